What follows belongs to an exercise in optimizing a design on an open flow for small area and a short achievable clock period; a production flow would make more cautious choices. At most, simulation tests tie the RTL to the original design; equivalence was not proved. Runs are listed by start time; runs that overlapped did not see each other's results, and the first one shown may already differ from the original design. Some runs may be left out. An edit can pass the tests and still lose a function that they never use. Function not checked in runs 2 to 18, 20, 28 to 30, 33, 37 to 39, 44 and 45: the RTL went through the layout flow alone.

===== run.sh =====
#!/bin/bash
# synth_recipe.tcl (not shown) runs the flow's synth.tcl, then flattens the netlist and writes it again
# the make line also repeats each setting of config.mk as NAME=value (left out here)
make -C /OpenROAD-flow-scripts/flow DESIGN_CONFIG=/design/flow/config.mk WORK_HOME=/design/flow/orfs CLKGATE_MAP_FILE= SYNTH_SCRIPT=/design/flow/synth_recipe.tcl finish

===== config.mk =====
export PLATFORM = sky130hd
export DESIGN_NAME = MAC
export DESIGN_NICKNAME = MAC
export VERILOG_FILES = /design/flow/design.v
export SDC_FILE = /design/flow/constraint.sdc
export NUM_CORES = 4
export LEC_CHECK = 0
export CAP_MARGIN = 20
export CORE_MARGIN = 2
export CORE_UTILIZATION = 40
export SLEW_MARGIN = 20

===== constraint.sdc =====
create_clock -name core_clock -period 18.0 [get_ports {clk}]
set_input_delay 3.6000 -clock core_clock [delete_from_list [all_inputs] [get_ports {clk}]]
set_output_delay 3.6000 -clock core_clock [all_outputs]
set_load 0.01 [all_outputs]

===== design.v =====
module HalfAdder(A,B,sum,C);                                                                            
	input A,B;
	output sum,C;
	assign sum = A ^ B;
	assign C = (A & B);
endmodule
module FullAdder1(A,B,Cin,sum,C);                                                                            
	input A,B,Cin;
	output sum,C;
	assign sum = A ^ B ^ Cin;
	assign C = ((A ^ B)&Cin) | (A&B);
endmodule
module Wallace (a,b,out);
input [7:0]a,b;
output [15:0]out;
reg c[7:0][7:0];
wire [55:1]sum;
wire [55:1]ca;
wire [10:0]d;
integer i,j;
always @* begin
for( i=0;i<8;i++)
begin
	for(j=0;j<8;j++)
	begin
		if(b[i]==0)
		c[i][j]=1'b0;
		else 
		c[i][j]=a[j];
	end
end	
end
assign out[0]=c[0][0];
HalfAdder h1(c[0][1],c[1][0],sum[1],ca[1]);
FullAdder1 f1(c[0][2],c[1][1],c[2][0],sum[2],ca[2]);
FullAdder1 f2(c[0][3],c[1][2],c[2][1],sum[3],ca[3]);
FullAdder1 f3(c[0][4],c[1][3],c[2][2],sum[4],ca[4]);
FullAdder1 f4(c[0][5],c[1][4],c[2][3],sum[5],ca[5]);	
FullAdder1 f5(c[0][6],c[1][5],c[2][4],sum[6],ca[6]);
FullAdder1 f6(c[0][7],c[1][6],c[2][5],sum[7],ca[7]);
HalfAdder h2(c[1][7],c[2][6],sum[8],ca[8]);
FullAdder1 f7(c[2][7],c[3][6],c[4][5],sum[9],ca[9]);
HalfAdder h3(c[3][1],c[4][0],sum[10],ca[10]);
FullAdder1 f11(c[3][2],c[4][1],c[5][0],sum[11],ca[11]);
FullAdder1 f8(c[3][3],c[4][2],c[5][1],sum[12],ca[12]);
FullAdder1 f9(c[3][4],c[4][3],c[5][2],sum[13],ca[13]);
FullAdder1 f10(c[3][5],c[4][4],c[5][3],sum[14],ca[14]);	
FullAdder1 f12(c[3][7],c[4][6],c[5][5],sum[15],ca[15]);
HalfAdder h4(c[4][7],c[5][6],sum[16],ca[16]);
HalfAdder h5(sum[2],ca[1],sum[17],ca[17]);
FullAdder1 f13(sum[3],ca[2],c[3][0],sum[18],ca[18]);
FullAdder1 f14(sum[4],ca[3],sum[10],sum[19],ca[19]);
FullAdder1 f15(sum[5],ca[4],sum[11],sum[20],ca[20]);
FullAdder1 f16(sum[6],ca[5],sum[12],sum[21],ca[21]);
FullAdder1 f17(sum[7],ca[6],sum[13],sum[22],ca[22]);
FullAdder1 f18(sum[8],ca[7],sum[14],sum[23],ca[23]);
FullAdder1 f19(ca[14],sum[9],ca[8],sum[24],ca[24]);
HalfAdder h6(ca[11],c[6][0],sum[25],ca[25]);
FullAdder1 f20(ca[12],c[6][1],c[7][0],sum[26],ca[26]);
FullAdder1 f21(ca[13],c[6][2],c[7][1],sum[27],ca[27]);
FullAdder1 f22(c[5][4],c[6][3],c[7][2],sum[28],ca[28]);
FullAdder1 f23(ca[9],c[6][4],c[7][3],sum[29],ca[29]);
FullAdder1 f24(ca[15],c[6][5],c[7][4],sum[30],ca[30]);
FullAdder1 f25(c[5][7],c[6][6],c[7][5],sum[31],ca[31]);
HalfAdder h7(c[6][7],c[7][6],sum[32],ca[32]);
HalfAdder h8(sum[18],ca[17],sum[33],ca[33]);
HalfAdder h9(sum[19],ca[18],sum[34],ca[34]);
FullAdder1 f26(sum[20],ca[19],ca[10],sum[35],ca[35]);
FullAdder1 f27(sum[21],ca[20],sum[25],sum[36],ca[36]);
FullAdder1 f28(sum[22],ca[21],sum[26],sum[37],ca[37]);
FullAdder1 f29(sum[23],ca[22],sum[27],sum[38],ca[38]);
FullAdder1 f30(sum[24],ca[23],sum[28],sum[39],ca[39]);
FullAdder1 f31(sum[15],ca[24],sum[29],sum[40],ca[40]);
HalfAdder h10(sum[16],sum[30],sum[41],ca[41]);
HalfAdder h11(ca[16],sum[31],sum[42],ca[42]);
HalfAdder h12(ca[33],sum[34],sum[43],ca[43]);
HalfAdder h13(ca[34],sum[35],sum[44],ca[44]);
HalfAdder h14(ca[35],sum[36],sum[45],ca[45]);
FullAdder1 f32(sum[37],ca[36],ca[25],sum[46],ca[46]);
FullAdder1 f33(sum[38],ca[37],ca[26],sum[47],ca[47]);
FullAdder1 f34(sum[39],ca[38],ca[27],sum[48],ca[48]);
FullAdder1 f35(sum[40],ca[39],ca[28],sum[49],ca[49]);
FullAdder1 f36(sum[41],ca[40],ca[29],sum[50],ca[50]);
FullAdder1 f37(sum[42],ca[41],ca[30],sum[51],ca[51]);
FullAdder1 f38(ca[42],sum[32],ca[31],sum[52],ca[52]);
HalfAdder h15(c[7][7],ca[32],sum[53],ca[53]);
assign out[1]=sum[1];
assign out[2]=sum[17];
assign out[3]=sum[33];
assign out[4]=sum[43];
HalfAdder h16(sum[44],ca[43],out[5],d[0]);
FullAdder1 f39(sum[45],ca[44],d[0],out[6],d[1]);
FullAdder1 f40(sum[46],ca[45],d[1],out[7],d[2]);
FullAdder1 f41(sum[47],ca[46],d[2],out[8],d[3]);
FullAdder1 f42(sum[48],ca[47],d[3],out[9],d[4]);
FullAdder1 f43(sum[49],ca[48],d[4],out[10],d[5]);
FullAdder1 f44(sum[50],ca[49],d[5],out[11],d[6]);
FullAdder1 f45(sum[51],ca[50],d[6],out[12],d[7]);
FullAdder1 f46(sum[52],ca[51],d[7],out[13],d[8]);
FullAdder1 f47(sum[53],ca[52],d[8],out[14],d[9]);
HalfAdder h17(d[9],ca[53],out[15],d[10]);
endmodule
module FullAdder3(A,B,Cin,sum,C);                                                                            
	input A,B,Cin;
	output sum,C;
	assign sum = A ^ B ^ Cin;
	assign C = ((A ^ B)&Cin) | (A&B);
endmodule
module FA4_2(A,B,Cin,Sum,Carry);
	input [3:0] A,B;
	input Cin;
	output [3:0] Sum;
	output Carry;
	wire w0,w1,w2;
	FullAdder3 fa0 (A[0],B[0],Cin,Sum[0],w0);
	FullAdder3 fa1 (A[1],B[1],w0,Sum[1],w1);
	FullAdder3 fa2 (A[2],B[2],w1,Sum[2],w2);
	FullAdder3 fa3 (A[3],B[3],w2,Sum[3],Carry);
endmodule
module FA8(A,B,Cin,Sum,Carry);
	input [7:0] A,B;
	input Cin;
	output [7:0] Sum;
	output Carry;
	wire w0;
	FA4_2 fa4_0 (A[3:0],B[3:0],Cin,Sum[3:0],w0);
	FA4_2 fa4_1 (A[7:4],B[7:4],w0,Sum[7:4],Carry);
endmodule
module Wallace16bit(A,B,out);
	input [15:0] A,B;
	output [35:0] out;
	wire [15:0] pp1,pp2,pp3,pp4;
	Wallace w1(A[7:0],B[7:0],pp1); 
	Wallace w2(A[15:8],B[7:0],pp2);
	Wallace w3(A[7:0],B[15:8],pp3);
	Wallace w4(A[15:8],B[15:8],pp4);
	assign out[7:0] = pp1[7:0];
	wire c1,c2,c3,c4,c5;
	wire [7:0] temp1,temp2;
	FA8 F1 (pp1[15:8],pp2[7:0],1'b0,temp1,c1);
	FA8 F2 (temp1,pp3[7:0],1'b0,out[15:8],c2);
	FA8 F3 (pp2[15:8],pp3[15:8],c1,temp2,c3);
	FA8 F4 (temp2,pp4[7:0],c2,out[23:16],c4);
	wire [7:0] ca1;
	assign ca1[0] = c3;
	assign ca1[7:1] = 7'd0;
	FA8 F5 (pp4[15:8],ca1,c4,out[31:24],c5);
	assign out[35:32] = 4'd0;
endmodule
module FullAdder2(A,B,Cin,sum,C);                                                                            
	input A,B,Cin;
	output sum,C;
	assign sum = A ^ B ^ Cin;
	assign C = ((A ^ B)&Cin) | (A&B);
endmodule
module FA4_1(A,B,Cin,Sum,Carry);
	input [3:0] A,B;
	input Cin;
	output [3:0] Sum;
	output Carry;
	wire w0,w1,w2;
	FullAdder2 fa0 (A[0],B[0],Cin,Sum[0],w0);
	FullAdder2 fa1 (A[1],B[1],w0,Sum[1],w1);
	FullAdder2 fa2 (A[2],B[2],w1,Sum[2],w2);
	FullAdder2 fa3 (A[3],B[3],w2,Sum[3],Carry);
endmodule
module FA16(A,B,Cin,Sum,Carry);
	input [15:0] A,B;
	input Cin;
	output [15:0] Sum;
	output Carry;
	wire w0,w1,w2;
	FA4_1 fa4_0 (A[3:0],B[3:0],Cin,Sum[3:0],w0);
	FA4_1 fa4_1 (A[7:4],B[7:4],w0,Sum[7:4],w1);
	FA4_1 fa4_2 (A[11:8],B[11:8],w1,Sum[11:8],w2);
	FA4_1 fa4_3 (A[15:12],B[15:12],w2,Sum[15:12],Carry);
endmodule
module FullAdder(A,B,Cin,sum,C);                                                                            
input A,B,Cin;
output sum,C;
assign sum = A ^ B ^ Cin;
assign C = ((A ^ B)&Cin) | (A&B);
endmodule
module FA4(A,B,Cin,Sum,Carry);
	input [3:0] A,B;
	input Cin;
	output [3:0] Sum;
	output Carry;
	wire w0,w1,w2;
	FullAdder fa0 (A[0],B[0],Cin,Sum[0],w0);
	FullAdder fa1 (A[1],B[1],w0,Sum[1],w1);
	FullAdder fa2 (A[2],B[2],w1,Sum[2],w2);
	FullAdder fa3 (A[3],B[3],w2,Sum[3],Carry);
endmodule
module FA36(A,B,Sum,Carry);
	input [35:0] A,B;
	output [35:0] Sum;
	output Carry;
	wire w0,w1;
	FA16 fa36_0 (A[15:0],B[15:0],1'b0,Sum[15:0],w0);
	FA16 fa36_1 (A[31:16],B[31:16],w0,Sum[31:16],w1);
	FA4 fa36_2 (A[35:32],B[35:32],w1,Sum[35:32],Carry);
endmodule
module DFlipFlop(d,clk,reset,q);
	input [35:0] d;
	input clk, reset;
	output reg [35:0] q;
	always @(posedge clk or posedge reset)
	begin
		if(reset)
 			q <= 36'd0;
		else
			q <= d;
	end
endmodule
module MAC(A,B,out,clk,reset);
	input [15:0] A,B;
	input clk,reset;
	output [35:0] out;
	wire [35:0] out1,temp;
	Wallace16bit w(A,B,out1);
	DFlipFlop d1 (out1,clk,reset,temp);
	wire [35:0] sumt,outff;
	wire c;
	FA36 fa (temp,outff,out,c);
	DFlipFlop d2 (out,clk,reset,outff);
endmodule

==> flow_metrics.py, run 1 <==
metrics = {
    "setup_path": {
        "worstSetupPathType": "flip-flop to primary output",
        "crit_required_ps": 14400,
        "cp_num_buf_inv": 1,
        "crit_fanout": 2,
        "max_stage_delay_ps": 410,
        "arrival_ps": 13980,
        "cp_top_family": "adder cells",
        "critPathSlowestCell": "fa_2",
        "start_kind": "flip-flop",
        "critical_path.most_common_cell": "fa_2",
        "critPathCaptureType": "primary output",
    },
    "global_route": {
        "grt.met1_usage_pct": 21.6,
        "grt_pass1_vias": 6558,
        "grt_pass1_wl_um": 33500,
        "grt_usage_pct": 15.2,
        "met3_usage_pct": 2.21,
        "top_usage_layer": "met2",
        "use_met2_pct": 24.9,
        "grt.overflow.total": 0,
        "antenna_found_initial": 0,
        "grt_max_degree": 69,
    },
    "logic_synthesis": {
        "yosys_warnings": 4,
        "synth_area_per_cell_sq_um": 11.2,
        "synth-seq-cells": 68,
        "postSynthCellCount": 945,
        "synth_cell_types": 10,
        "synth.yosys.seq_area_share_pct": 16.0,
        "synth.net_count": 1305,
        "syn_area_sq_um": 10600,
    },
    "drt": {
        "viasPerCell": 4.55,
        "drt-initial-drc-count": 186,
        "drc_errors": 0,
        "detail-route-antenna-nets": 0,
        "firstDrtPassIters": 4,
        "finalWirelength_um": 19200,
        "vias": 5912,
        "drt-wirelength-per-cell_um": 14.8,
    },
    "sta": {
        "finalClockSkew_ps": 11.3,
        "min_period_ps": 17580,
        "max-slew-margin-rel_pct": 44.3,
        "clock.fmax_mhz": 56.9,
        "min_period_over_period_pct": 97.7,
        "setup_viol": 0,
        "hold_viol": 0,
        "rsz0062_at_grt": "no",
        "slew_viol_final": 0,
        "tightest_slew_ps": 836,
        "finalWorstSetupSlack_ps": 417,
    },
    "die": {
        "rows": 59,
        "die_area_sq_um": 27900,
        "ios": 70,
        "die-height_um": 167,
        "coreArea_sq_um": 26100,
        "initial_core_util_pct": 40.7,
        "die-width_um": 167,
    },
    "place": {
        "gp_congestion": 0.759,
        "numPortBuffers": 69,
        "place_ws_ps": -910,
        "numPlacedInstances": 1283,
        "place_hpwl_um": 15000,
    },
    "clock_tree": {
        "postCtsSetupBuffers": 0,
        "cts_root_buffer": "clkbuf_16",
        "cts_tree": "done",
        "cts_sinks": 68,
        "htreeDepth": 3,
        "clockBufferDepth": 2,
        "clk_latency_ps": 340,
        "cts_buffers": 9,
        "clk_pin_slew_ps": 60,
    },
    "cells_and_area": {
        "syn2layout_area_growth_pct": 9.10,
        "fin_cells": 1298,
        "final_core_util_pct": 44.5,
        "layout-drive-gt1-share_pct": 5.19,
        "fin_nets": 1319,
        "antennaDiodeCount": 0,
        "fillers": 2443,
    },
    "status": {
        "status": "timing/DRC/antenna clean",
    },
    "worst_hold_path": {
        "hold_path.class": "flip-flop to flip-flop",
    },
    "job": {
        "drv_cap": 0,
    },
}
## worst paths after layout
path / slack [ps] / endpoint / cells past startpoint / start
hold / removal: 460 / d2.q[35]$_DFF_PP0_ / 1 / d2.q[35]$_DFF_PP0_
setup / recovery: 420 / out[34] / 36 / d1.q[0]$_DFF_PP0_
min in group asynchronous: 3840 / d1.q[24]$_DFF_PP0_ / 3 / reset
hold reg to reg: 460 / d2.q[35]$_DFF_PP0_ / 1 / d2.q[35]$_DFF_PP0_
max in group asynchronous: 13620 / d2.q[4]$_DFF_PP0_ / 3 / reset
setup reg to reg: 4470 / d2.q[35]$_DFF_PP0_ / 36 / d1.q[0]$_DFF_PP0_
## worst register-to-register path: cells and delay by family (launching register included)
kind                       cells  cell delay, ps
xor gates and xnor gates       1             160
adders and majority gates     35           12890
DFF                            1             360
## state kept, by name, summed over array words and instances, names as in the netlist
name  flops
d2.q     36
d1.q     32
## stage by stage
step / TNS [ps] / hold WS (ps) / area (sq um)
2_1_floorplan: 0 / 432 / 10700
3_3_place_gp: -2280 / 453 / 11200
3_5_place_dp: -2860 / 448 / 11200
4_1_cts: 0 / 461 / 11600
5_1_grt: 0 / 493 / 11600
6_report: 0 / 456 / 11600
## cells by family after synthesis
logic type / synth area share, %
and+or+nand+nor: 14.2
buffers and inverters: 13.2
DFF: 16.0
xor gates and xnor gates: 0.542
adders and majority gates: 56.1
## cell type report
type,instances,area (sq um),share of cell area (%)
Clock inverter,6,113,0.972
Clock buffer,9,225,1.94
Inverter,222,833,7.19
Multi-Input combinational cell,587,7590,65.6
Tap cell,335,419,3.62
Sequential cell,68,1700,14.7
Timing Repair Buffer,71,698,6.03
## metal layers
metal,routed length [um],share of wire [%]
met5,0,0
met4,209,1.1
met3,490,2.6
met2,9430,49
met1,9070,47
## timing repair
action / 4_1_cts / 5_1_grt
pin swaps: 6 / 8
hold buffers: 0 / 0
endpoints found under the setup margin: 6 / 4
resized for setup: 16 / 1
## cells in the mapped netlist
cell | n | area share [%]
fa_1 | 250 | 47
inv_1 | 222 | 7.8
dfrtp_1 | 68 | 16
buf_4 | 53 | 3.7
nand2_1 | 39 | 1.4
ha_1 | 76 | 9.0
xor2_1 | 4 | 0.33
buf_6 | 15 | 1.6
xnor3_1 | 1 | 0.21
and2_1 | 217 | 13
## cells in the final DEF, fill, tap and decap left out
master / n
inv_1: 221
clkdlybuf4s50_1: 66
clkbuf_16: 9
buf_4: 2
xnor3_1: 1
fa_1: 219
clkinv_2: 1
and2_1: 217
fa_2: 31
inv_6: 1
inv_2: 1
xor2_1: 4
ha_1: 76
bufinv_16: 3
buf_2: 1
clkinv_4: 1
dfrtp_1: 68
dlygate4sd2_1: 2
nand2_1: 39
Power of run 1 is not shown: the default activity estimate is doubtful for this run.
## Run 2: large edit since run 1, in outline
design.v: 227 -> 1065 lines; modules unchanged: 0
  MAC: edited, 12 -> 1065 lines, not shown
  removed: HalfAdder, FullAdder1, Wallace, FullAdder3, FA4_2, FA8, Wallace16bit, FullAdder2, FA4_1, FA16, FullAdder, FA4, FA36, DFlipFlop
==> run 2 against run 1 <==
Against the previous run: clock skew grew 1.2 ps; die area is essentially flat; flip-flop and latch count is the same; fmax grew 130%; via count grew 23%; core utilization grew 1.2 points; routed wire length grew 40%; first-iteration DRC count grew 95%; still clean on timing, DRC and antenna; final area grew 2.8%.
==> flow_metrics.py, run 2 <==
metrics = {
    "logic_synthesis": {
        "synth_top_family_by_area": "adder cells",
        "synth_area_per_cell_sq_um": 9.80,
        "synthXorXnorAreaFrac_pct": 2.55,
        "yosys_warnings": 1,
        "synth_commonest_cells": "243 x inv_1, 225 x fa_1, 164 x and2_1",
        "synthFlopType": "dfrtp_1",
        "yosys.area_share.simple_pct": 16.5,
        "synth_top_area_share_pct": 42.4,
        "synth.yosys.seq_area_share_pct": 16.0,
        "postSynthCellCount": 1085,
        "synth_most_common_cell": "inv_1",
        "synth_compound_area_share_pct": 6.50,
        "yosys.area.top_type": "fa_1",
        "synth-seq-cells": 68,
        "synth-edff-count": 0,
        "synthTopCellsByArea": "fa_1 42%, dfrtp_1 16%, and2_1 9.7%, inv_1 8.6%, ha_1 5.7%",
        "synthAdderAreaFrac_pct": 48.0,
        "synth.net_count": 1392,
        "syn_area_sq_um": 10600,
        "synth_cell_types": 54,
        "async_flop_share_pct": 100,
        "synthMuxAreaShare_pct": 0.283,
    },
    "cells_and_area": {
        "syn2layout_area_growth_pct": 12.1,
        "fin_nets": 1435,
        "final_core_util_pct": 45.7,
        "regMostFlops": "cs0",
        "reg_top3": "cs0 (36), cs1 (32)",
        "largest_reg_flops": 36,
        "final_cell_mix": "242 x inv_1, 225 x fa_1, 164 x and2_1, 106 x nand2_1, 69 x clkdlybuf4s50_1",
        "antennaDiodeCount": 0,
        "layout-drive-gt1-share_pct": 3.18,
        "final_common_cell": "inv_1",
    },
    "drt": {
        "firstDrtPassIters": 5,
        "drt-wirelength-per-cell_um": 18.3,
        "viasPerCell": 4.94,
        "finalWirelength_um": 26800,
        "drt-initial-drc-count": 362,
        "vias": 7243,
        "detail-route-antenna-nets": 0,
        "drc_errors": 0,
    },
    "die": {
        "ios": 70,
        "rows": 59,
        "die-height_um": 167,
        "die_area_sq_um": 27900,
        "coreArea_sq_um": 26100,
        "initial_core_util_pct": 40.8,
        "die-width_um": 167,
    },
    "worst_hold_path": {
        "hold_path.class": "flip-flop to flip-flop",
        "min_to": "cs0[35]$_DFF_PP0_",
        "hold_path_depth": 1,
        "min_from": "cs0[35]$_DFF_PP0_",
    },
    "setup_path": {
        "worstSetupPathType": "input port to flip-flop",
        "crit_fanout": 16,
        "crit_required_ps": 18230,
        "start_kind": "input port",
        "rr_startpoint": "cs0[7]$_DFF_PP0_",
        "rrSetupSlack_ps": 12300,
        "r2r_cells": 17,
        "r2r-end": "cs1[17]$_DFF_PP0_",
        "critPathCaptureType": "flip-flop",
        "arrival_ps": 7930,
    },
    "sta": {
        "min_period_ps": 7700,
        "fin_tns_setup_ps": 0,
        "rsz0062_at_grt": "no",
        "min_period_over_period_pct": 42.8,
        "tightest_slew_ps": 885,
        "max-slew-margin-rel_pct": 41.0,
        "slew_viol_final": 0,
        "setup_viol": 0,
        "finalWorstSetupSlack_ps": 10300,
        "clock.fmax_mhz": 130,
        "finalClockSkew_ps": 12.5,
        "hold_viol": 0,
    },
    "clock_tree": {
        "cts_hold_buf": 0,
        "post_cts_resized": 0,
        "clockBufferDepth": 2,
        "cts_root_buffer": "clkbuf_16",
        "cts_buffers": 9,
        "cts_tree": "done",
        "clk_pin_slew_ps": 60,
        "cts_sinks": 68,
        "postCtsSetupBuffers": 0,
        "clk_latency_ps": 360,
        "htreeDepth": 3,
    },
    "global_route": {
        "grt.met1_usage_pct": 26.9,
        "grt.overflow.total": 0,
        "grt_pass1_vias": 8065,
        "grt_pass1_wl_um": 43600,
        "antenna_found_initial": 0,
        "top_usage_layer": "met2",
        "met3_usage_pct": 3.59,
        "grt_max_degree": 69,
        "use_met2_pct": 34.6,
        "grt_usage_pct": 20.4,
    },
    "job": {
        "drv_cap": 0,
    },
    "place": {
        "gp_congestion": 0.876,
        "place_hpwl_um": 21800,
        "place_ws_ps": 9960,
        "numPortBuffers": 69,
    },
    "status": {
        "status": "timing/DRC/antenna clean",
    },
}
[run 2: changes by cell type after synthesis, moves of 11 or more]
cell	before	now
a21o_1	0	13
inv_1	222	243
ha_1	76	48
buf_6	15	1
nand2_1	39	106
nor2_1	0	21
clkbuf_1	0	34
o21ai_0	0	11
fa_1	250	225
a21oi_1	0	29
buf_4	53	0
and2_1	217	164
xnor2_1	0	18
[run 2: layout make-up]
| class | instances | area [sq um] |
|---|---|---|
| fill | 2510 | 14100 |
| multi-input combinational | 734 | 7850 |
| sequential | 68 | 1700 |
| inverter | 243 | 912 |
| timing repair buffer | 72 | 713 |
| tap | 335 | 419 |
| clock buffer | 9 | 225 |
| clock inverter | 6 | 88.8 |
[run 2: routing by layer]
layer	part of all wire (%)	wire length, um	vias up
met5	0	0	-
met1	43	11600	3722
met3	5.3	1430	34
li1	-	-	3300
met2	49	13100	187
met4	2.7	715	0
[run 2: how the worst max path moves through the flow]
stage	slack (ps)	end	startpoint	depth (start not counted)
final	10300	cs1[16]$_DFF_PP0_	A[8]	13
after global routing	10130	cs1[16]$_DFF_PP0_	A[8]	13
after CTS	10310	cs1[16]$_DFF_PP0_	A[8]	13
after detailed placement	9960	cs1[16]$_DFF_PP0_	A[8]	13
after global placement	10000	cs1[16]$_DFF_PP0_	A[8]	13
after floorplan	10880	cs1[16]$_DFF_PP0_	A[13]	13
[run 2: critical path: stages]
cell and delay [ps]:
clkdlybuf4s50_1 810, and2_1 390, fa_1 500, inv_1 60
fa_1 450, fa_1 440, fa_1 430, inv_1 80
fa_1 410, inv_1 80, fa_1 400, inv_1 60
ha_1 220
[run 2: cell families (layout without fill, tap and decap cells)]
kind of cell / Yosys count / count (layout)
DFF: 68 / 68
and+or+nand+nor: 329 / 329
xor gates and xnor gates: 31 / 31
buffers and inverters: 283 / 330
AOI/OAI and AO/OA: 98 / 98
adders and majority gates: 273 / 273
muxes: 3 / 3
[run 2: stage by stage]
| stage | instance area, sq um | hold slack, ps | std cells |
|---|---|---|---|
| finish | 11900 | 463 | 1467 |
| floorplan | 10600 | 487 | 1085 |
| global placement | 11600 | 451 | 1452 |
| detailed placement | 11600 | 452 | 1452 |
| CTS | 11900 | 466 | 1467 |
| global route | 11900 | 494 | 1467 |
Power of run 2 is left out: the tool's default activity adds up to more than one toggle a clock period on the data nets, which glitch-free logic cannot reach.
--- run 3: outline of the changes from run 2 ---
design.v: 1065 -> 837 lines; modules unchanged: 0
  MAC: edited, 1065 -> 825 lines, not shown
  FA: new, 6 lines
  HA: new, 6 lines
==> module FA as of run 3 <==
module FA(a, b, c, s, co);
  input a, b, c;
  output s, co;
  assign s = a ^ b ^ c;
  assign co = (a & b) | (a & c) | (b & c);
endmodule
==> module HA as of run 3 <==
module HA(a, b, s, co);
  input a, b;
  output s, co;
  assign s = a ^ b;
  assign co = a & b;
endmodule
removed: run.sh
==> flow/run.sh (new file) <==
#!/bin/bash
# Standard ORFS layout (standard.sh, standard synthesis unchanged) with two layout
# choices: port buffers of a given strength, and repair_timing aiming for extra setup slack
# so that the layout is optimised beyond the 18 ns constraint (the SDC is not changed).
set -euo pipefail
HERE=$(cd "$(dirname "$0")" && pwd)
source "$HERE/knobs.sh"
bash standard.sh BUFFER_PORTS_ARGS="-buffer_cell $PORT_BUF" SETUP_SLACK_MARGIN=$MARGIN finish > make_flow.log 2>&1
==> flow/knobs.sh (new file) <==
PORT_BUF=sky130_fd_sc_hd__buf_4
MARGIN=0
==> standard.sh (new file) <==
#!/bin/bash
# synth_recipe.tcl (not shown) runs the flow's synth.tcl, then flattens the netlist and writes it again
# the make line also repeats each setting of config.mk as NAME=value (left out here)
make -C /OpenROAD-flow-scripts/flow DESIGN_CONFIG=/design/flow/config.mk WORK_HOME=/design/flow/orfs CLKGATE_MAP_FILE= SYNTH_SCRIPT=/design/flow/synth_recipe.tcl "${@:-finish}"
--- a/config.mk
+++ b/config.mk
@@ -10,2 +10,3 @@
 export CORE_UTILIZATION = 40
 export SLEW_MARGIN = 20
+export SYNTH_HIERARCHICAL = 1
==> run 3 against run 2 <==
Against the previous run: synthesized cell count down 19%; largest cell class unchanged; fmax is 4.1% higher; worst hold slack better by 35 ps; still clean on timing, DRC and antenna; synthesized area shrank 5.6%; final cell count is 15% lower; final area down 6.7%; non-clock buffer count down 2.
==> flow_metrics.py, run 3 <==
metrics = {
    "status": {
        "status": "timing/DRC/antenna clean",
    },
    "drt": {
        "firstDrtPassIters": 4,
        "drt-wirelength-per-cell_um": 21.1,
        "drc_errors": 0,
        "viasPerCell": 5.30,
        "detail-route-antenna-nets": 0,
        "vias": 6632,
        "finalWirelength_um": 26400,
        "drt-initial-drc-count": 357,
    },
    "clock_tree": {
        "clk_pin_slew_ps": 60,
        "htreeDepth": 3,
        "cts_hold_buf": 0,
        "clockBufferDepth": 2,
        "postCtsSetupBuffers": 0,
        "cts_buffers": 9,
        "cts_root_buffer": "clkbuf_16",
        "cts_sinks": 68,
        "cts_tree": "done",
        "clk_latency_ps": 340,
        "post_cts_resized": 0,
    },
    "logic_synthesis": {
        "synthFlopType": "dfrtp_1",
        "postSynthCellCount": 879,
        "yosys_warnings": 7,
        "synth_top_area_share_pct": 44.9,
        "syn_area_sq_um": 10000,
        "async_flop_share_pct": 100,
        "synth.yosys.seq_area_share_pct": 17.0,
        "synth-edff-count": 0,
        "yosys.area.top_type": "fa_1",
        "synth_commonest_cells": "259 x and2_1, 225 x fa_1, 68 x dfrtp_1",
        "synth.net_count": 1186,
        "synth_area_per_cell_sq_um": 11.4,
        "synthTopCellsByArea": "fa_1 45%, dfrtp_1 17%, and2_1 16%, ha_1 6.0%, a21oi_1 1.9%",
        "synth_most_common_cell": "and2_1",
        "synth_cell_types": 51,
        "synth-seq-cells": 68,
    },
    "global_route": {
        "grt.overflow.total": 0,
        "grt_max_degree": 69,
        "grt_usage_pct": 21.3,
        "grt_pass1_wl_um": 41900,
        "grt_pass1_vias": 7517,
        "antenna_found_initial": 0,
    },
    "cells_and_area": {
        "fin_cells": 1252,
        "regMostFlops": "cs0",
        "largest_reg_flops": 36,
        "final_cell_mix": "259 x and2_1, 225 x fa_1, 70 x buf_4, 68 x dfrtp_1, 48 x ha_1",
        "final_core_util_pct": 45.4,
        "fin_nets": 1230,
        "final_common_cell": "and2_1",
        "fin_area_sq_um": 11100,
        "layout-drive-gt1-share_pct": 10.1,
        "reg_top3": "cs0 (36), cs1 (32)",
        "syn2layout_area_growth_pct": 10.7,
        "antennaDiodeCount": 0,
    },
    "place": {
        "gp_congestion": 0.848,
        "place_hpwl_um": 21100,
        "dpl_cell_area_sq_um": 10800,
        "numPlacedInstances": 1236,
        "numPortBuffers": 69,
    },
    "die": {
        "die-width_um": 162,
        "ios": 70,
        "coreArea_sq_um": 24500,
        "rows": 57,
        "die_area_sq_um": 26400,
        "initial_core_util_pct": 41.0,
        "die-height_um": 162,
    },
    "sta": {
        "slew_viol_final": 0,
        "min_period_over_period_pct": 41.1,
        "max-slew-margin-rel_pct": 34.1,
        "tightest_slew_ps": 982,
        "hold_viol": 0,
        "finalClockSkew_ps": 7.71,
        "fin_tns_setup_ps": 0,
        "min_period_ps": 7400,
        "clock.fmax_mhz": 135,
        "setup_viol": 0,
        "rsz0062_at_grt": "no",
    },
    "setup_path": {
        "critPathCaptureType": "primary output",
        "arrival_ps": 3800,
        "worstSetupPathType": "flip-flop to primary output",
        "start_kind": "flip-flop",
        "crit_required_ps": 14400,
        "crit_fanout": 4,
        "cp_num_buf_inv": 1,
        "cp_top_family": "compound AO/OA/AOI/OAI gates",
        "crit_chain": "ha_1, fa_1, a21oi_1, o22ai_1, nor4bb_1, o21ai_1, a211oi_1, o31ai_1, xnor2_1, buf_4",
        "max_stage_delay_ps": 550,
        "critPathSlowestCell": "a211oi_1",
        "rr_startpoint": "cs0[0]$_DFF_PP0_",
        "startpoint": "cs0[0]$_DFF_PP0_",
    },
    "worst_hold_path": {
        "hold_path.class": "flip-flop to flip-flop",
        "min_from": "cs1[0]$_DFF_PP0_",
    },
    "job": {
        "drv_cap": 0,
    },
}
## run 3: per-stage QoR
step	hold WS, ps	setup slack (ps)
6_report	498	10600
5_1_grt	532	10350
3_5_place_dp	489	10780
3_3_place_gp	485	10820
4_1_cts	502	10590
2_1_floorplan	524	11000
## run 3: metal layers
metal	share of wire (%)	GRT usage (%)	vias to the layer above
met5	0	0	-
met4	2.1	5.79	0
met3	3.9	2.57	35
met2	52	37.1	166
met1	42	28.3	3488
li1	-	-	2943
## run 3: cells by family after synthesis
logic type,synth area share [%]
AOI/OAI and AO/OA,7.59
and+or+nand+nor,20.2
xor gates and xnor gates,2.53
buffers and inverters,1.82
DFF,17.0
adders and majority gates,50.9
## run 3: worst reg2reg max path, delay by kind of cell, from the launching register on
kind | cells | cell delay, ps
flip-flops | 1 | 360
AO/OA/AOI/OAI | 3 | 700
XOR/XNOR | 1 | 360
AND/OR/NAND/NOR | 2 | 740
adder cells (fa/ha/maj) | 8 | 3690
## run 3: final timing paths
kind                                endpoint  cells past startpoint  slack [ps]
max in group asynchronous  cs1[28]$_DFF_PP0_                      3       13900
setup reg to reg           cs1[17]$_DFF_PP0_                     14       12030
hold / removal              cs0[0]$_DFF_PP0_                      1         500
hold reg to reg             cs0[0]$_DFF_PP0_                      1         500
setup / recovery                     out[28]                     10       10600
min in group asynchronous  cs0[35]$_DFF_PP0_                      3        3520
## run 3: area by class of cell
type / count / area, sq um
timing repair buffer: 70 / 526
clock buffer: 11 / 233
sequential: 68 / 1700
tap: 324 / 405
fill: 2299 / 13400
inverter: 11 / 41.3
clock inverter: 5 / 52.6
multi-input combinational: 763 / 8150
## run 3: per-module statistics from Yosys (local to each module, per instance)
module  copies in the design  flip-flops and latches  cell area [sq um]  cells inside
MAC                        1                      68               5350           639
FA                       224                       0               20.0             1
HA                        16                       0               12.5             1
Power of run 3 is left out for the same reason.
==> inputs of run 4 (changes only) <==
==> run.sh (new file) <==
#!/bin/bash
# synth_recipe.tcl (not shown) runs the flow's synth.tcl, then flattens the netlist and writes it again
# the make line also repeats each setting of config.mk as NAME=value (left out here)
make -C /OpenROAD-flow-scripts/flow DESIGN_CONFIG=/design/flow/config.mk WORK_HOME=/design/flow/orfs CLKGATE_MAP_FILE= SYNTH_SCRIPT=/design/flow/synth_recipe.tcl finish
removed: flow/run.sh
removed: flow/knobs.sh
removed: standard.sh
==> run 4 against run 3 <==
Against the previous run: still clean; routed wire length is essentially flat; setup slack got worse by 500 ps; die area unchanged; critical path type unchanged; highest routed layer unchanged.
==> flow_metrics.py, run 4 <==
metrics = {
    "status": {
        "status": "timing/DRC/antenna clean",
    },
    "job": {
        "drv_cap": 0,
    },
    "die": {
        "initial_core_util_pct": 41.0,
        "ios": 70,
        "die-height_um": 162,
        "die-width_um": 162,
        "die_area_sq_um": 26400,
        "coreArea_sq_um": 24500,
        "rows": 57,
    },
    "logic_synthesis": {
        "synth_compound_area_share_pct": 7.59,
        "synthAdderAreaFrac_pct": 50.9,
        "synth_most_common_cell": "and2_1",
        "synthXorXnorAreaFrac_pct": 2.53,
        "syn_area_sq_um": 10000,
        "synth-edff-count": 0,
        "synthFlopType": "dfrtp_1",
        "yosys_warnings": 7,
        "synthMuxAreaShare_pct": 0,
        "synth_top_family_by_area": "adder cells",
        "synth_commonest_cells": "259 x and2_1, 225 x fa_1, 68 x dfrtp_1",
        "synthTopCellsByArea": "fa_1 45%, dfrtp_1 17%, and2_1 16%, ha_1 6.0%, a21oi_1 1.9%",
        "synth_cell_types": 51,
        "async_flop_share_pct": 100,
        "synth.yosys.seq_area_share_pct": 17.0,
        "synth_top_area_share_pct": 44.9,
        "postSynthCellCount": 879,
        "synth_area_per_cell_sq_um": 11.4,
        "yosys.area.top_type": "fa_1",
        "synth.net_count": 1186,
        "yosys.area_share.simple_pct": 20.2,
        "synth-seq-cells": 68,
    },
    "cells_and_area": {
        "fin_nets": 1232,
        "fin_area_sq_um": 11300,
        "final_cell_mix": "259 x and2_1, 225 x fa_1, 69 x clkdlybuf4s50_1, 68 x dfrtp_1, 48 x ha_1",
        "regMostFlops": "cs0",
        "layout-drive-gt1-share_pct": 3.12,
        "final_core_util_pct": 46.2,
        "syn2layout_area_growth_pct": 12.5,
        "reg_top3": "cs0 (36), cs1 (32)",
        "largest_reg_flops": 36,
        "antennaDiodeCount": 0,
        "final_common_cell": "and2_1",
        "fillers": 2279,
    },
    "sta": {
        "fin_tns_setup_ps": 0,
        "slew_viol_final": 0,
        "whs_ps": 499,
        "min_period_ps": 7910,
        "finalClockSkew_ps": 15.5,
        "setup_viol": 0,
        "clock.fmax_mhz": 126,
        "min_period_over_period_pct": 43.9,
        "rsz0062_at_grt": "no",
        "hold_viol": 0,
        "max-slew-margin-rel_pct": 25.1,
        "tightest_slew_ps": 1120,
    },
    "clock_tree": {
        "clk_latency_ps": 350,
        "postCtsSetupBuffers": 0,
        "htreeDepth": 3,
        "cts_hold_buf": 0,
        "cts_root_buffer": "clkbuf_16",
        "clockBufferDepth": 2,
        "cts_tree": "done",
        "clk_pin_slew_ps": 50,
        "post_cts_resized": 0,
        "cts_sinks": 68,
        "cts_buffers": 9,
    },
    "worst_hold_path": {
        "hold_path.class": "flip-flop to flip-flop",
        "min_from": "cs1[0]$_DFF_PP0_",
        "hold_path_depth": 1,
        "min_to": "cs0[0]$_DFF_PP0_",
    },
    "global_route": {
        "grt_max_degree": 69,
        "antenna_found_initial": 1,
        "grt.overflow.total": 0,
        "grt_pass1_vias": 7544,
        "grt_usage_pct": 21.6,
        "grt_pass1_wl_um": 42400,
    },
    "place": {
        "gp_congestion": 0.820,
        "place_hpwl_um": 20600,
        "dpl_cell_area_sq_um": 11000,
        "numPortBuffers": 69,
    },
    "setup_path": {
        "critPathCaptureType": "primary output",
        "start_kind": "flip-flop",
        "r2r_cells": 13,
        "arrival_ps": 4310,
        "rrSetupSlack_ps": 12040,
        "worstSetupPathType": "flip-flop to primary output",
        "crit_required_ps": 14400,
        "crit_fanout": 4,
        "r2r-end": "cs1[17]$_DFF_PP0_",
        "rr_startpoint": "cs0[4]$_DFF_PP0_",
    },
    "drt": {
        "vias": 6709,
        "firstDrtPassIters": 4,
        "drc_errors": 0,
        "finalWirelength_um": 26500,
        "drt-wirelength-per-cell_um": 21.1,
        "drt-initial-drc-count": 388,
        "viasPerCell": 5.35,
        "detail-route-antenna-nets": 0,
    },
}
-- run 4: cell counts after synthesis --
Identical to the previous run, type by type.
-- run 4: worst max path at each step --
stage,from,end,slack [ps],cells after the start
final,cs0[0]$_DFF_PP0_,out[28],10090,10
after global routing,cs0[0]$_DFF_PP0_,out[28],9940,10
after CTS,cs0[0]$_DFF_PP0_,out[26],10190,10
after detailed placement,B[12],cs1[17]$_DFF_PP0_,10010,9
after global placement,B[12],cs1[17]$_DFF_PP0_,10000,9
after floorplan,A[4],cs1[17]$_DFF_PP0_,11000,9
-- run 4: logic make-up (layout without fill, tap and decap cells) --
group | count (synthesis) | count (layout)
xor gates and xnor gates | 29 | 29
buffers and inverters | 48 | 99
and+or+nand+nor | 345 | 345
DFF | 68 | 68
adders and majority gates | 273 | 273
AOI/OAI and AO/OA | 116 | 116
-- run 4: per-module statistics from Yosys (local to each module, per instance) --
module	copies in the design	area (sq um)	flops+latches	cells
MAC	1	5350	68	639
FA	224	20.0	0	1
HA	16	12.5	0	1
-- run 4: final cells by class --
class,count,area [sq um],share of cell area [%]
clock buffers,10,239,2.12
multi-input cells,763,8150,72.2
flip-flops and latches,68,1700,15.1
repair buffers,72,713,6.32
well taps,324,405,3.59
clock inverters,6,40.0,0.355
inverters,11,41.3,0.366
-- run 4: layer usage --
metal / vias up / part of all wire, % / global-route usage (%) / wire (um)
li1: 2946 / - / - / -
met4: 0 / 2.1 / 6.23 / 549
met5: - / 0 / 0 / 0
met2: 174 / 51 / 37.0 / 13600
met1: 3560 / 43 / 29.1 / 11300
met3: 29 / 3.9 / 2.83 / 1020
-- run 4: critical path, cell delays in order (launching register included) --
cell	delay, ps
dfrtp_1	360
ha_1	230
fa_1	420
a21oi_1	230
o22ai_1	240
nor4bb_1	500
o21ai_1	280
a211oi_1	560
o31ai_1	160
xnor2_1	360
clkdlybuf4s50_1	620
-- run 4: through the flow --
stage	instances	worst slack (ps)
2_1_floorplan	879	11000
3_3_place_gp	1238	10000
3_5_place_dp	1238	10010
4_1_cts	1254	10190
5_1_grt	1254	9940
6_report	1254	10090
Power of run 4 is left out for the same reason.
==> inputs of run 5 (changes only) <==
==> flow/run.sh (new file) <==
#!/bin/bash
# Standard ORFS layout (standard.sh, standard synthesis unchanged) with two layout
# choices: port buffers of a given strength, and repair_timing aiming for extra setup slack
# so that the layout is optimised beyond the 18 ns constraint (the SDC is not changed).
set -euo pipefail
HERE=$(cd "$(dirname "$0")" && pwd)
source "$HERE/knobs.sh"
bash standard.sh BUFFER_PORTS_ARGS="-buffer_cell $PORT_BUF" SETUP_SLACK_MARGIN=$MARGIN finish > make_flow.log 2>&1
==> flow/knobs.sh (new file) <==
PORT_BUF=sky130_fd_sc_hd__buf_4
MARGIN=11.5
==> standard.sh (new file) <==
#!/bin/bash
# synth_recipe.tcl (not shown) runs the flow's synth.tcl, then flattens the netlist and writes it again
# the make line also repeats each setting of config.mk as NAME=value (left out here)
make -C /OpenROAD-flow-scripts/flow DESIGN_CONFIG=/design/flow/config.mk WORK_HOME=/design/flow/orfs CLKGATE_MAP_FILE= SYNTH_SCRIPT=/design/flow/synth_recipe.tcl "${@:-finish}"
removed: run.sh
==> run 5 against run 4 <==
Against the previous run: clock skew shrank 4.8 ps; synthesized cell count is the same; count of clock-buffer cells in the layout is the same; sequential share of layout area shrank 1.7 points; non-clock buffer count grew 45; synthesized area is the same; setup slack gained 1300 ps; final area grew 13%; flip-flop and latch count is the same; critical path depth shrank 2; global-route usage grew 1.2 points; largest cell class unchanged.
==> flow_metrics.py, run 5 <==
metrics = {
    "logic_synthesis": {
        "synth_commonest_cells": "259 x and2_1, 225 x fa_1, 68 x dfrtp_1",
        "synth-edff-count": 0,
        "yosys.area.top_type": "fa_1",
        "synth_top_area_share_pct": 44.9,
        "postSynthCellCount": 879,
        "synthFlopType": "dfrtp_1",
        "synthTopCellsByArea": "fa_1 45%, dfrtp_1 17%, and2_1 16%, ha_1 6.0%, a21oi_1 1.9%",
        "synth_most_common_cell": "and2_1",
        "synth_area_per_cell_sq_um": 11.4,
        "yosys_warnings": 7,
        "synth_cell_types": 51,
        "synth.yosys.seq_area_share_pct": 17.0,
        "syn_area_sq_um": 10000,
        "synth-seq-cells": 68,
        "async_flop_share_pct": 100,
        "synth.net_count": 1186,
    },
    "clock_tree": {
        "clk_latency_ps": 350,
        "cts_root_buffer": "clkbuf_16",
        "cts_tree": "done",
        "cts_sinks": 68,
        "clockBufferDepth": 2,
        "cts_buffers": 9,
        "clk_pin_slew_ps": 60,
        "htreeDepth": 3,
    },
    "sta": {
        "min_period_ps": 6610,
        "slew_viol_final": 0,
        "finalClockSkew_ps": 10.7,
        "clock.fmax_mhz": 151,
        "max-slew-margin-rel_pct": 38.6,
        "min_period_over_period_pct": 36.7,
        "hold_viol": 0,
        "finalWorstSetupSlack_ps": 11390,
        "tightest_slew_ps": 921,
        "fin_tns_setup_ps": 0,
        "rsz0062_at_grt": "yes",
        "setup_viol": 0,
    },
    "global_route": {
        "grt_usage_pct": 22.8,
        "grt_max_degree": 69,
        "grt_pass1_wl_um": 44600,
        "grt.overflow.total": 0,
        "antenna_found_initial": 0,
        "grt_pass1_vias": 7873,
    },
    "cells_and_area": {
        "final_core_util_pct": 52.0,
        "final_common_cell": "and2_1",
        "antennaDiodeCount": 0,
        "reg_top3": "cs0 (36), cs1 (32)",
        "layout-drive-gt1-share_pct": 31.4,
        "fin_area_sq_um": 12700,
        "fin_nets": 1277,
        "largest_reg_flops": 36,
        "regMostFlops": "cs0",
        "final_cell_mix": "237 x and2_1, 163 x fa_1, 80 x buf_4, 68 x dfrtp_1, 62 x fa_2",
        "syn2layout_area_growth_pct": 26.8,
    },
    "die": {
        "die-width_um": 162,
        "ios": 70,
        "die_area_sq_um": 26400,
        "die-height_um": 162,
        "rows": 57,
        "initial_core_util_pct": 41.0,
        "coreArea_sq_um": 24500,
    },
    "drt": {
        "firstDrtPassIters": 5,
        "vias": 7095,
        "detail-route-antenna-nets": 0,
        "drt-initial-drc-count": 395,
        "finalWirelength_um": 28900,
        "drt-wirelength-per-cell_um": 22.2,
        "drc_errors": 0,
        "viasPerCell": 5.46,
    },
    "setup_path": {
        "arrival_ps": 6890,
        "start_kind": "input port",
        "cp_top_family": "adder cells",
        "critPathSlowestCell": "fa_2",
        "crit_required_ps": 18280,
        "worstSetupPathType": "input port to flip-flop",
        "critical_path.most_common_cell": "fa_2",
        "max_stage_delay_ps": 560,
        "cp_num_buf_inv": 1,
        "crit_chain": "buf_8, and2_4, fa_1, fa_2, fa_1, fa_2, fa_2, fa_2",
        "critPathCaptureType": "flip-flop",
        "crit_fanout": 16,
    },
    "worst_hold_path": {
        "hold_path.class": "flip-flop to flip-flop",
    },
    "status": {
        "status": "timing/DRC/antenna clean",
    },
    "place": {
        "place_ws_ps": 10960,
        "dpl_cell_area_sq_um": 11000,
        "gp_congestion": 0.827,
        "place_hpwl_um": 21000,
        "numPortBuffers": 69,
    },
    "job": {
        "drv_cap": 0,
    },
}
run 5: cell counts after synthesis:
Identical to the previous run, type by type.
run 5: stage by stage:
| step | std cells | hold slack [ps] |
|---|---|---|
| floorplan | 879 | 524 |
| global placement | 1236 | 503 |
| detailed placement | 1236 | 489 |
| CTS | 1281 | 513 |
| global route | 1299 | 542 |
| finish | 1299 | 512 |
run 5: layer usage:
layer,global-route usage [%],vias to the layer above,share of wire (%)
li1,-,3030,-
met1,29.4,3826,41
met2,39.3,201,52
met3,3.28,38,4.3
met4,8.49,0,2.6
met5,0,-,0
run 5: area by class of cell:
class	count	area [sq um]
Tap cell	324	405
Multi-Input combinational cell	763	9070
Clock buffer	10	239
Timing Repair Buffer	117	1180
Inverter	11	41.3
Clock inverter	6	95.1
Sequential cell	68	1700
Fill cell	2156	11700
run 5: what timing repair did:
action / in CTS / in global routing
endpoints found under the setup margin: 29 / 28
setup buffers: 28 / 18
resized for setup: 150 / 54
hold buffers: 0 / 0
gates cloned: 1 / 0
pin swaps: 40 / 37
hold endpoints to repair: 0 / 0
run 5: cells by family after synthesis:
| group | Yosys count | share of synthesized area, % |
|---|---|---|
| compound gates | 116 | 7.59 |
| fa+ha+maj | 273 | 50.9 |
| simple gates | 345 | 20.2 |
| xor+xnor | 29 | 2.53 |
| flops | 68 | 17.0 |
| buf+inv | 48 | 1.82 |
run 5: worst paths after layout:
check / from / depth (start not counted) / slack (ps) / end
min in group asynchronous: reset / 3 / 3520 / cs1[12]$_DFF_PP0_
worst min register to register: cs0[34]$_DFF_PP0_ / 1 / 510 / cs0[34]$_DFF_PP0_
worst min-delay path: cs0[34]$_DFF_PP0_ / 1 / 510 / cs0[34]$_DFF_PP0_
max in group asynchronous: reset / 3 / 13870 / cs0[20]$_DFF_PP0_
worst max register to register: cs1[0]$_DFF_PP0_ / 16 / 12500 / cs1[17]$_DFF_PP0_
worst max-delay path: A[11] / 8 / 11390 / cs1[17]$_DFF_PP0_
run 5: per-module statistics from Yosys, one instance, submodules excluded:
module	cells inside	times used	flip-flops and latches	area, sq um
MAC	639	1	68	5350
HA	1	16	0	12.5
FA	1	224	0	20.0
run 5: worst register-to-register path, cell delays in order, from the launching register on:
cell,delay [ps]
dfrtp_1,370
ha_2,200
fa_2,370
a21oi_4,180
o22ai_4,130
nor4bb_4,370
or2_4,220
o31a_1,240
buf_6,140
xnor2_4,80
buf_4,160
fa_2,400
fa_2,580
fa_1,440
fa_2,560
fa_2,450
fa_2,540
Power of run 5 is left out for the same reason.
==> inputs of run 6 (changes only) <==
==> flow/knobs.sh (replaced) <==
PORT_BUF=sky130_fd_sc_hd__buf_4
MARGIN=10
==> run 6 against run 5 <==
Against the previous run: register-to-register slack got worse by 470 ps; largest cell class unchanged; synthesized cell count is the same; routed wire length decreased by 8.4%; critical endpoint is now out[28]; final area decreased by 13%.
==> flow_metrics.py, run 6 <==
metrics = {
    "status": {
        "status": "timing/DRC/antenna clean",
    },
    "clock_tree": {
        "cts_buffers": 9,
        "cts_root_buffer": "clkbuf_16",
        "clk_pin_slew_ps": 60,
        "clockBufferDepth": 2,
        "post_cts_resized": 0,
        "cts_tree": "done",
        "htreeDepth": 3,
        "postCtsSetupBuffers": 0,
        "clk_latency_ps": 340,
        "cts_sinks": 68,
        "cts_hold_buf": 0,
    },
    "cells_and_area": {
        "final_common_cell": "and2_1",
        "fillers": 2299,
        "reg_top3": "cs0 (36), cs1 (32)",
        "largest_reg_flops": 36,
        "final_cell_mix": "259 x and2_1, 225 x fa_1, 70 x buf_4, 68 x dfrtp_1, 48 x ha_1",
        "antennaDiodeCount": 0,
        "regMostFlops": "cs0",
        "fin_nets": 1230,
        "layout-drive-gt1-share_pct": 10.1,
        "syn2layout_area_growth_pct": 10.7,
        "ff_latch_area_sq_um": 1700,
        "multi_input_area_sq_um": 8150,
    },
    "sta": {
        "hold_viol": 0,
        "tightest_slew_ps": 982,
        "min_period_over_period_pct": 41.1,
        "max-slew-margin-rel_pct": 34.1,
        "min_period_ps": 7400,
        "clock.fmax_mhz": 135,
        "slew_viol_final": 0,
        "rsz0062_at_grt": "no",
        "finalClockSkew_ps": 7.71,
        "setup_viol": 0,
        "fin_tns_setup_ps": 0,
    },
    "setup_path": {
        "arrival_ps": 3800,
        "start_kind": "flip-flop",
        "crit_required_ps": 14400,
        "crit_fanout": 4,
        "critPathCaptureType": "primary output",
        "worstSetupPathType": "flip-flop to primary output",
    },
    "logic_synthesis": {
        "synth.yosys.seq_area_share_pct": 17.0,
        "synth.net_count": 1186,
        "async_flop_share_pct": 100,
        "yosys.area.top_type": "fa_1",
        "postSynthCellCount": 879,
        "synth_cell_types": 51,
        "synth_top_area_share_pct": 44.9,
        "synth_most_common_cell": "and2_1",
        "synth_area_per_cell_sq_um": 11.4,
        "synth_commonest_cells": "259 x and2_1, 225 x fa_1, 68 x dfrtp_1",
        "synth-edff-count": 0,
        "synth-seq-cells": 68,
        "yosys_warnings": 7,
        "synthTopCellsByArea": "fa_1 45%, dfrtp_1 17%, and2_1 16%, ha_1 6.0%, a21oi_1 1.9%",
        "syn_area_sq_um": 10000,
        "synthFlopType": "dfrtp_1",
    },
    "drt": {
        "viasPerCell": 5.30,
        "finalWirelength_um": 26400,
        "vias": 6632,
        "drt-wirelength-per-cell_um": 21.1,
        "detail-route-antenna-nets": 0,
        "drt-initial-drc-count": 357,
        "firstDrtPassIters": 4,
        "drc_errors": 0,
    },
    "place": {
        "numPortBuffers": 69,
        "place_hpwl_um": 21100,
        "gp_congestion": 0.848,
    },
    "global_route": {
        "grt_pass1_wl_um": 41900,
        "antenna_found_initial": 0,
        "grt_usage_pct": 21.3,
        "grt_pass1_vias": 7517,
        "grt_max_degree": 69,
        "grt.overflow.total": 0,
    },
    "die": {
        "rows": 57,
        "die_area_sq_um": 26400,
        "die-width_um": 162,
        "initial_core_util_pct": 41.0,
        "ios": 70,
        "die-height_um": 162,
        "coreArea_sq_um": 24500,
    },
    "job": {
        "drv_cap": 0,
    },
    "worst_hold_path": {
        "hold_path.class": "flip-flop to flip-flop",
    },
}
==> run 6: cell counts after synthesis <==
Identical to the previous run, type by type.
==> run 6: layout make-up <==
class	instances	share of cell area [%]
clock buffer	11	2.10
clock inverter	5	0.473
inverter	11	0.372
multi-input combinational	763	73.4
sequential	68	15.3
tap	324	3.65
timing repair buffer	70	4.73
==> run 6: critical path: stages (launching register included) <==
cell and delay [ps]:
dfrtp_1 360, ha_1 220, fa_1 430, a21oi_1 240, o22ai_1 210, nor4bb_1 480
o21ai_1 280, a211oi_1 550, o31ai_1 160, xnor2_1 330, buf_4 190
==> run 6: worst paths after layout <==
path | startpoint | to | slack, ps | depth (start not counted)
max in group asynchronous | reset | cs1[28]$_DFF_PP0_ | 13900 | 3
min | cs1[0]$_DFF_PP0_ | cs0[0]$_DFF_PP0_ | 500 | 1
max | cs0[0]$_DFF_PP0_ | out[28] | 10600 | 10
min in group asynchronous | reset | cs0[35]$_DFF_PP0_ | 3520 | 3
min reg2reg | cs1[0]$_DFF_PP0_ | cs0[0]$_DFF_PP0_ | 500 | 1
max reg2reg | cs0[0]$_DFF_PP0_ | cs1[17]$_DFF_PP0_ | 12030 | 14
==> run 6: metrics by stage <==
stage | util [%] | setup slack [ps] | instance area, sq um | instances | hold slack, ps
after floorplan | - | 11000 | 10000 | 879 | 524
after global placement | 44.2 | 10820 | 10800 | 1236 | 485
after detailed placement | 44.2 | 10780 | 10800 | 1236 | 489
after CTS | 45.4 | 10590 | 11100 | 1252 | 502
after global routing | 45.4 | 10350 | 11100 | 1252 | 532
final | 45.4 | 10600 | 11100 | 1252 | 498
==> run 6: modules after synthesis (local to each module, per instance) <==
module	copies in the design	cells inside	flops+latches
FA	224	1	0
MAC	1	639	68
HA	16	1	0
==> run 6: kinds of logic after synthesis <==
group,after synthesis,synth area share [%]
buffers and inverters,48,1.82
AO/OA/AOI/OAI,116,7.59
adder cells (fa/ha/maj),273,50.9
XOR/XNOR,29,2.53
AND/OR/NAND/NOR,345,20.2
flip-flops,68,17.0
==> run 6: per-layer routing <==
metal	part of all wire (%)	up-vias	GRT usage (%)
met5	0	-	0
met3	3.9	35	2.57
li1	-	2943	-
met2	52	166	37.1
met1	42	3488	28.3
met4	2.1	0	5.79
Power of run 6 is left out for the same reason.
--- run 7: outline of the changes from run 6 ---
design.v: 837 -> 838 lines; modules unchanged: 2
  MAC: edited, 825 -> 826 lines, not shown
==> flow/knobs.sh (replaced) <==
PORT_BUF=sky130_fd_sc_hd__buf_4
MARGIN=0
==> run 7 against run 6 <==
Against the previous run: still clean; flip-flop and latch count did not move; setup slack better by 300 ps; die area did not move; synthesized area stayed put; global-route usage is 0.23 points lower; first-iteration DRC count is 8.4% higher; register-to-register slack improved by 510 ps; core utilization hardly changed; via count grew 0.32%; non-clock buffer count did not move; worst hold slack worse by 6.6 ps; critical endpoint is now out[26].
==> flow_metrics.py, run 7 <==
metrics = {
    "status": {
        "status": "timing/DRC/antenna clean",
    },
    "logic_synthesis": {
        "synth_most_common_cell": "and2_1",
        "synth.net_count": 1186,
        "synth_top_family_by_area": "adder cells",
        "synth_commonest_cells": "259 x and2_1, 225 x fa_1, 68 x dfrtp_1",
        "async_flop_share_pct": 100,
        "synthTopCellsByArea": "fa_1 45%, dfrtp_1 17%, and2_1 16%, ha_1 6.0%, a21oi_1 1.9%",
        "synth_top_area_share_pct": 44.9,
        "synth_cell_types": 51,
        "synthFlopType": "dfrtp_1",
        "synthXorXnorAreaFrac_pct": 2.53,
        "synth_area_per_cell_sq_um": 11.4,
        "yosys_warnings": 7,
        "syn_area_sq_um": 10000,
        "synth-seq-cells": 68,
        "synth-edff-count": 0,
        "yosys.area_share.simple_pct": 20.2,
        "synth_compound_area_share_pct": 7.59,
        "yosys.area.top_type": "fa_1",
        "synthMuxAreaShare_pct": 0,
        "synthAdderAreaFrac_pct": 50.9,
        "synth.yosys.seq_area_share_pct": 17.0,
        "postSynthCellCount": 879,
    },
    "cells_and_area": {
        "fillers": 2299,
        "largest_reg_flops": 36,
        "ff_latch_area_sq_um": 1700,
        "fin_nets": 1230,
        "syn2layout_area_growth_pct": 10.7,
        "regMostFlops": "x",
        "layout-drive-gt1-share_pct": 10.3,
        "final_cell_mix": "259 x and2_1, 225 x fa_1, 70 x buf_4, 68 x dfrtp_1, 48 x ha_1",
        "reg_top3": "x (36), y (32)",
        "multi_input_area_sq_um": 8150,
        "fin_area_sq_um": 11100,
        "fin_cells": 1252,
        "final_common_cell": "and2_1",
        "antennaDiodeCount": 0,
    },
    "clock_tree": {
        "cts_sinks": 68,
        "cts_hold_buf": 0,
        "cts_root_buffer": "clkbuf_16",
        "clk_latency_ps": 330,
        "postCtsSetupBuffers": 0,
        "htreeDepth": 3,
        "post_cts_resized": 0,
        "clk_pin_slew_ps": 50,
        "cts_tree": "done",
        "clockBufferDepth": 2,
        "cts_buffers": 9,
    },
    "setup_path": {
        "worstSetupPathType": "flip-flop to primary output",
        "start_kind": "flip-flop",
        "critPathCaptureType": "primary output",
        "arrival_ps": 3500,
        "crit_fanout": 4,
        "r2r-end": "y[17]$_DFF_PP0_",
        "r2r_cells": 14,
        "rrSetupSlack_ps": 12540,
        "rr_startpoint": "y[0]$_DFF_PP0_",
        "crit_required_ps": 14400,
    },
    "sta": {
        "min_period_over_period_pct": 39.5,
        "min_period_ps": 7100,
        "tightest_slew_ps": 912,
        "finalWorstSetupSlack_ps": 10900,
        "setup_viol": 0,
        "slew_viol_final": 0,
        "clock.fmax_mhz": 141,
        "finalClockSkew_ps": 6.28,
        "max-slew-margin-rel_pct": 38.9,
        "rsz0062_at_grt": "no",
        "fin_tns_setup_ps": 0,
        "hold_viol": 0,
    },
    "place": {
        "dpl_cell_area_sq_um": 10800,
        "numPortBuffers": 69,
        "numPlacedInstances": 1236,
        "gp_congestion": 0.899,
        "place_hpwl_um": 20600,
        "place_ws_ps": 11110,
    },
    "worst_hold_path": {
        "min_from": "x[0]$_DFF_PP0_",
        "min_to": "x[0]$_DFF_PP0_",
        "hold_path.class": "flip-flop to flip-flop",
        "hold_path_depth": 1,
    },
    "drt": {
        "viasPerCell": 5.31,
        "drt-initial-drc-count": 387,
        "finalWirelength_um": 25900,
        "firstDrtPassIters": 5,
        "drt-wirelength-per-cell_um": 20.7,
        "drc_errors": 0,
        "vias": 6653,
        "detail-route-antenna-nets": 0,
    },
    "global_route": {
        "grt_max_degree": 69,
        "antenna_found_initial": 0,
        "grt_pass1_wl_um": 41700,
        "grt_pass1_vias": 7273,
        "grt_usage_pct": 21.0,
        "grt.overflow.total": 0,
    },
    "die": {
        "die-width_um": 162,
        "rows": 57,
        "coreArea_sq_um": 24500,
        "ios": 70,
        "die-height_um": 162,
        "initial_core_util_pct": 41.0,
        "die_area_sq_um": 26400,
    },
    "job": {
        "drv_cap": 0,
    },
}
==> run 7: logic make-up after synthesis <==
| group | Yosys count |
|---|---|
| AND/OR/NAND/NOR | 345 |
| adder cells (fa/ha/maj) | 273 |
| AO/OA/AOI/OAI | 116 |
| flip-flops | 68 |
| buffers and inverters | 48 |
| XOR/XNOR | 29 |
==> run 7: worst max path at each step <==
stage	start	endpoint	depth (start not counted)
5_1_grt	y[0]$_DFF_PP0_	out[26]	10
3_5_place_dp	B[4]	y[17]$_DFF_PP0_	8
4_1_cts	y[0]$_DFF_PP0_	out[28]	10
3_3_place_gp	B[14]	y[15]$_DFF_PP0_	8
6_report	y[0]$_DFF_PP0_	out[26]	10
2_1_floorplan	A[14]	y[17]$_DFF_PP0_	8
==> run 7: per-module statistics from Yosys, one instance, submodules excluded <==
module	times used	cell area, sq um	flip-flops and latches
FA	224	20.0	0
MAC	1	5350	68
HA	16	12.5	0
==> run 7: layout make-up <==
class | instances | area share [%]
flip-flops and latches | 68 | 15.3
well taps | 324 | 3.65
clock buffers | 11 | 2.27
inverters | 11 | 0.372
clock inverters | 5 | 0.327
repair buffers | 70 | 4.73
multi-input cells | 763 | 73.3
==> run 7: critical path, stage by stage, from the launching register on <==
cell and delay, ps:
dfrtp_1 360, ha_1 220, fa_1 400, a21oi_1 220
o22ai_1 190, nor4bb_1 360, o21ai_1 220, a211oi_1 520
nor2_1 160, xor2_1 330, buf_4 190
==> run 7: layer usage <==
metal	GRT usage, %	vias to the layer above	share of wire [%]
li1	-	2942	-
met1	30.3	3553	48
met2	33.8	129	48
met3	2.93	29	3.1
met4	5.39	0	1.7
met5	0	-	0
==> run 7: metrics by stage <==
step	hold WS, ps	utilization, %
floorplan	524	-
global placement	476	44.2
detailed placement	492	44.2
CTS	500	45.4
global route	501	45.4
finish	491	45.4
Power of run 7 is left out for the same reason.
==> inputs of run 8 (changes only) <==
--- a/design.v
+++ b/design.v
@@ -823,5 +823,212 @@
       y <= ny;
     end
-  assign out = x + y;
+  wire [35:0] g = x & y;
+  wire [35:0] p = x ^ y;
+  wire G0_1 = g[1] | (p[1] & g[0]);
+  wire P0_1 = p[1] & p[0];
+  wire G0_3 = g[3] | (p[3] & g[2]);
+  wire P0_3 = p[3] & p[2];
+  wire G0_5 = g[5] | (p[5] & g[4]);
+  wire P0_5 = p[5] & p[4];
+  wire G0_7 = g[7] | (p[7] & g[6]);
+  wire P0_7 = p[7] & p[6];
+  wire G0_9 = g[9] | (p[9] & g[8]);
+  wire P0_9 = p[9] & p[8];
+  wire G0_11 = g[11] | (p[11] & g[10]);
+  wire P0_11 = p[11] & p[10];
+  wire G0_13 = g[13] | (p[13] & g[12]);
+  wire P0_13 = p[13] & p[12];
+  wire G0_15 = g[15] | (p[15] & g[14]);
+  wire P0_15 = p[15] & p[14];
+  wire G0_17 = g[17] | (p[17] & g[16]);
+  wire P0_17 = p[17] & p[16];
+  wire G0_19 = g[19] | (p[19] & g[18]);
+  wire P0_19 = p[19] & p[18];
+  wire G0_21 = g[21] | (p[21] & g[20]);
+  wire P0_21 = p[21] & p[20];
+  wire G0_23 = g[23] | (p[23] & g[22]);
+  wire P0_23 = p[23] & p[22];
+  wire G0_25 = g[25] | (p[25] & g[24]);
+  wire P0_25 = p[25] & p[24];
+  wire G0_27 = g[27] | (p[27] & g[26]);
+  wire P0_27 = p[27] & p[26];
+  wire G0_29 = g[29] | (p[29] & g[28]);
+  wire P0_29 = p[29] & p[28];
+  wire G0_31 = g[31] | (p[31] & g[30]);
+  wire P0_31 = p[31] & p[30];
+  wire G0_33 = g[33] | (p[33] & g[32]);
+  wire P0_33 = p[33] & p[32];
+  wire G1_2 = g[2] | (p[2] & G0_1);
+  wire P1_2 = p[2] & P0_1;
+  wire G1_3 = G0_3 | (P0_3 & G0_1);
+  wire P1_3 = P0_3 & P0_1;
+  wire G1_6 = g[6] | (p[6] & G0_5);
+  wire P1_6 = p[6] & P0_5;
+  wire G1_7 = G0_7 | (P0_7 & G0_5);
+  wire P1_7 = P0_7 & P0_5;
+  wire G1_10 = g[10] | (p[10] & G0_9);
+  wire P1_10 = p[10] & P0_9;
+  wire G1_11 = G0_11 | (P0_11 & G0_9);
+  wire P1_11 = P0_11 & P0_9;
+  wire G1_14 = g[14] | (p[14] & G0_13);
+  wire P1_14 = p[14] & P0_13;
+  wire G1_15 = G0_15 | (P0_15 & G0_13);
+  wire P1_15 = P0_15 & P0_13;
+  wire G1_18 = g[18] | (p[18] & G0_17);
+  wire P1_18 = p[18] & P0_17;
+  wire G1_19 = G0_19 | (P0_19 & G0_17);
+  wire P1_19 = P0_19 & P0_17;
+  wire G1_22 = g[22] | (p[22] & G0_21);
+  wire P1_22 = p[22] & P0_21;
+  wire G1_23 = G0_23 | (P0_23 & G0_21);
+  wire P1_23 = P0_23 & P0_21;
+  wire G1_26 = g[26] | (p[26] & G0_25);
+  wire P1_26 = p[26] & P0_25;
+  wire G1_27 = G0_27 | (P0_27 & G0_25);
+  wire P1_27 = P0_27 & P0_25;
+  wire G1_30 = g[30] | (p[30] & G0_29);
+  wire P1_30 = p[30] & P0_29;
+  wire G1_31 = G0_31 | (P0_31 & G0_29);
+  wire P1_31 = P0_31 & P0_29;
+  wire G1_34 = g[34] | (p[34] & G0_33);
+  wire P1_34 = p[34] & P0_33;
+  wire G2_4 = g[4] | (p[4] & G1_3);
+  wire P2_4 = p[4] & P1_3;
+  wire G2_5 = G0_5 | (P0_5 & G1_3);
+  wire P2_5 = P0_5 & P1_3;
+  wire G2_6 = G1_6 | (P1_6 & G1_3);
+  wire P2_6 = P1_6 & P1_3;
+  wire G2_7 = G1_7 | (P1_7 & G1_3);
+  wire P2_7 = P1_7 & P1_3;
+  wire G2_12 = g[12] | (p[12] & G1_11);
+  wire P2_12 = p[12] & P1_11;
+  wire G2_13 = G0_13 | (P0_13 & G1_11);
+  wire P2_13 = P0_13 & P1_11;
+  wire G2_14 = G1_14 | (P1_14 & G1_11);
+  wire P2_14 = P1_14 & P1_11;
+  wire G2_15 = G1_15 | (P1_15 & G1_11);
+  wire P2_15 = P1_15 & P1_11;
+  wire G2_20 = g[20] | (p[20] & G1_19);
+  wire P2_20 = p[20] & P1_19;
+  wire G2_21 = G0_21 | (P0_21 & G1_19);
+  wire P2_21 = P0_21 & P1_19;
+  wire G2_22 = G1_22 | (P1_22 & G1_19);
+  wire P2_22 = P1_22 & P1_19;
+  wire G2_23 = G1_23 | (P1_23 & G1_19);
+  wire P2_23 = P1_23 & P1_19;
+  wire G2_28 = g[28] | (p[28] & G1_27);
+  wire P2_28 = p[28] & P1_27;
+  wire G2_29 = G0_29 | (P0_29 & G1_27);
+  wire P2_29 = P0_29 & P1_27;
+  wire G2_30 = G1_30 | (P1_30 & G1_27);
+  wire P2_30 = P1_30 & P1_27;
+  wire G2_31 = G1_31 | (P1_31 & G1_27);
+  wire P2_31 = P1_31 & P1_27;
+  wire G3_8 = g[8] | (p[8] & G2_7);
+  wire P3_8 = p[8] & P2_7;
+  wire G3_9 = G0_9 | (P0_9 & G2_7);
+  wire P3_9 = P0_9 & P2_7;
+  wire G3_10 = G1_10 | (P1_10 & G2_7);
+  wire P3_10 = P1_10 & P2_7;
+  wire G3_11 = G1_11 | (P1_11 & G2_7);
+  wire P3_11 = P1_11 & P2_7;
+  wire G3_12 = G2_12 | (P2_12 & G2_7);
+  wire P3_12 = P2_12 & P2_7;
+  wire G3_13 = G2_13 | (P2_13 & G2_7);
+  wire P3_13 = P2_13 & P2_7;
+  wire G3_14 = G2_14 | (P2_14 & G2_7);
+  wire P3_14 = P2_14 & P2_7;
+  wire G3_15 = G2_15 | (P2_15 & G2_7);
+  wire P3_15 = P2_15 & P2_7;
+  wire G3_24 = g[24] | (p[24] & G2_23);
+  wire P3_24 = p[24] & P2_23;
+  wire G3_25 = G0_25 | (P0_25 & G2_23);
+  wire P3_25 = P0_25 & P2_23;
+  wire G3_26 = G1_26 | (P1_26 & G2_23);
+  wire P3_26 = P1_26 & P2_23;
+  wire G3_27 = G1_27 | (P1_27 & G2_23);
+  wire P3_27 = P1_27 & P2_23;
+  wire G3_28 = G2_28 | (P2_28 & G2_23);
+  wire P3_28 = P2_28 & P2_23;
+  wire G3_29 = G2_29 | (P2_29 & G2_23);
+  wire P3_29 = P2_29 & P2_23;
+  wire G3_30 = G2_30 | (P2_30 & G2_23);
+  wire P3_30 = P2_30 & P2_23;
+  wire G3_31 = G2_31 | (P2_31 & G2_23);
+  wire P3_31 = P2_31 & P2_23;
+  wire G4_16 = g[16] | (p[16] & G3_15);
+  wire P4_16 = p[16] & P3_15;
+  wire G4_17 = G0_17 | (P0_17 & G3_15);
+  wire P4_17 = P0_17 & P3_15;
+  wire G4_18 = G1_18 | (P1_18 & G3_15);
+  wire P4_18 = P1_18 & P3_15;
+  wire G4_19 = G1_19 | (P1_19 & G3_15);
+  wire P4_19 = P1_19 & P3_15;
+  wire G4_20 = G2_20 | (P2_20 & G3_15);
+  wire P4_20 = P2_20 & P3_15;
+  wire G4_21 = G2_21 | (P2_21 & G3_15);
+  wire P4_21 = P2_21 & P3_15;
+  wire G4_22 = G2_22 | (P2_22 & G3_15);
+  wire P4_22 = P2_22 & P3_15;
+  wire G4_23 = G2_23 | (P2_23 & G3_15);
+  wire P4_23 = P2_23 & P3_15;
+  wire G4_24 = G3_24 | (P3_24 & G3_15);
+  wire P4_24 = P3_24 & P3_15;
+  wire G4_25 = G3_25 | (P3_25 & G3_15);
+  wire P4_25 = P3_25 & P3_15;
+  wire G4_26 = G3_26 | (P3_26 & G3_15);
+  wire P4_26 = P3_26 & P3_15;
+  wire G4_27 = G3_27 | (P3_27 & G3_15);
+  wire P4_27 = P3_27 & P3_15;
+  wire G4_28 = G3_28 | (P3_28 & G3_15);
+  wire P4_28 = P3_28 & P3_15;
+  wire G4_29 = G3_29 | (P3_29 & G3_15);
+  wire P4_29 = P3_29 & P3_15;
+  wire G4_30 = G3_30 | (P3_30 & G3_15);
+  wire P4_30 = P3_30 & P3_15;
+  wire G4_31 = G3_31 | (P3_31 & G3_15);
+  wire P4_31 = P3_31 & P3_15;
+  wire G5_32 = g[32] | (p[32] & G4_31);
+  wire P5_32 = p[32] & P4_31;
+  wire G5_33 = G0_33 | (P0_33 & G4_31);
+  wire P5_33 = P0_33 & P4_31;
+  wire G5_34 = G1_34 | (P1_34 & G4_31);
+  wire P5_34 = P1_34 & P4_31;
+  assign out[0] = p[0];
+  assign out[1] = p[1] ^ g[0];
+  assign out[2] = p[2] ^ G0_1;
+  assign out[3] = p[3] ^ G1_2;
+  assign out[4] = p[4] ^ G1_3;
+  assign out[5] = p[5] ^ G2_4;
+  assign out[6] = p[6] ^ G2_5;
+  assign out[7] = p[7] ^ G2_6;
+  assign out[8] = p[8] ^ G2_7;
+  assign out[9] = p[9] ^ G3_8;
+  assign out[10] = p[10] ^ G3_9;
+  assign out[11] = p[11] ^ G3_10;
+  assign out[12] = p[12] ^ G3_11;
+  assign out[13] = p[13] ^ G3_12;
+  assign out[14] = p[14] ^ G3_13;
+  assign out[15] = p[15] ^ G3_14;
+  assign out[16] = p[16] ^ G3_15;
+  assign out[17] = p[17] ^ G4_16;
+  assign out[18] = p[18] ^ G4_17;
+  assign out[19] = p[19] ^ G4_18;
+  assign out[20] = p[20] ^ G4_19;
+  assign out[21] = p[21] ^ G4_20;
+  assign out[22] = p[22] ^ G4_21;
+  assign out[23] = p[23] ^ G4_22;
+  assign out[24] = p[24] ^ G4_23;
+  assign out[25] = p[25] ^ G4_24;
+  assign out[26] = p[26] ^ G4_25;
+  assign out[27] = p[27] ^ G4_26;
+  assign out[28] = p[28] ^ G4_27;
+  assign out[29] = p[29] ^ G4_28;
+  assign out[30] = p[30] ^ G4_29;
+  assign out[31] = p[31] ^ G4_30;
+  assign out[32] = p[32] ^ G4_31;
+  assign out[33] = p[33] ^ G5_32;
+  assign out[34] = p[34] ^ G5_33;
+  assign out[35] = p[35] ^ G5_34;
 endmodule
 module FA(a, b, c, s, co);
==> run 8 against run 7 <==
Against the previous run: non-clock buffer count unchanged; largest cell class unchanged; count of clock-buffer cells in the layout decreased by 2; fmax decreased by 0.53%; critical endpoint is now out[13]; still clean; global-route usage decreased by 0.69 points; first-iteration DRC count decreased by 25%.
==> flow_metrics.py, run 8 <==
metrics = {
    "status": {
        "status": "timing/DRC/antenna clean",
    },
    "clock_tree": {
        "clockBufferDepth": 2,
        "cts_buffers": 9,
        "cts_tree": "done",
        "htreeDepth": 3,
        "cts_hold_buf": 0,
        "cts_root_buffer": "clkbuf_16",
        "cts_sinks": 68,
        "clk_pin_slew_ps": 60,
        "post_cts_resized": 0,
        "postCtsSetupBuffers": 0,
        "clk_latency_ps": 350,
    },
    "logic_synthesis": {
        "synthTopCellsByArea": "fa_1 48%, dfrtp_1 18%, and2_1 17%, ha_1 6.3%, clkbuf_1 1.3%",
        "synthFlopType": "dfrtp_1",
        "async_flop_share_pct": 100,
        "synth.net_count": 1106,
        "synth_cell_types": 43,
        "synth_commonest_cells": "256 x and2_1, 229 x fa_1, 68 x dfrtp_1",
        "synth_area_per_cell_sq_um": 12.1,
        "yosys.area.top_type": "fa_1",
        "synth_most_common_cell": "and2_1",
        "synth-seq-cells": 68,
        "yosys_warnings": 7,
        "synth_top_area_share_pct": 47.8,
        "synth-edff-count": 0,
        "postSynthCellCount": 795,
        "syn_area_sq_um": 9600,
        "synth.yosys.seq_area_share_pct": 17.7,
    },
    "die": {
        "rows": 56,
        "initial_core_util_pct": 40.8,
        "die_area_sq_um": 25200,
        "die-width_um": 159,
        "ios": 70,
        "die-height_um": 159,
        "coreArea_sq_um": 23500,
    },
    "sta": {
        "finalClockSkew_ps": 11.9,
        "hold_viol": 0,
        "min_period_ps": 7140,
        "fin_tns_setup_ps": 0,
        "slew_viol_final": 0,
        "clock.fmax_mhz": 140,
        "max-slew-margin-rel_pct": 36.3,
        "whs_ps": 466,
        "rsz0062_at_grt": "no",
        "min_period_over_period_pct": 39.7,
        "tightest_slew_ps": 944,
        "setup_viol": 0,
    },
    "drt": {
        "detail-route-antenna-nets": 0,
        "drt-initial-drc-count": 292,
        "drc_errors": 0,
        "finalWirelength_um": 23800,
        "drt-wirelength-per-cell_um": 20.4,
        "firstDrtPassIters": 5,
        "vias": 6021,
        "viasPerCell": 5.16,
    },
    "setup_path": {
        "cp_num_buf_inv": 2,
        "max_stage_delay_ps": 800,
        "crit_required_ps": 14400,
        "critPathCaptureType": "primary output",
        "cp_top_family": "compound AO/OA/AOI/OAI gates",
        "worstSetupPathType": "flip-flop to primary output",
        "arrival_ps": 3540,
        "crit_fanout": 5,
        "start_kind": "flip-flop",
        "critPathSlowestCell": "o311ai_0",
        "crit_chain": "ha_1, inv_1, fa_1, nand2b_1, a21o_1, a21oi_1, o21ai_1, a21oi_1, nor2_1, o311ai_0, buf_4",
        "critical_path.most_common_cell": "a21oi_1",
    },
    "cells_and_area": {
        "ff_latch_area_sq_um": 1700,
        "layout-drive-gt1-share_pct": 10.6,
        "fillers": 2217,
        "multi_input_area_sq_um": 7670,
        "final_common_cell": "and2_1",
        "final_cell_mix": "256 x and2_1, 229 x fa_1, 70 x buf_4, 68 x dfrtp_1, 48 x ha_1",
        "reg_top3": "x (36), y (32)",
        "fin_nets": 1153,
        "largest_reg_flops": 36,
        "syn2layout_area_growth_pct": 11.1,
        "regMostFlops": "x",
        "antennaDiodeCount": 0,
    },
    "job": {
        "drv_cap": 0,
    },
    "global_route": {
        "grt_pass1_vias": 6839,
        "grt_max_degree": 69,
        "grt.overflow.total": 0,
        "grt.met1_usage_pct": 27.5,
        "antenna_found_initial": 0,
        "grt_pass1_wl_um": 39100,
        "top_usage_layer": "met2",
        "use_met2_pct": 34.2,
        "grt_usage_pct": 20.4,
        "met3_usage_pct": 4.05,
    },
    "place": {
        "place_hpwl_um": 18400,
        "gp_congestion": 0.809,
        "numPortBuffers": 69,
    },
    "worst_hold_path": {
        "hold_path.class": "flip-flop to flip-flop",
    },
}
## run 8: per-stage QoR
stage | std cells | area, sq um | util (%) | worst slack, ps
3_3_place_gp | 1150 | 10400 | 44.1 | 11120
2_1_floorplan | 795 | 9600 | - | 11260
5_1_grt | 1166 | 10700 | 45.3 | 10610
6_report | 1166 | 10700 | 45.3 | 10860
4_1_cts | 1166 | 10700 | 45.3 | 10790
3_5_place_dp | 1150 | 10400 | 44.1 | 11100
## run 8: cells by family (layout without fill, tap and decap cells)
group / count (synthesis) / count (layout) / share of synthesized area (%)
XOR/XNOR: 22 / 22 / 2.01
buffers and inverters: 59 / 111 / 2.35
multiplexers: 2 / 2 / 0.209
AND/OR/NAND/NOR: 309 / 309 / 19.5
flip-flops: 68 / 68 / 17.7
AO/OA/AOI/OAI: 58 / 58 / 4.15
adder cells (fa/ha/maj): 277 / 277 / 54.0
## run 8: final timing paths
check,start,endpoint,slack [ps],cells after the start
max,y[0]$_DFF_PP0_,out[13],10860,11
max reg2reg,y[0]$_DFF_PP0_,y[18]$_DFF_PP0_,12290,16
max in group asynchronous,reset,x[11]$_DFF_PP0_,13910,3
min in group asynchronous,reset,y[0]$_DFF_PP0_,3520,3
min,x[35]$_DFF_PP0_,x[35]$_DFF_PP0_,470,1
min reg2reg,x[35]$_DFF_PP0_,x[35]$_DFF_PP0_,470,1
## run 8: routing by layer
layer | part of all wire, % | up-vias
li1 | - | 2597
met1 | 42 | 3244
met2 | 51 | 156
met3 | 5.3 | 24
met4 | 1.9 | 0
met5 | 0 | -
## run 8: final cells by class
| class | count | area share (%) |
|---|---|---|
| Multi-Input combinational cell | 668 | 71.9 |
| Sequential cell | 68 | 16.0 |
| Timing Repair Buffer | 70 | 4.93 |
| Tap cell | 319 | 3.74 |
| Clock buffer | 9 | 2.11 |
| Inverter | 25 | 0.880 |
| Clock inverter | 7 | 0.481 |
## run 8: modules after synthesis (local to each module, per instance)
module  times used  flip-flops and latches  cell area [sq um]
FA             224                       0               20.0
MAC              1                      68               4910
HA              16                       0               12.5
Power of run 8 is left out for the same reason.
--- run 9: outline of the changes from run 8 ---
design.v: 1045 -> 1098 lines; modules unchanged: 2
  MAC: edited, 1033 -> 1081 lines, not shown
  INV: new, 5 lines
==> module INV as of run 9 <==
module INV(a, y);
  input a;
  output y;
  assign y = ~a;
endmodule
==> run 9 against run 8 <==
Against the previous run: die area is 2.0% lower; final area is 2.5% lower; flip-flop and latch count unchanged; critical path depth decreased by 4; core utilization decreased by 0.60 points; non-clock buffer count up 3; count of clock-buffer cells in the layout did not move; synthesized cell count rose by 11%; via count is 9.6% higher; routed wire length grew 5.3%; critical endpoint is now out[29].
==> flow_metrics.py, run 9 <==
metrics = {
    "die": {
        "initial_core_util_pct": 40.4,
        "rows": 56,
        "die-width_um": 157,
        "ios": 70,
        "coreArea_sq_um": 23300,
        "die-height_um": 157,
        "die_area_sq_um": 24700,
    },
    "drt": {
        "top_layer": "met4",
        "dr_wl_met3_um": 1720,
        "viasPerCell": 5.38,
        "finalWirelength_um": 25100,
        "wl_met2_um": 12400,
        "drc_errors": 0,
        "firstDrtPassIters": 5,
        "drt-wirelength-per-cell_um": 20.4,
        "detail-route-antenna-nets": 0,
        "drt-initial-drc-count": 395,
        "drt-met1-wl_um": 10200,
        "vias": 6601,
    },
    "setup_path": {
        "worstSetupPathType": "flip-flop to primary output",
        "crit_fanout": 7,
        "startpoint": "y[18]$_DFF_PP0_",
        "r2r_cells": 15,
        "r2r-end": "y[16]$_DFF_PP0_",
        "arrival_ps": 3510,
        "start_kind": "flip-flop",
        "critPathCaptureType": "primary output",
        "crit_required_ps": 14400,
        "rr_startpoint": "y[0]$_DFF_PP0_",
        "rrSetupSlack_ps": 12140,
    },
    "clock_tree": {
        "cts_sinks": 68,
        "cts_hold_buf": 0,
        "cts_buffers": 9,
        "htreeDepth": 3,
        "cts_root_buffer": "clkbuf_16",
        "clockBufferDepth": 2,
        "postCtsSetupBuffers": 0,
        "post_cts_resized": 0,
        "clk_latency_ps": 350,
        "cts_tree": "done",
        "clk_pin_slew_ps": 60,
    },
    "logic_synthesis": {
        "synth_top_area_share_pct": 48.8,
        "yosys_warnings": 7,
        "async_flop_share_pct": 100,
        "syn_area_sq_um": 9400,
        "synth-edff-count": 0,
        "synth_area_per_cell_sq_um": 10.6,
        "synth_most_common_cell": "nor2_1",
        "synthTopCellsByArea": "fa_1 49%, dfrtp_1 18%, nor2_1 11%, ha_1 6.4%, clkbuf_1 2.6%",
        "synth.yosys.seq_area_share_pct": 18.1,
        "synth_commonest_cells": "280 x nor2_1, 229 x fa_1, 68 x dfrtp_1",
        "synthFlopType": "dfrtp_1",
        "synth-seq-cells": 68,
        "synth.net_count": 1195,
        "postSynthCellCount": 884,
        "yosys.area.top_type": "fa_1",
        "synth_cell_types": 52,
    },
    "cells_and_area": {
        "antennaDiodeCount": 0,
        "fillers": 2245,
        "final_cell_mix": "280 x nor2_1, 229 x fa_1, 73 x buf_4, 68 x dfrtp_1, 57 x inv_1",
        "regMostFlops": "x",
        "syn2layout_area_growth_pct": 10.6,
        "layout-drive-gt1-share_pct": 11.9,
        "reg_top3": "x (36), y (32)",
        "fin_nets": 1214,
        "final_common_cell": "nor2_1",
        "largest_reg_flops": 36,
    },
    "sta": {
        "max-slew-margin-rel_pct": 39.9,
        "hold_viol": 0,
        "min_period_over_period_pct": 39.5,
        "rsz0062_at_grt": "no",
        "clock.fmax_mhz": 141,
        "finalClockSkew_ps": 6.06,
        "tightest_slew_ps": 901,
        "setup_viol": 0,
        "fin_tns_setup_ps": 0,
        "min_period_ps": 7110,
        "slew_viol_final": 0,
    },
    "worst_hold_path": {
        "hold_path_depth": 1,
        "min_to": "x[35]$_DFF_PP0_",
        "min_from": "x[35]$_DFF_PP0_",
        "hold_path.class": "flip-flop to flip-flop",
    },
    "global_route": {
        "grt_usage_pct": 22.4,
        "grt_pass1_vias": 7254,
        "grt.overflow.total": 0,
        "grt_max_degree": 69,
        "grt_pass1_wl_um": 40900,
        "antenna_found_initial": 0,
    },
    "status": {
        "status": "timing/DRC/antenna clean",
    },
    "job": {
        "drv_cap": 0,
    },
    "place": {
        "numPortBuffers": 69,
        "place_hpwl_um": 19500,
        "gp_congestion": 0.866,
    },
}
-- run 9: changes by cell type in the layout (fill, tap and decap cells not counted), moves of 3 or more --
cell / previous run / this run
nor3_1: 5 / 10
o22ai_1: 0 / 3
nor2_1: 11 / 280
o21bai_1: 4 / 1
buf_4: 70 / 73
xnor2_1: 13 / 17
a21oi_2: 0 / 6
inv_1: 24 / 57
or4_1: 3 / 0
o21ai_0: 11 / 4
and2_1: 256 / 2
xor2_1: 9 / 6
o41ai_2: 0 / 3
-- run 9: cell families after synthesis --
group,share of synthesized area (%)
AOI/OAI and AO/OA,5.67
xor gates and xnor gates,2.14
adders and majority gates,55.2
buffers and inverters,4.95
DFF,18.1
muxes,0.120
and+or+nand+nor,13.9
-- run 9: area by class of cell --
type	instances	area [sq um]	share of cell area, %
multi-input combinational	693	7230	69.5
timing repair buffer	73	548	5.27
clock inverter	7	76.3	0.734
clock buffer	9	225	2.17
tap	319	399	3.84
sequential	68	1700	16.4
inverter	58	218	2.09
-- run 9: per-layer routing --
layer / track usage (%) / up-vias
met5: 0 / -
met4: 7.97 / 0
met3: 4.02 / 45
met2: 36.8 / 289
met1: 30.2 / 3489
li1: - / 2778
-- run 9: worst max-delay path, cell delays in order (launching register included) --
cell and delay, ps:
dfrtp_1 390, ha_1 370, nand4_1 250, nor3_1 740, a21boi_4 450, a21oi_2 110, o311ai_1 600, buf_4 230
-- run 9: per-stage QoR --
| step | setup WS [ps] | instances | hold slack (ps) | instance area (sq um) | util (%) |
|---|---|---|---|---|---|
| detailed placement | 10650 | 1211 | 470 | 10100 | 43.4 |
| finish | 10890 | 1227 | 468 | 10400 | 44.7 |
| global route | 10630 | 1227 | 487 | 10400 | 44.7 |
| CTS | 10860 | 1227 | 480 | 10400 | 44.7 |
| floorplan | 10950 | 884 | 465 | 9400 | - |
| global placement | 10680 | 1211 | 455 | 10100 | 43.4 |
-- run 9: how the worst max path moves through the flow --
| stage | end | slack (ps) |
|---|---|---|
| after floorplan | y[17]$_DFF_PP0_ | 10950 |
| after global placement | y[18]$_DFF_PP0_ | 10680 |
| after detailed placement | y[18]$_DFF_PP0_ | 10650 |
| after CTS | out[15] | 10860 |
| after global routing | out[15] | 10630 |
| final | out[29] | 10890 |
-- run 9: modules after synthesis, one instance, submodules excluded --
module,cells,copies in the design,flip-flops and latches
HA,1,16,0
FA,1,224,0
MAC,612,1,68
INV,1,32,0
Power of run 9 is left out for the same reason.
==> inputs of run 10 (changes only) <==
--- a/design.v
+++ b/design.v
@@ -791,70 +791,136 @@
   wire s479, c480;
   FA us479 (acc[30], pp_15_15, c420, s479, c480);
-  assign nx[0] = acc[0];
-  assign ny[0] = pp_0_0;
-  assign nx[1] = pp_1_0;
-  assign ny[1] = s421;
-  assign nx[2] = c422;
-  assign ny[2] = s423;
-  assign nx[3] = c424;
-  assign ny[3] = s425;
-  assign nx[4] = c426;
-  assign ny[4] = s427;
-  assign nx[5] = c428;
-  assign ny[5] = s429;
-  assign nx[6] = c430;
-  assign ny[6] = s431;
-  assign nx[7] = c432;
-  assign ny[7] = s433;
-  assign nx[8] = c434;
-  assign ny[8] = s435;
-  assign nx[9] = c436;
-  assign ny[9] = s437;
-  assign nx[10] = c438;
-  assign ny[10] = s439;
-  assign nx[11] = c440;
-  assign ny[11] = s441;
-  assign nx[12] = c442;
-  assign ny[12] = s443;
-  assign nx[13] = c444;
-  assign ny[13] = s445;
-  assign nx[14] = c446;
-  assign ny[14] = s447;
-  assign nx[15] = c448;
-  assign ny[15] = s449;
-  assign nx[16] = c450;
-  assign ny[16] = s451;
-  assign nx[17] = c452;
-  assign ny[17] = s453;
-  assign nx[18] = c454;
-  assign ny[18] = s455;
-  assign nx[19] = c456;
-  assign ny[19] = s457;
-  assign nx[20] = c458;
-  assign ny[20] = s459;
-  assign nx[21] = c460;
-  assign ny[21] = s461;
-  assign nx[22] = c462;
-  assign ny[22] = s463;
-  assign nx[23] = s465;
-  assign ny[23] = c464;
-  assign nx[24] = c466;
-  assign ny[24] = s467;
-  assign nx[25] = c468;
-  assign ny[25] = s469;
-  assign nx[26] = c470;
-  assign ny[26] = s471;
-  assign nx[27] = s473;
-  assign ny[27] = c472;
-  assign nx[28] = c474;
-  assign ny[28] = s475;
-  assign nx[29] = s477;
-  assign ny[29] = c476;
-  assign nx[30] = s479;
-  assign ny[30] = c478;
-  assign nx[31] = acc[31];
-  assign ny[31] = c480;
+  wire s481, c482;
+  HA us481 (acc[0], pp_0_0, s481, c482);
+  wire s483, c484;
+  FA us483 (pp_1_0, c482, s421, s483, c484);
+  wire s485, c486;
+  FA us485 (c422, c484, s423, s485, c486);
+  wire s487, c488;
+  FA us487 (c424, s425, c486, s487, c488);
+  wire s489, c490;
+  FA us489 (c426, s427, c488, s489, c490);
+  wire s491, c492;
+  FA us491 (c428, s429, c490, s491, c492);
+  wire s493, c494;
+  HA us493 (c430, s431, s493, c494);
+  wire s495, c496;
+  FA us495 (c432, s433, c494, s495, c496);
+  wire s497, c498;
+  HA us497 (c434, s435, s497, c498);
+  wire s499, c500;
+  HA us499 (s497, c496, s499, c500);
+  wire s501, c502;
+  FA us501 (c436, c498, s437, s501, c502);
+  wire s503, c504;
+  HA us503 (c438, s439, s503, c504);
+  wire s505, c506;
+  HA us505 (c440, s441, s505, c506);
+  wire s507, c508;
+  HA us507 (c442, s443, s507, c508);
+  wire s509, c510;
+  HA us509 (c444, s445, s509, c510);
+  wire s511, c512;
+  HA us511 (c446, c510, s511, c512);
+  wire s513, c514;
+  HA us513 (c448, s449, s513, c514);
+  wire s515, c516;
+  HA us515 (c450, s451, s515, c516);
+  wire s517, c518;
+  HA us517 (c452, s453, s517, c518);
+  wire s519, c520;
+  HA us519 (c454, s455, s519, c520);
+  wire s521, c522;
+  HA us521 (c456, s457, s521, c522);
+  wire s523, c524;
+  HA us523 (c458, s459, s523, c524);
+  wire s525, c526;
+  HA us525 (c460, s461, s525, c526);
+  wire s527, c528;
+  HA us527 (c462, s463, s527, c528);
+  wire s529, c530;
+  HA us529 (s465, c464, s529, c530);
+  wire s531, c532;
+  HA us531 (c466, s467, s531, c532);
+  wire s533, c534;
+  HA us533 (c468, s469, s533, c534);
+  wire s535, c536;
+  HA us535 (c470, s471, s535, c536);
+  wire s537, c538;
+  HA us537 (s473, c472, s537, c538);
+  wire s539, c540;
+  HA us539 (c474, s475, s539, c540);
+  wire s541, c542;
+  HA us541 (s477, c476, s541, c542);
+  wire s543, c544;
+  HA us543 (s479, c478, s543, c544);
+  wire s545, c546;
+  HA us545 (acc[31], c480, s545, c546);
+  assign nx[0] = s481;
+  assign ny[0] = 1'b0;
+  assign nx[1] = s483;
+  assign ny[1] = 1'b0;
+  assign nx[2] = s485;
+  assign ny[2] = 1'b0;
+  assign nx[3] = s487;
+  assign ny[3] = 1'b0;
+  assign nx[4] = s489;
+  assign ny[4] = 1'b0;
+  assign nx[5] = s491;
+  assign ny[5] = 1'b0;
+  assign nx[6] = s493;
+  assign ny[6] = c492;
+  assign nx[7] = s495;
+  assign ny[7] = 1'b0;
+  assign nx[8] = s499;
+  assign ny[8] = 1'b0;
+  assign nx[9] = s501;
+  assign ny[9] = c500;
+  assign nx[10] = c502;
+  assign ny[10] = s503;
+  assign nx[11] = c504;
+  assign ny[11] = s505;
+  assign nx[12] = c506;
+  assign ny[12] = s507;
+  assign nx[13] = c508;
+  assign ny[13] = s509;
+  assign nx[14] = s447;
+  assign ny[14] = s511;
+  assign nx[15] = c512;
+  assign ny[15] = s513;
+  assign nx[16] = c514;
+  assign ny[16] = s515;
+  assign nx[17] = c516;
+  assign ny[17] = s517;
+  assign nx[18] = c518;
+  assign ny[18] = s519;
+  assign nx[19] = c520;
+  assign ny[19] = s521;
+  assign nx[20] = c522;
+  assign ny[20] = s523;
+  assign nx[21] = c524;
+  assign ny[21] = s525;
+  assign nx[22] = c526;
+  assign ny[22] = s527;
+  assign nx[23] = c528;
+  assign ny[23] = s529;
+  assign nx[24] = s531;
+  assign ny[24] = c530;
+  assign nx[25] = c532;
+  assign ny[25] = s533;
+  assign nx[26] = c534;
+  assign ny[26] = s535;
+  assign nx[27] = c536;
+  assign ny[27] = s537;
+  assign nx[28] = s539;
+  assign ny[28] = c538;
+  assign nx[29] = c540;
+  assign ny[29] = s541;
+  assign nx[30] = s543;
+  assign ny[30] = c542;
+  assign nx[31] = s545;
+  assign ny[31] = c544;
   assign nx[32] = acc[32];
-  assign ny[32] = 1'b0;
+  assign ny[32] = c546;
   assign nx[33] = acc[33];
   assign ny[33] = 1'b0;
@@ -873,10 +939,4 @@
   wire [35:0] g = x & y;
   wire [35:0] p = x ^ y;
-  wire G0_1 = g[1] | (p[1] & g[0]);
-  wire P0_1 = p[1] & p[0];
-  wire G0_3 = g[3] | (p[3] & g[2]);
-  wire P0_3 = p[3] & p[2];
-  wire G0_5 = g[5] | (p[5] & g[4]);
-  wire P0_5 = p[5] & p[4];
   wire G0_7 = g[7] | (p[7] & g[6]);
   wire P0_7 = p[7] & p[6];
@@ -907,163 +967,133 @@
   wire G0_33 = g[33] | (p[33] & g[32]);
   wire P0_33 = p[33] & p[32];
-  wire G1_2 = g[2] | (p[2] & G0_1);
-  wire P1_2 = p[2] & P0_1;
-  wire G1_3 = G0_3 | (P0_3 & G0_1);
-  wire P1_3 = P0_3 & P0_1;
-  wire G1_6 = g[6] | (p[6] & G0_5);
-  wire P1_6 = p[6] & P0_5;
-  wire G1_7 = G0_7 | (P0_7 & G0_5);
-  wire P1_7 = P0_7 & P0_5;
-  wire G1_10 = g[10] | (p[10] & G0_9);
-  wire P1_10 = p[10] & P0_9;
-  wire G1_11 = G0_11 | (P0_11 & G0_9);
-  wire P1_11 = P0_11 & P0_9;
-  wire G1_14 = g[14] | (p[14] & G0_13);
-  wire P1_14 = p[14] & P0_13;
-  wire G1_15 = G0_15 | (P0_15 & G0_13);
-  wire P1_15 = P0_15 & P0_13;
-  wire G1_18 = g[18] | (p[18] & G0_17);
-  wire P1_18 = p[18] & P0_17;
-  wire G1_19 = G0_19 | (P0_19 & G0_17);
-  wire P1_19 = P0_19 & P0_17;
-  wire G1_22 = g[22] | (p[22] & G0_21);
-  wire P1_22 = p[22] & P0_21;
-  wire G1_23 = G0_23 | (P0_23 & G0_21);
-  wire P1_23 = P0_23 & P0_21;
-  wire G1_26 = g[26] | (p[26] & G0_25);
-  wire P1_26 = p[26] & P0_25;
-  wire G1_27 = G0_27 | (P0_27 & G0_25);
-  wire P1_27 = P0_27 & P0_25;
-  wire G1_30 = g[30] | (p[30] & G0_29);
-  wire P1_30 = p[30] & P0_29;
-  wire G1_31 = G0_31 | (P0_31 & G0_29);
-  wire P1_31 = P0_31 & P0_29;
-  wire G1_34 = g[34] | (p[34] & G0_33);
-  wire P1_34 = p[34] & P0_33;
-  wire G2_4 = g[4] | (p[4] & G1_3);
-  wire P2_4 = p[4] & P1_3;
-  wire G2_5 = G0_5 | (P0_5 & G1_3);
-  wire P2_5 = P0_5 & P1_3;
-  wire G2_6 = G1_6 | (P1_6 & G1_3);
-  wire P2_6 = P1_6 & P1_3;
-  wire G2_7 = G1_7 | (P1_7 & G1_3);
-  wire P2_7 = P1_7 & P1_3;
-  wire G2_12 = g[12] | (p[12] & G1_11);
-  wire P2_12 = p[12] & P1_11;
-  wire G2_13 = G0_13 | (P0_13 & G1_11);
-  wire P2_13 = P0_13 & P1_11;
-  wire G2_14 = G1_14 | (P1_14 & G1_11);
-  wire P2_14 = P1_14 & P1_11;
-  wire G2_15 = G1_15 | (P1_15 & G1_11);
-  wire P2_15 = P1_15 & P1_11;
-  wire G2_20 = g[20] | (p[20] & G1_19);
-  wire P2_20 = p[20] & P1_19;
-  wire G2_21 = G0_21 | (P0_21 & G1_19);
-  wire P2_21 = P0_21 & P1_19;
-  wire G2_22 = G1_22 | (P1_22 & G1_19);
-  wire P2_22 = P1_22 & P1_19;
-  wire G2_23 = G1_23 | (P1_23 & G1_19);
-  wire P2_23 = P1_23 & P1_19;
-  wire G2_28 = g[28] | (p[28] & G1_27);
-  wire P2_28 = p[28] & P1_27;
-  wire G2_29 = G0_29 | (P0_29 & G1_27);
-  wire P2_29 = P0_29 & P1_27;
-  wire G2_30 = G1_30 | (P1_30 & G1_27);
-  wire P2_30 = P1_30 & P1_27;
-  wire G2_31 = G1_31 | (P1_31 & G1_27);
-  wire P2_31 = P1_31 & P1_27;
-  wire G3_8 = g[8] | (p[8] & G2_7);
-  wire P3_8 = p[8] & P2_7;
-  wire G3_9 = G0_9 | (P0_9 & G2_7);
-  wire P3_9 = P0_9 & P2_7;
-  wire G3_10 = G1_10 | (P1_10 & G2_7);
-  wire P3_10 = P1_10 & P2_7;
-  wire G3_11 = G1_11 | (P1_11 & G2_7);
-  wire P3_11 = P1_11 & P2_7;
-  wire G3_12 = G2_12 | (P2_12 & G2_7);
-  wire P3_12 = P2_12 & P2_7;
-  wire G3_13 = G2_13 | (P2_13 & G2_7);
-  wire P3_13 = P2_13 & P2_7;
-  wire G3_14 = G2_14 | (P2_14 & G2_7);
-  wire P3_14 = P2_14 & P2_7;
-  wire G3_15 = G2_15 | (P2_15 & G2_7);
-  wire P3_15 = P2_15 & P2_7;
-  wire G3_24 = g[24] | (p[24] & G2_23);
-  wire P3_24 = p[24] & P2_23;
-  wire G3_25 = G0_25 | (P0_25 & G2_23);
-  wire P3_25 = P0_25 & P2_23;
-  wire G3_26 = G1_26 | (P1_26 & G2_23);
-  wire P3_26 = P1_26 & P2_23;
-  wire G3_27 = G1_27 | (P1_27 & G2_23);
-  wire P3_27 = P1_27 & P2_23;
-  wire G3_28 = G2_28 | (P2_28 & G2_23);
-  wire P3_28 = P2_28 & P2_23;
-  wire G3_29 = G2_29 | (P2_29 & G2_23);
-  wire P3_29 = P2_29 & P2_23;
-  wire G3_30 = G2_30 | (P2_30 & G2_23);
-  wire P3_30 = P2_30 & P2_23;
-  wire G3_31 = G2_31 | (P2_31 & G2_23);
-  wire P3_31 = P2_31 & P2_23;
-  wire G4_16 = g[16] | (p[16] & G3_15);
-  wire P4_16 = p[16] & P3_15;
-  wire G4_17 = G0_17 | (P0_17 & G3_15);
-  wire P4_17 = P0_17 & P3_15;
-  wire G4_18 = G1_18 | (P1_18 & G3_15);
-  wire P4_18 = P1_18 & P3_15;
-  wire G4_19 = G1_19 | (P1_19 & G3_15);
-  wire P4_19 = P1_19 & P3_15;
-  wire G4_20 = G2_20 | (P2_20 & G3_15);
-  wire P4_20 = P2_20 & P3_15;
-  wire G4_21 = G2_21 | (P2_21 & G3_15);
-  wire P4_21 = P2_21 & P3_15;
-  wire G4_22 = G2_22 | (P2_22 & G3_15);
-  wire P4_22 = P2_22 & P3_15;
-  wire G4_23 = G2_23 | (P2_23 & G3_15);
-  wire P4_23 = P2_23 & P3_15;
-  wire G4_24 = G3_24 | (P3_24 & G3_15);
-  wire P4_24 = P3_24 & P3_15;
-  wire G4_25 = G3_25 | (P3_25 & G3_15);
-  wire P4_25 = P3_25 & P3_15;
-  wire G4_26 = G3_26 | (P3_26 & G3_15);
-  wire P4_26 = P3_26 & P3_15;
-  wire G4_27 = G3_27 | (P3_27 & G3_15);
-  wire P4_27 = P3_27 & P3_15;
-  wire G4_28 = G3_28 | (P3_28 & G3_15);
-  wire P4_28 = P3_28 & P3_15;
-  wire G4_29 = G3_29 | (P3_29 & G3_15);
-  wire P4_29 = P3_29 & P3_15;
-  wire G4_30 = G3_30 | (P3_30 & G3_15);
-  wire P4_30 = P3_30 & P3_15;
-  wire G4_31 = G3_31 | (P3_31 & G3_15);
-  wire P4_31 = P3_31 & P3_15;
-  wire G5_32 = g[32] | (p[32] & G4_31);
-  wire P5_32 = p[32] & P4_31;
-  wire G5_33 = G0_33 | (P0_33 & G4_31);
-  wire P5_33 = P0_33 & P4_31;
-  wire G5_34 = G1_34 | (P1_34 & G4_31);
-  wire P5_34 = P1_34 & P4_31;
+  wire G1_8 = g[8] | (p[8] & G0_7);
+  wire P1_8 = p[8] & P0_7;
+  wire G1_9 = G0_9 | (P0_9 & G0_7);
+  wire P1_9 = P0_9 & P0_7;
+  wire G1_12 = g[12] | (p[12] & G0_11);
+  wire P1_12 = p[12] & P0_11;
+  wire G1_13 = G0_13 | (P0_13 & G0_11);
+  wire P1_13 = P0_13 & P0_11;
+  wire G1_16 = g[16] | (p[16] & G0_15);
+  wire P1_16 = p[16] & P0_15;
+  wire G1_17 = G0_17 | (P0_17 & G0_15);
+  wire P1_17 = P0_17 & P0_15;
+  wire G1_20 = g[20] | (p[20] & G0_19);
+  wire P1_20 = p[20] & P0_19;
+  wire G1_21 = G0_21 | (P0_21 & G0_19);
+  wire P1_21 = P0_21 & P0_19;
+  wire G1_24 = g[24] | (p[24] & G0_23);
+  wire P1_24 = p[24] & P0_23;
+  wire G1_25 = G0_25 | (P0_25 & G0_23);
+  wire P1_25 = P0_25 & P0_23;
+  wire G1_28 = g[28] | (p[28] & G0_27);
+  wire P1_28 = p[28] & P0_27;
+  wire G1_29 = G0_29 | (P0_29 & G0_27);
+  wire P1_29 = P0_29 & P0_27;
+  wire G1_32 = g[32] | (p[32] & G0_31);
+  wire P1_32 = p[32] & P0_31;
+  wire G1_33 = G0_33 | (P0_33 & G0_31);
+  wire P1_33 = P0_33 & P0_31;
+  wire G2_10 = g[10] | (p[10] & G1_9);
+  wire P2_10 = p[10] & P1_9;
+  wire G2_11 = G0_11 | (P0_11 & G1_9);
+  wire P2_11 = P0_11 & P1_9;
+  wire G2_12 = G1_12 | (P1_12 & G1_9);
+  wire P2_12 = P1_12 & P1_9;
+  wire G2_13 = G1_13 | (P1_13 & G1_9);
+  wire P2_13 = P1_13 & P1_9;
+  wire G2_18 = g[18] | (p[18] & G1_17);
+  wire P2_18 = p[18] & P1_17;
+  wire G2_19 = G0_19 | (P0_19 & G1_17);
+  wire P2_19 = P0_19 & P1_17;
+  wire G2_20 = G1_20 | (P1_20 & G1_17);
+  wire P2_20 = P1_20 & P1_17;
+  wire G2_21 = G1_21 | (P1_21 & G1_17);
+  wire P2_21 = P1_21 & P1_17;
+  wire G2_26 = g[26] | (p[26] & G1_25);
+  wire P2_26 = p[26] & P1_25;
+  wire G2_27 = G0_27 | (P0_27 & G1_25);
+  wire P2_27 = P0_27 & P1_25;
+  wire G2_28 = G1_28 | (P1_28 & G1_25);
+  wire P2_28 = P1_28 & P1_25;
+  wire G2_29 = G1_29 | (P1_29 & G1_25);
+  wire P2_29 = P1_29 & P1_25;
+  wire G2_34 = g[34] | (p[34] & G1_33);
+  wire P2_34 = p[34] & P1_33;
+  wire G3_14 = g[14] | (p[14] & G2_13);
+  wire P3_14 = p[14] & P2_13;
+  wire G3_15 = G0_15 | (P0_15 & G2_13);
+  wire P3_15 = P0_15 & P2_13;
+  wire G3_16 = G1_16 | (P1_16 & G2_13);
+  wire P3_16 = P1_16 & P2_13;
+  wire G3_17 = G1_17 | (P1_17 & G2_13);
+  wire P3_17 = P1_17 & P2_13;
+  wire G3_18 = G2_18 | (P2_18 & G2_13);
+  wire P3_18 = P2_18 & P2_13;
+  wire G3_19 = G2_19 | (P2_19 & G2_13);
+  wire P3_19 = P2_19 & P2_13;
+  wire G3_20 = G2_20 | (P2_20 & G2_13);
+  wire P3_20 = P2_20 & P2_13;
+  wire G3_21 = G2_21 | (P2_21 & G2_13);
+  wire P3_21 = P2_21 & P2_13;
+  wire G3_30 = g[30] | (p[30] & G2_29);
+  wire P3_30 = p[30] & P2_29;
+  wire G3_31 = G0_31 | (P0_31 & G2_29);
+  wire P3_31 = P0_31 & P2_29;
+  wire G3_32 = G1_32 | (P1_32 & G2_29);
+  wire P3_32 = P1_32 & P2_29;
+  wire G3_33 = G1_33 | (P1_33 & G2_29);
+  wire P3_33 = P1_33 & P2_29;
+  wire G3_34 = G2_34 | (P2_34 & G2_29);
+  wire P3_34 = P2_34 & P2_29;
+  wire G4_22 = g[22] | (p[22] & G3_21);
+  wire P4_22 = p[22] & P3_21;
+  wire G4_23 = G0_23 | (P0_23 & G3_21);
+  wire P4_23 = P0_23 & P3_21;
+  wire G4_24 = G1_24 | (P1_24 & G3_21);
+  wire P4_24 = P1_24 & P3_21;
+  wire G4_25 = G1_25 | (P1_25 & G3_21);
+  wire P4_25 = P1_25 & P3_21;
+  wire G4_26 = G2_26 | (P2_26 & G3_21);
+  wire P4_26 = P2_26 & P3_21;
+  wire G4_27 = G2_27 | (P2_27 & G3_21);
+  wire P4_27 = P2_27 & P3_21;
+  wire G4_28 = G2_28 | (P2_28 & G3_21);
+  wire P4_28 = P2_28 & P3_21;
+  wire G4_29 = G2_29 | (P2_29 & G3_21);
+  wire P4_29 = P2_29 & P3_21;
+  wire G4_30 = G3_30 | (P3_30 & G3_21);
+  wire P4_30 = P3_30 & P3_21;
+  wire G4_31 = G3_31 | (P3_31 & G3_21);
+  wire P4_31 = P3_31 & P3_21;
+  wire G4_32 = G3_32 | (P3_32 & G3_21);
+  wire P4_32 = P3_32 & P3_21;
+  wire G4_33 = G3_33 | (P3_33 & G3_21);
+  wire P4_33 = P3_33 & P3_21;
+  wire G4_34 = G3_34 | (P3_34 & G3_21);
+  wire P4_34 = P3_34 & P3_21;
   assign out[0] = p[0];
-  assign out[1] = p[1] ^ g[0];
-  assign out[2] = p[2] ^ G0_1;
-  assign out[3] = p[3] ^ G1_2;
-  assign out[4] = p[4] ^ G1_3;
-  assign out[5] = p[5] ^ G2_4;
-  assign out[6] = p[6] ^ G2_5;
-  assign out[7] = p[7] ^ G2_6;
-  assign out[8] = p[8] ^ G2_7;
-  assign out[9] = p[9] ^ G3_8;
-  assign out[10] = p[10] ^ G3_9;
-  assign out[11] = p[11] ^ G3_10;
-  assign out[12] = p[12] ^ G3_11;
-  assign out[13] = p[13] ^ G3_12;
-  assign out[14] = p[14] ^ G3_13;
+  assign out[1] = p[1];
+  assign out[2] = p[2];
+  assign out[3] = p[3];
+  assign out[4] = p[4];
+  assign out[5] = p[5];
+  assign out[6] = p[6];
+  assign out[7] = p[7] ^ g[6];
+  assign out[8] = p[8] ^ G0_7;
+  assign out[9] = p[9] ^ G1_8;
+  assign out[10] = p[10] ^ G1_9;
+  assign out[11] = p[11] ^ G2_10;
+  assign out[12] = p[12] ^ G2_11;
+  assign out[13] = p[13] ^ G2_12;
+  assign out[14] = p[14] ^ G2_13;
   assign out[15] = p[15] ^ G3_14;
   assign out[16] = p[16] ^ G3_15;
-  assign out[17] = p[17] ^ G4_16;
-  assign out[18] = p[18] ^ G4_17;
-  assign out[19] = p[19] ^ G4_18;
-  assign out[20] = p[20] ^ G4_19;
-  assign out[21] = p[21] ^ G4_20;
-  assign out[22] = p[22] ^ G4_21;
+  assign out[17] = p[17] ^ G3_16;
+  assign out[18] = p[18] ^ G3_17;
+  assign out[19] = p[19] ^ G3_18;
+  assign out[20] = p[20] ^ G3_19;
+  assign out[21] = p[21] ^ G3_20;
+  assign out[22] = p[22] ^ G3_21;
   assign out[23] = p[23] ^ G4_22;
   assign out[24] = p[24] ^ G4_23;
@@ -1076,7 +1106,7 @@
   assign out[31] = p[31] ^ G4_30;
   assign out[32] = p[32] ^ G4_31;
-  assign out[33] = p[33] ^ G5_32;
-  assign out[34] = p[34] ^ G5_33;
-  assign out[35] = p[35] ^ G5_34;
+  assign out[33] = p[33] ^ G4_32;
+  assign out[34] = p[34] ^ G4_33;
+  assign out[35] = p[35] ^ G4_34;
 endmodule
 module FA(a, b, c, s, co);
==> run 10 against run 9 <==
Against the previous run: core utilization is 0.16 points lower; non-clock buffer count is 3 lower; clock skew is 5.3 ps higher; synthesized area is 2.4% lower; global-route usage is 1.6 points lower; first-iteration DRC count is 8.1% lower; final area is 3.3% lower; fmax is 2.5% lower; synthesized cell count is 4.6% lower; final cell count is 6.8% lower; setup slack worse by 180 ps; register-to-register slack better by 140 ps; critical path type is now input port to flip-flop; largest cell class unchanged; highest routed layer unchanged.
==> flow_metrics.py, run 10 <==
metrics = {
    "global_route": {
        "grt_pass1_wl_um": 37800,
        "grt_max_degree": 62,
        "antenna_found_initial": 0,
        "grt.overflow.total": 0,
        "grt_pass1_vias": 6960,
        "grt_usage_pct": 20.9,
    },
    "logic_synthesis": {
        "synth_commonest_cells": "268 x nor2_1, 234 x fa_1, 69 x ha_1",
        "synthFlopType": "dfrtp_1",
        "synth-edff-count": 0,
        "synth.yosys.seq_area_share_pct": 16.6,
        "syn_area_sq_um": 9170,
        "postSynthCellCount": 843,
        "async_flop_share_pct": 100,
        "yosys_warnings": 7,
        "synth_area_per_cell_sq_um": 10.9,
        "synth_most_common_cell": "nor2_1",
        "synth-seq-cells": 61,
        "synthTopCellsByArea": "fa_1 51%, dfrtp_1 17%, nor2_1 11%, ha_1 9.4%, clkbuf_1 2.3%",
        "synth_cell_types": 32,
        "synth_top_area_share_pct": 51.1,
        "yosys.area.top_type": "fa_1",
        "synth.net_count": 1180,
    },
    "cells_and_area": {
        "reg_top3": "x (36), y (25)",
        "fin_cells": 1143,
        "syn2layout_area_growth_pct": 9.63,
        "fin_nets": 1190,
        "regMostFlops": "x",
        "fin_area_sq_um": 10100,
        "largest_reg_flops": 36,
        "layout-drive-gt1-share_pct": 10.5,
        "final_cell_mix": "268 x nor2_1, 234 x fa_1, 70 x buf_4, 69 x ha_1, 61 x dfrtp_1",
        "antennaDiodeCount": 0,
        "final_common_cell": "nor2_1",
        "fillers": 2132,
    },
    "sta": {
        "fin_tns_setup_ps": 0,
        "hold_viol": 0,
        "rsz0062_at_grt": "no",
        "tightest_slew_ps": 850,
        "setup_viol": 0,
        "slew_viol_final": 0,
        "finalWorstSetupSlack_ps": 10710,
        "max-slew-margin-rel_pct": 43.3,
        "finalClockSkew_ps": 11.3,
        "min_period_ps": 7290,
        "min_period_over_period_pct": 40.5,
        "clock.fmax_mhz": 137,
    },
    "drt": {
        "detail-route-antenna-nets": 0,
        "drt-initial-drc-count": 363,
        "viasPerCell": 5.30,
        "vias": 6056,
        "drt-wirelength-per-cell_um": 20.2,
        "drc_errors": 0,
        "firstDrtPassIters": 5,
        "finalWirelength_um": 23100,
    },
    "worst_hold_path": {
        "hold_path.class": "flip-flop to flip-flop",
        "hold_path_depth": 1,
        "min_to": "x[35]$_DFF_PP0_",
        "min_from": "x[35]$_DFF_PP0_",
    },
    "die": {
        "coreArea_sq_um": 22600,
        "die-width_um": 155,
        "ios": 70,
        "initial_core_util_pct": 40.6,
        "die-height_um": 155,
        "rows": 55,
        "die_area_sq_um": 24200,
    },
    "clock_tree": {
        "clockBufferDepth": 2,
        "clk_pin_slew_ps": 60,
        "htreeDepth": 3,
        "postCtsSetupBuffers": 0,
        "cts_root_buffer": "clkbuf_16",
        "post_cts_resized": 0,
        "clk_latency_ps": 350,
        "cts_hold_buf": 0,
        "cts_sinks": 61,
        "cts_tree": "done",
        "cts_buffers": 9,
    },
    "place": {
        "numPlacedInstances": 1127,
        "place_ws_ps": 10370,
        "dpl_cell_area_sq_um": 9760,
        "numPortBuffers": 69,
        "gp_congestion": 0.894,
        "place_hpwl_um": 17700,
    },
    "job": {
        "drv_cap": 0,
    },
    "setup_path": {
        "arrival_ps": 7510,
        "crit_required_ps": 18220,
        "start_kind": "input port",
        "crit_fanout": 16,
        "r2r-end": "y[18]$_DFF_PP0_",
        "worstSetupPathType": "input port to flip-flop",
        "rr_startpoint": "y[9]$_DFF_PP0_",
        "rrSetupSlack_ps": 12280,
        "critPathCaptureType": "flip-flop",
        "r2r_cells": 15,
    },
    "status": {
        "status": "timing/DRC/antenna clean",
    },
}
run 10: cell families after synthesis:
logic type | synth area share, %
DFF | 16.6
xor gates and xnor gates | 2.10
buffers and inverters | 5.24
adders and majority gates | 60.5
AOI/OAI and AO/OA | 3.03
and+or+nand+nor | 12.5
run 10: metrics by stage:
step	hold slack [ps]	util [%]
final	470	44.6
after global routing	525	44.6
after CTS	477	44.6
after detailed placement	463	43.2
after global placement	468	43.2
after floorplan	480	-
run 10: area by class of cell:
class	instances	area [sq um]	area share (%)
Tap cell	285	357	3.55
Clock buffer	12	246	2.45
Sequential cell	61	1530	15.2
Timing Repair Buffer	70	526	5.23
Clock inverter	4	47.5	0.473
Multi-Input combinational cell	661	7170	71.3
Inverter	50	188	1.87
run 10: per-module statistics from Yosys (local to each module, per instance):
module / cell area (sq um) / cells inside / copies in the design / flops+latches
MAC: 3900 / 538 / 1 / 61
FA: 20.0 / 1 / 231 / 0
HA: 12.5 / 1 / 42 / 0
INV: 3.75 / 1 / 32 / 0
run 10: worst max-delay path, stage by stage:
cell	delay, ps
buf_4	100
inv_1	530
nor2_1	150
fa_1	520
fa_1	550
fa_1	430
fa_1	400
fa_1	520
fa_1	420
ha_1	280
run 10: worst max-delay path by stage:
stage / start / endpoint / slack [ps] / cells past startpoint
2_1_floorplan: B[6] / y[17]$_DFF_PP0_ / 10680 / 11
3_3_place_gp: B[5] / y[18]$_DFF_PP0_ / 10380 / 10
3_5_place_dp: B[5] / y[18]$_DFF_PP0_ / 10370 / 10
4_1_cts: B[5] / y[16]$_DFF_PP0_ / 10740 / 10
5_1_grt: A[11] / y[16]$_DFF_PP0_ / 10590 / 10
6_report: B[15] / y[16]$_DFF_PP0_ / 10710 / 10
run 10: metal layers:
metal | GRT usage (%) | wire length, um | vias to the layer above
li1 | - | - | 2583
met1 | 27.4 | 9550 | 3181
met3 | 3.76 | 1340 | 62
met2 | 33.6 | 11200 | 230
met5 | 0 | 0 | -
met4 | 10.2 | 1060 | 0
Power of run 10 is not shown: the default activity estimate is doubtful for this run.
==> inputs of run 11 (changes only) <==
==> design.v: back to that of run 9 <==
==> flow/run.sh (replaced) <==
#!/bin/bash
# The standard layout (standard.sh: standard synthesis and ORFS flow, SDC unchanged),
# with a hook after repair_design that sizes the port buffers and the operand inverters
# (hooks.tcl); knobs.sh holds the cell choices. make's output goes to make_flow.log, each
# ORFS step's log to orfs/logs/.
set -euo pipefail
HERE=$(cd "$(dirname "$0")" && pwd)
source "$HERE/knobs.sh"
export PORT_BUF_IN PORT_BUF_OUT OPND_INV
bash standard.sh POST_RESIZE_TCL="$HERE/hooks.tcl" SETUP_SLACK_MARGIN=$MARGIN finish > make_flow.log 2>&1
==> flow/hooks.tcl (new file) <==
# Sourced by ORFS after repair_design in the resize step (POST_RESIZE_TCL).
# Port buffers: inputs get $::env(PORT_BUF_IN), outputs $::env(PORT_BUF_OUT).
# Inverters fed by an input buffer (the operand inverters of the NOR partial
# products, each driving 16 gates) get $::env(OPND_INV).
set block [ord::get_db_block]
set n_in 0; set n_out 0; set n_inv 0
foreach bterm [$block getBTerms] {
  set net [$bterm getNet]
  if {$net eq "NULL"} continue
  set name [$bterm getName]
  if {$name eq "clk"} continue
  if {[$bterm getIoType] eq "INPUT"} {
    foreach it [$net getITerms] {
      set inst [$it getInst]
      set m [[$inst getMaster] getName]
      if {![string match "sky130_fd_sc_hd__buf_*" $m]} continue
      if {$m ne $::env(PORT_BUF_IN)} { replace_cell [get_cells [$inst getName]] [get_lib_cells $::env(PORT_BUF_IN)] }
      incr n_in
      foreach ot [$inst getITerms] {
        if {![$ot isOutputSignal]} continue
        set onet [$ot getNet]
        if {$onet eq "NULL"} continue
        foreach lt [$onet getITerms] {
          set li [$lt getInst]
          set lm [[$li getMaster] getName]
          if {[string match "sky130_fd_sc_hd__inv_*" $lm] && [$lt isInputSignal] && $::env(OPND_INV) ne ""} {
            replace_cell [get_cells [$li getName]] [get_lib_cells $::env(OPND_INV)]
            incr n_inv
          }
        }
      }
    }
  } else {
    foreach it [$net getITerms] {
      if {![$it isOutputSignal]} continue
      set inst [$it getInst]
      set m [[$inst getMaster] getName]
      if {![string match "sky130_fd_sc_hd__buf_*" $m]} continue
      if {$m ne $::env(PORT_BUF_OUT)} { replace_cell [get_cells [$inst getName]] [get_lib_cells $::env(PORT_BUF_OUT)] }
      incr n_out
    }
  }
}
puts "hooks: $n_in input buffers, $n_out output buffers, $n_inv operand inverters resized"
==> flow/knobs.sh (replaced) <==
PORT_BUF_IN=sky130_fd_sc_hd__buf_1
PORT_BUF_OUT=sky130_fd_sc_hd__buf_2
OPND_INV=sky130_fd_sc_hd__inv_4
MARGIN=0
==> run 11 against run 10 <==
Against the previous run: critical path depth unchanged; via count rose by 7.3%; register-to-register slack got worse by 150 ps; critical endpoint is now out[15]; first-iteration DRC count increased by 17%; still clean; synthesized area rose by 2.5%; worst hold slack worse by 4.6 ps.
==> flow_metrics.py, run 11 <==
metrics = {
    "clock_tree": {
        "clk_latency_ps": 350,
        "postCtsSetupBuffers": 0,
        "clockBufferDepth": 2,
        "cts_root_buffer": "clkbuf_16",
        "cts_tree": "done",
        "clk_pin_slew_ps": 60,
        "cts_buffers": 9,
        "htreeDepth": 3,
        "post_cts_resized": 0,
        "cts_hold_buf": 0,
        "cts_sinks": 68,
    },
    "setup_path": {
        "start_kind": "flip-flop",
        "max_stage_delay_ps": 720,
        "critPathSlowestCell": "o311ai_1",
        "worstSetupPathType": "flip-flop to primary output",
        "r2r_cells": 15,
        "critPathCaptureType": "primary output",
        "arrival_ps": 3910,
        "crit_required_ps": 14400,
        "crit_chain": "ha_1, inv_1, fa_1, nand2b_1, a211oi_2, nor2_1, a41oi_1, a21oi_1, o311ai_1, clkdlybuf4s50_1",
        "crit_fanout": 3,
    },
    "cells_and_area": {
        "antennaDiodeCount": 0,
        "fin_nets": 1214,
        "final_common_cell": "nor2_1",
        "layout-drive-gt1-share_pct": 4.30,
        "reg_top3": "x (36), y (32)",
        "largest_reg_flops": 36,
        "syn2layout_area_growth_pct": 12.5,
        "regMostFlops": "x",
        "final_cell_mix": "280 x nor2_1, 229 x fa_1, 69 x clkdlybuf4s50_1, 68 x dfrtp_1, 57 x inv_1",
    },
    "global_route": {
        "grt_usage_pct": 22.2,
        "grt.overflow.total": 0,
        "antenna_found_initial": 0,
        "grt_pass1_wl_um": 40100,
        "grt_pass1_vias": 7125,
        "grt_max_degree": 69,
    },
    "die": {
        "die-height_um": 157,
        "rows": 56,
        "ios": 70,
        "coreArea_sq_um": 23300,
        "initial_core_util_pct": 40.4,
        "die-width_um": 157,
        "die_area_sq_um": 24700,
    },
    "logic_synthesis": {
        "synthXorXnorAreaFrac_pct": 2.14,
        "async_flop_share_pct": 100,
        "yosys.area.top_type": "fa_1",
        "postSynthCellCount": 884,
        "syn_area_sq_um": 9400,
        "synthFlopType": "dfrtp_1",
        "synthTopCellsByArea": "fa_1 49%, dfrtp_1 18%, nor2_1 11%, ha_1 6.4%, clkbuf_1 2.6%",
        "synth_area_per_cell_sq_um": 10.6,
        "synth-seq-cells": 68,
        "synth.yosys.seq_area_share_pct": 18.1,
        "synthAdderAreaFrac_pct": 55.2,
        "synth-edff-count": 0,
        "synth_most_common_cell": "nor2_1",
        "synthMuxAreaShare_pct": 0.120,
        "synth_top_area_share_pct": 48.8,
        "synth_top_family_by_area": "adder cells",
        "yosys_warnings": 7,
        "synth.net_count": 1195,
        "synth_compound_area_share_pct": 5.67,
        "synth_cell_types": 52,
        "yosys.area_share.simple_pct": 13.9,
        "synth_commonest_cells": "280 x nor2_1, 229 x fa_1, 68 x dfrtp_1",
    },
    "sta": {
        "fin_tns_setup_ps": 0,
        "max-slew-margin-rel_pct": 40.3,
        "slew_viol_final": 0,
        "clock.fmax_mhz": 133,
        "hold_viol": 0,
        "min_period_ps": 7510,
        "rsz0062_at_grt": "no",
        "min_period_over_period_pct": 41.7,
        "finalClockSkew_ps": 7.20,
        "tightest_slew_ps": 896,
        "setup_viol": 0,
    },
    "drt": {
        "drc_errors": 0,
        "detail-route-antenna-nets": 0,
        "vias": 6497,
        "finalWirelength_um": 25200,
        "firstDrtPassIters": 6,
        "viasPerCell": 5.30,
        "drt-initial-drc-count": 423,
        "drt-wirelength-per-cell_um": 20.5,
    },
    "status": {
        "status": "timing/DRC/antenna clean",
    },
    "worst_hold_path": {
        "hold_path.class": "flip-flop to flip-flop",
        "hold_path_depth": 1,
    },
    "job": {
        "drv_cap": 0,
    },
    "place": {
        "place_hpwl_um": 19600,
        "gp_congestion": 0.856,
        "numPortBuffers": 69,
    },
}
[run 11: changes by cell type after synthesis, moves of 6 or more]
cell and delta:
buf_1 -8, buf_4 -6, clkbuf_1 +8, dfrtp_1 +7, ha_1 -21, inv_1 +8
nor2_1 +12
[run 11: layout make-up]
class / instances / area [sq um]
repair buffers: 73 / 721
multi-input cells: 693 / 7230
well taps: 319 / 399
inverters: 58 / 218
clock inverters: 7 / 76.3
flip-flops and latches: 68 / 1700
fillers: 2235 / 12700
clock buffers: 9 / 225
[run 11: per-module statistics from Yosys, one instance, submodules excluded]
module	cells inside	cell area [sq um]	times used
MAC	612	4600	1
HA	1	12.5	16
INV	1	3.75	32
FA	1	20.0	224
[run 11: kinds of logic after synthesis]
logic type	after synthesis
simple gates	325
xor+xnor	23
flops	68
compound gates	67
buf+inv	123
mux	1
fa+ha+maj	277
[run 11: stage by stage]
step	util [%]	setup WS [ps]	hold slack [ps]	area, sq um	instances
finish	45.5	10490	466	10600	1227
detailed placement	44.2	10310	459	10300	1211
CTS	45.5	10390	468	10600	1227
global route	45.5	10240	491	10600	1227
floorplan	-	10950	465	9400	884
global placement	44.2	10380	451	10300	1211
[run 11: critical path: cells and delay by family (launching register included)]
kind                       cells  cell delay (ps)
DFF                            1              330
AOI/OAI and AO/OA              4             1620
adders and majority gates      2              520
and+or+nand+nor                2              370
buffers and inverters          2              720
[run 11: routing by layer]
metal / GRT usage (%) / up-vias / part of all wire, %
met4: 9.31 / 0 / 4.3
li1: - / 2773 / -
met5: 0 / - / 0
met2: 35.1 / 282 / 48
met3: 4.96 / 51 / 7.2
met1: 29.6 / 3391 / 41
[run 11: path summary, 6_finish.rpt]
kind | from | to | slack (ps)
max in group asynchronous | reset | x[18]$_DFF_PP0_ | 13570
worst min-delay path | x[35]$_DFF_PP0_ | x[35]$_DFF_PP0_ | 470
min in group asynchronous | reset | x[34]$_DFF_PP0_ | 3840
worst max-delay path | x[0]$_DFF_PP0_ | out[15] | 10490
worst max register to register | x[0]$_DFF_PP0_ | y[17]$_DFF_PP0_ | 12130
worst min register to register | x[35]$_DFF_PP0_ | x[35]$_DFF_PP0_ | 470
Power of run 11 is not shown: default switching activity piles up to over one toggle a cycle in this logic, so the estimate is an artifact.
==> inputs of run 12 (changes only) <==
--- a/flow/run.sh
+++ b/flow/run.sh
@@ -8,3 +8,3 @@
 source "$HERE/knobs.sh"
 export PORT_BUF_IN PORT_BUF_OUT OPND_INV
-bash standard.sh POST_RESIZE_TCL="$HERE/hooks.tcl" SETUP_SLACK_MARGIN=$MARGIN finish > make_flow.log 2>&1
+bash standard.sh BUFFER_PORTS_ARGS="-buffer_cell $PORT_BUF_IN" POST_RESIZE_TCL="$HERE/hooks.tcl" SETUP_SLACK_MARGIN=$MARGIN finish > make_flow.log 2>&1
--- a/flow/hooks.tcl
+++ b/flow/hooks.tcl
@@ -14,5 +14,5 @@
       set inst [$it getInst]
       set m [[$inst getMaster] getName]
-      if {![string match "sky130_fd_sc_hd__buf_*" $m]} continue
+      if {![string match "sky130_fd_sc_hd__*buf*" $m]} continue
       if {$m ne $::env(PORT_BUF_IN)} { replace_cell [get_cells [$inst getName]] [get_lib_cells $::env(PORT_BUF_IN)] }
       incr n_in
@@ -36,5 +36,5 @@
       set inst [$it getInst]
       set m [[$inst getMaster] getName]
-      if {![string match "sky130_fd_sc_hd__buf_*" $m]} continue
+      if {![string match "sky130_fd_sc_hd__*buf*" $m]} continue
       if {$m ne $::env(PORT_BUF_OUT)} { replace_cell [get_cells [$inst getName]] [get_lib_cells $::env(PORT_BUF_OUT)] }
       incr n_out
--- a/config.mk
+++ b/config.mk
@@ -9,4 +9,5 @@
 export CORE_MARGIN = 2
 export CORE_UTILIZATION = 40
+export CTS_BUF_LIST = sky130_fd_sc_hd__clkbuf_8
 export SLEW_MARGIN = 20
 export SYNTH_HIERARCHICAL = 1
==> run 12 against run 11 <==
Against the previous run: via count is 0.15% higher; critical endpoint unchanged; flip-flop and latch count stayed put; core utilization is 1.9 points lower; non-clock buffer count stayed put; first-iteration DRC count is 6.4% lower; final area is 4.1% lower; count of clock-buffer cells in the layout stayed put; global-route usage is 0.12 points higher; largest cell class unchanged.
==> flow_metrics.py, run 12 <==
metrics = {
    "sta": {
        "setup_viol": 0,
        "fin_tns_setup_ps": 0,
        "hold_viol": 0,
        "slew_viol_final": 0,
        "finalClockSkew_ps": 15.1,
        "clock.fmax_mhz": 139,
        "min_period_over_period_pct": 39.9,
        "whs_ps": 461,
        "min_period_ps": 7180,
        "max-slew-margin-rel_pct": 38.3,
        "rsz0062_at_grt": "no",
        "tightest_slew_ps": 925,
    },
    "logic_synthesis": {
        "synth_most_common_cell": "nor2_1",
        "synthFlopType": "dfrtp_1",
        "async_flop_share_pct": 100,
        "synthTopCellsByArea": "fa_1 49%, dfrtp_1 18%, nor2_1 11%, ha_1 6.4%, clkbuf_1 2.6%",
        "synth_cell_types": 52,
        "synth-edff-count": 0,
        "synth_commonest_cells": "280 x nor2_1, 229 x fa_1, 68 x dfrtp_1",
        "synth-seq-cells": 68,
        "syn_area_sq_um": 9400,
        "synth_area_per_cell_sq_um": 10.6,
        "postSynthCellCount": 884,
        "yosys.area.top_type": "fa_1",
        "synth_top_area_share_pct": 48.8,
        "synth.yosys.seq_area_share_pct": 18.1,
        "yosys_warnings": 7,
        "synth.net_count": 1195,
    },
    "drt": {
        "drt-wirelength-per-cell_um": 20.4,
        "drc_errors": 0,
        "vias": 6507,
        "viasPerCell": 5.30,
        "drt-initial-drc-count": 396,
        "finalWirelength_um": 25100,
        "detail-route-antenna-nets": 0,
        "firstDrtPassIters": 5,
    },
    "global_route": {
        "grt_pass1_wl_um": 40700,
        "grt_max_degree": 69,
        "grt_usage_pct": 22.3,
        "antenna_found_initial": 0,
        "grt.overflow.total": 0,
        "grt_pass1_vias": 7177,
    },
    "cells_and_area": {
        "antennaDiodeCount": 0,
        "regMostFlops": "x",
        "syn2layout_area_growth_pct": 7.89,
        "largest_reg_flops": 36,
        "fillers": 2258,
        "final_common_cell": "nor2_1",
        "reg_top3": "x (36), y (32)",
        "fin_nets": 1214,
        "final_core_util_pct": 43.6,
        "final_cell_mix": "280 x nor2_1, 229 x fa_1, 68 x dfrtp_1, 48 x ha_1, 36 x buf_2",
        "multi_input_area_sq_um": 7230,
        "layout-drive-gt1-share_pct": 11.8,
        "fin_area_sq_um": 10100,
        "ff_latch_area_sq_um": 1700,
    },
    "setup_path": {
        "r2r-end": "y[16]$_DFF_PP0_",
        "critPathCaptureType": "primary output",
        "crit_required_ps": 14400,
        "cp_top_family": "compound AO/OA/AOI/OAI gates",
        "arrival_ps": 3580,
        "worstSetupPathType": "flip-flop to primary output",
        "critPathSlowestCell": "o311ai_1",
        "crit_fanout": 3,
        "cp_num_buf_inv": 2,
        "r2r_cells": 15,
        "rr_startpoint": "y[0]$_DFF_PP0_",
        "start_kind": "flip-flop",
        "crit_chain": "ha_1, inv_1, fa_1, nand2b_1, a211oi_2, nor2_1, a41oi_1, a21oi_1, o311ai_1, buf_2",
        "rrSetupSlack_ps": 12070,
        "max_stage_delay_ps": 740,
    },
    "job": {
        "drv_cap": 0,
    },
    "die": {
        "die-height_um": 157,
        "die_area_sq_um": 24700,
        "rows": 56,
        "ios": 70,
        "die-width_um": 157,
        "initial_core_util_pct": 40.4,
        "coreArea_sq_um": 23300,
    },
    "place": {
        "dpl_cell_area_sq_um": 9970,
        "place_hpwl_um": 19200,
        "gp_congestion": 0.900,
        "numPortBuffers": 69,
    },
    "worst_hold_path": {
        "hold_path_depth": 1,
        "min_to": "x[35]$_DFF_PP0_",
        "hold_path.class": "flip-flop to flip-flop",
        "min_from": "x[35]$_DFF_PP0_",
    },
    "clock_tree": {
        "clk_latency_ps": 380,
        "cts_buffers": 9,
        "htreeDepth": 3,
        "cts_sinks": 68,
        "clockBufferDepth": 2,
        "postCtsSetupBuffers": 0,
        "clk_pin_slew_ps": 90,
        "post_cts_resized": 0,
        "cts_root_buffer": "clkbuf_8",
        "cts_hold_buf": 0,
        "cts_tree": "done",
    },
    "status": {
        "status": "timing/DRC/antenna clean",
    },
}
## run 12: cell count changes in the layout (fill, tap and decap cells not counted), sizes merged
cell / change
buf: +69
clkdlybuf4s50: -69
clkinv: +2
clkinvlp: -2
bufinv: -1
inv: +1
## run 12: cell families (layout without fill, tap and decap cells)
family,count (synthesis),count (layout),share of synthesized area (%)
flops,68,68,18.1
buf+inv,123,147,4.95
simple gates,325,325,13.9
xor+xnor,23,23,2.14
mux,1,1,0.120
fa+ha+maj,277,277,55.2
compound gates,67,67,5.67
## run 12: layer usage
metal / global-route usage (%) / share of wire (%)
met1: 30.2 / 41
met3: 4.10 / 8.0
met5: 0 / 0
met2: 37.2 / 49
met4: 5.84 / 2.0
## run 12: area by class of cell
cell class / count / area share [%]
Multi-Input combinational cell: 693 / 71.3
Sequential cell: 68 / 16.8
Tap cell: 319 / 3.94
Timing Repair Buffer: 73 / 3.29
Inverter: 58 / 2.96
Clock buffer: 9 / 1.22
Clock inverter: 7 / 0.493
## run 12: worst max-delay path by stage
stage	from	to	slack, ps	cells past startpoint
after floorplan	B[6]	y[17]$_DFF_PP0_	10950	10
after global placement	B[5]	y[18]$_DFF_PP0_	10720	9
final	y[0]$_DFF_PP0_	out[15]	10820	10
after CTS	y[0]$_DFF_PP0_	out[15]	10790	10
after global routing	y[0]$_DFF_PP0_	out[15]	10540	10
after detailed placement	B[5]	y[19]$_DFF_PP0_	11010	9
## run 12: Yosys stat by module, one instance, submodules excluded
module	area (sq um)	cells inside	copies in the design	flops+latches
FA	20.0	1	224	0
INV	3.75	1	32	0
MAC	4600	612	1	68
HA	12.5	1	16	0
## run 12: worst reg2reg max path, cell delays in order, from the launching register on
cell      delay [ps]
dfrtp_1          340
ha_1             130
inv_1             40
fa_1             410
nand2b_1         240
a211oi_2         340
nor2_1           140
a41oi_1          380
a21oi_1          160
o311ai_1         740
fa_1             560
fa_1             530
fa_1             450
fa_1             400
fa_1             510
fa_1             420
## run 12: per-stage QoR
step | instances | setup slack (ps)
after global routing | 1227 | 10540
after floorplan | 884 | 10950
after detailed placement | 1211 | 11010
after global placement | 1211 | 10720
after CTS | 1227 | 10790
final | 1227 | 10820
Power of run 12 is left out for the same reason.
==> inputs of run 13 (changes only) <==
--- a/config.mk
+++ b/config.mk
@@ -9,5 +9,4 @@
 export CORE_MARGIN = 2
 export CORE_UTILIZATION = 40
-export CTS_BUF_LIST = sky130_fd_sc_hd__clkbuf_8
 export SLEW_MARGIN = 20
 export SYNTH_HIERARCHICAL = 1
==> run 13 against run 12 <==
Against the previous run: still clean; synthesized cell count stayed put; clock skew down 3.5 ps; via count grew 0.45%; die area is the same; final cell count did not move; critical endpoint unchanged.
==> flow_metrics.py, run 13 <==
metrics = {
    "status": {
        "status": "timing/DRC/antenna clean",
    },
    "worst_hold_path": {
        "min_to": "x[35]$_DFF_PP0_",
        "hold_path_depth": 1,
        "hold_path.class": "flip-flop to flip-flop",
        "min_from": "x[35]$_DFF_PP0_",
    },
    "clock_tree": {
        "cts_sinks": 68,
        "clk_pin_slew_ps": 60,
        "cts_hold_buf": 0,
        "clockBufferDepth": 2,
        "cts_root_buffer": "clkbuf_16",
        "postCtsSetupBuffers": 0,
        "cts_buffers": 9,
        "cts_tree": "done",
        "clk_latency_ps": 350,
        "post_cts_resized": 0,
        "htreeDepth": 3,
    },
    "logic_synthesis": {
        "yosys_warnings": 7,
        "synth_commonest_cells": "280 x nor2_1, 229 x fa_1, 68 x dfrtp_1",
        "synth_area_per_cell_sq_um": 10.6,
        "synth_top_area_share_pct": 48.8,
        "synth.yosys.seq_area_share_pct": 18.1,
        "syn_area_sq_um": 9400,
        "async_flop_share_pct": 100,
        "postSynthCellCount": 884,
        "synth_most_common_cell": "nor2_1",
        "synth-edff-count": 0,
        "yosys.area.top_type": "fa_1",
        "synth-seq-cells": 68,
        "synth_cell_types": 52,
        "synthTopCellsByArea": "fa_1 49%, dfrtp_1 18%, nor2_1 11%, ha_1 6.4%, clkbuf_1 2.6%",
        "synthFlopType": "dfrtp_1",
        "synth.net_count": 1195,
    },
    "cells_and_area": {
        "largest_reg_flops": 36,
        "layout-drive-gt1-share_pct": 11.8,
        "antennaDiodeCount": 0,
        "regMostFlops": "x",
        "final_common_cell": "nor2_1",
        "fin_nets": 1214,
        "reg_top3": "x (36), y (32)",
        "final_cell_mix": "280 x nor2_1, 229 x fa_1, 68 x dfrtp_1, 48 x ha_1, 36 x buf_2",
        "syn2layout_area_growth_pct": 8.97,
        "fin_area_sq_um": 10200,
    },
    "setup_path": {
        "cp_num_buf_inv": 2,
        "rrSetupSlack_ps": 12120,
        "cp_top_family": "compound AO/OA/AOI/OAI gates",
        "max_stage_delay_ps": 700,
        "critPathSlowestCell": "o311ai_1",
        "crit_chain": "ha_1, inv_1, fa_1, nand2b_1, a211oi_2, nor2_1, a41oi_1, a21oi_1, o311ai_1, buf_2",
        "start_kind": "flip-flop",
        "crit_required_ps": 14400,
        "r2r_cells": 15,
        "r2r-end": "y[16]$_DFF_PP0_",
        "critPathCaptureType": "primary output",
        "crit_fanout": 3,
        "worstSetupPathType": "flip-flop to primary output",
        "rr_startpoint": "y[0]$_DFF_PP0_",
        "arrival_ps": 3490,
    },
    "die": {
        "coreArea_sq_um": 23300,
        "die-width_um": 157,
        "die_area_sq_um": 24700,
        "ios": 70,
        "die-height_um": 157,
        "initial_core_util_pct": 40.4,
        "rows": 56,
    },
    "drt": {
        "drc_errors": 0,
        "drt-wirelength-per-cell_um": 20.4,
        "finalWirelength_um": 25100,
        "firstDrtPassIters": 5,
        "viasPerCell": 5.33,
        "drt-initial-drc-count": 467,
        "vias": 6536,
        "detail-route-antenna-nets": 0,
    },
    "place": {
        "numPortBuffers": 69,
        "dpl_cell_area_sq_um": 9970,
        "place_hpwl_um": 19200,
        "gp_congestion": 0.900,
    },
    "sta": {
        "min_period_over_period_pct": 39.4,
        "fin_tns_setup_ps": 0,
        "setup_viol": 0,
        "hold_viol": 0,
        "slew_viol_final": 0,
        "rsz0062_at_grt": "no",
        "finalClockSkew_ps": 11.6,
        "clock.fmax_mhz": 141,
        "max-slew-margin-rel_pct": 39.1,
        "tightest_slew_ps": 913,
        "min_period_ps": 7100,
    },
    "global_route": {
        "antenna_found_initial": 0,
        "grt.overflow.total": 0,
        "grt_pass1_wl_um": 40600,
        "grt_usage_pct": 22.3,
        "grt_pass1_vias": 7167,
        "grt_max_degree": 69,
    },
    "job": {
        "drv_cap": 0,
    },
}
run 13: cell counts after synthesis:
No cell type changed its count.
run 13: layer usage:
layer	share of wire (%)	global-route usage (%)	up-vias	wire, um
li1	-	-	2779	-
met1	41	30.6	3411	10400
met2	49	36.9	313	12200
met3	7.7	3.77	33	1930
met4	2.1	6.02	0	520
met5	0	0	-	0
run 13: worst max-delay path by stage:
| stage | from | endpoint | slack (ps) | cells after the start |
|---|---|---|---|---|
| floorplan | B[6] | y[17]$_DFF_PP0_ | 10950 | 10 |
| global placement | B[5] | y[18]$_DFF_PP0_ | 10720 | 9 |
| detailed placement | B[5] | y[19]$_DFF_PP0_ | 11010 | 9 |
| CTS | y[0]$_DFF_PP0_ | out[15] | 10840 | 10 |
| global route | y[0]$_DFF_PP0_ | out[15] | 10590 | 10 |
| finish | y[0]$_DFF_PP0_ | out[15] | 10910 | 10 |
run 13: final cells by class:
cell class              count  area, sq um
clock buffers               9          225
well taps                 319          399
repair buffers             73          334
inverters                  58          300
fillers                  2240        13000
clock inverters             7         50.0
multi-input cells         693         7230
flip-flops and latches     68         1700
run 13: cell families after synthesis:
kind of cell | synth area share, %
AO/OA/AOI/OAI | 5.67
XOR/XNOR | 2.14
adder cells (fa/ha/maj) | 55.2
buffers and inverters | 4.95
flip-flops | 18.1
multiplexers | 0.120
AND/OR/NAND/NOR | 13.9
run 13: Yosys stat by module, one instance, submodules excluded:
module / flops+latches / cells
MAC: 68 / 612
FA: 0 / 1
HA: 0 / 1
INV: 0 / 1
run 13: stage by stage:
step	instances	util, %	hold WS, ps	setup WS (ps)
after floorplan	884	-	465	10950
after global placement	1211	42.3	451	10720
after detailed placement	1211	42.9	446	11010
after CTS	1227	44.0	462	10840
after global routing	1227	44.0	505	10590
final	1227	44.0	455	10910
Power of run 13 is left out for the same reason.
==> run 14: too many edits to list; what changed since run 13 <==
design.v: 1098 -> 1456 lines; modules unchanged: 3
  MAC: edited, 1081 -> 1409 lines, not shown
  AOI21: new, 5 lines
  OAI21: new, 5 lines
  NAND2: new, 5 lines
  NOR2: new, 5 lines
  XOR2: new, 5 lines
  XNOR2: new, 5 lines
==> module AOI21 as of run 14 <==
module AOI21(a1, a2, b1, y);
  input a1, a2, b1;
  output y;
  assign y = ~((a1 & a2) | b1);
endmodule
==> module OAI21 as of run 14 <==
module OAI21(a1, a2, b1, y);
  input a1, a2, b1;
  output y;
  assign y = ~((a1 | a2) & b1);
endmodule
==> module NAND2 as of run 14 <==
module NAND2(a, b, y);
  input a, b;
  output y;
  assign y = ~(a & b);
endmodule
==> module NOR2 as of run 14 <==
module NOR2(a, b, y);
  input a, b;
  output y;
  assign y = ~(a | b);
endmodule
==> module XOR2 as of run 14 <==
module XOR2(a, b, y);
  input a, b;
  output y;
  assign y = a ^ b;
endmodule
==> module XNOR2 as of run 14 <==
module XNOR2(a, b, y);
  input a, b;
  output y;
  assign y = ~(a ^ b);
endmodule
==> run 14 against run 13 <==
Against the previous run: first-iteration DRC count down 23%; non-clock buffer count shrank 2; core utilization fell by 2.8 points; global-route usage shrank 2.9 points; die area is 7.7% higher; largest cell class unchanged; routed wire length down 5.6%; setup slack better by 190 ps.
==> flow_metrics.py, run 14 <==
metrics = {
    "status": {
        "status": "timing/DRC/antenna clean",
    },
    "setup_path": {
        "cp_num_buf_inv": 2,
        "worstSetupPathType": "flip-flop to primary output",
        "critical_path.most_common_cell": "a21oi_2",
        "crit_fanout": 17,
        "arrival_ps": 3310,
        "max_stage_delay_ps": 470,
        "cp_top_family": "compound AO/OA/AOI/OAI gates",
        "crit_chain": "ha_1, a21oi_2, o21ai_1, a21oi_2, o21ai_2, buf_4, a21oi_2, xnor2_1, buf_2",
        "critPathSlowestCell": "o21ai_1",
        "start_kind": "flip-flop",
        "crit_required_ps": 14400,
        "critPathCaptureType": "primary output",
    },
    "clock_tree": {
        "cts_sinks": 68,
        "post_cts_resized": 0,
        "cts_tree": "done",
        "clk_latency_ps": 350,
        "cts_root_buffer": "clkbuf_16",
        "clockBufferDepth": 2,
        "postCtsSetupBuffers": 0,
        "clk_pin_slew_ps": 70,
        "cts_buffers": 9,
        "cts_hold_buf": 0,
        "htreeDepth": 3,
    },
    "logic_synthesis": {
        "synth_most_common_cell": "nor2_1",
        "synthTopCellsByArea": "fa_1 44%, dfrtp_1 17%, nor2_1 9.7%, buf_6 6.3%, ha_1 5.9%",
        "yosys_warnings": 7,
        "synth-edff-count": 0,
        "synthFlopType": "dfrtp_1",
        "yosys.area.top_type": "fa_1",
        "synth_commonest_cells": "263 x nor2_1, 224 x fa_1, 82 x inv_1",
        "synth.yosys.seq_area_share_pct": 16.8,
        "synth_cell_types": 14,
        "postSynthCellCount": 947,
        "synth_area_per_cell_sq_um": 10.7,
        "synth-seq-cells": 68,
        "synth_top_area_share_pct": 44.2,
        "syn_area_sq_um": 10100,
        "synth.net_count": 1253,
        "async_flop_share_pct": 100,
    },
    "place": {
        "place_ws_ps": 11040,
        "numPortBuffers": 69,
        "numPlacedInstances": 1248,
        "place_hpwl_um": 18100,
        "dpl_cell_area_sq_um": 10000,
        "gp_congestion": 0.844,
    },
    "drt": {
        "detail-route-antenna-nets": 0,
        "drt-initial-drc-count": 358,
        "drt-wirelength-per-cell_um": 18.7,
        "vias": 6300,
        "viasPerCell": 4.98,
        "finalWirelength_um": 23700,
        "firstDrtPassIters": 4,
        "drc_errors": 0,
    },
    "cells_and_area": {
        "layout-drive-gt1-share_pct": 16.6,
        "fin_area_sq_um": 10300,
        "fillers": 2438,
        "regMostFlops": "x",
        "antennaDiodeCount": 0,
        "final_cell_mix": "263 x nor2_1, 224 x fa_1, 68 x dfrtp_1, 49 x inv_1",
        "fin_cells": 1264,
        "reg_top3": "x (36), y (32)",
        "syn2layout_area_growth_pct": 1.74,
        "final_common_cell": "nor2_1",
        "largest_reg_flops": 36,
        "fin_nets": 1235,
    },
    "sta": {
        "min_period_ps": 6910,
        "setup_viol": 0,
        "clock.fmax_mhz": 145,
        "hold_viol": 0,
        "slew_viol_final": 0,
        "finalClockSkew_ps": 10.7,
        "max-slew-margin-rel_pct": 40.4,
        "fin_tns_setup_ps": 0,
        "rsz0062_at_grt": "no",
        "min_period_over_period_pct": 38.4,
        "tightest_slew_ps": 893,
        "finalWorstSetupSlack_ps": 11090,
    },
    "die": {
        "die_area_sq_um": 26600,
        "initial_core_util_pct": 40.5,
        "die-width_um": 163,
        "rows": 58,
        "die-height_um": 163,
        "coreArea_sq_um": 25000,
        "ios": 70,
    },
    "global_route": {
        "grt.overflow.total": 0,
        "antenna_found_initial": 0,
        "grt_pass1_wl_um": 39000,
        "grt_max_degree": 69,
        "grt_pass1_vias": 7015,
        "grt_usage_pct": 19.4,
    },
    "worst_hold_path": {
        "hold_path.class": "flip-flop to flip-flop",
    },
    "job": {
        "drv_cap": 0,
    },
}
-- run 14: metal layers --
layer  track usage [%]  share of wire, %  vias to the layer above
li1                  -                 -                     2759
met5                 0                 0                        -
met1              25.8                43                     3348
met4              6.19               2.4                        0
met3              2.23               3.9                       31
met2              33.4                51                      162
-- run 14: per-module statistics from Yosys (local to each module, per instance) --
module / cell area (sq um) / times used / cells inside
MAC: 3660 / 1 / 425
FA: 20.0 / 224 / 1
HA: 12.5 / 48 / 1
AOI21: 8.76 / 48 / 1
XNOR2: 8.76 / 21 / 1
XOR2: 8.76 / 14 / 1
OAI21: 5.00 / 32 / 1
INV: 3.75 / 81 / 1
NAND2: 3.75 / 28 / 1
NOR2: 3.75 / 26 / 1
-- run 14: final timing paths --
path	from	endpoint	slack, ps	cells after the start
min in group asynchronous	reset	x[4]$_DFF_PP0_	3520	3
worst max-delay path	x[1]$_DFF_PP0_	out[17]	11090	9
worst min register to register	x[35]$_DFF_PP0_	x[35]$_DFF_PP0_	450	1
worst min-delay path	x[35]$_DFF_PP0_	x[35]$_DFF_PP0_	450	1
max in group asynchronous	reset	y[29]$_DFF_PP0_	13880	3
worst max register to register	x[1]$_DFF_PP0_	y[18]$_DFF_PP0_	12370	14
-- run 14: logic make-up after synthesis --
group           Yosys count  share of synthesized area [%]
fa+ha+maj               272                           50.1
xor+xnor                 35                           3.02
flops                    68                           16.8
compound gates           80                           5.73
simple gates            310                           11.9
buf+inv                 182                           12.4
-- run 14: cell type report --
cell class / count / area [sq um] / area share (%)
Inverter: 82 / 390 / 3.78
Timing Repair Buffer: 71 / 319 / 3.09
Tap cell: 330 / 413 / 4.00
Clock inverter: 7 / 80.1 / 0.776
Clock buffer: 9 / 225 / 2.18
Sequential cell: 68 / 1700 / 16.5
Multi-Input combinational cell: 697 / 7190 / 69.7
-- run 14: per-stage QoR --
| step | hold WS, ps | utilization [%] |
|---|---|---|
| after CTS | 457 | 41.2 |
| after detailed placement | 442 | 40.0 |
| final | 451 | 41.2 |
| after global placement | 442 | 39.5 |
| after global routing | 479 | 41.2 |
| after floorplan | 432 | - |
Power of run 14 is left out for the same reason.
## Run 15: large edit since run 14, in outline
design.v: 1456 -> 1622 lines; modules unchanged: 9
  MAC: edited, 1409 -> 1575 lines, not shown
==> run 15 against run 14 <==
Against the previous run: final cell count grew 6.8%; core utilization grew 0.43 points; first-iteration DRC count grew 22%; synthesized area grew 5.1%; routed wire length grew 20%; worst hold slack gained 7.3 ps; global-route usage grew 1.9 points; setup slack gained 270 ps; synthesized cell count grew 8.8%; non-clock buffer count shrank 1; critical path depth shrank 2; register-to-register slack gained 230 ps; critical path type unchanged; critical endpoint is now out[16]; highest routed layer unchanged.
==> flow_metrics.py, run 15 <==
metrics = {
    "global_route": {
        "grt.overflow.total": 0,
        "grt_max_degree": 69,
        "grt_pass1_wl_um": 45600,
        "antenna_found_initial": 0,
        "grt_pass1_vias": 8090,
        "grt_usage_pct": 21.3,
    },
    "clock_tree": {
        "postCtsSetupBuffers": 0,
        "htreeDepth": 3,
        "cts_root_buffer": "clkbuf_16",
        "clk_pin_slew_ps": 60,
        "cts_buffers": 9,
        "cts_hold_buf": 0,
        "cts_tree": "done",
        "post_cts_resized": 0,
        "clk_latency_ps": 350,
        "cts_sinks": 68,
        "clockBufferDepth": 2,
    },
    "sta": {
        "fin_tns_setup_ps": 0,
        "tightest_slew_ps": 885,
        "clock.fmax_mhz": 151,
        "finalClockSkew_ps": 10.4,
        "max-slew-margin-rel_pct": 41.0,
        "hold_viol": 0,
        "slew_viol_final": 0,
        "rsz0062_at_grt": "no",
        "min_period_ps": 6640,
        "setup_viol": 0,
        "min_period_over_period_pct": 36.9,
    },
    "worst_hold_path": {
        "hold_path.class": "flip-flop to flip-flop",
    },
    "drt": {
        "drt-wirelength-per-cell_um": 21.1,
        "viasPerCell": 5.42,
        "detail-route-antenna-nets": 0,
        "finalWirelength_um": 28500,
        "vias": 7313,
        "drt-initial-drc-count": 435,
        "firstDrtPassIters": 22,
        "drc_errors": 0,
    },
    "die": {
        "initial_core_util_pct": 40.8,
        "ios": 70,
        "coreArea_sq_um": 26100,
        "die-width_um": 167,
        "die_area_sq_um": 28000,
        "die-height_um": 167,
        "rows": 59,
    },
    "place": {
        "numPortBuffers": 69,
        "gp_congestion": 0.897,
        "place_hpwl_um": 22800,
        "dpl_cell_area_sq_um": 10500,
    },
    "setup_path": {
        "crit_fanout": 5,
        "crit_chain": "ha_1, a21oi_2, o21ai_1, a21oi_2, o21ai_1, xor2_1, buf_2",
        "cp_num_buf_inv": 1,
        "max_stage_delay_ps": 560,
        "arrival_ps": 3040,
        "start_kind": "flip-flop",
        "cp_top_family": "compound AO/OA/AOI/OAI gates",
        "crit_required_ps": 14400,
        "worstSetupPathType": "flip-flop to primary output",
        "critPathSlowestCell": "xor2_1",
        "critPathCaptureType": "primary output",
    },
    "logic_synthesis": {
        "synthTopCellsByArea": "fa_1 42%, dfrtp_1 16%, nor2_1 10%, a21oi_2 6.7%, buf_6 6.0%",
        "async_flop_share_pct": 100,
        "synth_top_area_share_pct": 42.1,
        "yosys_warnings": 7,
        "synth.yosys.seq_area_share_pct": 16.0,
        "synth-edff-count": 0,
        "synth_commonest_cells": "289 x nor2_1, 224 x fa_1, 81 x a21oi_2",
        "postSynthCellCount": 1030,
        "syn_area_sq_um": 10700,
        "synth_most_common_cell": "nor2_1",
        "synth_area_per_cell_sq_um": 10.3,
        "yosys.area.top_type": "fa_1",
        "synthFlopType": "dfrtp_1",
        "synth_cell_types": 14,
        "synth.net_count": 1336,
        "synth-seq-cells": 68,
    },
    "job": {
        "drv_cap": 0,
    },
    "cells_and_area": {
        "fin_area_sq_um": 10900,
        "fillers": 2593,
        "layout-drive-gt1-share_pct": 18.2,
        "syn2layout_area_growth_pct": 2.14,
        "largest_reg_flops": 36,
        "reg_top3": "x (36), y (32)",
        "fin_nets": 1317,
        "final_common_cell": "nor2_1",
        "regMostFlops": "x",
        "antennaDiodeCount": 0,
        "final_cell_mix": "289 x nor2_1, 224 x fa_1, 81 x a21oi_2, 68 x dfrtp_1, 64 x nand2_1",
    },
    "status": {
        "status": "timing/DRC/antenna clean",
    },
}
==> run 15: changes by cell type in the layout (fill, tap and decap cells not counted), moves of 2 or more <==
cell | previous run | this run
a21oi_2 | 48 | 81
bufinv_16 | 1 | 4
inv_1 | 49 | 8
inv_6 | 3 | 1
nand2_1 | 28 | 64
nor2_1 | 263 | 289
o21ai_1 | 31 | 61
==> run 15: per-module statistics from Yosys, one instance, submodules excluded <==
| module | cell area (sq um) | flip-flops and latches |
|---|---|---|
| NOR2 | 3.75 | 0 |
| MAC | 3660 | 68 |
| FA | 20.0 | 0 |
| AOI21 | 8.76 | 0 |
| INV | 3.75 | 0 |
| XNOR2 | 8.76 | 0 |
| XOR2 | 8.76 | 0 |
| OAI21 | 5.00 | 0 |
| NAND2 | 3.75 | 0 |
| HA | 12.5 | 0 |
==> run 15: worst paths after layout <==
check	from	endpoint	slack, ps	depth (start not counted)
min in group asynchronous	reset	x[35]$_DFF_PP0_	3520	3
worst min register to register	x[35]$_DFF_PP0_	x[35]$_DFF_PP0_	460	1
worst min-delay path	x[35]$_DFF_PP0_	x[35]$_DFF_PP0_	460	1
worst max-delay path	y[1]$_DFF_PP0_	out[16]	11360	7
max in group asynchronous	reset	y[13]$_DFF_PP0_	13890	3
worst max register to register	y[1]$_DFF_PP0_	y[17]$_DFF_PP0_	12600	12
==> run 15: area by class of cell <==
type                            count  area, sq um  share of cell area [%]
Clock inverter                      6          136                    1.25
Sequential cell                    68         1700                    15.6
Inverter                           41          236                    2.17
Timing Repair Buffer               70          312                    2.86
Tap cell                          335          419                    3.85
Multi-Input combinational cell    821         7850                    72.1
Clock buffer                        9          225                    2.07
==> run 15: worst reg2reg max path, delay by kind of cell (launching register included) <==
family                   cells  cell delay [ps]
AO/OA/AOI/OAI                4             1190
XOR/XNOR                     1              560
adder cells (fa/ha/maj)      7             3180
flip-flops                   1              370
==> run 15: kinds of logic (layout without fill, tap and decap cells) <==
kind of cell | after synthesis | in the layout | synth area share, %
simple gates | 372 | 372 | 13.6
fa+ha+maj | 272 | 272 | 47.7
compound gates | 142 | 142 | 9.53
buf+inv | 141 | 126 | 10.3
flops | 68 | 68 | 16.0
xor+xnor | 35 | 35 | 2.88
==> run 15: through the flow <==
step / std cells / setup slack [ps] / utilization [%] / hold WS (ps)
finish: 1350 / 11360 / 41.6 / 459
global route: 1350 / 11290 / 41.6 / 490
CTS: 1350 / 11410 / 41.6 / 461
detailed placement: 1335 / 11040 / 40.3 / 443
global placement: 1335 / 10750 / 39.8 / 448
floorplan: 1030 / 11190 / - / 432
==> run 15: metal layers <==
metal | vias to the layer above | track usage (%) | share of wire (%)
met4 | 0 | 4.42 | 1.5
met3 | 35 | 3.45 | 7.3
met5 | - | 0 | 0
met1 | 3822 | 29.6 | 43
li1 | 3121 | - | -
met2 | 335 | 35.6 | 49
Power of run 15 is left out for the same reason.
==> inputs of run 16 (changes only) <==
==> design.v: back to that of run 14 <==
--- a/flow/run.sh
+++ b/flow/run.sh
@@ -7,4 +7,4 @@
 HERE=$(cd "$(dirname "$0")" && pwd)
 source "$HERE/knobs.sh"
-export PORT_BUF_IN PORT_BUF_OUT OPND_INV
+export PORT_BUF_IN PORT_BUF_OUT OPND_INV DOWNSIZE HOOK_MARGIN
 bash standard.sh BUFFER_PORTS_ARGS="-buffer_cell $PORT_BUF_IN" POST_RESIZE_TCL="$HERE/hooks.tcl" SETUP_SLACK_MARGIN=$MARGIN finish > make_flow.log 2>&1
--- a/flow/hooks.tcl
+++ b/flow/hooks.tcl
@@ -43,2 +43,29 @@
 }
 puts "hooks: $n_in input buffers, $n_out output buffers, $n_inv operand inverters resized"
+
+# Optional: every other cell to its drive-1 size (synthesis picks larger ones for speed),
+# then repair_timing aiming at $::env(HOOK_MARGIN) ns of setup slack, so that only the
+# cells on the paths that set the achieved period are sized up.
+if {[info exists ::env(DOWNSIZE)] && $::env(DOWNSIZE)} {
+  set n_down 0
+  foreach inst [$block getInsts] {
+    set m [[$inst getMaster] getName]
+    if {[string match "*dfrtp*" $m] || [string match "*dfstp*" $m]} continue
+    if {![regexp {^(sky130_fd_sc_hd__[a-z0-9]+)_([0-9]+)$} $m -> base sz]} continue
+    if {$sz <= 1} continue
+    set iname [$inst getName]
+    if {[string match "input*" $iname] || [string match "output*" $iname]} continue
+    if {[string match "sky130_fd_sc_hd__inv*" $m] && $::env(OPND_INV) eq $m} continue
+    set lc [get_lib_cells -quiet ${base}_1]
+    if {$lc eq ""} continue
+    replace_cell [get_cells $iname] $lc
+    incr n_down
+  }
+  puts "hooks: $n_down cells downsized"
+}
+if {[info exists ::env(HOOK_MARGIN)] && $::env(HOOK_MARGIN) > 0} {
+  estimate_parasitics -placement
+  puts "hooks: worst slack before [sta::worst_slack_cmd max]"
+  repair_timing -setup -setup_margin $::env(HOOK_MARGIN) -match_cell_footprint -verbose
+  puts "hooks: worst slack after [sta::worst_slack_cmd max]"
+}
--- a/flow/knobs.sh
+++ b/flow/knobs.sh
@@ -3,2 +3,4 @@
 OPND_INV=sky130_fd_sc_hd__inv_4
 MARGIN=0
+DOWNSIZE=1
+HOOK_MARGIN=0
==> run 16 against run 15 <==
Against the previous run: global-route usage shrank 2.2 points; critical path depth up 3; clock skew hardly changed; first-iteration DRC count fell by 13%; register-to-register slack worse by 680 ps; count of clock-buffer cells in the layout stayed put; final area down 7.1%; final cell count shrank 6.3%; core utilization decreased by 1.2 points; via count fell by 13%; routed wire length fell by 18%.
==> flow_metrics.py, run 16 <==
metrics = {
    "global_route": {
        "grt_usage_pct": 19.1,
        "antenna_found_initial": 0,
        "grt_pass1_wl_um": 38200,
        "grt_max_degree": 69,
        "grt_pass1_vias": 6924,
        "grt.overflow.total": 0,
    },
    "sta": {
        "min_period_ps": 7570,
        "max-slew-margin-rel_pct": 36.0,
        "finalWorstSetupSlack_ps": 10430,
        "slew_viol_final": 0,
        "hold_viol": 0,
        "setup_viol": 0,
        "finalClockSkew_ps": 9.95,
        "tightest_slew_ps": 961,
        "fin_tns_setup_ps": 0,
        "clock.fmax_mhz": 132,
        "rsz0062_at_grt": "no",
        "min_period_over_period_pct": 42.1,
    },
    "clock_tree": {
        "cts_root_buffer": "clkbuf_16",
        "clockBufferDepth": 2,
        "cts_buffers": 9,
        "clk_latency_ps": 350,
        "cts_hold_buf": 0,
        "cts_tree": "done",
        "htreeDepth": 3,
        "clk_pin_slew_ps": 70,
        "post_cts_resized": 0,
        "postCtsSetupBuffers": 0,
        "cts_sinks": 68,
    },
    "logic_synthesis": {
        "syn_area_sq_um": 10100,
        "synthFlopType": "dfrtp_1",
        "postSynthCellCount": 947,
        "yosys.area.top_type": "fa_1",
        "synth-edff-count": 0,
        "synth.net_count": 1253,
        "synth.yosys.seq_area_share_pct": 16.8,
        "synth_area_per_cell_sq_um": 10.7,
        "yosys_warnings": 7,
        "synth_cell_types": 14,
        "synth_most_common_cell": "nor2_1",
        "synth_commonest_cells": "263 x nor2_1, 224 x fa_1, 82 x inv_1",
        "synthTopCellsByArea": "fa_1 44%, dfrtp_1 17%, nor2_1 9.7%, buf_6 6.3%, ha_1 5.9%",
        "synth_top_area_share_pct": 44.2,
        "synth-seq-cells": 68,
        "async_flop_share_pct": 100,
    },
    "setup_path": {
        "crit_fanout": 17,
        "arrival_ps": 3970,
        "worstSetupPathType": "flip-flop to primary output",
        "critPathCaptureType": "primary output",
        "endpoint": "out[33]",
        "start_kind": "flip-flop",
        "rrSetupSlack_ps": 11920,
        "max_stage_delay_ps": 710,
        "r2r_cells": 14,
        "cp_num_buf_inv": 2,
        "startpoint": "x[1]$_DFF_PP0_",
        "r2r-end": "y[18]$_DFF_PP0_",
        "crit_required_ps": 14400,
        "path_depth": 10,
        "cp_top_family": "compound AO/OA/AOI/OAI gates",
        "critical_path.most_common_cell": "a21oi_1",
        "crit_chain": "ha_1, a21oi_1, o21ai_1, a21oi_1, o21ai_1, clkbuf_2, a21oi_1, nor2_1, xor2_1, buf_2",
        "critPathSlowestCell": "a21oi_1",
        "rr_startpoint": "x[1]$_DFF_PP0_",
    },
    "worst_hold_path": {
        "hold_path_depth": 1,
        "hold_path.class": "flip-flop to flip-flop",
    },
    "drt": {
        "drt-initial-drc-count": 380,
        "detail-route-antenna-nets": 0,
        "vias": 6344,
        "drt-wirelength-per-cell_um": 18.5,
        "finalWirelength_um": 23400,
        "drc_errors": 0,
        "viasPerCell": 5.02,
        "firstDrtPassIters": 5,
    },
    "die": {
        "die-height_um": 163,
        "die_area_sq_um": 26600,
        "rows": 58,
        "coreArea_sq_um": 25000,
        "ios": 70,
        "die-width_um": 163,
        "initial_core_util_pct": 40.5,
    },
    "cells_and_area": {
        "layout-drive-gt1-share_pct": 9.41,
        "final_cell_mix": "282 x nor2_1, 224 x fa_1, 68 x dfrtp_1, 49 x inv_1",
        "fin_nets": 1236,
        "syn2layout_area_growth_pct": -0.271,
        "reg_top3": "x (36), y (32)",
        "largest_reg_flops": 36,
        "ff_latch_area_sq_um": 1700,
        "antennaDiodeCount": 0,
        "fillers": 2467,
        "multi_input_area_sq_um": 6960,
        "regMostFlops": "x",
        "final_core_util_pct": 40.4,
        "final_common_cell": "nor2_1",
    },
    "place": {
        "gp_congestion": 0.844,
        "numPortBuffers": 69,
        "place_ws_ps": 10430,
        "place_hpwl_um": 18000,
    },
    "status": {
        "status": "timing/DRC/antenna clean",
    },
    "job": {
        "drv_cap": 0,
    },
}
run 16: cell count changes in the layout (fill, tap and decap cells not counted), sizes merged:
| cell | previous run | this run |
|---|---|---|
| bufinv | 4 | 1 |
| a21oi | 81 | 48 |
| clkbuf | 9 | 11 |
| nor2 | 308 | 282 |
| inv | 42 | 85 |
| o21ai | 61 | 32 |
| clkinv | 0 | 1 |
| clkinvlp | 1 | 2 |
| nand2 | 64 | 28 |
run 16: worst reg2reg max path, stage by stage (launching register included):
cell	delay, ps
dfrtp_1	370
ha_1	320
a21oi_1	330
o21ai_1	250
a21oi_1	710
o21ai_1	200
clkbuf_2	420
a21oi_1	280
xnor2_1	280
fa_1	510
fa_1	550
fa_1	440
fa_1	390
fa_1	510
fa_1	400
run 16: final cells by class:
type / count / area share, %
Tap cell: 330 / 4.08
Multi-Input combinational cell: 697 / 68.8
Inverter: 82 / 3.86
Sequential cell: 68 / 16.8
Clock buffer: 9 / 2.23
Clock inverter: 7 / 0.817
Timing Repair Buffer: 72 / 3.40
run 16: cells by family after synthesis:
kind of cell    after synthesis  share of synthesized area, %
compound gates               80                          5.73
fa+ha+maj                   272                          50.1
flops                        68                          16.8
buf+inv                     182                          12.4
xor+xnor                     35                          3.02
simple gates                310                          11.9
run 16: Yosys stat by module, one instance, submodules excluded:
module  cells inside  times used  cell area (sq um)
AOI21              1          48               8.76
HA                 1          48               12.5
XOR2               1          14               8.76
OAI21              1          32               5.00
NOR2               1          26               3.75
FA                 1         224               20.0
INV                1          81               3.75
XNOR2              1          21               8.76
NAND2              1          28               3.75
MAC              425           1               3660
run 16: routing by layer:
metal  part of all wire, %  routed length [um]  vias to the layer above  track usage [%]
met1                    42                9920                     3328             25.4
li1                      -                   -                     2773                -
met3                   5.7                1330                       35             3.45
met4                   2.5                 596                        0             5.91
met2                    49               11600                      208             32.0
met5                     0                   0                        -                0
run 16: worst min path at each step:
stage,from,endpoint,slack [ps]
2_1_floorplan,x[35]$_DFF_PP0_,x[35]$_DFF_PP0_,430
3_3_place_gp,x[35]$_DFF_PP0_,x[35]$_DFF_PP0_,440
3_5_place_dp,x[35]$_DFF_PP0_,x[35]$_DFF_PP0_,440
4_1_cts,x[35]$_DFF_PP0_,x[35]$_DFF_PP0_,460
5_1_grt,x[35]$_DFF_PP0_,x[35]$_DFF_PP0_,480
6_report,x[35]$_DFF_PP0_,x[35]$_DFF_PP0_,450
run 16: metrics by stage:
stage	std cells	hold WS [ps]	instance area, sq um
final	1265	452	10100
after global routing	1265	479	10100
after CTS	1264	457	10100
after detailed placement	1248	442	9770
after global placement	1248	442	9880
after floorplan	947	432	10100
Power of run 16 is left out for the same reason.
## Run 17: large edit since run 16, in outline
design.v: 1456 -> 1403 lines; modules unchanged: 9
  MAC: edited, 1409 -> 1356 lines, shown in part
==> module MAC, changes in run 17, first 51 of 985 lines <==
@@ -7,4 +7,6 @@
   wire [35:0] acc = out;
   wire [35:0] nx, ny;
+  reg cr;    
+  wire ncr;
   wire na0, nb0;
   INV uia0 (A[0], na0);
@@ -791,16 +793,29 @@
   wire s479, c480;
   FA us479 (acc[30], pp_15_15, c420, s479, c480);
-  assign nx[0] = acc[0];
-  assign ny[0] = pp_0_0;
-  assign nx[1] = pp_1_0;
-  assign ny[1] = s421;
-  assign nx[2] = c422;
-  assign ny[2] = s423;
-  assign nx[3] = c424;
-  assign ny[3] = s425;
-  assign nx[4] = c426;
-  assign ny[4] = s427;
-  assign nx[5] = c428;
-  assign ny[5] = s429;
+  wire s481, c482;
+  HA us481 (acc[0], pp_0_0, s481, c482);
+  wire s483, c484;
+  FA us483 (pp_1_0, c482, s421, s483, c484);
+  wire s485, c486;
+  FA us485 (c422, c484, s423, s485, c486);
+  wire s487, c488;
+  FA us487 (c424, s425, c486, s487, c488);
+  wire s489, c490;
+  FA us489 (c426, s427, c488, s489, c490);
+  wire s491, c492;
+  FA us491 (c428, s429, c490, s491, c492);
+  assign ncr = c492;
+  assign nx[0] = s481;
+  assign ny[0] = 1'b0;
+  assign nx[1] = s483;
+  assign ny[1] = 1'b0;
+  assign nx[2] = s485;
+  assign ny[2] = 1'b0;
+  assign nx[3] = s487;
+  assign ny[3] = 1'b0;
+  assign nx[4] = s489;
+  assign ny[4] = 1'b0;
+  assign nx[5] = s491;
+  assign ny[5] = 1'b0;
   assign nx[6] = c430;
   assign ny[6] = s431;
@@ -867,543 +882,475 @@
       x <= 36'd0;
==> flow/knobs.sh (replaced) <==
PORT_BUF_IN=sky130_fd_sc_hd__buf_1
PORT_BUF_OUT=sky130_fd_sc_hd__buf_2
OPND_INV=sky130_fd_sc_hd__inv_4
MARGIN=0
DOWNSIZE=0
HOOK_MARGIN=0
==> run 17 against run 16 <==
Against the previous run: highest routed layer unchanged; die area is 1.7% lower; final cell count is 3.2% lower; worst hold slack better by 18 ps; flip-flop and latch count is 5 lower; register-to-register slack better by 350 ps; still clean; core utilization is 0.97 points higher; critical endpoint is now out[18]; setup slack better by 510 ps.
==> flow_metrics.py, run 17 <==
metrics = {
    "logic_synthesis": {
        "synth_cell_types": 14,
        "synthMuxAreaShare_pct": 0,
        "synth_most_common_cell": "nor2_1",
        "synth_compound_area_share_pct": 5.34,
        "postSynthCellCount": 913,
        "yosys_warnings": 7,
        "synth-seq-cells": 63,
        "async_flop_share_pct": 100,
        "syn_area_sq_um": 9960,
        "synthFlopType": "dfrtp_1",
        "yosys.area.top_type": "fa_1",
        "yosys.area_share.simple_pct": 12.1,
        "synth_top_area_share_pct": 46.0,
        "synth-edff-count": 0,
        "synth_commonest_cells": "259 x nor2_1, 229 x fa_1, 71 x inv_1",
        "synth_area_per_cell_sq_um": 10.9,
        "synthAdderAreaFrac_pct": 51.4,
        "synth_top_family_by_area": "adder cells",
        "synth.net_count": 1219,
        "synth.yosys.seq_area_share_pct": 15.8,
        "synthTopCellsByArea": "fa_1 46%, dfrtp_1 16%, nor2_1 9.8%, ha_1 5.4%, buf_6 5.3%",
        "synthXorXnorAreaFrac_pct": 2.64,
    },
    "die": {
        "die_area_sq_um": 26200,
        "rows": 57,
        "ios": 70,
        "die-width_um": 162,
        "coreArea_sq_um": 24400,
        "die-height_um": 162,
        "initial_core_util_pct": 40.8,
    },
    "cells_and_area": {
        "reg_top3": "x (36), y (26), cr (1)",
        "largest_reg_flops": 36,
        "final_cell_mix": "259 x nor2_1, 229 x fa_1, 63 x dfrtp_1, 47 x a21oi_2, 43 x ha_1",
        "final_common_cell": "nor2_1",
        "layout-drive-gt1-share_pct": 17.4,
        "regMostFlops": "x",
        "syn2layout_area_growth_pct": 1.24,
        "fin_nets": 1202,
        "antennaDiodeCount": 0,
        "fillers": 2387,
    },
    "drt": {
        "drt-initial-drc-count": 360,
        "drc_errors": 0,
        "detail-route-antenna-nets": 0,
        "firstDrtPassIters": 5,
        "drt-wirelength-per-cell_um": 19.0,
        "vias": 6149,
        "finalWirelength_um": 23200,
        "viasPerCell": 5.02,
    },
    "sta": {
        "max-slew-margin-rel_pct": 42.7,
        "hold_viol": 0,
        "tightest_slew_ps": 860,
        "clock.fmax_mhz": 142,
        "setup_viol": 0,
        "slew_viol_final": 0,
        "rsz0062_at_grt": "no",
        "min_period_over_period_pct": 39.2,
        "fin_tns_setup_ps": 0,
        "min_period_ps": 7060,
        "finalClockSkew_ps": 12.2,
    },
    "setup_path": {
        "max_stage_delay_ps": 540,
        "start_kind": "flip-flop",
        "critPathSlowestCell": "o21ai_1",
        "arrival_ps": 3460,
        "crit_fanout": 14,
        "crit_chain": "ha_1, nand2_1, o21ai_1, inv_1, o21ai_2, buf_4, inv_1, o21ai_1, xor2_1, buf_2",
        "cp_num_buf_inv": 4,
        "crit_required_ps": 14400,
        "worstSetupPathType": "flip-flop to primary output",
        "critPathCaptureType": "primary output",
        "cp_top_family": "buffers and inverters",
    },
    "status": {
        "status": "timing/DRC/antenna clean",
    },
    "clock_tree": {
        "clockBufferDepth": 2,
        "cts_tree": "done",
        "post_cts_resized": 0,
        "clk_latency_ps": 350,
        "htreeDepth": 3,
        "cts_buffers": 9,
        "cts_sinks": 63,
        "cts_hold_buf": 0,
        "postCtsSetupBuffers": 0,
        "clk_pin_slew_ps": 60,
        "cts_root_buffer": "clkbuf_16",
    },
    "global_route": {
        "grt_pass1_wl_um": 37800,
        "grt_max_degree": 64,
        "antenna_found_initial": 0,
        "grt_usage_pct": 19.0,
        "grt.overflow.total": 0,
        "grt_pass1_vias": 6796,
    },
    "place": {
        "numPortBuffers": 69,
        "gp_congestion": 0.840,
        "place_hpwl_um": 17500,
    },
    "job": {
        "drv_cap": 0,
    },
    "worst_hold_path": {
        "hold_path.class": "flip-flop to flip-flop",
    },
}
[run 17: metal layers]
| metal | wire [um] | GRT usage (%) |
|---|---|---|
| met5 | 0 | 0 |
| met1 | 10200 | 26.5 |
| met4 | 489 | 4.79 |
| met2 | 11400 | 31.0 |
| met3 | 1140 | 3.27 |
[run 17: cell families (layout without fill, tap and decap cells)]
group                    after synthesis  count (layout)
AO/OA/AOI/OAI                         71              71
XOR/XNOR                              30              30
adder cells (fa/ha/maj)              272             272
buffers and inverters                171             159
flip-flops                            63              63
AND/OR/NAND/NOR                      306             306
[run 17: area by class of cell]
| cell class | count | area [sq um] | share of cell area (%) |
|---|---|---|---|
| Tap cell | 324 | 405 | 4.02 |
| Sequential cell | 63 | 1580 | 15.6 |
| Multi-Input combinational cell | 679 | 7120 | 70.6 |
| Clock buffer | 10 | 239 | 2.37 |
| Clock inverter | 6 | 68.8 | 0.682 |
| Inverter | 71 | 349 | 3.46 |
| Timing Repair Buffer | 72 | 327 | 3.24 |
[run 17: path summary, 6_finish.rpt]
path                            startpoint              end  slack (ps)  cells past startpoint
max                         x[6]$_DFF_PP0_          out[18]       10940                     10
min                        x[35]$_DFF_PP0_  x[35]$_DFF_PP0_         470                      1
max reg2reg                 x[6]$_DFF_PP0_  y[19]$_DFF_PP0_       12270                     15
min reg2reg                x[35]$_DFF_PP0_  x[35]$_DFF_PP0_         470                      1
max in group asynchronous            reset   x[2]$_DFF_PP0_       13910                      3
min in group asynchronous            reset  x[34]$_DFF_PP0_        3500                      3
[run 17: metrics by stage]
step | utilization [%] | area, sq um | instances | setup WS, ps | hold WS [ps]
5_1_grt | 41.4 | 10100 | 1225 | 10810 | 491
3_3_place_gp | 39.6 | 9650 | 1209 | 10690 | 442
2_1_floorplan | - | 9960 | 913 | 11190 | 432
3_5_place_dp | 40.1 | 9780 | 1209 | 10990 | 469
4_1_cts | 41.4 | 10100 | 1225 | 10890 | 480
6_report | 41.4 | 10100 | 1225 | 10940 | 470
[run 17: Yosys stat by module (local to each module, per instance)]
module  cells  flops+latches
AOI21       1              0
FA          1              0
HA          1              0
INV         1              0
MAC       420             63
NAND2       1              0
NOR2        1              0
OAI21       1              0
XNOR2       1              0
XOR2        1              0
Power of run 17 is left out for the same reason.
==> run 18: too many edits to list; what changed since run 17 <==
design.v: 1403 -> 1515 lines; modules unchanged: 9
  MAC: edited, 1356 -> 1468 lines, not shown
==> run 18 against run 17 <==
Against the previous run: still clean on timing, DRC and antenna; final cell count is 4.9% higher; synthesized cell count grew 6.1%; critical path depth unchanged; core utilization is 0.051 points lower; global-route usage is 2.0 points higher; critical path type is now input port to flip-flop; largest cell class unchanged.
==> flow_metrics.py, run 18 <==
metrics = {
    "status": {
        "status": "timing/DRC/antenna clean",
    },
    "logic_synthesis": {
        "postSynthCellCount": 969,
        "synth-seq-cells": 63,
        "synthXorXnorAreaFrac_pct": 2.55,
        "synthAdderAreaFrac_pct": 49.7,
        "synth.yosys.seq_area_share_pct": 15.3,
        "synth.net_count": 1275,
        "yosys.area_share.simple_pct": 13.2,
        "synth_top_family_by_area": "adder cells",
        "synthMuxAreaShare_pct": 0,
        "synth_top_area_share_pct": 44.5,
        "synth_cell_types": 14,
        "yosys.area.top_type": "fa_1",
        "syn_area_sq_um": 10300,
        "synthFlopType": "dfrtp_1",
        "synth_compound_area_share_pct": 7.95,
        "synth_area_per_cell_sq_um": 10.6,
        "synth_commonest_cells": "277 x nor2_1, 229 x fa_1, 66 x a21oi_2",
        "async_flop_share_pct": 100,
        "yosys_warnings": 7,
        "synthTopCellsByArea": "fa_1 45%, dfrtp_1 15%, nor2_1 10%, a21oi_2 5.6%, ha_1 5.2%",
        "synth_most_common_cell": "nor2_1",
        "synth-edff-count": 0,
    },
    "clock_tree": {
        "cts_sinks": 63,
        "cts_hold_buf": 0,
        "cts_tree": "done",
        "htreeDepth": 3,
        "clockBufferDepth": 2,
        "cts_buffers": 9,
        "postCtsSetupBuffers": 0,
        "clk_latency_ps": 340,
        "post_cts_resized": 0,
        "cts_root_buffer": "clkbuf_16",
        "clk_pin_slew_ps": 60,
    },
    "cells_and_area": {
        "antennaDiodeCount": 0,
        "regMostFlops": "x",
        "reg_top3": "x (36), y (26), cr (1)",
        "final_cell_mix": "277 x nor2_1, 229 x fa_1, 66 x a21oi_2, 63 x dfrtp_1, 51 x nand2_1",
        "fin_nets": 1257,
        "layout-drive-gt1-share_pct": 18.1,
        "fin_cells": 1285,
        "final_common_cell": "nor2_1",
        "largest_reg_flops": 36,
        "final_core_util_pct": 41.3,
        "syn2layout_area_growth_pct": 1.29,
    },
    "sta": {
        "hold_viol": 0,
        "min_period_ps": 6620,
        "tightest_slew_ps": 778,
        "min_period_over_period_pct": 36.8,
        "finalClockSkew_ps": 13.5,
        "setup_viol": 0,
        "fin_tns_setup_ps": 0,
        "slew_viol_final": 0,
        "clock.fmax_mhz": 151,
        "rsz0062_at_grt": "no",
        "whs_ps": 458,
        "max-slew-margin-rel_pct": 48.1,
    },
    "drt": {
        "drc_errors": 0,
        "detail-route-antenna-nets": 0,
        "viasPerCell": 5.21,
        "drt-wirelength-per-cell_um": 20.5,
        "drt-initial-drc-count": 368,
        "firstDrtPassIters": 4,
        "finalWirelength_um": 26300,
        "vias": 6691,
    },
    "setup_path": {
        "r2r_cells": 12,
        "max_stage_delay_ps": 570,
        "critical_path.most_common_cell": "fa_1",
        "arrival_ps": 6820,
        "critPathSlowestCell": "fa_1",
        "crit_fanout": 16,
        "rrSetupSlack_ps": 12930,
        "crit_chain": "buf_1, inv_4, buf_4, nor2_1, fa_1, fa_1, fa_1, fa_1, fa_1, fa_1",
        "worstSetupPathType": "input port to flip-flop",
        "start_kind": "input port",
        "critPathCaptureType": "flip-flop",
        "crit_required_ps": 18210,
    },
    "die": {
        "ios": 70,
        "die_area_sq_um": 27000,
        "initial_core_util_pct": 40.8,
        "coreArea_sq_um": 25300,
        "die-width_um": 164,
        "rows": 58,
        "die-height_um": 164,
    },
    "place": {
        "gp_congestion": 0.937,
        "numPortBuffers": 69,
        "numPlacedInstances": 1270,
        "place_hpwl_um": 20800,
    },
    "global_route": {
        "grt.overflow.total": 0,
        "grt_usage_pct": 21.0,
        "grt_max_degree": 64,
        "grt_pass1_wl_um": 42400,
        "grt_pass1_vias": 7572,
        "antenna_found_initial": 0,
    },
    "worst_hold_path": {
        "hold_path_depth": 1,
        "hold_path.class": "flip-flop to flip-flop",
    },
    "job": {
        "drv_cap": 0,
    },
}
run 18: per-stage QoR:
step / setup slack (ps) / area (sq um)
after global routing: 11300 / 10400
after floorplan: 11190 / 10300
final: 11380 / 10400
after CTS: 11400 / 10400
after detailed placement: 11040 / 10100
after global placement: 10710 / 9980
run 18: path summary, 6_finish.rpt:
| kind | end | start |
|---|---|---|
| max | y[17]$_DFF_PP0_ | B[0] |
| min | x[35]$_DFF_PP0_ | x[35]$_DFF_PP0_ |
| max reg2reg | y[18]$_DFF_PP0_ | x[8]$_DFF_PP0_ |
| min reg2reg | x[35]$_DFF_PP0_ | x[35]$_DFF_PP0_ |
| max in group asynchronous | x[4]$_DFF_PP0_ | reset |
| min in group asynchronous | x[34]$_DFF_PP0_ | reset |
run 18: area by class of cell:
cell class / instances / area, sq um
clock buffers: 10 / 239
flip-flops and latches: 63 / 1580
multi-input cells: 765 / 7570
well taps: 330 / 413
fillers: 2511 / 14800
clock inverters: 5 / 81.3
inverters: 41 / 236
repair buffers: 71 / 319
run 18: logic make-up after synthesis:
group           count (synthesis)
simple gates                  349
fa+ha+maj                     272
buf+inv                       141
compound gates                114
flops                          63
xor+xnor                       30
run 18: layer usage:
layer | part of all wire, % | vias to the layer above | wire [um] | global-route usage, %
li1 | - | 2908 | - | -
met1 | 45 | 3505 | 11800 | 29.6
met2 | 45 | 239 | 12000 | 32.3
met3 | 7.4 | 39 | 1950 | 4.72
met4 | 2.4 | 0 | 622 | 7.08
met5 | 0 | - | 0 | 0
run 18: modules after synthesis (local to each module, per instance):
module	flops+latches	cells inside
OAI21	0	1
AOI21	0	1
XOR2	0	1
NAND2	0	1
MAC	63	420
INV	0	1
NOR2	0	1
HA	0	1
FA	0	1
XNOR2	0	1
run 18: critical path: cells and delay by family:
family                     cells  cell delay [ps]
adders and majority gates      6             2740
buffers and inverters          3              370
and+or+nand+nor                1              100
Power of run 18 is left out for the same reason.
## Run 19: large edit since run 18, in outline
design.v: 1515 -> 1343 lines; modules unchanged: 9
  MAC: edited, 1468 -> 1296 lines, not shown
==> run 19 against run 18 <==
Against the previous run: critical path type unchanged; routed wire length is 7.6% lower; largest cell class unchanged; critical path depth stayed put; final cell count is 6.8% lower; global-route usage is 0.77 points lower.
==> flow_metrics.py, run 19 <==
metrics = {
    "sta": {
        "clock.fmax_mhz": 148,
        "rsz0062_at_grt": "no",
        "hold_viol": 0,
        "slew_viol_final": 0,
        "min_period_over_period_pct": 37.5,
        "tightest_slew_ps": 841,
        "min_period_ps": 6740,
        "finalClockSkew_ps": 13.0,
        "setup_viol": 0,
        "max-slew-margin-rel_pct": 43.9,
        "fin_tns_setup_ps": 0,
    },
    "drt": {
        "firstDrtPassIters": 5,
        "viasPerCell": 5.17,
        "drt-wirelength-per-cell_um": 20.3,
        "drt-initial-drc-count": 456,
        "vias": 6198,
        "detail-route-antenna-nets": 0,
        "drc_errors": 0,
        "finalWirelength_um": 24300,
    },
    "clock_tree": {
        "cts_buffers": 9,
        "clk_latency_ps": 350,
        "cts_hold_buf": 0,
        "htreeDepth": 3,
        "clk_pin_slew_ps": 60,
        "clockBufferDepth": 2,
        "cts_root_buffer": "clkbuf_16",
        "post_cts_resized": 0,
        "postCtsSetupBuffers": 0,
        "cts_sinks": 63,
        "cts_tree": "done",
    },
    "global_route": {
        "grt_max_degree": 64,
        "grt.overflow.total": 0,
        "antenna_found_initial": 0,
        "grt.met1_usage_pct": 27.0,
        "grt_usage_pct": 20.2,
        "grt_pass1_vias": 7005,
        "top_usage_layer": "met2",
        "grt_pass1_wl_um": 39500,
        "use_met2_pct": 33.1,
        "met3_usage_pct": 3.54,
    },
    "cells_and_area": {
        "regMostFlops": "x",
        "reg_top3": "x (36), y (26), cr (1)",
        "layout-drive-gt1-share_pct": 18.1,
        "final_cell_mix": "256 x nor2_1, 229 x fa_1, 63 x dfrtp_1, 46 x a21oi_2, 43 x ha_1",
        "syn2layout_area_growth_pct": 1.91,
        "final_common_cell": "nor2_1",
        "largest_reg_flops": 36,
        "antennaDiodeCount": 0,
        "fin_nets": 1175,
    },
    "die": {
        "initial_core_util_pct": 40.6,
        "die-width_um": 161,
        "die-height_um": 161,
        "die_area_sq_um": 25900,
        "ios": 70,
        "rows": 57,
        "coreArea_sq_um": 24200,
    },
    "setup_path": {
        "crit_fanout": 16,
        "worstSetupPathType": "input port to flip-flop",
        "critPathSlowestCell": "fa_1",
        "critPathCaptureType": "flip-flop",
        "arrival_ps": 6960,
        "critical_path.most_common_cell": "fa_1",
        "crit_chain": "buf_1, inv_4, buf_4, nor2_1, fa_1, fa_1, fa_1, fa_1, fa_1, fa_1",
        "rrSetupSlack_ps": 12540,
        "max_stage_delay_ps": 570,
        "cp_top_family": "adder cells",
        "crit_required_ps": 18220,
        "cp_num_buf_inv": 3,
        "start_kind": "input port",
    },
    "logic_synthesis": {
        "synth_top_area_share_pct": 46.6,
        "yosys.area.top_type": "fa_1",
        "yosys_warnings": 7,
        "synth.net_count": 1189,
        "async_flop_share_pct": 100,
        "synth_area_per_cell_sq_um": 11.2,
        "syn_area_sq_um": 9850,
        "synthTopCellsByArea": "fa_1 47%, dfrtp_1 16%, nor2_1 9.8%, ha_1 5.5%, buf_6 5.4%",
        "synthFlopType": "dfrtp_1",
        "synth_commonest_cells": "256 x nor2_1, 229 x fa_1, 63 x dfrtp_1",
        "synth_most_common_cell": "nor2_1",
        "synth-edff-count": 0,
        "synth_cell_types": 14,
        "synth-seq-cells": 63,
        "postSynthCellCount": 883,
        "synth.yosys.seq_area_share_pct": 16.0,
    },
    "worst_hold_path": {
        "hold_path.class": "flip-flop to flip-flop",
    },
    "place": {
        "place_hpwl_um": 19000,
        "gp_congestion": 0.841,
        "numPortBuffers": 69,
    },
    "job": {
        "drv_cap": 0,
    },
    "status": {
        "status": "timing/DRC/antenna clean",
    },
}
==> run 19: cell types whose count changed in the layout (fill, tap and decap cells not counted), moves of 3 or more <==
cell     change
inv_1        +3
nor2_1      -21
a21oi_2     -20
nand2_1     -24
xnor2_1      +5
xor2_1       -5
o21ai_1     -24
buf_4        +4
==> run 19: kinds of logic (layout without fill, tap and decap cells) <==
logic type      after synthesis  count (layout)  share of synthesized area [%]
compound gates               70              70                           5.31
fa+ha+maj                   272             272                           52.0
simple gates                304             304                           12.1
xor+xnor                     30              30                           2.67
buf+inv                     144             135                           11.9
flops                        63              63                           16.0
==> run 19: through the flow <==
stage,area [sq um],hold WS [ps],util [%],cells,worst slack (ps)
2_1_floorplan,9850,435,-,883,11190
3_3_place_gp,9550,451,39.4,1182,10690
4_1_cts,10000,460,41.4,1198,11280
5_1_grt,10000,504,41.4,1198,11140
3_5_place_dp,9680,451,39.9,1182,10940
6_report,10000,458,41.4,1198,11260
==> run 19: final cells by class <==
cell class / count / area (sq um)
fillers: 2366 / 14200
multi-input cells: 676 / 7100
flip-flops and latches: 63 / 1580
clock buffers: 9 / 225
well taps: 324 / 405
clock inverters: 7 / 128
inverters: 44 / 248
repair buffers: 75 / 349
==> run 19: layer usage <==
| metal | routed length [um] | part of all wire, % |
|---|---|---|
| met2 | 11900 | 49 |
| met3 | 1440 | 5.9 |
| met4 | 827 | 3.4 |
| met1 | 10200 | 42 |
| met5 | 0 | 0 |
==> run 19: worst paths after layout <==
path / from / to / cells past startpoint
worst max-delay path: B[15] / y[16]$_DFF_PP0_ / 10
worst min register to register: x[35]$_DFF_PP0_ / x[35]$_DFF_PP0_ / 1
worst min-delay path: x[35]$_DFF_PP0_ / x[35]$_DFF_PP0_ / 1
min in group asynchronous: reset / x[34]$_DFF_PP0_ / 3
max in group asynchronous: reset / x[1]$_DFF_PP0_ / 3
worst max register to register: x[6]$_DFF_PP0_ / y[19]$_DFF_PP0_ / 13
==> run 19: Yosys stat by module (local to each module, per instance), a selection <==
module | copies in the design | cell area, sq um | flip-flops and latches | cells inside
INV | 43 | 3.75 | 0 | 1
XOR2 | 6 | 8.76 | 0 | 1
XNOR2 | 24 | 8.76 | 0 | 1
MAC | 1 | 3600 | 63 | 420
OAI21 | 24 | 5.00 | 0 | 1
NAND2 | 27 | 3.75 | 0 | 1
AOI21 | 46 | 8.76 | 0 | 1
HA | 43 | 12.5 | 0 | 1
Power of run 19 is left out for the same reason.
==> run 20: too many edits to list; what changed since run 19 <==
design.v: 1343 -> 1389 lines; modules unchanged: 9
  MAC: edited, 1296 -> 1337 lines, shown in part
  OR2: new, 5 lines
==> module MAC, changes in run 20, first 38 of 1535 lines <==
@@ -5,326 +5,317 @@
   reg [35:0] x;
   reg [35:0] y;
-  wire [35:0] acc = out;
+  wire [35:0] nacc;    
+  assign nacc[0] = x[0];
+  assign nacc[1] = x[1];
+  assign nacc[2] = x[2];
+  assign nacc[3] = x[3];
+  assign nacc[4] = x[4];
+  assign nacc[5] = x[5];
+  INV uacc6 (out[6], nacc[6]);
+  INV uacc7 (out[7], nacc[7]);
+  INV uacc8 (out[8], nacc[8]);
+  INV uacc9 (out[9], nacc[9]);
+  INV uacc10 (out[10], nacc[10]);
+  INV uacc11 (out[11], nacc[11]);
+  INV uacc12 (out[12], nacc[12]);
+  INV uacc13 (out[13], nacc[13]);
+  INV uacc14 (out[14], nacc[14]);
+  INV uacc15 (out[15], nacc[15]);
+  INV uacc16 (out[16], nacc[16]);
+  INV uacc17 (out[17], nacc[17]);
+  INV uacc18 (out[18], nacc[18]);
+  INV uacc19 (out[19], nacc[19]);
+  INV uacc20 (out[20], nacc[20]);
+  INV uacc21 (out[21], nacc[21]);
+  INV uacc22 (out[22], nacc[22]);
+  INV uacc23 (out[23], nacc[23]);
+  INV uacc24 (out[24], nacc[24]);
+  INV uacc25 (out[25], nacc[25]);
+  INV uacc26 (out[26], nacc[26]);
+  INV uacc27 (out[27], nacc[27]);
+  INV uacc28 (out[28], nacc[28]);
+  INV uacc29 (out[29], nacc[29]);
+  INV uacc30 (out[30], nacc[30]);
+  INV uacc31 (out[31], nacc[31]);
+  INV uacc32 (out[32], nacc[32]);
==> module OR2 as of run 20 <==
module OR2(a, b, y);
  input a, b;
  output y;
  assign y = a | b;
endmodule
==> flow/knobs.sh (replaced) <==
PORT_BUF_IN=sky130_fd_sc_hd__buf_4
PORT_BUF_OUT=sky130_fd_sc_hd__buf_2
OPND_INV=sky130_fd_sc_hd__inv_4
MARGIN=0
DOWNSIZE=0
HOOK_MARGIN=0
==> run 20 against run 19 <==
Against the previous run: setup slack improved by 36 ps; die area increased by 1.1%; synthesized area increased by 1.1%; register-to-register slack about the same; fmax increased by 0.53%; core utilization about the same; global-route usage decreased by 0.12 points; non-clock buffer count shrank 5; critical path depth fell by 2; clock skew increased by 0.75 ps; final area grew 0.64%.
==> flow_metrics.py, run 20 <==
metrics = {
    "drt": {
        "viasPerCell": 5.03,
        "drt-wirelength-per-cell_um": 19.9,
        "vias": 6230,
        "drt-initial-drc-count": 492,
        "detail-route-antenna-nets": 0,
        "finalWirelength_um": 24700,
        "drc_errors": 0,
        "firstDrtPassIters": 5,
    },
    "sta": {
        "slew_viol_final": 0,
        "min_period_ps": 6710,
        "min_period_over_period_pct": 37.3,
        "finalWorstSetupSlack_ps": 11290,
        "fin_tns_setup_ps": 0,
        "setup_viol": 0,
        "max-slew-margin-rel_pct": 45.6,
        "rsz0062_at_grt": "no",
        "finalClockSkew_ps": 13.7,
        "hold_viol": 0,
        "clock.fmax_mhz": 149,
        "tightest_slew_ps": 816,
    },
    "setup_path": {
        "critPathCaptureType": "primary output",
        "worstSetupPathType": "flip-flop to primary output",
        "arrival_ps": 3110,
        "start_kind": "flip-flop",
        "crit_fanout": 5,
        "crit_required_ps": 14400,
    },
    "die": {
        "die-width_um": 162,
        "rows": 57,
        "ios": 70,
        "coreArea_sq_um": 24400,
        "die_area_sq_um": 26200,
        "die-height_um": 162,
        "initial_core_util_pct": 40.8,
    },
    "clock_tree": {
        "post_cts_resized": 0,
        "clk_pin_slew_ps": 70,
        "cts_sinks": 63,
        "cts_buffers": 9,
        "htreeDepth": 3,
        "clockBufferDepth": 2,
        "postCtsSetupBuffers": 0,
        "cts_tree": "done",
        "cts_root_buffer": "clkbuf_16",
        "clk_latency_ps": 360,
        "cts_hold_buf": 0,
    },
    "logic_synthesis": {
        "postSynthCellCount": 929,
        "synth_area_per_cell_sq_um": 10.7,
        "async_flop_share_pct": 100,
        "synth.net_count": 1192,
        "synth_most_common_cell": "nand2_1",
        "synth-edff-count": 0,
        "yosys.area.top_type": "fa_1",
        "synthTopCellsByArea": "fa_1 46%, dfstp_2 17%, nand2_1 10%, buf_6 7.0%, a21oi_2 4.0%",
        "synth_cell_types": 15,
        "synthFlopType": "dfstp_2",
        "synth_commonest_cells": "270 x nand2_1, 229 x fa_1, 63 x dfstp_2",
        "yosys_warnings": 7,
        "synth.yosys.seq_area_share_pct": 16.6,
        "synth-seq-cells": 63,
        "synth_top_area_share_pct": 46.1,
        "syn_area_sq_um": 9950,
    },
    "global_route": {
        "grt_usage_pct": 20.1,
        "antenna_found_initial": 0,
        "grt.overflow.total": 0,
        "grt_max_degree": 64,
        "grt_pass1_vias": 6834,
        "grt_pass1_wl_um": 39400,
    },
    "cells_and_area": {
        "antennaDiodeCount": 0,
        "layout-drive-gt1-share_pct": 22.5,
        "multi_input_area_sq_um": 7120,
        "fin_nets": 1173,
        "syn2layout_area_growth_pct": 1.46,
        "final_cell_mix": "270 x nand2_1, 229 x fa_1, 63 x dfstp_2, 50 x nor2_1",
        "final_common_cell": "nand2_1",
        "largest_reg_flops": 36,
        "regMostFlops": "x",
        "final_core_util_pct": 41.4,
        "fillers": 2381,
        "ff_latch_area_sq_um": 1660,
        "reg_top3": "x (36), y (26), cr (1)",
    },
    "job": {
        "drv_cap": 0,
    },
    "place": {
        "gp_congestion": 0.861,
        "numPortBuffers": 69,
        "place_hpwl_um": 19400,
        "place_ws_ps": 11140,
    },
    "worst_hold_path": {
        "hold_path.class": "flip-flop to flip-flop",
    },
    "status": {
        "status": "timing/DRC/antenna clean",
    },
}
==> run 20: cell types whose count changed in the layout (fill, tap and decap cells not counted), sizes merged, moves of 17 or more <==
cell,change
xor2,+27
ha,-43
nand2,+253
dfstp,+63
nor2,-227
or2,+17
dfrtp,-63
==> run 20: final timing paths <==
kind | startpoint | to | slack, ps | cells past startpoint
min in group asynchronous | reset | x[30]$_DFF_PP1_ | 3880 | 3
min reg2reg | x[0]$_DFF_PP1_ | x[0]$_DFF_PP1_ | 500 | 1
min | x[0]$_DFF_PP1_ | x[0]$_DFF_PP1_ | 500 | 1
max in group asynchronous | reset | y[7]$_DFF_PP1_ | 14020 | 3
max | x[6]$_DFF_PP1_ | out[21] | 11290 | 8
max reg2reg | x[6]$_DFF_PP1_ | y[18]$_DFF_PP1_ | 12540 | 14
==> run 20: metal layers <==
layer / vias to the layer above / share of wire, % / track usage, %
met5: - / 0 / 0
met4: 0 / 2.1 / 5.47
met3: 33 / 6.8 / 4.37
met2: 219 / 46 / 31.4
met1: 3283 / 45 / 28.7
li1: 2695 / - / -
==> run 20: cell families after synthesis <==
logic type                 count (synthesis)  synth area share (%)
AOI/OAI and AO/OA                         70                  5.26
and+or+nand+nor                          347                  13.8
DFF                                       63                  16.6
buffers and inverters                    147                  11.9
xor gates and xnor gates                  73                  6.42
adders and majority gates                229                  46.1
==> run 20: through the flow <==
stage / hold slack, ps / cells / cell area [sq um]
after floorplan: 473 / 929 / 9950
after global placement: 488 / 1223 / 9880
after detailed placement: 492 / 1223 / 9790
after CTS: 504 / 1239 / 10100
after global routing: 525 / 1239 / 10100
final: 501 / 1239 / 10100
==> run 20: layout make-up <==
type,count,area share [%]
Clock buffer,9,2.23
Clock inverter,7,0.793
Timing Repair Buffer,70,4.31
Tap cell,324,4.01
Sequential cell,63,16.4
Multi-Input combinational cell,719,70.5
Inverter,47,1.77
==> run 20: critical path, cell delays in order, from the launching register on <==
cell	delay, ps
dfstp_2	540
xor2_1	300
nand2_1	150
o21ai_1	570
a21oi_2	170
o21ai_1	390
a21oi_2	100
xnor2_1	310
buf_2	200
==> run 20: Yosys stat by module (local to each module, per instance) <==
module	copies in the design	flops+latches
OR2	17	0
OAI21	24	0
XNOR2	40	0
XOR2	33	0
NOR2	50	0
NAND2	24	0
INV	46	0
MAC	1	63
FA	229	0
AOI21	46	0
Power of run 20 is left out for the same reason.
==> inputs of run 21 (changes only) <==
==> design.v: back to that of run 19 <==
--- a/flow/run.sh
+++ b/flow/run.sh
@@ -8,3 +8,5 @@
 source "$HERE/knobs.sh"
 export PORT_BUF_IN PORT_BUF_OUT OPND_INV DOWNSIZE HOOK_MARGIN
-bash standard.sh BUFFER_PORTS_ARGS="-buffer_cell $PORT_BUF_IN" POST_RESIZE_TCL="$HERE/hooks.tcl" SETUP_SLACK_MARGIN=$MARGIN finish > make_flow.log 2>&1
+EXTRA=()
+if [[ -n "${CTS_ARGS_K:-}" ]]; then EXTRA+=("CTS_ARGS=$CTS_ARGS_K"); fi
+bash standard.sh BUFFER_PORTS_ARGS="-buffer_cell $PORT_BUF_IN" POST_RESIZE_TCL="$HERE/hooks.tcl" SETUP_SLACK_MARGIN=$MARGIN ${EXTRA[@]+"${EXTRA[@]}"} finish > make_flow.log 2>&1
==> flow/knobs.sh (replaced) <==
PORT_BUF_IN=sky130_fd_sc_hd__buf_1
PORT_BUF_OUT=sky130_fd_sc_hd__buf_2
OPND_INV=sky130_fd_sc_hd__inv_4
MARGIN=0
DOWNSIZE=0
HOOK_MARGIN=0
CTS_ARGS_K="-sink_clustering_enable -repair_clock_nets -dont_use_dummy_load"
==> run 21 against run 20 <==
Against the previous run: still clean; via count down 0.51%; non-clock buffer count rose by 5; sequential share of layout area down 0.48 points; clock skew is 8.2 ps higher; count of clock-buffer cells in the layout unchanged; setup slack got worse by 43 ps; final area shrank 1.9%; global-route usage rose by 0.064 points; routed wire length down 1.4%; final cell count is 3.9% lower; critical path type is now input port to flip-flop; highest routed layer unchanged.
==> flow_metrics.py, run 21 <==
metrics = {
    "drt": {
        "drt-initial-drc-count": 514,
        "drt-wirelength-per-cell_um": 20.4,
        "detail-route-antenna-nets": 0,
        "viasPerCell": 5.20,
        "finalWirelength_um": 24400,
        "firstDrtPassIters": 5,
        "vias": 6198,
        "drc_errors": 0,
    },
    "logic_synthesis": {
        "synth_most_common_cell": "nor2_1",
        "synth_top_area_share_pct": 46.6,
        "synth-edff-count": 0,
        "synth.net_count": 1189,
        "yosys_warnings": 7,
        "syn_area_sq_um": 9850,
        "synth_area_per_cell_sq_um": 11.2,
        "synth_cell_types": 14,
        "postSynthCellCount": 883,
        "synthFlopType": "dfrtp_1",
        "async_flop_share_pct": 100,
        "yosys.area.top_type": "fa_1",
        "synth_commonest_cells": "256 x nor2_1, 229 x fa_1, 63 x dfrtp_1",
        "synth-seq-cells": 63,
        "synthTopCellsByArea": "fa_1 47%, dfrtp_1 16%, nor2_1 9.8%, ha_1 5.5%, buf_6 5.4%",
        "synth.yosys.seq_area_share_pct": 16.0,
    },
    "die": {
        "initial_core_util_pct": 40.6,
        "die-height_um": 161,
        "coreArea_sq_um": 24200,
        "die_area_sq_um": 25900,
        "rows": 57,
        "die-width_um": 161,
        "ios": 70,
    },
    "sta": {
        "hold_viol": 0,
        "min_period_over_period_pct": 37.5,
        "fin_tns_setup_ps": 0,
        "min_period_ps": 6750,
        "clock.fmax_mhz": 148,
        "setup_viol": 0,
        "tightest_slew_ps": 843,
        "max-slew-margin-rel_pct": 43.8,
        "whs_ps": 456,
        "finalClockSkew_ps": 21.9,
        "slew_viol_final": 0,
        "rsz0062_at_grt": "no",
    },
    "cells_and_area": {
        "fin_area_sq_um": 9910,
        "final_common_cell": "nor2_1",
        "layout-drive-gt1-share_pct": 17.4,
        "fin_nets": 1175,
        "antennaDiodeCount": 0,
        "reg_top3": "x (36), y (26), cr (1)",
        "largest_reg_flops": 36,
        "regMostFlops": "x",
        "syn2layout_area_growth_pct": 0.610,
        "final_cell_mix": "256 x nor2_1, 229 x fa_1, 63 x dfrtp_1, 46 x a21oi_2, 43 x ha_1",
    },
    "job": {
        "drv_cap": 0,
    },
    "place": {
        "numPortBuffers": 69,
        "place_hpwl_um": 19000,
        "gp_congestion": 0.841,
        "dpl_cell_area_sq_um": 9680,
    },
    "clock_tree": {
        "cts_buffers": 9,
        "postCtsSetupBuffers": 0,
        "cts_hold_buf": 0,
        "clk_pin_slew_ps": 60,
        "cts_tree": "done",
        "clk_latency_ps": 350,
        "htreeDepth": 3,
        "post_cts_resized": 0,
        "clockBufferDepth": 2,
        "cts_root_buffer": "clkbuf_16",
        "cts_sinks": 63,
    },
    "setup_path": {
        "crit_fanout": 16,
        "worstSetupPathType": "input port to flip-flop",
        "rrSetupSlack_ps": 12550,
        "crit_required_ps": 18210,
        "arrival_ps": 6960,
        "start_kind": "input port",
        "critPathCaptureType": "flip-flop",
    },
    "status": {
        "status": "timing/DRC/antenna clean",
    },
    "worst_hold_path": {
        "hold_path.class": "flip-flop to flip-flop",
    },
    "global_route": {
        "grt_pass1_wl_um": 39400,
        "grt_usage_pct": 20.2,
        "antenna_found_initial": 0,
        "grt.overflow.total": 0,
        "grt_pass1_vias": 6973,
        "grt_max_degree": 64,
    },
}
-- run 21: cell count changes in the layout (fill, tap and decap cells not counted), sizes merged, moves of 5 or more --
cell,delta
nand2,-253
xnor2,-16
dfstp,-63
buf,+5
or2,-17
dfrtp,+63
ha,+43
inv,-5
xor2,-27
nor2,+227
-- run 21: worst max-delay path, stage by stage --
cell	delay, ps
buf_1	120
inv_4	30
buf_4	200
nor2_1	170
fa_1	470
fa_1	570
fa_1	460
fa_1	400
fa_1	500
fa_1	410
-- run 21: path summary, 6_finish.rpt --
kind                                  from               to  depth (start not counted)
setup / recovery                     B[15]  y[16]$_DFF_PP0_                         10
hold / removal             x[35]$_DFF_PP0_  x[35]$_DFF_PP0_                          1
setup reg to reg            x[6]$_DFF_PP0_  y[19]$_DFF_PP0_                         13
hold reg to reg            x[35]$_DFF_PP0_  x[35]$_DFF_PP0_                          1
max in group asynchronous            reset   x[7]$_DFF_PP0_                          3
min in group asynchronous            reset  x[34]$_DFF_PP0_                          3
-- run 21: logic make-up (layout without fill, tap and decap cells) --
family | count (synthesis) | in the layout | share of synthesized area [%]
adder cells (fa/ha/maj) | 272 | 272 | 52.0
buffers and inverters | 144 | 128 | 11.9
AO/OA/AOI/OAI | 70 | 70 | 5.31
AND/OR/NAND/NOR | 304 | 304 | 12.1
flip-flops | 63 | 63 | 16.0
XOR/XNOR | 30 | 30 | 2.67
-- run 21: metal layers --
layer / vias up / global-route usage (%) / wire length (um) / share of wire, %
li1: 2611 / - / - / -
met1: 3293 / 27.0 / 10300 / 42
met5: - / 0 / 0 / 0
met4: 0 / 7.59 / 785 / 3.2
met3: 53 / 3.62 / 1390 / 5.7
met2: 241 / 33.1 / 11900 / 49
-- run 21: per-stage QoR --
stage	cells	util, %	worst slack, ps
finish	1191	40.9	11250
global route	1191	40.9	11150
CTS	1191	40.9	11270
detailed placement	1182	39.9	10940
global placement	1182	39.4	10690
floorplan	883	-	11190
-- run 21: Yosys stat by module, one instance, submodules excluded --
module	flops+latches	cell area (sq um)	copies in the design	cells inside
MAC	63	3600	1	420
FA	0	20.0	229	1
HA	0	12.5	43	1
AOI21	0	8.76	46	1
XNOR2	0	8.76	24	1
XOR2	0	8.76	6	1
OAI21	0	5.00	24	1
INV	0	3.75	43	1
NAND2	0	3.75	27	1
NOR2	0	3.75	21	1
-- run 21: cell type report --
class	instances	area, sq um
Sequential cell	63	1580
Clock buffer	9	225
Multi-Input combinational cell	676	7100
Timing Repair Buffer	75	349
Tap cell	324	405
Fill cell	2381	14300
Inverter	44	248
Power of run 21 is left out for the same reason.
==> inputs of run 22 (changes only) <==
==> flow/knobs.sh (replaced) <==
PORT_BUF_IN=sky130_fd_sc_hd__buf_1
PORT_BUF_OUT=sky130_fd_sc_hd__buf_2
OPND_INV=sky130_fd_sc_hd__inv_4
MARGIN=0
DOWNSIZE=0
HOOK_MARGIN=11.6
CTS_ARGS_K=""
==> run 22 against run 21 <==
Against the previous run: still clean on timing, DRC and antenna; fmax decreased by 0.30%; global-route usage increased by 1.3 points; routed wire length increased by 7.2%; final cell count increased by 4.2%; count of clock-buffer cells in the layout unchanged; die area unchanged; first-iteration DRC count decreased by 17%; via count increased by 2.9%; core utilization increased by 3.7 points; register-to-register slack got worse by 40 ps; sequential share of layout area decreased by 1.3 points; highest routed layer unchanged.
==> flow_metrics.py, run 22 <==
metrics = {
    "global_route": {
        "grt.overflow.total": 0,
        "grt.met1_usage_pct": 27.2,
        "antenna_found_initial": 0,
        "grt_usage_pct": 21.5,
        "grt_pass1_wl_um": 41200,
        "use_met2_pct": 36.1,
        "grt_max_degree": 64,
        "top_usage_layer": "met2",
        "grt_pass1_vias": 7002,
        "met3_usage_pct": 3.67,
    },
    "clock_tree": {
        "cts_hold_buf": 0,
        "clockBufferDepth": 2,
        "cts_root_buffer": "clkbuf_16",
        "cts_buffers": 9,
        "clk_latency_ps": 360,
        "htreeDepth": 3,
        "postCtsSetupBuffers": 0,
        "cts_sinks": 63,
        "clk_pin_slew_ps": 70,
        "cts_tree": "done",
        "post_cts_resized": 0,
    },
    "worst_hold_path": {
        "hold_path.class": "flip-flop to flip-flop",
        "hold_path_depth": 1,
    },
    "die": {
        "die-height_um": 161,
        "ios": 70,
        "rows": 57,
        "coreArea_sq_um": 24200,
        "initial_core_util_pct": 40.6,
        "die-width_um": 161,
        "die_area_sq_um": 25900,
    },
    "setup_path": {
        "crit_required_ps": 14400,
        "r2r_cells": 13,
        "critPathCaptureType": "primary output",
        "worstSetupPathType": "flip-flop to primary output",
        "arrival_ps": 3170,
        "start_kind": "flip-flop",
        "crit_fanout": 5,
    },
    "logic_synthesis": {
        "synth_cell_types": 14,
        "synth-edff-count": 0,
        "synth_top_area_share_pct": 46.6,
        "synthTopCellsByArea": "fa_1 47%, dfrtp_1 16%, nor2_1 9.8%, ha_1 5.5%, buf_6 5.4%",
        "synth_commonest_cells": "256 x nor2_1, 229 x fa_1, 63 x dfrtp_1",
        "synth_most_common_cell": "nor2_1",
        "syn_area_sq_um": 9850,
        "yosys_warnings": 7,
        "synth_area_per_cell_sq_um": 11.2,
        "synthFlopType": "dfrtp_1",
        "async_flop_share_pct": 100,
        "synth-seq-cells": 63,
        "synth.net_count": 1189,
        "synth.yosys.seq_area_share_pct": 16.0,
        "yosys.area.top_type": "fa_1",
        "postSynthCellCount": 883,
    },
    "drt": {
        "finalWirelength_um": 26100,
        "drt-initial-drc-count": 426,
        "firstDrtPassIters": 4,
        "drc_errors": 0,
        "detail-route-antenna-nets": 0,
        "drt-wirelength-per-cell_um": 21.0,
        "vias": 6379,
        "viasPerCell": 5.14,
    },
    "cells_and_area": {
        "reg_top3": "x (36), y (26), cr (1)",
        "syn2layout_area_growth_pct": 9.68,
        "fillers": 2314,
        "fin_nets": 1218,
        "antennaDiodeCount": 0,
        "multi_input_area_sq_um": 7300,
        "layout-drive-gt1-share_pct": 29.2,
        "ff_latch_area_sq_um": 1580,
        "largest_reg_flops": 36,
        "final_common_cell": "nor2_1",
        "final_cell_mix": "235 x nor2_1, 190 x fa_1, 63 x dfrtp_1, 46 x a21oi_2, 43 x ha_1",
        "regMostFlops": "x",
    },
    "sta": {
        "hold_viol": 0,
        "fin_tns_setup_ps": 0,
        "setup_viol": 0,
        "min_period_ps": 6770,
        "max-slew-margin-rel_pct": 42.7,
        "slew_viol_final": 0,
        "rsz0062_at_grt": "no",
        "tightest_slew_ps": 859,
        "clock.fmax_mhz": 148,
        "finalClockSkew_ps": 11.3,
        "min_period_over_period_pct": 37.6,
    },
    "job": {
        "drv_cap": 0,
    },
    "place": {
        "numPortBuffers": 69,
        "gp_congestion": 0.841,
        "place_hpwl_um": 21900,
    },
    "status": {
        "status": "timing/DRC/antenna clean",
    },
}
[run 22: changes by cell type in the layout (fill, tap and decap cells not counted), moves of 13 or more]
| cell | change |
|---|---|
| nor2_1 | -21 |
| inv_4 | -14 |
| fa_1 | -39 |
| bufinv_8 | +13 |
| buf_4 | +25 |
| fa_2 | +39 |
[run 22: through the flow]
| step | hold WS [ps] | worst slack [ps] | std cells | util [%] | cell area (sq um) |
|---|---|---|---|---|---|
| 6_report | 462 | 11230 | 1241 | 44.5 | 10800 |
| 5_1_grt | 503 | 11090 | 1241 | 44.5 | 10800 |
| 4_1_cts | 467 | 11260 | 1241 | 44.5 | 10800 |
| 3_5_place_dp | 457 | 11050 | 1225 | 43.4 | 10500 |
| 3_3_place_gp | 451 | 10690 | 1182 | 39.4 | 9550 |
| 2_1_floorplan | 435 | 11190 | 883 | - | 9850 |
[run 22: logic make-up after synthesis]
group	share of synthesized area (%)
AND/OR/NAND/NOR	12.1
flip-flops	16.0
AO/OA/AOI/OAI	5.31
buffers and inverters	11.9
XOR/XNOR	2.67
adder cells (fa/ha/maj)	52.0
[run 22: routing by layer]
metal	up-vias	wire length, um
met2	260	13100
met3	58	1470
met1	3364	10300
li1	2697	-
met5	-	0
met4	0	1290
[run 22: worst paths after layout]
check                           startpoint              end  slack [ps]
setup reg to reg            x[6]$_DFF_PP0_  y[19]$_DFF_PP0_       12510
min in group asynchronous            reset  x[34]$_DFF_PP0_        3480
hold reg to reg            x[35]$_DFF_PP0_  x[35]$_DFF_PP0_         460
setup / recovery            x[6]$_DFF_PP0_          out[17]       11230
max in group asynchronous            reset  x[17]$_DFF_PP0_       13940
hold / removal             x[35]$_DFF_PP0_  x[35]$_DFF_PP0_         460
[run 22: critical path, cell delays in order, from the launching register on]
cell	delay (ps)
dfrtp_1	360
ha_1	350
nand2_1	140
o21ai_1	610
inv_1	90
o21ai_1	340
a21oi_2	100
xnor2_1	580
buf_2	250
[run 22: cell type report]
cell class	count	share of cell area, %
multi-input combinational	676	67.6
sequential	63	14.6
timing repair buffer	117	7.61
tap	324	3.75
inverter	44	3.74
clock buffer	9	2.09
clock inverter	7	0.533
timing repair inverter	1	0.0579
[run 22: Yosys stat by module (local to each module, per instance)]
module  flip-flops and latches  copies in the design  cells  area (sq um)
NAND2                        0                    27      1          3.75
AOI21                        0                    46      1          8.76
FA                           0                   229      1          20.0
NOR2                         0                    21      1          3.75
OAI21                        0                    24      1          5.00
HA                           0                    43      1          12.5
MAC                         63                     1    420          3600
XNOR2                        0                    24      1          8.76
INV                          0                    43      1          3.75
XOR2                         0                     6      1          8.76
Power of run 22 is left out for the same reason.
==> inputs of run 23 (changes only) <==
--- a/flow/knobs.sh
+++ b/flow/knobs.sh
@@ -4,4 +4,4 @@
 MARGIN=0
 DOWNSIZE=0
-HOOK_MARGIN=11.6
-CTS_ARGS_K=""
+HOOK_MARGIN=0
+CTS_ARGS_K="-sink_clustering_enable -repair_clock_nets -dont_use_dummy_load -buf_list sky130_fd_sc_hd__clkbuf_8"
==> run 23 against run 22 <==
Against the previous run: die area unchanged; register-to-register slack improved by 50 ps; clock skew rose by 25 ps; global-route usage decreased by 1.3 points; sequential share of layout area rose by 1.5 points; via count fell by 3.5%; highest routed layer unchanged; synthesized cell count is the same; fmax grew 0.63%.
==> flow_metrics.py, run 23 <==
metrics = {
    "place": {
        "place_hpwl_um": 19000,
        "gp_congestion": 0.841,
        "numPortBuffers": 69,
        "dpl_cell_area_sq_um": 9680,
    },
    "setup_path": {
        "crit_fanout": 5,
        "start_kind": "flip-flop",
        "startpoint": "x[6]$_DFF_PP0_",
        "worstSetupPathType": "flip-flop to primary output",
        "rr_startpoint": "x[6]$_DFF_PP0_",
        "arrival_ps": 3130,
        "crit_required_ps": 14400,
        "critPathCaptureType": "primary output",
    },
    "cells_and_area": {
        "final_core_util_pct": 40.4,
        "antennaDiodeCount": 0,
        "reg_top3": "x (36), y (26), cr (1)",
        "final_common_cell": "nor2_1",
        "fillers": 2396,
        "largest_reg_flops": 36,
        "final_cell_mix": "256 x nor2_1, 229 x fa_1, 63 x dfrtp_1, 46 x a21oi_2, 43 x ha_1",
        "regMostFlops": "x",
        "fin_area_sq_um": 9800,
        "fin_nets": 1175,
        "syn2layout_area_growth_pct": -0.419,
        "layout-drive-gt1-share_pct": 17.4,
    },
    "drt": {
        "wl_met2_um": 11800,
        "vias": 6157,
        "drc_errors": 0,
        "drt-initial-drc-count": 449,
        "top_layer": "met4",
        "dr_wl_met3_um": 1350,
        "finalWirelength_um": 24300,
        "drt-met1-wl_um": 10400,
        "firstDrtPassIters": 4,
        "viasPerCell": 5.17,
        "drt-wirelength-per-cell_um": 20.4,
        "detail-route-antenna-nets": 0,
    },
    "global_route": {
        "grt_usage_pct": 20.2,
        "grt_pass1_wl_um": 39200,
        "grt_pass1_vias": 6948,
        "grt.overflow.total": 0,
        "antenna_found_initial": 0,
        "grt_max_degree": 64,
    },
    "die": {
        "initial_core_util_pct": 40.6,
        "coreArea_sq_um": 24200,
        "ios": 70,
        "die-height_um": 161,
        "die-width_um": 161,
        "die_area_sq_um": 25900,
        "rows": 57,
    },
    "status": {
        "status": "timing/DRC/antenna clean",
    },
    "sta": {
        "setup_viol": 0,
        "min_period_ps": 6730,
        "fin_tns_setup_ps": 0,
        "finalClockSkew_ps": 36.6,
        "rsz0062_at_grt": "no",
        "tightest_slew_ps": 849,
        "hold_viol": 0,
        "slew_viol_final": 0,
        "max-slew-margin-rel_pct": 43.4,
        "clock.fmax_mhz": 149,
        "min_period_over_period_pct": 37.4,
    },
    "logic_synthesis": {
        "synth-edff-count": 0,
        "yosys_warnings": 7,
        "synth-seq-cells": 63,
        "synthMuxAreaShare_pct": 0,
        "postSynthCellCount": 883,
        "synth_commonest_cells": "256 x nor2_1, 229 x fa_1, 63 x dfrtp_1",
        "synth.net_count": 1189,
        "synth_most_common_cell": "nor2_1",
        "synth_top_area_share_pct": 46.6,
        "synth.yosys.seq_area_share_pct": 16.0,
        "synthFlopType": "dfrtp_1",
        "synthXorXnorAreaFrac_pct": 2.67,
        "synth_top_family_by_area": "adder cells",
        "synthTopCellsByArea": "fa_1 47%, dfrtp_1 16%, nor2_1 9.8%, ha_1 5.5%, buf_6 5.4%",
        "yosys.area.top_type": "fa_1",
        "synth_cell_types": 14,
        "synthAdderAreaFrac_pct": 52.0,
        "synth_compound_area_share_pct": 5.31,
        "yosys.area_share.simple_pct": 12.1,
        "synth_area_per_cell_sq_um": 11.2,
        "syn_area_sq_um": 9850,
        "async_flop_share_pct": 100,
    },
    "clock_tree": {
        "cts_tree": "done",
        "clk_pin_slew_ps": 70,
        "post_cts_resized": 0,
        "cts_hold_buf": 0,
        "htreeDepth": 3,
        "cts_root_buffer": "clkbuf_8",
        "clockBufferDepth": 2,
        "clk_latency_ps": 380,
        "postCtsSetupBuffers": 0,
        "cts_buffers": 9,
        "cts_sinks": 63,
    },
    "worst_hold_path": {
        "hold_path.class": "flip-flop to flip-flop",
        "min_from": "x[35]$_DFF_PP0_",
    },
    "job": {
        "drv_cap": 0,
    },
}
## run 23: final timing paths
check,endpoint,slack (ps),cells past startpoint
max,out[17],11270,8
min in group asynchronous,x[34]$_DFF_PP0_,3450,3
min reg2reg,x[35]$_DFF_PP0_,460,1
max in group asynchronous,x[7]$_DFF_PP0_,13940,3
min,x[35]$_DFF_PP0_,460,1
max reg2reg,y[19]$_DFF_PP0_,12560,13
## run 23: metrics by stage
stage | cells | hold slack [ps] | worst slack [ps]
5_1_grt | 1191 | 506 | 11110
2_1_floorplan | 883 | 435 | 11190
3_3_place_gp | 1182 | 451 | 10690
6_report | 1191 | 459 | 11270
4_1_cts | 1191 | 462 | 11270
3_5_place_dp | 1182 | 451 | 10940
## run 23: cell families (layout without fill, tap and decap cells)
logic type	count (synthesis)	after routing
compound gates	70	70
xor+xnor	30	30
fa+ha+maj	272	272
buf+inv	144	128
flops	63	63
simple gates	304	304
## run 23: layout make-up
type | count | area [sq um] | share of cell area, %
inverters | 44 | 248 | 2.53
flip-flops and latches | 63 | 1580 | 16.1
clock buffers | 9 | 124 | 1.26
well taps | 324 | 405 | 4.13
repair buffers | 75 | 349 | 3.56
multi-input cells | 676 | 7100 | 72.4
## run 23: modules after synthesis (local to each module, per instance)
module | cells inside | copies in the design
INV | 1 | 43
OAI21 | 1 | 24
HA | 1 | 43
XNOR2 | 1 | 24
MAC | 420 | 1
FA | 1 | 229
AOI21 | 1 | 46
NAND2 | 1 | 27
XOR2 | 1 | 6
NOR2 | 1 | 21
## run 23: critical path, cell delays in order, from the launching register on
cell,delay (ps)
dfrtp_1,370
ha_1,340
nand2_1,140
o21ai_1,570
inv_1,90
o21ai_1,350
a21oi_2,100
xnor2_1,540
buf_2,250
## run 23: layer usage
| metal | up-vias | GRT usage, % |
|---|---|---|
| met1 | 3281 | 27.1 |
| met5 | - | 0 |
| met4 | 0 | 7.95 |
| li1 | 2606 | - |
| met3 | 46 | 3.74 |
| met2 | 224 | 32.7 |
Power of run 23 is left out for the same reason.
==> inputs of run 24 (changes only) <==
==> flow/knobs.sh (replaced) <==
PORT_BUF_IN=sky130_fd_sc_hd__buf_1
PORT_BUF_OUT=sky130_fd_sc_hd__buf_2
OPND_INV=sky130_fd_sc_hd__inv_4
MARGIN=0
DOWNSIZE=0
HOOK_MARGIN=0
CTS_ARGS_K="-sink_clustering_enable -repair_clock_nets -dont_use_dummy_load -buf_list {sky130_fd_sc_hd__clkbuf_4 sky130_fd_sc_hd__clkbuf_8} -sink_clustering_size 10"
==> run 24 against run 23 <==
Against the previous run: worst hold slack unchanged; sequential share of layout area did not move; register-to-register slack about the same; critical endpoint unchanged; highest routed layer unchanged.
==> flow_metrics.py, run 24 <==
metrics = {
    "cells_and_area": {
        "antennaDiodeCount": 0,
        "reg_top3": "x (36), y (26), cr (1)",
        "multi_input_area_sq_um": 7100,
        "syn2layout_area_growth_pct": -0.419,
        "layout-drive-gt1-share_pct": 17.4,
        "ff_latch_area_sq_um": 1580,
        "final_common_cell": "nor2_1",
        "fin_cells": 1191,
        "fin_nets": 1175,
        "regMostFlops": "x",
        "final_cell_mix": "256 x nor2_1, 229 x fa_1, 63 x dfrtp_1, 46 x a21oi_2, 43 x ha_1",
        "largest_reg_flops": 36,
        "fillers": 2396,
    },
    "sta": {
        "slew_viol_final": 0,
        "finalClockSkew_ps": 36.6,
        "setup_viol": 0,
        "rsz0062_at_grt": "no",
        "min_period_ps": 6730,
        "min_period_over_period_pct": 37.4,
        "hold_viol": 0,
        "max-slew-margin-rel_pct": 43.4,
        "fin_tns_setup_ps": 0,
        "tightest_slew_ps": 849,
        "clock.fmax_mhz": 149,
    },
    "global_route": {
        "grt_pass1_wl_um": 39200,
        "grt_usage_pct": 20.2,
        "grt.met1_usage_pct": 27.1,
        "antenna_found_initial": 0,
        "top_usage_layer": "met2",
        "use_met2_pct": 32.7,
        "grt.overflow.total": 0,
        "grt_max_degree": 64,
        "met3_usage_pct": 3.74,
        "grt_pass1_vias": 6948,
    },
    "die": {
        "initial_core_util_pct": 40.6,
        "die-width_um": 161,
        "die-height_um": 161,
        "rows": 57,
        "ios": 70,
        "die_area_sq_um": 25900,
        "coreArea_sq_um": 24200,
    },
    "drt": {
        "detail-route-antenna-nets": 0,
        "firstDrtPassIters": 4,
        "drt-wirelength-per-cell_um": 20.4,
        "finalWirelength_um": 24300,
        "vias": 6157,
        "drc_errors": 0,
        "viasPerCell": 5.17,
        "drt-initial-drc-count": 449,
    },
    "setup_path": {
        "r2r-end": "y[19]$_DFF_PP0_",
        "crit_chain": "ha_1, nand2_1, o21ai_1, inv_1, o21ai_1, a21oi_2, xnor2_1, buf_2",
        "r2r_cells": 13,
        "crit_fanout": 5,
        "max_stage_delay_ps": 570,
        "rrSetupSlack_ps": 12560,
        "worstSetupPathType": "flip-flop to primary output",
        "cp_num_buf_inv": 2,
        "rr_startpoint": "x[6]$_DFF_PP0_",
        "arrival_ps": 3130,
        "crit_required_ps": 14400,
        "start_kind": "flip-flop",
        "cp_top_family": "compound AO/OA/AOI/OAI gates",
        "critPathCaptureType": "primary output",
        "critPathSlowestCell": "o21ai_1",
        "critical_path.most_common_cell": "o21ai_1",
    },
    "logic_synthesis": {
        "syn_area_sq_um": 9850,
        "synth_cell_types": 14,
        "synth_top_area_share_pct": 46.6,
        "async_flop_share_pct": 100,
        "synth_most_common_cell": "nor2_1",
        "postSynthCellCount": 883,
        "synth.yosys.seq_area_share_pct": 16.0,
        "yosys_warnings": 7,
        "synth_area_per_cell_sq_um": 11.2,
        "synth-edff-count": 0,
        "yosys.area.top_type": "fa_1",
        "synthTopCellsByArea": "fa_1 47%, dfrtp_1 16%, nor2_1 9.8%, ha_1 5.5%, buf_6 5.4%",
        "synth-seq-cells": 63,
        "synth_commonest_cells": "256 x nor2_1, 229 x fa_1, 63 x dfrtp_1",
        "synthFlopType": "dfrtp_1",
        "synth.net_count": 1189,
    },
    "clock_tree": {
        "clk_latency_ps": 380,
        "clockBufferDepth": 2,
        "cts_hold_buf": 0,
        "cts_buffers": 9,
        "htreeDepth": 3,
        "cts_root_buffer": "clkbuf_8",
        "postCtsSetupBuffers": 0,
        "cts_sinks": 63,
        "post_cts_resized": 0,
        "clk_pin_slew_ps": 70,
        "cts_tree": "done",
    },
    "worst_hold_path": {
        "min_from": "x[35]$_DFF_PP0_",
        "min_to": "x[35]$_DFF_PP0_",
        "hold_path.class": "flip-flop to flip-flop",
        "hold_path_depth": 1,
    },
    "job": {
        "drv_cap": 0,
    },
    "place": {
        "place_hpwl_um": 19000,
        "numPlacedInstances": 1182,
        "numPortBuffers": 69,
        "gp_congestion": 0.841,
    },
    "status": {
        "status": "timing/DRC/antenna clean",
    },
}
-- run 24: kinds of logic after synthesis --
kind of cell    Yosys count  synth area share, %
simple gates            304                 12.1
fa+ha+maj               272                 52.0
buf+inv                 144                 11.9
compound gates           70                 5.31
flops                    63                 16.0
xor+xnor                 30                 2.67
-- run 24: how the worst max path moves through the flow --
stage,startpoint,to,slack (ps),cells after the start
2_1_floorplan,A[10],y[17]$_DFF_PP0_,11190,10
3_3_place_gp,A[12],y[17]$_DFF_PP0_,10690,9
3_5_place_dp,B[15],y[16]$_DFF_PP0_,10940,10
4_1_cts,x[6]$_DFF_PP0_,out[17],11270,8
5_1_grt,y[7]$_DFF_PP0_,out[17],11110,8
6_report,x[6]$_DFF_PP0_,out[17],11270,8
-- run 24: layer usage --
metal	wire [um]	part of all wire (%)	vias to the layer above
met2	11800	49	224
met4	776	3.2	0
met5	0	0	-
met3	1350	5.5	46
met1	10400	43	3281
li1	-	-	2606
-- run 24: per-stage QoR --
stage          hold slack [ps]  utilization (%)  area, sq um  setup slack [ps]
2_1_floorplan              435                -         9850             11190
3_3_place_gp               451             39.4         9550             10690
3_5_place_dp               451             39.9         9680             10940
4_1_cts                    462             40.4         9800             11270
5_1_grt                    506             40.4         9800             11110
6_report                   459             40.4         9800             11270
-- run 24: worst register-to-register path, stage by stage (launching register included) --
cell and delay (ps):
dfrtp_1 370, ha_1 340, nand2_1 140, o21ai_1 570, inv_1 90, o21ai_1 350, a21oi_2 100, xnor2_1 540
fa_1 530, fa_1 430, fa_1 500, fa_1 400, fa_1 520, fa_1 420
-- run 24: modules after synthesis, one instance, submodules excluded --
module | times used | cells inside | flops+latches | area [sq um]
OAI21 | 24 | 1 | 0 | 5.00
INV | 43 | 1 | 0 | 3.75
FA | 229 | 1 | 0 | 20.0
NOR2 | 21 | 1 | 0 | 3.75
XNOR2 | 24 | 1 | 0 | 8.76
AOI21 | 46 | 1 | 0 | 8.76
NAND2 | 27 | 1 | 0 | 3.75
HA | 43 | 1 | 0 | 12.5
XOR2 | 6 | 1 | 0 | 8.76
MAC | 1 | 420 | 63 | 3600
-- run 24: final cells by class --
type                       instances  area share, %
clock buffer                       9           1.26
inverter                          44           2.53
multi-input combinational        676           72.4
tap                              324           4.13
timing repair buffer              75           3.56
sequential                        63           16.1
Power of run 24 is left out for the same reason.
==> inputs of run 25 (changes only) <==
--- a/flow/run.sh
+++ b/flow/run.sh
@@ -7,5 +7,5 @@
 HERE=$(cd "$(dirname "$0")" && pwd)
 source "$HERE/knobs.sh"
-export PORT_BUF_IN PORT_BUF_OUT OPND_INV DOWNSIZE HOOK_MARGIN
+export PORT_BUF_IN PORT_BUF_OUT OPND_INV DOWNSIZE HOOK_MARGIN SWAP_CELLS
 EXTRA=()
 if [[ -n "${CTS_ARGS_K:-}" ]]; then EXTRA+=("CTS_ARGS=$CTS_ARGS_K"); fi
--- a/flow/hooks.tcl
+++ b/flow/hooks.tcl
@@ -70,2 +70,18 @@
   puts "hooks: worst slack after [sta::worst_slack_cmd max]"
 }
+
+# Optional: given cell masters swapped wholesale (e.g. every fa_1 to fa_2), from SWAP_CELLS
+# as "from1 to1 from2 to2 ...".
+if {[info exists ::env(SWAP_CELLS)] && $::env(SWAP_CELLS) ne ""} {
+  set n_sw 0
+  foreach {from to} $::env(SWAP_CELLS) {
+    set lc [get_lib_cells $to]
+    foreach inst [$block getInsts] {
+      if {[[$inst getMaster] getName] eq $from} {
+        replace_cell [get_cells [$inst getName]] $lc
+        incr n_sw
+      }
+    }
+  }
+  puts "hooks: $n_sw cells swapped"
+}
==> flow/knobs.sh (replaced) <==
PORT_BUF_IN=sky130_fd_sc_hd__buf_1
PORT_BUF_OUT=sky130_fd_sc_hd__buf_2
OPND_INV=sky130_fd_sc_hd__inv_4
MARGIN=0
DOWNSIZE=0
HOOK_MARGIN=0
CTS_ARGS_K="-sink_clustering_enable -repair_clock_nets -dont_use_dummy_load -buf_list sky130_fd_sc_hd__clkbuf_8"
SWAP_CELLS="sky130_fd_sc_hd__fa_1 sky130_fd_sc_hd__fa_2"
--- a/config.mk
+++ b/config.mk
@@ -8,5 +8,6 @@
 export CAP_MARGIN = 20
 export CORE_MARGIN = 2
-export CORE_UTILIZATION = 40
+export CORE_UTILIZATION = 60
+export PLACE_DENSITY = 0.8
 export SLEW_MARGIN = 20
 export SYNTH_HIERARCHICAL = 1
==> run 25 against run 24 <==
Against the previous run: synthesized cell count stayed put; critical path depth stayed put; die area is 33% lower; core utilization is 24 points higher; worst hold slack hardly changed; clock skew is 6.6 ps lower; flip-flop and latch count stayed put; register-to-register slack worse by 190 ps; setup slack worse by 66 ps; global-route usage is 8.6 points higher; first-iteration DRC count is 3.6% lower; final area is 4.1% higher.
==> flow_metrics.py, run 25 <==
metrics = {
    "status": {
        "status": "timing/DRC/antenna clean",
    },
    "setup_path": {
        "crit_required_ps": 14400,
        "critical_path.most_common_cell": "o21ai_1",
        "crit_fanout": 5,
        "max_stage_delay_ps": 630,
        "crit_chain": "ha_1, nand2_1, o21ai_1, inv_1, o21ai_1, a21oi_2, xnor2_1, buf_2",
        "start_kind": "flip-flop",
        "critPathCaptureType": "primary output",
        "arrival_ps": 3190,
        "worstSetupPathType": "flip-flop to primary output",
        "critPathSlowestCell": "xnor2_1",
    },
    "drt": {
        "drt-met1-wl_um": 8790,
        "firstDrtPassIters": 6,
        "wl_met2_um": 11800,
        "drt-initial-drc-count": 433,
        "detail-route-antenna-nets": 0,
        "drc_errors": 0,
        "finalWirelength_um": 23900,
        "top_layer": "met4",
        "dr_wl_met3_um": 2310,
        "drt-wirelength-per-cell_um": 22.2,
        "vias": 6407,
        "viasPerCell": 5.94,
    },
    "cells_and_area": {
        "reg_top3": "x (36), y (26), cr (1)",
        "final_core_util_pct": 64.0,
        "final_common_cell": "nor2_1",
        "largest_reg_flops": 36,
        "layout-drive-gt1-share_pct": 43.5,
        "fin_cells": 1078,
        "fillers": 1153,
        "regMostFlops": "x",
        "final_cell_mix": "256 x nor2_1, 229 x fa_2, 63 x dfrtp_1, 46 x a21oi_2, 43 x ha_1",
        "antennaDiodeCount": 0,
        "syn2layout_area_growth_pct": 3.65,
        "fin_nets": 1170,
        "fin_area_sq_um": 10200,
    },
    "global_route": {
        "grt_max_degree": 64,
        "grt_usage_pct": 28.8,
        "antenna_found_initial": 0,
        "grt.overflow.total": 0,
        "grt_pass1_vias": 7211,
        "grt_pass1_wl_um": 37900,
    },
    "logic_synthesis": {
        "synth_commonest_cells": "256 x nor2_1, 229 x fa_1, 63 x dfrtp_1",
        "async_flop_share_pct": 100,
        "synth-seq-cells": 63,
        "synth_cell_types": 14,
        "synth.net_count": 1189,
        "syn_area_sq_um": 9850,
        "synth_area_per_cell_sq_um": 11.2,
        "synth-edff-count": 0,
        "synthFlopType": "dfrtp_1",
        "synthTopCellsByArea": "fa_1 47%, dfrtp_1 16%, nor2_1 9.8%, ha_1 5.5%, buf_6 5.4%",
        "synth_top_area_share_pct": 46.6,
        "postSynthCellCount": 883,
        "yosys_warnings": 7,
        "synth.yosys.seq_area_share_pct": 16.0,
        "synth_most_common_cell": "nor2_1",
        "yosys.area.top_type": "fa_1",
    },
    "clock_tree": {
        "postCtsSetupBuffers": 0,
        "cts_sinks": 63,
        "clk_latency_ps": 360,
        "cts_buffers": 9,
        "clk_pin_slew_ps": 90,
        "post_cts_resized": 0,
        "htreeDepth": 3,
        "cts_tree": "done",
        "cts_root_buffer": "clkbuf_8",
        "cts_hold_buf": 0,
        "clockBufferDepth": 2,
    },
    "sta": {
        "fin_tns_setup_ps": 0,
        "max-slew-margin-rel_pct": 45.5,
        "finalClockSkew_ps": 30.0,
        "min_period_ps": 6790,
        "min_period_over_period_pct": 37.7,
        "clock.fmax_mhz": 147,
        "hold_viol": 0,
        "rsz0062_at_grt": "no",
        "slew_viol_final": 0,
        "tightest_slew_ps": 817,
        "setup_viol": 0,
    },
    "job": {
        "drv_cap": 0,
    },
    "die": {
        "rows": 46,
        "initial_core_util_pct": 61.8,
        "coreArea_sq_um": 15900,
        "die_area_sq_um": 17500,
        "die-width_um": 132,
        "ios": 70,
        "die-height_um": 132,
    },
    "place": {
        "dpl_cell_area_sq_um": 10100,
        "place_hpwl_um": 18700,
        "numPortBuffers": 69,
        "numPlacedInstances": 1069,
        "gp_congestion": 0.876,
    },
    "worst_hold_path": {
        "hold_path.class": "flip-flop to flip-flop",
    },
}
-- run 25: changes by cell type in the layout (fill, tap and decap cells not counted), sizes merged --
| cell | before | now |
|---|---|---|
| buf | 75 | 70 |
-- run 25: Yosys stat by module, one instance, submodules excluded --
module / times used / area (sq um) / flops+latches / cells
AOI21: 46 / 8.76 / 0 / 1
XNOR2: 24 / 8.76 / 0 / 1
NAND2: 27 / 3.75 / 0 / 1
FA: 229 / 20.0 / 0 / 1
OAI21: 24 / 5.00 / 0 / 1
HA: 43 / 12.5 / 0 / 1
INV: 43 / 3.75 / 0 / 1
XOR2: 6 / 8.76 / 0 / 1
MAC: 1 / 3600 / 63 / 420
NOR2: 21 / 3.75 / 0 / 1
-- run 25: path summary, 6_finish.rpt --
| kind | start | endpoint | slack [ps] | depth (start not counted) |
|---|---|---|---|---|
| worst max-delay path | x[7]$_DFF_PP0_ | out[17] | 11210 | 8 |
| worst min-delay path | x[35]$_DFF_PP0_ | x[35]$_DFF_PP0_ | 460 | 1 |
| worst max register to register | x[7]$_DFF_PP0_ | y[18]$_DFF_PP0_ | 12370 | 13 |
| worst min register to register | x[35]$_DFF_PP0_ | x[35]$_DFF_PP0_ | 460 | 1 |
| max in group asynchronous | reset | x[4]$_DFF_PP0_ | 13950 | 3 |
| min in group asynchronous | reset | x[32]$_DFF_PP0_ | 3450 | 3 |
-- run 25: final cells by class --
cell class,instances,area (sq um),share of cell area [%]
multi-input combinational,676,7670,75.2
sequential,63,1580,15.4
timing repair buffer,70,312,3.05
tap,216,270,2.65
inverter,44,248,2.43
clock buffer,9,124,1.21
-- run 25: critical path, delay by kind of cell (launching register included) --
kind                       cells  cell delay, ps
AOI/OAI and AO/OA              3            1040
xor gates and xnor gates       1             630
DFF                            1             360
buffers and inverters          2             350
adders and majority gates      1             340
and+or+nand+nor                1             140
-- run 25: metrics by stage --
step	setup WS (ps)	hold slack (ps)
after floorplan	11190	435
after global placement	10710	470
after detailed placement	11010	455
after CTS	11230	468
after global routing	11140	482
final	11210	459
-- run 25: cell families after synthesis --
group | Yosys count | synth area share, %
adder cells (fa/ha/maj) | 272 | 52.0
XOR/XNOR | 30 | 2.67
AO/OA/AOI/OAI | 70 | 5.31
buffers and inverters | 144 | 11.9
AND/OR/NAND/NOR | 304 | 12.1
flip-flops | 63 | 16.0
-- run 25: metal layers --
metal | vias to the layer above | track usage [%]
met5 | - | 0
met4 | 0 | 12.4
met3 | 84 | 6.61
met2 | 398 | 47.4
met1 | 3338 | 37.1
li1 | 2587 | -
Power of run 25 is left out for the same reason.
==> inputs of run 26 (changes only) <==
--- a/flow/run.sh
+++ b/flow/run.sh
@@ -7,5 +7,5 @@
 HERE=$(cd "$(dirname "$0")" && pwd)
 source "$HERE/knobs.sh"
-export PORT_BUF_IN PORT_BUF_OUT OPND_INV DOWNSIZE HOOK_MARGIN SWAP_CELLS
+export PORT_BUF_IN PORT_BUF_OUT OPND_INV DOWNSIZE HOOK_MARGIN SWAP_CELLS HOOK_SEQ
 EXTRA=()
 if [[ -n "${CTS_ARGS_K:-}" ]]; then EXTRA+=("CTS_ARGS=$CTS_ARGS_K"); fi
--- a/flow/hooks.tcl
+++ b/flow/hooks.tcl
@@ -67,5 +67,7 @@
   estimate_parasitics -placement
   puts "hooks: worst slack before [sta::worst_slack_cmd max]"
-  repair_timing -setup -setup_margin $::env(HOOK_MARGIN) -match_cell_footprint -verbose
+  set seq {}
+  if {[info exists ::env(HOOK_SEQ)] && $::env(HOOK_SEQ) ne ""} { set seq [list -sequence $::env(HOOK_SEQ)] }
+  repair_timing -setup -setup_margin $::env(HOOK_MARGIN) -match_cell_footprint {*}$seq -verbose
   puts "hooks: worst slack after [sta::worst_slack_cmd max]"
 }
==> flow/knobs.sh (replaced) <==
PORT_BUF_IN=sky130_fd_sc_hd__buf_1
PORT_BUF_OUT=sky130_fd_sc_hd__buf_2
OPND_INV=sky130_fd_sc_hd__inv_4
MARGIN=0
DOWNSIZE=0
HOOK_MARGIN=11.2
CTS_ARGS_K="-sink_clustering_enable -repair_clock_nets -dont_use_dummy_load -buf_list sky130_fd_sc_hd__clkbuf_8"
SWAP_CELLS=""
HOOK_SEQ="sizeup"
==> run 26 against run 25 <==
Against the previous run: final cell count unchanged; register-to-register slack better by 180 ps; still clean; routed wire length down 3.1%; final area down 4.3%; synthesized area unchanged.
==> flow_metrics.py, run 26 <==
metrics = {
    "worst_hold_path": {
        "min_from": "x[35]$_DFF_PP0_",
        "min_to": "x[35]$_DFF_PP0_",
        "hold_path_depth": 1,
        "hold_path.class": "flip-flop to flip-flop",
    },
    "logic_synthesis": {
        "synthTopCellsByArea": "fa_1 47%, dfrtp_1 16%, nor2_1 9.8%, ha_1 5.5%, buf_6 5.4%",
        "synth_top_area_share_pct": 46.6,
        "async_flop_share_pct": 100,
        "synth_area_per_cell_sq_um": 11.2,
        "postSynthCellCount": 883,
        "synth_most_common_cell": "nor2_1",
        "synth-seq-cells": 63,
        "yosys.area.top_type": "fa_1",
        "synth_commonest_cells": "256 x nor2_1, 229 x fa_1, 63 x dfrtp_1",
        "synth_cell_types": 14,
        "syn_area_sq_um": 9850,
        "synth.yosys.seq_area_share_pct": 16.0,
        "yosys_warnings": 7,
        "synth.net_count": 1189,
        "synth-edff-count": 0,
        "synthFlopType": "dfrtp_1",
    },
    "setup_path": {
        "r2r_cells": 13,
        "crit_required_ps": 14400,
        "rrSetupSlack_ps": 12550,
        "crit_fanout": 5,
        "worstSetupPathType": "flip-flop to primary output",
        "critPathCaptureType": "primary output",
        "arrival_ps": 3100,
        "start_kind": "flip-flop",
        "r2r-end": "y[18]$_DFF_PP0_",
        "rr_startpoint": "x[7]$_DFF_PP0_",
    },
    "global_route": {
        "top_usage_layer": "met2",
        "grt.met1_usage_pct": 37.2,
        "antenna_found_initial": 0,
        "use_met2_pct": 46.4,
        "grt_usage_pct": 28.5,
        "met3_usage_pct": 6.34,
        "grt_pass1_vias": 7176,
        "grt_max_degree": 64,
        "grt.overflow.total": 0,
        "grt_pass1_wl_um": 37800,
    },
    "drt": {
        "finalWirelength_um": 23200,
        "detail-route-antenna-nets": 0,
        "drt-initial-drc-count": 480,
        "viasPerCell": 5.86,
        "drt-wirelength-per-cell_um": 21.5,
        "drc_errors": 0,
        "firstDrtPassIters": 5,
        "vias": 6312,
    },
    "clock_tree": {
        "clockBufferDepth": 2,
        "cts_tree": "done",
        "post_cts_resized": 0,
        "cts_buffers": 9,
        "clk_pin_slew_ps": 90,
        "cts_hold_buf": 0,
        "htreeDepth": 3,
        "cts_root_buffer": "clkbuf_8",
        "clk_latency_ps": 360,
        "postCtsSetupBuffers": 0,
        "cts_sinks": 63,
    },
    "sta": {
        "min_period_ps": 6700,
        "slew_viol_final": 0,
        "clock.fmax_mhz": 149,
        "tightest_slew_ps": 809,
        "rsz0062_at_grt": "no",
        "min_period_over_period_pct": 37.2,
        "hold_viol": 0,
        "max-slew-margin-rel_pct": 46.1,
        "finalClockSkew_ps": 26.0,
        "fin_tns_setup_ps": 0,
        "setup_viol": 0,
    },
    "status": {
        "status": "timing/DRC/antenna clean",
    },
    "cells_and_area": {
        "fin_nets": 1170,
        "antennaDiodeCount": 0,
        "regMostFlops": "x",
        "reg_top3": "x (36), y (26), cr (1)",
        "ff_latch_area_sq_um": 1580,
        "fillers": 1234,
        "syn2layout_area_growth_pct": -0.762,
        "final_cell_mix": "250 x nor2_1, 217 x fa_1, 63 x dfrtp_1, 46 x a21oi_2, 43 x ha_1",
        "layout-drive-gt1-share_pct": 19.0,
        "multi_input_area_sq_um": 7160,
        "largest_reg_flops": 36,
        "final_common_cell": "nor2_1",
    },
    "die": {
        "die-width_um": 132,
        "rows": 46,
        "die_area_sq_um": 17500,
        "coreArea_sq_um": 15900,
        "initial_core_util_pct": 61.8,
        "die-height_um": 132,
        "ios": 70,
    },
    "place": {
        "gp_congestion": 0.876,
        "place_hpwl_um": 17900,
        "numPortBuffers": 69,
    },
    "job": {
        "drv_cap": 0,
    },
}
run 26: critical path: stages, from the launching register on:
cell	delay (ps)
dfrtp_1	360
ha_1	340
nand2_1	130
o21ai_1	520
inv_1	90
o21ai_1	410
a21oi_2	110
xnor2_1	540
buf_2	250
run 26: through the flow:
stage / std cells / setup slack [ps] / util [%] / cell area [sq um] / hold WS [ps]
floorplan: 883 / 11190 / - / 9850 / 435
global placement: 1069 / 10710 / 58.8 / 9380 / 470
detailed placement: 1069 / 11090 / 60.5 / 9650 / 455
CTS: 1078 / 11320 / 61.3 / 9770 / 466
global route: 1078 / 11190 / 61.3 / 9770 / 480
finish: 1078 / 11300 / 61.3 / 9770 / 458
run 26: cell families after synthesis:
| logic type | after synthesis | synth area share (%) |
|---|---|---|
| simple gates | 304 | 12.1 |
| flops | 63 | 16.0 |
| compound gates | 70 | 5.31 |
| fa+ha+maj | 272 | 52.0 |
| xor+xnor | 30 | 2.67 |
| buf+inv | 144 | 11.9 |
run 26: layer usage:
metal	up-vias	part of all wire [%]	wire, um
met5	-	0	0
met4	0	3.7	850
met2	343	50	11500
met3	72	8.8	2030
li1	2594	-	-
met1	3303	38	8740
run 26: Yosys stat by module (local to each module, per instance):
module	cell area [sq um]	cells	flops+latches
AOI21	8.76	1	0
FA	20.0	1	0
HA	12.5	1	0
INV	3.75	1	0
MAC	3600	420	63
NAND2	3.75	1	0
NOR2	3.75	1	0
OAI21	5.00	1	0
XNOR2	8.76	1	0
XOR2	8.76	1	0
run 26: worst max path at each step:
stage	startpoint	endpoint	slack, ps	depth (start not counted)
finish	x[7]$_DFF_PP0_	out[17]	11300	8
global route	y[6]$_DFF_PP0_	out[17]	11190	8
CTS	x[6]$_DFF_PP0_	out[17]	11320	8
detailed placement	B[7]	y[19]$_DFF_PP0_	11090	9
global placement	B[14]	y[16]$_DFF_PP0_	10710	9
floorplan	A[10]	y[17]$_DFF_PP0_	11190	10
run 26: final cells by class:
class	instances	area share, %
Timing Repair Buffer	70	3.19
Multi-Input combinational cell	676	73.3
Clock buffer	9	1.27
Inverter	44	3.34
Tap cell	216	2.77
Sequential cell	63	16.1
Power of run 26 is left out for the same reason.
==> inputs of run 27 (changes only) <==
--- a/flow/run.sh
+++ b/flow/run.sh
@@ -7,5 +7,5 @@
 HERE=$(cd "$(dirname "$0")" && pwd)
 source "$HERE/knobs.sh"
-export PORT_BUF_IN PORT_BUF_OUT OPND_INV DOWNSIZE HOOK_MARGIN SWAP_CELLS HOOK_SEQ
+export PORT_BUF_IN PORT_BUF_OUT OPND_INV DOWNSIZE HOOK_MARGIN
 EXTRA=()
 if [[ -n "${CTS_ARGS_K:-}" ]]; then EXTRA+=("CTS_ARGS=$CTS_ARGS_K"); fi
--- a/flow/hooks.tcl
+++ b/flow/hooks.tcl
@@ -67,23 +67,5 @@
   estimate_parasitics -placement
   puts "hooks: worst slack before [sta::worst_slack_cmd max]"
-  set seq {}
-  if {[info exists ::env(HOOK_SEQ)] && $::env(HOOK_SEQ) ne ""} { set seq [list -sequence $::env(HOOK_SEQ)] }
-  repair_timing -setup -setup_margin $::env(HOOK_MARGIN) -match_cell_footprint {*}$seq -verbose
+  repair_timing -setup -setup_margin $::env(HOOK_MARGIN) -match_cell_footprint -verbose
   puts "hooks: worst slack after [sta::worst_slack_cmd max]"
 }
-
-# Optional: given cell masters swapped wholesale (e.g. every fa_1 to fa_2), from SWAP_CELLS
-# as "from1 to1 from2 to2 ...".
-if {[info exists ::env(SWAP_CELLS)] && $::env(SWAP_CELLS) ne ""} {
-  set n_sw 0
-  foreach {from to} $::env(SWAP_CELLS) {
-    set lc [get_lib_cells $to]
-    foreach inst [$block getInsts] {
-      if {[[$inst getMaster] getName] eq $from} {
-        replace_cell [get_cells [$inst getName]] $lc
-        incr n_sw
-      }
-    }
-  }
-  puts "hooks: $n_sw cells swapped"
-}
==> flow/knobs.sh (replaced) <==
PORT_BUF_IN=sky130_fd_sc_hd__buf_1
PORT_BUF_OUT=sky130_fd_sc_hd__buf_2
OPND_INV=sky130_fd_sc_hd__inv_4
MARGIN=0
DOWNSIZE=0
HOOK_MARGIN=0
CTS_ARGS_K="-sink_clustering_enable -repair_clock_nets -dont_use_dummy_load -buf_list sky130_fd_sc_hd__clkbuf_8"
==> run 27 against run 26 <==
Against the previous run: critical path type unchanged; final cell count unchanged; count of clock-buffer cells in the layout unchanged; global-route usage down 0.91 points; setup slack got worse by 39 ps; worst hold slack barely moved; first-iteration DRC count is 19% higher; synthesized area stayed put; die area unchanged; clock skew increased by 0.57 ps; sequential share of layout area is 0.23 points higher; synthesized cell count unchanged; via count barely moved.
==> flow_metrics.py, run 27 <==
metrics = {
    "clock_tree": {
        "cts_buffers": 9,
        "clk_latency_ps": 370,
        "clockBufferDepth": 2,
        "postCtsSetupBuffers": 0,
        "cts_sinks": 63,
        "cts_tree": "done",
        "htreeDepth": 3,
        "clk_pin_slew_ps": 90,
        "cts_hold_buf": 0,
        "cts_root_buffer": "clkbuf_8",
        "post_cts_resized": 0,
    },
    "drt": {
        "finalWirelength_um": 22800,
        "vias": 6310,
        "firstDrtPassIters": 5,
        "viasPerCell": 5.85,
        "detail-route-antenna-nets": 0,
        "drc_errors": 0,
        "drt-initial-drc-count": 570,
        "drt-wirelength-per-cell_um": 21.2,
    },
    "logic_synthesis": {
        "syn_area_sq_um": 9850,
        "synth_commonest_cells": "256 x nor2_1, 229 x fa_1, 63 x dfrtp_1",
        "postSynthCellCount": 883,
        "synth_most_common_cell": "nor2_1",
        "synth_cell_types": 14,
        "synth-edff-count": 0,
        "synthFlopType": "dfrtp_1",
        "synthTopCellsByArea": "fa_1 47%, dfrtp_1 16%, nor2_1 9.8%, ha_1 5.5%, buf_6 5.4%",
        "async_flop_share_pct": 100,
        "synth-seq-cells": 63,
        "synth_top_area_share_pct": 46.6,
        "synth.net_count": 1189,
        "yosys.area.top_type": "fa_1",
        "synth_area_per_cell_sq_um": 11.2,
        "synth.yosys.seq_area_share_pct": 16.0,
        "yosys_warnings": 7,
    },
    "setup_path": {
        "critPathCaptureType": "primary output",
        "arrival_ps": 3140,
        "start_kind": "flip-flop",
        "r2r-end": "y[18]$_DFF_PP0_",
        "r2r_cells": 13,
        "startpoint": "x[6]$_DFF_PP0_",
        "crit_required_ps": 14400,
        "worstSetupPathType": "flip-flop to primary output",
        "rrSetupSlack_ps": 12500,
        "rr_startpoint": "x[6]$_DFF_PP0_",
        "crit_fanout": 5,
        "endpoint": "out[17]",
    },
    "die": {
        "rows": 46,
        "initial_core_util_pct": 61.8,
        "die_area_sq_um": 17500,
        "coreArea_sq_um": 15900,
        "die-height_um": 132,
        "die-width_um": 132,
        "ios": 70,
    },
    "cells_and_area": {
        "largest_reg_flops": 36,
        "antennaDiodeCount": 0,
        "reg_top3": "x (36), y (26), cr (1)",
        "layout-drive-gt1-share_pct": 16.9,
        "fin_nets": 1170,
        "final_cell_mix": "256 x nor2_1, 229 x fa_1, 63 x dfrtp_1, 46 x a21oi_2, 43 x ha_1",
        "final_common_cell": "nor2_1",
        "syn2layout_area_growth_pct": -2.17,
        "regMostFlops": "x",
    },
    "place": {
        "numPortBuffers": 69,
        "place_hpwl_um": 17700,
        "gp_congestion": 0.876,
    },
    "global_route": {
        "grt_pass1_vias": 6935,
        "grt_usage_pct": 27.6,
        "met3_usage_pct": 5.42,
        "grt_pass1_wl_um": 36500,
        "grt_max_degree": 64,
        "grt.met1_usage_pct": 37.0,
        "antenna_found_initial": 0,
        "use_met2_pct": 44.7,
        "top_usage_layer": "met2",
        "grt.overflow.total": 0,
    },
    "sta": {
        "rsz0062_at_grt": "no",
        "setup_viol": 0,
        "hold_viol": 0,
        "max-slew-margin-rel_pct": 45.8,
        "fin_tns_setup_ps": 0,
        "slew_viol_final": 0,
        "finalClockSkew_ps": 26.5,
        "tightest_slew_ps": 814,
        "clock.fmax_mhz": 148,
        "min_period_over_period_pct": 37.5,
        "min_period_ps": 6740,
    },
    "worst_hold_path": {
        "hold_path.class": "flip-flop to flip-flop",
        "hold_path_depth": 1,
    },
    "job": {
        "drv_cap": 0,
    },
    "status": {
        "status": "timing/DRC/antenna clean",
    },
}
[run 27: worst max-delay path: stages, from the launching register on]
cell and delay, ps:
dfrtp_1 370, ha_1 340, nand2_1 130, o21ai_1 530
inv_1 90, o21ai_1 400, a21oi_2 110, xnor2_1 570
buf_2 250
[run 27: worst min-delay path by stage]
stage / startpoint / to
detailed placement: x[35]$_DFF_PP0_ / x[35]$_DFF_PP0_
global placement: x[35]$_DFF_PP0_ / x[35]$_DFF_PP0_
finish: x[35]$_DFF_PP0_ / x[35]$_DFF_PP0_
global route: x[35]$_DFF_PP0_ / x[35]$_DFF_PP0_
CTS: x[35]$_DFF_PP0_ / x[35]$_DFF_PP0_
floorplan: x[35]$_DFF_PP0_ / x[35]$_DFF_PP0_
[run 27: logic make-up after synthesis]
family | after synthesis | synth area share [%]
AOI/OAI and AO/OA | 70 | 5.31
adders and majority gates | 272 | 52.0
DFF | 63 | 16.0
xor gates and xnor gates | 30 | 2.67
buffers and inverters | 144 | 11.9
and+or+nand+nor | 304 | 12.1
[run 27: routing by layer]
layer  up-vias  wire length, um
met1      3220             8580
met5         -                0
met2       407            11100
met3        89             2250
met4         0              911
li1       2594                -
[run 27: cell type report]
type / instances / area [sq um]
Sequential cell: 63 / 1580
Inverter: 44 / 248
Clock buffer: 9 / 124
Tap cell: 216 / 270
Multi-Input combinational cell: 676 / 7100
Fill cell: 1263 / 6310
Timing Repair Buffer: 70 / 312
[run 27: through the flow]
step	hold slack [ps]	instance area, sq um	worst slack [ps]	cells	utilization (%)
floorplan	435	9850	11190	883	-
CTS	468	9630	11240	1078	60.4
global route	481	9630	11110	1078	60.4
detailed placement	455	9510	11040	1069	59.6
finish	458	9630	11260	1078	60.4
global placement	470	9380	10710	1069	58.8
[run 27: Yosys stat by module (local to each module, per instance)]
module / flops+latches / cell area (sq um) / times used
AOI21: 0 / 8.76 / 46
FA: 0 / 20.0 / 229
HA: 0 / 12.5 / 43
INV: 0 / 3.75 / 43
MAC: 63 / 3600 / 1
NAND2: 0 / 3.75 / 27
NOR2: 0 / 3.75 / 21
OAI21: 0 / 5.00 / 24
XNOR2: 0 / 8.76 / 24
XOR2: 0 / 8.76 / 6
Power of run 27 is left out for the same reason.
## Run 28: large edit since run 27, in outline
design.v: 1343 -> 1515 lines; modules unchanged: 9
  MAC: edited, 1296 -> 1468 lines, not shown
==> run 28 against run 27 <==
Against the previous run: critical endpoint is now y[19]$_DFF_PP0_; flip-flop and latch count stayed put; core utilization about the same; still clean on timing, DRC and antenna; fmax is 1.4% higher; setup slack improved by 96 ps; register-to-register slack better by 290 ps.
==> flow_metrics.py, run 28 <==
metrics = {
    "setup_path": {
        "start_kind": "input port",
        "critPathSlowestCell": "fa_1",
        "critical_path.most_common_cell": "fa_1",
        "critPathCaptureType": "flip-flop",
        "arrival_ps": 6870,
        "crit_required_ps": 18220,
        "crit_chain": "buf_1, inv_4, nor2_1, fa_1, fa_1, fa_1, fa_1, fa_1, fa_1",
        "worstSetupPathType": "input port to flip-flop",
        "crit_fanout": 16,
        "max_stage_delay_ps": 590,
    },
    "status": {
        "status": "timing/DRC/antenna clean",
    },
    "global_route": {
        "grt_pass1_wl_um": 40900,
        "grt_pass1_vias": 7437,
        "grt.overflow.total": 0,
        "grt_max_degree": 64,
        "grt_usage_pct": 30.1,
        "antenna_found_initial": 0,
    },
    "logic_synthesis": {
        "yosys_warnings": 7,
        "postSynthCellCount": 969,
        "synthFlopType": "dfrtp_1",
        "yosys.area.top_type": "fa_1",
        "synth_commonest_cells": "277 x nor2_1, 229 x fa_1, 66 x a21oi_2",
        "synth-edff-count": 0,
        "synth.net_count": 1275,
        "synth_area_per_cell_sq_um": 10.6,
        "synth_top_area_share_pct": 44.5,
        "synth-seq-cells": 63,
        "synth_cell_types": 14,
        "syn_area_sq_um": 10300,
        "synth_most_common_cell": "nor2_1",
        "synthTopCellsByArea": "fa_1 45%, dfrtp_1 15%, nor2_1 10%, a21oi_2 5.6%, ha_1 5.2%",
        "async_flop_share_pct": 100,
        "synth.yosys.seq_area_share_pct": 15.3,
    },
    "drt": {
        "drc_errors": 0,
        "viasPerCell": 5.98,
        "drt-initial-drc-count": 711,
        "finalWirelength_um": 25400,
        "drt-wirelength-per-cell_um": 21.7,
        "vias": 6988,
        "detail-route-antenna-nets": 0,
        "firstDrtPassIters": 5,
    },
    "sta": {
        "fin_tns_setup_ps": 0,
        "min_period_over_period_pct": 36.9,
        "hold_viol": 0,
        "rsz0062_at_grt": "no",
        "min_period_ps": 6650,
        "tightest_slew_ps": 788,
        "finalClockSkew_ps": 29.8,
        "max-slew-margin-rel_pct": 47.4,
        "clock.fmax_mhz": 150,
        "slew_viol_final": 0,
        "setup_viol": 0,
    },
    "clock_tree": {
        "clockBufferDepth": 2,
        "clk_latency_ps": 370,
        "cts_sinks": 63,
        "cts_tree": "done",
        "postCtsSetupBuffers": 0,
        "cts_buffers": 9,
        "clk_pin_slew_ps": 80,
        "htreeDepth": 3,
        "cts_root_buffer": "clkbuf_8",
        "cts_hold_buf": 0,
        "post_cts_resized": 0,
    },
    "die": {
        "die-width_um": 135,
        "die_area_sq_um": 18200,
        "ios": 70,
        "die-height_um": 135,
        "coreArea_sq_um": 16700,
        "initial_core_util_pct": 61.7,
        "rows": 47,
    },
    "cells_and_area": {
        "syn2layout_area_growth_pct": -2.03,
        "final_common_cell": "nor2_1",
        "layout-drive-gt1-share_pct": 17.5,
        "antennaDiodeCount": 0,
        "reg_top3": "x (36), y (26), cr (1)",
        "largest_reg_flops": 36,
        "fin_nets": 1256,
        "final_core_util_pct": 60.4,
        "regMostFlops": "x",
        "final_cell_mix": "277 x nor2_1, 229 x fa_1, 66 x a21oi_2, 63 x dfrtp_1, 51 x nand2_1",
    },
    "job": {
        "drv_cap": 0,
    },
    "worst_hold_path": {
        "hold_path.class": "flip-flop to flip-flop",
    },
    "place": {
        "place_hpwl_um": 20100,
        "numPortBuffers": 69,
        "gp_congestion": 0.950,
    },
}
==> run 28: cell types whose count changed after synthesis <==
| cell | change |
|---|---|
| nand2_1 | +24 |
| o21ai_1 | +24 |
| nor2_1 | +21 |
| a21oi_2 | +20 |
| xnor2_1 | -5 |
| xor2_1 | +5 |
| inv_1 | -3 |
==> run 28: worst max-delay path: cells and delay by family <==
kind	cells	cell delay, ps
adder cells (fa/ha/maj)	6	2840
buffers and inverters	2	300
AND/OR/NAND/NOR	1	120
==> run 28: through the flow <==
stage / std cells / area, sq um / hold slack [ps] / setup slack [ps]
2_1_floorplan: 969 / 10300 / 435 / 11190
3_3_place_gp: 1159 / 9840 / 448 / 10790
3_5_place_dp: 1159 / 9970 / 455 / 11020
4_1_cts: 1168 / 10100 / 466 / 11390
5_1_grt: 1168 / 10100 / 503 / 11280
6_report: 1168 / 10100 / 455 / 11350
==> run 28: per-module statistics from Yosys (local to each module, per instance) <==
module,cell area [sq um],times used,cells inside
HA,12.5,43,1
INV,3.75,40,1
NAND2,3.75,51,1
NOR2,3.75,42,1
XNOR2,8.76,19,1
AOI21,8.76,66,1
MAC,3600,1,420
FA,20.0,229,1
OAI21,5.00,48,1
XOR2,8.76,11,1
==> run 28: cells by family (layout without fill, tap and decap cells) <==
family,count (synthesis),after routing,synth area share [%]
buffers and inverters,141,120,11.2
AND/OR/NAND/NOR,349,349,13.2
AO/OA/AOI/OAI,114,114,7.95
flip-flops,63,63,15.3
XOR/XNOR,30,30,2.55
adder cells (fa/ha/maj),272,272,49.7
==> run 28: final timing paths <==
check,start,cells after the start,endpoint,slack [ps]
min in group asynchronous,reset,3,x[35]$_DFF_PP0_,3450
setup reg to reg,y[8]$_DFF_PP0_,12,y[19]$_DFF_PP0_,12790
hold reg to reg,x[35]$_DFF_PP0_,1,x[35]$_DFF_PP0_,460
hold / removal,x[35]$_DFF_PP0_,1,x[35]$_DFF_PP0_,460
max in group asynchronous,reset,3,y[10]$_DFF_PP0_,13980
setup / recovery,B[5],9,y[19]$_DFF_PP0_,11350
==> run 28: layer usage <==
layer	vias to the layer above	GRT usage, %	routed length (um)
met4	0	8.85	670
li1	2903	-	-
met1	3547	42.7	10100
met3	63	10.4	3260
met5	-	0	0
met2	475	44.6	11300
==> run 28: area by class of cell <==
cell class	instances	area, sq um
multi-input cells	765	7570
fillers	1406	6610
flip-flops and latches	63	1580
repair buffers	70	312
well taps	220	275
inverters	41	236
clock buffers	9	124
Power of run 28 is left out for the same reason.
==> run 29: too many edits to list; what changed since run 28 <==
design.v: 1515 -> 1317 lines; modules unchanged: 9
  MAC: edited, 1468 -> 1270 lines, shown in part
==> module MAC, changes in run 29, first 54 of 900 lines <==
@@ -805,5 +805,9 @@
   wire s491, c492;
   FA us491 (c428, s429, c490, s491, c492);
-  assign ncr = c492;
+  wire s493, c494;
+  FA us493 (c430, s431, c492, s493, c494);
+  wire s495, c496;
+  FA us495 (c432, s433, c494, s495, c496);
+  assign ncr = c496;
   assign nx[0] = s481;
   assign ny[0] = 1'b0;
@@ -818,8 +822,8 @@
   assign nx[5] = s491;
   assign ny[5] = 1'b0;
-  assign nx[6] = c430;
-  assign ny[6] = s431;
-  assign nx[7] = c432;
-  assign ny[7] = s433;
+  assign nx[6] = s493;
+  assign ny[6] = 1'b0;
+  assign nx[7] = s495;
+  assign ny[7] = 1'b0;
   assign nx[8] = c434;
   assign ny[8] = s435;
@@ -889,485 +893,287 @@
     end
   wire ag1, ap2;
-  HA uap2 (x[6], y[6], ap2, ag1);
+  HA uap2 (x[8], y[8], ap2, ag1);
   wire ag3, ap4;
-  HA uap4 (x[7], y[7], ap4, ag3);
+  HA uap4 (x[9], y[9], ap4, ag3);
   wire ag5, ap6;
-  HA uap6 (x[8], y[8], ap6, ag5);
+  HA uap6 (x[10], y[10], ap6, ag5);
   wire ag7, ap8;
-  HA uap8 (x[9], y[9], ap8, ag7);
+  HA uap8 (x[11], y[11], ap8, ag7);
   wire ag9, ap10;
-  HA uap10 (x[10], y[10], ap10, ag9);
+  HA uap10 (x[12], y[12], ap10, ag9);
   wire ag11, ap12;
-  HA uap12 (x[11], y[11], ap12, ag11);
+  HA uap12 (x[13], y[13], ap12, ag11);
   wire ag13, ap14;
-  HA uap14 (x[12], y[12], ap14, ag13);
+  HA uap14 (x[14], y[14], ap14, ag13);
   wire ag15, ap16;
-  HA uap16 (x[13], y[13], ap16, ag15);
+  HA uap16 (x[15], y[15], ap16, ag15);
   wire ag17, ap18;
-  HA uap18 (x[14], y[14], ap18, ag17);
+  HA uap18 (x[16], y[16], ap18, ag17);
   wire ag19, ap20;
==> run 29 against run 28 <==
Against the previous run: sequential share of layout area up 0.40 points; still clean on timing, DRC and antenna; clock skew down 5.3 ps; worst hold slack better by 1.7 ps; setup slack worse by 290 ps; core utilization down 0.47 points; synthesized area down 5.5%; synthesized cell count down 10%; first-iteration DRC count down 34%; fmax down 4.2%; via count down 10%; final area down 5.6%; largest cell class unchanged.
==> flow_metrics.py, run 29 <==
metrics = {
    "status": {
        "status": "timing/DRC/antenna clean",
    },
    "clock_tree": {
        "cts_sinks": 61,
        "cts_hold_buf": 0,
        "htreeDepth": 3,
        "cts_root_buffer": "clkbuf_8",
        "clockBufferDepth": 2,
        "clk_pin_slew_ps": 80,
        "postCtsSetupBuffers": 0,
        "clk_latency_ps": 360,
        "cts_buffers": 9,
        "post_cts_resized": 0,
        "cts_tree": "done",
    },
    "logic_synthesis": {
        "synth-seq-cells": 61,
        "synth.net_count": 1174,
        "synth_most_common_cell": "nor2_1",
        "synth_area_per_cell_sq_um": 11.2,
        "synth_cell_types": 14,
        "yosys_warnings": 7,
        "synthFlopType": "dfrtp_1",
        "synth.yosys.seq_area_share_pct": 15.7,
        "synth-edff-count": 0,
        "yosys.area.top_type": "fa_1",
        "synthTopCellsByArea": "fa_1 48%, dfrtp_1 16%, nor2_1 9.8%, buf_6 5.4%, ha_1 5.3%",
        "postSynthCellCount": 868,
        "async_flop_share_pct": 100,
        "synth_top_area_share_pct": 47.5,
        "synth_commonest_cells": "254 x nor2_1, 231 x fa_1, 61 x dfrtp_1",
        "syn_area_sq_um": 9730,
    },
    "setup_path": {
        "critPathSlowestCell": "fa_1",
        "start_kind": "input port",
        "cp_top_family": "adder cells",
        "startpoint": "A[0]",
        "crit_required_ps": 18210,
        "worstSetupPathType": "input port to flip-flop",
        "rr_startpoint": "x[8]$_DFF_PP0_",
        "rrSetupSlack_ps": 12810,
        "r2r-end": "y[19]$_DFF_PP0_",
        "crit_chain": "buf_1, inv_4, nor2_1, ha_1, fa_1, fa_1, fa_1, fa_1, fa_1, fa_1, fa_1",
        "critPathCaptureType": "flip-flop",
        "cp_num_buf_inv": 2,
        "arrival_ps": 7150,
        "r2r_cells": 12,
        "max_stage_delay_ps": 450,
        "crit_fanout": 16,
        "critical_path.most_common_cell": "fa_1",
    },
    "cells_and_area": {
        "antennaDiodeCount": 0,
        "largest_reg_flops": 36,
        "reg_top3": "x (36), y (24), cr (1)",
        "regMostFlops": "x",
        "fin_cells": 1064,
        "fin_nets": 1156,
        "layout-drive-gt1-share_pct": 16.9,
        "final_cell_mix": "254 x nor2_1, 231 x fa_1, 61 x dfrtp_1, 42 x a21oi_2, 41 x ha_1",
        "final_common_cell": "nor2_1",
        "syn2layout_area_growth_pct": -2.12,
    },
    "sta": {
        "tightest_slew_ps": 769,
        "setup_viol": 0,
        "hold_viol": 0,
        "fin_tns_setup_ps": 0,
        "clock.fmax_mhz": 144,
        "max-slew-margin-rel_pct": 48.7,
        "finalClockSkew_ps": 24.4,
        "min_period_ps": 6940,
        "min_period_over_period_pct": 38.6,
        "whs_ps": 457,
        "rsz0062_at_grt": "no",
        "slew_viol_final": 0,
    },
    "die": {
        "die_area_sq_um": 17300,
        "coreArea_sq_um": 15900,
        "die-width_um": 131,
        "rows": 46,
        "die-height_um": 131,
        "ios": 70,
        "initial_core_util_pct": 61.2,
    },
    "drt": {
        "vias": 6255,
        "drt-wirelength-per-cell_um": 21.2,
        "finalWirelength_um": 22500,
        "drt-initial-drc-count": 472,
        "drc_errors": 0,
        "firstDrtPassIters": 5,
        "detail-route-antenna-nets": 0,
        "viasPerCell": 5.88,
    },
    "global_route": {
        "use_met2_pct": 44.3,
        "met3_usage_pct": 6.79,
        "grt_max_degree": 62,
        "grt_usage_pct": 27.4,
        "grt_pass1_vias": 6850,
        "top_usage_layer": "met2",
        "grt.met1_usage_pct": 36.7,
        "antenna_found_initial": 0,
        "grt_pass1_wl_um": 35900,
        "grt.overflow.total": 0,
    },
    "worst_hold_path": {
        "min_to": "x[35]$_DFF_PP0_",
        "min_from": "x[35]$_DFF_PP0_",
        "hold_path.class": "flip-flop to flip-flop",
        "hold_path_depth": 1,
    },
    "place": {
        "numPlacedInstances": 1055,
        "place_hpwl_um": 17300,
        "gp_congestion": 0.922,
        "numPortBuffers": 69,
    },
    "job": {
        "drv_cap": 0,
    },
}
==> run 29: cell types whose count changed after synthesis, moves of 3 or more <==
cell	before	now
a21oi_2	66	42
o21ai_1	48	22
xor2_1	11	6
nor2_1	277	254
nand2_1	51	25
xnor2_1	19	22
==> run 29: metrics by stage <==
step | worst slack, ps | cell area, sq um | utilization [%]
after CTS | 11090 | 9520 | 59.9
after global placement | 10530 | 9270 | 58.4
after global routing | 10990 | 9520 | 59.9
after detailed placement | 10740 | 9400 | 59.2
final | 11060 | 9520 | 59.9
after floorplan | 10920 | 9730 | -
==> run 29: logic make-up after synthesis <==
family	synth area share (%)
compound gates	4.91
simple gates	12.1
flops	15.7
buf+inv	12.0
xor+xnor	2.52
fa+ha+maj	52.8
==> run 29: final cells by class <==
type | instances | area, sq um
Tap cell | 216 | 270
Clock buffer | 9 | 124
Timing Repair Buffer | 71 | 319
Fill cell | 1325 | 6360
Multi-Input combinational cell | 664 | 7040
Sequential cell | 61 | 1530
Inverter | 43 | 244
==> run 29: layer usage <==
layer / vias to the layer above / wire, um
met5: - / 0
met4: 0 / 692
met3: 75 / 2370
met2: 433 / 11000
met1: 3204 / 8480
li1: 2543 / -
==> run 29: Yosys stat by module (local to each module, per instance) <==
module | cell area, sq um | copies in the design | cells
MAC | 3550 | 1 | 418
FA | 20.0 | 231 | 1
HA | 12.5 | 41 | 1
AOI21 | 8.76 | 42 | 1
XNOR2 | 8.76 | 22 | 1
XOR2 | 8.76 | 6 | 1
OAI21 | 5.00 | 22 | 1
INV | 3.75 | 42 | 1
NAND2 | 3.75 | 25 | 1
NOR2 | 3.75 | 19 | 1
==> run 29: how the worst max path moves through the flow <==
stage / to / slack (ps) / cells past startpoint
final: x[7]$_DFF_PP0_ / 11060 / 11
after global routing: x[7]$_DFF_PP0_ / 10990 / 11
after CTS: x[7]$_DFF_PP0_ / 11090 / 11
after detailed placement: x[7]$_DFF_PP0_ / 10740 / 11
after global placement: x[7]$_DFF_PP0_ / 10530 / 11
after floorplan: x[7]$_DFF_PP0_ / 10920 / 12
==> run 29: worst register-to-register path, cell delays in order (launching register included) <==
cell and delay [ps]:
dfrtp_1 360, ha_1 340, nand2_1 130, o21ai_1 490, inv_1 90, o21ai_1 420, xor2_1 460, fa_1 510
fa_1 520, fa_1 450, fa_1 390, fa_1 500, fa_1 400
Power of run 29 is left out for the same reason.
## Run 30: large edit since run 29, in outline
design.v: 1317 -> 1403 lines; modules unchanged: 9
  MAC: edited, 1270 -> 1356 lines, shown in part
==> module MAC, changes in run 30, first 54 of 791 lines <==
@@ -805,9 +805,5 @@
   wire s491, c492;
   FA us491 (c428, s429, c490, s491, c492);
-  wire s493, c494;
-  FA us493 (c430, s431, c492, s493, c494);
-  wire s495, c496;
-  FA us495 (c432, s433, c494, s495, c496);
-  assign ncr = c496;
+  assign ncr = c492;
   assign nx[0] = s481;
   assign ny[0] = 1'b0;
@@ -822,8 +818,8 @@
   assign nx[5] = s491;
   assign ny[5] = 1'b0;
-  assign nx[6] = s493;
-  assign ny[6] = 1'b0;
-  assign nx[7] = s495;
-  assign ny[7] = 1'b0;
+  assign nx[6] = c430;
+  assign ny[6] = s431;
+  assign nx[7] = c432;
+  assign ny[7] = s433;
   assign nx[8] = c434;
   assign ny[8] = s435;
@@ -893,287 +889,373 @@
     end
   wire ag1, ap2;
-  HA uap2 (x[8], y[8], ap2, ag1);
+  HA uap2 (x[6], y[6], ap2, ag1);
   wire ag3, ap4;
-  HA uap4 (x[9], y[9], ap4, ag3);
+  HA uap4 (x[7], y[7], ap4, ag3);
   wire ag5, ap6;
-  HA uap6 (x[10], y[10], ap6, ag5);
+  HA uap6 (x[8], y[8], ap6, ag5);
   wire ag7, ap8;
-  HA uap8 (x[11], y[11], ap8, ag7);
+  HA uap8 (x[9], y[9], ap8, ag7);
   wire ag9, ap10;
-  HA uap10 (x[12], y[12], ap10, ag9);
+  HA uap10 (x[10], y[10], ap10, ag9);
   wire ag11, ap12;
-  HA uap12 (x[13], y[13], ap12, ag11);
+  HA uap12 (x[11], y[11], ap12, ag11);
   wire ag13, ap14;
-  HA uap14 (x[14], y[14], ap14, ag13);
+  HA uap14 (x[12], y[12], ap14, ag13);
   wire ag15, ap16;
-  HA uap16 (x[15], y[15], ap16, ag15);
+  HA uap16 (x[13], y[13], ap16, ag15);
   wire ag17, ap18;
-  HA uap18 (x[16], y[16], ap18, ag17);
+  HA uap18 (x[14], y[14], ap18, ag17);
   wire ag19, ap20;
==> run 30 against run 29 <==
Against the previous run: still clean; first-iteration DRC count shrank 8.7%; synthesized area up 2.4%; count of clock-buffer cells in the layout unchanged; worst hold slack worse by 2.7 ps; flip-flop and latch count is 2 higher.
==> flow_metrics.py, run 30 <==
metrics = {
    "status": {
        "status": "timing/DRC/antenna clean",
    },
    "place": {
        "dpl_cell_area_sq_um": 9640,
        "place_hpwl_um": 17400,
        "gp_congestion": 0.904,
        "numPlacedInstances": 1104,
        "numPortBuffers": 69,
    },
    "global_route": {
        "antenna_found_initial": 0,
        "grt.overflow.total": 0,
        "grt_pass1_vias": 7199,
        "grt_max_degree": 64,
        "grt_pass1_wl_um": 37400,
        "top_usage_layer": "met2",
        "met3_usage_pct": 5.75,
        "grt.met1_usage_pct": 36.4,
        "grt_usage_pct": 28.1,
        "use_met2_pct": 46.2,
    },
    "worst_hold_path": {
        "hold_path.class": "flip-flop to flip-flop",
    },
    "cells_and_area": {
        "final_cell_mix": "259 x nor2_1, 229 x fa_1, 63 x dfrtp_1, 47 x a21oi_2, 43 x ha_1",
        "regMostFlops": "x",
        "reg_top3": "x (36), y (26), cr (1)",
        "syn2layout_area_growth_pct": -1.98,
        "antennaDiodeCount": 0,
        "fin_area_sq_um": 9770,
        "fin_cells": 1113,
        "largest_reg_flops": 36,
        "final_common_cell": "nor2_1",
        "final_core_util_pct": 59.5,
        "fin_nets": 1201,
        "layout-drive-gt1-share_pct": 16.7,
    },
    "logic_synthesis": {
        "synthFlopType": "dfrtp_1",
        "yosys_warnings": 7,
        "synth.yosys.seq_area_share_pct": 15.8,
        "synthTopCellsByArea": "fa_1 46%, dfrtp_1 16%, nor2_1 9.8%, ha_1 5.4%, buf_6 5.3%",
        "async_flop_share_pct": 100,
        "synth_top_area_share_pct": 46.0,
        "synth_compound_area_share_pct": 5.34,
        "yosys.area.top_type": "fa_1",
        "syn_area_sq_um": 9960,
        "synth-edff-count": 0,
        "synth_cell_types": 14,
        "synth_top_family_by_area": "adder cells",
        "synth_most_common_cell": "nor2_1",
        "synth_area_per_cell_sq_um": 10.9,
        "synth.net_count": 1219,
        "synth_commonest_cells": "259 x nor2_1, 229 x fa_1, 71 x inv_1",
        "synthAdderAreaFrac_pct": 51.4,
        "synthMuxAreaShare_pct": 0,
        "postSynthCellCount": 913,
        "synthXorXnorAreaFrac_pct": 2.64,
        "yosys.area_share.simple_pct": 12.1,
        "synth-seq-cells": 63,
    },
    "drt": {
        "drt-wirelength-per-cell_um": 20.3,
        "finalWirelength_um": 22600,
        "detail-route-antenna-nets": 0,
        "drc_errors": 0,
        "firstDrtPassIters": 6,
        "vias": 6422,
        "viasPerCell": 5.77,
        "drt-initial-drc-count": 431,
    },
    "setup_path": {
        "worstSetupPathType": "flip-flop to primary output",
        "rrSetupSlack_ps": 12240,
        "cp_num_buf_inv": 4,
        "cp_top_family": "buffers and inverters",
        "critPathCaptureType": "primary output",
        "crit_required_ps": 14400,
        "crit_chain": "ha_1, nand2_1, o21ai_1, inv_1, o21ai_2, buf_4, inv_1, o21ai_1, xor2_1, buf_2",
        "crit_fanout": 14,
        "arrival_ps": 3450,
        "max_stage_delay_ps": 520,
        "start_kind": "flip-flop",
        "critPathSlowestCell": "o21ai_1",
    },
    "sta": {
        "finalClockSkew_ps": 19.6,
        "min_period_over_period_pct": 39.2,
        "fin_tns_setup_ps": 0,
        "rsz0062_at_grt": "no",
        "tightest_slew_ps": 830,
        "clock.fmax_mhz": 142,
        "setup_viol": 0,
        "hold_viol": 0,
        "slew_viol_final": 0,
        "max-slew-margin-rel_pct": 44.7,
        "min_period_ps": 7050,
    },
    "die": {
        "die-height_um": 133,
        "coreArea_sq_um": 16400,
        "initial_core_util_pct": 60.7,
        "rows": 47,
        "die_area_sq_um": 17700,
        "die-width_um": 133,
        "ios": 70,
    },
    "clock_tree": {
        "cts_tree": "done",
        "post_cts_resized": 0,
        "clockBufferDepth": 2,
        "htreeDepth": 3,
        "clk_latency_ps": 370,
        "clk_pin_slew_ps": 70,
        "cts_sinks": 63,
        "cts_buffers": 9,
        "cts_root_buffer": "clkbuf_8",
        "cts_hold_buf": 0,
        "postCtsSetupBuffers": 0,
    },
    "job": {
        "drv_cap": 0,
    },
}
-- run 30: cell types whose count changed after synthesis, sizes merged --
cell / before / now
xor2: 6 / 13
ha: 41 / 43
inv: 43 / 71
a21oi: 42 / 47
o21ai: 22 / 24
dfrtp: 61 / 63
xnor2: 22 / 17
fa: 231 / 229
nor2: 275 / 280
nand2: 25 / 26
-- run 30: worst reg2reg max path, delay by kind of cell (launching register included) --
kind / cells / cell delay, ps
fa+ha+maj: 7 / 3110
flops: 1 / 380
simple gates: 1 / 60
buf+inv: 3 / 740
xor+xnor: 1 / 420
compound gates: 3 / 920
-- run 30: per-stage QoR --
step | setup slack [ps] | hold slack [ps]
2_1_floorplan | 11190 | 432
3_3_place_gp | 10760 | 443
3_5_place_dp | 11050 | 450
4_1_cts | 10950 | 460
5_1_grt | 10780 | 472
6_report | 10950 | 454
-- run 30: path summary, 6_finish.rpt --
| check | to | from | cells past startpoint |
|---|---|---|---|
| max in group asynchronous | x[21]$_DFF_PP0_ | reset | 3 |
| worst min register to register | x[35]$_DFF_PP0_ | x[35]$_DFF_PP0_ | 1 |
| worst min-delay path | x[35]$_DFF_PP0_ | x[35]$_DFF_PP0_ | 1 |
| worst max register to register | y[19]$_DFF_PP0_ | x[6]$_DFF_PP0_ | 15 |
| min in group asynchronous | x[15]$_DFF_PP0_ | reset | 3 |
| worst max-delay path | out[18] | x[6]$_DFF_PP0_ | 10 |
-- run 30: Yosys stat by module (local to each module, per instance) --
module | flip-flops and latches | area [sq um] | copies in the design | cells
AOI21 | 0 | 8.76 | 47 | 1
FA | 0 | 20.0 | 229 | 1
HA | 0 | 12.5 | 43 | 1
INV | 0 | 3.75 | 70 | 1
MAC | 63 | 3600 | 1 | 420
NAND2 | 0 | 3.75 | 26 | 1
NOR2 | 0 | 3.75 | 24 | 1
OAI21 | 0 | 5.00 | 24 | 1
XNOR2 | 0 | 8.76 | 17 | 1
XOR2 | 0 | 8.76 | 13 | 1
-- run 30: per-layer routing --
layer / vias up / share of wire (%)
li1: 2654 / -
met1: 3323 / 37
met2: 358 / 50
met3: 87 / 8.5
met4: 0 / 4.8
met5: - / 0
-- run 30: layout make-up --
type | count | area [sq um]
multi-input cells | 679 | 7120
clock buffers | 9 | 124
fillers | 1309 | 6640
well taps | 220 | 275
flip-flops and latches | 63 | 1580
repair buffers | 71 | 319
inverters | 71 | 349
-- run 30: logic make-up after synthesis --
logic type	Yosys count
xor gates and xnor gates	30
and+or+nand+nor	306
adders and majority gates	272
DFF	63
buffers and inverters	171
AOI/OAI and AO/OA	71
Power of run 30 is left out for the same reason.
==> inputs of run 31 (changes only) <==
==> design.v: back to that of run 19 <==
--- a/config.mk
+++ b/config.mk
@@ -8,6 +8,6 @@
 export CAP_MARGIN = 20
 export CORE_MARGIN = 2
-export CORE_UTILIZATION = 60
-export PLACE_DENSITY = 0.8
+export CORE_UTILIZATION = 75
+export PLACE_DENSITY = 0.9
 export SLEW_MARGIN = 20
 export SYNTH_HIERARCHICAL = 1
==> run 31 against run 30 <==
Against the previous run: synthesized area shrank 1.2%; via count grew 2.9%; sequential share of layout area grew 0.32 points; worst hold slack gained 17 ps; count of clock-buffer cells in the layout is the same; largest cell class unchanged; setup slack gained 220 ps; critical path type unchanged; critical path depth shrank 2.
==> flow_metrics.py, run 31 <==
metrics = {
    "drt": {
        "drt-wirelength-per-cell_um": 23.1,
        "finalWirelength_um": 23900,
        "firstDrtPassIters": 6,
        "viasPerCell": 6.39,
        "drt-initial-drc-count": 770,
        "drc_errors": 0,
        "vias": 6611,
        "detail-route-antenna-nets": 0,
    },
    "clock_tree": {
        "postCtsSetupBuffers": 0,
        "clockBufferDepth": 2,
        "clk_pin_slew_ps": 60,
        "cts_root_buffer": "clkbuf_8",
        "post_cts_resized": 0,
        "cts_hold_buf": 0,
        "htreeDepth": 3,
        "cts_tree": "done",
        "cts_buffers": 9,
        "cts_sinks": 63,
        "clk_latency_ps": 370,
    },
    "logic_synthesis": {
        "synth_most_common_cell": "nor2_1",
        "synthTopCellsByArea": "fa_1 47%, dfrtp_1 16%, nor2_1 9.8%, ha_1 5.5%, buf_6 5.4%",
        "synthFlopType": "dfrtp_1",
        "synth_top_area_share_pct": 46.6,
        "synth_cell_types": 14,
        "postSynthCellCount": 883,
        "synth_area_per_cell_sq_um": 11.2,
        "synth-seq-cells": 63,
        "synth.yosys.seq_area_share_pct": 16.0,
        "yosys.area.top_type": "fa_1",
        "synth-edff-count": 0,
        "async_flop_share_pct": 100,
        "synth_commonest_cells": "256 x nor2_1, 229 x fa_1, 63 x dfrtp_1",
        "yosys_warnings": 7,
        "synth.net_count": 1189,
        "syn_area_sq_um": 9850,
    },
    "setup_path": {
        "rrSetupSlack_ps": 12390,
        "cp_top_family": "compound AO/OA/AOI/OAI gates",
        "rr_startpoint": "x[6]$_DFF_PP0_",
        "cp_num_buf_inv": 2,
        "r2r_cells": 13,
        "arrival_ps": 3230,
        "r2r-end": "y[18]$_DFF_PP0_",
        "start_kind": "flip-flop",
        "crit_fanout": 5,
        "max_stage_delay_ps": 560,
        "critPathSlowestCell": "xnor2_1",
        "critPathCaptureType": "primary output",
        "critical_path.most_common_cell": "o21ai_1",
        "crit_required_ps": 14400,
        "worstSetupPathType": "flip-flop to primary output",
        "crit_chain": "ha_1, nand2_1, o21ai_1, inv_1, o21ai_1, a21oi_2, xnor2_1, buf_2",
    },
    "worst_hold_path": {
        "min_from": "x[35]$_DFF_PP0_",
        "min_to": "x[35]$_DFF_PP0_",
        "hold_path.class": "flip-flop to flip-flop",
        "hold_path_depth": 1,
    },
    "sta": {
        "min_period_over_period_pct": 37.9,
        "min_period_ps": 6830,
        "finalClockSkew_ps": 18.5,
        "rsz0062_at_grt": "no",
        "clock.fmax_mhz": 146,
        "slew_viol_final": 0,
        "setup_viol": 0,
        "hold_viol": 0,
        "max-slew-margin-rel_pct": 45.6,
        "tightest_slew_ps": 816,
        "fin_tns_setup_ps": 0,
    },
    "cells_and_area": {
        "final_cell_mix": "256 x nor2_1, 229 x fa_1, 63 x dfrtp_1, 46 x a21oi_2, 43 x ha_1",
        "regMostFlops": "x",
        "layout-drive-gt1-share_pct": 16.9,
        "fillers": 830,
        "antennaDiodeCount": 0,
        "reg_top3": "x (36), y (26), cr (1)",
        "syn2layout_area_growth_pct": -2.73,
        "fin_nets": 1170,
        "largest_reg_flops": 36,
        "final_common_cell": "nor2_1",
    },
    "global_route": {
        "grt_usage_pct": 36.0,
        "grt_max_degree": 64,
        "grt.overflow.total": 0,
        "grt_pass1_wl_um": 37700,
        "antenna_found_initial": 0,
        "grt_pass1_vias": 7240,
    },
    "place": {
        "numPortBuffers": 69,
        "gp_congestion": 0.909,
        "place_hpwl_um": 17900,
    },
    "job": {
        "drv_cap": 0,
    },
    "die": {
        "die_area_sq_um": 14100,
        "coreArea_sq_um": 12700,
        "die-width_um": 119,
        "initial_core_util_pct": 77.4,
        "die-height_um": 119,
        "rows": 41,
        "ios": 70,
    },
    "status": {
        "status": "timing/DRC/antenna clean",
    },
}
run 31: cell count changes in the layout (fill, tap and decap cells not counted), sizes merged:
cell   change
a21oi      -1
xnor2      +7
buf        -1
inv       -27
nand2      +1
nor2       -3
xor2       -7
run 31: cell families after synthesis:
kind of cell	synth area share [%]
compound gates	5.31
xor+xnor	2.67
fa+ha+maj	52.0
buf+inv	11.9
simple gates	12.1
flops	16.0
run 31: per-stage QoR:
stage | worst slack (ps) | instances | area [sq um] | util [%] | hold slack, ps
5_1_grt | 11080 | 1034 | 9580 | 75.3 | 499
6_report | 11170 | 1034 | 9580 | 75.3 | 471
2_1_floorplan | 11190 | 883 | 9850 | - | 435
3_5_place_dp | 11030 | 1025 | 9450 | 74.3 | 476
4_1_cts | 11290 | 1034 | 9580 | 75.3 | 484
3_3_place_gp | 10740 | 1025 | 9330 | 73.3 | 447
run 31: layout make-up:
| class | count | area, sq um | share of cell area (%) |
|---|---|---|---|
| Multi-Input combinational cell | 676 | 7100 | 74.2 |
| Sequential cell | 63 | 1580 | 16.5 |
| Timing Repair Buffer | 70 | 312 | 3.25 |
| Inverter | 44 | 248 | 2.59 |
| Tap cell | 172 | 215 | 2.25 |
| Clock buffer | 9 | 124 | 1.29 |
run 31: Yosys stat by module, one instance, submodules excluded, excerpt:
| module | area [sq um] | times used |
|---|---|---|
| HA | 12.5 | 43 |
| NAND2 | 3.75 | 27 |
| XOR2 | 8.76 | 6 |
| INV | 3.75 | 43 |
| OAI21 | 5.00 | 24 |
| NOR2 | 3.75 | 21 |
| MAC | 3600 | 1 |
| FA | 20.0 | 229 |
| AOI21 | 8.76 | 46 |
run 31: routing by layer:
metal	part of all wire, %	wire length [um]	global-route usage, %	vias to the layer above
li1	-	-	-	2593
met1	35	8310	47.8	3290
met2	47	11200	56.0	603
met3	14	3240	10.6	125
met4	4.7	1120	15.6	0
met5	0	0	0	-
run 31: how the worst max path moves through the flow:
stage               slack [ps]              end  cells after the start            from
global placement         10740  y[18]$_DFF_PP0_                      9            B[7]
global route             11080          out[17]                      8  x[7]$_DFF_PP0_
CTS                      11290          out[17]                      8  x[6]$_DFF_PP0_
detailed placement       11030  y[21]$_DFF_PP0_                      9            B[5]
floorplan                11190  y[17]$_DFF_PP0_                     10           A[10]
finish                   11170          out[17]                      8  x[6]$_DFF_PP0_
Power of run 31 is left out for the same reason.
==> inputs of run 32 (changes only) <==
==> flow/knobs.sh (replaced) <==
PORT_BUF_IN=sky130_fd_sc_hd__buf_1
PORT_BUF_OUT=sky130_fd_sc_hd__buf_1
OPND_INV=sky130_fd_sc_hd__inv_2
MARGIN=0
DOWNSIZE=0
HOOK_MARGIN=0
CTS_ARGS_K="-sink_clustering_enable -repair_clock_nets -dont_use_dummy_load -buf_list sky130_fd_sc_hd__clkbuf_8"
--- a/config.mk
+++ b/config.mk
@@ -8,6 +8,6 @@
 export CAP_MARGIN = 20
 export CORE_MARGIN = 2
-export CORE_UTILIZATION = 75
-export PLACE_DENSITY = 0.9
+export CORE_UTILIZATION = 60
+export PLACE_DENSITY = 0.8
 export SLEW_MARGIN = 20
 export SYNTH_HIERARCHICAL = 1
==> run 32 against run 31 <==
Against the previous run: still clean; core utilization down 16 points; synthesized cell count unchanged; critical path depth up 1; via count down 5.5%; non-clock buffer count unchanged; register-to-register slack better by 80 ps; setup slack better by 74 ps; synthesized area unchanged; largest cell class unchanged.
==> flow_metrics.py, run 32 <==
metrics = {
    "cells_and_area": {
        "fin_cells": 1078,
        "antennaDiodeCount": 0,
        "multi_input_area_sq_um": 7100,
        "reg_top3": "x (36), y (26), cr (1)",
        "final_common_cell": "nor2_1",
        "regMostFlops": "x",
        "fillers": 1300,
        "syn2layout_area_growth_pct": -3.47,
        "final_cell_mix": "256 x nor2_1, 229 x fa_1, 69 x buf_1, 63 x dfrtp_1, 46 x a21oi_2",
        "ff_latch_area_sq_um": 1580,
        "layout-drive-gt1-share_pct": 12.8,
        "largest_reg_flops": 36,
        "fin_nets": 1170,
    },
    "logic_synthesis": {
        "synthFlopType": "dfrtp_1",
        "synth-edff-count": 0,
        "synth.yosys.seq_area_share_pct": 16.0,
        "synth.net_count": 1189,
        "async_flop_share_pct": 100,
        "synthTopCellsByArea": "fa_1 47%, dfrtp_1 16%, nor2_1 9.8%, ha_1 5.5%, buf_6 5.4%",
        "synth_commonest_cells": "256 x nor2_1, 229 x fa_1, 63 x dfrtp_1",
        "yosys.area.top_type": "fa_1",
        "synth_cell_types": 14,
        "yosys_warnings": 7,
        "synth_most_common_cell": "nor2_1",
        "synth_top_area_share_pct": 46.6,
        "syn_area_sq_um": 9850,
        "postSynthCellCount": 883,
        "synth_area_per_cell_sq_um": 11.2,
        "synth-seq-cells": 63,
    },
    "clock_tree": {
        "cts_root_buffer": "clkbuf_8",
        "clk_pin_slew_ps": 80,
        "htreeDepth": 3,
        "clk_latency_ps": 350,
        "clockBufferDepth": 2,
        "cts_tree": "done",
        "cts_hold_buf": 0,
        "post_cts_resized": 0,
        "cts_sinks": 63,
        "cts_buffers": 9,
        "postCtsSetupBuffers": 0,
    },
    "job": {
        "drv_cap": 0,
    },
    "die": {
        "ios": 70,
        "coreArea_sq_um": 15900,
        "rows": 46,
        "die-width_um": 132,
        "initial_core_util_pct": 61.8,
        "die_area_sq_um": 17500,
        "die-height_um": 132,
    },
    "setup_path": {
        "cp_top_family": "adder cells",
        "path_depth": 9,
        "start_kind": "input port",
        "arrival_ps": 6970,
        "max_stage_delay_ps": 550,
        "critPathSlowestCell": "fa_1",
        "crit_fanout": 16,
        "critPathCaptureType": "flip-flop",
        "endpoint": "y[16]$_DFF_PP0_",
        "crit_chain": "buf_1, inv_2, nor2_1, fa_1, fa_1, fa_1, fa_1, fa_1, fa_1",
        "r2r_cells": 13,
        "r2r-end": "y[18]$_DFF_PP0_",
        "crit_required_ps": 18210,
        "rr_startpoint": "x[6]$_DFF_PP0_",
        "critical_path.most_common_cell": "fa_1",
        "cp_num_buf_inv": 2,
        "startpoint": "B[15]",
        "rrSetupSlack_ps": 12470,
        "worstSetupPathType": "input port to flip-flop",
    },
    "place": {
        "numPortBuffers": 69,
        "gp_congestion": 0.876,
        "place_hpwl_um": 17600,
        "numPlacedInstances": 1069,
    },
    "drt": {
        "drc_errors": 0,
        "drt-initial-drc-count": 523,
        "drt-wirelength-per-cell_um": 21.1,
        "finalWirelength_um": 22800,
        "viasPerCell": 5.79,
        "detail-route-antenna-nets": 0,
        "vias": 6246,
        "firstDrtPassIters": 7,
    },
    "sta": {
        "max-slew-margin-rel_pct": 46.1,
        "slew_viol_final": 0,
        "min_period_over_period_pct": 37.5,
        "min_period_ps": 6750,
        "fin_tns_setup_ps": 0,
        "setup_viol": 0,
        "clock.fmax_mhz": 148,
        "finalClockSkew_ps": 24.4,
        "rsz0062_at_grt": "no",
        "hold_viol": 0,
        "tightest_slew_ps": 809,
    },
    "global_route": {
        "antenna_found_initial": 0,
        "grt_max_degree": 64,
        "grt_pass1_vias": 6849,
        "grt_pass1_wl_um": 36600,
        "grt_usage_pct": 27.7,
        "grt.overflow.total": 0,
    },
    "worst_hold_path": {
        "hold_path.class": "flip-flop to flip-flop",
    },
    "status": {
        "status": "timing/DRC/antenna clean",
    },
}
[run 32: cell counts after synthesis]
Identical to the previous run, type by type.
[run 32: worst min-delay path by stage]
stage	cells past startpoint	end	from
after floorplan	1	x[35]$_DFF_PP0_	x[35]$_DFF_PP0_
after global placement	1	x[35]$_DFF_PP0_	x[35]$_DFF_PP0_
after detailed placement	1	x[35]$_DFF_PP0_	x[35]$_DFF_PP0_
after CTS	1	x[35]$_DFF_PP0_	x[35]$_DFF_PP0_
after global routing	1	x[35]$_DFF_PP0_	x[35]$_DFF_PP0_
final	1	x[35]$_DFF_PP0_	x[35]$_DFF_PP0_
[run 32: per-module statistics from Yosys, one instance, submodules excluded, excerpt]
module,copies in the design,flip-flops and latches
AOI21,46,0
FA,229,0
HA,43,0
MAC,1,63
NOR2,21,0
OAI21,24,0
XNOR2,24,0
XOR2,6,0
[run 32: worst reg2reg max path, delay by kind of cell (launching register included)]
| kind | cells | cell delay, ps |
|---|---|---|
| xor gates and xnor gates | 1 | 640 |
| DFF | 1 | 360 |
| AOI/OAI and AO/OA | 3 | 1020 |
| buffers and inverters | 1 | 90 |
| and+or+nand+nor | 1 | 120 |
| adders and majority gates | 7 | 3180 |
[run 32: kinds of logic after synthesis]
group,Yosys count,share of synthesized area [%]
AO/OA/AOI/OAI,70,5.31
XOR/XNOR,30,2.67
AND/OR/NAND/NOR,304,12.1
adder cells (fa/ha/maj),272,52.0
buffers and inverters,144,11.9
flip-flops,63,16.0
[run 32: layout make-up]
type | instances | share of cell area, %
well taps | 216 | 2.84
inverters | 44 | 1.74
multi-input cells | 676 | 74.7
repair buffers | 70 | 2.80
clock buffers | 9 | 1.30
flip-flops and latches | 63 | 16.6
[run 32: per-stage QoR]
stage / setup slack [ps] / instance area [sq um] / util, % / hold WS, ps
detailed placement: 10920 / 9380 / 58.8 / 458
global route: 11190 / 9500 / 59.6 / 483
floorplan: 11190 / 9850 / - / 435
CTS: 11270 / 9500 / 59.6 / 469
global placement: 10710 / 9380 / 58.8 / 470
finish: 11250 / 9500 / 59.6 / 460
[run 32: per-layer routing]
layer / vias to the layer above / track usage, % / share of wire (%)
li1: 2590 / - / -
met1: 3190 / 38.1 / 38
met2: 388 / 45.1 / 48
met3: 78 / 4.34 / 9.3
met4: 0 / 10.7 / 3.9
met5: - / 0 / 0
Power of run 32 is left out for the same reason.
==> inputs of run 33 (changes only) <==
==> design.v: back to that of run 28 <==
==> flow/knobs.sh (replaced) <==
PORT_BUF_IN=sky130_fd_sc_hd__buf_1
PORT_BUF_OUT=sky130_fd_sc_hd__buf_2
OPND_INV=sky130_fd_sc_hd__inv_4
MARGIN=0
DOWNSIZE=1
HOOK_MARGIN=0
CTS_ARGS_K="-sink_clustering_enable -repair_clock_nets -dont_use_dummy_load -buf_list sky130_fd_sc_hd__clkbuf_8"
==> run 33 against run 32 <==
Against the previous run: critical endpoint is now y[19]$_DFF_PP0_; still clean on timing, DRC and antenna; fmax increased by 1.5%; highest routed layer unchanged; global-route usage is 1.8 points higher; setup slack gained 100 ps; flip-flop and latch count unchanged.
==> flow_metrics.py, run 33 <==
metrics = {
    "status": {
        "status": "timing/DRC/antenna clean",
    },
    "cells_and_area": {
        "final_cell_mix": "298 x nor2_1, 229 x fa_1, 66 x a21oi_1, 63 x dfrtp_1, 51 x nand2_1",
        "final_core_util_pct": 58.8,
        "fillers": 1443,
        "final_common_cell": "nor2_1",
        "layout-drive-gt1-share_pct": 8.43,
        "syn2layout_area_growth_pct": -4.68,
        "reg_top3": "x (36), y (26), cr (1)",
        "largest_reg_flops": 36,
        "regMostFlops": "x",
        "fin_nets": 1257,
        "antennaDiodeCount": 0,
    },
    "setup_path": {
        "crit_fanout": 16,
        "start_kind": "input port",
        "critPathCaptureType": "flip-flop",
        "arrival_ps": 6870,
        "worstSetupPathType": "input port to flip-flop",
        "crit_required_ps": 18220,
    },
    "die": {
        "coreArea_sq_um": 16700,
        "initial_core_util_pct": 61.7,
        "die-height_um": 135,
        "ios": 70,
        "die_area_sq_um": 18200,
        "die-width_um": 135,
        "rows": 47,
    },
    "drt": {
        "wl_met2_um": 11100,
        "top_layer": "met4",
        "drt-initial-drc-count": 605,
        "finalWirelength_um": 25000,
        "firstDrtPassIters": 5,
        "drt-wirelength-per-cell_um": 21.4,
        "viasPerCell": 5.93,
        "dr_wl_met3_um": 3160,
        "detail-route-antenna-nets": 0,
        "vias": 6929,
        "drc_errors": 0,
        "drt-met1-wl_um": 10200,
    },
    "clock_tree": {
        "cts_sinks": 63,
        "htreeDepth": 3,
        "clk_latency_ps": 360,
        "clockBufferDepth": 2,
        "cts_hold_buf": 0,
        "post_cts_resized": 0,
        "cts_root_buffer": "clkbuf_8",
        "cts_buffers": 9,
        "clk_pin_slew_ps": 80,
        "postCtsSetupBuffers": 0,
        "cts_tree": "done",
    },
    "sta": {
        "setup_viol": 0,
        "min_period_ps": 6650,
        "min_period_over_period_pct": 37.0,
        "clock.fmax_mhz": 150,
        "hold_viol": 0,
        "max-slew-margin-rel_pct": 58.0,
        "rsz0062_at_grt": "no",
        "finalWorstSetupSlack_ps": 11350,
        "fin_tns_setup_ps": 0,
        "finalClockSkew_ps": 20.6,
        "tightest_slew_ps": 629,
        "slew_viol_final": 0,
    },
    "logic_synthesis": {
        "synth-edff-count": 0,
        "synth_cell_types": 14,
        "synth_most_common_cell": "nor2_1",
        "synthTopCellsByArea": "fa_1 45%, dfrtp_1 15%, nor2_1 10%, a21oi_2 5.6%, ha_1 5.2%",
        "synth_area_per_cell_sq_um": 10.6,
        "syn_area_sq_um": 10300,
        "synth_commonest_cells": "277 x nor2_1, 229 x fa_1, 66 x a21oi_2",
        "yosys_warnings": 7,
        "synth-seq-cells": 63,
        "async_flop_share_pct": 100,
        "synthFlopType": "dfrtp_1",
        "yosys.area.top_type": "fa_1",
        "synth.yosys.seq_area_share_pct": 15.3,
        "synth_top_area_share_pct": 44.5,
        "postSynthCellCount": 969,
        "synth.net_count": 1275,
    },
    "global_route": {
        "grt.overflow.total": 0,
        "grt_max_degree": 64,
        "grt_pass1_wl_um": 40300,
        "grt_usage_pct": 29.5,
        "grt_pass1_vias": 7383,
        "antenna_found_initial": 0,
    },
    "place": {
        "place_hpwl_um": 19700,
        "gp_congestion": 0.950,
        "numPortBuffers": 69,
        "place_ws_ps": 11010,
    },
    "worst_hold_path": {
        "hold_path.class": "flip-flop to flip-flop",
    },
    "job": {
        "drv_cap": 0,
    },
}
run 33: modules after synthesis (local to each module, per instance), excerpt:
module / times used / area, sq um / cells
NOR2: 42 / 3.75 / 1
INV: 40 / 3.75 / 1
XOR2: 11 / 8.76 / 1
NAND2: 51 / 3.75 / 1
OAI21: 48 / 5.00 / 1
AOI21: 66 / 8.76 / 1
MAC: 1 / 3600 / 420
FA: 229 / 20.0 / 1
XNOR2: 19 / 8.76 / 1
run 33: path summary, 6_finish.rpt:
| check | from | to | slack, ps | cells past startpoint |
|---|---|---|---|---|
| max | B[5] | y[19]$_DFF_PP0_ | 11350 | 9 |
| min | x[35]$_DFF_PP0_ | x[35]$_DFF_PP0_ | 460 | 1 |
| max reg2reg | x[6]$_DFF_PP0_ | y[19]$_DFF_PP0_ | 12830 | 12 |
| min reg2reg | x[35]$_DFF_PP0_ | x[35]$_DFF_PP0_ | 460 | 1 |
| max in group asynchronous | reset | y[6]$_DFF_PP0_ | 14220 | 4 |
| min in group asynchronous | reset | x[34]$_DFF_PP0_ | 3240 | 3 |
run 33: cell type report:
cell class	instances	area (sq um)	area share, %
clock buffers	9	124	1.26
inverters	41	236	2.41
multi-input cells	765	7270	74.0
flip-flops and latches	63	1580	16.1
well taps	220	275	2.80
repair buffers	71	339	3.45
run 33: per-layer routing:
layer | GRT usage (%) | vias to the layer above
met3 | 11.3 | 62
li1 | - | 2907
met2 | 43.7 | 485
met5 | 0 | -
met1 | 41.7 | 3475
met4 | 7.87 | 0
run 33: metrics by stage:
stage	area, sq um	hold WS [ps]	std cells
6_report	9820	462	1169
5_1_grt	9820	500	1169
4_1_cts	9790	467	1168
3_5_place_dp	9660	457	1159
3_3_place_gp	9840	448	1159
2_1_floorplan	10300	435	969
run 33: logic make-up (layout without fill, tap and decap cells):
family,after synthesis,in the layout,share of synthesized area (%)
AND/OR/NAND/NOR,349,349,13.2
XOR/XNOR,30,30,2.55
AO/OA/AOI/OAI,114,114,7.95
flip-flops,63,63,15.3
adder cells (fa/ha/maj),272,272,49.7
buffers and inverters,141,121,11.2
run 33: worst max-delay path, cell delays in order:
cell and delay (ps):
buf_1 100, inv_4 190, nor2_1 110, fa_1 470, fa_1 580, fa_1 450
fa_1 400, fa_1 510, fa_1 430
Power of run 33 is left out for the same reason.
==> inputs of run 34 (changes only) <==
==> design.v: back to that of run 19 <==
==> flow/knobs.sh (replaced) <==
PORT_BUF_IN=sky130_fd_sc_hd__buf_1
PORT_BUF_OUT=sky130_fd_sc_hd__buf_1
OPND_INV=sky130_fd_sc_hd__inv_2
MARGIN=0
DOWNSIZE=1
HOOK_MARGIN=0
CTS_ARGS_K="-sink_clustering_enable -repair_clock_nets -dont_use_dummy_load -buf_list sky130_fd_sc_hd__clkbuf_8"
==> run 34 against run 33 <==
Against the previous run: still clean on timing, DRC and antenna; non-clock buffer count did not move; worst hold slack got worse by 1.9 ps; sequential share of layout area rose by 0.88 points; first-iteration DRC count fell by 22%; register-to-register slack got worse by 180 ps; synthesized cell count fell by 8.9%; fmax fell by 1.4%; final cell count fell by 7.7%; count of clock-buffer cells in the layout did not move; routed wire length fell by 8.8%; flip-flop and latch count did not move.
==> flow_metrics.py, run 34 <==
metrics = {
    "worst_hold_path": {
        "hold_path.class": "flip-flop to flip-flop",
    },
    "logic_synthesis": {
        "yosys.area_share.simple_pct": 12.1,
        "synth.yosys.seq_area_share_pct": 16.0,
        "syn_area_sq_um": 9850,
        "postSynthCellCount": 883,
        "synth-seq-cells": 63,
        "yosys.area.top_type": "fa_1",
        "synth_cell_types": 14,
        "synth_commonest_cells": "256 x nor2_1, 229 x fa_1, 63 x dfrtp_1",
        "synthAdderAreaFrac_pct": 52.0,
        "synth_top_family_by_area": "adder cells",
        "synthFlopType": "dfrtp_1",
        "synth_compound_area_share_pct": 5.31,
        "synth_area_per_cell_sq_um": 11.2,
        "synth_top_area_share_pct": 46.6,
        "yosys_warnings": 7,
        "async_flop_share_pct": 100,
        "synthXorXnorAreaFrac_pct": 2.67,
        "synth-edff-count": 0,
        "synthTopCellsByArea": "fa_1 47%, dfrtp_1 16%, nor2_1 9.8%, ha_1 5.5%, buf_6 5.4%",
        "synth_most_common_cell": "nor2_1",
        "synth.net_count": 1189,
        "synthMuxAreaShare_pct": 0,
    },
    "drt": {
        "dr_wl_met3_um": 2060,
        "top_layer": "met4",
        "vias": 6273,
        "detail-route-antenna-nets": 0,
        "drc_errors": 0,
        "drt-met1-wl_um": 8820,
        "finalWirelength_um": 22800,
        "viasPerCell": 5.81,
        "wl_met2_um": 11000,
        "drt-initial-drc-count": 474,
        "drt-wirelength-per-cell_um": 21.2,
        "firstDrtPassIters": 5,
    },
    "cells_and_area": {
        "final_cell_mix": "277 x nor2_1, 229 x fa_1, 69 x buf_1, 63 x dfrtp_1, 46 x a21oi_1",
        "antennaDiodeCount": 0,
        "regMostFlops": "x",
        "syn2layout_area_growth_pct": -5.48,
        "largest_reg_flops": 36,
        "fin_nets": 1171,
        "layout-drive-gt1-share_pct": 5.10,
        "final_common_cell": "nor2_1",
        "reg_top3": "x (36), y (26), cr (1)",
    },
    "global_route": {
        "grt_usage_pct": 27.7,
        "grt_pass1_vias": 6974,
        "antenna_found_initial": 0,
        "grt_pass1_wl_um": 36500,
        "grt.overflow.total": 0,
        "grt_max_degree": 64,
    },
    "sta": {
        "slew_viol_final": 0,
        "rsz0062_at_grt": "no",
        "fin_tns_setup_ps": 0,
        "hold_viol": 0,
        "clock.fmax_mhz": 148,
        "min_period_ps": 6750,
        "min_period_over_period_pct": 37.5,
        "tightest_slew_ps": 660,
        "max-slew-margin-rel_pct": 55.7,
        "setup_viol": 0,
        "finalClockSkew_ps": 24.4,
    },
    "job": {
        "drv_cap": 0,
    },
    "clock_tree": {
        "cts_hold_buf": 0,
        "postCtsSetupBuffers": 0,
        "htreeDepth": 3,
        "clk_latency_ps": 360,
        "clk_pin_slew_ps": 80,
        "cts_sinks": 63,
        "clockBufferDepth": 2,
        "post_cts_resized": 0,
        "cts_tree": "done",
        "cts_root_buffer": "clkbuf_8",
        "cts_buffers": 9,
    },
    "status": {
        "status": "timing/DRC/antenna clean",
    },
    "die": {
        "rows": 46,
        "die_area_sq_um": 17500,
        "coreArea_sq_um": 15900,
        "ios": 70,
        "die-width_um": 132,
        "die-height_um": 132,
        "initial_core_util_pct": 61.8,
    },
    "setup_path": {
        "start_kind": "input port",
        "arrival_ps": 6970,
        "worstSetupPathType": "input port to flip-flop",
        "crit_fanout": 16,
        "crit_required_ps": 18230,
        "critPathCaptureType": "flip-flop",
    },
    "place": {
        "place_hpwl_um": 17600,
        "numPortBuffers": 69,
        "gp_congestion": 0.876,
    },
}
[run 34: final timing paths]
check / endpoint / slack, ps / cells past startpoint / startpoint
max in group asynchronous: x[4]$_DFF_PP0_ / 14250 / 4 / reset
min in group asynchronous: x[32]$_DFF_PP0_ / 3210 / 3 / reset
max reg2reg: y[18]$_DFF_PP0_ / 12650 / 13 / x[6]$_DFF_PP0_
min: x[35]$_DFF_PP0_ / 460 / 1 / x[35]$_DFF_PP0_
min reg2reg: x[35]$_DFF_PP0_ / 460 / 1 / x[35]$_DFF_PP0_
max: y[15]$_DFF_PP0_ / 11250 / 9 / B[14]
[run 34: cell families after synthesis]
family / count (synthesis)
simple gates: 304
fa+ha+maj: 272
buf+inv: 144
compound gates: 70
flops: 63
xor+xnor: 30
[run 34: through the flow]
| stage | cell area (sq um) | worst slack [ps] | instances | hold slack, ps | utilization, % |
|---|---|---|---|---|---|
| final | 9310 | 11250 | 1079 | 460 | 58.4 |
| after global routing | 9310 | 11200 | 1079 | 482 | 58.4 |
| after CTS | 9280 | 11270 | 1078 | 469 | 58.2 |
| after detailed placement | 9150 | 10880 | 1069 | 458 | 57.4 |
| after global placement | 9380 | 10710 | 1069 | 470 | 58.8 |
| after floorplan | 9850 | 11190 | 883 | 435 | - |
[run 34: area by class of cell]
cell class	instances	area [sq um]
Multi-Input combinational cell	676	6880
Fill cell	1355	6640
Sequential cell	63	1580
Timing Repair Buffer	71	294
Tap cell	216	270
Inverter	44	165
Clock buffer	9	124
[run 34: layer usage]
layer | up-vias | GRT usage, %
met5 | - | 0
met4 | 0 | 12.2
met3 | 78 | 5.84
met2 | 386 | 44.3
met1 | 3215 | 36.9
li1 | 2594 | -
[run 34: modules after synthesis (local to each module, per instance)]
module  flip-flops and latches  copies in the design  area [sq um]
AOI21                        0                    46          8.76
XOR2                         0                     6          8.76
HA                           0                    43          12.5
MAC                         63                     1          3600
NOR2                         0                    21          3.75
INV                          0                    43          3.75
OAI21                        0                    24          5.00
XNOR2                        0                    24          8.76
FA                           0                   229          20.0
NAND2                        0                    27          3.75
[run 34: worst max-delay path, stage by stage]
cell	delay, ps
buf_1	80
inv_2	320
nor2_1	130
fa_1	550
fa_1	440
fa_1	490
fa_1	410
fa_1	540
fa_1	410
Power of run 34 is left out for the same reason.
==> inputs of run 35 (changes only) <==
--- a/flow/knobs.sh
+++ b/flow/knobs.sh
@@ -1,5 +1,5 @@
 PORT_BUF_IN=sky130_fd_sc_hd__buf_1
 PORT_BUF_OUT=sky130_fd_sc_hd__buf_1
-OPND_INV=sky130_fd_sc_hd__inv_2
+OPND_INV=sky130_fd_sc_hd__inv_4
 MARGIN=0
 DOWNSIZE=1
==> run 35 against run 34 <==
Against the previous run: still clean on timing, DRC and antenna; register-to-register slack got worse by 100 ps; critical path depth increased by 1; worst hold slack about the same; final cell count unchanged; synthesized cell count unchanged; die area unchanged; sequential share of layout area decreased by 0.15 points; critical path type is now flip-flop to primary output; critical endpoint is now out[23]; largest cell class unchanged.
==> flow_metrics.py, run 35 <==
metrics = {
    "status": {
        "status": "timing/DRC/antenna clean",
    },
    "clock_tree": {
        "cts_tree": "done",
        "postCtsSetupBuffers": 0,
        "clockBufferDepth": 2,
        "cts_buffers": 9,
        "htreeDepth": 3,
        "clk_pin_slew_ps": 80,
        "cts_hold_buf": 0,
        "clk_latency_ps": 360,
        "cts_sinks": 63,
        "cts_root_buffer": "clkbuf_8",
        "post_cts_resized": 0,
    },
    "cells_and_area": {
        "syn2layout_area_growth_pct": -4.64,
        "largest_reg_flops": 36,
        "regMostFlops": "x",
        "final_common_cell": "nor2_1",
        "final_core_util_pct": 58.9,
        "final_cell_mix": "277 x nor2_1, 229 x fa_1, 69 x buf_1, 63 x dfrtp_1, 46 x a21oi_1",
        "fin_cells": 1079,
        "reg_top3": "x (36), y (26), cr (1)",
        "fin_nets": 1171,
        "layout-drive-gt1-share_pct": 5.10,
        "antennaDiodeCount": 0,
    },
    "drt": {
        "detail-route-antenna-nets": 0,
        "vias": 6333,
        "drc_errors": 0,
        "drt-wirelength-per-cell_um": 21.4,
        "drt-initial-drc-count": 477,
        "viasPerCell": 5.87,
        "firstDrtPassIters": 6,
        "finalWirelength_um": 23100,
    },
    "logic_synthesis": {
        "synth.yosys.seq_area_share_pct": 16.0,
        "synthTopCellsByArea": "fa_1 47%, dfrtp_1 16%, nor2_1 9.8%, ha_1 5.5%, buf_6 5.4%",
        "synth-seq-cells": 63,
        "synth_area_per_cell_sq_um": 11.2,
        "synth_cell_types": 14,
        "async_flop_share_pct": 100,
        "syn_area_sq_um": 9850,
        "synth_commonest_cells": "256 x nor2_1, 229 x fa_1, 63 x dfrtp_1",
        "synth-edff-count": 0,
        "synth.net_count": 1189,
        "synthFlopType": "dfrtp_1",
        "synth_most_common_cell": "nor2_1",
        "postSynthCellCount": 883,
        "yosys_warnings": 7,
        "synth_top_area_share_pct": 46.6,
        "yosys.area.top_type": "fa_1",
    },
    "sta": {
        "tightest_slew_ps": 720,
        "min_period_over_period_pct": 37.0,
        "fin_tns_setup_ps": 0,
        "min_period_ps": 6670,
        "max-slew-margin-rel_pct": 51.7,
        "setup_viol": 0,
        "slew_viol_final": 0,
        "hold_viol": 0,
        "finalClockSkew_ps": 23.7,
        "finalWorstSetupSlack_ps": 11330,
        "rsz0062_at_grt": "no",
        "clock.fmax_mhz": 150,
    },
    "setup_path": {
        "crit_required_ps": 14400,
        "cp_top_family": "compound AO/OA/AOI/OAI gates",
        "cp_num_buf_inv": 2,
        "critPathCaptureType": "primary output",
        "crit_fanout": 3,
        "arrival_ps": 3070,
        "critPathSlowestCell": "a21oi_1",
        "critical_path.most_common_cell": "a21oi_1",
        "max_stage_delay_ps": 420,
        "worstSetupPathType": "flip-flop to primary output",
        "crit_chain": "ha_1, a21oi_1, o21ai_1, a21oi_1, o21ai_1, a21oi_1, inv_1, a21oi_1, xnor2_1, buf_1",
        "start_kind": "flip-flop",
    },
    "die": {
        "die_area_sq_um": 17500,
        "coreArea_sq_um": 15900,
        "ios": 70,
        "die-width_um": 132,
        "die-height_um": 132,
        "initial_core_util_pct": 61.8,
        "rows": 46,
    },
    "global_route": {
        "grt_pass1_vias": 6972,
        "grt_usage_pct": 27.6,
        "antenna_found_initial": 0,
        "grt_max_degree": 64,
        "grt.overflow.total": 0,
        "grt_pass1_wl_um": 36400,
    },
    "job": {
        "drv_cap": 0,
    },
    "place": {
        "numPlacedInstances": 1069,
        "numPortBuffers": 69,
        "gp_congestion": 0.876,
        "place_hpwl_um": 17700,
        "place_ws_ps": 10920,
    },
    "worst_hold_path": {
        "hold_path.class": "flip-flop to flip-flop",
    },
}
run 35: through the flow:
stage          hold WS [ps]  instance area [sq um]
3_3_place_gp            470                   9380
4_1_cts                 468                   9360
2_1_floorplan           435                   9850
3_5_place_dp            457                   9230
5_1_grt                 482                   9390
6_report                460                   9390
run 35: final timing paths:
kind | startpoint | end | slack [ps] | depth (start not counted)
worst min register to register | x[35]$_DFF_PP0_ | x[35]$_DFF_PP0_ | 460 | 1
worst max register to register | x[6]$_DFF_PP0_ | y[18]$_DFF_PP0_ | 12550 | 13
worst min-delay path | x[35]$_DFF_PP0_ | x[35]$_DFF_PP0_ | 460 | 1
max in group asynchronous | reset | y[11]$_DFF_PP0_ | 14210 | 4
min in group asynchronous | reset | x[32]$_DFF_PP0_ | 3250 | 3
worst max-delay path | x[21]$_DFF_PP0_ | out[23] | 11330 | 10
run 35: cell type report:
class                   instances  area (sq um)
well taps                     216           270
clock buffers                   9           124
repair buffers                 71           294
multi-input cells             676          6880
fillers                      1326          6550
flip-flops and latches         63          1580
inverters                      44           248
run 35: modules after synthesis, one instance, submodules excluded, a selection:
| module | times used | cells |
|---|---|---|
| INV | 43 | 1 |
| XOR2 | 6 | 1 |
| NAND2 | 27 | 1 |
| FA | 229 | 1 |
| AOI21 | 46 | 1 |
| NOR2 | 21 | 1 |
| MAC | 1 | 420 |
run 35: logic make-up (layout without fill, tap and decap cells):
group                      after synthesis  after routing  share of synthesized area, %
and+or+nand+nor                        304            304                          12.1
adders and majority gates              272            272                          52.0
buffers and inverters                  144            124                          11.9
AOI/OAI and AO/OA                       70             70                          5.31
DFF                                     63             63                          16.0
xor gates and xnor gates                30             30                          2.67
run 35: per-layer routing:
layer  vias to the layer above  global-route usage [%]  part of all wire (%)
li1                       2596                       -                     -
met1                      3263                    37.2                    39
met2                       396                    44.0                    48
met3                        78                    5.54                   8.9
met4                         0                    12.1                   4.1
met5                         -                       0                     0
Power of run 35 is left out for the same reason.
==> inputs of run 36 (changes only) <==
--- a/flow/knobs.sh
+++ b/flow/knobs.sh
@@ -1,4 +1,4 @@
 PORT_BUF_IN=sky130_fd_sc_hd__buf_1
-PORT_BUF_OUT=sky130_fd_sc_hd__buf_1
+PORT_BUF_OUT=sky130_fd_sc_hd__buf_2
 OPND_INV=sky130_fd_sc_hd__inv_4
 MARGIN=0
==> run 36 against run 35 <==
Against the previous run: final cell count stayed put; non-clock buffer count stayed put; setup slack better by 37 ps; largest cell class unchanged; count of clock-buffer cells in the layout stayed put; clock skew is 8.5 ps higher; core utilization is 0.28 points higher; die area stayed put; via count is 0.16% higher.
==> flow_metrics.py, run 36 <==
metrics = {
    "setup_path": {
        "r2r_cells": 13,
        "rr_startpoint": "x[6]$_DFF_PP0_",
        "r2r-end": "y[18]$_DFF_PP0_",
        "crit_chain": "buf_1, inv_4, nor2_1, fa_1, fa_1, fa_1, fa_1, fa_1, fa_1",
        "arrival_ps": 6840,
        "critical_path.most_common_cell": "fa_1",
        "rrSetupSlack_ps": 12610,
        "crit_required_ps": 18220,
        "crit_fanout": 16,
        "worstSetupPathType": "input port to flip-flop",
        "max_stage_delay_ps": 570,
        "critPathCaptureType": "flip-flop",
        "critPathSlowestCell": "fa_1",
        "start_kind": "input port",
    },
    "cells_and_area": {
        "antennaDiodeCount": 0,
        "syn2layout_area_growth_pct": -4.18,
        "fin_nets": 1171,
        "largest_reg_flops": 36,
        "regMostFlops": "x",
        "final_cell_mix": "277 x nor2_1, 229 x fa_1, 63 x dfrtp_1, 46 x a21oi_1, 43 x ha_1",
        "final_common_cell": "nor2_1",
        "layout-drive-gt1-share_pct": 9.27,
        "final_core_util_pct": 59.2,
        "fillers": 1325,
        "reg_top3": "x (36), y (26), cr (1)",
    },
    "global_route": {
        "grt_usage_pct": 27.6,
        "grt_pass1_vias": 7028,
        "grt.overflow.total": 0,
        "antenna_found_initial": 0,
        "grt_max_degree": 64,
        "grt_pass1_wl_um": 36600,
    },
    "logic_synthesis": {
        "synth_top_area_share_pct": 46.6,
        "synthMuxAreaShare_pct": 0,
        "synthTopCellsByArea": "fa_1 47%, dfrtp_1 16%, nor2_1 9.8%, ha_1 5.5%, buf_6 5.4%",
        "synth_most_common_cell": "nor2_1",
        "synth.net_count": 1189,
        "synth_top_family_by_area": "adder cells",
        "yosys.area_share.simple_pct": 12.1,
        "async_flop_share_pct": 100,
        "yosys_warnings": 7,
        "synth_commonest_cells": "256 x nor2_1, 229 x fa_1, 63 x dfrtp_1",
        "synth-seq-cells": 63,
        "synth_compound_area_share_pct": 5.31,
        "syn_area_sq_um": 9850,
        "synth.yosys.seq_area_share_pct": 16.0,
        "synth_cell_types": 14,
        "synth_area_per_cell_sq_um": 11.2,
        "yosys.area.top_type": "fa_1",
        "synth-edff-count": 0,
        "synthXorXnorAreaFrac_pct": 2.67,
        "postSynthCellCount": 883,
        "synthAdderAreaFrac_pct": 52.0,
        "synthFlopType": "dfrtp_1",
    },
    "sta": {
        "min_period_ps": 6630,
        "slew_viol_final": 0,
        "clock.fmax_mhz": 151,
        "max-slew-margin-rel_pct": 52.2,
        "finalClockSkew_ps": 32.2,
        "fin_tns_setup_ps": 0,
        "setup_viol": 0,
        "rsz0062_at_grt": "no",
        "hold_viol": 0,
        "tightest_slew_ps": 712,
        "finalWorstSetupSlack_ps": 11370,
        "whs_ps": 458,
        "min_period_over_period_pct": 36.8,
    },
    "status": {
        "status": "timing/DRC/antenna clean",
    },
    "clock_tree": {
        "postCtsSetupBuffers": 0,
        "clk_latency_ps": 360,
        "cts_hold_buf": 0,
        "cts_sinks": 63,
        "cts_root_buffer": "clkbuf_8",
        "clockBufferDepth": 2,
        "post_cts_resized": 0,
        "htreeDepth": 3,
        "cts_tree": "done",
        "clk_pin_slew_ps": 90,
        "cts_buffers": 9,
    },
    "drt": {
        "detail-route-antenna-nets": 0,
        "finalWirelength_um": 22800,
        "drt-wirelength-per-cell_um": 21.1,
        "vias": 6343,
        "viasPerCell": 5.88,
        "drc_errors": 0,
        "firstDrtPassIters": 6,
        "drt-initial-drc-count": 476,
    },
    "die": {
        "die_area_sq_um": 17500,
        "coreArea_sq_um": 15900,
        "die-height_um": 132,
        "ios": 70,
        "rows": 46,
        "initial_core_util_pct": 61.8,
        "die-width_um": 132,
    },
    "worst_hold_path": {
        "hold_path_depth": 1,
        "min_to": "x[35]$_DFF_PP0_",
        "min_from": "x[35]$_DFF_PP0_",
        "hold_path.class": "flip-flop to flip-flop",
    },
    "place": {
        "place_ws_ps": 10910,
        "numPortBuffers": 69,
        "gp_congestion": 0.876,
        "place_hpwl_um": 17700,
    },
    "job": {
        "drv_cap": 0,
    },
}
-- run 36: kinds of logic after synthesis --
group | after synthesis
AO/OA/AOI/OAI | 70
XOR/XNOR | 30
adder cells (fa/ha/maj) | 272
buffers and inverters | 144
flip-flops | 63
AND/OR/NAND/NOR | 304
-- run 36: metal layers --
layer	GRT usage (%)	routed length (um)	share of wire, %	up-vias
met3	5.69	2490	11	72
met4	11.2	949	4.2	0
met2	44.1	10900	48	456
met1	37.6	8460	37	3218
li1	-	-	-	2597
met5	0	0	0	-
-- run 36: cell type report --
class / instances / area, sq um / area share (%)
Clock buffer: 9 / 124 / 1.31
Inverter: 44 / 248 / 2.63
Multi-Input combinational cell: 676 / 6880 / 72.9
Sequential cell: 63 / 1580 / 16.7
Tap cell: 216 / 270 / 2.86
Timing Repair Buffer: 71 / 339 / 3.59
-- run 36: per-module statistics from Yosys, one instance, submodules excluded, excerpt --
module  cells inside  flip-flops and latches  cell area, sq um  copies in the design
AOI21              1                       0              8.76                    46
FA                 1                       0              20.0                   229
HA                 1                       0              12.5                    43
MAC              420                      63              3600                     1
NAND2              1                       0              3.75                    27
OAI21              1                       0              5.00                    24
XOR2               1                       0              8.76                     6
-- run 36: critical path, delay by kind of cell --
kind          cells  cell delay (ps)
fa+ha+maj         6             2830
buf+inv           2              310
simple gates      1              100
-- run 36: worst max-delay path by stage --
stage,start,depth (start not counted),slack (ps),end
2_1_floorplan,A[10],10,11190,y[17]$_DFF_PP0_
3_3_place_gp,B[14],9,10710,y[16]$_DFF_PP0_
3_5_place_dp,reset,3,10910,x[0]$_DFF_PP0_
4_1_cts,reset,3,11230,y[10]$_DFF_PP0_
5_1_grt,x[7]$_DFF_PP0_,8,11240,out[17]
6_report,A[12],9,11370,y[17]$_DFF_PP0_
-- run 36: per-stage QoR --
step | instances | cell area (sq um)
2_1_floorplan | 883 | 9850
3_3_place_gp | 1069 | 9380
3_5_place_dp | 1069 | 9280
4_1_cts | 1078 | 9400
5_1_grt | 1079 | 9430
6_report | 1079 | 9430
Power of run 36 is left out for the same reason.
==> run 37: too many edits to list; what changed since run 36 <==
design.v: 1343 -> 1381 lines; modules unchanged: 9
  MAC: edited, 1296 -> 1334 lines, not shown
==> run 37 against run 36 <==
Against the previous run: worst hold slack barely moved; still clean; routed wire length grew 6.5%; largest cell class unchanged; flip-flop and latch count stayed put; count of clock-buffer cells in the layout unchanged; synthesized cell count is 3.6% higher; critical path depth is 1 lower; fmax decreased by 0.44%; sequential share of layout area barely moved; core utilization increased by 0.14 points.
==> flow_metrics.py, run 37 <==
metrics = {
    "status": {
        "status": "timing/DRC/antenna clean",
    },
    "global_route": {
        "grt_max_degree": 64,
        "grt_pass1_wl_um": 38400,
        "antenna_found_initial": 0,
        "grt.overflow.total": 0,
        "use_met2_pct": 46.8,
        "grt.met1_usage_pct": 38.7,
        "met3_usage_pct": 9.23,
        "grt_usage_pct": 29.6,
        "grt_pass1_vias": 7191,
        "top_usage_layer": "met2",
    },
    "sta": {
        "finalClockSkew_ps": 17.4,
        "hold_viol": 0,
        "clock.fmax_mhz": 150,
        "rsz0062_at_grt": "no",
        "setup_viol": 0,
        "slew_viol_final": 0,
        "max-slew-margin-rel_pct": 52.2,
        "min_period_ps": 6660,
        "fin_tns_setup_ps": 0,
        "tightest_slew_ps": 711,
        "min_period_over_period_pct": 37.0,
    },
    "setup_path": {
        "arrival_ps": 3060,
        "start_kind": "flip-flop",
        "max_stage_delay_ps": 610,
        "crit_required_ps": 14400,
        "critPathCaptureType": "primary output",
        "worstSetupPathType": "flip-flop to primary output",
        "startpoint": "y[6]$_DFF_PP0_",
        "cp_top_family": "compound AO/OA/AOI/OAI gates",
        "crit_chain": "xnor2_1, nor2_1, a21oi_1, inv_1, a21oi_1, o21ai_1, xnor2_1, buf_2",
        "cp_num_buf_inv": 2,
        "critPathSlowestCell": "xnor2_1",
        "rr_startpoint": "y[6]$_DFF_PP0_",
        "crit_fanout": 5,
    },
    "clock_tree": {
        "clk_latency_ps": 380,
        "cts_hold_buf": 0,
        "cts_root_buffer": "clkbuf_8",
        "cts_sinks": 63,
        "post_cts_resized": 0,
        "postCtsSetupBuffers": 0,
        "clockBufferDepth": 2,
        "cts_tree": "done",
        "htreeDepth": 3,
        "clk_pin_slew_ps": 80,
        "cts_buffers": 9,
    },
    "die": {
        "die_area_sq_um": 17400,
        "die-height_um": 132,
        "rows": 46,
        "die-width_um": 132,
        "initial_core_util_pct": 61.4,
        "ios": 70,
        "coreArea_sq_um": 15900,
    },
    "logic_synthesis": {
        "async_flop_share_pct": 100,
        "synth_cell_types": 14,
        "synth-seq-cells": 63,
        "synth_commonest_cells": "261 x nor2_1, 229 x fa_1, 63 x dfrtp_1",
        "synth.yosys.seq_area_share_pct": 16.1,
        "synth_most_common_cell": "nor2_1",
        "synth-edff-count": 0,
        "synth.net_count": 1195,
        "yosys_warnings": 7,
        "postSynthCellCount": 915,
        "synth_top_area_share_pct": 46.8,
        "yosys.area.top_type": "fa_1",
        "synth_area_per_cell_sq_um": 10.7,
        "synthTopCellsByArea": "fa_1 47%, dfrtp_1 16%, nor2_1 10%, buf_6 5.4%, xnor2_1 4.5%",
        "synthFlopType": "dfrtp_1",
        "syn_area_sq_um": 9790,
    },
    "job": {
        "drv_cap": 0,
    },
    "worst_hold_path": {
        "hold_path.class": "flip-flop to flip-flop",
        "min_from": "x[35]$_DFF_PP0_",
    },
    "place": {
        "gp_congestion": 0.860,
        "place_hpwl_um": 18200,
        "numPortBuffers": 69,
    },
    "drt": {
        "drt-wirelength-per-cell_um": 21.9,
        "detail-route-antenna-nets": 0,
        "finalWirelength_um": 24300,
        "vias": 6554,
        "firstDrtPassIters": 6,
        "drt-initial-drc-count": 594,
        "viasPerCell": 5.90,
        "drc_errors": 0,
    },
    "cells_and_area": {
        "antennaDiodeCount": 0,
        "reg_top3": "x (36), y (26), cr (1)",
        "final_cell_mix": "282 x nor2_1, 229 x fa_1, 63 x dfrtp_1, 50 x xnor2_1, 48 x nand2_1",
        "fin_nets": 1177,
        "largest_reg_flops": 36,
        "fillers": 1323,
        "regMostFlops": "x",
        "final_common_cell": "nor2_1",
        "syn2layout_area_growth_pct": -3.40,
        "layout-drive-gt1-share_pct": 8.94,
    },
}
[run 37: cell count changes after synthesis, sizes merged]
cell   change
nor2       +5
nand2     +21
ha        -26
xnor2     +26
a21oi     -21
o21ai     +21
inv        +6
[run 37: worst reg2reg max path: cells and delay by family (launching register included)]
| family | cells | cell delay (ps) |
|---|---|---|
| flip-flops | 1 | 390 |
| buffers and inverters | 1 | 90 |
| adder cells (fa/ha/maj) | 6 | 2810 |
| XOR/XNOR | 2 | 890 |
| AND/OR/NAND/NOR | 1 | 130 |
| AO/OA/AOI/OAI | 3 | 940 |
[run 37: through the flow]
stage	instances	setup slack [ps]	cell area [sq um]	hold WS (ps)	util [%]
detailed placement	1101	10790	9300	449	58.3
global placement	1101	10760	9320	447	58.5
global route	1111	11140	9460	464	59.3
finish	1111	11340	9460	458	59.3
CTS	1110	11180	9430	461	59.1
floorplan	915	11190	9790	435	-
[run 37: Yosys stat by module (local to each module, per instance)]
module,times used,flops+latches,cells
AOI21,25,0,1
FA,229,0,1
HA,17,0,1
INV,49,0,1
MAC,1,63,420
NAND2,48,0,1
NOR2,26,0,1
OAI21,45,0,1
XNOR2,50,0,1
XOR2,6,0,1
[run 37: final cells by class]
class	instances	area, sq um	share of cell area, %
Timing Repair Buffer	71	339	3.59
Clock buffer	9	124	1.31
Sequential cell	63	1580	16.7
Tap cell	216	270	2.86
Multi-Input combinational cell	702	6880	72.7
Inverter	50	270	2.86
[run 37: path summary, 6_finish.rpt]
kind	end	slack, ps	cells after the start
min in group asynchronous	x[31]$_DFF_PP0_	3240	3
max in group asynchronous	x[3]$_DFF_PP0_	14220	4
worst max register to register	y[18]$_DFF_PP0_	12630	13
worst min-delay path	x[35]$_DFF_PP0_	460	1
worst min register to register	x[35]$_DFF_PP0_	460	1
worst max-delay path	out[17]	11340	8
[run 37: cells by family (layout without fill, tap and decap cells)]
| logic type | count (synthesis) | count (layout) | share of synthesized area (%) |
|---|---|---|---|
| fa+ha+maj | 246 | 246 | 49.0 |
| simple gates | 330 | 330 | 13.2 |
| compound gates | 70 | 70 | 4.54 |
| flops | 63 | 63 | 16.1 |
| buf+inv | 150 | 130 | 12.2 |
| xor+xnor | 56 | 56 | 5.01 |
[run 37: per-layer routing]
layer / share of wire, % / up-vias
met5: 0 / -
met4: 3.6 / 0
met3: 12 / 79
met2: 48 / 482
met1: 36 / 3325
li1: - / 2668
Power of run 37 is left out for the same reason.
## Run 38: large edit since run 37, in outline
design.v: 1381 -> 1347 lines; modules unchanged: 9
  MAC: edited, 1334 -> 1300 lines, not shown
==> run 38 against run 37 <==
Against the previous run: fmax is 0.71% lower; via count is 5.3% lower; worst hold slack worse by 6.0 ps; first-iteration DRC count is 13% lower; global-route usage is 2.4 points lower; setup slack worse by 48 ps; die area is 0.91% higher; synthesized cell count is 3.2% lower; register-to-register slack better by 20 ps; non-clock buffer count stayed put; critical endpoint is now out[29].
==> flow_metrics.py, run 38 <==
metrics = {
    "status": {
        "status": "timing/DRC/antenna clean",
    },
    "clock_tree": {
        "cts_root_buffer": "clkbuf_8",
        "cts_tree": "done",
        "htreeDepth": 3,
        "cts_sinks": 64,
        "clk_pin_slew_ps": 70,
        "clk_latency_ps": 350,
        "post_cts_resized": 0,
        "postCtsSetupBuffers": 0,
        "cts_hold_buf": 0,
        "clockBufferDepth": 2,
        "cts_buffers": 9,
    },
    "cells_and_area": {
        "final_cell_mix": "277 x nor2_1, 228 x fa_1, 64 x dfrtp_1, 47 x a21oi_1, 44 x ha_1",
        "multi_input_area_sq_um": 6880,
        "ff_latch_area_sq_um": 1600,
        "fillers": 1352,
        "reg_top3": "x (36), y (27), cr (1)",
        "largest_reg_flops": 36,
        "fin_nets": 1174,
        "layout-drive-gt1-share_pct": 9.24,
        "regMostFlops": "x",
        "syn2layout_area_growth_pct": -4.20,
        "final_common_cell": "nor2_1",
        "antennaDiodeCount": 0,
    },
    "logic_synthesis": {
        "synth_top_area_share_pct": 46.2,
        "synthXorXnorAreaFrac_pct": 2.75,
        "syn_area_sq_um": 9880,
        "synth-seq-cells": 64,
        "async_flop_share_pct": 100,
        "synthFlopType": "dfrtp_1",
        "synth_cell_types": 14,
        "yosys.area.top_type": "fa_1",
        "synthMuxAreaShare_pct": 0,
        "synth-edff-count": 0,
        "synth_area_per_cell_sq_um": 11.2,
        "synthTopCellsByArea": "fa_1 46%, dfrtp_1 16%, nor2_1 9.7%, ha_1 5.6%, buf_6 5.4%",
        "yosys.area_share.simple_pct": 12.1,
        "synth.yosys.seq_area_share_pct": 16.2,
        "synth_most_common_cell": "nor2_1",
        "synth_commonest_cells": "256 x nor2_1, 228 x fa_1, 64 x dfrtp_1",
        "synth_compound_area_share_pct": 5.38,
        "yosys_warnings": 7,
        "synthAdderAreaFrac_pct": 51.8,
        "synth.net_count": 1192,
        "postSynthCellCount": 886,
        "synth_top_family_by_area": "adder cells",
    },
    "setup_path": {
        "rr_startpoint": "x[5]$_DFF_PP0_",
        "arrival_ps": 3110,
        "startpoint": "x[5]$_DFF_PP0_",
        "crit_fanout": 5,
        "start_kind": "flip-flop",
        "crit_required_ps": 14400,
        "r2r_cells": 13,
        "worstSetupPathType": "flip-flop to primary output",
        "critPathCaptureType": "primary output",
        "endpoint": "out[29]",
        "rrSetupSlack_ps": 12650,
        "r2r-end": "y[18]$_DFF_PP0_",
    },
    "die": {
        "die_area_sq_um": 17500,
        "die-width_um": 132,
        "die-height_um": 132,
        "rows": 46,
        "ios": 70,
        "coreArea_sq_um": 16000,
        "initial_core_util_pct": 61.8,
    },
    "global_route": {
        "grt.overflow.total": 0,
        "grt_usage_pct": 27.2,
        "grt_pass1_wl_um": 36100,
        "grt_max_degree": 65,
        "grt_pass1_vias": 6732,
        "antenna_found_initial": 0,
    },
    "drt": {
        "vias": 6206,
        "drt-wirelength-per-cell_um": 20.5,
        "firstDrtPassIters": 6,
        "drt-initial-drc-count": 519,
        "drc_errors": 0,
        "detail-route-antenna-nets": 0,
        "viasPerCell": 5.74,
        "finalWirelength_um": 22200,
    },
    "sta": {
        "rsz0062_at_grt": "no",
        "hold_viol": 0,
        "slew_viol_final": 0,
        "max-slew-margin-rel_pct": 54.7,
        "setup_viol": 0,
        "fin_tns_setup_ps": 0,
        "min_period_ps": 6710,
        "whs_ps": 452,
        "clock.fmax_mhz": 149,
        "finalClockSkew_ps": 27.2,
        "min_period_over_period_pct": 37.3,
        "tightest_slew_ps": 675,
    },
    "place": {
        "gp_congestion": 0.919,
        "numPortBuffers": 69,
        "place_hpwl_um": 17400,
    },
    "worst_hold_path": {
        "hold_path.class": "flip-flop to flip-flop",
    },
    "job": {
        "drv_cap": 0,
    },
}
==> run 38: how the worst min path moves through the flow <==
stage                            to  slack (ps)  depth (start not counted)             from
floorplan           x[35]$_DFF_PP0_         440                          1  x[35]$_DFF_PP0_
global placement    x[35]$_DFF_PP0_         450                          1  x[35]$_DFF_PP0_
detailed placement  x[35]$_DFF_PP0_         450                          1  x[35]$_DFF_PP0_
CTS                 x[35]$_DFF_PP0_         460                          1  x[35]$_DFF_PP0_
global route        x[35]$_DFF_PP0_         490                          1  x[35]$_DFF_PP0_
finish              x[35]$_DFF_PP0_         450                          1  x[35]$_DFF_PP0_
==> run 38: layer usage <==
metal / up-vias / share of wire (%) / global-route usage [%]
li1: 2608 / - / -
met1: 3164 / 39 / 38.1
met2: 368 / 47 / 42.5
met3: 66 / 10 / 5.88
met4: 0 / 3.7 / 10.2
met5: - / 0 / 0
==> run 38: modules after synthesis, one instance, submodules excluded <==
module,flops+latches,area (sq um),cells
MAC,64,3620,421
FA,0,20.0,1
NOR2,0,3.75,1
XOR2,0,8.76,1
NAND2,0,3.75,1
HA,0,12.5,1
INV,0,3.75,1
AOI21,0,8.76,1
OAI21,0,5.00,1
XNOR2,0,8.76,1
==> run 38: final cells by class <==
type / instances / share of cell area [%]
multi-input cells: 678 / 72.7
inverters: 44 / 2.62
repair buffers: 71 / 3.58
well taps: 216 / 2.86
clock buffers: 9 / 1.31
flip-flops and latches: 64 / 16.9
==> run 38: through the flow <==
stage          util, %  instances  setup slack, ps  area (sq um)
3_3_place_gp      58.8       1072            10780          9420
5_1_grt           59.2       1082            10940          9470
3_5_place_dp      58.2       1072            10760          9310
2_1_floorplan        -        886            11190          9880
4_1_cts           59.0       1081            11130          9430
6_report          59.2       1082            11290          9470
==> run 38: kinds of logic (layout without fill, tap and decap cells) <==
logic type               count (synthesis)  in the layout
AND/OR/NAND/NOR                        304            304
adder cells (fa/ha/maj)                272            272
buffers and inverters                  144            124
AO/OA/AOI/OAI                           71             71
flip-flops                              64             64
XOR/XNOR                                31             31
==> run 38: critical path, stage by stage, from the launching register on <==
cell	delay, ps
dfrtp_1	360
ha_1	310
a21oi_1	440
o21ai_1	300
a21oi_1	350
inv_1	130
a21oi_1	250
inv_1	70
a21oi_1	150
xnor2_1	210
buf_2	200
Power of run 38 is left out for the same reason.
==> run 39: too many edits to list; what changed since run 38 <==
design.v: 1347 -> 1321 lines; modules unchanged: 9
  MAC: edited, 1300 -> 1274 lines, shown in part
==> module MAC, changes in run 39, first 54 of 703 lines <==
@@ -803,5 +803,9 @@
   wire s489, c490;
   FA us489 (c426, s427, c488, s489, c490);
-  assign ncr = c490;
+  wire s491, c492;
+  FA us491 (c428, s429, c490, s491, c492);
+  wire s493, c494;
+  FA us493 (c430, s431, c492, s493, c494);
+  assign ncr = c494;
   assign nx[0] = s481;
   assign ny[0] = 1'b0;
@@ -814,8 +818,8 @@
   assign nx[4] = s489;
   assign ny[4] = 1'b0;
-  assign nx[5] = c428;
-  assign ny[5] = s429;
-  assign nx[6] = c430;
-  assign ny[6] = s431;
+  assign nx[5] = s491;
+  assign ny[5] = 1'b0;
+  assign nx[6] = s493;
+  assign ny[6] = 1'b0;
   assign nx[7] = c432;
   assign ny[7] = s433;
@@ -887,317 +891,291 @@
     end
   wire ag1, ap2;
-  HA uap2 (x[5], y[5], ap2, ag1);
+  HA uap2 (x[7], y[7], ap2, ag1);
   wire ag3, ap4;
-  HA uap4 (x[6], y[6], ap4, ag3);
+  HA uap4 (x[8], y[8], ap4, ag3);
   wire ag5, ap6;
-  HA uap6 (x[7], y[7], ap6, ag5);
+  HA uap6 (x[9], y[9], ap6, ag5);
   wire ag7, ap8;
-  HA uap8 (x[8], y[8], ap8, ag7);
+  HA uap8 (x[10], y[10], ap8, ag7);
   wire ag9, ap10;
-  HA uap10 (x[9], y[9], ap10, ag9);
+  HA uap10 (x[11], y[11], ap10, ag9);
   wire ag11, ap12;
-  HA uap12 (x[10], y[10], ap12, ag11);
+  HA uap12 (x[12], y[12], ap12, ag11);
   wire ag13, ap14;
-  HA uap14 (x[11], y[11], ap14, ag13);
+  HA uap14 (x[13], y[13], ap14, ag13);
   wire ag15, ap16;
-  HA uap16 (x[12], y[12], ap16, ag15);
+  HA uap16 (x[14], y[14], ap16, ag15);
   wire ag17, ap18;
-  HA uap18 (x[13], y[13], ap18, ag17);
+  HA uap18 (x[15], y[15], ap18, ag17);
   wire ag19, ap20;
==> run 39 against run 38 <==
Against the previous run: flip-flop and latch count shrank 2; final area decreased by 1.1%; first-iteration DRC count up 8.5%; worst hold slack improved by 4.9 ps; synthesized cell count is 1.7% lower; register-to-register slack improved by 60 ps; core utilization down 0.23 points; clock skew decreased by 5.5 ps; critical path type is now input port to flip-flop; highest routed layer unchanged.
==> flow_metrics.py, run 39 <==
metrics = {
    "cells_and_area": {
        "layout-drive-gt1-share_pct": 9.39,
        "largest_reg_flops": 36,
        "antennaDiodeCount": 0,
        "regMostFlops": "x",
        "fillers": 1340,
        "syn2layout_area_growth_pct": -4.14,
        "reg_top3": "x (36), y (25), cr (1)",
        "final_common_cell": "nor2_1",
        "final_cell_mix": "275 x nor2_1, 230 x fa_1, 62 x dfrtp_1, 43 x a21oi_1, 42 x ha_1",
        "fin_nets": 1160,
    },
    "global_route": {
        "grt_max_degree": 63,
        "grt.overflow.total": 0,
        "grt_pass1_wl_um": 35700,
        "antenna_found_initial": 0,
        "grt_pass1_vias": 6740,
        "grt_usage_pct": 27.0,
    },
    "logic_synthesis": {
        "synthFlopType": "dfrtp_1",
        "synthTopCellsByArea": "fa_1 47%, dfrtp_1 16%, nor2_1 9.8%, buf_6 5.4%, ha_1 5.4%",
        "synth-seq-cells": 62,
        "synth_top_area_share_pct": 47.2,
        "synth-edff-count": 0,
        "synth_area_per_cell_sq_um": 11.2,
        "synth.net_count": 1177,
        "synth_commonest_cells": "254 x nor2_1, 230 x fa_1, 62 x dfrtp_1",
        "synth_cell_types": 14,
        "yosys.area.top_type": "fa_1",
        "async_flop_share_pct": 100,
        "synth.yosys.seq_area_share_pct": 15.9,
        "synth_most_common_cell": "nor2_1",
        "postSynthCellCount": 871,
        "syn_area_sq_um": 9760,
        "yosys_warnings": 7,
    },
    "setup_path": {
        "crit_chain": "buf_1, inv_4, buf_1, nor2_1, fa_1, fa_1, fa_1, fa_1, fa_1, fa_1",
        "rr_startpoint": "x[7]$_DFF_PP0_",
        "start_kind": "input port",
        "crit_fanout": 16,
        "worstSetupPathType": "input port to flip-flop",
        "startpoint": "B[14]",
        "crit_required_ps": 18210,
        "r2r_cells": 13,
        "critPathSlowestCell": "buf_1",
        "arrival_ps": 7480,
        "rrSetupSlack_ps": 12710,
        "r2r-end": "y[17]$_DFF_PP0_",
        "critPathCaptureType": "flip-flop",
        "path_depth": 10,
        "cp_num_buf_inv": 3,
        "critical_path.most_common_cell": "fa_1",
        "cp_top_family": "adder cells",
        "max_stage_delay_ps": 750,
    },
    "sta": {
        "min_period_over_period_pct": 40.4,
        "finalClockSkew_ps": 21.7,
        "fin_tns_setup_ps": 0,
        "tightest_slew_ps": 1030,
        "slew_viol_final": 0,
        "setup_viol": 0,
        "hold_viol": 0,
        "min_period_ps": 7260,
        "rsz0062_at_grt": "no",
        "max-slew-margin-rel_pct": 31.4,
        "clock.fmax_mhz": 138,
    },
    "die": {
        "die_area_sq_um": 17300,
        "ios": 70,
        "rows": 46,
        "die-width_um": 132,
        "coreArea_sq_um": 15900,
        "die-height_um": 132,
        "initial_core_util_pct": 61.5,
    },
    "drt": {
        "drt-wirelength-per-cell_um": 20.6,
        "finalWirelength_um": 22000,
        "drt-initial-drc-count": 563,
        "wl_met2_um": 10500,
        "top_layer": "met4",
        "drc_errors": 0,
        "viasPerCell": 5.84,
        "dr_wl_met3_um": 2350,
        "vias": 6241,
        "drt-met1-wl_um": 8260,
        "detail-route-antenna-nets": 0,
        "firstDrtPassIters": 5,
    },
    "place": {
        "numPortBuffers": 69,
        "gp_congestion": 0.888,
        "place_hpwl_um": 16900,
    },
    "worst_hold_path": {
        "min_to": "x[35]$_DFF_PP0_",
        "hold_path.class": "flip-flop to flip-flop",
        "hold_path_depth": 1,
        "min_from": "x[35]$_DFF_PP0_",
    },
    "status": {
        "status": "timing/DRC/antenna clean",
    },
    "clock_tree": {
        "clk_latency_ps": 350,
        "cts_sinks": 62,
        "postCtsSetupBuffers": 0,
        "clk_pin_slew_ps": 70,
        "cts_hold_buf": 0,
        "cts_root_buffer": "clkbuf_8",
        "clockBufferDepth": 2,
        "htreeDepth": 3,
        "cts_tree": "done",
        "cts_buffers": 9,
        "post_cts_resized": 0,
    },
    "job": {
        "drv_cap": 0,
    },
}
==> run 39: kinds of logic after synthesis <==
group	Yosys count	share of synthesized area, %
simple gates	300	12.1
fa+ha+maj	272	52.5
buf+inv	143	11.9
compound gates	65	4.98
flops	62	15.9
xor+xnor	29	2.60
==> run 39: worst max-delay path by stage <==
stage                           end
finish              y[15]$_DFF_PP0_
global route        y[17]$_DFF_PP0_
CTS                 y[17]$_DFF_PP0_
detailed placement  y[17]$_DFF_PP0_
global placement    y[20]$_DFF_PP0_
floorplan           y[17]$_DFF_PP0_
==> run 39: worst reg2reg max path: stages, from the launching register on <==
cell,delay [ps]
dfrtp_1,360
ha_1,310
a21oi_1,480
o21ai_1,320
a21oi_1,350
inv_1,110
a21oi_1,170
xnor2_1,280
fa_1,510
fa_1,460
fa_1,520
fa_1,390
fa_1,500
fa_1,410
==> run 39: area by class of cell <==
class / instances / area [sq um] / share of cell area [%]
inverter: 43 / 244 / 2.61
clock buffer: 9 / 124 / 1.32
multi-input combinational: 666 / 6840 / 73.0
sequential: 62 / 1550 / 16.6
tap: 216 / 270 / 2.89
timing repair buffer: 72 / 335 / 3.58
==> run 39: layer usage <==
layer  vias to the layer above  global-route usage [%]
met4                         0                    10.5
met1                      3190                    36.4
met2                       410                    42.6
li1                       2560                       -
met5                         -                       0
met3                        81                    6.64
==> run 39: metrics by stage <==
step	hold slack [ps]	area [sq um]	instances	worst slack, ps	utilization, %
after global placement	448	9310	1058	10770	58.6
after floorplan	435	9760	871	11190	-
after CTS	463	9340	1067	10760	58.8
after global routing	485	9360	1068	10690	58.9
after detailed placement	454	9210	1058	10380	58.0
final	457	9360	1068	10740	58.9
==> run 39: per-module statistics from Yosys, one instance, submodules excluded, a selection <==
module,flops+latches,copies in the design,cells,area [sq um]
HA,0,42,1,12.5
AOI21,0,43,1,8.76
INV,0,42,1,3.75
NOR2,0,19,1,3.75
NAND2,0,25,1,3.75
FA,0,230,1,20.0
XNOR2,0,23,1,8.76
MAC,62,1,419,3570
Power of run 39 is left out for the same reason.
==> inputs of run 40 (changes only) <==
==> design.v: back to that of run 19 <==
--- a/config.mk
+++ b/config.mk
@@ -6,8 +6,8 @@
 export NUM_CORES = 4
 export LEC_CHECK = 0
-export CAP_MARGIN = 20
+export CAP_MARGIN = 5
 export CORE_MARGIN = 2
 export CORE_UTILIZATION = 60
 export PLACE_DENSITY = 0.8
-export SLEW_MARGIN = 20
+export SLEW_MARGIN = 5
 export SYNTH_HIERARCHICAL = 1
==> run 40 against run 39 <==
Against the previous run: still clean; setup slack gained 620 ps; non-clock buffer count shrank 1; die area grew 0.81%; final area grew 0.79%; final cell count grew 1.0%; critical endpoint is now y[17]$_DFF_PP0_; highest routed layer unchanged.
==> flow_metrics.py, run 40 <==
metrics = {
    "sta": {
        "rsz0062_at_grt": "no",
        "whs_ps": 458,
        "finalClockSkew_ps": 32.2,
        "hold_viol": 0,
        "clock.fmax_mhz": 151,
        "min_period_ps": 6640,
        "min_period_over_period_pct": 36.9,
        "max-slew-margin-rel_pct": 50.6,
        "fin_tns_setup_ps": 0,
        "finalWorstSetupSlack_ps": 11360,
        "slew_viol_final": 0,
        "setup_viol": 0,
        "tightest_slew_ps": 736,
    },
    "die": {
        "die-width_um": 132,
        "initial_core_util_pct": 61.8,
        "coreArea_sq_um": 15900,
        "die_area_sq_um": 17500,
        "rows": 46,
        "die-height_um": 132,
        "ios": 70,
    },
    "logic_synthesis": {
        "postSynthCellCount": 883,
        "syn_area_sq_um": 9850,
        "yosys.area.top_type": "fa_1",
        "synth_most_common_cell": "nor2_1",
        "synthFlopType": "dfrtp_1",
        "synth-seq-cells": 63,
        "synth-edff-count": 0,
        "yosys_warnings": 7,
        "synth_cell_types": 14,
        "synth_top_area_share_pct": 46.6,
        "synth.yosys.seq_area_share_pct": 16.0,
        "synthTopCellsByArea": "fa_1 47%, dfrtp_1 16%, nor2_1 9.8%, ha_1 5.5%, buf_6 5.4%",
        "synth_area_per_cell_sq_um": 11.2,
        "synth_commonest_cells": "256 x nor2_1, 229 x fa_1, 63 x dfrtp_1",
        "async_flop_share_pct": 100,
        "synth.net_count": 1189,
    },
    "clock_tree": {
        "post_cts_resized": 0,
        "cts_root_buffer": "clkbuf_8",
        "cts_hold_buf": 0,
        "clockBufferDepth": 2,
        "cts_buffers": 9,
        "htreeDepth": 3,
        "clk_latency_ps": 360,
        "postCtsSetupBuffers": 0,
        "cts_sinks": 63,
        "clk_pin_slew_ps": 90,
        "cts_tree": "done",
    },
    "drt": {
        "vias": 6302,
        "firstDrtPassIters": 5,
        "detail-route-antenna-nets": 0,
        "drt-wirelength-per-cell_um": 21.1,
        "viasPerCell": 5.84,
        "finalWirelength_um": 22700,
        "drc_errors": 0,
        "drt-initial-drc-count": 450,
    },
    "setup_path": {
        "worstSetupPathType": "input port to flip-flop",
        "rr_startpoint": "x[6]$_DFF_PP0_",
        "critPathCaptureType": "flip-flop",
        "startpoint": "A[12]",
        "arrival_ps": 6850,
        "crit_fanout": 16,
        "crit_required_ps": 18210,
        "start_kind": "input port",
    },
    "job": {
        "drv_cap": 0,
    },
    "cells_and_area": {
        "fin_nets": 1171,
        "final_common_cell": "nor2_1",
        "antennaDiodeCount": 0,
        "reg_top3": "x (36), y (26), cr (1)",
        "syn2layout_area_growth_pct": -4.18,
        "layout-drive-gt1-share_pct": 9.27,
        "final_cell_mix": "277 x nor2_1, 229 x fa_1, 63 x dfrtp_1, 46 x a21oi_1, 43 x ha_1",
        "final_core_util_pct": 59.2,
        "fillers": 1326,
        "regMostFlops": "x",
        "largest_reg_flops": 36,
    },
    "global_route": {
        "antenna_found_initial": 0,
        "grt_max_degree": 64,
        "grt.overflow.total": 0,
        "grt_pass1_vias": 7028,
        "grt_usage_pct": 27.6,
        "grt_pass1_wl_um": 36600,
    },
    "worst_hold_path": {
        "min_from": "x[35]$_DFF_PP0_",
        "hold_path.class": "flip-flop to flip-flop",
    },
    "place": {
        "place_hpwl_um": 17700,
        "place_ws_ps": 10910,
        "numPortBuffers": 69,
        "gp_congestion": 0.876,
    },
    "status": {
        "status": "timing/DRC/antenna clean",
    },
}
[run 40: cell types whose count changed in the layout (fill, tap and decap cells not counted), moves of 2 or more]
| cell | previous run | this run |
|---|---|---|
| o21ai_1 | 22 | 24 |
| nor2_1 | 275 | 277 |
| a21oi_1 | 43 | 46 |
| nand2_1 | 25 | 27 |
[run 40: final cells by class]
cell class | count | area (sq um) | share of cell area (%)
clock buffers | 9 | 124 | 1.31
inverters | 44 | 248 | 2.63
multi-input cells | 676 | 6880 | 72.9
flip-flops and latches | 63 | 1580 | 16.7
well taps | 216 | 270 | 2.86
repair buffers | 71 | 339 | 3.59
[run 40: metrics by stage]
step | instances | cell area, sq um
after detailed placement | 1069 | 9280
after global routing | 1079 | 9430
after floorplan | 883 | 9850
after CTS | 1078 | 9400
final | 1079 | 9430
after global placement | 1069 | 9380
[run 40: metal layers]
metal / routed length, um / vias up / share of wire [%] / GRT usage, %
met2: 10900 / 387 / 48 / 44.1
met5: 0 / - / 0 / 0
met3: 2040 / 78 / 9.0 / 5.69
met4: 947 / 0 / 4.2 / 11.2
met1: 8870 / 3244 / 39 / 37.6
li1: - / 2593 / - / -
[run 40: path summary, 6_finish.rpt]
path                       cells after the start              end  slack (ps)
max reg2reg                                   13  y[18]$_DFF_PP0_       12590
min in group asynchronous                      4  x[33]$_DFF_PP0_        3400
min                                            1  x[35]$_DFF_PP0_         460
min reg2reg                                    1  x[35]$_DFF_PP0_         460
max in group asynchronous                      4  y[10]$_DFF_PP0_       14290
max                                            9  y[17]$_DFF_PP0_       11360
[run 40: worst max-delay path, cell delays in order]
cell    delay, ps
buf_1         100
inv_4         200
nor2_1        100
fa_1          570
fa_1          460
fa_1          470
fa_1          390
fa_1          520
fa_1          420
[run 40: cells by family after synthesis]
| group | count (synthesis) | share of synthesized area [%] |
|---|---|---|
| flip-flops | 63 | 16.0 |
| adder cells (fa/ha/maj) | 272 | 52.0 |
| buffers and inverters | 144 | 11.9 |
| AND/OR/NAND/NOR | 304 | 12.1 |
| AO/OA/AOI/OAI | 70 | 5.31 |
| XOR/XNOR | 30 | 2.67 |
[run 40: Yosys stat by module (local to each module, per instance)]
| module | area (sq um) | copies in the design | flip-flops and latches |
|---|---|---|---|
| AOI21 | 8.76 | 46 | 0 |
| FA | 20.0 | 229 | 0 |
| HA | 12.5 | 43 | 0 |
| INV | 3.75 | 43 | 0 |
| MAC | 3600 | 1 | 63 |
| NAND2 | 3.75 | 27 | 0 |
| NOR2 | 3.75 | 21 | 0 |
| OAI21 | 5.00 | 24 | 0 |
| XNOR2 | 8.76 | 24 | 0 |
| XOR2 | 8.76 | 6 | 0 |
Power of run 40 is left out for the same reason.
==> inputs of run 41 (changes only) <==
==> flow/knobs.sh (replaced) <==
PORT_BUF_IN=sky130_fd_sc_hd__buf_1
PORT_BUF_OUT=sky130_fd_sc_hd__buf_2
OPND_INV=sky130_fd_sc_hd__inv_4
MARGIN=0
DOWNSIZE=1
HOOK_MARGIN=0
CTS_ARGS_K="-sink_clustering_enable -repair_clock_nets -dont_use_dummy_load -buf_list sky130_fd_sc_hd__clkbuf_8 -sink_clustering_size 20 -sink_clustering_max_diameter 120"
--- a/config.mk
+++ b/config.mk
@@ -6,8 +6,8 @@
 export NUM_CORES = 4
 export LEC_CHECK = 0
-export CAP_MARGIN = 5
+export CAP_MARGIN = 20
 export CORE_MARGIN = 2
 export CORE_UTILIZATION = 60
 export PLACE_DENSITY = 0.8
-export SLEW_MARGIN = 5
+export SLEW_MARGIN = 20
 export SYNTH_HIERARCHICAL = 1
==> run 41 against run 40 <==
Against the previous run: via count up 0.65%; synthesized cell count stayed put; critical path depth did not move; flip-flop and latch count unchanged; final area unchanged; worst hold slack about the same; routed wire length increased by 0.29%; clock skew is essentially flat; count of clock-buffer cells in the layout unchanged.
==> flow_metrics.py, run 41 <==
metrics = {
    "place": {
        "place_hpwl_um": 17700,
        "place_ws_ps": 10910,
        "numPortBuffers": 69,
        "gp_congestion": 0.876,
        "dpl_cell_area_sq_um": 9280,
    },
    "setup_path": {
        "cp_num_buf_inv": 2,
        "max_stage_delay_ps": 570,
        "startpoint": "A[12]",
        "cp_top_family": "adder cells",
        "critPathSlowestCell": "fa_1",
        "start_kind": "input port",
        "arrival_ps": 6840,
        "crit_required_ps": 18220,
        "rr_startpoint": "x[6]$_DFF_PP0_",
        "worstSetupPathType": "input port to flip-flop",
        "critPathCaptureType": "flip-flop",
        "critical_path.most_common_cell": "fa_1",
        "crit_chain": "buf_1, inv_4, nor2_1, fa_1, fa_1, fa_1, fa_1, fa_1, fa_1",
        "crit_fanout": 16,
    },
    "global_route": {
        "grt_usage_pct": 27.6,
        "grt_pass1_wl_um": 36600,
        "grt_max_degree": 64,
        "grt_pass1_vias": 7028,
        "grt.overflow.total": 0,
        "antenna_found_initial": 0,
    },
    "sta": {
        "finalClockSkew_ps": 32.2,
        "min_period_ps": 6630,
        "finalWorstSetupSlack_ps": 11370,
        "setup_viol": 0,
        "hold_viol": 0,
        "slew_viol_final": 0,
        "clock.fmax_mhz": 151,
        "rsz0062_at_grt": "no",
        "fin_tns_setup_ps": 0,
        "tightest_slew_ps": 712,
        "max-slew-margin-rel_pct": 52.2,
        "min_period_over_period_pct": 36.8,
    },
    "logic_synthesis": {
        "postSynthCellCount": 883,
        "synth-seq-cells": 63,
        "synth_most_common_cell": "nor2_1",
        "synth_cell_types": 14,
        "yosys_warnings": 7,
        "synthFlopType": "dfrtp_1",
        "synth-edff-count": 0,
        "synth.yosys.seq_area_share_pct": 16.0,
        "synthTopCellsByArea": "fa_1 47%, dfrtp_1 16%, nor2_1 9.8%, ha_1 5.5%, buf_6 5.4%",
        "syn_area_sq_um": 9850,
        "synth_area_per_cell_sq_um": 11.2,
        "async_flop_share_pct": 100,
        "synth_top_area_share_pct": 46.6,
        "synth_commonest_cells": "256 x nor2_1, 229 x fa_1, 63 x dfrtp_1",
        "synth.net_count": 1189,
        "yosys.area.top_type": "fa_1",
    },
    "cells_and_area": {
        "regMostFlops": "x",
        "layout-drive-gt1-share_pct": 9.27,
        "final_common_cell": "nor2_1",
        "reg_top3": "x (36), y (26), cr (1)",
        "syn2layout_area_growth_pct": -4.18,
        "fillers": 1325,
        "antennaDiodeCount": 0,
        "largest_reg_flops": 36,
        "fin_area_sq_um": 9430,
        "final_cell_mix": "277 x nor2_1, 229 x fa_1, 63 x dfrtp_1, 46 x a21oi_1, 43 x ha_1",
        "fin_nets": 1171,
    },
    "drt": {
        "drt-initial-drc-count": 476,
        "viasPerCell": 5.88,
        "vias": 6343,
        "drt-wirelength-per-cell_um": 21.1,
        "drc_errors": 0,
        "firstDrtPassIters": 6,
        "finalWirelength_um": 22800,
        "detail-route-antenna-nets": 0,
    },
    "clock_tree": {
        "cts_root_buffer": "clkbuf_8",
        "clk_latency_ps": 360,
        "cts_hold_buf": 0,
        "cts_tree": "done",
        "postCtsSetupBuffers": 0,
        "cts_sinks": 63,
        "cts_buffers": 9,
        "clk_pin_slew_ps": 90,
        "clockBufferDepth": 2,
        "htreeDepth": 3,
        "post_cts_resized": 0,
    },
    "die": {
        "die-height_um": 132,
        "coreArea_sq_um": 15900,
        "rows": 46,
        "ios": 70,
        "die_area_sq_um": 17500,
        "initial_core_util_pct": 61.8,
        "die-width_um": 132,
    },
    "status": {
        "status": "timing/DRC/antenna clean",
    },
    "worst_hold_path": {
        "min_from": "x[35]$_DFF_PP0_",
        "hold_path.class": "flip-flop to flip-flop",
    },
    "job": {
        "drv_cap": 0,
    },
}
==> run 41: cell counts after synthesis <==
No cell type changed its count.
==> run 41: routing by layer <==
metal	GRT usage [%]	vias to the layer above	share of wire [%]
met1	37.6	3218	37
met5	0	-	0
met2	44.1	456	48
li1	-	2597	-
met3	5.69	72	11
met4	11.2	0	4.2
==> run 41: layout make-up <==
| class | instances | area [sq um] | share of cell area [%] |
|---|---|---|---|
| Clock buffer | 9 | 124 | 1.31 |
| Sequential cell | 63 | 1580 | 16.7 |
| Multi-Input combinational cell | 676 | 6880 | 72.9 |
| Inverter | 44 | 248 | 2.63 |
| Tap cell | 216 | 270 | 2.86 |
| Timing Repair Buffer | 71 | 339 | 3.59 |
==> run 41: final timing paths <==
kind / slack, ps / depth (start not counted) / endpoint
min in group asynchronous: 3240 / 3 / x[32]$_DFF_PP0_
worst min register to register: 460 / 1 / x[35]$_DFF_PP0_
max in group asynchronous: 14220 / 4 / y[10]$_DFF_PP0_
worst max register to register: 12610 / 13 / y[18]$_DFF_PP0_
worst max-delay path: 11370 / 9 / y[17]$_DFF_PP0_
worst min-delay path: 460 / 1 / x[35]$_DFF_PP0_
==> run 41: Yosys stat by module, one instance, submodules excluded <==
module	copies in the design	flip-flops and latches	area, sq um	cells inside
INV	43	0	3.75	1
NAND2	27	0	3.75	1
XNOR2	24	0	8.76	1
AOI21	46	0	8.76	1
MAC	1	63	3600	420
FA	229	0	20.0	1
NOR2	21	0	3.75	1
OAI21	24	0	5.00	1
HA	43	0	12.5	1
XOR2	6	0	8.76	1
==> run 41: kinds of logic after synthesis <==
logic type	count (synthesis)	synth area share, %
and+or+nand+nor	304	12.1
AOI/OAI and AO/OA	70	5.31
adders and majority gates	272	52.0
buffers and inverters	144	11.9
xor gates and xnor gates	30	2.67
DFF	63	16.0
==> run 41: stage by stage <==
step / instances / hold slack [ps] / utilization (%)
2_1_floorplan: 883 / 435 / -
3_3_place_gp: 1069 / 470 / 58.8
3_5_place_dp: 1069 / 455 / 58.2
4_1_cts: 1078 / 467 / 59.0
5_1_grt: 1079 / 480 / 59.2
6_report: 1079 / 458 / 59.2
Power of run 41 is left out for the same reason.
==> inputs of run 42 (changes only) <==
==> flow/knobs.sh (replaced) <==
PORT_BUF_IN=sky130_fd_sc_hd__buf_1
PORT_BUF_OUT=sky130_fd_sc_hd__buf_2
OPND_INV=sky130_fd_sc_hd__inv_4
MARGIN=0
DOWNSIZE=1
HOOK_MARGIN=0
CTS_ARGS_K="-sink_clustering_enable -repair_clock_nets -dont_use_dummy_load -buf_list sky130_fd_sc_hd__clkbuf_8"
--- a/config.mk
+++ b/config.mk
@@ -9,4 +9,5 @@
 export CORE_MARGIN = 2
 export CORE_UTILIZATION = 60
+export GPL_ROUTABILITY_DRIVEN = 0
 export PLACE_DENSITY = 0.8
 export SLEW_MARGIN = 20
==> run 42 against run 41 <==
Against the previous run: first-iteration DRC count stayed put; synthesized cell count stayed put; flip-flop and latch count unchanged; routed wire length unchanged; critical path depth unchanged; final area did not move; synthesized area stayed put; core utilization did not move; clock skew stayed put; count of clock-buffer cells in the layout unchanged; final cell count unchanged; critical endpoint unchanged.
==> flow_metrics.py, run 42 <==
metrics = {
    "drt": {
        "finalWirelength_um": 22800,
        "vias": 6343,
        "viasPerCell": 5.88,
        "detail-route-antenna-nets": 0,
        "drc_errors": 0,
        "drt-wirelength-per-cell_um": 21.1,
        "drt-initial-drc-count": 476,
        "firstDrtPassIters": 6,
    },
    "setup_path": {
        "crit_fanout": 16,
        "worstSetupPathType": "input port to flip-flop",
        "r2r_cells": 13,
        "arrival_ps": 6840,
        "critPathCaptureType": "flip-flop",
        "start_kind": "input port",
        "crit_required_ps": 18220,
    },
    "sta": {
        "min_period_over_period_pct": 36.8,
        "tightest_slew_ps": 712,
        "hold_viol": 0,
        "finalClockSkew_ps": 32.2,
        "rsz0062_at_grt": "no",
        "max-slew-margin-rel_pct": 52.2,
        "min_period_ps": 6630,
        "slew_viol_final": 0,
        "clock.fmax_mhz": 151,
        "fin_tns_setup_ps": 0,
        "setup_viol": 0,
    },
    "logic_synthesis": {
        "synth_top_area_share_pct": 46.6,
        "syn_area_sq_um": 9850,
        "synth_cell_types": 14,
        "synth-seq-cells": 63,
        "yosys.area.top_type": "fa_1",
        "synth_most_common_cell": "nor2_1",
        "synth_commonest_cells": "256 x nor2_1, 229 x fa_1, 63 x dfrtp_1",
        "synthFlopType": "dfrtp_1",
        "synth-edff-count": 0,
        "synthTopCellsByArea": "fa_1 47%, dfrtp_1 16%, nor2_1 9.8%, ha_1 5.5%, buf_6 5.4%",
        "yosys_warnings": 7,
        "synth.net_count": 1189,
        "async_flop_share_pct": 100,
        "postSynthCellCount": 883,
        "synth_area_per_cell_sq_um": 11.2,
        "synth.yosys.seq_area_share_pct": 16.0,
    },
    "cells_and_area": {
        "fillers": 1325,
        "layout-drive-gt1-share_pct": 9.27,
        "final_cell_mix": "277 x nor2_1, 229 x fa_1, 63 x dfrtp_1, 46 x a21oi_1, 43 x ha_1",
        "regMostFlops": "x",
        "final_common_cell": "nor2_1",
        "ff_latch_area_sq_um": 1580,
        "antennaDiodeCount": 0,
        "multi_input_area_sq_um": 6880,
        "syn2layout_area_growth_pct": -4.18,
        "fin_nets": 1171,
        "reg_top3": "x (36), y (26), cr (1)",
        "largest_reg_flops": 36,
    },
    "die": {
        "die-width_um": 132,
        "die-height_um": 132,
        "rows": 46,
        "initial_core_util_pct": 61.8,
        "die_area_sq_um": 17500,
        "ios": 70,
        "coreArea_sq_um": 15900,
    },
    "place": {
        "numPortBuffers": 69,
        "place_hpwl_um": 17700,
    },
    "worst_hold_path": {
        "hold_path_depth": 1,
        "hold_path.class": "flip-flop to flip-flop",
    },
    "clock_tree": {
        "cts_root_buffer": "clkbuf_8",
        "postCtsSetupBuffers": 0,
        "post_cts_resized": 0,
        "clk_pin_slew_ps": 90,
        "clk_latency_ps": 360,
        "cts_sinks": 63,
        "cts_tree": "done",
        "clockBufferDepth": 2,
        "cts_hold_buf": 0,
        "htreeDepth": 3,
        "cts_buffers": 9,
    },
    "global_route": {
        "grt_pass1_wl_um": 36600,
        "antenna_found_initial": 0,
        "grt.overflow.total": 0,
        "grt_usage_pct": 27.6,
        "grt_max_degree": 64,
        "grt_pass1_vias": 7028,
    },
    "job": {
        "drv_cap": 0,
    },
    "status": {
        "status": "timing/DRC/antenna clean",
    },
}
==> run 42: cell counts in the layout (fill, tap and decap cells not counted) <==
No cell type changed its count.
==> run 42: logic make-up (layout without fill, tap and decap cells) <==
kind of cell,count (synthesis),after routing,synth area share (%)
AO/OA/AOI/OAI,70,70,5.31
XOR/XNOR,30,30,2.67
adder cells (fa/ha/maj),272,272,52.0
buffers and inverters,144,124,11.9
flip-flops,63,63,16.0
AND/OR/NAND/NOR,304,304,12.1
==> run 42: through the flow <==
| step | hold slack (ps) | area (sq um) | cells | util [%] | setup WS (ps) |
|---|---|---|---|---|---|
| finish | 458 | 9430 | 1079 | 59.2 | 11370 |
| global route | 480 | 9430 | 1079 | 59.2 | 11240 |
| global placement | 470 | 9380 | 1069 | 58.8 | 10710 |
| CTS | 467 | 9400 | 1078 | 59.0 | 11230 |
| floorplan | 435 | 9850 | 883 | - | 11190 |
| detailed placement | 455 | 9280 | 1069 | 58.2 | 10910 |
==> run 42: layer usage <==
metal	up-vias	global-route usage, %	wire length, um
met5	-	0	0
met4	0	11.2	949
met3	72	5.69	2490
met2	456	44.1	10900
met1	3218	37.6	8460
li1	2597	-	-
==> run 42: cell type report <==
type / instances / share of cell area (%)
clock buffers: 9 / 1.31
inverters: 44 / 2.63
multi-input cells: 676 / 72.9
flip-flops and latches: 63 / 16.7
well taps: 216 / 2.86
repair buffers: 71 / 3.59
==> run 42: path summary, 6_finish.rpt <==
| path | startpoint | to | slack (ps) |
|---|---|---|---|
| worst max-delay path | A[12] | y[17]$_DFF_PP0_ | 11370 |
| worst min-delay path | x[35]$_DFF_PP0_ | x[35]$_DFF_PP0_ | 460 |
| worst max register to register | x[6]$_DFF_PP0_ | y[18]$_DFF_PP0_ | 12610 |
| worst min register to register | x[35]$_DFF_PP0_ | x[35]$_DFF_PP0_ | 460 |
| max in group asynchronous | reset | y[10]$_DFF_PP0_ | 14220 |
| min in group asynchronous | reset | x[32]$_DFF_PP0_ | 3240 |
==> run 42: worst max-delay path, stage by stage <==
cell and delay, ps:
buf_1 100, inv_4 210, nor2_1 100, fa_1 570, fa_1 460, fa_1 470, fa_1 390, fa_1 530
fa_1 410
==> run 42: per-module statistics from Yosys, one instance, submodules excluded, a selection <==
module  copies in the design  area, sq um
FA                       229         20.0
XOR2                       6         8.76
OAI21                     24         5.00
XNOR2                     24         8.76
NOR2                      21         3.75
NAND2                     27         3.75
MAC                        1         3600
INV                       43         3.75
Power of run 42 is left out for the same reason.
==> inputs of run 43 (changes only) <==
--- a/config.mk
+++ b/config.mk
@@ -8,7 +8,6 @@
 export CAP_MARGIN = 20
 export CORE_MARGIN = 2
-export CORE_UTILIZATION = 60
-export GPL_ROUTABILITY_DRIVEN = 0
-export PLACE_DENSITY = 0.8
+export CORE_UTILIZATION = 50
+export PLACE_DENSITY = 0.7
 export SLEW_MARGIN = 20
 export SYNTH_HIERARCHICAL = 1
==> run 43 against run 42 <==
Against the previous run: still clean; setup slack lost 47 ps; final area grew 0.57%; count of clock-buffer cells in the layout is the same; global-route usage shrank 3.4 points; synthesized cell count is the same; register-to-register slack lost 20 ps; routed wire length grew 0.83%; sequential share of layout area shrank 0.095 points; worst hold slack lost 0.55 ps; synthesized area is the same.
==> flow_metrics.py, run 43 <==
metrics = {
    "die": {
        "die-width_um": 144,
        "die-height_um": 144,
        "rows": 51,
        "coreArea_sq_um": 19400,
        "ios": 70,
        "die_area_sq_um": 20800,
        "initial_core_util_pct": 50.8,
    },
    "logic_synthesis": {
        "synthMuxAreaShare_pct": 0,
        "synth.net_count": 1189,
        "yosys.area_share.simple_pct": 12.1,
        "synthXorXnorAreaFrac_pct": 2.67,
        "synth_most_common_cell": "nor2_1",
        "async_flop_share_pct": 100,
        "synthTopCellsByArea": "fa_1 47%, dfrtp_1 16%, nor2_1 9.8%, ha_1 5.5%, buf_6 5.4%",
        "yosys_warnings": 7,
        "synth-seq-cells": 63,
        "synthAdderAreaFrac_pct": 52.0,
        "synth-edff-count": 0,
        "synth_top_family_by_area": "adder cells",
        "synth_compound_area_share_pct": 5.31,
        "synth_commonest_cells": "256 x nor2_1, 229 x fa_1, 63 x dfrtp_1",
        "yosys.area.top_type": "fa_1",
        "syn_area_sq_um": 9850,
        "synth_area_per_cell_sq_um": 11.2,
        "postSynthCellCount": 883,
        "synth.yosys.seq_area_share_pct": 16.0,
        "synth_top_area_share_pct": 46.6,
        "synthFlopType": "dfrtp_1",
        "synth_cell_types": 14,
    },
    "clock_tree": {
        "clockBufferDepth": 2,
        "cts_hold_buf": 0,
        "cts_sinks": 63,
        "htreeDepth": 3,
        "post_cts_resized": 0,
        "cts_root_buffer": "clkbuf_8",
        "cts_buffers": 9,
        "clk_latency_ps": 370,
        "cts_tree": "done",
        "clk_pin_slew_ps": 70,
        "postCtsSetupBuffers": 0,
    },
    "cells_and_area": {
        "final_common_cell": "nor2_1",
        "final_cell_mix": "277 x nor2_1, 229 x fa_1, 63 x dfrtp_1, 46 x a21oi_1, 43 x ha_1",
        "fin_cells": 1128,
        "layout-drive-gt1-share_pct": 9.27,
        "largest_reg_flops": 36,
        "reg_top3": "x (36), y (26), cr (1)",
        "antennaDiodeCount": 0,
        "fin_nets": 1171,
        "syn2layout_area_growth_pct": -3.63,
        "regMostFlops": "x",
    },
    "sta": {
        "rsz0062_at_grt": "no",
        "finalWorstSetupSlack_ps": 11320,
        "slew_viol_final": 0,
        "finalClockSkew_ps": 20.7,
        "min_period_ps": 6680,
        "hold_viol": 0,
        "tightest_slew_ps": 701,
        "clock.fmax_mhz": 150,
        "setup_viol": 0,
        "min_period_over_period_pct": 37.1,
        "max-slew-margin-rel_pct": 52.9,
        "fin_tns_setup_ps": 0,
    },
    "global_route": {
        "antenna_found_initial": 0,
        "grt_usage_pct": 24.2,
        "grt_pass1_wl_um": 37000,
        "grt.overflow.total": 0,
        "grt_max_degree": 64,
        "grt_pass1_vias": 6720,
    },
    "place": {
        "numPlacedInstances": 1118,
        "gp_congestion": 0.882,
        "numPortBuffers": 69,
        "place_ws_ps": 10780,
        "place_hpwl_um": 17900,
    },
    "job": {
        "drv_cap": 0,
    },
    "drt": {
        "firstDrtPassIters": 4,
        "vias": 6140,
        "viasPerCell": 5.44,
        "finalWirelength_um": 23000,
        "detail-route-antenna-nets": 0,
        "drc_errors": 0,
        "drt-wirelength-per-cell_um": 20.4,
        "drt-initial-drc-count": 471,
    },
    "setup_path": {
        "crit_fanout": 5,
        "crit_required_ps": 14400,
        "start_kind": "flip-flop",
        "worstSetupPathType": "flip-flop to primary output",
        "arrival_ps": 3080,
        "critPathCaptureType": "primary output",
    },
    "status": {
        "status": "timing/DRC/antenna clean",
    },
    "worst_hold_path": {
        "hold_path.class": "flip-flop to flip-flop",
    },
}
==> run 43: changes by cell type in the layout (fill, tap and decap cells not counted) <==
cell / before / now
buf_16: 1 / 0
buf_12: 0 / 1
==> run 43: per-module statistics from Yosys (local to each module, per instance) <==
| module | cell area, sq um | times used |
|---|---|---|
| AOI21 | 8.76 | 46 |
| FA | 20.0 | 229 |
| HA | 12.5 | 43 |
| INV | 3.75 | 43 |
| MAC | 3600 | 1 |
| NAND2 | 3.75 | 27 |
| NOR2 | 3.75 | 21 |
| OAI21 | 5.00 | 24 |
| XNOR2 | 8.76 | 24 |
| XOR2 | 8.76 | 6 |
==> run 43: final timing paths <==
kind / start / endpoint / slack [ps] / depth (start not counted)
worst max-delay path: x[6]$_DFF_PP0_ / out[17] / 11320 / 8
worst min-delay path: x[35]$_DFF_PP0_ / x[35]$_DFF_PP0_ / 460 / 1
worst max register to register: x[6]$_DFF_PP0_ / y[18]$_DFF_PP0_ / 12590 / 13
worst min register to register: x[35]$_DFF_PP0_ / x[35]$_DFF_PP0_ / 460 / 1
max in group asynchronous: reset / x[23]$_DFF_PP0_ / 14100 / 4
min in group asynchronous: reset / x[33]$_DFF_PP0_ / 3350 / 3
==> run 43: logic make-up (layout without fill, tap and decap cells) <==
| kind of cell | count (synthesis) | in the layout |
|---|---|---|
| and+or+nand+nor | 304 | 304 |
| xor gates and xnor gates | 30 | 30 |
| AOI/OAI and AO/OA | 70 | 70 |
| adders and majority gates | 272 | 272 |
| DFF | 63 | 63 |
| buffers and inverters | 144 | 124 |
==> run 43: routing by layer <==
metal	track usage, %	up-vias	share of wire [%]
li1	-	2594	-
met1	33.3	3214	40
met2	39.6	293	50
met3	4.64	39	7.4
met4	7.36	0	2.3
met5	0	-	0
==> run 43: worst max-delay path, cell delays in order, from the launching register on <==
cell and delay [ps]:
dfrtp_1 360, ha_1 320, nand2_1 130, o21ai_1 460, inv_1 100, o21ai_1 340
a21oi_1 140, xnor2_1 600, buf_2 250
==> run 43: final cells by class <==
class | instances | area, sq um
inverter | 44 | 248
sequential | 63 | 1580
clock buffer | 9 | 124
tap | 265 | 332
timing repair buffer | 71 | 332
multi-input combinational | 676 | 6880
fill | 1793 | 9910
==> run 43: metrics by stage <==
| step | area [sq um] | hold WS, ps | util (%) |
|---|---|---|---|
| global placement | 9440 | 450 | 48.7 |
| CTS | 9460 | 463 | 48.8 |
| global route | 9490 | 486 | 48.9 |
| finish | 9490 | 457 | 48.9 |
| floorplan | 9850 | 435 | - |
| detailed placement | 9340 | 447 | 48.1 |
Power of run 43 is left out for the same reason.
==> inputs of run 44 (changes only) <==
--- a/design.v
+++ b/design.v
@@ -510,5 +510,5 @@
   FA us195 (s77, s79, s9, s195, c196);
   wire s197, c198;
-  FA us197 (s81, c76, s83, s197, c198);
+  FA us197 (c76, s81, s83, s197, c198);
   wire s199, c200;
   FA us199 (c78, c80, s17, s199, c200);
@@ -516,5 +516,5 @@
   FA us201 (s85, s87, c82, s201, c202);
   wire s203, c204;
-  FA us203 (c84, s89, s91, s203, c204);
+  FA us203 (s89, c84, s91, s203, c204);
   wire s205, c206;
   FA us205 (c86, c88, s25, s205, c206);
@@ -534,5 +534,5 @@
   FA us219 (s111, s37, c106, s219, c220);
   wire s221, c222;
-  FA us221 (c108, s113, s115, s221, c222);
+  FA us221 (s113, c108, s115, s221, c222);
   wire s223, c224;
   FA us223 (c110, c112, s117, s223, c224);
@@ -608,11 +608,11 @@
   FA us293 (s171, c168, s173, s293, c294);
   wire s295, c296;
-  FA us295 (c170, s175, c172, s295, c296);
+  FA us295 (c170, c172, s175, s295, c296);
   wire s297, c298;
   FA us297 (c174, s177, s179, s297, c298);
   wire s299, c300;
-  FA us299 (c176, c178, c180, s299, c300);
+  FA us299 (c176, c178, s181, s299, c300);
   wire s301, c302;
-  FA us301 (s181, s183, s185, s301, c302);
+  FA us301 (c180, s183, s185, s301, c302);
   wire s303, c304;
   FA us303 (c182, c184, c186, s303, c304);
@@ -646,7 +646,7 @@
   FA us331 (c224, c226, s229, s331, c332);
   wire s333, c334;
-  FA us333 (s231, c228, s233, s333, c334);
+  FA us333 (s231, s233, c228, s333, c334);
   wire s335, c336;
-  FA us335 (c230, c232, s235, s335, c336);
+  FA us335 (c230, s235, c232, s335, c336);
   wire s337, c338;
   FA us337 (s237, s239, c234, s337, c338);
@@ -662,5 +662,5 @@
   FA us347 (c248, c250, s253, s347, c348);
   wire s349, c350;
-  FA us349 (s255, c252, s257, s349, c350);
+  FA us349 (s255, s257, c252, s349, c350);
   wire s351, c352;
   FA us351 (pp_15_10, c254, c256, s351, c352);
@@ -698,5 +698,5 @@
   FA us383 (c292, s295, c294, s383, c384);
   wire s385, c386;
-  FA us385 (c296, c298, s299, s385, c386);
+  FA us385 (c296, s299, c298, s385, c386);
   wire s387, c388;
   FA us387 (c300, c302, s303, s387, c388);
@@ -716,5 +716,5 @@
   FA us401 (c328, s331, c330, s401, c402);
   wire s403, c404;
-  FA us403 (c332, s335, c334, s403, c404);
+  FA us403 (c332, s335, s337, s403, c404);
   wire s405, c406;
   FA us405 (c336, s339, s341, s405, c406);
@@ -724,9 +724,9 @@
   FA us409 (c344, s347, c346, s409, c410);
   wire s411, c412;
-  FA us411 (c348, s351, c350, s411, c412);
+  FA us411 (c348, s351, s353, s411, c412);
   wire s413, c414;
   FA us413 (s355, c352, s357, s413, c414);
   wire s415, c416;
-  FA us415 (c356, s359, c358, s415, c416);
+  FA us415 (c356, s359, s361, s415, c416);
   wire s417, c418;
   FA us417 (pp_15_13, c360, s363, s417, c418);
@@ -760,5 +760,5 @@
   FA us445 (s305, c386, s387, s445, c446);
   wire s447, c448;
-  FA us447 (c388, s309, s389, s447, c448);
+  FA us447 (s309, c388, s389, s447, c448);
   wire s449, c450;
   FA us449 (s313, c390, s391, s449, c450);
@@ -774,5 +774,5 @@
   FA us459 (s333, c400, s401, s459, c460);
   wire s461, c462;
-  FA us461 (s337, c402, s403, s461, c462);
+  FA us461 (c334, s403, c402, s461, c462);
   wire s463, c464;
   FA us463 (c338, s405, c404, s463, c464);
@@ -782,9 +782,9 @@
   FA us467 (s349, c408, s409, s467, c468);
   wire s469, c470;
-  FA us469 (s353, c410, s411, s469, c470);
+  FA us469 (c350, s411, c410, s469, c470);
   wire s471, c472;
   FA us471 (c354, s413, c412, s471, c472);
   wire s473, c474;
-  FA us473 (s361, c414, s415, s473, c474);
+  FA us473 (c358, s415, c414, s473, c474);
   wire s475, c476;
   FA us475 (c362, s417, c416, s475, c476);
@@ -848,20 +848,20 @@
   assign nx[20] = c458;
   assign ny[20] = s459;
-  assign nx[21] = c460;
-  assign ny[21] = s461;
-  assign nx[22] = c462;
-  assign ny[22] = s463;
+  assign nx[21] = s461;
+  assign ny[21] = c460;
+  assign nx[22] = s463;
+  assign ny[22] = c462;
   assign nx[23] = s465;
   assign ny[23] = c464;
   assign nx[24] = c466;
   assign ny[24] = s467;
-  assign nx[25] = c468;
-  assign ny[25] = s469;
-  assign nx[26] = c470;
-  assign ny[26] = s471;
+  assign nx[25] = s469;
+  assign ny[25] = c468;
+  assign nx[26] = s471;
+  assign ny[26] = c470;
   assign nx[27] = s473;
   assign ny[27] = c472;
-  assign nx[28] = c474;
-  assign ny[28] = s475;
+  assign nx[28] = s475;
+  assign ny[28] = c474;
   assign nx[29] = s477;
   assign ny[29] = c476;
@@ -1301,9 +1301,4 @@
   assign co = (a & b) | (a & c) | (b & c);
 endmodule
-module INV(a, y);
-  input a;
-  output y;
-  assign y = ~a;
-endmodule
 module AOI21(a1, a2, b1, y);
   input a1, a2, b1;
@@ -1336,4 +1331,9 @@
   assign y = ~(a ^ b);
 endmodule
+module INV(a, y);
+  input a;
+  output y;
+  assign y = ~a;
+endmodule
 module HA(a, b, s, co);
   input a, b;
--- a/config.mk
+++ b/config.mk
@@ -8,6 +8,6 @@
 export CAP_MARGIN = 20
 export CORE_MARGIN = 2
-export CORE_UTILIZATION = 50
-export PLACE_DENSITY = 0.7
+export CORE_UTILIZATION = 60
+export PLACE_DENSITY = 0.8
 export SLEW_MARGIN = 20
 export SYNTH_HIERARCHICAL = 1
==> run 44 against run 43 <==
Against the previous run: largest cell class unchanged; count of clock-buffer cells in the layout unchanged; via count rose by 4.3%; register-to-register slack better by 110 ps; global-route usage is 3.9 points higher; synthesized cell count did not move; core utilization up 10 points; critical path type is now input port to flip-flop; clock skew decreased by 4.1 ps; routed wire length rose by 1.3%; final area is 0.57% lower.
==> flow_metrics.py, run 44 <==
metrics = {
    "clock_tree": {
        "cts_sinks": 63,
        "cts_buffers": 9,
        "clk_pin_slew_ps": 80,
        "postCtsSetupBuffers": 0,
        "clockBufferDepth": 2,
        "cts_hold_buf": 0,
        "cts_tree": "done",
        "htreeDepth": 3,
        "post_cts_resized": 0,
        "cts_root_buffer": "clkbuf_8",
        "clk_latency_ps": 360,
    },
    "worst_hold_path": {
        "hold_path.class": "flip-flop to flip-flop",
    },
    "die": {
        "coreArea_sq_um": 15900,
        "initial_core_util_pct": 61.8,
        "ios": 70,
        "rows": 46,
        "die-width_um": 132,
        "die_area_sq_um": 17500,
        "die-height_um": 132,
    },
    "logic_synthesis": {
        "synthFlopType": "dfrtp_1",
        "synth.yosys.seq_area_share_pct": 16.0,
        "async_flop_share_pct": 100,
        "synth_top_area_share_pct": 46.6,
        "postSynthCellCount": 883,
        "synth_most_common_cell": "nor2_1",
        "synthTopCellsByArea": "fa_1 47%, dfrtp_1 16%, nor2_1 9.8%, ha_1 5.5%, buf_6 5.4%",
        "synth-edff-count": 0,
        "synth_commonest_cells": "256 x nor2_1, 229 x fa_1, 63 x dfrtp_1",
        "synth_area_per_cell_sq_um": 11.2,
        "yosys_warnings": 7,
        "synth.net_count": 1189,
        "synth-seq-cells": 63,
        "synth_cell_types": 14,
        "syn_area_sq_um": 9850,
        "yosys.area.top_type": "fa_1",
    },
    "sta": {
        "max-slew-margin-rel_pct": 58.5,
        "setup_viol": 0,
        "rsz0062_at_grt": "no",
        "slew_viol_final": 0,
        "min_period_over_period_pct": 36.9,
        "fin_tns_setup_ps": 0,
        "tightest_slew_ps": 618,
        "min_period_ps": 6640,
        "finalClockSkew_ps": 16.6,
        "clock.fmax_mhz": 151,
        "finalWorstSetupSlack_ps": 11360,
        "hold_viol": 0,
    },
    "drt": {
        "drt-initial-drc-count": 577,
        "detail-route-antenna-nets": 0,
        "finalWirelength_um": 23300,
        "drt-wirelength-per-cell_um": 21.6,
        "firstDrtPassIters": 5,
        "drc_errors": 0,
        "viasPerCell": 5.94,
        "vias": 6404,
    },
    "cells_and_area": {
        "final_common_cell": "nor2_1",
        "largest_reg_flops": 36,
        "layout-drive-gt1-share_pct": 9.27,
        "syn2layout_area_growth_pct": -4.18,
        "reg_top3": "x (36), y (26), cr (1)",
        "final_core_util_pct": 59.2,
        "final_cell_mix": "277 x nor2_1, 229 x fa_1, 63 x dfrtp_1, 46 x a21oi_1, 43 x ha_1",
        "fin_area_sq_um": 9430,
        "fin_nets": 1171,
        "regMostFlops": "x",
        "antennaDiodeCount": 0,
    },
    "setup_path": {
        "crit_fanout": 16,
        "worstSetupPathType": "input port to flip-flop",
        "critPathCaptureType": "flip-flop",
        "crit_required_ps": 18230,
        "start_kind": "input port",
        "arrival_ps": 6870,
    },
    "place": {
        "dpl_cell_area_sq_um": 9280,
        "gp_congestion": 0.877,
        "place_ws_ps": 10830,
        "place_hpwl_um": 17800,
        "numPortBuffers": 69,
    },
    "global_route": {
        "grt_usage_pct": 28.2,
        "antenna_found_initial": 0,
        "grt_pass1_wl_um": 37200,
        "grt_pass1_vias": 6921,
        "grt_max_degree": 64,
        "grt.overflow.total": 0,
    },
    "status": {
        "status": "timing/DRC/antenna clean",
    },
    "job": {
        "drv_cap": 0,
    },
}
[run 44: modules after synthesis, one instance, submodules excluded]
module  flip-flops and latches  cells
HA                           0      1
XOR2                         0      1
AOI21                        0      1
NOR2                         0      1
NAND2                        0      1
FA                           0      1
INV                          0      1
OAI21                        0      1
MAC                         63    420
XNOR2                        0      1
[run 44: final timing paths]
kind	from	end	slack, ps	depth (start not counted)
setup / recovery	A[0]	y[16]$_DFF_PP0_	11360	9
hold / removal	x[35]$_DFF_PP0_	x[35]$_DFF_PP0_	460	1
setup reg to reg	x[6]$_DFF_PP0_	y[18]$_DFF_PP0_	12700	13
hold reg to reg	x[35]$_DFF_PP0_	x[35]$_DFF_PP0_	460	1
max in group asynchronous	reset	x[2]$_DFF_PP0_	14220	4
min in group asynchronous	reset	y[30]$_DFF_PP0_	3250	3
[run 44: layout make-up]
| cell class | instances | area [sq um] |
|---|---|---|
| Clock buffer | 9 | 124 |
| Fill cell | 1345 | 6510 |
| Sequential cell | 63 | 1580 |
| Multi-Input combinational cell | 676 | 6880 |
| Timing Repair Buffer | 71 | 339 |
| Inverter | 44 | 248 |
| Tap cell | 216 | 270 |
[run 44: logic make-up (layout without fill, tap and decap cells)]
logic type	count (synthesis)	count (layout)	synth area share, %
AO/OA/AOI/OAI	70	70	5.31
flip-flops	63	63	16.0
buffers and inverters	144	124	11.9
adder cells (fa/ha/maj)	272	272	52.0
XOR/XNOR	30	30	2.67
AND/OR/NAND/NOR	304	304	12.1
[run 44: worst max-delay path, stage by stage]
cell and delay, ps:
buf_1 190, inv_4 140, nor2_1 150, fa_1 470, fa_1 540, fa_1 440, fa_1 390, fa_1 530
fa_1 410
[run 44: through the flow]
| stage | instances | hold slack (ps) |
|---|---|---|
| 2_1_floorplan | 883 | 435 |
| 3_5_place_dp | 1069 | 456 |
| 5_1_grt | 1079 | 499 |
| 6_report | 1079 | 458 |
| 3_3_place_gp | 1069 | 475 |
| 4_1_cts | 1078 | 469 |
[run 44: per-layer routing]
layer / track usage (%) / vias to the layer above / routed length, um
li1: - / 2589 / -
met1: 36.8 / 3273 / 8750
met2: 45.4 / 445 / 11200
met3: 6.65 / 97 / 2260
met4: 12.5 / 0 / 1040
met5: 0 / - / 0
Power of run 44 is left out for the same reason.
==> inputs of run 45 (changes only) <==
--- a/design.v
+++ b/design.v
@@ -314,9 +314,11 @@
   wire pp_15_15 = ~(na15 | nb15);
   wire s1, c2;
-  HA us1 (acc[12], pp_0_12, s1, c2);
+  XOR2 us1 (acc[12], pp_0_12, s1);
+  AND2 uc2 (acc[12], pp_0_12, c2);
   wire s3, c4;
   FA us3 (acc[13], pp_0_13, pp_10_3, s3, c4);
   wire s5, c6;
-  HA us5 (pp_11_2, pp_12_1, s5, c6);
+  XOR2 us5 (pp_11_2, pp_12_1, s5);
+  AND2 uc6 (pp_11_2, pp_12_1, c6);
   wire s7, c8;
   FA us7 (acc[14], pp_0_14, pp_10_4, s7, c8);
@@ -324,5 +326,6 @@
   FA us9 (pp_11_3, pp_12_2, pp_13_1, s9, c10);
   wire s11, c12;
-  HA us11 (pp_14_0, pp_1_13, s11, c12);
+  XOR2 us11 (pp_14_0, pp_1_13, s11);
+  AND2 uc12 (pp_14_0, pp_1_13, c12);
   wire s13, c14;
   FA us13 (acc[15], pp_0_15, pp_10_5, s13, c14);
@@ -332,5 +335,6 @@
   FA us17 (pp_14_1, pp_15_0, pp_1_14, s17, c18);
   wire s19, c20;
-  HA us19 (pp_2_13, pp_3_12, s19, c20);
+  XOR2 us19 (pp_2_13, pp_3_12, s19);
+  AND2 uc20 (pp_2_13, pp_3_12, c20);
   wire s21, c22;
   FA us21 (acc[16], pp_10_6, pp_11_5, s21, c22);
@@ -340,5 +344,6 @@
   FA us25 (pp_15_1, pp_1_15, pp_2_14, s25, c26);
   wire s27, c28;
-  HA us27 (pp_3_13, pp_4_12, s27, c28);
+  XOR2 us27 (pp_3_13, pp_4_12, s27);
+  AND2 uc28 (pp_3_13, pp_4_12, c28);
   wire s29, c30;
   FA us29 (acc[17], pp_10_7, pp_11_6, s29, c30);
@@ -354,9 +359,11 @@
   FA us39 (acc[19], pp_10_9, pp_11_8, s39, c40);
   wire s41, c42;
-  HA us41 (acc[8], pp_0_8, s41, c42);
+  XOR2 us41 (acc[8], pp_0_8, s41);
+  AND2 uc42 (acc[8], pp_0_8, c42);
   wire s43, c44;
   FA us43 (acc[9], pp_0_9, pp_1_8, s43, c44);
   wire s45, c46;
-  HA us45 (pp_2_7, pp_3_6, s45, c46);
+  XOR2 us45 (pp_2_7, pp_3_6, s45);
+  AND2 uc46 (pp_2_7, pp_3_6, c46);
   wire s47, c48;
   FA us47 (acc[10], pp_0_10, pp_10_0, s47, c48);
@@ -364,5 +371,6 @@
   FA us49 (pp_1_9, pp_2_8, pp_3_7, s49, c50);
   wire s51, c52;
-  HA us51 (pp_4_6, pp_5_5, s51, c52);
+  XOR2 us51 (pp_4_6, pp_5_5, s51);
+  AND2 uc52 (pp_4_6, pp_5_5, c52);
   wire s53, c54;
   FA us53 (acc[11], pp_0_11, pp_10_1, s53, c54);
@@ -372,5 +380,6 @@
   FA us57 (pp_3_8, pp_4_7, pp_5_6, s57, c58);
   wire s59, c60;
-  HA us59 (pp_6_5, pp_7_4, s59, c60);
+  XOR2 us59 (pp_6_5, pp_7_4, s59);
+  AND2 uc60 (pp_6_5, pp_7_4, c60);
   wire s61, c62;
   FA us61 (pp_10_2, pp_11_1, pp_12_0, s61, c62);
@@ -458,9 +467,11 @@
   FA us143 (acc[23], pp_10_13, pp_11_12, s143, c144);
   wire s145, c146;
-  HA us145 (acc[5], pp_0_5, s145, c146);
+  XOR2 us145 (acc[5], pp_0_5, s145);
+  AND2 uc146 (acc[5], pp_0_5, c146);
   wire s147, c148;
   FA us147 (acc[6], pp_0_6, pp_1_5, s147, c148);
   wire s149, c150;
-  HA us149 (pp_2_4, pp_3_3, s149, c150);
+  XOR2 us149 (pp_2_4, pp_3_3, s149);
+  AND2 uc150 (pp_2_4, pp_3_3, c150);
   wire s151, c152;
   FA us151 (acc[7], pp_0_7, pp_1_6, s151, c152);
@@ -468,5 +479,6 @@
   FA us153 (pp_2_5, pp_3_4, pp_4_3, s153, c154);
   wire s155, c156;
-  HA us155 (pp_5_2, pp_6_1, s155, c156);
+  XOR2 us155 (pp_5_2, pp_6_1, s155);
+  AND2 uc156 (pp_5_2, pp_6_1, c156);
   wire s157, c158;
   FA us157 (pp_1_7, pp_2_6, pp_3_5, s157, c158);
@@ -578,9 +590,11 @@
   FA us263 (acc[26], pp_11_15, pp_12_14, s263, c264);
   wire s265, c266;
-  HA us265 (acc[3], pp_0_3, s265, c266);
+  XOR2 us265 (acc[3], pp_0_3, s265);
+  AND2 uc266 (acc[3], pp_0_3, c266);
   wire s267, c268;
   FA us267 (acc[4], pp_0_4, pp_1_3, s267, c268);
   wire s269, c270;
-  HA us269 (pp_2_2, pp_3_1, s269, c270);
+  XOR2 us269 (pp_2_2, pp_3_1, s269);
+  AND2 uc270 (pp_2_2, pp_3_1, c270);
   wire s271, c272;
   FA us271 (pp_1_4, pp_2_3, pp_3_2, s271, c272);
@@ -678,5 +692,6 @@
   FA us363 (acc[28], pp_13_15, pp_14_14, s363, c364);
   wire s365, c366;
-  HA us365 (acc[2], pp_0_2, s365, c366);
+  XOR2 us365 (acc[2], pp_0_2, s365);
+  AND2 uc366 (acc[2], pp_0_2, c366);
   wire s367, c368;
   FA us367 (pp_1_2, pp_2_1, pp_3_0, s367, c368);
@@ -734,5 +749,6 @@
   FA us419 (acc[29], pp_14_15, pp_15_14, s419, c420);
   wire s421, c422;
-  HA us421 (acc[1], pp_0_1, s421, c422);
+  XOR2 us421 (acc[1], pp_0_1, s421);
+  AND2 uc422 (acc[1], pp_0_1, c422);
   wire s423, c424;
   FA us423 (pp_1_1, pp_2_0, s365, s423, c424);
@@ -794,5 +810,6 @@
   FA us479 (acc[30], pp_15_15, c420, s479, c480);
   wire s481, c482;
-  HA us481 (acc[0], pp_0_0, s481, c482);
+  XOR2 us481 (acc[0], pp_0_0, s481);
+  AND2 uc482 (acc[0], pp_0_0, c482);
   wire s483, c484;
   FA us483 (pp_1_0, c482, s421, s483, c484);
@@ -1331,4 +1348,9 @@
   assign y = ~(a ^ b);
 endmodule
+module AND2(a, b, y);
+  input a, b;
+  output y;
+  assign y = a & b;
+endmodule
 module INV(a, y);
   input a;
==> run 45 against run 44 <==
Against the previous run: still clean on timing, DRC and antenna; die area up 0.42%; setup slack better by 20 ps; register-to-register slack better by 50 ps; flip-flop and latch count unchanged; synthesized cell count up 1.9%; fmax up 0.31%; final area up 0.37%; worst hold slack better by 9.9 ps; routed wire length down 4.3%; critical path type unchanged; highest routed layer unchanged.
==> flow_metrics.py, run 45 <==
metrics = {
    "setup_path": {
        "worstSetupPathType": "input port to flip-flop",
        "start_kind": "input port",
        "r2r_cells": 13,
        "critPathCaptureType": "flip-flop",
        "arrival_ps": 6850,
        "crit_fanout": 16,
        "crit_required_ps": 18240,
    },
    "logic_synthesis": {
        "synth-seq-cells": 63,
        "synthTopCellsByArea": "fa_1 46%, dfrtp_1 16%, nor2_1 9.7%, buf_6 5.4%, a21oi_2 4.1%",
        "synth_top_family_by_area": "adder cells",
        "synth-edff-count": 0,
        "async_flop_share_pct": 100,
        "synthAdderAreaFrac_pct": 49.7,
        "synth_compound_area_share_pct": 5.29,
        "synthMuxAreaShare_pct": 0,
        "synth_commonest_cells": "256 x nor2_1, 229 x fa_1, 63 x dfrtp_1",
        "synth_area_per_cell_sq_um": 11.0,
        "synth_cell_types": 15,
        "synth.yosys.seq_area_share_pct": 15.9,
        "synth_most_common_cell": "nor2_1",
        "yosys_warnings": 7,
        "yosys.area_share.simple_pct": 13.1,
        "synth_top_area_share_pct": 46.4,
        "synth.net_count": 1189,
        "synthXorXnorAreaFrac_pct": 4.16,
        "syn_area_sq_um": 9890,
        "synthFlopType": "dfrtp_1",
        "postSynthCellCount": 900,
        "yosys.area.top_type": "fa_1",
    },
    "cells_and_area": {
        "largest_reg_flops": 36,
        "reg_top3": "x (36), y (26), cr (1)",
        "regMostFlops": "x",
        "fin_cells": 1096,
        "fin_nets": 1171,
        "fin_area_sq_um": 9470,
        "layout-drive-gt1-share_pct": 9.09,
        "syn2layout_area_growth_pct": -4.24,
        "antennaDiodeCount": 0,
        "final_common_cell": "nor2_1",
        "final_cell_mix": "277 x nor2_1, 229 x fa_1, 63 x dfrtp_1, 46 x a21oi_1, 36 x buf_2",
        "final_core_util_pct": 59.2,
    },
    "sta": {
        "rsz0062_at_grt": "no",
        "setup_viol": 0,
        "slew_viol_final": 0,
        "tightest_slew_ps": 602,
        "clock.fmax_mhz": 151,
        "min_period_ps": 6620,
        "min_period_over_period_pct": 36.8,
        "finalClockSkew_ps": 23.3,
        "fin_tns_setup_ps": 0,
        "hold_viol": 0,
        "max-slew-margin-rel_pct": 59.7,
    },
    "clock_tree": {
        "clk_pin_slew_ps": 70,
        "clockBufferDepth": 2,
        "clk_latency_ps": 360,
        "htreeDepth": 3,
        "cts_tree": "done",
        "cts_sinks": 63,
        "cts_buffers": 9,
        "cts_root_buffer": "clkbuf_8",
        "cts_hold_buf": 0,
        "post_cts_resized": 0,
        "postCtsSetupBuffers": 0,
    },
    "status": {
        "status": "timing/DRC/antenna clean",
    },
    "global_route": {
        "grt_pass1_vias": 6678,
        "antenna_found_initial": 0,
        "grt_max_degree": 64,
        "grt.overflow.total": 0,
        "grt_usage_pct": 26.9,
        "grt_pass1_wl_um": 35500,
    },
    "drt": {
        "finalWirelength_um": 22300,
        "vias": 6286,
        "viasPerCell": 5.74,
        "detail-route-antenna-nets": 0,
        "drt-wirelength-per-cell_um": 20.3,
        "firstDrtPassIters": 7,
        "drt-initial-drc-count": 453,
        "drc_errors": 0,
    },
    "die": {
        "die-height_um": 132,
        "initial_core_util_pct": 61.8,
        "ios": 70,
        "die-width_um": 132,
        "rows": 46,
        "coreArea_sq_um": 16000,
        "die_area_sq_um": 17500,
    },
    "job": {
        "drv_cap": 0,
    },
    "worst_hold_path": {
        "hold_path_depth": 1,
        "hold_path.class": "flip-flop to flip-flop",
    },
    "place": {
        "place_hpwl_um": 17100,
        "numPortBuffers": 69,
        "dpl_cell_area_sq_um": 9320,
        "numPlacedInstances": 1086,
        "gp_congestion": 0.905,
    },
}
-- run 45: changes by cell type after synthesis --
cell	delta
and2_1	+17
ha_1	-17
xor2_1	+17
-- run 45: logic make-up after synthesis --
logic type,Yosys count
flip-flops,63
adder cells (fa/ha/maj),255
buffers and inverters,144
AO/OA/AOI/OAI,70
AND/OR/NAND/NOR,321
XOR/XNOR,47
-- run 45: through the flow --
stage	worst slack (ps)	hold slack (ps)
finish	11380	468
global route	11160	479
CTS	11110	467
detailed placement	10770	457
global placement	10740	451
floorplan	11190	435
-- run 45: final cells by class --
class | count | area [sq um]
Inverter | 44 | 248
Multi-Input combinational cell | 693 | 6920
Sequential cell | 63 | 1580
Tap cell | 216 | 270
Clock buffer | 9 | 124
Timing Repair Buffer | 71 | 332
Fill cell | 1376 | 6530
-- run 45: critical path, stage by stage --
cell	delay (ps)
buf_1	190
inv_4	140
nor2_1	150
fa_1	450
fa_1	540
fa_1	430
fa_1	400
fa_1	530
fa_1	410
-- run 45: worst paths after layout --
path / startpoint / endpoint / slack [ps]
setup / recovery: A[0] / y[16]$_DFF_PP0_ / 11380
hold / removal: x[35]$_DFF_PP0_ / x[35]$_DFF_PP0_ / 470
setup reg to reg: x[6]$_DFF_PP0_ / y[18]$_DFF_PP0_ / 12750
hold reg to reg: x[35]$_DFF_PP0_ / x[35]$_DFF_PP0_ / 470
max in group asynchronous: reset / y[29]$_DFF_PP0_ / 14110
min in group asynchronous: reset / x[8]$_DFF_PP0_ / 3360
-- run 45: Yosys stat by module (local to each module, per instance), excerpt --
module | cells | cell area [sq um] | flip-flops and latches | copies in the design
AND2 | 1 | 6.26 | 0 | 17
AOI21 | 1 | 8.76 | 0 | 46
HA | 1 | 12.5 | 0 | 26
INV | 1 | 3.75 | 0 | 43
MAC | 420 | 3600 | 63 | 1
NOR2 | 1 | 3.75 | 0 | 21
OAI21 | 1 | 5.00 | 0 | 24
XNOR2 | 1 | 8.76 | 0 | 24
XOR2 | 1 | 8.76 | 0 | 23
-- run 45: metal layers --
metal	global-route usage, %	wire [um]	vias to the layer above
li1	-	-	2633
met1	36.1	8560	3210
met2	41.9	10600	379
met3	7.07	2230	64
met4	11.6	846	0
met5	0	0	-
Power of run 45 is left out for the same reason.

re-timing with driven ports:
How much do the figures lean on ideal ports? The routed layouts below were timed once more, with nothing changed but the port constraints.
Step 1, drivers: a clkbuf_16 drives clk and a buf_2 each remaining input, both assumed.
Step 2 also shifts input and output timing later by t, the mid clock arrival at the registers, as if the neighbouring blocks saw the same clock.
Slacks: ideal / step 1 / step 2; pairs: ideal / step 1.
run | t (ns) | slack for setup (ns) | pins driven straight from the clock port
run 1 | 0.384 | 0.417 / 0.370 / 0.754 | 1
run 2 | 0.396 | 10.297 / 10.291 / 9.921 | 1
run 3 | 0.376 | 10.598 / 10.557 / 10.791 | 1
run 4 | 0.387 | 10.095 / 10.049 / 9.954 | 1
run 5 | 0.390 | 11.394 / 11.381 / 10.991 | 1
run 6 | 0.376 | 10.598 / 10.557 / 10.791 | 1
run 7 | 0.368 | 10.896 / 10.860 / 11.079 | 1
run 8 | 0.386 | 10.859 / 10.815 / 11.076 | 1
run 9 | 0.395 | 10.894 / 10.848 / 10.546 | 1
run 10 | 0.392 | 10.713 / 10.738 / 10.346 | 1
run 11 | 0.393 | 10.492 / 10.444 / 10.310 | 1
run 12 | 0.414 | 10.822 / 10.781 / 11.019 | 1
run 13 | 0.393 | 10.905 / 10.858 / 11.017 | 1
run 14 | 0.398 | 11.093 / 11.044 / 11.026 | 1
run 15 | 0.385 | 11.360 / 11.315 / 11.011 | 1
run 16 | 0.395 | 10.429 / 10.382 / 10.777 | 1
run 17 | 0.384 | 10.938 / 10.897 / 10.976 | 1
run 18 | 0.382 | 11.385 / 11.412 / 11.030 | 1
run 19 | 0.389 | 11.258 / 11.217 / 10.892 | 1
run 20 | 0.396 | 11.293 / 11.247 / 11.093 | 1
run 21 | 0.382 | 11.251 / 11.239 / 10.890 | 1
run 22 | 0.397 | 11.230 / 11.184 / 11.043 | 1
run 23 | 0.409 | 11.273 / 11.228 / 10.907 | 1
run 24 | 0.409 | 11.273 / 11.228 / 10.907 | 1
run 25 | 0.386 | 11.207 / 11.169 / 10.996 | 1
run 26 | 0.393 | 11.295 / 11.254 / 11.063 | 1
run 27 | 0.390 | 11.256 / 11.220 / 10.999 | 1
run 28 | 0.385 | 11.352 / 11.367 / 10.982 | 1
run 29 | 0.385 | 11.058 / 11.070 / 10.685 | 1
run 30 | 0.400 | 10.949 / 10.909 / 11.019 | 1
run 31 | 0.393 | 11.172 / 11.138 / 10.969 | 1
run 32 | 0.379 | 11.247 / 11.232 / 10.877 | 1
run 33 | 0.385 | 11.347 / 11.360 / 10.976 | 1
run 34 | 0.392 | 11.252 / 11.268 / 10.877 | 1
run 35 | 0.388 | 11.334 / 11.298 / 11.002 | 1
run 36 | 0.386 | 11.371 / 11.345 / 11.003 | 1
run 37 | 0.403 | 11.341 / 11.305 / 11.010 | 1
run 38 | 0.376 | 11.294 / 11.253 / 10.985 | 1
run 39 | 0.374 | 10.736 / 10.748 / 10.374 | 1
run 40 | 0.383 | 11.360 / 11.328 / 10.995 | 1
run 41 | 0.386 | 11.371 / 11.345 / 11.003 | 1
run 42 | 0.386 | 11.371 / 11.345 / 11.003 | 1
run 43 | 0.393 | 11.324 / 11.286 / 11.000 | 1
run 44 | 0.383 | 11.362 / 11.369 / 10.987 | 1
run 45 | 0.387 | 11.382 / 11.348 / 11.013 | 1
After both steps every run listed still meets setup and hold. For run 5, which loses most, drivers alone change the setup slack by -0.013 ns; drivers and shift together by -0.403 ns.
